What follows belongs to an exercise in optimizing a design on an open flow for small area; a production flow would make more cautious choices. At most, simulation tests tie the RTL to the original design; equivalence was not proved. The runs stand in the order in which they began. Some may have run side by side, so a run need not build on the results above it, and the first need not be the original design. Not every run is shown, and edits may drop behaviour that the tests do not exercise. Function not checked in runs 1, 4 to 7, 15, 22, 23 and 28: the RTL went through the layout flow alone. In runs 6 to 31 the design's own scripts or RTL, not TritonCTS, make the clock network. The clock input has no modelled driver; a real chip could not lean on it and would need a root buffer or a full tree.

`flow/run.sh`:
```
#!/bin/bash
# synth_recipe.tcl (not shown) runs the flow's synth.tcl, then flattens the netlist and writes it again
# the make line also repeats each setting of config.mk as NAME=value (left out here)
make -C /OpenROAD-flow-scripts/flow DESIGN_CONFIG=/design/flow/config.mk WORK_HOME=/design/flow/orfs CLKGATE_MAP_FILE= SYNTH_SCRIPT=/design/flow/synth_recipe.tcl finish
```
`flow/config.mk`:
```
export PLATFORM = sky130hd
export DESIGN_NAME = uart_rx
export DESIGN_NICKNAME = uart_rx
export VERILOG_FILES = /design/flow/design.v
export SDC_FILE = /design/flow/constraint.sdc
export NUM_CORES = 4
export LEC_CHECK = 0
export CAP_MARGIN = 20
export CORE_MARGIN = 2
export CORE_UTILIZATION = 40
export SLEW_MARGIN = 20
```
`flow/constraint.sdc`:
```
create_clock -name core_clock -period 100.0 [get_ports {i_Clock}]
set_input_delay 20.0000 -clock core_clock [delete_from_list [all_inputs] [get_ports {i_Clock}]]
set_output_delay 20.0000 -clock core_clock [all_outputs]
set_load 0.01 [all_outputs]
```
`flow/design.v`:
```
module uart_rx
  #(parameter CLKS_PER_BIT = 104)
  (
   input        i_Clock,
   input        i_Rst,
   input        i_Rx_Serial,
   output reg [15:0] o_Rx_Byte,
  output reg square_wave,
  output reg pin1,
  output  reg pin2
  );
  parameter s_IDLE         = 3'b000;
  parameter s_RX_START_BIT = 3'b001;
  parameter s_RX_DATA_BITS = 3'b010;
  parameter s_RX_STOP_BIT  = 3'b011;
  parameter s_CLEANUP      = 3'b100;
  reg  [7:0] data_check;
  reg [7:0] first_8bit;
  reg [7:0] second_8bit;
  reg           r_Rx_Data_R;
  reg           r_Rx_Data;
  reg [15:0]     r_Clock_Count;
  reg [4:0]     r_Bit_Index;  
  reg [15:0]     r_Rx_Byte;
  reg [2:0]     r_SM_Main;
wire [60:0] distZ = 61'hFFFFFFFFFFFFFF;
reg [23:0] counter;
reg toggle;
reg toggle_n;
wire [23:0] store;
wire [15:0] distA;
reg [15:0] distB;
reg stop;
reg [15:0] rpm;
assign distA =40*distZ;
assign store = (rpm == 16'd0) ? 24'hFFFFFF : (18 * 100000)/ rpm;
  always @(posedge i_Clock)
    begin
    if (i_Rst)
    begin
      r_Rx_Data_R <= 1'b1;
      r_Rx_Data   <= 1'b1;
      o_Rx_Byte   <= 16'd0;
      rpm         <= 16'd0;
      counter     <= 24'd0;
      toggle      <= 1'b1;
      distB       <= 16'd0;
      stop        <= 1'b0;
      square_wave <= 1'b1;
      pin1        <= 1'b0;
      pin2        <= 1'b0;
    end
    else
    begin
      r_Rx_Data_R <= i_Rx_Serial;
      r_Rx_Data   <= i_Rx_Serial;
     o_Rx_Byte[15:8] <= second_8bit;
     o_Rx_Byte[7:0] <= first_8bit;
     rpm <= {second_8bit, first_8bit};
toggle_n = toggle;
if (stop==0)
begin
counter <= counter + 1;
if (counter >= store )
begin
toggle_n = ~toggle;
toggle <= toggle_n;
counter<=0;
if (second_8bit[7] == 0)
begin
pin1 <= 0;
pin2 <= 1;
end
else
begin
pin1 <= 1;
pin2 <= 0;
end
if (toggle_n==0)
begin
distB <= distB +1;
end
end
if (distB ==distA)
begin
stop <= 1;
end
else
begin
square_wave <= toggle_n;
end
end
end
end
always @(posedge i_Clock)
begin
    if (i_Rst)
    begin
      r_SM_Main     <= s_IDLE;
      r_Clock_Count <= 16'd0;
      r_Bit_Index   <= 5'd0;
      r_Rx_Byte     <= 16'd0;
      data_check    <= 8'h00;
      first_8bit    <= 8'h00;
      second_8bit   <= 8'h00;
    end
    else
      case (r_SM_Main)
        s_IDLE :
          begin
            r_Clock_Count <= 0;
            r_Bit_Index   <= 0;
            if (r_Rx_Data == 1'b0)           
              r_SM_Main <= s_RX_START_BIT;
            else
              r_SM_Main <= s_IDLE;
          end
        s_RX_START_BIT :
          begin
            if (r_Clock_Count == (CLKS_PER_BIT-1)/2)
              begin
                if (r_Rx_Data == 1'b0)
                  begin
                    r_Clock_Count <= 0;   
                    r_SM_Main     <= s_RX_DATA_BITS;
                  end
                else
                  r_SM_Main <= s_IDLE;
              end
            else
              begin
                r_Clock_Count <= r_Clock_Count + 1;
                r_SM_Main     <= s_RX_START_BIT;
              end
          end  
        s_RX_DATA_BITS :
          begin
            if (r_Clock_Count < CLKS_PER_BIT-1)
              begin
                r_Clock_Count <= r_Clock_Count + 1;
                r_SM_Main     <= s_RX_DATA_BITS;
              end
            else
              begin
                r_Clock_Count          <= 0;
                r_Rx_Byte[r_Bit_Index] <= r_Rx_Data;
                if (r_Bit_Index < 8)
                  begin
                    r_Bit_Index <= r_Bit_Index + 1;
                    r_SM_Main   <= s_RX_DATA_BITS;
                  end
                else
                  begin
						 if (data_check == 8'h01)
						 begin
                   first_8bit <= r_Rx_Byte[7:0];
						 data_check <= 8'h00;
						 end
						 if (data_check == 8'h00)
						 begin
					second_8bit <= r_Rx_Byte[7:0];
						 data_check <= 8'h01;
						 end
                    r_Bit_Index <= 0;
                    r_SM_Main   <= s_RX_STOP_BIT;
                  end
              end
          end  
        s_RX_STOP_BIT :
          begin
            if (r_Clock_Count < CLKS_PER_BIT-1)
              begin
                r_Clock_Count <= r_Clock_Count + 1;
                r_SM_Main     <= s_RX_STOP_BIT;
              end
            else
              begin
                r_Clock_Count <= 0;
                r_SM_Main     <= s_CLEANUP;
              end
          end  
        s_CLEANUP :
          begin
            r_SM_Main <= s_IDLE;
          end
        default :
          r_SM_Main <= s_IDLE;
      endcase
    end
endmodule  
```
==> impl.org, run 1 <==
** Run status
- The run finished with no timing, DRC or antenna violations.

** Cells and area
- Compared with the post-synthesis result, the final layout area differs by 6.59%.
- Nets :: 4701
- In the final layout, the share of cells above drive strength 1 is 7.10%.
- Fin area :: between 0.03 and 0.04 sq mm
- # diodes :: 0

** Global routing
- Wire length of the first global-routing pass :: around 150000 microns
- Global routing used 32.9% of the available met1 tracks.
- Most congested layer reported by global routing :: met2
- In the global route stage, overall resource usage came out at around 23%.
- Global-route track usage on met2 :: between 30% and 40%
- Entering global routing, the biggest net connects slightly below 80 pins.
- The initial antenna violation count is 0.
- For this run the aggregate overflow at the end of global routing stands at 0.
- Number of global-route vias before repair :: about 29k
- Global routing used 1.68% of the available met3 tracks.

** Clock tree
- TritonCTS clock tree :: built
- After clock tree synthesis, the clock-pin slew on the worst setup and hold paths is approximately 90 ps.
- Clock latency on the worst-skew pair, taken at its later pin, is between 300 and 400 ps.
- Worst-case clock buffer depth :: 2
- TritonCTS sink count :: between 100 and 150
- The number of hold buffers added after CTS was 0.
- CTS buffer count :: 9
- CTS H-Tree Depth :: 3
- The cell sitting at the root of the clock tree is a clkbuf_16.

** Synth
- Counting distinct cell types in the post-synthesis netlist gives 118.
- Mux share of post-synthesis cell area :: ~4.6%
- For this run, the number of Yosys warnings is 1.
- The synthesized design contains 0 enable-type register cells.
- Post-synthesis xor/xnor area fraction :: around 8.5%
- Instance count of the mapped netlist :: between 4k and 5k
- Primary flip-flop cell chosen by synthesis mapping :: dfxtp_1
- Of the total synthesized cell area, the portion taken by AND, OR, NAND and NOR gates is 28.0%.
- Sequential-to-total area share from yosys stat :: under 10%
- FFs w/ async S/R, synth :: 0%
- Yosys reg bits :: roughly 110
- Synth Area in Adders :: roughly 16%
- In this run the mean area of a mapped cell was between 6 and 7 sq um.
- Synthesized net count :: approximately 4.7k
- The synthesized netlist devotes a little under a third of its cell area to compound gates.
- Summing every instance area after synthesis gives between 0.03 and 0.04 sq mm.
- Dominant combinational cell family by area after synthesis :: compound AO/OA/AOI/OAI gates

** Detailed routing
- Avg Vias per Cell :: around 6
- The final route contains between 30k and 40k vias.
- Drt total wl :: around 95000 microns
- Once detail routing completed, the nets flagged for antenna violations numbered 0.
- First-pass iteration count of the detailed router :: 8
- DR iter-0 viols :: ~2.6k
- DRC viols :: 0
- Post-DR wirelength/cell :: between 15 and 20 microns

** Floorplan
- Number of cell rows :: 100
- Die Outline Area :: about 0.078 sq mm
- 22 I/O pins were placed.
- The die is 278 microns tall.
- Measured along the x axis, the die boundary spans ~280 microns.
- In this run the standard cell core region covers 0.0746 sq mm.
- Once the floorplan was initialized, standard cells occupied between 40% and 50% of the core.

** Critical path
- The largest individual stage delay along the critical path comes from the cell nor2_1.
- Delay of the slowest cell on the worst path :: 630 ps
- Capture point of the worst reg-to-reg path :: distB[9]$_SDFFE_PP0P_
- The number of cells on the worst reg-to-reg path is 452.
- Required time of the worst setup path :: 100230 ps
- The setup check on the worst reg-to-reg path leaves a slack of between 8000 and 9000 ps.
- Of all nets on the critical path, the largest fanout is 37.
- CP dominant cell by count :: a21oi_1
- Launch point of the worst reg-to-reg path :: o_Rx_Byte[7]$_SDFF_PP0_
- CP startpoint kind :: register
- Element type at the critical path end :: register
- Critical path data arrival time :: around 92000 ps
- Critical path type :: register to register
- The most critical setup path has its startpoint at o_Rx_Byte[7]$_SDFF_PP0_.

** STA
- Setup-failing EPs final :: 0
- The worst path uses between 90% and 100% of the clock period.
- Worst slew slack as a fraction of its limit :: a little under two fifths
- Least-Margin Pin Slew :: around 900 ps
- Hold violation total from the final report :: 0
- Timing would allow up to ~0.011 GHz.
- Slew Limit Fails :: 0
- Minimum period implied by the final worst setup slack :: around 92000 ps
- Largest clock skew in the final design :: between 15 and 20 ps

** Placement
- Detailed placement finished with a half-perimeter wire length of between 70000 and 80000 microns.
- Routability cong. :: approximately 0.95
- During placement, the flow inserted port buffers numbering 21.
- Placed instance area :: 0.0314 sq mm

** Hold path
- Type of the worst min-delay path :: register to register
- Number of instances on the worst hold path :: 1
- Hold Crit Endpoint :: o_Rx_Byte[3]$_SDFF_PP0_
- The startpoint identified for the worst hold timing path is first_8bit[3]$_SDFFE_PP0P_.

** Run
- The tool flagged a number of max-cap violations equal to 0.
-- state kept, by name, summed over array words and instances, names as in the netlist --
signal	count
toggle	1
r_Clock_Count	16
r_Rx_Byte	8
data_check	1
first_8bit	8
r_Bit_Index	5
square_wave	1
distB	16
stop	1
r_SM_Main	3
second_8bit	8
r_Rx_Data	1
o_Rx_Byte	16
pin2	1
counter	24
pin1	1
-- logic make-up after synthesis --
| kind of cell | after synthesis |
|---|---|
| AO/OA/AOI/OAI | 1420 |
| adder cells (fa/ha/maj) | 392 |
| flip-flops | 111 |
| buffers and inverters | 288 |
| multiplexers | 128 |
| XOR/XNOR | 293 |
| AND/OR/NAND/NOR | 1701 |
-- per-stage QoR --
stage                     setup WS, ps  hold slack (ps)  std cells  utilization (%)  TNS [ps]
final                             8320              454       5280             43.1         0
after global routing              -234              473       5280             43.1     -1250
after CTS                         2410              454       5256             42.5         0
after detailed placement          2920              451       5240             42.1         0
after global placement            5050              446       5240             42.1         0
after floorplan                  11000              437       4333                -         0
-- critical path, delay by kind of cell, from the launching register on --
kind            cells  cell delay, ps
xor+xnor            1             150
fa+ha+maj          31            9830
compound gates    259           50350
mux                 5            1650
simple gates      138           25450
flops               1             410
buf+inv            18            3450
-- layer usage --
metal	up-vias	routed length (microns)
li1	16066	-
met1	14643	45900
met2	854	41700
met3	153	4370
met4	0	2510
met5	-	0
-- cell usage after synthesis, types with 84 or more instances --
cell type / n / area, sq um
a21o_1: 149 / 1120
a21oi_1: 375 / 1880
clkbuf_1: 84 / 315
dfxtp_1: 111 / 2220
ha_1: 392 / 4900
inv_1: 166 / 623
nand2_1: 364 / 1370
nand2b_1: 99 / 619
nand3_1: 122 / 611
nor2_1: 533 / 2000
nor3_1: 127 / 636
o21a_1: 115 / 863
o21ai_0: 269 / 1350
xnor2_1: 166 / 1450
xor2_1: 127 / 1110
-- layout by cell type (no fill, tap or decap), types with 16 or more instances in the layout --
cell,Yosys,final
a21oi_1,375,372
nor2_1,533,527
nand3_1,122,120
mux2_2,74,74
buf_4,2,58
mux2i_1,51,51
or2_2,31,31
nand2b_1,99,99
nand4_1,56,56
a31oi_1,38,37
o31ai_1,43,43
inv_1,166,166
and2_1,45,45
a211oi_1,41,40
a21o_1,149,148
a21boi_0,27,27
o21ai_1,30,30
and3_1,34,34
nor3_1,127,123
o21bai_1,28,28
clkdlybuf4s50_1,0,20
dfxtp_1,111,110
ha_1,392,392
o21a_1,115,114
nand2_1,364,361
o21ai_0,269,267
xnor2_1,166,166
nor2b_1,66,66
or3_1,73,72
xor2_1,127,127
nor4_1,36,34
o211ai_1,50,50
nand3b_1,16,16
or4_1,17,17
-- what timing repair did --
| action | in CTS | in global routing |
|---|---|---|
| hold endpoints to repair | 0 | 0 |
| buffers inserted | 0 | 22 |
| resized for setup | 0 | 53 |
| endpoints found under the setup margin | 0 | 44 |
-- how the worst max path moves through the flow --
stage,end,slack (ps),cells past startpoint
2_1_floorplan,distB[11]$_SDFFE_PP0P_,11000,481
3_3_place_gp,distB[9]$_SDFFE_PP0P_,5050,448
3_5_place_dp,distB[9]$_SDFFE_PP0P_,2920,446
4_1_cts,distB[9]$_SDFFE_PP0P_,2410,446
5_1_grt,distB[9]$_SDFFE_PP0P_,-230,455
6_report,distB[9]$_SDFFE_PP0P_,8320,452
-- layout make-up --
type	count	area, sq um
flip-flops and latches	111	2220
fillers	7759	42500
clock buffers	9	225
inverters	167	627
repair buffers	81	672
multi-input cells	3936	27100
well taps	969	1210
clock inverters	7	96.3
Power of run 1 is left out: the tool's default activity adds up to more than one toggle a clock period on the data nets, which glitch-free logic cannot reach.
==> inputs of run 2 (changes only) <==
==> flow/design.v (replaced) <==
module uart_rx
  #(parameter CLKS_PER_BIT = 104)
  (
   input             i_Clock,
   input             i_Rst,
   input             i_Rx_Serial,
   output reg [15:0] o_Rx_Byte,
   output reg        square_wave,
   output reg        pin1,
   output reg        pin2
   );
  reg       r_Rx_Data;
  reg [3:0] r_Phase;
  reg [6:0] r_Count;
  reg [7:0] r_Byte;
  reg       r_Hi_Done;       
  reg [23:0] counter;
  reg [15:0] distB;
  reg [20:0] store;
  reg [20:0] quot;
  reg [15:0] rem;
  wire idle    = (r_Phase == 4'd0);
  wire start   = (r_Phase == 4'd1);
  wire data    = (r_Phase >= 4'd2) && (r_Phase <= 4'd9);
  wire slot8   = (r_Phase == 4'd10);
  wire stopb   = (r_Phase == 4'd11);
  wire cleanup = (r_Phase == 4'd12);
  wire c_end  = r_Count[6] & r_Count[5] & r_Count[2] & r_Count[1] & r_Count[0];
  wire c_half = r_Count[5] & r_Count[4] & r_Count[1] & r_Count[0];
  wire adv_start = start & c_half;
  wire adv_bit   = (data | slot8 | stopb) & c_end;
  wire upd       = stopb & (r_Count == 7'd0);   
  always @(posedge i_Clock) begin
    if (i_Rst) begin
      r_Rx_Data <= 1'b1;
      r_Phase   <= 4'd0;
      r_Count   <= 7'd0;
      r_Hi_Done <= 1'b0;
    end else begin
      r_Rx_Data <= i_Rx_Serial;
      r_Count   <= (idle | adv_start | adv_bit) ? 7'd0 : r_Count + 7'd1;
      if (idle) begin
        if (!r_Rx_Data) r_Phase <= 4'd1;
      end else if (adv_start) begin
        r_Phase <= r_Rx_Data ? 4'd0 : 4'd2;
      end else if (adv_bit | cleanup) begin
        r_Phase <= cleanup ? 4'd0 : r_Phase + 4'd1;
      end
      if (slot8 & c_end) r_Hi_Done <= ~r_Hi_Done;
    end
  end
  always @(posedge i_Clock)
    if (data & c_end) r_Byte <= {r_Rx_Data, r_Byte[7:1]};
  always @(posedge i_Clock) begin
    if (i_Rst)
      o_Rx_Byte <= 16'd0;
    else if (upd) begin
      if (r_Hi_Done) o_Rx_Byte[15:8] <= r_Byte;
      else           o_Rx_Byte[7:0]  <= r_Byte;
    end
  end
  localparam [20:0] DIVIDEND = 21'd1800000;
  wire [15:0] divisor = r_Hi_Done ? {o_Rx_Byte[15:8], r_Byte} : {r_Byte, o_Rx_Byte[7:0]};
  wire [6:0]  bit_no  = 7'd103 - r_Count;
  wire        nbit    = (bit_no <= 7'd20) ? DIVIDEND[bit_no[4:0]] : 1'b0;
  wire [16:0] trial   = {rem, nbit};
  wire [17:0] diff    = {1'b0, trial} - {2'b00, divisor};
  wire        qbit    = ~diff[17];
  always @(posedge i_Clock) begin
    rem   <= slot8 ? (qbit ? diff[15:0] : trial[15:0]) : 16'd0;
    quot  <= {quot[19:0], qbit};
    if (upd) store <= quot;
  end
  wire rpm_zero = (o_Rx_Byte == 16'd0);
  wire ge = rpm_zero ? (&counter)
                     : ((|counter[23:21]) | (counter[20:0] >= store));
  wire stop = (distB == 16'd65496);
  wire ev   = ge & ~stop;
  wire hi7  = (upd & r_Hi_Done) ? r_Byte[7] : o_Rx_Byte[15];
  always @(posedge i_Clock) begin
    if (i_Rst) begin
      counter     <= 24'd0;
      distB       <= 16'd0;
      square_wave <= 1'b1;
      pin1        <= 1'b0;
      pin2        <= 1'b0;
    end else if (!stop) begin
      counter <= ev ? 24'd0 : counter + 24'd1;
      if (ev) begin
        square_wave <= ~square_wave;
        pin1        <= hi7;
        pin2        <= ~hi7;
        if (square_wave) distB <= distB + 16'd1;
      end
    end
  end
endmodule
==> impl.org, run 2 <==
** Floorplan
- The core footprint is 0.0171 sq mm (-77%).
- DIE WIDTH :: 136 microns (-51%)
- Die height :: 136 microns (-51%)
- IO Pins :: 22 (unchanged)
- The number of placement rows came to 48 (-52%).
- The floorplan die area is 0.0184 sq mm (-76%).
- The effective utilization at floorplan came to 40.4% (about the same).

** Clock tree
- Worst-case clock buffer depth :: 2 (unchanged)
- The hold buffer count at CTS is 0 (unchanged).
- Register clock-pin slew on the reported worst setup and hold paths :: 60 ps (-30 ps)
- Clock tree synthesis selected as its root buffer the cell clkbuf_16.
- Post-CTS setup buffer count :: 0 (unchanged)
- TritonCTS sink count :: 138 (+24%)
- The TritonCTS buffer count is 17 (+8).
- CTS H-Tree Depth :: 4 (+1)
- Later-pin clock latency in the skew report :: 430 ps (+60 ps)
- The post-CTS resize count is 0 (unchanged).
- TritonCTS clock tree :: built

** Hold path
- The worst hold path cell count was 0 (-1).
- In this run the most critical hold path is launched from quot[5]$_DFF_P_.
- Type of the worst min-delay path :: register to register
- The path with the worst hold slack has its endpoint at quot[6]$_DFF_P_.

** Critical path
- Grouping stages by cell kind, the critical path spends the most delay in buffers and inverters.
- The worst setup path is of the register to primary output kind.
- Critical path data arrival time :: 1460 ps (-90450 ps)
- Ordered cell list for the critical path :: clkdlybuf4s50_1
- Launch point of the worst reg-to-reg path :: r_Count[3]$_SDFF_PP0_
- Number of buffers and inverters on the critical path :: 1 (-17)
- Required time of the worst setup path :: 80000 ps (-20230 ps)
- Library cell contributing the largest single delay on the critical path :: clkdlybuf4s50_1
- Maximum fanout encountered on the critical timing path :: 7 (-81%)
- STA classifies the critical path startpoint as a register.
- The worst setup path is captured at a primary output.
- Internal reg-to-reg setup slack :: 95800 ps (+87480 ps)
- Delay of the slowest cell on the worst path :: 590 ps (-40 ps)
- The endpoint identified for the worst register-to-register timing path is rem[13]$_SDFF_PN0_.
- The number of cell instances on the worst register-to-register path was 16 (-96%).

** STA
- Least-Margin Pin Slew :: 976 ps (+72.5 ps)
- The final max-slew violation count was 0 (unchanged).
- Maximum clock frequency :: 0.0466 GHz (+330%)
- Setup repair after global routing missed its margin :: no
- Minimum setup slack in the final design :: 78540 ps (+70220 ps)
- Worst slew slack as a fraction of its limit :: 34.8% (-3.2 points)
- Minimum period implied by the final worst setup slack :: 21460 ps (-70220 ps)
- The setup-violating endpoint count in the final report came to 0 (unchanged).
- The period utilization was 21.5% (-70 points).
- The setup skew after layout is 5.57 ps (-12.3 ps).
- The accumulated negative setup slack is 0 ps (unchanged).
- The number of hold violations in the final report is 0 (unchanged).

** Global routing
- The initial antenna violation count came to 0 (unchanged).
- The via count of the first global-routing pass was 4813 (-83%).
- The pin count of the biggest net entering global routing was 52 (-33%).
- GRT Resource Usage Total :: 16.2% (-7.0 points)
- The total grt overflow came to 0 (unchanged).
- Wire length of the first global-routing pass :: 23400 microns (-85%)

** Synth
- Synthesized net count :: 750 (-84%)
- Biggest area contributors in the synthesized netlist :: dfxtp_1, edfxtp_1, ha_1, mux2i_1, nor2_1
- Sequential-to-total area share from yosys stat :: 44.1% (+37 points)
- Yosys reg bits :: 138 (+24%)
- Average instance area after synthesis :: 9.98 sq um (+43%)
- dfxtp_1 is the most common cell in the netlist.
- The number of different library cells in the post-synthesis netlist came to 68 (-42%).
- The synthesized instance count was 694 (-84%).
- The compound-gate portion of the synthesized area came to 9.56% (-22 points).
- Of all cell types, the one taking the most synthesized area is dfxtp_1.
- The cell area after synthesis came to 0.00692 sq mm (-77%).
- The number of enable flip-flop cells after synthesis came to 29 (+29).
- FFs w/ async S/R, synth :: 0% (unchanged)
- Number of warning messages in the yosys log :: 1 (unchanged)
- Top-area cell type share of the netlist area :: 31.5% (+15 points)
- Primary flip-flop cell chosen by synthesis mapping :: dfxtp_1
- Leading cell types by count after synthesis :: dfxtp_1, nor2_1, ha_1
- The post-synthesis share of cell area spent on xor and xnor gates was 5.06% (-3.5 points).
- After synthesis, the largest family of logic cells by area is simple AND/OR/NAND/NOR gates.
- The adder-cell share of the synthesized area is 9.69% (-6.6 points).
- Post-synthesis share of cell area spent on and, or, nand and nor gates :: 20.4% (-7.6 points)
- Mux share of post-synthesis cell area :: 6.99% (+2.4 points)

** Detailed routing
- The detailed-routing iteration count for the pre-antenna-repair pass was 5 (-3).
- Number of nets still failing antenna checks after routing :: 0 (unchanged)
- Via Count :: 4944 (-84%)
- Avg Vias per Cell :: 5.20 (-13%)
- The initial detailed-routing violation count came to 297 (-88%).
- Post-DR wirelength/cell :: 14.8 microns (-17%)
- DRC viols :: 0 (unchanged)
- The routed wire length was 14100 microns (-85%).

** Cells and area
- Most flop-heavy register :: counter
- Nets :: 769 (-84%)
- Synthesis-to-finish area growth :: 13.3%
- The fill cell total of the finished layout was 1585 (-80%).
- Max FFs per register :: 24 (unchanged)
- The share of post-route cells with drive strength above 1 was 11.2% (+4.1 points).
- # diodes :: 0 (unchanged)
- Most common cell after layout, fill and taps aside :: dfxtp_1
- The largest registers in the layout are counter x24, quot x21, store x21.
- Highest-count cells in the layout ignoring fill and taps :: dfxtp_1, nor2_1, ha_1

** Placement
- Count of input and output buffers :: 21 (unchanged)
- The pre-CTS worst setup slack came to 78130 ps (+75210 ps).
- The final weighted congestion in routability-driven placement is 0.809 (-15%).
- Half-perimeter wire length after detailed placement :: 10100 microns (-86%)

** Run status
- The flow ran to the end and the layout has no timing, DRC or antenna violations.

** Run
- The max-capacitance violation count was 0 (unchanged).
[run 2: cell types whose count changed in the layout (fill, tap and decap cells not counted), moves of 113 or more]
cell     previous run  this run
xnor2_1           166        22
nand2_1           361        39
inv_1             166        37
a21oi_1           372        34
ha_1              392        52
nor2_1            527        71
a21o_1            148         9
o21ai_0           267        16
nor3_1            123        10
[run 2: metrics by stage]
step	area, sq um	utilization [%]	cells	hold slack (ps)
floorplan	6920	-	694	327
global placement	7280	42.5	919	329
detailed placement	7280	42.5	919	333
CTS	7850	45.8	951	346
global route	7850	45.8	951	353
finish	7850	45.8	951	343
[run 2: cells by family (layout without fill, tap and decap cells)]
family / after synthesis / count (layout)
xor gates and xnor gates: 40 / 40
muxes: 47 / 47
and+or+nand+nor: 253 / 253
buffers and inverters: 60 / 92
DFF: 138 / 138
AOI/OAI and AO/OA: 103 / 103
adders and majority gates: 53 / 53
[run 2: worst max path at each step]
stage	from	end	slack [ps]	depth (start not counted)
final	square_wave$_SDFFE_PP1P_	square_wave	78540	1
after global routing	i_Rst	counter[1]$_SDFFE_PP0N_	78390	3
after CTS	square_wave$_SDFFE_PP1P_	square_wave	78530	1
after detailed placement	i_Rst	counter[0]$_SDFFE_PP0N_	78130	3
after global placement	i_Rst	counter[3]$_SDFFE_PP0N_	78170	3
after floorplan	i_Rst	o_Rx_Byte[15]$_SDFFE_PP0P_	79280	3
[run 2: layout make-up]
type | count | area [sq um] | area share [%]
Clock buffer | 17 | 425 | 5.42
Clock inverter | 15 | 139 | 1.77
Inverter | 37 | 139 | 1.77
Multi-Input combinational cell | 496 | 3590 | 45.7
Sequential cell | 138 | 3050 | 38.9
Tap cell | 225 | 282 | 3.59
Timing Repair Buffer | 23 | 220 | 2.81
[run 2: metal layers]
metal | GRT usage, % | wire length [microns]
met1 | 19.8 | 6430
met4 | 5.84 | 229
met5 | 0 | 0
met3 | 4.23 | 449
met2 | 27.6 | 6960
Power of run 2 is not shown: the default activity estimate is doubtful for this run.
==> inputs of run 3 (changes only) <==
--- a/flow/config.mk
+++ b/flow/config.mk
@@ -5,7 +5,9 @@
 export SDC_FILE = /design/flow/constraint.sdc
 export NUM_CORES = 4
 export LEC_CHECK = 0
+export ABC_AREA = 1
 export CAP_MARGIN = 20
 export CORE_MARGIN = 2
-export CORE_UTILIZATION = 40
+export CORE_UTILIZATION = 60
+export CTS_BUF_LIST = sky130_fd_sc_hd__clkbuf_2 sky130_fd_sc_hd__clkbuf_4 sky130_fd_sc_hd__clkbuf_8
 export SLEW_MARGIN = 20
==> impl.org, run 3 <==
** Synth
- Biggest area contributors in the synthesized netlist :: dfxtp_1, edfxtp_1, nand2_1, ha_1, inv_1
- Summed over all instances, the cell type with the most area after synthesis is dfxtp_1.
- The fraction of synthesized cell area taken by the top area cell type was 29.9% (-1.6 points).
- The register area share after synthesis came to 41.8% (-2.3 points).
- The most common cell in the synthesized netlist is nand2_1.
- The count of state elements after synthesis came to 138 (unchanged).
- The average size of a mapped cell came to 7.73 sq um (-22%).
- The most used flip-flop cell after synthesis is dfxtp_1.
- The number of different library cells in the post-synthesis netlist came to 43 (-37%).
- Netlist area before placement :: 0.00730 sq mm (+5.5%)
- Leading cell types by count after synthesis :: nand2_1, inv_1, dfxtp_1
- The proportion of register bits with asynchronous set or reset after synthesis was 0% (unchanged).
- Synthesized net count :: 1000 (+33%)
- The number of enable flip-flop cells after synthesis was 29 (unchanged).
- Number of warning messages in the yosys log :: 1 (unchanged)
- The synthesized instance count came to 944 (+36%).

** Clock tree
- Worst-case clock buffer depth :: 2 (unchanged)
- Post-CTS setup buffer count :: 0 (unchanged)
- TritonCTS clock tree :: built
- CTS placed an instance of clkbuf_8 at the clock tree root.
- The H-tree depth reported by CTS came to 4 (unchanged).
- The insertion delay of the later-clocked pin in the worst-skew pair is 450 ps (+20 ps).
- The TritonCTS sink count is 138 (unchanged).
- Hold_buf cts :: 0 (unchanged)
- The clock edge transition at the registers on the reported setup and hold paths was 90 ps (+30 ps).
- CTS buffer count :: 17 (unchanged)
- PostCTS Resize Cnt :: 0 (unchanged)

** Cells and area
- Filler Cell Count :: 1027 (-35%)
- Total area of multi-input combinational cells :: 0.00358 sq mm (-0.31%)
- In the final layout, the registers with the most flip-flops are counter x24, quot x21, store x21.
- The library cell used most frequently in the layout, excluding fill and tap cells, is nand2_1.
- Nets :: 1021 (+33%)
- The area growth from synthesis to layout is 9.37%.
- The share of post-route cells with drive strength above 1 came to 6.75% (-4.4 points).
- Area used by sequential logic in the layout :: 0.00305 sq mm (unchanged)
- # diodes :: 0 (unchanged)
- Highest-count cells in the layout ignoring fill and taps :: nand2_1, inv_1, dfxtp_1
- The flip-flop count of the largest register, all copies and words added came to 24 (unchanged).
- Most flop-heavy register :: counter

** Detailed routing
- First-pass iteration count of the detailed router :: 6 (+1)
- The number of routed nets with antenna violations came to 0 (unchanged).
- After detailed routing, no signal wire sits above met4.
- Via Count :: 6062 (+23%)
- The routed wire length came to 15600 microns (+11%).
- Met2 wirelength from detailed routing :: 7460 microns (+7.2%)
- Sum of met3 wire segment lengths after detailed routing :: 712 microns (+59%)
- The average wire per standard cell came to 13.9 microns (-6.2%).
- The routed metal-1 wirelength came to 7130 microns (+11%).
- The via count normalized by instance count is 5.39 (+3.6%).
- The post-route DRC violation count came to 0 (unchanged).
- DR iter-0 viols :: 405 (+36%)

** Critical path
- Reg2Reg Depth :: 19 (+3)
- Internal reg-to-reg setup slack :: 96510 ps (+710 ps)
- Number of buffers and inverters on the critical path :: 1 (unchanged)
- By startpoint and endpoint, the worst setup path is classified as register to primary output.
- In this run the critical register-to-register path is launched from r_Count[3]$_SDFF_PP0_.
- The data required time at the worst endpoint is 80000 ps (about the same).
- On the critical path the largest part of the delay comes from buffers and inverters.
- Maximum fanout encountered on the critical timing path :: 8 (+1)
- Capture point of the worst reg-to-reg path :: rem[12]$_SDFF_PN0_
- Among all stages on the critical path, the largest delay is contributed by clkdlybuf4s50_1.
- The maximum cell stage delay along the critical path was 600 ps (about the same).
- STA classifies the critical path startpoint as a register.
- Critical path data arrival time :: 1540 ps (+80 ps)
- Ordered cell list for the critical path :: clkdlybuf4s50_1
- Element type at the critical path end :: primary output

** STA
- Setup repair after global routing missed its margin :: no
- The minimum clock period is 21540 ps (+79.1 ps).
- Hold violation total from the final report :: 0 (unchanged)
- The slew of the pin with the lowest slew margin came to 943 ps (-32.8 ps).
- The setup-violating endpoint count in the final report is 0 (unchanged).
- Final clock period utilization by the worst path :: 21.5% (+0.079 points)
- The final max-slew violation count was 0 (unchanged).
- The relative slew slack is 37.1% (+2.3 points).
- The setup skew after layout was 12.7 ps (+7.17 ps).
- The accumulated negative setup slack came to 0 ps (unchanged).
- Maximum clock frequency :: 0.0464 GHz (-0.37%)

** Global routing
- The via count of the first global-routing pass came to 5791 (+20%).
- The total grt overflow came to 0 (unchanged).
- GRT Resource Usage Total :: 25.4% (+9.2 points)
- Initial antenna violation count :: 0 (unchanged)
- Largest net degree at the start of global routing :: 34 (-35%)
- Wire length of the first global-routing pass :: 26400 microns (+12%)

** Floorplan
- Initial cell density of the core :: 61.0% (+21 points)
- DIE WIDTH :: 114 microns (-16%)
- The die height came to 114 microns (-16%).
- Die Outline Area :: 0.0131 sq mm (-29%)
- The core footprint is 0.0120 sq mm (-30%).
- The number of placement rows came to 40 (-17%).
- IO Pins :: 22 (unchanged)

** Hold path
- Launch point of the worst hold path :: quot[17]$_DFF_P_
- Hold Crit Endpoint :: quot[18]$_DFF_P_
- Type of the worst min-delay path :: register to register
- The worst hold path cell count came to 0 (unchanged).

** Placement
- The detailed placement HPWL was 11400 microns (+13%).
- Count of input and output buffers :: 21 (unchanged)
- The final weighted congestion in routability-driven placement is 0.864 (+6.8%).

** Run
- Max Cap Viol :: 0 (unchanged)

** Run status
- The flow ran to the end and the layout has no timing, DRC or antenna violations.
==> run 3: worst max-delay path by stage <==
stage / start / end / slack [ps] / depth (start not counted)
finish: square_wave$_SDFFE_PP1P_ / square_wave / 78460 / 1
global route: i_Rst / distB[7]$_SDFFE_PP0P_ / 78370 / 7
CTS: square_wave$_SDFFE_PP1P_ / square_wave / 78440 / 1
detailed placement: i_Rst / distB[7]$_SDFFE_PP0P_ / 78030 / 7
global placement: i_Rst / distB[7]$_SDFFE_PP0P_ / 78100 / 7
floorplan: i_Rst / r_Phase[0]$_SDFFE_PP0P_ / 79060 / 5
==> run 3: logic make-up (layout without fill, tap and decap cells) <==
| logic type | count (synthesis) | after routing | share of synthesized area [%] |
|---|---|---|---|
| AO/OA/AOI/OAI | 142 | 142 | 10.3 |
| XOR/XNOR | 25 | 25 | 3.00 |
| adder cells (fa/ha/maj) | 53 | 53 | 9.19 |
| buffers and inverters | 164 | 198 | 9.19 |
| flip-flops | 138 | 138 | 41.8 |
| AND/OR/NAND/NOR | 422 | 422 | 26.5 |
==> run 3: cell type report <==
type / count / area share [%]
multi-input cells: 642 / 44.8
repair buffers: 23 / 2.82
flip-flops and latches: 138 / 38.2
well taps: 147 / 2.30
clock buffers: 18 / 3.10
inverters: 143 / 6.72
clock inverters: 14 / 2.02
==> run 3: layer usage <==
metal / vias up / global-route usage [%]
li1: 3138 / -
met5: - / 0
met1: 2760 / 32.4
met4: 0 / 10.0
met3: 23 / 5.61
met2: 141 / 42.1
==> run 3: metrics by stage <==
step / setup WS [ps] / util [%] / std cells / hold WS, ps / cell area, sq um
3_3_place_gp: 78100 / 63.3 / 1093 / 330 / 7580
6_report: 78460 / 66.8 / 1125 / 346 / 7990
5_1_grt: 78370 / 66.8 / 1125 / 361 / 7990
4_1_cts: 78440 / 66.8 / 1125 / 352 / 7990
3_5_place_dp: 78030 / 63.3 / 1093 / 336 / 7580
2_1_floorplan: 79060 / - / 944 / 327 / 7300
Power of run 3 is not shown: the default activity estimate is doubtful for this run.
==> inputs of run 4 (changes only) <==
==> flow/design.v (replaced) <==
module uart_rx
  #(parameter CLKS_PER_BIT = 104)
  (
   input             i_Clock,
   input             i_Rst,
   input             i_Rx_Serial,
   output reg [15:0] o_Rx_Byte,
   output reg        square_wave,
   output reg        pin1,
   output reg        pin2
   );
  reg       r_Rx_Data;
  reg [3:0] r_Phase;
  reg [6:0] r_Count;         
  reg [7:0] r_Byte;
  reg       r_Hi_Done;       
  reg [23:0] counter;
  reg [15:0] steps;          
  reg [20:0] store;
  reg [20:0] quot;
  reg [15:0] rem;
  wire idle    = (r_Phase == 4'd0);
  wire start   = (r_Phase == 4'd1);
  wire data    = (r_Phase >= 4'd2) && (r_Phase <= 4'd9);
  wire slot8   = (r_Phase == 4'd10);
  wire stopb   = (r_Phase == 4'd11);
  wire cleanup = (r_Phase == 4'd12);
  wire c_zero = (r_Count == 7'd0);
  wire c_top  = r_Count[6] & r_Count[5] & r_Count[2] & r_Count[1] & r_Count[0];
  wire adv_start = start & c_zero;
  wire adv_bit   = (data | slot8 | stopb) & c_zero;
  wire upd       = stopb & c_top;        
  always @(posedge i_Clock) begin
    if (i_Rst) begin
      r_Rx_Data <= 1'b1;
      r_Phase   <= 4'd0;
      r_Hi_Done <= 1'b0;
    end else begin
      r_Rx_Data <= i_Rx_Serial;
      if (idle) begin
        if (!r_Rx_Data) r_Phase <= 4'd1;
      end else if (adv_start) begin
        r_Phase <= r_Rx_Data ? 4'd0 : 4'd2;
      end else if (adv_bit | cleanup) begin
        r_Phase <= cleanup ? 4'd0 : r_Phase + 4'd1;
      end
      if (slot8 & c_zero) r_Hi_Done <= ~r_Hi_Done;
    end
  end
  always @(posedge i_Clock)
    r_Count <= idle ? 7'd51 : c_zero ? 7'd103 : r_Count - 7'd1;
  always @(posedge i_Clock)
    if (data & c_zero) r_Byte <= {r_Rx_Data, r_Byte[7:1]};
  always @(posedge i_Clock) begin
    if (i_Rst)
      o_Rx_Byte <= 16'd0;
    else if (upd) begin
      if (r_Hi_Done) o_Rx_Byte[15:8] <= r_Byte;
      else           o_Rx_Byte[7:0]  <= r_Byte;
    end
  end
  localparam [31:0] DIVIDEND = 32'd1800000;
  wire [15:0] divisor = r_Hi_Done ? {o_Rx_Byte[15:8], r_Byte} : {r_Byte, o_Rx_Byte[7:0]};
  wire        nbit    = ~r_Count[6] & ~r_Count[5] & DIVIDEND[r_Count[4:0]];
  wire [16:0] trial   = {rem, nbit};
  wire [17:0] diff    = {1'b0, trial} - {2'b00, divisor};
  wire        qbit    = ~diff[17];
  always @(posedge i_Clock) begin
    rem  <= slot8 ? (qbit ? diff[15:0] : trial[15:0]) : 16'd0;
    quot <= {quot[19:0], qbit};
    if (upd) store <= quot;
  end
  localparam [15:0] STEPS_SEED = 16'hFFFF;
  localparam [15:0] STEPS_STOP = 16'h9097;   
  wire rpm_zero = (o_Rx_Byte == 16'd0);
  wire ge = rpm_zero ? (&counter)
                     : ((|counter[23:21]) | (counter[20:0] >= store));
  wire stop = (steps == STEPS_STOP);
  wire ev   = ge & ~stop;
  wire hi7  = (upd & r_Hi_Done) ? r_Byte[7] : o_Rx_Byte[15];
  always @(posedge i_Clock) begin
    if (i_Rst) begin
      counter     <= 24'd0;
      steps       <= STEPS_SEED;
      square_wave <= 1'b1;
      pin1        <= 1'b0;
      pin2        <= 1'b0;
    end else begin
      counter <= ev ? 24'd0 : counter + 24'd1;
      if (ev) begin
        square_wave <= ~square_wave;
        pin1        <= hi7;
        pin2        <= ~hi7;
        if (square_wave)
          steps <= {steps[14:0], steps[15] ^ steps[14] ^ steps[12] ^ steps[3]};
      end
    end
  end
endmodule
==> flow/flow/run.sh (new file) <==
#!/bin/bash
# Standard ORFS layout with a lighter clock tree (no dummy loads, small
# buffers), minimum-size port buffers and power recovery (downsizing).
set -euo pipefail
export CTS_ARGS="-sink_clustering_enable -repair_clock_nets -dont_use_dummy_load -buf_list sky130_fd_sc_hd__clkbuf_8 -sink_clustering_size 30 -sink_clustering_max_diameter 60"
export BUFFER_PORTS_ARGS="-buffer_cell sky130_fd_sc_hd__buf_1"
export RECOVER_POWER=100
bash standard.sh > flow_make.log 2>&1
==> flow/standard.sh (new file) <==
#!/bin/bash
# synth_recipe.tcl (not shown) runs the flow's synth.tcl, then flattens the netlist and writes it again
# the make line also repeats each setting of config.mk as NAME=value (left out here)
make -C /OpenROAD-flow-scripts/flow DESIGN_CONFIG=/design/flow/config.mk WORK_HOME=/design/flow/orfs CLKGATE_MAP_FILE= SYNTH_SCRIPT=/design/flow/synth_recipe.tcl "${@:-finish}"
==> flow/config.mk (replaced) <==
export PLATFORM = sky130hd
export DESIGN_NAME = uart_rx
export DESIGN_NICKNAME = uart_rx
export VERILOG_FILES = /design/flow/design.v
export SDC_FILE = /design/flow/constraint.sdc
export NUM_CORES = 4
export LEC_CHECK = 0
export CAP_MARGIN = 20
export CORE_MARGIN = 2
export CORE_UTILIZATION = 40
export SLEW_MARGIN = 20
removed: flow/run.sh
==> impl.org, run 4 <==
** Run status
- Status :: complete, but fails checks
- A clean result was blocked by max-capacitance violations, max-slew violations.

** Floorplan
- The horizontal die dimension is 132 microns (+15%).
- Initial cell density of the core :: 41.0% (-20 points)
- IO Pins :: 22 (unchanged)
- The floorplan die area came to 0.0173 sq mm (+33%).
- Placeable Area :: 0.0159 sq mm (+33%)
- Die height :: 132 microns (+15%)
- The number of placement rows was 46 (+15%).

** STA
- The slew of the pin with the lowest slew margin was 1800 ps (+852 ps).
- The final max-slew violation count is 44 (+44).
- Worst-case hold slack :: 338 ps (-7.74 ps)
- The period utilization came to 22.3% (+0.72 points).
- The accumulated negative setup slack is 0 ps (unchanged).
- The setup skew after layout came to 19.3 ps (+6.59 ps).
- The relative slew slack was -19.7% (-57 points).
- Setup repair after global routing left no endpoint under its margin.
- Minimum period implied by the final worst setup slack :: 22260 ps (+717 ps)
- Maximum clock frequency :: 0.0449 GHz (-3.2%)
- The number of hold violations in the final report was 0 (unchanged).
- The setup-violating endpoint count in the final report came to 0 (unchanged).

** Clock tree
- Register clock-pin slew on the reported worst setup and hold paths :: 70 ps (-20 ps)
- Clock root buffer master :: clkbuf_8
- The post-CTS setup buffer count was 0 (unchanged).
- The TritonCTS buffer count is 17 (unchanged).
- Worst-case clock buffer depth :: 2 (unchanged)
- Later-pin clock latency in the skew report :: 440 ps (about the same)
- The H-tree depth reported by CTS was 4 (unchanged).
- TritonCTS sink count :: 138 (unchanged)
- The post-CTS resize count is 0 (unchanged).
- TritonCTS built the clock tree.
- Hold_buf cts :: 0 (unchanged)

** Global routing
- The total grt overflow is 0 (unchanged).
- The initial antenna violation count came to 0 (unchanged).
- The fraction of met3 tracks used by global routing came to 3.36% (-2.3 points).
- The via count of the first global-routing pass is 4457 (-23%).
- The overall track demand over capacity in global routing is 15.6% (-9.8 points).
- Largest net degree at the start of global routing :: 44 (+29%)
- The layer flagged by global routing as most heavily used is met2.
- The global-route met2 utilization was 25.2% (-17 points).
- Wire length of the first global-routing pass :: 21600 microns (-18%)
- Met1 track demand over resource in global routing :: 20.0% (-12 points)

** Cells and area
- The library cell used most frequently in the layout, excluding fill and tap cells, is dfxtp_1.
- Max FFs per register :: 24 (unchanged)
- The largest registers in the layout are counter x24, quot x21, store x21.
- The area growth from synthesis to layout is 7.17%.
- In the layout the commonest cells are dfxtp_1, nor2_1, mux2i_1.
- Filler Cell Count :: 1568 (+53%)
- The number of inserted diodes came to 0 (unchanged).
- The share of post-route cells with drive strength above 1 is 3.89% (-2.9 points).
- The number of nets in the finished design is 721 (-29%).
- Most flop-heavy register :: counter

** Detailed routing
- Number of nets still failing antenna checks after routing :: 0 (unchanged)
- The initial detailed-routing violation count was 295 (-27%).
- The routed wire length is 12600 microns (-19%).
- The via count normalized by instance count is 5.10 (-5.3%).
- The average wire per standard cell was 14.2 microns (+2.4%).
- Via Count :: 4515 (-26%)
- First-pass iteration count of the detailed router :: 5 (-1)
- DRC viols :: 0 (unchanged)

** Critical path
- Cell family with most CP delay :: buffers and inverters
- Number of buffers and inverters on the critical path :: 1 (unchanged)
- Library cell contributing the largest single delay on the critical path :: clkbuf_1
- Maximum fanout encountered on the critical timing path :: 43 (+35)
- STA classifies the critical path endpoint as a register.
- Ordered cell list for the critical path :: clkbuf_1 > or2_0 > nor2_1
- The data required time at the worst endpoint is 100270 ps (+20270 ps).
- CP startpoint kind :: input pin
- The maximum cell stage delay along the critical path is 1260 ps (+660 ps).
- The data arrival at the endpoint of the critical path came to 22530 ps (+20990 ps).
- Critical path type :: input pin to register

** Synth
- The synthesized netlist net count was 695 (-31%).
- The cell area after synthesis came to 0.00651 sq mm (-11%).
- Sequential-to-total area share from yosys stat :: 46.9% (+5.1 points)
- Biggest area contributors in the synthesized netlist :: dfxtp_1, edfxtp_1, mux2i_1, ha_1, nor2_1
- Instance count of the mapped netlist :: 645 (-32%)
- Number of flops mapped to enable cells by yosys :: 29 (unchanged)
- The number of different library cells in the post-synthesis netlist was 61 (+42%).
- Primary flip-flop cell chosen by synthesis mapping :: dfxtp_1
- Cell taking the most area after synthesis :: dfxtp_1
- Average instance area after synthesis :: 10.1 sq um (+31%)
- After synthesis, the most frequently instantiated cells are dfxtp_1, nor2_1, mux2i_1.
- The warning count from the yosys run came to 1 (unchanged).
- The count of state elements after synthesis came to 138 (unchanged).
- Most frequently used cell type in the post-synthesis netlist :: dfxtp_1
- Top-area cell type share of the netlist area :: 33.5% (+3.6 points)
- The proportion of register bits with asynchronous set or reset after synthesis came to 0% (unchanged).

** Hold path
- Type of the worst min-delay path :: register to register

** Placement
- The quantity of I/O buffers inserted on ports was 21 (unchanged).
- Routability cong. :: 0.888 (+2.8%)
- The detailed placement HPWL was 9220 microns (-19%).

** Run
- The max-capacitance violation count is 1 (+1).
## run 4: cell families (layout without fill, tap and decap cells)
| family | Yosys count | count (layout) | share of synthesized area [%] |
|---|---|---|---|
| adders and majority gates | 47 | 47 | 9.15 |
| and+or+nand+nor | 223 | 223 | 17.2 |
| AOI/OAI and AO/OA | 85 | 85 | 8.72 |
| xor gates and xnor gates | 37 | 37 | 4.98 |
| buffers and inverters | 55 | 79 | 3.84 |
| DFF | 138 | 138 | 46.9 |
| muxes | 60 | 60 | 9.24 |
## run 4: final timing paths
path	from	to	slack, ps	cells past startpoint
hold / removal	quot[4]$_DFF_P_	quot[5]$_DFF_P_	340	0
hold reg to reg	quot[4]$_DFF_P_	quot[5]$_DFF_P_	340	0
setup / recovery	i_Rst	counter[3]$_SDFF_PP0_	77740	3
setup reg to reg	r_Hi_Done$_SDFFE_PP0P_	rem[1]$_SDFF_PP0_	95420	10
## run 4: worst register-to-register path: stages, from the launching register on
cell and delay, ps:
dfxtp_1 1040, mux2i_1 380, ha_1 280, nand2b_1 110, a2111oi_0 200, o31ai_1 420, a31oi_1 180, nor3_1 730
inv_1 590, and2_0 320, a211oi_1 210
## run 4: metal layers
metal  wire length, microns  vias up
met4                    246        0
met1                   6090     2114
li1                       -     2316
met3                    404       16
met2                   5830       69
met5                      0        -
## run 4: metrics by stage
step	cells	setup WS, ps	util, %	area, sq um
6_report	885	77740	43.9	6980
5_1_grt	885	77440	43.9	6980
4_1_cts	885	78780	44.1	7010
3_5_place_dp	868	78310	42.6	6770
3_3_place_gp	868	78380	42.6	6770
2_1_floorplan	645	79050	-	6510
## run 4: layout make-up
cell class                      instances  area, sq um  share of cell area, %
Inverter                               40          150                   2.15
Timing Repair Buffer                   22         82.6                   1.18
Tap cell                              216          270                   3.87
Multi-Input combinational cell        452         3190                   45.7
Sequential cell                       138         3050                   43.8
Clock buffer                           17          234                   3.35
Power of run 4 is not shown: the default activity estimate is doubtful for this run.
==> inputs of run 5 (changes only) <==
==> flow/run.sh (new file) <==
#!/bin/bash
# synth_recipe.tcl (not shown) runs the flow's synth.tcl, then flattens the netlist and writes it again
# the make line also repeats each setting of config.mk as NAME=value (left out here)
make -C /OpenROAD-flow-scripts/flow DESIGN_CONFIG=/design/flow/config.mk WORK_HOME=/design/flow/orfs CLKGATE_MAP_FILE= SYNTH_SCRIPT=/design/flow/synth_recipe.tcl finish
removed: flow/flow/run.sh
removed: flow/standard.sh
==> impl.org, run 5 <==
** Synth
- Number of warning messages in the yosys log :: 1 (unchanged)
- Number of flops mapped to enable cells by yosys :: 29 (unchanged)
- The synthesized instance count was 645 (unchanged).
- The number of different library cells in the post-synthesis netlist was 61 (unchanged).
- Cell taking the most area after synthesis :: dfxtp_1
- Most frequently used cell type in the post-synthesis netlist :: dfxtp_1
- The register area share after synthesis is 46.9% (unchanged).
- Synthesized net count :: 695 (unchanged)
- The cell area after synthesis was 0.00651 sq mm (unchanged).
- The most used flip-flop cell after synthesis is dfxtp_1.
- FFs w/ async S/R, synth :: 0% (unchanged)
- Top-area cell type share of the netlist area :: 33.5% (unchanged)
- Counting instances in the post-synthesis netlist gives the leading cell types as dfxtp_1, nor2_1, mux2i_1.
- The count of state elements after synthesis is 138 (unchanged).
- Biggest area contributors in the synthesized netlist :: dfxtp_1, edfxtp_1, mux2i_1, ha_1, nor2_1
- The average size of a mapped cell was 10.1 sq um (unchanged).

** Critical path
- On the critical path the largest part of the delay comes from buffers and inverters.
- Element type at the critical path end :: primary output
- The worst setup path is launched from a register.
- The maximum fanout along the worst path is 4 (-91%).
- Delay of the slowest cell on the worst path :: 590 ps (-670 ps)
- Ordered cell list for the critical path :: clkdlybuf4s50_1
- For this design, the slowest cell found on the critical path is clkdlybuf4s50_1.
- The critical path is of the register to primary output type.
- The data arrival at the endpoint of the critical path came to 1450 ps (-21080 ps).
- Required time of the worst setup path :: 80000 ps (-20270 ps)
- The count of buffering cells on the critical path with inverters included is 1 (unchanged).

** Detailed routing
- The met3 wire length came to 318 microns (-21%).
- DR iter-0 viols :: 214 (-27%)
- The via count normalized by instance count is 5.16 (+1.1%).
- The detailed-routing iteration count for the pre-antenna-repair pass was 6 (+1).
- The routed metal-1 wirelength came to 6030 microns (-0.95%).
- The number of routed nets with antenna violations is 0 (unchanged).
- The post-route DRC violation count came to 0 (unchanged).
- The average wire per standard cell was 14.3 microns (+0.59%).
- Via Count :: 4654 (+3.1%)
- The wire length on met2 came to 6410 microns (+9.8%).
- The routed wire length came to 12900 microns (+2.5%).
- Uppermost layer routed :: met4

** Clock tree
- Clock root buffer master :: clkbuf_16
- The buffer levels on the longest clock path came to 2 (unchanged).
- The TritonCTS buffer count was 17 (unchanged).
- PostCTS Resize Cnt :: 0 (unchanged)
- TritonCTS sink count :: 138 (unchanged)
- The insertion delay of the later-clocked pin in the worst-skew pair was 420 ps (-20 ps).
- Register clock-pin slew on the reported worst setup and hold paths :: 60 ps (about the same)
- Hold_buf cts :: 0 (unchanged)
- The H-tree depth reported by CTS came to 4 (unchanged).
- TritonCTS built the clock tree.
- The post-CTS setup buffer count came to 0 (unchanged).

** Global routing
- GRT Resource Usage Total :: 16.0% (+0.36 points)
- The pin count of the biggest net entering global routing was 44 (unchanged).
- The via count of the first global-routing pass is 4711 (+5.7%).
- Total global routing overflow :: 0 (unchanged)
- The initial antenna violation count was 0 (unchanged).
- Wire length of the first global-routing pass :: 22400 microns (+3.7%)

** STA
- The timing-limited maximum frequency was 0.0466 GHz (+3.8%).
- Setup repair after global routing left no endpoint under its margin.
- The relative slew slack came to 45.6% (+65 points).
- The number of hold violations in the final report came to 0 (unchanged).
- The setup skew after layout came to 11.4 ps (-7.98 ps).
- The accumulated negative setup slack came to 0 ps (unchanged).
- Slew Limit Fails :: 0 (-100%)
- The period utilization is 21.4% (-0.81 points).
- Least-Margin Pin Slew :: 815 ps (-980 ps)
- The minimum clock period is 21450 ps (-810 ps).
- The setup-violating endpoint count in the final report is 0 (unchanged).

** Placement
- Number of cells in the design after placement :: 870 (+0.23%)
- Routability cong. :: 0.846 (-4.7%)
- The quantity of I/O buffers inserted on ports was 21 (unchanged).
- Half-perimeter wire length after detailed placement :: 9440 microns (+2.4%)

** Cells and area
- Highest-count cells in the layout ignoring fill and taps :: dfxtp_1, nor2_1, mux2i_1
- The sequential standard cell area came to 0.00305 sq mm (unchanged).
- Leaving out fill and tap cells, the most frequent cell in the layout is dfxtp_1.
- The number of nets in the finished design is 723 (+0.28%).
- # diodes :: 0 (unchanged)
- The fill cell total of the finished layout is 1519 (-3.1%).
- The share of post-route cells with drive strength above 1 came to 6.71% (+2.8 points).
- Synthesis-to-finish area growth :: 14.5%
- The largest registers in the layout are counter x24, quot x21, store x21.
- The combined area of the multi-input logic cells came to 0.00321 sq mm (+0.78%).
- Most flop-heavy register :: counter
- The number of non-filler instances in the completed layout is 902 (+1.9%).
- The final standard cell utilization of the core was 46.9% (+3.0 points).
- The flip-flop count of the largest register, all copies and words added came to 24 (unchanged).

** Floorplan
- The core footprint was 0.0159 sq mm (unchanged).
- The I/O pin count is 22 (unchanged).
- Number of cell rows :: 46 (unchanged)
- Die height :: 132 microns (unchanged)
- Initial cell density of the core :: 41.0% (unchanged)
- The floorplan die area is 0.0173 sq mm (unchanged).
- The horizontal die dimension was 132 microns (unchanged).

** Hold path
- The worst hold path belongs to the class register to register.

** Run status
- The flow ran to the end and the layout has no timing, DRC or antenna violations.

** Run
- Max Cap Viol :: 0 (-1)
==> run 5: cell counts after synthesis <==
Identical to the previous run, type by type.
==> run 5: per-layer routing <==
layer,GRT usage [%],up-vias
li1,-,2342
met1,19.7,2243
met2,26.9,59
met3,3.94,10
met4,6.16,0
met5,0,-
==> run 5: final cells by class <==
class / count / area share [%]
clock buffer: 19 / 5.81
clock inverter: 13 / 1.41
inverter: 40 / 2.01
multi-input combinational: 452 / 43.1
sequential: 138 / 40.9
tap: 216 / 3.62
timing repair buffer: 24 / 3.12
==> run 5: worst paths after layout <==
check                                   from           endpoint  slack (ps)  cells past startpoint
setup / recovery  o_Rx_Byte[10]$_SDFFE_PP0P_      o_Rx_Byte[10]       78550                      1
hold reg to reg              quot[6]$_DFF_P_    quot[7]$_DFF_P_         350                      0
setup reg to reg      r_Hi_Done$_SDFFE_PP0P_  rem[1]$_SDFF_PP0_       96100                     11
hold / removal               quot[6]$_DFF_P_    quot[7]$_DFF_P_         350                      0
==> run 5: metrics by stage <==
stage	instance area, sq um	setup slack (ps)	hold slack [ps]
CTS	7460	78550	346
global placement	6920	78200	329
finish	7460	78550	346
global route	7460	78430	352
floorplan	6510	79050	327
detailed placement	6920	78140	333
==> run 5: cell families after synthesis <==
group	Yosys count	synth area share, %
AND/OR/NAND/NOR	223	17.2
multiplexers	60	9.24
flip-flops	138	46.9
adder cells (fa/ha/maj)	47	9.15
AO/OA/AOI/OAI	85	8.72
XOR/XNOR	37	4.98
buffers and inverters	55	3.84
Power of run 5 is not shown: the default activity estimate is doubtful for this run.
==> inputs of run 6 (changes only) <==
==> flow/flow/run.sh (new file) <==
#!/bin/bash
# ORFS layout (standard.sh) with two changes: the clock tree is built
# by hand (one root buffer and a few leaf buffers, see cts_hook.tcl) and the
# port buffers are the smallest buffer cell.
set -euo pipefail
here=$(pwd)
export PRE_CTS_TCL=$here/flow/cts_hook.tcl
export MCTS_NBUF=8
export MCTS_BCELL=sky130_fd_sc_hd__clkbuf_8
export MCTS_RCELL=sky130_fd_sc_hd__clkbuf_16
export BUFFER_PORTS_ARGS="-buffer_cell sky130_fd_sc_hd__buf_1"
bash standard.sh > $here/flow_make.log 2>&1
==> flow/flow/cts_hook.tcl (new file) <==
# Manual clock buffering: the clock port drives one root buffer, which drives
# nbuf leaf buffers (or the registers directly when nbuf is 0); registers are
# split among the leaves by position.
proc manual_cts {nbuf bcell {rcell sky130_fd_sc_hd__clkbuf_16}} {
  set block [ord::get_db_block]
  set port_net [$block findNet i_Clock]
  set sinks {}
  foreach it [$port_net getITerms] {
    if {[$it isInputSignal]} { lappend sinks $it }
  }
  set master [[ord::get_db] findMaster $rcell]
  set root [odb::dbInst_create $block $master clkroot]
  set rnet [odb::dbNet_create $block clknet_root]
  $rnet setSigType CLOCK
  [$root findITerm A] connect $port_net
  [$root findITerm X] connect $rnet
  # centroid of sinks
  set n [llength $sinks]
  set sx 0; set sy 0
  foreach it $sinks {
    set b [[$it getInst] getBBox]
    set sx [expr {$sx + ([$b xMin] + [$b xMax]) / 2}]
    set sy [expr {$sy + ([$b yMin] + [$b yMax]) / 2}]
  }
  set cx [expr {$sx / $n}]; set cy [expr {$sy / $n}]
  $root setLocation $cx $cy
  $root setPlacementStatus PLACED
  if {$nbuf == 0} {
    foreach it $sinks { $it disconnect; $it connect $rnet }
    return
  }
  # split sinks into nbuf groups by angle around the centroid
  set lst {}
  foreach it $sinks {
    set b [[$it getInst] getBBox]
    set x [expr {([$b xMin] + [$b xMax]) / 2 - $cx}]
    set y [expr {([$b yMin] + [$b yMax]) / 2 - $cy}]
    lappend lst [list [expr {atan2($y, $x)}] $it $x $y]
  }
  set lst [lsort -real -index 0 $lst]
  set bm [[ord::get_db] findMaster $bcell]
  for {set k 0} {$k < $nbuf} {incr k} {
    set lo [expr {$k * $n / $nbuf}]; set hi [expr {($k + 1) * $n / $nbuf}]
    set buf [odb::dbInst_create $block $bm clkleaf_$k]
    set net [odb::dbNet_create $block clknet_leaf_$k]
    $net setSigType CLOCK
    [$buf findITerm A] connect $rnet
    [$buf findITerm X] connect $net
    set gx 0; set gy 0
    for {set i $lo} {$i < $hi} {incr i} {
      set e [lindex $lst $i]
      set it [lindex $e 1]
      $it disconnect; $it connect $net
      set gx [expr {$gx + [lindex $e 2]}]; set gy [expr {$gy + [lindex $e 3]}]
    }
    set m [expr {$hi - $lo}]
    $buf setLocation [expr {int($cx + $gx / $m)}] [expr {int($cy + $gy / $m)}]
    $buf setPlacementStatus PLACED
  }
}

# ORFS's cts.tcl calls clock_tree_synthesis after this hook; build the tree
# by hand instead (one root buffer, a few leaf buffers).
rename clock_tree_synthesis tritoncts_unused
proc clock_tree_synthesis {args} {
  manual_cts $::env(MCTS_NBUF) $::env(MCTS_BCELL) $::env(MCTS_RCELL)
}
==> flow/standard.sh (new file) <==
#!/bin/bash
# synth_recipe.tcl (not shown) runs the flow's synth.tcl, then flattens the netlist and writes it again
# the make line also repeats each setting of config.mk as NAME=value (left out here)
make -C /OpenROAD-flow-scripts/flow DESIGN_CONFIG=/design/flow/config.mk WORK_HOME=/design/flow/orfs CLKGATE_MAP_FILE= SYNTH_SCRIPT=/design/flow/synth_recipe.tcl "${@:-finish}"
removed: flow/run.sh
==> impl.org, run 6 <==
** STA
- Worst-case hold slack :: 345 ps (-0.516 ps)
- The final max-slew violation count came to 0 (unchanged).
- The setup skew after layout is 15.5 ps (+4.17 ps).
- Least-Margin Pin Slew :: 1130 ps (+316 ps)
- Setup-failing EPs final :: 0 (unchanged)
- The timing-limited maximum frequency came to 0.0469 GHz (+0.65%).
- Final clock period utilization by the worst path :: 21.3% (-0.14 points)
- The minimum clock period was 21310 ps (-139 ps).
- The number of hold violations in the final report was 0 (unchanged).
- Setup repair after global routing missed its margin :: no
- Worst slew slack as a fraction of its limit :: 24.4% (-21 points)
- Sum of negative setup slack :: 0 ps (unchanged)

** Floorplan
- The floorplan die area is 0.0173 sq mm (unchanged).
- Placeable Area :: 0.0159 sq mm (unchanged)
- Number of cell rows :: 46 (unchanged)
- Initial cell density of the core :: 41.0% (unchanged)
- IO Pins :: 22 (unchanged)
- The die height was 132 microns (unchanged).
- DIE WIDTH :: 132 microns (unchanged)

** Clock tree
- The clock edge transition at the registers on the reported setup and hold paths is 110 ps (+50 ps).
- Later-pin clock latency in the skew report :: 360 ps (-60 ps)
- The post-CTS setup buffer count came to 0 (unchanged).
- Hold_buf cts :: 0 (unchanged)
- PostCTS Resize Cnt :: 0 (unchanged)

** Global routing
- The wire length of the first global-routing pass came to 21300 microns (-4.8%).
- GRT Resource Usage Total :: 14.4% (-1.6 points)
- Number of global-route vias before repair :: 4381 (-7.0%)
- Initial antenna violation count :: 0 (unchanged)
- The pin count of the biggest net entering global routing was 44 (unchanged).
- The total grt overflow is 0 (unchanged).

** Synth
- The synthesized netlist net count is 695 (unchanged).
- After synthesis, the most frequently instantiated cells are dfxtp_1, nor2_1, mux2i_1.
- Primary flip-flop cell chosen by synthesis mapping :: dfxtp_1
- Cell taking the most area after synthesis :: dfxtp_1
- The synthesized instance count was 645 (unchanged).
- Most frequently used cell type in the post-synthesis netlist :: dfxtp_1
- The warning count from the yosys run was 1 (unchanged).
- Netlist area before placement :: 0.00651 sq mm (unchanged)
- Biggest area contributors in the synthesized netlist :: dfxtp_1, edfxtp_1, mux2i_1, ha_1, nor2_1
- The count of state elements after synthesis was 138 (unchanged).
- Number of flops mapped to enable cells by yosys :: 29 (unchanged)
- The number of different library cells in the post-synthesis netlist is 61 (unchanged).
- The fraction of synthesized cell area taken by the top area cell type was 33.5% (unchanged).
- FFs w/ async S/R, synth :: 0% (unchanged)
- Sequential-to-total area share from yosys stat :: 46.9% (unchanged)
- The average size of a mapped cell is 10.1 sq um (unchanged).

** Cells and area
- The number of inserted diodes is 0 (unchanged).
- Fin area :: 0.00691 sq mm (-7.3%)
- The share of post-route cells with drive strength above 1 is 4.08% (-2.6 points).
- Most flop-heavy register :: counter
- In the final layout, the registers with the most flip-flops are counter x24, quot x21, store x21.
- Post-layout utilization of the core :: 43.5% (-3.4 points)
- Synthesis-to-finish area growth :: 6.11%
- Leaving out fill and tap cells, the most frequent cell in the layout is dfxtp_1.
- Max FFs per register :: 24 (unchanged)
- Highest-count cells in the layout ignoring fill and taps :: dfxtp_1, nor2_1, mux2i_1
- The number of nets in the finished design is 713 (-1.4%).

** Run status
- The flow ran to the end and the layout has no timing, DRC or antenna violations.

** Detailed routing
- Via Count :: 4502 (-3.3%)
- The routed wire length came to 12600 microns (-2.4%).
- Number of nets still failing antenna checks after routing :: 0 (unchanged)
- The detailed-routing iteration count for the pre-antenna-repair pass was 4 (-2).
- The average wire per standard cell came to 14.4 microns (+0.43%).
- The via count normalized by instance count is 5.13 (-0.51%).
- The initial detailed-routing violation count was 269 (+26%).
- DRC viols :: 0 (unchanged)

** Critical path
- The worst setup path is launched from an input pin.
- The worst setup path is of the input pin to register kind.
- Required time of the worst setup path :: 100220 ps (+20220 ps)
- The data arrival at the endpoint of the critical path is 21530 ps (+20080 ps).
- STA classifies the critical path endpoint as a register.
- Maximum fanout encountered on the critical timing path :: 43 (+39)

** Hold path
- The worst hold path belongs to the class register to register.

** Placement
- The placed instance area came to 0.00677 sq mm (-2.1%).
- The final weighted congestion in routability-driven placement was 0.888 (+5.0%).
- The detailed placement HPWL came to 9220 microns (-2.3%).
- The quantity of I/O buffers inserted on ports was 21 (unchanged).

** Run
- The max-capacitance violation count came to 0 (unchanged).
run 6: path summary, 6_finish.rpt:
kind	to	slack, ps	startpoint	cells after the start
worst max-delay path	counter[17]$_SDFF_PP0_	78690	i_Rst	3
worst min-delay path	quot[15]$_DFF_P_	350	quot[14]$_DFF_P_	0
worst max register to register	rem[1]$_SDFF_PP0_	96040	r_Hi_Done$_SDFFE_PP0P_	10
worst min register to register	quot[15]$_DFF_P_	350	quot[14]$_DFF_P_	0
run 6: cells by family (layout without fill, tap and decap cells):
| group | after synthesis | in the layout | share of synthesized area (%) |
|---|---|---|---|
| buffers and inverters | 55 | 71 | 3.84 |
| muxes | 60 | 60 | 9.24 |
| AOI/OAI and AO/OA | 85 | 85 | 8.72 |
| xor gates and xnor gates | 37 | 37 | 4.98 |
| adders and majority gates | 47 | 47 | 9.15 |
| DFF | 138 | 138 | 46.9 |
| and+or+nand+nor | 223 | 223 | 17.2 |
run 6: critical path: stages:
cell and delay [ps]:
clkbuf_2 620, or2_1 760, nor2_1 120
run 6: per-layer routing:
| metal | track usage, % | wire length [microns] | vias to the layer above |
|---|---|---|---|
| met1 | 19.9 | 6130 | 2117 |
| met3 | 1.12 | 351 | 16 |
| li1 | - | - | 2304 |
| met2 | 25.1 | 5890 | 65 |
| met5 | 0 | 0 | - |
| met4 | 1.99 | 219 | 0 |
run 6: layout make-up:
class	count	area (sq um)
fillers	1555	8980
flip-flops and latches	138	3050
repair buffers	22	87.6
well taps	216	270
plain buffers	9	135
multi-input cells	452	3210
inverters	40	150
run 6: metrics by stage:
step,cells,worst slack (ps)
after floorplan,645,79050
after global routing,877,78530
final,877,78690
after CTS,877,78310
after detailed placement,868,78310
after global placement,868,78380
Power of run 6 is not shown: the default activity estimate is doubtful for this run.
==> inputs of run 7 (changes only) <==
--- a/flow/config.mk
+++ b/flow/config.mk
@@ -7,5 +7,5 @@
 export LEC_CHECK = 0
 export CAP_MARGIN = 20
 export CORE_MARGIN = 2
-export CORE_UTILIZATION = 40
+export CORE_UTILIZATION = 65
 export SLEW_MARGIN = 20
==> impl.org, run 7 <==
** Synth
- FFs w/ async S/R, synth :: 0% (unchanged)
- The register area share after synthesis came to 46.9% (unchanged).
- Number of flops mapped to enable cells by yosys :: 29 (unchanged)
- Number of warning messages in the yosys log :: 1 (unchanged)
- Cell taking the most area after synthesis :: dfxtp_1
- The count of state elements after synthesis came to 138 (unchanged).
- In the synthesized netlist the dominant register cell turns out to be dfxtp_1.
- The synthesized instance count is 645 (unchanged).
- The average size of a mapped cell was 10.1 sq um (unchanged).
- Synthesized net count :: 695 (unchanged)
- Netlist area before placement :: 0.00651 sq mm (unchanged)
- After synthesis, the cell types taking the most area are dfxtp_1, edfxtp_1, mux2i_1, ha_1, nor2_1.
- Number of distinct library cell variants in the gate-level netlist after synthesis :: 61 (unchanged)
- The commonest cells after synthesis are dfxtp_1, nor2_1, mux2i_1.
- Top-area cell type share of the netlist area :: 33.5% (unchanged)
- Most frequently used cell type in the post-synthesis netlist :: dfxtp_1

** Floorplan
- The floorplan die area is 0.0108 sq mm (-37%).
- Die height :: 104 microns (-21%)
- The horizontal die dimension is 104 microns (-21%).
- IO Pins :: 22 (unchanged)
- The core footprint was 0.00973 sq mm (-39%).
- The number of placement rows came to 36 (-22%).
- The effective utilization at floorplan is 66.9% (+26 points).

** Cells and area
- The fill cell total of the finished layout is 786 (-49%).
- Most flop-heavy register :: counter
- Ratio of cells with drive above 1 in the final layout :: 4.23% (+0.14 points)
- Highest-count cells in the layout ignoring fill and taps :: dfxtp_1, nor2_1, mux2i_1
- Fin area :: 0.00681 sq mm (-1.4%)
- Most common cell after layout, fill and taps aside :: dfxtp_1
- The number of nets in the finished design was 714 (+0.14%).
- The largest registers in the layout are counter x24, quot x21, store x21.
- # diodes :: 0 (unchanged)
- Relative to the synthesized area, the layout overhead comes to 4.63%.
- The flip-flop count of the largest register, all copies and words added was 24 (unchanged).

** Placement
- The quantity of I/O buffers inserted on ports was 21 (unchanged).
- Half-perimeter wire length after detailed placement :: 9050 microns (-1.8%)
- Placed instance area :: 0.00668 sq mm (-1.4%)
- The pre-CTS worst setup slack is 78350 ps (+47.2 ps).
- The final weighted congestion in routability-driven placement came to 0.879 (-1.0%).

** STA
- The minimum setup slack in the final design is 78700 ps (+13.8 ps).
- The accumulated negative setup slack is 0 ps (unchanged).
- The setup skew after layout was 11.2 ps (-4.29 ps).
- Setup repair after global routing left no endpoint under its margin.
- The setup-violating endpoint count in the final report was 0 (unchanged).
- The relative slew slack is 45.1% (+21 points).
- Final clock period utilization by the worst path :: 21.3% (about the same)
- Maximum clock frequency :: 0.0470 GHz (about the same)
- Least-Margin Pin Slew :: 824 ps (-308 ps)
- The final max-slew violation count is 0 (unchanged).
- The number of hold violations in the final report came to 0 (unchanged).
- The minimum clock period was 21300 ps (-13.8 ps).

** Global routing
- The total grt overflow was 0 (unchanged).
- Number of global-route vias before repair :: 4467 (+2.0%)
- The pin count of the biggest net entering global routing is 44 (unchanged).
- Wire length of the first global-routing pass :: 21000 microns (-1.3%)
- GRT Resource Usage Total :: 22.9% (+8.6 points)
- Initial antenna violation count :: 0 (unchanged)

** Critical path
- The maximum cell stage delay along the critical path was 730 ps (-30 ps).
- The critical path starts at i_Rst.
- CP startpoint kind :: input pin
- Launch point of the worst reg-to-reg path :: r_Hi_Done$_SDFFE_PP0P_
- Ordered cell list for the critical path :: clkbuf_2 > or2_1 > nor2_1
- Maximum fanout encountered on the critical timing path :: 43 (unchanged)
- The data arrival at the endpoint of the critical path came to 21500 ps (-30 ps).
- The worst setup path is captured at a register.
- The critical path ends at counter[7]$_SDFF_PP0_.
- The reg-to-reg setup timing slack is 96250 ps (+210 ps).
- Reg2Reg Depth :: 11 (+1)
- The slowest stage of the critical path is the or2_1 cell.
- Cell family with most CP delay :: simple AND/OR/NAND/NOR gates
- Capture point of the worst reg-to-reg path :: rem[1]$_SDFF_PP0_
- The data required time at the worst endpoint is 100200 ps (-20 ps).
- Critical path type :: input pin to register
- The number of stages on the worst setup path was 3 (unchanged).
- Number of buffers and inverters on the critical path :: 1 (unchanged)

** Detailed routing
- The number of routed nets with antenna violations is 0 (unchanged).
- Avg Vias per Cell :: 5.69 (+11%)
- The routed wire length is 12300 microns (-2.6%).
- DRC viols :: 0 (unchanged)
- The average wire per standard cell was 15.4 microns (+7.5%).
- The initial detailed-routing violation count was 214 (-20%).
- First-pass iteration count of the detailed router :: 4 (unchanged)
- Via Count :: 4526 (+0.53%)

** Clock tree
- The insertion delay of the later-clocked pin in the worst-skew pair came to 350 ps (about the same).
- Post-CTS setup buffer count :: 0 (unchanged)
- The hold buffer count at CTS came to 0 (unchanged).
- The post-CTS resize count came to 0 (unchanged).
- Register clock-pin slew on the reported worst setup and hold paths :: 100 ps (about the same)

** Hold path
- Type of the worst min-delay path :: register to register

** Run status
- The flow ran to the end and the layout has no timing, DRC or antenna violations.

** Run
- Max Cap Viol :: 0 (unchanged)
[run 7: cell counts after synthesis]
Identical to the previous run, type by type.
[run 7: area by class of cell]
type	count	area, sq um	area share (%)
well taps	133	166	2.44
multi-input cells	452	3210	47.2
plain buffers	9	135	1.98
repair buffers	23	95.1	1.40
inverters	40	150	2.20
flip-flops and latches	138	3050	44.8
[run 7: routing by layer]
| metal | vias up | GRT usage (%) | share of wire [%] |
|---|---|---|---|
| met3 | 22 | 1.82 | 3.2 |
| met5 | - | 0 | 0 |
| met2 | 61 | 42.6 | 51 |
| li1 | 2290 | - | - |
| met1 | 2153 | 29.0 | 44 |
| met4 | 0 | 5.21 | 2.4 |
[run 7: worst min-delay path by stage]
stage	start	slack, ps	cells after the start	to
after floorplan	quot[9]$_DFF_P_	330	0	quot[10]$_DFF_P_
final	quot[19]$_DFF_P_	350	0	quot[20]$_DFF_P_
after global placement	quot[3]$_DFF_P_	330	0	quot[4]$_DFF_P_
after global routing	quot[14]$_DFF_P_	360	0	quot[15]$_DFF_P_
after CTS	quot[19]$_DFF_P_	340	0	quot[20]$_DFF_P_
after detailed placement	quot[19]$_DFF_P_	340	0	quot[20]$_DFF_P_
[run 7: logic make-up (layout without fill, tap and decap cells)]
family	Yosys count	count (layout)	synth area share, %
simple gates	223	223	17.2
flops	138	138	46.9
compound gates	85	85	8.72
mux	60	60	9.24
buf+inv	55	72	3.84
fa+ha+maj	47	47	9.15
xor+xnor	37	37	4.98
[run 7: stage by stage]
step	hold WS [ps]	util [%]	std cells
floorplan	327	-	645
global placement	329	68.6	786
detailed placement	335	68.6	786
CTS	335	70.0	795
global route	361	70.0	795
finish	348	70.0	795
Power of run 7 is not shown: the default activity estimate is doubtful for this run.
==> inputs of run 8 (changes only) <==
--- a/flow/design.v
+++ b/flow/design.v
@@ -63,8 +63,18 @@
   wire [15:0] divisor = r_Hi_Done ? {o_Rx_Byte[15:8], r_Byte} : {r_Byte, o_Rx_Byte[7:0]};
   wire        nbit    = ~r_Count[6] & ~r_Count[5] & DIVIDEND[r_Count[4:0]];
   wire [16:0] trial   = {rem, nbit};
-  wire [17:0] diff    = {1'b0, trial} - {2'b00, divisor};
-  wire        qbit    = ~diff[17];
+  wire [17:0] borrow;
+  wire [16:0] diff;
+  assign borrow[0] = 1'b0;
+  genvar gi;
+  generate
+    for (gi = 0; gi < 17; gi = gi + 1) begin : g_sub
+      wire dv = (gi < 16) ? divisor[gi] : 1'b0;
+      assign diff[gi]     = trial[gi] ^ dv ^ borrow[gi];
+      assign borrow[gi+1] = (~trial[gi] & dv) | (~trial[gi] & borrow[gi]) | (dv & borrow[gi]);
+    end
+  endgenerate
+  wire        qbit    = ~borrow[17];
   always @(posedge i_Clock) begin
     rem  <= slot8 ? (qbit ? diff[15:0] : trial[15:0]) : 16'd0;
     quot <= {quot[19:0], qbit};
@@ -73,8 +83,15 @@
   localparam [15:0] STEPS_SEED = 16'hFFFF;
   localparam [15:0] STEPS_STOP = 16'h9097;   
   wire rpm_zero = (o_Rx_Byte == 16'd0);
+  wire [21:0] cb;
+  assign cb[0] = 1'b0;
+  generate
+    for (gi = 0; gi < 21; gi = gi + 1) begin : g_cmp
+      assign cb[gi+1] = (~counter[gi] & store[gi]) | (~(counter[gi] ^ store[gi]) & cb[gi]);
+    end
+  endgenerate
   wire ge = rpm_zero ? (&counter)
-                     : ((|counter[23:21]) | (counter[20:0] >= store));
+                     : ((|counter[23:21]) | ~cb[21]);
   wire stop = (steps == STEPS_STOP);
   wire ev   = ge & ~stop;
   wire hi7  = (upd & r_Hi_Done) ? r_Byte[7] : o_Rx_Byte[15];
--- a/flow/config.mk
+++ b/flow/config.mk
@@ -7,5 +7,5 @@
 export LEC_CHECK = 0
 export CAP_MARGIN = 20
 export CORE_MARGIN = 2
-export CORE_UTILIZATION = 65
+export CORE_UTILIZATION = 40
 export SLEW_MARGIN = 20
==> impl.org, run 8 <==
** Critical path
- Element type at the critical path end :: register
- The slowest stage of the critical path belongs to the cell or3_1.
- Maximum fanout encountered on the critical timing path :: 44 (+2.3%)
- The worst setup path is of the input pin to register kind.
- Number of buffers and inverters on the critical path :: 1 (unchanged)
- The data required time at the worst endpoint came to 100210 ps (about the same).
- Delay of the slowest cell on the worst path :: 760 ps (+30 ps)
- The data arrival at the endpoint of the critical path came to 21550 ps (+50 ps).
- Cell family with most CP delay :: simple AND/OR/NAND/NOR gates
- CP startpoint kind :: input pin
- The critical path goes through clkbuf_2 > or3_1 > nor2_1.

** Cells and area
- Highest-count cells in the layout ignoring fill and taps :: dfxtp_1, nor2_1, inv_1
- Most common cell after layout, fill and taps aside :: dfxtp_1
- Compared with the post-synthesis result, the final layout area differs by 5.89%.
- The combined area of the multi-input logic cells was 0.00278 sq mm (-13%).
- Final instance count without filler cells :: 765 (-3.8%)
- Registers with the most flip-flops :: counter x24, quot x21, store x21
- The cell area after layout is 0.00646 sq mm (-5.2%).
- The number of nets in the finished design was 627 (-12%).
- Filler Cell Count :: 1383 (+76%)
- Post-layout utilization of the core :: 42.9% (-27 points)
- The sequential standard cell area was 0.00305 sq mm (unchanged).
- Most flop-heavy register :: counter
- # diodes :: 0 (unchanged)
- The flip-flop count of the largest register, all copies and words added came to 24 (unchanged).
- The share of post-route cells with drive strength above 1 is 7.97% (+3.7 points).

** Detailed routing
- First-pass iteration count of the detailed router :: 4 (unchanged)
- Avg Vias per Cell :: 5.01 (-12%)
- The average wire per standard cell was 14.2 microns (-8.0%).
- The initial detailed-routing violation count is 192 (-10%).
- The routed wire length came to 10900 microns (-12%).
- The number of routed nets with antenna violations came to 0 (unchanged).
- Via Count :: 3833 (-15%)
- The post-route DRC violation count was 0 (unchanged).

** STA
- Setup repair after global routing left no endpoint under its margin.
- The relative slew slack was 29.9% (-15 points).
- The minimum clock period was 21350 ps (+50.1 ps).
- Sum of negative setup slack :: 0 ps (unchanged)
- The final max-slew violation count is 0 (unchanged).
- The number of hold violations in the final report came to 0 (unchanged).
- The setup-violating endpoint count in the final report came to 0 (unchanged).
- Largest clock skew in the final design :: 16.4 ps (+5.13 ps)
- Least-Margin Pin Slew :: 1050 ps (+227 ps)
- Maximum clock frequency :: 0.0468 GHz (-0.23%)
- The period utilization was 21.3% (+0.050 points).

** Run status
- The run finished with no timing, DRC or antenna violations.

** Synth
- The number of enable flip-flop cells after synthesis is 29 (unchanged).
- FFs w/ async S/R, synth :: 0% (unchanged)
- The register area share after synthesis is 50.1% (+3.2 points).
- Netlist area before placement :: 0.00610 sq mm (-6.4%)
- Leading cell types by count after synthesis :: dfxtp_1, nor2_1, inv_1
- Average instance area after synthesis :: 10.8 sq um (+6.5%)
- Biggest area contributors in the synthesized netlist :: dfxtp_1, edfxtp_1, ha_1, nor2_1, mux2i_1
- Synthesized net count :: 615 (-12%)
- Among all cell types in the netlist, the one instantiated most often is dfxtp_1.
- The count of state elements after synthesis came to 138 (unchanged).
- Instance count of the mapped netlist :: 567 (-12%)
- The fraction of synthesized cell area taken by the top area cell type is 35.8% (+2.3 points).
- The most used flip-flop cell after synthesis is dfxtp_1.
- dfxtp_1 takes more of the synthesized area than any other cell.
- Number of distinct library cell variants in the gate-level netlist after synthesis :: 57 (-6.6%)
- Number of warning messages in the yosys log :: 1 (unchanged)

** Floorplan
- DIE WIDTH :: 127 microns (+22%)
- The floorplan die area came to 0.0162 sq mm (+50%).
- The die height came to 127 microns (+22%).
- Placeable Area :: 0.0150 sq mm (+55%)
- Number of cell rows :: 45 (+25%)
- IO Pins :: 22 (unchanged)
- Initial cell density of the core :: 40.6% (-26 points)

** Placement
- The final weighted congestion in routability-driven placement was 0.756 (-14%).
- The quantity of I/O buffers inserted on ports was 21 (unchanged).
- The placed instance area is 0.00631 sq mm (-5.5%).
- Number of cells in the design after placement :: 755 (-3.9%)
- Half-perimeter wire length after detailed placement :: 7780 microns (-14%)

** Run
- Max Cap Viol :: 0 (unchanged)

** Global routing
- Initial antenna violation count :: 0 (unchanged)
- The overall track demand over capacity in global routing is 13.7% (-9.3 points).
- The total grt overflow was 0 (unchanged).
- Largest net degree at the start of global routing :: 45 (+2.3%)
- The via count of the first global-routing pass was 3927 (-12%).
- Wire length of the first global-routing pass :: 18900 microns (-9.9%)

** Clock tree
- Register clock-pin slew on the reported worst setup and hold paths :: 100 ps (about the same)
- PostCTS Resize Cnt :: 0 (unchanged)
- Post-CTS setup buffer count :: 0 (unchanged)
- The insertion delay of the later-clocked pin in the worst-skew pair is 350 ps (about the same).
- Hold_buf cts :: 0 (unchanged)

** Hold path
- Type of the worst min-delay path :: register to register
## run 8: path summary, 6_finish.rpt
path | slack [ps] | from | depth (start not counted) | end
setup / recovery | 78650 | i_Rst | 3 | counter[9]$_SDFF_PP0_
hold / removal | 350 | quot[12]$_DFF_P_ | 0 | quot[13]$_DFF_P_
setup reg to reg | 91640 | r_Hi_Done$_SDFFE_PP0P_ | 20 | rem[2]$_SDFF_PP0_
hold reg to reg | 350 | quot[12]$_DFF_P_ | 0 | quot[13]$_DFF_P_
## run 8: cells by family (layout without fill, tap and decap cells)
family | after synthesis | count (layout) | share of synthesized area [%]
flip-flops | 138 | 138 | 50.1
AO/OA/AOI/OAI | 57 | 57 | 6.92
XOR/XNOR | 28 | 28 | 4.02
adder cells (fa/ha/maj) | 45 | 45 | 11.1
buffers and inverters | 64 | 74 | 4.41
multiplexers | 49 | 49 | 8.39
AND/OR/NAND/NOR | 186 | 186 | 15.1
## run 8: layout make-up
class / count / share of cell area, %
repair buffers: 22 / 1.41
multi-input cells: 365 / 43.1
inverters: 43 / 2.50
plain buffers: 9 / 2.09
flip-flops and latches: 138 / 47.3
well taps: 188 / 3.64
## run 8: per-layer routing
| layer | routed length [microns] | GRT usage, % |
|---|---|---|
| met3 | 372 | 1.38 |
| met2 | 5000 | 23.4 |
| met4 | 222 | 2.33 |
| met1 | 5260 | 19.1 |
| met5 | 0 | 0 |
## run 8: per-stage QoR
stage	hold WS (ps)	setup WS, ps
detailed placement	335	78310
global route	363	78530
CTS	338	78300
global placement	332	78340
floorplan	327	79050
finish	347	78650
Power of run 8 is not shown: the default activity estimate is doubtful for this run.
==> inputs of run 9 (changes only) <==
==> flow/flow/run.sh (replaced) <==
#!/bin/bash
# The standard layout (standard.sh) with three changes:
#  - synthesis maps the logic with an area-oriented ABC script
#    (flow/abc_area.script) and without ORFS's adder cell extraction; the
#    rest of synthesis (register mapping, flattening, renaming) is the standard flow's
#    standard synthesis, unchanged;
#  - the clock tree is built by hand: one root buffer and a few leaf buffers
#    (flow/cts_hook.tcl);
#  - the port buffers are the smallest buffer cell.
# Each tool's output stays in ORFS's logs under orfs/logs; make's output is in
# flow_make.log.
set -euo pipefail
here=$(pwd)

# synthesis: ORFS's synth.tcl with the abc call pointed at our script
sed -e 's#^  log_cmd abc {\*}\$abc_args$#  set abc_args [lreplace $abc_args 1 1 '"$here"'/flow/abc_area.script]\n  log_cmd abc {*}$abc_args#' \
  "$FLOW_HOME/scripts/synth.tcl" > "$here/synth_custom.tcl"
grep -q "abc_area.script" "$here/synth_custom.tcl"
sed -e 's#^source \$::env(SCRIPTS_DIR)/synth.tcl$#source '"$here"'/synth_custom.tcl#' \
  "$here/synth_recipe.tcl" > "$here/synth_recipe_custom.tcl"
grep -q "synth_custom.tcl" "$here/synth_recipe_custom.tcl"
sed -e 's#SYNTH_SCRIPT=[^ ]*#SYNTH_SCRIPT='"$here"'/synth_recipe_custom.tcl ADDER_MAP_FILE=#' \
  "$here/standard.sh" > "$here/standard_custom.sh"
grep -q "synth_recipe_custom.tcl ADDER_MAP_FILE=" "$here/standard_custom.sh"

export PRE_CTS_TCL=$here/flow/cts_hook.tcl
export MCTS_NBUF=8
export MCTS_BCELL=sky130_fd_sc_hd__clkbuf_8
export MCTS_RCELL=sky130_fd_sc_hd__clkbuf_16
export BUFFER_PORTS_ARGS="-buffer_cell sky130_fd_sc_hd__buf_1"
bash "$here/standard_custom.sh" > "$here/flow_make.log" 2>&1
==> flow/flow/abc_area.script (new file) <==
strash
&get -n
&fraig -x
&put
scorr
dc2
strash
&get -n
&dch -f
&nf -R 1000
&put
==> impl.org, run 9 <==
** Global routing
- Number of global-route vias before repair :: 3745 (-4.6%)
- The total grt overflow was 0 (unchanged).
- The initial antenna violation count came to 0 (unchanged).
- GRT Resource Usage Total :: 14.3% (+0.62 points)
- The wire length of the first global-routing pass is 17500 microns (-7.8%).
- Largest net degree at the start of global routing :: 43 (-4.4%)

** STA
- Hold violation total from the final report :: 0 (unchanged)
- Largest clock skew in the final design :: 15.2 ps (-1.19 ps)
- Worst slew slack as a fraction of its limit :: 45.7% (+16 points)
- The smallest hold slack was 351 ps (+3.67 ps).
- The accumulated negative setup slack was 0 ps (unchanged).
- The minimum setup slack in the final design is 78740 ps (+88.4 ps).
- Minimum period implied by the final worst setup slack :: 21260 ps (-88.4 ps)
- The period utilization is 21.3% (-0.088 points).
- Least-Margin Pin Slew :: 814 ps (-237 ps)
- Setup repair after global routing missed its margin :: no
- The final max-slew violation count is 0 (unchanged).
- The timing-limited maximum frequency is 0.0470 GHz (+0.42%).
- Setup-failing EPs final :: 0 (unchanged)

** Synth
- Top-area cell type share of the netlist area :: 41.0% (+5.2 points)
- Post-synthesis xor/xnor area fraction :: 2.80% (-1.2 points)
- The number of enable flip-flop cells after synthesis was 29 (unchanged).
- After synthesis, the largest family of logic cells by area is simple AND/OR/NAND/NOR gates.
- Number of distinct library cell variants in the gate-level netlist after synthesis :: 45 (-21%)
- Mux share of post-synthesis cell area :: 1.15% (-7.2 points)
- Leading cell types by count after synthesis :: dfxtp_1, nand2_1, nor2_1
- Instance count of the mapped netlist :: 554 (-2.3%)
- The register area share after synthesis came to 57.4% (+7.3 points).
- Summed over all instances, the cell type with the most area after synthesis is dfxtp_1.
- Yosys reg bits :: 138 (unchanged)
- Biggest area contributors in the synthesized netlist :: dfxtp_1, edfxtp_1, a21oi_1, nand2_1, nor2_1
- Netlist area before placement :: 0.00532 sq mm (-13%)
- The compound-gate portion of the synthesized area is 13.5% (+6.5 points).
- Average instance area after synthesis :: 9.60 sq um (-11%)
- The warning count from the yosys run came to 1 (unchanged).
- dfxtp_1 is the most common cell in the netlist.
- Post-synthesis share of cell area spent on and, or, nand and nor gates :: 23.0% (+7.9 points)
- The adder-cell share of the synthesized area was 0.753% (-10 points).
- FFs w/ async S/R, synth :: 0% (unchanged)
- The synthesized netlist net count is 557 (-9.4%).
- Primary flip-flop cell chosen by synthesis mapping :: dfxtp_1

** Run status
- Status :: timing/DRC/antenna clean

** Floorplan
- The core footprint was 0.0131 sq mm (-13%).
- Die Outline Area :: 0.0142 sq mm (-12%)
- The number of placement rows was 42 (-6.7%).
- The I/O pin count came to 22 (unchanged).
- The effective utilization at floorplan is 40.5% (-0.072 points).
- The die height was 119 microns (-6.4%).
- The horizontal die dimension is 119 microns (-6.4%).

** Run
- The max-capacitance violation count was 0 (unchanged).

** Placement
- The pre-CTS worst setup slack is 78340 ps (+37.0 ps).
- The detailed placement HPWL came to 7020 microns (-9.8%).
- Routability cong. :: 0.764 (+1.1%)
- The quantity of I/O buffers inserted on ports came to 21 (unchanged).

** Clock tree
- The post-CTS setup buffer count came to 0 (unchanged).
- The hold buffer count at CTS is 0 (unchanged).
- Later-pin clock latency in the skew report :: 350 ps (about the same)
- Register clock-pin slew on the reported worst setup and hold paths :: 100 ps (about the same)
- PostCTS Resize Cnt :: 0 (unchanged)

** Critical path
- Critical path type :: input pin to register
- The worst setup path is launched from an input pin.
- STA classifies the critical path endpoint as a register.
- The slowest stage of the critical path belongs to the cell or2_1.
- The data required time at the worst endpoint is 100200 ps (about the same).
- Reg2Reg Depth :: 42 (+110%)
- Internal reg-to-reg setup slack :: 93600 ps (+1960 ps)
- The maximum fanout along the worst path was 42 (-4.5%).
- Critical path data arrival time :: 21460 ps (-90 ps)
- Ordered cell list for the critical path :: clkbuf_2 > or2_1 > nor2_1
- Delay of the slowest cell on the worst path :: 710 ps (-50 ps)

** Hold path
- Type of the worst min-delay path :: register to register
- Number of instances on the worst hold path :: 0 (unchanged)

** Cells and area
- Max FFs per register :: 24 (unchanged)
- Leaving out fill and tap cells, the most frequent cells in the layout are dfxtp_1, nand2_1, nor2_1.
- Most flop-heavy register :: counter
- The share of post-route cells with drive strength above 1 was 2.56% (-5.4 points).
- The largest registers in the layout are counter x24, quot x21, store x21.
- Nets :: 591 (-5.7%)
- # diodes :: 0 (unchanged)
- Synthesis-to-finish area growth :: 8.73%
- Most common cell after layout, fill and taps aside :: dfxtp_1

** Detailed routing
- DR iter-0 viols :: 249 (+30%)
- Avg Vias per Cell :: 5.20 (+3.9%)
- DRC viols :: 0 (unchanged)
- The average wire per standard cell was 13.4 microns (-5.9%).
- The detailed-routing iteration count for the pre-antenna-repair pass is 4 (unchanged).
- Number of nets still failing antenna checks after routing :: 0 (unchanged)
- The routed wire length came to 10200 microns (-6.2%).
- Via Count :: 3966 (+3.5%)
[run 9: cell types whose count changed after synthesis, sizes merged, moves of 28 or more]
cell and change:
nor3 +28, ha -30, inv -43, nor2 -35
nand2 +39, a21oi +42
[run 9: worst max-delay path: cells and delay by family]
| kind | cells | cell delay (ps) |
|---|---|---|
| AND/OR/NAND/NOR | 2 | 830 |
| buffers and inverters | 1 | 610 |
[run 9: metal layers]
layer  track usage [%]  up-vias  routed length [microns]  part of all wire [%]
met1              20.1     1847                     4970                    49
met3              2.11       13                      390                   3.8
met2              23.8       45                     4670                    46
met4              2.28        0                      148                   1.5
met5                 0        -                        0                     0
li1                  -     2061                        -                     -
[run 9: path summary, 6_finish.rpt]
| check | startpoint | endpoint |
|---|---|---|
| hold / removal | quot[4]$_DFF_P_ | quot[5]$_DFF_P_ |
| hold reg to reg | quot[4]$_DFF_P_ | quot[5]$_DFF_P_ |
| setup reg to reg | r_Count[0]$_SDFF_PP1_ | rem[3]$_SDFF_PP0_ |
| setup / recovery | i_Rst | counter[23]$_SDFF_PP0_ |
[run 9: cell type report]
type | instances | area [sq um]
Buffer | 9 | 135
Timing Repair Buffer | 23 | 95.1
Inverter | 21 | 78.8
Sequential cell | 138 | 3050
Fill cell | 1278 | 7350
Multi-Input combinational cell | 395 | 2200
Tap cell | 176 | 220
[run 9: cells by family after synthesis]
kind of cell / count (synthesis)
AND/OR/NAND/NOR: 249
flip-flops: 138
AO/OA/AOI/OAI: 119
buffers and inverters: 21
XOR/XNOR: 17
multiplexers: 6
adder cells (fa/ha/maj): 4
[run 9: metrics by stage]
step	instance area, sq um	std cells	util, %
floorplan	5320	554	-
global placement	5640	753	42.9
detailed placement	5640	753	42.9
CTS	5780	762	44.0
global route	5780	762	44.0
finish	5780	762	44.0
Power of run 9 is not shown: the default activity estimate is doubtful for this run.
==> inputs of run 10 (changes only) <==
--- a/flow/flow/run.sh
+++ b/flow/flow/run.sh
@@ -24,8 +24,8 @@
 grep -q "synth_recipe_custom.tcl ADDER_MAP_FILE=" "$here/standard_custom.sh"
 
 export PRE_CTS_TCL=$here/flow/cts_hook.tcl
-export MCTS_NBUF=8
-export MCTS_BCELL=sky130_fd_sc_hd__clkbuf_8
-export MCTS_RCELL=sky130_fd_sc_hd__clkbuf_16
+export MCTS_NBUF=12
+export MCTS_BCELL=sky130_fd_sc_hd__clkbuf_4
+export MCTS_RCELL=sky130_fd_sc_hd__clkbuf_8
 export BUFFER_PORTS_ARGS="-buffer_cell sky130_fd_sc_hd__buf_1"
 bash "$here/standard_custom.sh" > "$here/flow_make.log" 2>&1
--- a/flow/config.mk
+++ b/flow/config.mk
@@ -7,5 +7,5 @@
 export LEC_CHECK = 0
 export CAP_MARGIN = 20
 export CORE_MARGIN = 2
-export CORE_UTILIZATION = 40
+export CORE_UTILIZATION = 70
 export SLEW_MARGIN = 20
==> impl.org, run 10 <==
** Run status
- The flow ran to the end and the layout has no timing, DRC or antenna violations.

** Cells and area
- Synthesis-to-finish area growth :: 6.61%
- The fill cell total of the finished layout was 530 (-59%).
- The combined area of the multi-input logic cells came to 0.00219 sq mm (-0.28%).
- The flip-flop count of the largest register, all copies and words added came to 24 (unchanged).
- The number of nets in the finished design is 598 (+1.2%).
- Leaving out fill and tap cells, the most frequent cell in the layout is dfxtp_1.
- The sequential standard cell area is 0.00305 sq mm (unchanged).
- Most flop-heavy register :: counter
- # diodes :: 0 (unchanged)
- In the layout the commonest cells are dfxtp_1, nand2_1, nor2_1.
- The share of post-route cells with drive strength above 1 is 3.37% (+0.81 points).
- Registers with the most flip-flops :: counter x24, quot x21, store x21

** Critical path
- The number of cell instances on the worst register-to-register path came to 42 (unchanged).
- The number of stages on the worst setup path was 1 (-2).
- Number of buffers and inverters on the critical path :: 1 (unchanged)
- The data required time at the worst endpoint came to 80000 ps (-20200 ps).
- CP startpoint kind :: register
- The maximum fanout along the worst path is 4 (-90%).
- The critical path is of the register to primary output type.
- Cell family with most CP delay :: flip-flops
- The most critical setup path has its startpoint at o_Rx_Byte[15]$_SDFFE_PP0P_.
- The startpoint identified for the worst register-to-register timing path is r_Count[0]$_SDFF_PP1_.
- The maximum cell stage delay along the critical path was 440 ps (-270 ps).
- STA classifies the critical path endpoint as a primary output.
- Critical path data arrival time :: 1020 ps (-20440 ps)
- Ordered cell list for the critical path :: buf_1
- The largest individual stage delay along the critical path comes from the cell dfxtp_1.

** STA
- Worst slew slack as a fraction of its limit :: 48.8% (+3.1 points)
- The minimum setup slack in the final design was 78980 ps (+242 ps).
- Minimum period implied by the final worst setup slack :: 21020 ps (-242 ps)
- The period utilization was 21.0% (-0.24 points).
- The accumulated negative setup slack is 0 ps (unchanged).
- Maximum clock frequency :: 0.0476 GHz (+1.2%)
- Largest clock skew in the final design :: 18.8 ps (+3.66 ps)
- Setup-failing EPs final :: 0 (unchanged)
- Hold violation total from the final report :: 0 (unchanged)
- The slew of the pin with the lowest slew margin is 767 ps (-47.4 ps).
- Setup repair after global routing missed its margin :: no
- Slew Limit Fails :: 0 (unchanged)

** Detailed routing
- The post-route DRC violation count is 0 (unchanged).
- The initial detailed-routing violation count came to 210 (-16%).
- Via Count :: 4082 (+2.9%)
- First-pass iteration count of the detailed router :: 4 (unchanged)
- The via count normalized by instance count is 5.90 (+13%).
- Number of nets still failing antenna checks after routing :: 0 (unchanged)
- The routed wire length is 10300 microns (+1.7%).
- Post-DR wirelength/cell :: 15.0 microns (+12%)

** Global routing
- Number of global-route vias before repair :: 3985 (+6.4%)
- Total global routing overflow :: 0 (unchanged)
- Initial antenna violation count :: 0 (unchanged)
- Wire length of the first global-routing pass :: 17700 microns (+1.6%)
- The pin count of the biggest net entering global routing came to 43 (unchanged).
- GRT Resource Usage Total :: 24.9% (+11 points)

** Floorplan
- The horizontal die dimension is 91.2 microns (-24%).
- The I/O pin count came to 22 (unchanged).
- The core footprint is 0.00729 sq mm (-44%).
- The effective utilization at floorplan came to 72.9% (+32 points).
- Die Outline Area :: 0.00831 sq mm (-42%)
- Die height :: 91.2 microns (-24%)
- Number of cell rows :: 31 (-26%)

** Hold path
- Launch point of the worst hold path :: quot[18]$_DFF_P_
- The worst hold path cell count is 0 (unchanged).
- In this run the worst hold path is classified as register to register.

** Placement
- Half-perimeter wire length after detailed placement :: 7170 microns (+2.1%)
- The pre-CTS worst setup slack came to 78870 ps (+532 ps).
- Count of input and output buffers :: 21 (unchanged)
- The final weighted congestion in routability-driven placement came to 0.858 (+12%).

** Clock tree
- Register clock-pin slew on the reported worst setup and hold paths :: 120 ps (+20 ps)
- PostCTS Resize Cnt :: 0 (unchanged)
- The hold buffer count at CTS came to 0 (unchanged).
- Later-pin clock latency in the skew report :: 400 ps (+50 ps)
- Post-CTS setup buffer count :: 0 (unchanged)

** Synth
- In the synthesized netlist, the cells that appear most often are dfxtp_1, nand2_1, nor2_1.
- Instance count of the mapped netlist :: 554 (unchanged)
- Netlist area before placement :: 0.00532 sq mm (unchanged)
- Number of distinct library cell variants in the gate-level netlist after synthesis :: 45 (unchanged)
- The count of state elements after synthesis came to 138 (unchanged).
- Top-area cell type share of the netlist area :: 41.0% (unchanged)
- Cell taking the most area after synthesis :: dfxtp_1
- The proportion of register bits with asynchronous set or reset after synthesis came to 0% (unchanged).
- Biggest area contributors in the synthesized netlist :: dfxtp_1, edfxtp_1, a21oi_1, nand2_1, nor2_1
- Sequential-to-total area share from yosys stat :: 57.4% (unchanged)
- Most frequently used cell type in the post-synthesis netlist :: dfxtp_1
- The warning count from the yosys run was 1 (unchanged).
- The number of enable flip-flop cells after synthesis is 29 (unchanged).
- The synthesized netlist net count is 557 (unchanged).
- Average instance area after synthesis :: 9.60 sq um (unchanged)
- In the synthesized netlist the dominant register cell turns out to be dfxtp_1.

** Run
- The max-capacitance violation count came to 0 (unchanged).
## run 10: cell count changes in the layout (fill, tap and decap cells not counted)
cell	change
clkbuf_2	-1
buf_4	+3
clkbuf_4	+12
buf_1	+1
nor4_1	+1
or2_0	+1
or2_1	-1
clkbuf_16	-1
nor4_2	-1
clkbuf_8	-7
## run 10: worst paths after layout
check                       to  slack (ps)
min reg2reg   quot[19]$_DFF_P_         350
min           quot[19]$_DFF_P_         350
max              o_Rx_Byte[15]       78980
max reg2reg  rem[4]$_SDFF_PP0_       93240
## run 10: routing by layer
layer  GRT usage [%]  wire length (microns)  vias up
met5               0                      0        -
met3            1.99                    398        8
met1            34.0                   4720     1919
met4            5.68                     96        0
met2            43.5                   5140       83
li1                -                      -     2072
## run 10: stage by stage
| stage | instance area, sq um | hold slack (ps) | utilization [%] | std cells |
|---|---|---|---|---|
| 2_1_floorplan | 5320 | 327 | - | 554 |
| 3_3_place_gp | 5560 | 330 | 76.3 | 679 |
| 3_5_place_dp | 5560 | 334 | 76.3 | 679 |
| 4_1_cts | 5670 | 337 | 77.7 | 692 |
| 5_1_grt | 5670 | 362 | 77.8 | 692 |
| 6_report | 5670 | 345 | 77.8 | 692 |
## run 10: cell type report
type	instances	share of cell area, %
flip-flops and latches	138	53.8
multi-input cells	395	38.7
well taps	99	2.18
repair buffers	26	2.05
plain buffers	13	1.83
inverters	21	1.39
## run 10: kinds of logic after synthesis
family          count (synthesis)  share of synthesized area [%]
fa+ha+maj                       4                          0.753
xor+xnor                       17                           2.80
simple gates                  249                           23.0
flops                         138                           57.4
buf+inv                        21                           1.48
mux                             6                           1.15
compound gates                119                           13.5
Power of run 10 is not shown: the default activity estimate is doubtful for this run.
==> inputs of run 11 (changes only) <==
--- a/flow/design.v
+++ b/flow/design.v
@@ -16,8 +16,8 @@
   reg       r_Hi_Done;       
   reg [23:0] counter;
   reg [15:0] steps;          
-  reg [20:0] store;
-  reg [20:0] quot;
+  reg [15:0] store;          
+  reg [15:0] quot;
   reg [15:0] rem;
   wire idle    = (r_Phase == 4'd0);
   wire start   = (r_Phase == 4'd1);
@@ -77,17 +77,30 @@
   wire        qbit    = ~borrow[17];
   always @(posedge i_Clock) begin
     rem  <= slot8 ? (qbit ? diff[15:0] : trial[15:0]) : 16'd0;
-    quot <= {quot[19:0], qbit};
+    quot <= {quot[14:0], qbit};
     if (upd) store <= quot;
   end
   localparam [15:0] STEPS_SEED = 16'hFFFF;
   localparam [15:0] STEPS_STOP = 16'h9097;   
   wire rpm_zero = (o_Rx_Byte == 16'd0);
+  wire [4:0] rl = o_Rx_Byte[4:0];
+  wire rpm_small = (o_Rx_Byte[15:5] == 11'd0) && (rl != 5'd0) && (rl < 5'd28);
+  wire [4:0] half_top =
+      !rpm_small   ? 5'd0  :
+      (rl == 5'd1) ? 5'd27 :
+      (rl == 5'd2) ? 5'd13 :
+      (rl == 5'd3) ? 5'd9  :
+      (rl == 5'd4) ? 5'd6  :
+      (rl == 5'd5) ? 5'd5  :
+      (rl == 5'd6) ? 5'd4  :
+      (rl <= 5'd9) ? 5'd3  :
+      (rl <= 5'd13) ? 5'd2 : 5'd1;
+  wire [20:0] half = {half_top, store};
   wire [21:0] cb;
   assign cb[0] = 1'b0;
   generate
     for (gi = 0; gi < 21; gi = gi + 1) begin : g_cmp
-      assign cb[gi+1] = (~counter[gi] & store[gi]) | (~(counter[gi] ^ store[gi]) & cb[gi]);
+      assign cb[gi+1] = (~counter[gi] & half[gi]) | (~(counter[gi] ^ half[gi]) & cb[gi]);
     end
   endgenerate
   wire ge = rpm_zero ? (&counter)
--- a/flow/flow/run.sh
+++ b/flow/flow/run.sh
@@ -24,8 +24,8 @@
 grep -q "synth_recipe_custom.tcl ADDER_MAP_FILE=" "$here/standard_custom.sh"
 
 export PRE_CTS_TCL=$here/flow/cts_hook.tcl
-export MCTS_NBUF=12
-export MCTS_BCELL=sky130_fd_sc_hd__clkbuf_4
-export MCTS_RCELL=sky130_fd_sc_hd__clkbuf_8
+export MCTS_NBUF=8
+export MCTS_BCELL=sky130_fd_sc_hd__clkbuf_8
+export MCTS_RCELL=sky130_fd_sc_hd__clkbuf_16
 export BUFFER_PORTS_ARGS="-buffer_cell sky130_fd_sc_hd__buf_1"
 bash "$here/standard_custom.sh" > "$here/flow_make.log" 2>&1
--- a/flow/config.mk
+++ b/flow/config.mk
@@ -7,5 +7,5 @@
 export LEC_CHECK = 0
 export CAP_MARGIN = 20
 export CORE_MARGIN = 2
-export CORE_UTILIZATION = 70
+export CORE_UTILIZATION = 40
 export SLEW_MARGIN = 20
==> impl.org, run 11 <==
** Placement
- The detailed placement HPWL was 7350 microns (+2.5%).
- Routability cong. :: 0.796 (-7.2%)
- Count of input and output buffers :: 21 (unchanged)

** Hold path
- Hold Crit Endpoint :: quot[15]$_DFF_P_
- The startpoint identified for the worst hold timing path is quot[14]$_DFF_P_.
- The worst hold path cell count came to 0 (unchanged).
- Type of the worst min-delay path :: register to register

** Detailed routing
- The number of routed nets with antenna violations came to 0 (unchanged).
- The routed wire length came to 10400 microns (+0.23%).
- DRC viols :: 0 (unchanged)
- Post-DR wirelength/cell :: 13.5 microns (-9.5%)
- The via total after detailed routing is 3981 (-2.5%).
- Avg Vias per Cell :: 5.20 (-12%)
- The initial detailed-routing violation count came to 316 (+50%).
- First-pass iteration count of the detailed router :: 4 (unchanged)

** Cells and area
- From synthesis to final layout, the design area changed by 9.22%.
- The flip-flop count of the largest register, all copies and words added was 24 (unchanged).
- Leaving out fill and tap cells, the most frequent cells in the layout are dfxtp_1, nor2_1, a21oi_1.
- The share of post-route cells with drive strength above 1 was 2.69% (-0.68 points).
- Most flop-heavy register :: counter
- Most common cell after layout, fill and taps aside :: dfxtp_1
- Nets :: 599 (+0.17%)
- # diodes :: 0 (unchanged)

** Critical path
- For this design, the slowest cell found on the critical path is or2_1.
- STA classifies the critical path startpoint as an input pin.
- The data required time at the worst endpoint was 100200 ps (+20200 ps).
- Critical path type :: input pin to register
- Maximum fanout encountered on the critical timing path :: 40 (+36)
- Delay of the slowest cell on the worst path :: 710 ps (+270 ps)
- Critical path data arrival time :: 21440 ps (+20420 ps)
- Number of buffers and inverters on the critical path :: 1 (unchanged)
- The reg-to-reg setup timing slack was 93320 ps (+80 ps).
- Capture point of the worst reg-to-reg path :: steps[0]$_SDFFE_PP1P_
- Cell family with most CP delay :: simple AND/OR/NAND/NOR gates
- The number of cell instances on the worst register-to-register path is 24 (-43%).
- Element type at the critical path end :: register
- Launch point of the worst reg-to-reg path :: counter[0]$_SDFF_PP0_
- Ordered cell list for the critical path :: clkbuf_2 > or2_1 > nor3b_1

** STA
- Hold violation total from the final report :: 0 (unchanged)
- Least-Margin Pin Slew :: 869 ps (+103 ps)
- Maximum clock frequency :: 0.0471 GHz (-1.1%)
- The relative slew slack is 41.9% (-6.9 points).
- The minimum clock period came to 21240 ps (+229 ps).
- The setup skew after layout was 17.6 ps (-1.24 ps).
- Final clock period utilization by the worst path :: 21.2% (+0.23 points)
- Setup repair after global routing left no endpoint under its margin.
- Sum of negative setup slack :: 0 ps (unchanged)
- The final max-slew violation count is 0 (unchanged).
- The setup-violating endpoint count in the final report was 0 (unchanged).

** Global routing
- Largest net degree at the start of global routing :: 41 (-4.7%)
- The wire length of the first global-routing pass is 17500 microns (-1.6%).
- Total global routing overflow :: 0 (unchanged)
- The overall track demand over capacity in global routing is 14.6% (-10 points).
- Initial antenna violation count :: 0 (unchanged)
- The via count of the first global-routing pass is 3667 (-8.0%).

** Run status
- The run finished with no timing, DRC or antenna violations.

** Floorplan
- The number of placement rows came to 41 (+32%).
- The I/O pin count is 22 (unchanged).
- Placeable Area :: 0.0126 sq mm (+73%)
- Initial cell density of the core :: 41.0% (-32 points)
- Die Outline Area :: 0.0138 sq mm (+67%)
- The horizontal die dimension is 118 microns (+29%).
- Die height :: 118 microns (+29%)

** Synth
- Biggest area contributors in the synthesized netlist :: dfxtp_1, edfxtp_1, nor2_1, a21oi_1, o21ai_0
- The count of state elements after synthesis came to 128 (-7.2%).
- The number of enable flip-flop cells after synthesis came to 24 (-17%).
- The cell area after synthesis is 0.00517 sq mm (-2.8%).
- Number of warning messages in the yosys log :: 1 (unchanged)
- The fraction of synthesized cell area taken by the top area cell type came to 40.3% (-0.75 points).
- The synthesized netlist net count was 562 (+0.90%).
- The proportion of register bits with asynchronous set or reset after synthesis is 0% (unchanged).
- The average size of a mapped cell is 9.25 sq um (-3.7%).
- In the synthesized netlist the dominant register cell turns out to be dfxtp_1.
- The most common cell in the synthesized netlist is dfxtp_1.
- Leading cell types by count after synthesis :: dfxtp_1, nor2_1, a21oi_1
- The synthesized instance count was 559 (+0.90%).
- Number of distinct library cell variants in the gate-level netlist after synthesis :: 41 (-8.9%)
- The register area share after synthesis is 54.2% (-3.2 points).
- dfxtp_1 takes more of the synthesized area than any other cell.

** Run
- The max-capacitance violation count is 0 (unchanged).

** Clock tree
- The insertion delay of the later-clocked pin in the worst-skew pair is 350 ps (-50 ps).
- The post-CTS setup buffer count came to 0 (unchanged).
- Register clock-pin slew on the reported worst setup and hold paths :: 110 ps (about the same)
- Hold_buf cts :: 0 (unchanged)
- PostCTS Resize Cnt :: 0 (unchanged)
[run 11: cell types whose count changed after synthesis, sizes merged, moves of 6 or more]
cell    previous run  this run
clkinv            21        31
maj3               4        10
nand2             62        38
nand3              2         9
o21ai             26        41
[run 11: cell type report]
| type | count | area [sq um] |
|---|---|---|
| Sequential cell | 128 | 2800 |
| Inverter | 31 | 116 |
| Multi-Input combinational cell | 400 | 2260 |
| Timing Repair Buffer | 26 | 121 |
| Tap cell | 172 | 215 |
| Buffer | 9 | 135 |
| Fill cell | 1281 | 6970 |
[run 11: kinds of logic after synthesis]
kind of cell / share of synthesized area [%]
compound gates: 14.3
xor+xnor: 2.71
fa+ha+maj: 1.94
buf+inv: 2.25
flops: 54.2
mux: 1.19
simple gates: 23.4
[run 11: worst max-delay path by stage]
stage / start / end / slack, ps / cells past startpoint
3_3_place_gp: i_Rst / counter[8]$_SDFF_PP0_ / 78070 / 3
5_1_grt: i_Rst / counter[8]$_SDFF_PP0_ / 78620 / 3
3_5_place_dp: i_Rst / counter[9]$_SDFF_PP0_ / 78350 / 3
2_1_floorplan: i_Rst / counter[12]$_SDFF_PP0_ / 79070 / 2
4_1_cts: i_Rst / counter[9]$_SDFF_PP0_ / 78360 / 3
6_report: i_Rst / counter[8]$_SDFF_PP0_ / 78760 / 3
[run 11: metrics by stage]
| stage | hold WS, ps | worst slack [ps] | cells | instance area, sq um | util [%] |
|---|---|---|---|---|---|
| after floorplan | 327 | 79070 | 559 | 5170 | - |
| after global placement | 331 | 78070 | 756 | 5500 | 43.6 |
| after detailed placement | 333 | 78350 | 757 | 5510 | 43.7 |
| after CTS | 333 | 78360 | 766 | 5650 | 44.7 |
| after global routing | 359 | 78620 | 766 | 5650 | 44.7 |
| final | 346 | 78760 | 766 | 5650 | 44.7 |
[run 11: routing by layer]
metal	part of all wire (%)	track usage, %
met1	48	20.6
met2	46	24.2
met3	3.6	1.41
met4	2.4	3.39
met5	0	0
Power of run 11 is not shown: the default activity estimate is doubtful for this run.
==> inputs of run 12 (changes only) <==
==> flow/flow/abc_area.script (replaced) <==
strash
&get -n
&fraig -x
&put
scorr
dc2
strash
&get -n
&dch -f
&nf -R 1000
&put
mfs2 -W 4 -M 5000
strash
&get -n
&dch -f
&nf -R 1000
&put
==> impl.org, run 12 <==
** Synth
- Mux share of post-synthesis cell area :: 2.35% (+1.2 points)
- Leading cell types by count after synthesis :: dfxtp_1, a21oi_1, nand2_1
- The synthesized instance count came to 539 (-3.6%).
- Synthesized net count :: 542 (-3.6%)
- Dominant combinational cell family by area after synthesis :: compound AO/OA/AOI/OAI gates
- Biggest area contributors in the synthesized netlist :: dfxtp_1, edfxtp_1, a21oi_1, nand2_1, o21ai_0
- The cell area after synthesis came to 0.00511 sq mm (-1.2%).
- Synth Area in Adders :: 3.33% (+1.4 points)
- By instance count, the leading cell after synthesis is dfxtp_1.
- The register area share after synthesis was 54.9% (+0.66 points).
- Cell taking the most area after synthesis :: dfxtp_1
- Post-synthesis share of cell area spent on and, or, nand and nor gates :: 16.3% (-7.0 points)
- The fraction of synthesized cell area taken by the top area cell type is 40.8% (+0.49 points).
- The number of different library cells in the post-synthesis netlist is 41 (unchanged).
- The proportion of register bits with asynchronous set or reset after synthesis is 0% (unchanged).
- The post-synthesis share of cell area spent on xor and xnor gates was 4.12% (+1.4 points).
- The count of state elements after synthesis was 128 (unchanged).
- Among all flip-flop cells after synthesis, the most frequent one is dfxtp_1.
- Average instance area after synthesis :: 9.48 sq um (+2.5%)
- Number of warning messages in the yosys log :: 1 (unchanged)
- Number of flops mapped to enable cells by yosys :: 24 (unchanged)
- Complex-gate fraction of the synthesized area :: 16.9% (+2.5 points)

** Cells and area
- The flip-flop count of the largest register, all copies and words added came to 24 (unchanged).
- Most flop-heavy register :: counter
- The area growth from synthesis to layout is 9.70%.
- Highest-count cells in the layout ignoring fill and taps :: dfxtp_1, a21oi_1, nand2_1
- Most common cell after layout, fill and taps aside :: dfxtp_1
- The share of post-route cells with drive strength above 1 was 3.29% (+0.60 points).
- The number of nets in the finished design came to 582 (-2.8%).
- Filler Cell Count :: 1251 (-2.3%)
- The number of inserted diodes came to 0 (unchanged).

** Detailed routing
- DR iter-0 viols :: 228 (-28%)
- Drt total wl :: 10100 microns (-3.1%)
- Avg Vias per Cell :: 5.19 (-0.20%)
- Post-DR wirelength/cell :: 13.4 microns (-0.89%)
- The detailed-routing iteration count for the pre-antenna-repair pass was 4 (unchanged).
- The routed metal-1 wirelength came to 4850 microns (-2.6%).
- The via total after detailed routing came to 3885 (-2.4%).
- The post-route DRC violation count was 0 (unchanged).
- The wire length on met2 is 4520 microns (-5.2%).
- The met3 wire length came to 490 microns (+32%).
- The number of routed nets with antenna violations was 0 (unchanged).
- Uppermost layer routed :: met4

** STA
- Slew Limit Fails :: 0 (unchanged)
- Sum of negative setup slack :: 0 ps (unchanged)
- The number of hold violations in the final report came to 0 (unchanged).
- Final clock period utilization by the worst path :: 21.1% (-0.11 points)
- Worst slew slack as a fraction of its limit :: 31.1% (-11 points)
- Setup-failing EPs final :: 0 (unchanged)
- Setup repair after global routing missed its margin :: no
- The smallest hold slack is 353 ps (+7.25 ps).
- Least-Margin Pin Slew :: 1030 ps (+160 ps)
- The minimum setup slack in the final design is 78860 ps (+109 ps).
- Maximum clock frequency :: 0.0473 GHz (+0.52%)
- Minimum period implied by the final worst setup slack :: 21140 ps (-109 ps)
- The setup skew after layout is 9.35 ps (-8.24 ps).

** Critical path
- The worst register-to-register path ends at rem[2]$_SDFF_PP0_.
- Delay of the slowest cell on the worst path :: 550 ps (-160 ps)
- CP startpoint kind :: register
- Reg2Reg Depth :: 31 (+29%)
- Ordered cell list for the critical path :: buf_1
- In this run the critical register-to-register path is launched from r_Count[0]$_SDFF_PP1_.
- Critical path type :: register to primary output
- Required time of the worst setup path :: 80000 ps (-20200 ps)
- The reg-to-reg setup timing slack is 91900 ps (-1420 ps).
- Number of buffers and inverters on the critical path :: 1 (unchanged)
- Among all stages on the critical path, the largest delay is contributed by dfxtp_1.
- Cell family with most CP delay :: flip-flops
- The maximum fanout along the worst path was 12 (-70%).
- Element type at the critical path end :: primary output
- Critical path data arrival time :: 1140 ps (-20300 ps)

** Run status
- The run finished with no timing, DRC or antenna violations.

** Floorplan
- The die height was 117 microns (-0.59%).
- The effective utilization at floorplan is 40.8% (-0.16 points).
- DIE WIDTH :: 117 microns (-0.59%)
- The core footprint came to 0.0125 sq mm (-0.81%).
- The floorplan die area came to 0.0137 sq mm (-1.2%).
- Number of cell rows :: 41 (unchanged)
- IO Pins :: 22 (unchanged)

** Placement
- Routability cong. :: 0.785 (-1.4%)
- The detailed placement HPWL is 6980 microns (-5.0%).
- The pre-CTS worst setup slack was 78610 ps (+261 ps).
- The quantity of I/O buffers inserted on ports is 21 (unchanged).

** Global routing
- Total global routing overflow :: 0 (unchanged)
- GRT Resource Usage Total :: 14.6% (+0.026 points)
- Largest net degree at the start of global routing :: 41 (unchanged)
- The via count of the first global-routing pass was 3579 (-2.4%).
- The initial antenna violation count is 0 (unchanged).
- Wire length of the first global-routing pass :: 16700 microns (-4.1%)

** Hold path
- The worst hold path cell count is 0 (unchanged).
- Type of the worst min-delay path :: register to register
- For hold timing, the worst endpoint is quot[5]$_DFF_P_.
- The worst hold path begins at quot[4]$_DFF_P_.

** Clock tree
- The post-CTS setup buffer count was 0 (unchanged).
- Later-pin clock latency in the skew report :: 340 ps (about the same)
- PostCTS Resize Cnt :: 0 (unchanged)
- Hold_buf cts :: 0 (unchanged)
- Register clock-pin slew on the reported worst setup and hold paths :: 100 ps (about the same)

** Run
- The max-capacitance violation count was 0 (unchanged).
## run 12: kinds of logic after synthesis
kind of cell	after synthesis
AND/OR/NAND/NOR	175
AO/OA/AOI/OAI	154
flip-flops	128
buffers and inverters	29
XOR/XNOR	24
adder cells (fa/ha/maj)	17
multiplexers	12
## run 12: layout make-up
cell class	count	area [sq um]	share of cell area, %
multi-input combinational	382	2200	39.3
tap	172	215	3.84
buffer	9	135	2.41
timing repair buffer	29	140	2.50
sequential	128	2800	50.0
inverter	29	109	1.94
## run 12: layer usage
layer	vias up	GRT usage, %
li1	2007	-
met1	1807	20.4
met2	56	24.6
met3	15	2.06
met4	0	2.59
met5	-	0
## run 12: worst max path at each step
| stage | start | endpoint | depth (start not counted) |
|---|---|---|---|
| 2_1_floorplan | i_Rst | counter[12]$_SDFF_PP0_ | 2 |
| 3_3_place_gp | i_Rst | counter[15]$_SDFF_PP0_ | 4 |
| 3_5_place_dp | i_Rst | counter[20]$_SDFF_PP0_ | 4 |
| 4_1_cts | i_Rst | counter[20]$_SDFF_PP0_ | 4 |
| 5_1_grt | o_Rx_Byte[1]$_SDFFE_PP0P_ | o_Rx_Byte[1] | 1 |
| 6_report | o_Rx_Byte[1]$_SDFFE_PP0P_ | o_Rx_Byte[1] | 1 |
## run 12: per-stage QoR
stage	instance area [sq um]	util, %	instances
floorplan	5110	-	539
global placement	5470	43.7	740
detailed placement	5470	43.7	740
CTS	5600	44.8	749
global route	5600	44.8	749
finish	5600	44.8	749
Power of run 12 is not shown: the default activity estimate is doubtful for this run.
==> inputs of run 13 (changes only) <==
--- a/flow/config.mk
+++ b/flow/config.mk
@@ -8,4 +8,5 @@
 export CAP_MARGIN = 20
 export CORE_MARGIN = 2
 export CORE_UTILIZATION = 40
+export GPL_TIMING_DRIVEN = 0
 export SLEW_MARGIN = 20
==> impl.org, run 13 <==
** Clock tree
- Register clock-pin slew on the reported worst setup and hold paths :: 100 ps (about the same)
- The post-CTS setup buffer count came to 0 (unchanged).
- The post-CTS resize count is 0 (unchanged).
- The hold buffer count at CTS was 0 (unchanged).
- The insertion delay of the later-clocked pin in the worst-skew pair was 350 ps (about the same).

** Synth
- Average instance area after synthesis :: 9.48 sq um (unchanged)
- Number of warning messages in the yosys log :: 1 (unchanged)
- Number of flops mapped to enable cells by yosys :: 24 (unchanged)
- In the synthesized netlist the dominant register cell turns out to be dfxtp_1.
- The proportion of register bits with asynchronous set or reset after synthesis is 0% (unchanged).
- Of all cell types, the one taking the most synthesized area is dfxtp_1.
- The count of state elements after synthesis came to 128 (unchanged).
- Biggest area contributors in the synthesized netlist :: dfxtp_1, edfxtp_1, a21oi_1, nand2_1, o21ai_0
- The fraction of synthesized cell area taken by the top area cell type came to 40.8% (unchanged).
- The synthesized instance count was 539 (unchanged).
- The register area share after synthesis came to 54.9% (unchanged).
- Most frequently used cell type in the post-synthesis netlist :: dfxtp_1
- The number of different library cells in the post-synthesis netlist is 41 (unchanged).
- Leading cell types by count after synthesis :: dfxtp_1, a21oi_1, nand2_1
- Synthesized net count :: 542 (unchanged)
- The cell area after synthesis is 0.00511 sq mm (unchanged).

** Cells and area
- Filler Cell Count :: 1208 (-3.4%)
- Nets :: 578 (-0.69%)
- Highest-count cells in the layout ignoring fill and taps :: dfxtp_1, a21oi_1, nand2_1
- # diodes :: 0 (unchanged)
- The library cell used most frequently in the layout, excluding fill and tap cells, is dfxtp_1.
- Most flop-heavy register :: counter
- The flip-flop count of the largest register, all copies and words added is 24 (unchanged).
- The share of post-route cells with drive strength above 1 is 3.49% (+0.20 points).
- Synthesis-to-finish area growth :: 9.43%

** Floorplan
- The horizontal die dimension was 117 microns (unchanged).
- Initial cell density of the core :: 40.8% (unchanged)
- Die Outline Area :: 0.0137 sq mm (unchanged)
- The core footprint was 0.0125 sq mm (unchanged).
- Number of cell rows :: 41 (unchanged)
- Die height :: 117 microns (unchanged)
- IO Pins :: 22 (unchanged)

** Detailed routing
- Number of nets still failing antenna checks after routing :: 0 (unchanged)
- Post-DR wirelength/cell :: 13.8 microns (+3.2%)
- Drt total wl :: 10300 microns (+2.6%)
- The via count normalized by instance count was 5.20 (+0.30%).
- DR iter-0 viols :: 225 (-1.3%)
- DRC viols :: 0 (unchanged)
- The via total after detailed routing was 3876 (-0.23%).
- The detailed-routing iteration count for the pre-antenna-repair pass is 6 (+2).
- After detailed routing, no signal wire sits above met4.
- Detailed-route wire length on metal 1 :: 5030 microns (+3.5%)
- Sum of met3 wire segment lengths after detailed routing :: 452 microns (-7.8%)
- Met2 wirelength from detailed routing :: 4670 microns (+3.4%)

** Critical path
- The critical path is of the input pin to register type.
- The worst register-to-register path ends at rem[5]$_SDFF_PP0_.
- STA classifies the critical path endpoint as a register.
- The data required time at the worst endpoint is 100190 ps (+20190 ps).
- Maximum fanout encountered on the critical timing path :: 40 (+28)
- CP startpoint kind :: input pin
- The number of cell instances on the worst register-to-register path is 30 (-3.2%).
- The reg-to-reg setup timing slack is 91320 ps (-580 ps).
- Launch point of the worst reg-to-reg path :: r_Count[0]$_SDFF_PP1_
- The data arrival at the endpoint of the critical path is 21490 ps (+20350 ps).

** STA
- The period utilization came to 21.3% (+0.16 points).
- The number of hold violations in the final report was 0 (unchanged).
- The relative slew slack was 37.8% (+6.7 points).
- Least-Margin Pin Slew :: 927 ps (-103 ps)
- The minimum clock period is 21300 ps (+160 ps).
- Setup-failing EPs final :: 0 (unchanged)
- The final max-slew violation count is 0 (unchanged).
- The timing-limited maximum frequency came to 0.0470 GHz (-0.75%).
- Largest clock skew in the final design :: 11.8 ps (+2.47 ps)
- The accumulated negative setup slack was 0 ps (unchanged).
- Setup repair after global routing left no endpoint under its margin.

** Global routing
- Wire length of the first global-routing pass :: 17700 microns (+5.6%)
- The total grt overflow was 0 (unchanged).
- The pin count of the biggest net entering global routing is 41 (unchanged).
- Initial antenna violation count :: 0 (unchanged)
- The via count of the first global-routing pass was 3728 (+4.2%).
- GRT Resource Usage Total :: 15.6% (+0.96 points)

** Hold path
- Type of the worst min-delay path :: register to register
- In this run the most critical hold path is launched from quot[9]$_DFF_P_.
- Hold Crit Endpoint :: quot[10]$_DFF_P_
- The worst hold path cell count is 0 (unchanged).

** Placement
- Half-perimeter wire length after detailed placement :: 7110 microns (+1.8%)
- Routability cong. :: 0.830 (+5.7%)
- Count of input and output buffers :: 21 (unchanged)

** Run status
- Status :: timing/DRC/antenna clean

** Run
- Max Cap Viol :: 0 (unchanged)
run 13: layout make-up:
cell class | count | area (sq um) | area share, %
well taps | 172 | 215 | 3.85
inverters | 29 | 109 | 1.95
multi-input cells | 382 | 2220 | 39.7
repair buffers | 25 | 108 | 1.93
plain buffers | 9 | 135 | 2.42
flip-flops and latches | 128 | 2800 | 50.2
run 13: worst max path at each step:
stage / from / slack, ps / cells after the start / to
5_1_grt: i_Rst / 78550 / 3 / counter[14]$_SDFF_PP0_
4_1_cts: i_Rst / 78330 / 3 / counter[5]$_SDFF_PP0_
2_1_floorplan: i_Rst / 79070 / 2 / counter[12]$_SDFF_PP0_
3_3_place_gp: i_Rst / 77310 / 3 / counter[5]$_SDFF_PP0_
6_report: i_Rst / 78700 / 3 / counter[5]$_SDFF_PP0_
3_5_place_dp: i_Rst / 78320 / 3 / counter[5]$_SDFF_PP0_
run 13: cells by family (layout without fill, tap and decap cells):
logic type                 Yosys count  after routing  share of synthesized area [%]
and+or+nand+nor                    175            175                           16.3
xor gates and xnor gates            24             24                           4.12
AOI/OAI and AO/OA                  154            154                           16.9
buffers and inverters               29             63                           2.13
muxes                               12             12                           2.35
adders and majority gates           17             17                           3.33
DFF                                128            128                           54.9
run 13: critical path, stage by stage:
cell and delay [ps]:
buf_2 580, or2_1 750, nor3b_1 130
run 13: layer usage:
metal	vias to the layer above	track usage, %
met5	-	0
met4	0	2.51
met3	15	1.96
met2	59	25.9
met1	1795	22.3
li1	2007	-
run 13: through the flow:
step	cells	hold WS (ps)	setup slack, ps	cell area (sq um)	utilization [%]
global placement	732	329	77310	5400	43.2
finish	745	351	78700	5590	44.7
floorplan	539	327	79070	5110	-
global route	745	357	78550	5590	44.7
detailed placement	736	334	78320	5450	43.5
CTS	745	334	78330	5580	44.6
Power of run 13 is not shown: the default activity estimate is doubtful for this run.
==> inputs of run 14 (changes only) <==
--- a/flow/flow/run.sh
+++ b/flow/flow/run.sh
@@ -24,8 +24,8 @@
 grep -q "synth_recipe_custom.tcl ADDER_MAP_FILE=" "$here/standard_custom.sh"
 
 export PRE_CTS_TCL=$here/flow/cts_hook.tcl
-export MCTS_NBUF=8
-export MCTS_BCELL=sky130_fd_sc_hd__clkbuf_8
-export MCTS_RCELL=sky130_fd_sc_hd__clkbuf_16
+export MCTS_NBUF=4
+export MCTS_BCELL=sky130_fd_sc_hd__clkbuf_16
+export MCTS_RCELL=sky130_fd_sc_hd__clkbuf_8
 export BUFFER_PORTS_ARGS="-buffer_cell sky130_fd_sc_hd__buf_1"
 bash "$here/standard_custom.sh" > "$here/flow_make.log" 2>&1
==> flow/flow/cts_hook.tcl (replaced) <==
# Hand-built clock tree: the clock port drives one root buffer, the root
# drives nbuf leaf buffers, and each leaf drives a cluster of registers.
# Clusters come from a few rounds of capacity-limited k-means on the
# registers' placed positions; each buffer sits at its loads' centroid.
proc mcts_center {pts} {
  set sx 0.0; set sy 0.0
  foreach p $pts { set sx [expr {$sx + [lindex $p 0]}]; set sy [expr {$sy + [lindex $p 1]}] }
  set n [llength $pts]
  return [list [expr {$sx / $n}] [expr {$sy / $n}]]
}

proc manual_cts {nbuf bcell rcell} {
  set block [ord::get_db_block]
  set port_net [$block findNet i_Clock]
  set sinks {}
  set pts {}
  foreach it [$port_net getITerms] {
    if {[$it isInputSignal]} {
      lappend sinks $it
      set b [[$it getInst] getBBox]
      lappend pts [list [expr {([$b xMin] + [$b xMax]) / 2.0}] [expr {([$b yMin] + [$b yMax]) / 2.0}]]
    }
  }
  set n [llength $sinks]
  set c0 [mcts_center $pts]
  # initial centers: angular sectors around the centroid
  set order {}
  for {set i 0} {$i < $n} {incr i} {
    set p [lindex $pts $i]
    lappend order [list [expr {atan2([lindex $p 1] - [lindex $c0 1], [lindex $p 0] - [lindex $c0 0])}] $i]
  }
  set order [lsort -real -index 0 $order]
  set assign [lrepeat $n 0]
  for {set k 0} {$k < $nbuf} {incr k} {
    for {set j [expr {$k * $n / $nbuf}]} {$j < ($k + 1) * $n / $nbuf} {incr j} {
      lset assign [lindex $order $j 1] $k
    }
  }
  set cap [expr {int(ceil(1.15 * $n / $nbuf))}]
  for {set round 0} {$round < 20} {incr round} {
    set centers {}
    for {set k 0} {$k < $nbuf} {incr k} {
      set g {}
      for {set i 0} {$i < $n} {incr i} { if {[lindex $assign $i] == $k} { lappend g [lindex $pts $i] } }
      if {[llength $g] == 0} { lappend centers $c0 } else { lappend centers [mcts_center $g] }
    }
    set pairs {}
    for {set i 0} {$i < $n} {incr i} {
      set p [lindex $pts $i]
      for {set k 0} {$k < $nbuf} {incr k} {
        set c [lindex $centers $k]
        lappend pairs [list [expr {abs([lindex $p 0] - [lindex $c 0]) + abs([lindex $p 1] - [lindex $c 1])}] $i $k]
      }
    }
    set pairs [lsort -real -index 0 $pairs]
    set done [lrepeat $n 0]
    set size [lrepeat $nbuf 0]
    foreach pr $pairs {
      set i [lindex $pr 1]; set k [lindex $pr 2]
      if {[lindex $done $i] || [lindex $size $k] >= $cap} { continue }
      lset done $i 1
      lset assign $i $k
      lset size $k [expr {[lindex $size $k] + 1}]
    }
  }
  set rnet [odb::dbNet_create $block clknet_root]
  $rnet setSigType CLOCK
  set root [odb::dbInst_create $block [[ord::get_db] findMaster $rcell] clkroot]
  [$root findITerm A] connect $port_net
  [$root findITerm X] connect $rnet
  set bm [[ord::get_db] findMaster $bcell]
  set bpts {}
  for {set k 0} {$k < $nbuf} {incr k} {
    set g {}
    set net [odb::dbNet_create $block clknet_leaf_$k]
    $net setSigType CLOCK
    for {set i 0} {$i < $n} {incr i} {
      if {[lindex $assign $i] == $k} {
        set it [lindex $sinks $i]
        $it disconnect
        $it connect $net
        lappend g [lindex $pts $i]
      }
    }
    if {[llength $g] == 0} { odb::dbNet_destroy $net; continue }
    set c [mcts_center $g]
    set buf [odb::dbInst_create $block $bm clkleaf_$k]
    [$buf findITerm A] connect $rnet
    [$buf findITerm X] connect $net
    $buf setLocation [expr {int([lindex $c 0])}] [expr {int([lindex $c 1])}]
    $buf setPlacementStatus PLACED
    lappend bpts $c
  }
  set c [mcts_center $bpts]
  $root setLocation [expr {int([lindex $c 0])}] [expr {int([lindex $c 1])}]
  $root setPlacementStatus PLACED
}

# ORFS's cts.tcl calls clock_tree_synthesis after this hook; build the tree
# by hand instead.
rename clock_tree_synthesis tritoncts_unused
proc clock_tree_synthesis {args} {
  manual_cts $::env(MCTS_NBUF) $::env(MCTS_BCELL) $::env(MCTS_RCELL)
}
==> impl.org, run 14 <==
** Cells and area
- Highest-count cells in the layout ignoring fill and taps :: dfxtp_1, a21oi_1, nand2_1
- # diodes :: 0 (unchanged)
- Most flop-heavy register :: counter
- From synthesis to final layout, the design area changed by 9.02%.
- The flip-flop count of the largest register, all copies and words added was 24 (unchanged).
- Ratio of cells with drive above 1 in the final layout :: 2.81% (-0.68 points)
- The library cell used most frequently in the layout, excluding fill and tap cells, is dfxtp_1.
- The number of nets in the finished design is 574 (-0.69%).

** Synth
- The fraction of synthesized cell area taken by the top area cell type is 40.8% (unchanged).
- After synthesis, the cell types taking the most area are dfxtp_1, edfxtp_1, a21oi_1, nand2_1, o21ai_0.
- Most frequently used cell type in the post-synthesis netlist :: dfxtp_1
- Number of flops mapped to enable cells by yosys :: 24 (unchanged)
- Cell taking the most area after synthesis :: dfxtp_1
- Yosys reg bits :: 128 (unchanged)
- Primary flip-flop cell chosen by synthesis mapping :: dfxtp_1
- The average size of a mapped cell is 9.48 sq um (unchanged).
- The synthesized instance count is 539 (unchanged).
- The commonest cells after synthesis are dfxtp_1, a21oi_1, nand2_1.
- Netlist area before placement :: 0.00511 sq mm (unchanged)
- The warning count from the yosys run was 1 (unchanged).
- The register area share after synthesis is 54.9% (unchanged).
- Synthesized net count :: 542 (unchanged)
- Number of distinct library cell variants in the gate-level netlist after synthesis :: 41 (unchanged)
- The proportion of register bits with asynchronous set or reset after synthesis came to 0% (unchanged).

** Floorplan
- The horizontal die dimension was 117 microns (unchanged).
- The die height is 117 microns (unchanged).
- Initial cell density of the core :: 40.8% (unchanged)
- The I/O pin count came to 22 (unchanged).
- The number of placement rows is 41 (unchanged).
- The core footprint was 0.0125 sq mm (unchanged).
- The floorplan die area was 0.0137 sq mm (unchanged).

** Critical path
- The critical path is of the input pin to register type.
- CP startpoint kind :: input pin
- The data required time at the worst endpoint is 100230 ps (+40 ps).
- Critical path data arrival time :: 21480 ps (about the same)
- The worst register-to-register path begins at r_Count[0]$_SDFF_PP1_.
- Maximum fanout encountered on the critical timing path :: 40 (unchanged)
- Tracing the worst setup path back leads to its startpoint at i_Rst.
- STA classifies the critical path endpoint as a register.

** STA
- Least-Margin Pin Slew :: 909 ps (-18.0 ps)
- Hold violation total from the final report :: 0 (unchanged)
- Setup repair after global routing missed its margin :: no
- The relative slew slack came to 38.8% (+1.0 points).
- The period utilization was 21.3% (-0.042 points).
- The setup-violating endpoint count in the final report is 0 (unchanged).
- Sum of negative setup slack :: 0 ps (unchanged)
- Minimum period implied by the final worst setup slack :: 21250 ps (-42.0 ps)
- Maximum clock frequency :: 0.0471 GHz (+0.20%)
- The final max-slew violation count came to 0 (unchanged).
- The minimum setup slack in the final design was 78750 ps (+42.0 ps).
- Largest clock skew in the final design :: 20.7 ps (+8.91 ps)

** Detailed routing
- Drt total wl :: 10100 microns (-2.5%)
- The wire length on met2 was 4640 microns (-0.60%).
- Via Count :: 3885 (+0.23%)
- The routed metal-1 wirelength is 4930 microns (-1.9%).
- The initial detailed-routing violation count is 181 (-20%).
- The average wire per standard cell is 13.6 microns (-2.0%).
- The number of routed nets with antenna violations came to 0 (unchanged).
- DRC viols :: 0 (unchanged)
- The detailed-routing iteration count for the pre-antenna-repair pass is 5 (-1).
- Avg Vias per Cell :: 5.24 (+0.77%)
- The met3 wire length is 359 microns (-21%).
- Uppermost layer routed :: met4

** Placement
- Worst slack after detailed placement :: 78320 ps (unchanged)
- Half-perimeter wire length after detailed placement :: 7110 microns (unchanged)
- The final weighted congestion in routability-driven placement is 0.830 (unchanged).
- The quantity of I/O buffers inserted on ports came to 21 (unchanged).

** Global routing
- The wire length of the first global-routing pass came to 17500 microns (-1.2%).
- The via count of the first global-routing pass came to 3676 (-1.4%).
- GRT Resource Usage Total :: 15.3% (-0.28 points)
- Initial antenna violation count :: 0 (unchanged)
- The total grt overflow was 0 (unchanged).
- Largest net degree at the start of global routing :: 41 (unchanged)

** Hold path
- Launch point of the worst hold path :: quot[5]$_DFF_P_
- The path class of the tightest hold or removal check is register to register.

** Clock tree
- The clock edge transition at the registers on the reported setup and hold paths was 120 ps (+20 ps).
- PostCTS Resize Cnt :: 0 (unchanged)
- The hold buffer count at CTS came to 0 (unchanged).
- Later-pin clock latency in the skew report :: 380 ps (+30 ps)
- The post-CTS setup buffer count was 0 (unchanged).

** Run status
- Status :: timing/DRC/antenna clean

** Run
- Max Cap Viol :: 0 (unchanged)
==> run 14: worst paths after layout <==
check	endpoint	slack, ps	cells past startpoint
worst min register to register	quot[6]$_DFF_P_	340	0
worst max-delay path	counter[23]$_SDFF_PP0_	78750	3
worst max register to register	rem[5]$_SDFF_PP0_	91390	30
worst min-delay path	quot[6]$_DFF_P_	340	0
==> run 14: area by class of cell <==
cell class	instances	area (sq um)
fill	1203	6950
sequential	128	2800
multi-input combinational	382	2220
tap	172	215
buffer	5	114
inverter	29	109
timing repair buffer	25	108
==> run 14: logic make-up after synthesis <==
logic type,after synthesis,synth area share [%]
buffers and inverters,29,2.13
adder cells (fa/ha/maj),17,3.33
flip-flops,128,54.9
XOR/XNOR,24,4.12
AND/OR/NAND/NOR,175,16.3
multiplexers,12,2.35
AO/OA/AOI/OAI,154,16.9
==> run 14: metal layers <==
metal / GRT usage [%] / vias up
met5: 0 / -
met4: 1.80 / 0
met3: 1.08 / 11
met2: 25.9 / 55
met1: 22.3 / 1823
li1: - / 1996
==> run 14: per-stage QoR <==
step                      hold slack (ps)  utilization, %  std cells  area, sq um
after floorplan                       327               -        539         5110
after global placement                329            43.2        732         5400
after detailed placement              334            43.5        736         5450
after CTS                             334            44.4        741         5560
after global routing                  345            44.5        741         5570
final                                 335            44.5        741         5570
==> run 14: critical path, stage by stage <==
cell     delay (ps)
buf_2           590
or2_1           750
nor3b_1         120
Power of run 14 is not shown: the default activity estimate is doubtful for this run.
==> inputs of run 15 (changes only) <==
--- a/flow/design.v
+++ b/flow/design.v
@@ -9,7 +9,8 @@
    output reg        pin1,
    output reg        pin2
    );
-  reg       r_Rx_Data;
+  localparam [3:0] PH_SLOT8 = 4'd8, PH_STOP = 4'd9, PH_IDLE = 4'd10,
+                   PH_START = 4'd11;
   reg [3:0] r_Phase;
   reg [6:0] r_Count;         
   reg [7:0] r_Byte;
@@ -17,51 +18,51 @@
   reg [23:0] counter;
   reg [15:0] steps;          
   reg [15:0] store;          
-  reg [15:0] quot;
+  reg [14:0] quot;
   reg [15:0] rem;
-  wire idle    = (r_Phase == 4'd0);
-  wire start   = (r_Phase == 4'd1);
-  wire data    = (r_Phase >= 4'd2) && (r_Phase <= 4'd9);
-  wire slot8   = (r_Phase == 4'd10);
-  wire stopb   = (r_Phase == 4'd11);
-  wire cleanup = (r_Phase == 4'd12);
+  wire rx      = i_Rx_Serial;
+  wire idle    = (r_Phase == PH_IDLE);
+  wire start   = (r_Phase == PH_START);
+  wire data    = ~r_Phase[3];
+  wire slot8   = (r_Phase == PH_SLOT8);
+  wire stopb   = (r_Phase == PH_STOP);
   wire c_zero = (r_Count == 7'd0);
-  wire c_top  = r_Count[6] & r_Count[5] & r_Count[2] & r_Count[1] & r_Count[0];
+  wire c_104  = r_Count[6] & r_Count[5] & r_Count[3];
+  wire c_103  = r_Count[6] & r_Count[5] & r_Count[2] & r_Count[1] & r_Count[0];
   wire adv_start = start & c_zero;
   wire adv_bit   = (data | slot8 | stopb) & c_zero;
-  wire upd       = stopb & c_top;        
+  wire upd       = stopb & c_103;
   always @(posedge i_Clock) begin
     if (i_Rst) begin
-      r_Rx_Data <= 1'b1;
-      r_Phase   <= 4'd0;
+      r_Phase   <= PH_IDLE;
       r_Hi_Done <= 1'b0;
     end else begin
-      r_Rx_Data <= i_Rx_Serial;
       if (idle) begin
-        if (!r_Rx_Data) r_Phase <= 4'd1;
+        if (!rx) r_Phase <= PH_START;
       end else if (adv_start) begin
-        r_Phase <= r_Rx_Data ? 4'd0 : 4'd2;
-      end else if (adv_bit | cleanup) begin
-        r_Phase <= cleanup ? 4'd0 : r_Phase + 4'd1;
+        r_Phase <= rx ? PH_IDLE : 4'd0;
+      end else if (adv_bit) begin
+        r_Phase <= r_Phase + 4'd1;
       end
-      if (slot8 & c_zero) r_Hi_Done <= ~r_Hi_Done;
+      if (upd) r_Hi_Done <= ~r_Hi_Done;
     end
   end
   always @(posedge i_Clock)
-    r_Count <= idle ? 7'd51 : c_zero ? 7'd103 : r_Count - 7'd1;
+    r_Count <= idle ? 7'd51 : c_zero ? (slot8 ? 7'd104 : 7'd103) : r_Count - 7'd1;
   always @(posedge i_Clock)
-    if (data & c_zero) r_Byte <= {r_Rx_Data, r_Byte[7:1]};
+    if (data & c_zero) r_Byte <= {rx, r_Byte[7:1]};
   always @(posedge i_Clock) begin
     if (i_Rst)
       o_Rx_Byte <= 16'd0;
     else if (upd) begin
-      if (r_Hi_Done) o_Rx_Byte[15:8] <= r_Byte;
-      else           o_Rx_Byte[7:0]  <= r_Byte;
+      if (!r_Hi_Done) o_Rx_Byte[15:8] <= r_Byte;
+      else            o_Rx_Byte[7:0]  <= r_Byte;
     end
   end
   localparam [31:0] DIVIDEND = 32'd1800000;
+  localparam [31:0] DIV_BY_4 = DIVIDEND >> 2;    
   wire [15:0] divisor = r_Hi_Done ? {o_Rx_Byte[15:8], r_Byte} : {r_Byte, o_Rx_Byte[7:0]};
-  wire        nbit    = ~r_Count[6] & ~r_Count[5] & DIVIDEND[r_Count[4:0]];
+  wire        nbit    = ~r_Count[6] & ~r_Count[5] & DIV_BY_4[r_Count[4:0]];
   wire [16:0] trial   = {rem, nbit};
   wire [17:0] borrow;
   wire [16:0] diff;
@@ -76,9 +77,9 @@
   endgenerate
   wire        qbit    = ~borrow[17];
   always @(posedge i_Clock) begin
-    rem  <= slot8 ? (qbit ? diff[15:0] : trial[15:0]) : 16'd0;
-    quot <= {quot[14:0], qbit};
-    if (upd) store <= quot;
+    rem  <= (slot8 | (stopb & c_104)) ? (qbit ? diff[15:0] : trial[15:0]) : 16'd0;
+    quot <= {quot[13:0], qbit};
+    if (upd) store <= {quot, qbit};
   end
   localparam [15:0] STEPS_SEED = 16'hFFFF;
   localparam [15:0] STEPS_STOP = 16'h9097;   
@@ -107,7 +108,7 @@
                      : ((|counter[23:21]) | ~cb[21]);
   wire stop = (steps == STEPS_STOP);
   wire ev   = ge & ~stop;
-  wire hi7  = (upd & r_Hi_Done) ? r_Byte[7] : o_Rx_Byte[15];
+  wire hi7  = (upd & ~r_Hi_Done) ? r_Byte[7] : o_Rx_Byte[15];
   always @(posedge i_Clock) begin
     if (i_Rst) begin
       counter     <= 24'd0;
==> flow/flow/run.sh (replaced) <==
#!/bin/bash
set -euo pipefail
here=$(pwd)

python3 "$here/flow/make_synth.py" "$here" "$FLOW_HOME"
sed -e 's#SYNTH_SCRIPT=[^ ]*#SYNTH_SCRIPT='"$here"'/synth_recipe_multi.tcl ADDER_MAP_FILE=#' \
  "$here/standard.sh" > "$here/standard_custom.sh"
grep -q "synth_recipe_multi.tcl ADDER_MAP_FILE=" "$here/standard_custom.sh"

export PRE_CTS_TCL=$here/flow/cts_hook.tcl
export MCTS_NBUF=8
export MCTS_BCELL=sky130_fd_sc_hd__clkbuf_8
export MCTS_RCELL=sky130_fd_sc_hd__clkbuf_16
export BUFFER_PORTS_ARGS="-buffer_cell sky130_fd_sc_hd__buf_1"
bash "$here/standard_custom.sh" > "$here/flow_make.log" 2>&1
==> flow/flow/abc_a.script (new file) <==
strash
&get -n
&fraig -x
&put
scorr
dc2
strash
&get -n
&dch -f
&nf -R 1000
&put
mfs2 -W 4 -M 5000
strash
&get -n
&dch -f
&nf -R 1000
&put
==> flow/flow/abc_b.script (new file) <==
strash
&get -n
&fraig -x
&put
scorr
dc2
strash
&get -n
&dch -f
&nf -R 1000
&put
==> flow/flow/abc_c.script (new file) <==
strash
dch
map -a
topo
dnsize
==> flow/flow/abc_d.script (new file) <==
strash
&get -n
&fraig -x
&put
scorr
dc2
strash
&get -n
&dch -f
&nf -R 1000
&put
mfs2 -W 4 -M 5000
strash
&get -n
&dch -f
&nf -R 1000
&put
mfs2 -W 4 -M 5000
strash
&get -n
&dch -f
&nf -R 1000
&put
==> flow/flow/abc_e.script (new file) <==
strash
dc2
strash
dch -f
map -a
mfs2 -W 4 -M 5000
strash
dch -f
map -a
==> flow/flow/abc_f.script (new file) <==
strash
&get -n
&fraig -x
&put
scorr
dc2
strash
&get -n
&dch -f
&if -K 4 -a
&mfs
&st
&dch -f
&nf -R 1000
&put
==> flow/flow/abc_g.script (new file) <==
strash
&get -n
&fraig -x
&put
scorr
dc2
strash
&get -n
&dch -f
&nf -R 1000 -a
&put
mfs2 -W 4 -M 5000
strash
&get -n
&dch -f
&nf -R 1000 -a
&put
==> flow/flow/abc_h.script (new file) <==
strash
&get -n
&fraig -x
&put
scorr
dc2
strash
&get -n
&synch2
&dch -f
&nf -R 1000
&put
mfs2 -W 4 -M 5000
strash
&get -n
&dch -f
&nf -R 1000
&put
==> flow/flow/abc_i.script (new file) <==
strash
dc2
strash
balance
rewrite
refactor
balance
rewrite
rewrite -z
balance
refactor -z
rewrite -z
balance
strash
&get -n
&dch -f
&nf -R 1000
&put
mfs2 -W 4 -M 5000
strash
&get -n
&dch -f
&nf -R 1000
&put
==> flow/flow/abc_j.script (new file) <==
strash
&get -n
&fraig -x
&put
scorr
dc2
strash
&get -n
&dch -f
&if -K 6 -a
&mfs
&st
&dch -f
&nf -R 1000
&put
mfs2 -W 4 -M 5000
strash
&get -n
&dch -f
&nf -R 1000
&put
==> flow/flow/cts_hook.tcl: back to that of run 6 <==
==> flow/flow/make_synth.py (new file) <==
"""Write synth_multi.tcl and synth_recipe_multi.tcl into the work folder.

synth_multi.tcl is ORFS's synth.tcl with its single ABC call replaced by a
loop: ABC runs once per flow/abc_*.script on the same design and the
smallest result (by liberty cell area) is kept. Everything else, register
mapping included, is ORFS's synthesis as bench's standard synthesis runs it.
synth_recipe_multi.tcl is bench's synth_recipe.tcl sourcing synth_multi.tcl.
"""
import os
import sys

work, flow_home = sys.argv[1], sys.argv[2]
src = open(os.path.join(flow_home, "scripts", "synth.tcl")).read()
old = "  log_cmd abc {*}$abc_args\n"
if src.count(old) != 1:
    sys.exit("synth.tcl: abc call not found")
new = """  set abc_rest [lrange $abc_args 2 end]
  design -save my_pre_abc
  set best_area -1
  foreach scr [lsort [glob %s/flow/abc_*.script]] {
    design -load my_pre_abc
    log_cmd abc -script $scr {*}$abc_rest
    opt_clean -purge
    set st [tee -q -s result.string stat {*}$lib_args]
    if { ![regexp {Chip area for module '[^']*': ([0-9.]+)} $st -> area] } {
      error "no area from stat after $scr"
    }
    puts "ABC script $scr: area $area"
    if { $best_area < 0 || $area < $best_area } {
      set best_area $area
      set best_scr $scr
      design -save my_best_abc
    }
  }
  design -load my_best_abc
  puts "ABC best script $best_scr: area $best_area"
""" % work
open(os.path.join(work, "synth_multi.tcl"), "w").write(src.replace(old, new))

b = open(os.path.join(work, "synth_recipe.tcl")).read()
line = "source $::env(SCRIPTS_DIR)/synth.tcl"
if b.count(line) != 1:
    sys.exit("synth_recipe.tcl: source line not found")
b = b.replace(line, "source %s/synth_multi.tcl" % work)
open(os.path.join(work, "synth_recipe_multi.tcl"), "w").write(b)
removed: flow/flow/abc_area.script
==> impl.org, run 15 <==
** STA
- The minimum clock period is 21140 ps (-113 ps).
- Hold violation total from the final report :: 0 (unchanged)
- Setup repair after global routing missed its margin :: no
- The final max-slew violation count came to 0 (unchanged).
- The period utilization came to 21.1% (-0.11 points).
- Largest clock skew in the final design :: 7.05 ps (-13.7 ps)
- The accumulated negative setup slack was 0 ps (unchanged).
- Setup-failing EPs final :: 0 (unchanged)
- The timing-limited maximum frequency came to 0.0473 GHz (+0.54%).
- The slew of the pin with the lowest slew margin is 1040 ps (+127 ps).
- Minimum setup slack in the final design :: 78860 ps (+113 ps)
- The relative slew slack is 30.8% (-8.0 points).

** Synth
- The synthesized instance count came to 550 (+2.0%).
- Most frequently used cell type in the post-synthesis netlist :: dfxtp_1
- Number of distinct library cell variants in the gate-level netlist after synthesis :: 42 (+2.4%)
- The average size of a mapped cell came to 9.31 sq um (-1.7%).
- Leading cell types by count after synthesis :: dfxtp_1, nor2_1, a21oi_1
- Number of flops mapped to enable cells by yosys :: 24 (unchanged)
- Top-area cell type share of the netlist area :: 39.9% (-0.90 points)
- Synthesized net count :: 553 (+2.0%)
- By area the synthesized netlist is led by dfxtp_1, edfxtp_1, nor2_1, a21oi_1, o21ai_0.
- The warning count from the yosys run is 1 (unchanged).
- Summed over all instances, the cell type with the most area after synthesis is dfxtp_1.
- For this run, the leading register cell type out of synthesis is dfxtp_1.
- The register area share after synthesis is 53.9% (-0.94 points).
- Yosys reg bits :: 126 (-1.6%)
- Netlist area before placement :: 0.00512 sq mm (+0.29%)
- FFs w/ async S/R, synth :: 0% (unchanged)

** Detailed routing
- First-pass iteration count of the detailed router :: 4 (-1)
- The number of routed nets with antenna violations is 0 (unchanged).
- DR iter-0 viols :: 174 (-3.9%)
- Post-DR wirelength/cell :: 12.9 microns (-4.9%)
- The post-route DRC violation count is 0 (unchanged).
- The via total after detailed routing is 3846 (-1.0%).
- The via count normalized by instance count was 5.09 (-2.8%).
- The routed wire length came to 9750 microns (-3.1%).

** Global routing
- The via count of the first global-routing pass was 3470 (-5.6%).
- The pin count of the biggest net entering global routing came to 41 (unchanged).
- The initial antenna violation count is 0 (unchanged).
- The wire length of the first global-routing pass came to 16300 microns (-6.5%).
- Total global routing overflow :: 0 (unchanged)
- The overall track demand over capacity in global routing came to 14.2% (-1.1 points).

** Critical path
- The slowest stage of the critical path belongs to the cell buf_2.
- Critical path type :: input pin to register
- Element type at the critical path end :: register
- Launch point of the worst reg-to-reg path :: r_Hi_Done$_SDFFE_PP0P_
- Reg2Reg Depth :: 34 (+13%)
- The maximum fanout along the worst path came to 40 (unchanged).
- The maximum cell stage delay along the critical path was 560 ps (-190 ps).
- Cell family with most CP delay :: buffers and inverters
- The worst register-to-register path ends at rem[11]$_SDFF_PN0_.
- STA classifies the critical path startpoint as an input pin.
- The reg-to-reg setup timing slack came to 91400 ps (about the same).
- The data required time at the worst endpoint is 100220 ps (about the same).
- The signal on the critical path passes through buf_2 > or2_1 > buf_8 > nor3_1.
- Number of buffers and inverters on the critical path :: 2 (+1)
- Critical path data arrival time :: 21360 ps (-120 ps)

** Clock tree
- Hold_buf cts :: 0 (unchanged)
- Post-CTS setup buffer count :: 0 (unchanged)
- Later-pin clock latency in the skew report :: 350 ps (-30 ps)
- Register clock-pin slew on the reported worst setup and hold paths :: 90 ps (-30 ps)
- The post-CTS resize count came to 0 (unchanged).

** Floorplan
- The number of placement rows came to 41 (unchanged).
- IO Pins :: 22 (unchanged)
- Placeable Area :: 0.0126 sq mm (+0.41%)
- The effective utilization at floorplan is 40.8% (-0.047 points).
- The die height was 117 microns (+0.15%).
- Die Outline Area :: 0.0137 sq mm (+0.29%)
- The horizontal die dimension came to 117 microns (+0.15%).

** Cells and area
- The number of nets in the finished design was 588 (+2.4%).
- The share of post-route cells with drive strength above 1 came to 2.40% (-0.41 points).
- The number of inserted diodes was 0 (unchanged).
- The register with the most flip-flops in the final layout is counter.
- Synthesis-to-finish area growth :: 9.09% (about the same)
- Most common cell after layout, fill and taps aside :: dfxtp_1
- Highest-count cells in the layout ignoring fill and taps :: dfxtp_1, nor2_1, a21oi_1
- Total area of multi-input combinational cells :: 0.00219 sq mm (-1.2%)
- The flip-flop count of the largest register, all copies and words added came to 24 (unchanged).
- Area used by sequential logic in the layout :: 0.00276 sq mm (-1.5%)
- Filler Cell Count :: 1203 (unchanged)

** Hold path
- For hold timing, the worst endpoint is quot[13]$_DFF_P_.
- The startpoint identified for the worst hold timing path is quot[12]$_DFF_P_.
- The worst hold path belongs to the class register to register.
- The worst hold path cell count was 0 (unchanged).

** Run
- Max Cap Viol :: 0 (unchanged)

** Placement
- Routability cong. :: 0.795 (-4.3%)
- Count of input and output buffers :: 21 (unchanged)
- The detailed placement HPWL came to 6870 microns (-3.3%).
- Worst slack after detailed placement :: 78470 ps (+150 ps)

** Run status
- Status :: timing/DRC/antenna clean
-- run 15: cell types whose count changed in the layout (fill, tap and decap cells not counted), sizes merged, moves of 9 or more --
cell    previous run  this run
nor3              21        30
clkinv            29        46
a21oi             75        49
nor2              43        68
nor2b              6        15
nand3              4        14
maj3              17         6
nand2             56        28
-- run 15: metrics by stage --
stage,utilization (%),cells,area [sq um],hold slack [ps]
finish,44.5,755,5590,352
global route,44.5,755,5590,359
CTS,44.5,755,5590,333
detailed placement,43.4,746,5450,333
global placement,43.1,743,5420,330
floorplan,-,550,5120,327
-- run 15: kinds of logic (layout without fill, tap and decap cells) --
group | Yosys count | in the layout | synth area share (%)
AO/OA/AOI/OAI | 127 | 127 | 13.9
XOR/XNOR | 34 | 34 | 5.81
AND/OR/NAND/NOR | 192 | 192 | 18.1
multiplexers | 19 | 19 | 3.71
adder cells (fa/ha/maj) | 6 | 6 | 1.17
buffers and inverters | 46 | 79 | 3.37
flip-flops | 126 | 126 | 53.9
-- run 15: routing by layer --
layer | GRT usage (%) | vias to the layer above | part of all wire, %
li1 | - | 1993 | -
met1 | 20.4 | 1797 | 50
met2 | 23.5 | 45 | 44
met3 | 1.70 | 11 | 3.9
met4 | 1.88 | 0 | 1.5
met5 | 0 | - | 0
-- run 15: layout make-up --
cell class,instances,area share [%]
multi-input cells,378,39.2
flip-flops and latches,126,49.4
well taps,172,3.85
plain buffers,9,2.42
repair buffers,24,1.97
inverters,46,3.09
-- run 15: worst max-delay path by stage --
stage	start	end	slack (ps)	cells after the start
floorplan	i_Rst	pin1$_SDFFE_PP0P_	78970	2
global placement	i_Rst	pin1$_SDFFE_PP0P_	77110	3
detailed placement	i_Rst	counter[15]$_SDFF_PP0_	78470	4
CTS	i_Rst	counter[15]$_SDFF_PP0_	78470	4
global route	i_Rst	counter[15]$_SDFF_PP0_	78760	4
finish	i_Rst	counter[15]$_SDFF_PP0_	78860	4
-- run 15: worst register-to-register path, delay by kind of cell (launching register included) --
kind	cells	cell delay (ps)
xor+xnor	1	150
flops	1	1020
fa+ha+maj	4	1500
simple gates	21	4720
compound gates	8	1100
Power of run 15 is not shown: the default activity estimate is doubtful for this run.
==> inputs of run 16 (changes only) <==
==> flow/design.v: back to that of run 11 <==
==> impl.org, run 16 <==
** Global routing
- The overall track demand over capacity in global routing was 15.6% (+1.4 points).
- Most congested layer reported by global routing :: met2
- Total global routing overflow :: 0 (unchanged)
- The fraction of met3 tracks used by global routing is 1.96% (+0.26 points).
- The wire length of the first global-routing pass is 17700 microns (+8.2%).
- Global-route track usage on met2 :: 25.9% (+2.4 points)
- The pin count of the biggest net entering global routing is 41 (unchanged).
- Number of global-route vias before repair :: 3728 (+7.4%)
- Met1 track demand over resource in global routing :: 22.3% (+1.9 points)
- Initial antenna violation count :: 0 (unchanged)

** Synth
- Top-area cell type share of the netlist area :: 40.8% (+0.90 points)
- Synthesized net count :: 542 (-2.0%)
- The number of different library cells in the post-synthesis netlist was 41 (-2.4%).
- Number of warning messages in the yosys log :: 1 (unchanged)
- Biggest area contributors in the synthesized netlist :: dfxtp_1, edfxtp_1, a21oi_1, nand2_1, o21ai_0
- Instance count of the mapped netlist :: 539 (-2.0%)
- Sequential-to-total area share from yosys stat :: 54.9% (+0.94 points)
- After synthesis, the most frequently instantiated cells are dfxtp_1, a21oi_1, nand2_1.
- Number of flops mapped to enable cells by yosys :: 24 (unchanged)
- Yosys reg bits :: 128 (+1.6%)
- FFs w/ async S/R, synth :: 0% (unchanged)
- The average size of a mapped cell is 9.48 sq um (+1.7%).
- Cell taking the most area after synthesis :: dfxtp_1
- Netlist area before placement :: 0.00511 sq mm (-0.29%)
- Primary flip-flop cell chosen by synthesis mapping :: dfxtp_1
- Most frequently used cell type in the post-synthesis netlist :: dfxtp_1

** STA
- The final max-slew violation count is 0 (unchanged).
- Maximum clock frequency :: 0.0470 GHz (-0.73%)
- The setup skew after layout came to 11.8 ps (+4.78 ps).
- Setup repair after global routing missed its margin :: no
- Worst slew slack as a fraction of its limit :: 37.8% (+7.0 points)
- The number of hold violations in the final report is 0 (unchanged).
- Final clock period utilization by the worst path :: 21.3% (+0.16 points)
- Setup-failing EPs final :: 0 (unchanged)
- Sum of negative setup slack :: 0 ps (unchanged)
- The slew of the pin with the lowest slew margin is 927 ps (-109 ps).
- The minimum clock period came to 21300 ps (+155 ps).

** Hold path
- The min-delay analysis places its worst path in the category register to register.

** Detailed routing
- The post-route DRC violation count came to 0 (unchanged).
- The routed wire length is 10300 microns (+5.9%).
- The detailed-routing iteration count for the pre-antenna-repair pass came to 6 (+2).
- The average wire per standard cell came to 13.8 microns (+7.3%).
- The via count normalized by instance count was 5.20 (+2.1%).
- Number of nets still failing antenna checks after routing :: 0 (unchanged)
- DR iter-0 viols :: 225 (+29%)
- Via Count :: 3876 (+0.78%)

** Cells and area
- Fin area :: 0.00559 sq mm (about the same)
- Most common cell after layout, fill and taps aside :: dfxtp_1
- # diodes :: 0 (unchanged)
- Nets :: 578 (-1.7%)
- Most flop-heavy register :: counter
- Max FFs per register :: 24 (unchanged)
- Ratio of cells with drive above 1 in the final layout :: 3.49% (+1.1 points)
- Highest-count cells in the layout ignoring fill and taps :: dfxtp_1, a21oi_1, nand2_1
- Synthesis-to-finish area growth :: 9.43%
- Filler Cell Count :: 1208 (+0.42%)

** Floorplan
- IO Pins :: 22 (unchanged)
- Die height :: 117 microns (-0.15%)
- The horizontal die dimension was 117 microns (-0.15%).
- Initial cell density of the core :: 40.8% (+0.047 points)
- Placeable Area :: 0.0125 sq mm (-0.41%)
- Number of cell rows :: 41 (unchanged)
- The floorplan die area was 0.0137 sq mm (-0.29%).

** Critical path
- Walking the worst path, the cells encountered are buf_2 > or2_1 > nor3b_1.
- The data arrival at the endpoint of the critical path is 21490 ps (+130 ps).
- Required time of the worst setup path :: 100190 ps (-30 ps)
- Element type at the critical path end :: register
- Critical path type :: input pin to register
- CP startpoint kind :: input pin
- Delay of the slowest cell on the worst path :: 750 ps (+190 ps)
- Library cell contributing the largest single delay on the critical path :: or2_1
- The maximum fanout along the worst path came to 40 (unchanged).

** Placement
- The final weighted congestion in routability-driven placement came to 0.830 (+4.5%).
- Count of input and output buffers :: 21 (unchanged)
- The placed instance area is 0.00545 sq mm (-0.11%).
- Half-perimeter wire length after detailed placement :: 7110 microns (+3.4%)

** Clock tree
- The hold buffer count at CTS is 0 (unchanged).
- The clock edge transition at the registers on the reported setup and hold paths came to 100 ps (about the same).
- Later-pin clock latency in the skew report :: 350 ps (about the same)
- The post-CTS setup buffer count came to 0 (unchanged).
- The post-CTS resize count was 0 (unchanged).

** Run status
- Status :: timing/DRC/antenna clean

** Run
- Max Cap Viol :: 0 (unchanged)
run 16: logic make-up after synthesis:
kind of cell	count (synthesis)	synth area share [%]
muxes	12	2.35
buffers and inverters	29	2.13
xor gates and xnor gates	24	4.12
adders and majority gates	17	3.33
and+or+nand+nor	175	16.3
DFF	128	54.9
AOI/OAI and AO/OA	154	16.9
run 16: per-stage QoR:
stage / setup slack (ps) / util [%] / instances / hold WS (ps)
floorplan: 79070 / - / 539 / 327
global placement: 77310 / 43.2 / 732 / 329
detailed placement: 78320 / 43.5 / 736 / 334
CTS: 78330 / 44.6 / 745 / 334
global route: 78550 / 44.7 / 745 / 357
finish: 78700 / 44.7 / 745 / 351
run 16: path summary, 6_finish.rpt:
check / startpoint / endpoint / slack (ps) / cells past startpoint
min: quot[9]$_DFF_P_ / quot[10]$_DFF_P_ / 350 / 0
max reg2reg: r_Count[0]$_SDFF_PP1_ / rem[5]$_SDFF_PP0_ / 91320 / 30
max: i_Rst / counter[5]$_SDFF_PP0_ / 78700 / 3
min reg2reg: quot[9]$_DFF_P_ / quot[10]$_DFF_P_ / 350 / 0
run 16: per-layer routing:
| layer | share of wire [%] | wire [microns] |
|---|---|---|
| met1 | 49 | 5030 |
| met2 | 45 | 4670 |
| met3 | 4.4 | 452 |
| met4 | 1.6 | 170 |
| met5 | 0 | 0 |
run 16: cell type report:
class	count	area [sq um]	share of cell area (%)
timing repair buffer	25	108	1.93
inverter	29	109	1.95
multi-input combinational	382	2220	39.7
buffer	9	135	2.42
tap	172	215	3.85
sequential	128	2800	50.2
run 16: critical path, delay by kind of cell:
kind | cells | cell delay, ps
buffers and inverters | 1 | 580
AND/OR/NAND/NOR | 2 | 880
Power of run 16 is not shown: the default activity estimate is doubtful for this run.
==> inputs of run 17 (changes only) <==
--- a/flow/flow/run.sh
+++ b/flow/flow/run.sh
@@ -9,7 +9,7 @@
 
 export PRE_CTS_TCL=$here/flow/cts_hook.tcl
 export MCTS_NBUF=8
-export MCTS_BCELL=sky130_fd_sc_hd__clkbuf_8
-export MCTS_RCELL=sky130_fd_sc_hd__clkbuf_16
+export MCTS_BCELL=sky130_fd_sc_hd__inv_8
+export MCTS_RCELL=sky130_fd_sc_hd__inv_16
 export BUFFER_PORTS_ARGS="-buffer_cell sky130_fd_sc_hd__buf_1"
 bash "$here/standard_custom.sh" > "$here/flow_make.log" 2>&1
--- a/flow/flow/cts_hook.tcl
+++ b/flow/flow/cts_hook.tcl
@@ -1,6 +1,13 @@
 # Manual clock buffering: the clock port drives one root buffer, which drives
 # nbuf leaf buffers (or the registers directly when nbuf is 0); registers are
 # split among the leaves by position.
+# output pin of a buffer (X) or inverter (Y)
+proc mcts_out {inst} {
+  set it [$inst findITerm X]
+  if {$it eq "NULL" || $it eq ""} { set it [$inst findITerm Y] }
+  return $it
+}
+
 proc manual_cts {nbuf bcell {rcell sky130_fd_sc_hd__clkbuf_16}} {
   set block [ord::get_db_block]
   set port_net [$block findNet i_Clock]
@@ -13,7 +20,7 @@
   set rnet [odb::dbNet_create $block clknet_root]
   $rnet setSigType CLOCK
   [$root findITerm A] connect $port_net
-  [$root findITerm X] connect $rnet
+  [mcts_out $root] connect $rnet
   # centroid of sinks
   set n [llength $sinks]
   set sx 0; set sy 0
@@ -45,7 +52,7 @@
     set net [odb::dbNet_create $block clknet_leaf_$k]
     $net setSigType CLOCK
     [$buf findITerm A] connect $rnet
-    [$buf findITerm X] connect $net
+    [mcts_out $buf] connect $net
     set gx 0; set gy 0
     for {set i $lo} {$i < $hi} {incr i} {
       set e [lindex $lst $i]
==> impl.org, run 17 <==
** Run status
- The flow ran to the end and the layout has no timing, DRC or antenna violations.

** Critical path
- Required time of the worst setup path :: 100010 ps (-180 ps)
- The number of cell instances on the worst register-to-register path is 30 (unchanged).
- The data arrival at the endpoint of the critical path was 21490 ps (about the same).
- Critical path type :: input pin to register
- The maximum fanout along the worst path is 40 (unchanged).
- The worst setup path is captured at a register.
- STA classifies the critical path startpoint as an input pin.

** Floorplan
- The number of placement rows is 41 (unchanged).
- Die height :: 117 microns (unchanged)
- Die Outline Area :: 0.0137 sq mm (unchanged)
- The effective utilization at floorplan was 40.8% (unchanged).
- The I/O pin count is 22 (unchanged).
- The core footprint was 0.0125 sq mm (unchanged).
- DIE WIDTH :: 117 microns (unchanged)

** Detailed routing
- The via count normalized by instance count was 5.22 (+0.31%).
- The number of routed nets with antenna violations came to 0 (unchanged).
- The detailed-routing iteration count for the pre-antenna-repair pass was 4 (-2).
- DRC viols :: 0 (unchanged)
- Drt total wl :: 10200 microns (-0.90%)
- Post-DR wirelength/cell :: 13.7 microns (-0.90%)
- DR iter-0 viols :: 205 (-8.9%)
- Via Count :: 3888 (+0.31%)

** Cells and area
- Nets :: 578 (unchanged)
- The number of inserted diodes is 0 (unchanged).
- Ratio of cells with drive above 1 in the final layout :: 3.49% (unchanged)
- Compared with the post-synthesis result, the final layout area differs by 8.94%.
- Most common cell after layout, fill and taps aside :: dfxtp_1
- The fill cell total of the finished layout is 1213 (+0.41%).
- The register with the most flip-flops in the final layout is counter.
- The flip-flop count of the largest register, all copies and words added is 24 (unchanged).
- Highest-count cells in the layout ignoring fill and taps :: dfxtp_1, a21oi_1, nand2_1

** Synth
- Most frequently used cell type in the post-synthesis netlist :: dfxtp_1
- Leading cell types by count after synthesis :: dfxtp_1, a21oi_1, nand2_1
- Cell taking the most area after synthesis :: dfxtp_1
- Number of flops mapped to enable cells by yosys :: 24 (unchanged)
- Average instance area after synthesis :: 9.48 sq um (unchanged)
- The count of state elements after synthesis is 128 (unchanged).
- For this run, the leading register cell type out of synthesis is dfxtp_1.
- The fraction of synthesized cell area taken by the top area cell type came to 40.8% (unchanged).
- Sequential-to-total area share from yosys stat :: 54.9% (unchanged)
- The proportion of register bits with asynchronous set or reset after synthesis is 0% (unchanged).
- Synthesized net count :: 542 (unchanged)
- Biggest area contributors in the synthesized netlist :: dfxtp_1, edfxtp_1, a21oi_1, nand2_1, o21ai_0
- The synthesized instance count was 539 (unchanged).
- The cell area after synthesis came to 0.00511 sq mm (unchanged).
- Number of distinct library cell variants in the gate-level netlist after synthesis :: 41 (unchanged)
- Number of warning messages in the yosys log :: 1 (unchanged)

** Global routing
- The total grt overflow came to 0 (unchanged).
- Wire length of the first global-routing pass :: 17700 microns (unchanged)
- Number of global-route vias before repair :: 3736 (+0.21%)
- GRT Resource Usage Total :: 15.5% (-0.044 points)
- The pin count of the biggest net entering global routing was 41 (unchanged).
- Initial antenna violation count :: 0 (unchanged)

** STA
- Largest clock skew in the final design :: 9.41 ps (-2.41 ps)
- The number of hold violations in the final report came to 0 (unchanged).
- The accumulated negative setup slack came to 0 ps (unchanged).
- The minimum setup slack in the final design was 78520 ps (-185 ps).
- The timing-limited maximum frequency is 0.0466 GHz (-0.86%).
- Setup repair after global routing left no endpoint under its margin.
- Least-Margin Pin Slew :: 921 ps (-5.47 ps)
- The relative slew slack is 38.0% (+0.17 points).
- The period utilization came to 21.5% (+0.18 points).
- Slew Limit Fails :: 0 (unchanged)
- Minimum period implied by the final worst setup slack :: 21480 ps (+185 ps)
- Setup-failing EPs final :: 0 (unchanged)

** Placement
- The detailed placement HPWL came to 7110 microns (unchanged).
- Worst slack after detailed placement :: 78320 ps (unchanged)
- Count of input and output buffers :: 21 (unchanged)
- The final weighted congestion in routability-driven placement is 0.830 (unchanged).

** Hold path
- The worst hold path cell count came to 0 (unchanged).
- Type of the worst min-delay path :: register to register

** Clock tree
- Later-pin clock latency in the skew report :: 160 ps (-190 ps)
- PostCTS Resize Cnt :: 0 (unchanged)
- The hold buffer count at CTS was 0 (unchanged).
- The post-CTS setup buffer count came to 0 (unchanged).
- Register clock-pin slew on the reported worst setup and hold paths :: 80 ps (-20 ps)

** Run
- The max-capacitance violation count was 0 (unchanged).
## run 17: changes by cell type in the layout (fill, tap and decap cells not counted), sizes merged
cell    delta
inv        +9
clkbuf     -9
## run 17: area by class of cell
class,count,area (sq um),area share (%)
Tap cell,172,215,3.87
Sequential cell,128,2800,50.4
Multi-Input combinational cell,382,2220,39.9
Timing Repair Buffer,25,108,1.93
Inverter,38,219,3.94
## run 17: cells by family (layout without fill, tap and decap cells)
family | Yosys count | in the layout | synth area share [%]
AND/OR/NAND/NOR | 175 | 175 | 16.3
multiplexers | 12 | 12 | 2.35
XOR/XNOR | 24 | 24 | 4.12
flip-flops | 128 | 128 | 54.9
buffers and inverters | 29 | 63 | 2.13
adder cells (fa/ha/maj) | 17 | 17 | 3.33
AO/OA/AOI/OAI | 154 | 154 | 16.9
## run 17: per-stage QoR
| step | hold slack (ps) | cell area (sq um) | util (%) | cells |
|---|---|---|---|---|
| after floorplan | 327 | 5110 | - | 539 |
| after global placement | 329 | 5400 | 43.2 | 732 |
| after detailed placement | 334 | 5450 | 43.5 | 736 |
| after CTS | 334 | 5560 | 44.4 | 745 |
| after global routing | 355 | 5560 | 44.5 | 745 |
| final | 346 | 5560 | 44.5 | 745 |
## run 17: path summary, 6_finish.rpt
kind | end | slack, ps | startpoint
worst max-delay path | counter[5]$_SDFF_PP0_ | 78520 | i_Rst
worst min-delay path | quot[10]$_DFF_P_ | 350 | quot[9]$_DFF_P_
worst max register to register | rem[5]$_SDFF_PP0_ | 91310 | r_Count[0]$_SDFF_PP1_
worst min register to register | quot[10]$_DFF_P_ | 350 | quot[9]$_DFF_P_
## run 17: worst max-delay path: stages
cell and delay (ps):
buf_2 580, or2_1 750, nor3b_1 130
## run 17: per-layer routing
layer,wire (microns),vias to the layer above,track usage [%]
met5,0,-,0
met4,176,0,2.43
met2,4640,75,26.0
met1,4890,1787,22.3
met3,523,15,1.70
li1,-,2011,-
Power of run 17 is not shown: the default activity estimate is doubtful for this run.
==> inputs of run 18 (changes only) <==
--- a/flow/flow/run.sh
+++ b/flow/flow/run.sh
@@ -9,7 +9,7 @@
 
 export PRE_CTS_TCL=$here/flow/cts_hook.tcl
 export MCTS_NBUF=8
-export MCTS_BCELL=sky130_fd_sc_hd__inv_8
-export MCTS_RCELL=sky130_fd_sc_hd__inv_16
+export MCTS_BCELL=sky130_fd_sc_hd__inv_6
+export MCTS_RCELL=sky130_fd_sc_hd__inv_12
 export BUFFER_PORTS_ARGS="-buffer_cell sky130_fd_sc_hd__buf_1"
 bash "$here/standard_custom.sh" > "$here/flow_make.log" 2>&1
==> impl.org, run 18 <==
** STA
- Setup repair after global routing left no endpoint under its margin.
- Setup-failing EPs final :: 0 (unchanged)
- Hold violation total from the final report :: 0 (unchanged)
- Final clock period utilization by the worst path :: 21.5% (about the same)
- The accumulated negative setup slack came to 0 ps (unchanged).
- Worst slew slack as a fraction of its limit :: 37.4% (-0.57 points)
- The slew of the pin with the lowest slew margin is 933 ps (+11.3 ps).
- Slew Limit Fails :: 0 (unchanged)
- The setup skew after layout was 11.2 ps (+1.79 ps).
- Minimum period implied by the final worst setup slack :: 21470 ps (-6.00 ps)
- The timing-limited maximum frequency is 0.0466 GHz (about the same).

** Synth
- Among all flip-flop cells after synthesis, the most frequent one is dfxtp_1.
- Synthesized net count :: 542 (unchanged)
- Biggest area contributors in the synthesized netlist :: dfxtp_1, edfxtp_1, a21oi_1, nand2_1, o21ai_0
- Number of warning messages in the yosys log :: 1 (unchanged)
- The average size of a mapped cell is 9.48 sq um (unchanged).
- Netlist area before placement :: 0.00511 sq mm (unchanged)
- Top-area cell type share of the netlist area :: 40.8% (unchanged)
- FFs w/ async S/R, synth :: 0% (unchanged)
- The synthesized instance count is 539 (unchanged).
- The count of state elements after synthesis is 128 (unchanged).
- Cell taking the most area after synthesis :: dfxtp_1
- Most frequently used cell type in the post-synthesis netlist :: dfxtp_1
- Leading cell types by count after synthesis :: dfxtp_1, a21oi_1, nand2_1
- Number of flops mapped to enable cells by yosys :: 24 (unchanged)
- Number of distinct library cell variants in the gate-level netlist after synthesis :: 41 (unchanged)
- The register area share after synthesis came to 54.9% (unchanged).

** Detailed routing
- DRC viols :: 0 (unchanged)
- Post-DR wirelength/cell :: 13.8 microns (+0.61%)
- The detailed-routing iteration count for the pre-antenna-repair pass is 4 (unchanged).
- Avg Vias per Cell :: 5.20 (-0.33%)
- Number of nets still failing antenna checks after routing :: 0 (unchanged)
- The via total after detailed routing is 3875 (-0.33%).
- The routed wire length is 10300 microns (+0.61%).
- The initial detailed-routing violation count was 201 (-2.0%).

** Placement
- The quantity of I/O buffers inserted on ports was 21 (unchanged).
- The detailed placement HPWL was 7110 microns (unchanged).
- Routability cong. :: 0.830 (unchanged)

** Run
- Max Cap Viol :: 0 (unchanged)

** Global routing
- The wire length of the first global-routing pass is 17700 microns (about the same).
- Number of global-route vias before repair :: 3732 (-0.11%)
- The initial antenna violation count is 0 (unchanged).
- GRT Resource Usage Total :: 15.6% (about the same)
- Largest net degree at the start of global routing :: 41 (unchanged)
- Total global routing overflow :: 0 (unchanged)

** Hold path
- Number of instances on the worst hold path :: 0 (unchanged)
- The min-delay analysis places its worst path in the category register to register.

** Floorplan
- Placeable Area :: 0.0125 sq mm (unchanged)
- The floorplan die area is 0.0137 sq mm (unchanged).
- Number of cell rows :: 41 (unchanged)
- Die height :: 117 microns (unchanged)
- DIE WIDTH :: 117 microns (unchanged)
- The I/O pin count came to 22 (unchanged).
- Initial cell density of the core :: 40.8% (unchanged)

** Clock tree
- Register clock-pin slew on the reported worst setup and hold paths :: 100 ps (+20 ps)
- Hold_buf cts :: 0 (unchanged)
- Post-CTS setup buffer count :: 0 (unchanged)
- Later-pin clock latency in the skew report :: 170 ps (about the same)
- PostCTS Resize Cnt :: 0 (unchanged)

** Critical path
- In this run the worst setup path begins at i_Rst.
- In this run the worst setup path terminates at counter[5]$_SDFF_PP0_.
- Maximum fanout encountered on the critical timing path :: 40 (unchanged)
- Required time of the worst setup path :: 100020 ps (about the same)
- Reg2Reg Depth :: 30 (unchanged)
- STA classifies the critical path endpoint as a register.
- CP startpoint kind :: input pin
- By startpoint and endpoint, the worst setup path is classified as input pin to register.
- Internal reg-to-reg setup slack :: 91330 ps (+20 ps)
- Critical path data arrival time :: 21500 ps (about the same)
- The endpoint identified for the worst register-to-register timing path is rem[1]$_SDFF_PP0_.
- Launch point of the worst reg-to-reg path :: r_Count[0]$_SDFF_PP1_

** Cells and area
- The number of nets in the finished design was 578 (unchanged).
- The share of post-route cells with drive strength above 1 was 3.49% (unchanged).
- Post-layout utilization of the core :: 44.3% (-0.19 points)
- Most flop-heavy register :: counter
- The library cell used most frequently in the layout, excluding fill and tap cells, is dfxtp_1.
- # diodes :: 0 (unchanged)
- Compared with the post-synthesis result, the final layout area differs by 8.48%.
- Highest-count cells in the layout ignoring fill and taps :: dfxtp_1, a21oi_1, nand2_1
- The flip-flop count of the largest register, all copies and words added was 24 (unchanged).

** Run status
- Status :: timing/DRC/antenna clean
## run 18: changes by cell type in the layout (fill, tap and decap cells not counted)
cell    previous run  this run
inv_12             0         1
inv_8              8         0
inv_16             1         0
inv_6              0         8
## run 18: worst min-delay path by stage
| stage | startpoint | endpoint |
|---|---|---|
| 3_3_place_gp | quot[5]$_DFF_P_ | quot[6]$_DFF_P_ |
| 6_report | quot[9]$_DFF_P_ | quot[10]$_DFF_P_ |
| 2_1_floorplan | quot[9]$_DFF_P_ | quot[10]$_DFF_P_ |
| 3_5_place_dp | quot[6]$_DFF_P_ | quot[7]$_DFF_P_ |
| 5_1_grt | quot[9]$_DFF_P_ | quot[10]$_DFF_P_ |
| 4_1_cts | quot[6]$_DFF_P_ | quot[7]$_DFF_P_ |
## run 18: per-stage QoR
step | hold slack, ps | cells | setup WS (ps) | area (sq um)
after floorplan | 327 | 539 | 79070 | 5110
after global placement | 329 | 732 | 77310 | 5400
after detailed placement | 334 | 736 | 78320 | 5450
after CTS | 334 | 745 | 78330 | 5530
after global routing | 355 | 745 | 78370 | 5540
final | 349 | 745 | 78530 | 5540
## run 18: layout make-up
type / count / area [sq um]
fillers: 1217 / 6980
multi-input cells: 382 / 2220
well taps: 172 / 215
flip-flops and latches: 128 / 2800
repair buffers: 25 / 108
inverters: 38 / 195
## run 18: per-layer routing
layer	vias to the layer above	track usage, %	share of wire [%]
li1	2009	-	-
met1	1792	22.4	49
met2	57	25.9	45
met3	17	1.75	4.2
met4	0	2.43	1.7
met5	-	0	0
## run 18: cells by family (layout without fill, tap and decap cells)
| logic type | after synthesis | in the layout | synth area share, % |
|---|---|---|---|
| simple gates | 175 | 175 | 16.3 |
| compound gates | 154 | 154 | 16.9 |
| flops | 128 | 128 | 54.9 |
| buf+inv | 29 | 63 | 2.13 |
| xor+xnor | 24 | 24 | 4.12 |
| fa+ha+maj | 17 | 17 | 3.33 |
| mux | 12 | 12 | 2.35 |
## run 18: critical path: stages
cell     delay (ps)
buf_2           580
or2_1           750
nor3b_1         130
Power of run 18 is not shown: the default activity estimate is doubtful for this run.
==> inputs of run 19 (changes only) <==
--- a/flow/flow/run.sh
+++ b/flow/flow/run.sh
@@ -8,8 +8,8 @@
 grep -q "synth_recipe_multi.tcl ADDER_MAP_FILE=" "$here/standard_custom.sh"
 
 export PRE_CTS_TCL=$here/flow/cts_hook.tcl
-export MCTS_NBUF=8
-export MCTS_BCELL=sky130_fd_sc_hd__inv_6
+export MCTS_NBUF=6
+export MCTS_BCELL=sky130_fd_sc_hd__inv_8
 export MCTS_RCELL=sky130_fd_sc_hd__inv_12
 export BUFFER_PORTS_ARGS="-buffer_cell sky130_fd_sc_hd__buf_1"
 bash "$here/standard_custom.sh" > "$here/flow_make.log" 2>&1
==> impl.org, run 19 <==
** Floorplan
- Die height :: 117 microns (unchanged)
- Initial cell density of the core :: 40.8% (unchanged)
- Number of cell rows :: 41 (unchanged)
- Die Outline Area :: 0.0137 sq mm (unchanged)
- DIE WIDTH :: 117 microns (unchanged)
- Placeable Area :: 0.0125 sq mm (unchanged)
- IO Pins :: 22 (unchanged)

** Clock tree
- The insertion delay of the later-clocked pin in the worst-skew pair came to 170 ps (about the same).
- Hold_buf cts :: 0 (unchanged)
- Register clock-pin slew on the reported worst setup and hold paths :: 100 ps (about the same)
- The post-CTS setup buffer count came to 0 (unchanged).
- PostCTS Resize Cnt :: 0 (unchanged)

** Synth
- In the synthesized netlist, the cells that appear most often are dfxtp_1, a21oi_1, nand2_1.
- Biggest area contributors in the synthesized netlist :: dfxtp_1, edfxtp_1, a21oi_1, nand2_1, o21ai_0
- Top-area cell type share of the netlist area :: 40.8% (unchanged)
- The biggest area contributor in the post-synthesis netlist is dfxtp_1.
- Yosys reg bits :: 128 (unchanged)
- FFs w/ async S/R, synth :: 0% (unchanged)
- Complex-gate fraction of the synthesized area :: 16.9% (unchanged)
- Number of distinct library cell variants in the gate-level netlist after synthesis :: 41 (unchanged)
- Number of warning messages in the yosys log :: 1 (unchanged)
- The average size of a mapped cell was 9.48 sq um (unchanged).
- Synth Area in Adders :: 3.33% (unchanged)
- Primary flip-flop cell chosen by synthesis mapping :: dfxtp_1
- The register area share after synthesis is 54.9% (unchanged).
- After synthesis, the largest family of logic cells by area is compound AO/OA/AOI/OAI gates.
- Netlist area before placement :: 0.00511 sq mm (unchanged)
- The simple-gate portion of the synthesized area came to 16.3% (unchanged).
- Mux share of post-synthesis cell area :: 2.35% (unchanged)
- Most frequently used cell type in the post-synthesis netlist :: dfxtp_1
- The synthesized netlist net count came to 542 (unchanged).
- Number of flops mapped to enable cells by yosys :: 24 (unchanged)
- The post-synthesis share of cell area spent on xor and xnor gates is 4.12% (unchanged).
- The synthesized instance count was 539 (unchanged).

** Detailed routing
- DRC viols :: 0 (unchanged)
- Drt total wl :: 10200 microns (-1.1%)
- The initial detailed-routing violation count came to 206 (+2.5%).
- The average wire per standard cell came to 13.7 microns (-0.79%).
- The via count normalized by instance count was 5.21 (+0.11%).
- The detailed-routing iteration count for the pre-antenna-repair pass is 5 (+1).
- The number of routed nets with antenna violations is 0 (unchanged).
- Via Count :: 3869 (-0.15%)

** Critical path
- The number of cell instances on the worst register-to-register path came to 30 (unchanged).
- The worst setup path is launched from an input pin.
- The data arrival at the endpoint of the critical path came to 21490 ps (about the same).
- The maximum fanout along the worst path is 40 (unchanged).
- Required time of the worst setup path :: 100020 ps (about the same)
- The worst setup path is captured at a register.
- Critical path type :: input pin to register

** Global routing
- The via count of the first global-routing pass was 3709 (-0.62%).
- Wire length of the first global-routing pass :: 17600 microns (-0.54%)
- Total global routing overflow :: 0 (unchanged)
- Largest net degree at the start of global routing :: 41 (unchanged)
- Initial antenna violation count :: 0 (unchanged)
- GRT Resource Usage Total :: 15.4% (-0.13 points)

** STA
- The relative slew slack came to 38.5% (+1.1 points).
- The timing-limited maximum frequency is 0.0466 GHz (about the same).
- The final max-slew violation count came to 0 (unchanged).
- Setup repair after global routing left no endpoint under its margin.
- The setup skew after layout came to 9.66 ps (-1.55 ps).
- Minimum period implied by the final worst setup slack :: 21470 ps (-1.80 ps)
- The period utilization is 21.5% (about the same).
- Hold violation total from the final report :: 0 (unchanged)
- Least-Margin Pin Slew :: 914 ps (-18.8 ps)
- The accumulated negative setup slack was 0 ps (unchanged).
- Setup-failing EPs final :: 0 (unchanged)

** Placement
- The detailed placement HPWL was 7110 microns (unchanged).
- Count of input and output buffers :: 21 (unchanged)
- Placed instance area :: 0.00545 sq mm (unchanged)
- The final weighted congestion in routability-driven placement was 0.830 (unchanged).

** Cells and area
- Synthesis-to-finish area growth :: 8.43% (about the same)
- The library cell used most frequently in the layout, excluding fill and tap cells, is dfxtp_1.
- Ratio of cells with drive above 1 in the final layout :: 3.15% (-0.34 points)
- Fin area :: 0.00554 sq mm (about the same)
- The number of inserted diodes is 0 (unchanged).
- Max FFs per register :: 24 (unchanged)
- The number of nets in the finished design came to 576 (-0.35%).
- Most flop-heavy register :: counter
- The library cells used most frequently in the layout, excluding fill and tap cells, are dfxtp_1, a21oi_1, nand2_1.

** Run status
- Status :: timing/DRC/antenna clean

** Hold path
- The path class of the tightest hold or removal check is register to register.
- Number of instances on the worst hold path :: 0 (unchanged)

** Run
- Max Cap Viol :: 0 (unchanged)
[run 19: cell counts after synthesis]
Identical to the previous run, type by type.
[run 19: final cells by class]
class / count / area, sq um
fillers: 1214 / 6980
inverters: 36 / 193
multi-input cells: 382 / 2220
flip-flops and latches: 128 / 2800
well taps: 172 / 215
repair buffers: 25 / 108
[run 19: path summary, 6_finish.rpt]
| check | end | slack [ps] | from |
|---|---|---|---|
| setup reg to reg | rem[1]$_SDFF_PP0_ | 91300 | r_Count[0]$_SDFF_PP1_ |
| hold / removal | quot[7]$_DFF_P_ | 350 | quot[6]$_DFF_P_ |
| setup / recovery | counter[5]$_SDFF_PP0_ | 78530 | i_Rst |
| hold reg to reg | quot[7]$_DFF_P_ | 350 | quot[6]$_DFF_P_ |
[run 19: logic make-up (layout without fill, tap and decap cells)]
kind of cell / count (synthesis) / count (layout)
adders and majority gates: 17 / 17
muxes: 12 / 12
and+or+nand+nor: 175 / 175
buffers and inverters: 29 / 61
xor gates and xnor gates: 24 / 24
DFF: 128 / 128
AOI/OAI and AO/OA: 154 / 154
[run 19: worst max-delay path: stages]
cell and delay [ps]:
buf_2 580, or2_1 750, nor3b_1 130
[run 19: layer usage]
metal	GRT usage (%)	part of all wire, %	up-vias
li1	-	-	2007
met1	22.3	49	1804
met2	25.9	46	52
met3	1.54	4.0	6
met4	2.04	0.97	0
met5	0	0	-
[run 19: stage by stage]
stage               hold slack [ps]  util [%]  setup WS [ps]  instances
global placement                329      43.2          77310        732
floorplan                       327         -          79070        539
detailed placement              334      43.5          78320        736
global route                    356      44.2          78370        743
finish                          353      44.2          78530        743
CTS                             334      44.2          78330        743
Power of run 19 is not shown: the default activity estimate is doubtful for this run.
==> inputs of run 20 (changes only) <==
--- a/flow/config.mk
+++ b/flow/config.mk
@@ -5,8 +5,8 @@
 export SDC_FILE = /design/flow/constraint.sdc
 export NUM_CORES = 4
 export LEC_CHECK = 0
-export CAP_MARGIN = 20
+export CAP_MARGIN = 0
 export CORE_MARGIN = 2
 export CORE_UTILIZATION = 40
 export GPL_TIMING_DRIVEN = 0
-export SLEW_MARGIN = 20
+export SLEW_MARGIN = 0
==> impl.org, run 20 <==
** STA
- Least-Margin Pin Slew :: 1160 ps (+244 ps)
- Maximum clock frequency :: 0.0466 GHz (about the same)
- Worst slew slack as a fraction of its limit :: 22.7% (-16 points)
- Largest clock skew in the final design :: 11.8 ps (+2.12 ps)
- The final max-slew violation count is 0 (unchanged).
- Hold violation total from the final report :: 0 (unchanged)
- Sum of negative setup slack :: 0 ps (unchanged)
- The period utilization is 21.5% (about the same).
- The setup-violating endpoint count in the final report was 0 (unchanged).
- The minimum clock period is 21460 ps (-10.9 ps).
- Setup repair after global routing left no endpoint under its margin.

** Detailed routing
- DRC viols :: 0 (unchanged)
- Drt total wl :: 10200 microns (+0.65%)
- First-pass iteration count of the detailed router :: 4 (-1)
- The average wire per standard cell came to 13.8 microns (+0.92%).
- DR iter-0 viols :: 185 (-10%)
- The via total after detailed routing is 3866 (-0.078%).
- Avg Vias per Cell :: 5.22 (+0.19%)
- The number of routed nets with antenna violations came to 0 (unchanged).

** Floorplan
- The number of placement rows was 41 (unchanged).
- Die height :: 117 microns (unchanged)
- Placeable Area :: 0.0125 sq mm (unchanged)
- IO Pins :: 22 (unchanged)
- Die Outline Area :: 0.0137 sq mm (unchanged)
- The horizontal die dimension is 117 microns (unchanged).
- Initial cell density of the core :: 40.8% (unchanged)

** Synth
- The number of different library cells in the post-synthesis netlist was 41 (unchanged).
- The cell area after synthesis came to 0.00511 sq mm (unchanged).
- Synthesized net count :: 542 (unchanged)
- The fraction of synthesized cell area taken by the top area cell type came to 40.8% (unchanged).
- Primary flip-flop cell chosen by synthesis mapping :: dfxtp_1
- Sequential-to-total area share from yosys stat :: 54.9% (unchanged)
- Most frequently used cell type in the post-synthesis netlist :: dfxtp_1
- The warning count from the yosys run came to 1 (unchanged).
- Yosys reg bits :: 128 (unchanged)
- The synthesized instance count is 539 (unchanged).
- Average instance area after synthesis :: 9.48 sq um (unchanged)
- Cell taking the most area after synthesis :: dfxtp_1
- The proportion of register bits with asynchronous set or reset after synthesis was 0% (unchanged).
- Number of flops mapped to enable cells by yosys :: 24 (unchanged)
- Biggest area contributors in the synthesized netlist :: dfxtp_1, edfxtp_1, a21oi_1, nand2_1, o21ai_0
- Counting instances in the post-synthesis netlist gives the leading cell types as dfxtp_1, a21oi_1, nand2_1.

** Global routing
- The wire length of the first global-routing pass is 17200 microns (-2.0%).
- The initial antenna violation count came to 0 (unchanged).
- GRT Resource Usage Total :: 15.2% (-0.23 points)
- The pin count of the biggest net entering global routing came to 41 (unchanged).
- Number of global-route vias before repair :: 3622 (-2.3%)
- The total grt overflow is 0 (unchanged).

** Hold path
- The min-delay analysis places its worst path in the category register to register.
- The worst hold path cell count came to 0 (unchanged).

** Cells and area
- Synthesis-to-finish area growth :: 8.11%
- Nets :: 574 (-0.35%)
- Ratio of cells with drive above 1 in the final layout :: 2.28% (-0.87 points)
- Highest-count cells in the layout ignoring fill and taps :: dfxtp_1, a21oi_1, nand2_1
- Max FFs per register :: 24 (unchanged)
- Most common cell after layout, fill and taps aside :: dfxtp_1
- Most flop-heavy register :: counter
- The number of inserted diodes is 0 (unchanged).
- The cell area after layout is 0.00552 sq mm (-0.29%).

** Clock tree
- The insertion delay of the later-clocked pin in the worst-skew pair is 170 ps (about the same).
- Hold_buf cts :: 0 (unchanged)
- The post-CTS setup buffer count came to 0 (unchanged).
- The post-CTS resize count came to 0 (unchanged).
- Register clock-pin slew on the reported worst setup and hold paths :: 110 ps (about the same)

** Critical path
- Delay of the slowest cell on the worst path :: 750 ps (about the same)
- CP startpoint kind :: input pin
- STA classifies the critical path endpoint as a register.
- The critical path is of the input pin to register type.
- The maximum fanout along the worst path was 40 (unchanged).
- Critical path data arrival time :: 21490 ps (about the same)
- The data required time at the worst endpoint is 100030 ps (about the same).
- Ordered cell list for the critical path :: buf_2 > or2_1 > nor3b_1
- The number of cell instances on the worst register-to-register path was 26 (-13%).
- Library cell contributing the largest single delay on the critical path :: or2_1

** Placement
- The placed instance area came to 0.00543 sq mm (-0.25%).
- The quantity of I/O buffers inserted on ports was 21 (unchanged).
- The final weighted congestion in routability-driven placement was 0.830 (unchanged).
- Half-perimeter wire length after detailed placement :: 7110 microns (about the same)

** Run status
- The run finished with no timing, DRC or antenna violations.

** Run
- Max Cap Viol :: 0 (unchanged)
run 20: cell counts after synthesis:
Identical to the previous run, type by type.
run 20: cells by family (layout without fill, tap and decap cells):
| logic type | Yosys count | after routing | share of synthesized area [%] |
|---|---|---|---|
| XOR/XNOR | 24 | 24 | 4.12 |
| adder cells (fa/ha/maj) | 17 | 17 | 3.33 |
| AO/OA/AOI/OAI | 154 | 154 | 16.9 |
| flip-flops | 128 | 128 | 54.9 |
| AND/OR/NAND/NOR | 175 | 175 | 16.3 |
| buffers and inverters | 29 | 59 | 2.13 |
| multiplexers | 12 | 12 | 2.35 |
run 20: worst paths after layout:
path	startpoint	end	slack, ps
max	i_Rst	counter[5]$_SDFF_PP0_	78540
min	quot[8]$_DFF_P_	quot[9]$_DFF_P_	350
max reg2reg	r_Hi_Done$_SDFFE_PP0P_	rem[1]$_SDFF_PP0_	90590
min reg2reg	quot[8]$_DFF_P_	quot[9]$_DFF_P_	350
run 20: layer usage:
metal / routed length, microns / GRT usage, %
met1: 5130 / 21.7
met2: 4660 / 25.7
met4: 157 / 2.59
met3: 296 / 1.18
met5: 0 / 0
run 20: critical path: cells and delay by family:
kind | cells | cell delay [ps]
and+or+nand+nor | 2 | 870
buffers and inverters | 1 | 580
run 20: final cells by class:
cell class,count,area (sq um)
tap,172,215
multi-input combinational,382,2210
inverter,36,193
timing repair buffer,23,98.8
sequential,128,2800
fill,1215,7000
run 20: through the flow:
step / worst slack (ps) / util [%] / hold slack [ps] / std cells
after floorplan: 79070 / - / 327 / 539
after global routing: 78360 / 44.1 / 361 / 741
after global placement: 77310 / 43.2 / 329 / 732
after CTS: 77940 / 44.1 / 334 / 741
final: 78540 / 44.1 / 350 / 741
after detailed placement: 77930 / 43.4 / 334 / 734
Power of run 20 is not shown: the default activity estimate is doubtful for this run.
==> inputs of run 21 (changes only) <==
--- a/flow/flow/cts_hook.tcl
+++ b/flow/flow/cts_hook.tcl
@@ -1,6 +1,8 @@
-# Manual clock buffering: the clock port drives one root buffer, which drives
-# nbuf leaf buffers (or the registers directly when nbuf is 0); registers are
-# split among the leaves by position.
+# Manual clock tree: the clock port drives one root cell (a buffer or an
+# inverter), which drives nbuf leaf cells of the same kind (or the registers
+# directly when nbuf is 0); the registers are split among the leaves by their
+# angle around the registers' centroid, and each leaf sits at the centroid of
+# its registers.
 # output pin of a buffer (X) or inverter (Y)
 proc mcts_out {inst} {
   set it [$inst findITerm X]
==> impl.org, run 21 <==
** Run status
- Status :: timing/DRC/antenna clean

** Clock tree
- The post-CTS setup buffer count was 0 (unchanged).
- PostCTS Resize Cnt :: 0 (unchanged)
- The hold buffer count at CTS came to 0 (unchanged).
- The insertion delay of the later-clocked pin in the worst-skew pair is 170 ps (about the same).
- Register clock-pin slew on the reported worst setup and hold paths :: 110 ps (about the same)

** Cells and area
- Most common cell after layout, fill and taps aside :: dfxtp_1
- # diodes :: 0 (unchanged)
- Most flop-heavy register :: counter
- The share of post-route cells with drive strength above 1 came to 2.28% (unchanged).
- The flip-flop count of the largest register, all copies and words added came to 24 (unchanged).
- Highest-count cells in the layout ignoring fill and taps :: dfxtp_1, a21oi_1, nand2_1
- The number of nets in the finished design came to 574 (unchanged).
- Synthesis-to-finish area growth :: 8.11% (unchanged)

** STA
- Worst slew slack as a fraction of its limit :: 22.7% (unchanged)
- The period utilization was 21.5% (unchanged).
- The number of hold violations in the final report was 0 (unchanged).
- The setup-violating endpoint count in the final report came to 0 (unchanged).
- Maximum clock frequency :: 0.0466 GHz (unchanged)
- The final max-slew violation count was 0 (unchanged).
- Largest clock skew in the final design :: 11.8 ps (unchanged)
- Minimum period implied by the final worst setup slack :: 21460 ps (unchanged)
- The accumulated negative setup slack was 0 ps (unchanged).
- The slew of the pin with the lowest slew margin is 1160 ps (unchanged).
- Setup repair after global routing missed its margin :: no

** Synth
- Top-area cell type share of the netlist area :: 40.8% (unchanged)
- The number of enable flip-flop cells after synthesis came to 24 (unchanged).
- Sorting the synthesized cells by how often they occur yields dfxtp_1, a21oi_1, nand2_1.
- Mux share of post-synthesis cell area :: 2.35% (unchanged)
- The simple-gate portion of the synthesized area was 16.3% (unchanged).
- The post-synthesis share of cell area spent on xor and xnor gates was 4.12% (unchanged).
- Sequential-to-total area share from yosys stat :: 54.9% (unchanged)
- Biggest area contributors in the synthesized netlist :: dfxtp_1, edfxtp_1, a21oi_1, nand2_1, o21ai_0
- Yosys reg bits :: 128 (unchanged)
- FFs w/ async S/R, synth :: 0% (unchanged)
- dfxtp_1 is the most common cell in the netlist.
- The average size of a mapped cell is 9.48 sq um (unchanged).
- Complex-gate fraction of the synthesized area :: 16.9% (unchanged)
- Dominant combinational cell family by area after synthesis :: compound AO/OA/AOI/OAI gates
- The warning count from the yosys run came to 1 (unchanged).
- The number of different library cells in the post-synthesis netlist was 41 (unchanged).
- Primary flip-flop cell chosen by synthesis mapping :: dfxtp_1
- The adder-cell share of the synthesized area was 3.33% (unchanged).
- Netlist area before placement :: 0.00511 sq mm (unchanged)
- Instance count of the mapped netlist :: 539 (unchanged)
- Synthesized net count :: 542 (unchanged)
- The synthesized design spends more area on one cell type than any other, namely dfxtp_1.

** Global routing
- Largest net degree at the start of global routing :: 41 (unchanged)
- Initial antenna violation count :: 0 (unchanged)
- The wire length of the first global-routing pass is 17200 microns (unchanged).
- Total global routing overflow :: 0 (unchanged)
- GRT Resource Usage Total :: 15.2% (unchanged)
- Number of global-route vias before repair :: 3622 (unchanged)

** Critical path
- Element type at the critical path end :: register
- Ordered cell list for the critical path :: buf_2 > or2_1 > nor3b_1
- The data arrival at the endpoint of the critical path is 21490 ps (about the same).
- Internal reg-to-reg setup slack :: 90590 ps (about the same)
- The endpoint identified for the worst register-to-register timing path is rem[1]$_SDFF_PP0_.
- The data required time at the worst endpoint was 100030 ps (about the same).
- The slowest stage of the critical path belongs to the cell or2_1.
- Reg2Reg Depth :: 26 (unchanged)
- Maximum fanout encountered on the critical timing path :: 40 (unchanged)
- Launch point of the worst reg-to-reg path :: r_Hi_Done$_SDFFE_PP0P_
- Delay of the slowest cell on the worst path :: 750 ps (about the same)
- CP startpoint kind :: input pin
- The setup path with the least slack is of type input pin to register.

** Placement
- The final weighted congestion in routability-driven placement was 0.830 (unchanged).
- Count of input and output buffers :: 21 (unchanged)
- Half-perimeter wire length after detailed placement :: 7110 microns (unchanged)

** Detailed routing
- DRC viols :: 0 (unchanged)
- Number of nets still failing antenna checks after routing :: 0 (unchanged)
- DR iter-0 viols :: 185 (unchanged)
- Avg Vias per Cell :: 5.22 (unchanged)
- The via total after detailed routing was 3866 (unchanged).
- Post-DR wirelength/cell :: 13.8 microns (unchanged)
- The detailed-routing iteration count for the pre-antenna-repair pass is 4 (unchanged).
- The routed wire length is 10200 microns (unchanged).

** Floorplan
- IO Pins :: 22 (unchanged)
- DIE WIDTH :: 117 microns (unchanged)
- The floorplan die area was 0.0137 sq mm (unchanged).
- Initial cell density of the core :: 40.8% (unchanged)
- The number of placement rows was 41 (unchanged).
- Placeable Area :: 0.0125 sq mm (unchanged)
- The die height was 117 microns (unchanged).

** Hold path
- The path with the worst hold slack has its endpoint at quot[9]$_DFF_P_.
- Number of instances on the worst hold path :: 0 (unchanged)
- The path class of the tightest hold or removal check is register to register.
- In this run the most critical hold path is launched from quot[8]$_DFF_P_.

** Run
- Max Cap Viol :: 0 (unchanged)
-- run 21: cell counts in the layout (fill, tap and decap cells not counted) --
Identical to the previous run, type by type.
-- run 21: how the worst max path moves through the flow --
stage	startpoint	endpoint	cells past startpoint
global route	i_Rst	counter[14]$_SDFF_PP0_	3
CTS	i_Rst	counter[12]$_SDFF_PP0_	3
floorplan	i_Rst	counter[12]$_SDFF_PP0_	2
finish	i_Rst	counter[5]$_SDFF_PP0_	3
global placement	i_Rst	counter[5]$_SDFF_PP0_	3
detailed placement	i_Rst	counter[5]$_SDFF_PP0_	3
-- run 21: layer usage --
metal	track usage (%)	part of all wire (%)
met1	21.7	50
met2	25.7	45
met3	1.18	2.9
met4	2.59	1.5
met5	0	0
-- run 21: kinds of logic after synthesis --
family / after synthesis
flops: 128
mux: 12
compound gates: 154
fa+ha+maj: 17
simple gates: 175
xor+xnor: 24
buf+inv: 29
-- run 21: layout make-up --
class	instances	area, sq um
fillers	1215	7000
multi-input cells	382	2210
inverters	36	193
well taps	172	215
flip-flops and latches	128	2800
repair buffers	23	98.8
-- run 21: per-stage QoR --
stage | hold slack, ps | worst slack, ps | instances | area [sq um] | utilization (%)
2_1_floorplan | 327 | 79070 | 539 | 5110 | -
3_3_place_gp | 329 | 77310 | 732 | 5400 | 43.2
3_5_place_dp | 334 | 77930 | 734 | 5430 | 43.4
4_1_cts | 334 | 77940 | 741 | 5520 | 44.1
5_1_grt | 361 | 78360 | 741 | 5520 | 44.1
6_report | 350 | 78540 | 741 | 5520 | 44.1
-- run 21: critical path, delay by kind of cell --
kind                   cells  cell delay [ps]
and+or+nand+nor            2              870
buffers and inverters      1              580
Power of run 21 is not shown: the default activity estimate is doubtful for this run.
==> inputs of run 22 (changes only) <==
==> flow/design.v: back to that of run 15 <==
==> impl.org, run 22 <==
** Global routing
- The wire length of the first global-routing pass came to 16100 microns (-6.7%).
- The total grt overflow came to 0 (unchanged).
- GRT Resource Usage Total :: 13.9% (-1.3 points)
- Largest net degree at the start of global routing :: 41 (unchanged)
- Number of global-route vias before repair :: 3383 (-6.6%)
- Initial antenna violation count :: 0 (unchanged)

** Placement
- Half-perimeter wire length after detailed placement :: 6710 microns (-5.7%)
- Routability cong. :: 0.795 (-4.3%)
- The quantity of I/O buffers inserted on ports was 21 (unchanged).

** Cells and area
- The number of nets in the finished design came to 584 (+1.7%).
- Ratio of cells with drive above 1 in the final layout :: 1.73% (-0.56 points)
- In the layout the commonest cells are dfxtp_1, nor2_1, a21oi_1.
- Post-layout utilization of the core :: 43.9% (-0.21 points)
- Most common cell after layout, fill and taps aside :: dfxtp_1
- The number of inserted diodes came to 0 (unchanged).
- Relative to the synthesized area, the layout overhead comes to 7.72%.
- Max FFs per register :: 24 (unchanged)
- More flip-flops sit in one register than any other, and that register is counter.

** Detailed routing
- First-pass iteration count of the detailed router :: 4 (unchanged)
- DRC viols :: 0 (unchanged)
- Post-DR wirelength/cell :: 12.6 microns (-8.8%)
- Number of nets still failing antenna checks after routing :: 0 (unchanged)
- The via count normalized by instance count came to 5.09 (-2.4%).
- The routed wire length is 9470 microns (-7.6%).
- Via Count :: 3824 (-1.1%)
- The initial detailed-routing violation count was 266 (+44%).

** Run
- The max-capacitance violation count came to 0 (unchanged).

** Synth
- The most used flip-flop cell after synthesis is dfxtp_1.
- The synthesized instance count came to 550 (+2.0%).
- The average size of a mapped cell is 9.31 sq um (-1.7%).
- Number of warning messages in the yosys log :: 1 (unchanged)
- Synthesized net count :: 553 (+2.0%)
- Biggest area contributors in the synthesized netlist :: dfxtp_1, edfxtp_1, nor2_1, a21oi_1, o21ai_0
- Netlist area before placement :: 0.00512 sq mm (+0.29%)
- Leading cell types by count after synthesis :: dfxtp_1, nor2_1, a21oi_1
- Sequential-to-total area share from yosys stat :: 53.9% (-0.94 points)
- The number of enable flip-flop cells after synthesis is 24 (unchanged).
- The fraction of synthesized cell area taken by the top area cell type is 39.9% (-0.90 points).
- FFs w/ async S/R, synth :: 0% (unchanged)
- The count of state elements after synthesis is 126 (-1.6%).
- Most frequently used cell type in the post-synthesis netlist :: dfxtp_1
- Cell taking the most area after synthesis :: dfxtp_1
- The number of different library cells in the post-synthesis netlist came to 42 (+2.4%).

** Floorplan
- IO Pins :: 22 (unchanged)
- Placeable Area :: 0.0126 sq mm (+0.41%)
- DIE WIDTH :: 117 microns (+0.15%)
- The die height was 117 microns (+0.15%).
- Die Outline Area :: 0.0137 sq mm (+0.29%)
- The effective utilization at floorplan came to 40.8% (-0.047 points).
- The number of placement rows is 41 (unchanged).

** Hold path
- Number of instances on the worst hold path :: 0 (unchanged)
- The path with the worst hold slack has its endpoint at quot[4]$_DFF_P_.
- Type of the worst min-delay path :: register to register
- Launch point of the worst hold path :: quot[3]$_DFF_P_

** Critical path
- The worst register-to-register path begins at r_Hi_Done$_SDFFE_PP0P_.
- The data arrival at the endpoint of the critical path was 21550 ps (+60 ps).
- The worst setup path is captured at a register.
- Maximum fanout encountered on the critical timing path :: 40 (unchanged)
- The worst setup path is of the input pin to register kind.
- Required time of the worst setup path :: 100020 ps (about the same)
- Capture point of the worst reg-to-reg path :: rem[2]$_SDFF_PN0_
- Internal reg-to-reg setup slack :: 91490 ps (+900 ps)
- STA classifies the critical path startpoint as an input pin.
- Reg2Reg Depth :: 34 (+31%)

** STA
- Sum of negative setup slack :: 0 ps (unchanged)
- Hold violation total from the final report :: 0 (unchanged)
- Setup repair after global routing missed its margin :: no
- Setup-failing EPs final :: 0 (unchanged)
- The timing-limited maximum frequency was 0.0464 GHz (-0.32%).
- The smallest hold slack came to 352 ps (+1.61 ps).
- Least-Margin Pin Slew :: 1030 ps (-130 ps)
- Minimum period implied by the final worst setup slack :: 21530 ps (+68.1 ps)
- Largest clock skew in the final design :: 9.93 ps (-1.84 ps)
- The relative slew slack is 31.4% (+8.7 points).
- Final clock period utilization by the worst path :: 21.5% (+0.068 points)
- The final max-slew violation count came to 0 (unchanged).

** Clock tree
- Later-pin clock latency in the skew report :: 170 ps (about the same)
- The clock edge transition at the registers on the reported setup and hold paths is 100 ps (about the same).
- PostCTS Resize Cnt :: 0 (unchanged)
- The post-CTS setup buffer count was 0 (unchanged).
- The hold buffer count at CTS was 0 (unchanged).

** Run status
- Status :: timing/DRC/antenna clean
## run 22: final cells by class
cell class | count | area (sq um)
Fill cell | 1237 | 7050
Sequential cell | 126 | 2760
Multi-Input combinational cell | 378 | 2190
Inverter | 53 | 256
Tap cell | 172 | 215
Timing Repair Buffer | 22 | 91.3
## run 22: metal layers
layer	up-vias	GRT usage, %	wire length, microns
li1	1982	-	-
met1	1784	21.3	4910
met2	50	22.1	4120
met3	8	1.49	333
met4	0	1.18	102
met5	-	0	0
## run 22: worst max-delay path by stage
stage / start / endpoint / depth (start not counted)
floorplan: i_Rst / pin1$_SDFFE_PP0P_ / 2
global placement: i_Rst / pin1$_SDFFE_PP0P_ / 3
detailed placement: i_Rst / pin1$_SDFFE_PP0P_ / 3
CTS: i_Rst / pin1$_SDFFE_PP0P_ / 3
global route: i_Rst / counter[23]$_SDFF_PP0_ / 3
finish: i_Rst / pin1$_SDFFE_PP0P_ / 3
## run 22: logic make-up after synthesis
logic type / after synthesis / synth area share [%]
compound gates: 127 / 13.9
buf+inv: 46 / 3.37
fa+ha+maj: 6 / 1.17
simple gates: 192 / 18.1
xor+xnor: 34 / 5.81
mux: 19 / 3.71
flops: 126 / 53.9
## run 22: through the flow
stage          std cells  setup slack [ps]  cell area (sq um)
2_1_floorplan        550             78970               5120
3_3_place_gp         743             77110               5420
6_report             751             78470               5520
3_5_place_dp         744             78240               5430
4_1_cts              751             78230               5520
5_1_grt              751             78340               5520
## run 22: worst max-delay path, cell delays in order
cell,delay [ps]
buf_2,570
or2_1,790
o22ai_1,180
Power of run 22 is not shown: the default activity estimate is doubtful for this run.
==> inputs of run 23 (changes only) <==
--- a/flow/design.v
+++ b/flow/design.v
@@ -11,6 +11,7 @@
    );
   localparam [3:0] PH_SLOT8 = 4'd8, PH_STOP = 4'd9, PH_IDLE = 4'd10,
                    PH_START = 4'd11;
+  reg       r_Rx_Data;
   reg [3:0] r_Phase;
   reg [6:0] r_Count;         
   reg [7:0] r_Byte;
@@ -18,51 +19,50 @@
   reg [23:0] counter;
   reg [15:0] steps;          
   reg [15:0] store;          
-  reg [14:0] quot;
+  reg [15:0] quot;
   reg [15:0] rem;
-  wire rx      = i_Rx_Serial;
   wire idle    = (r_Phase == PH_IDLE);
   wire start   = (r_Phase == PH_START);
   wire data    = ~r_Phase[3];
   wire slot8   = (r_Phase == PH_SLOT8);
   wire stopb   = (r_Phase == PH_STOP);
   wire c_zero = (r_Count == 7'd0);
-  wire c_104  = r_Count[6] & r_Count[5] & r_Count[3];
-  wire c_103  = r_Count[6] & r_Count[5] & r_Count[2] & r_Count[1] & r_Count[0];
+  wire c_top  = r_Count[6] & r_Count[5] & r_Count[3];    
   wire adv_start = start & c_zero;
   wire adv_bit   = (data | slot8 | stopb) & c_zero;
-  wire upd       = stopb & c_103;
+  wire upd       = stopb & c_top;        
   always @(posedge i_Clock) begin
     if (i_Rst) begin
+      r_Rx_Data <= 1'b1;
       r_Phase   <= PH_IDLE;
       r_Hi_Done <= 1'b0;
     end else begin
+      r_Rx_Data <= i_Rx_Serial;
       if (idle) begin
-        if (!rx) r_Phase <= PH_START;
+        if (!r_Rx_Data) r_Phase <= PH_START;
       end else if (adv_start) begin
-        r_Phase <= rx ? PH_IDLE : 4'd0;
+        r_Phase <= r_Rx_Data ? PH_IDLE : 4'd0;
       end else if (adv_bit) begin
         r_Phase <= r_Phase + 4'd1;
       end
-      if (upd) r_Hi_Done <= ~r_Hi_Done;
+      if (slot8 & c_zero) r_Hi_Done <= ~r_Hi_Done;
     end
   end
   always @(posedge i_Clock)
     r_Count <= idle ? 7'd51 : c_zero ? (slot8 ? 7'd104 : 7'd103) : r_Count - 7'd1;
   always @(posedge i_Clock)
-    if (data & c_zero) r_Byte <= {rx, r_Byte[7:1]};
+    if (data & c_zero) r_Byte <= {r_Rx_Data, r_Byte[7:1]};
   always @(posedge i_Clock) begin
     if (i_Rst)
       o_Rx_Byte <= 16'd0;
     else if (upd) begin
-      if (!r_Hi_Done) o_Rx_Byte[15:8] <= r_Byte;
-      else            o_Rx_Byte[7:0]  <= r_Byte;
+      if (r_Hi_Done) o_Rx_Byte[15:8] <= r_Byte;
+      else           o_Rx_Byte[7:0]  <= r_Byte;
     end
   end
   localparam [31:0] DIVIDEND = 32'd1800000;
-  localparam [31:0] DIV_BY_4 = DIVIDEND >> 2;    
   wire [15:0] divisor = r_Hi_Done ? {o_Rx_Byte[15:8], r_Byte} : {r_Byte, o_Rx_Byte[7:0]};
-  wire        nbit    = ~r_Count[6] & ~r_Count[5] & DIV_BY_4[r_Count[4:0]];
+  wire        nbit    = ~r_Count[6] & ~r_Count[5] & DIVIDEND[r_Count[4:0]];
   wire [16:0] trial   = {rem, nbit};
   wire [17:0] borrow;
   wire [16:0] diff;
@@ -77,9 +77,9 @@
   endgenerate
   wire        qbit    = ~borrow[17];
   always @(posedge i_Clock) begin
-    rem  <= (slot8 | (stopb & c_104)) ? (qbit ? diff[15:0] : trial[15:0]) : 16'd0;
-    quot <= {quot[13:0], qbit};
-    if (upd) store <= {quot, qbit};
+    rem  <= slot8 ? (qbit ? diff[15:0] : trial[15:0]) : 16'd0;
+    quot <= {quot[14:0], qbit};
+    if (upd) store <= quot;
   end
   localparam [15:0] STEPS_SEED = 16'hFFFF;
   localparam [15:0] STEPS_STOP = 16'h9097;   
@@ -108,7 +108,7 @@
                      : ((|counter[23:21]) | ~cb[21]);
   wire stop = (steps == STEPS_STOP);
   wire ev   = ge & ~stop;
-  wire hi7  = (upd & ~r_Hi_Done) ? r_Byte[7] : o_Rx_Byte[15];
+  wire hi7  = (upd & r_Hi_Done) ? r_Byte[7] : o_Rx_Byte[15];
   always @(posedge i_Clock) begin
     if (i_Rst) begin
       counter     <= 24'd0;
==> impl.org, run 23 <==
** Cells and area
- Highest-count cells in the layout ignoring fill and taps :: dfxtp_1, nor2_1, a21oi_1
- Synthesis-to-finish area growth :: 8.26%
- # diodes :: 0 (unchanged)
- The flip-flop count of the largest register, all copies and words added came to 24 (unchanged).
- The share of post-route cells with drive strength above 1 was 2.11% (+0.38 points).
- The number of nets in the finished design was 575 (-1.5%).
- The library cell used most frequently in the layout, excluding fill and tap cells, is dfxtp_1.
- Most flop-heavy register :: counter
- Filler Cell Count :: 1242 (+0.40%)

** Clock tree
- The hold buffer count at CTS came to 0 (unchanged).
- Post-CTS setup buffer count :: 0 (unchanged)
- PostCTS Resize Cnt :: 0 (unchanged)
- The insertion delay of the later-clocked pin in the worst-skew pair came to 170 ps (about the same).
- Register clock-pin slew on the reported worst setup and hold paths :: 100 ps (about the same)

** Synth
- Biggest area contributors in the synthesized netlist :: dfxtp_1, edfxtp_1, nor2_1, a21oi_1, o21ai_0
- The register area share after synthesis was 54.7% (+0.79 points).
- Instance count of the mapped netlist :: 540 (-1.8%)
- The count of state elements after synthesis came to 128 (+1.6%).
- By count the netlist is led by dfxtp_1, nor2_1, a21oi_1.
- Number of warning messages in the yosys log :: 1 (unchanged)
- Most frequently used cell type in the post-synthesis netlist :: dfxtp_1
- Top-area cell type share of the netlist area :: 40.7% (+0.79 points)
- The largest total area in the synthesized netlist belongs to dfxtp_1.
- The number of different library cells in the post-synthesis netlist came to 41 (-2.4%).
- FFs w/ async S/R, synth :: 0% (unchanged)
- The average size of a mapped cell was 9.48 sq um (+1.8%).
- Number of flops mapped to enable cells by yosys :: 24 (unchanged)
- Synthesized net count :: 543 (-1.8%)
- Netlist area before placement :: 0.00512 sq mm (about the same)
- The most used flip-flop cell after synthesis is dfxtp_1.

** STA
- The setup skew after layout came to 10.0 ps (+0.117 ps).
- Slew Limit Fails :: 0 (unchanged)
- Setup repair after global routing missed its margin :: no
- Final clock period utilization by the worst path :: 21.5% (about the same)
- The accumulated negative setup slack was 0 ps (unchanged).
- The number of hold violations in the final report came to 0 (unchanged).
- Least-Margin Pin Slew :: 1250 ps (+219 ps)
- Maximum clock frequency :: 0.0465 GHz (about the same)
- The setup-violating endpoint count in the final report was 0 (unchanged).
- The relative slew slack is 16.4% (-15 points).
- Minimum period implied by the final worst setup slack :: 21510 ps (-19.2 ps)

** Run
- The max-capacitance violation count came to 0 (unchanged).

** Floorplan
- The number of placement rows was 41 (unchanged).
- Placeable Area :: 0.0126 sq mm (unchanged)
- The I/O pin count was 22 (unchanged).
- Die height :: 117 microns (about the same)
- The effective utilization at floorplan came to 40.7% (about the same).
- DIE WIDTH :: 117 microns (about the same)
- The floorplan die area was 0.0137 sq mm (about the same).

** Detailed routing
- Number of nets still failing antenna checks after routing :: 0 (unchanged)
- The routed wire length is 9870 microns (+4.2%).
- The initial detailed-routing violation count came to 212 (-20%).
- The detailed-routing iteration count for the pre-antenna-repair pass came to 4 (unchanged).
- The average wire per standard cell came to 13.3 microns (+5.5%).
- Via Count :: 3803 (-0.55%)
- The via count normalized by instance count came to 5.13 (+0.66%).
- The post-route DRC violation count came to 0 (unchanged).

** Global routing
- The total grt overflow came to 0 (unchanged).
- The pin count of the biggest net entering global routing was 43 (+4.9%).
- The initial antenna violation count is 0 (unchanged).
- The overall track demand over capacity in global routing was 14.5% (+0.61 points).
- Wire length of the first global-routing pass :: 16400 microns (+2.4%)
- The via count of the first global-routing pass was 3432 (+1.4%).

** Hold path
- Type of the worst min-delay path :: register to register

** Critical path
- The worst setup path is launched from an input pin.
- Critical path type :: input pin to register
- STA classifies the critical path endpoint as a register.
- The maximum fanout along the worst path is 42 (+5.0%).
- Critical path data arrival time :: 21530 ps (-20 ps)
- Required time of the worst setup path :: 100020 ps (about the same)

** Placement
- The detailed placement HPWL was 7060 microns (+5.2%).
- Count of input and output buffers :: 21 (unchanged)
- Routability cong. :: 0.747 (-5.9%)

** Run status
- The flow ran to the end and the layout has no timing, DRC or antenna violations.
-- run 23: cell count changes after synthesis, sizes merged, moves of 4 or more --
cell and delta:
clkinv -13, maj3 +11, nor2b -10, nor2 +9, nand3 -8, a211oi +6
mux2i -6, xnor2 -4
-- run 23: path summary, 6_finish.rpt --
check,slack (ps),from,cells past startpoint,end
min reg2reg,350,quot[12]$_DFF_P_,0,quot[13]$_DFF_P_
max reg2reg,89940,r_Hi_Done$_SDFFE_PP0P_,28,rem[2]$_SDFF_PN0_
max,78490,i_Rst,3,pin1$_SDFFE_PP0P_
min,350,quot[12]$_DFF_P_,0,quot[13]$_DFF_P_
-- run 23: kinds of logic after synthesis --
kind of cell	count (synthesis)	synth area share, %
and+or+nand+nor	193	17.8
DFF	128	54.7
AOI/OAI and AO/OA	127	14.2
buffers and inverters	33	2.42
xor gates and xnor gates	28	4.79
adders and majority gates	17	3.32
muxes	14	2.76
-- run 23: metrics by stage --
step                      cells  setup WS [ps]  hold WS, ps  instance area, sq um  util, %
after floorplan             540          78970          327                  5120        -
after global placement      733          77110          331                  5420     43.1
after detailed placement    735          77860          334                  5460     43.4
after CTS                   742          77860          334                  5540     44.1
after global routing        742          78320          358                  5540     44.1
final                       742          78490          354                  5540     44.1
-- run 23: critical path: stages --
cell     delay (ps)
buf_2           580
or2_1           770
o22ai_1         180
-- run 23: final cells by class --
type / count / area [sq um] / area share, %
well taps: 172 / 215 / 3.88
multi-input cells: 379 / 2220 / 40.0
repair buffers: 23 / 103 / 1.85
inverters: 40 / 208 / 3.75
flip-flops and latches: 128 / 2800 / 50.6
-- run 23: metal layers --
metal | share of wire [%] | track usage [%]
met1 | 50 | 20.4
met2 | 45 | 24.6
met3 | 3.6 | 1.80
met4 | 1.5 | 2.20
met5 | 0 | 0
Power of run 23 is not shown: the default activity estimate is doubtful for this run.
==> inputs of run 24 (changes only) <==
--- a/flow/design.v
+++ b/flow/design.v
@@ -9,8 +9,6 @@
    output reg        pin1,
    output reg        pin2
    );
-  localparam [3:0] PH_SLOT8 = 4'd8, PH_STOP = 4'd9, PH_IDLE = 4'd10,
-                   PH_START = 4'd11;
   reg       r_Rx_Data;
   reg [3:0] r_Phase;
   reg [6:0] r_Count;         
@@ -21,35 +19,36 @@
   reg [15:0] store;          
   reg [15:0] quot;
   reg [15:0] rem;
-  wire idle    = (r_Phase == PH_IDLE);
-  wire start   = (r_Phase == PH_START);
-  wire data    = ~r_Phase[3];
-  wire slot8   = (r_Phase == PH_SLOT8);
-  wire stopb   = (r_Phase == PH_STOP);
+  wire idle    = (r_Phase == 4'd0);
+  wire start   = (r_Phase == 4'd1);
+  wire data    = (r_Phase >= 4'd2) && (r_Phase <= 4'd9);
+  wire slot8   = (r_Phase == 4'd10);
+  wire stopb   = (r_Phase == 4'd11);
+  wire cleanup = (r_Phase == 4'd12);
   wire c_zero = (r_Count == 7'd0);
-  wire c_top  = r_Count[6] & r_Count[5] & r_Count[3];    
+  wire c_top  = r_Count[6] & r_Count[5] & r_Count[2] & r_Count[1] & r_Count[0];
   wire adv_start = start & c_zero;
   wire adv_bit   = (data | slot8 | stopb) & c_zero;
   wire upd       = stopb & c_top;        
   always @(posedge i_Clock) begin
     if (i_Rst) begin
       r_Rx_Data <= 1'b1;
-      r_Phase   <= PH_IDLE;
+      r_Phase   <= 4'd0;
       r_Hi_Done <= 1'b0;
     end else begin
       r_Rx_Data <= i_Rx_Serial;
       if (idle) begin
-        if (!r_Rx_Data) r_Phase <= PH_START;
+        if (!r_Rx_Data) r_Phase <= 4'd1;
       end else if (adv_start) begin
-        r_Phase <= r_Rx_Data ? PH_IDLE : 4'd0;
-      end else if (adv_bit) begin
-        r_Phase <= r_Phase + 4'd1;
+        r_Phase <= r_Rx_Data ? 4'd0 : 4'd2;
+      end else if (adv_bit | cleanup) begin
+        r_Phase <= cleanup ? 4'd0 : r_Phase + 4'd1;
       end
       if (slot8 & c_zero) r_Hi_Done <= ~r_Hi_Done;
     end
   end
   always @(posedge i_Clock)
-    r_Count <= idle ? 7'd51 : c_zero ? (slot8 ? 7'd104 : 7'd103) : r_Count - 7'd1;
+    r_Count <= idle ? 7'd51 : c_zero ? 7'd103 : r_Count - 7'd1;
   always @(posedge i_Clock)
     if (data & c_zero) r_Byte <= {r_Rx_Data, r_Byte[7:1]};
   always @(posedge i_Clock) begin
--- a/flow/flow/run.sh
+++ b/flow/flow/run.sh
@@ -8,7 +8,7 @@
 grep -q "synth_recipe_multi.tcl ADDER_MAP_FILE=" "$here/standard_custom.sh"
 
 export PRE_CTS_TCL=$here/flow/cts_hook.tcl
-export MCTS_NBUF=6
+export MCTS_NBUF=5
 export MCTS_BCELL=sky130_fd_sc_hd__inv_8
 export MCTS_RCELL=sky130_fd_sc_hd__inv_12
 export BUFFER_PORTS_ARGS="-buffer_cell sky130_fd_sc_hd__buf_1"
--- a/flow/config.mk
+++ b/flow/config.mk
@@ -7,6 +7,6 @@
 export LEC_CHECK = 0
 export CAP_MARGIN = 0
 export CORE_MARGIN = 2
-export CORE_UTILIZATION = 40
+export CORE_UTILIZATION = 65
 export GPL_TIMING_DRIVEN = 0
 export SLEW_MARGIN = 0
==> impl.org, run 24 <==
** Synth
- The most used flip-flop cell after synthesis is dfxtp_1.
- The number of different library cells in the post-synthesis netlist came to 41 (unchanged).
- The number of enable flip-flop cells after synthesis came to 24 (unchanged).
- Biggest area contributors in the synthesized netlist :: dfxtp_1, edfxtp_1, a21oi_1, nand2_1, o21ai_0
- Yosys reg bits :: 128 (unchanged)
- The average size of a mapped cell is 9.48 sq um (about the same).
- The register area share after synthesis came to 54.9% (+0.15 points).
- Netlist area before placement :: 0.00511 sq mm (-0.27%)
- Summed over all instances, the cell type with the most area after synthesis is dfxtp_1.
- The fraction of synthesized cell area taken by the top area cell type is 40.8% (+0.11 points).
- Most frequently used cell type in the post-synthesis netlist :: dfxtp_1
- Leading cell types by count after synthesis :: dfxtp_1, a21oi_1, nand2_1
- The synthesized netlist net count came to 542 (-0.18%).
- Number of warning messages in the yosys log :: 1 (unchanged)
- FFs w/ async S/R, synth :: 0% (unchanged)
- The synthesized instance count came to 539 (-0.19%).

** Critical path
- The maximum cell stage delay along the critical path was 1070 ps (+300 ps).
- CP startpoint kind :: input pin
- The data arrival at the endpoint of the critical path came to 21780 ps (+250 ps).
- Critical path type :: input pin to register
- Walking the worst path, the cells encountered are buf_2 > or2_0 > nor3b_1.
- Library cell contributing the largest single delay on the critical path :: or2_0
- Number of buffers and inverters on the critical path :: 1 (unchanged)
- Worst setup path start :: i_Rst
- The data required time at the worst endpoint is 100000 ps (-20 ps).
- Element type at the critical path end :: register
- Maximum fanout encountered on the critical timing path :: 40 (-4.8%)
- In this design, the largest share of critical-path delay is due to simple AND/OR/NAND/NOR gates.
- The worst register-to-register path begins at r_Hi_Done$_SDFFE_PP0P_.

** Placement
- Half-perimeter wire length after detailed placement :: 6720 microns (-4.8%)
- The placed instance area came to 0.00533 sq mm (-2.4%).
- The quantity of I/O buffers inserted on ports is 21 (unchanged).
- The final weighted congestion in routability-driven placement came to 0.843 (+13%).

** Floorplan
- Die Outline Area :: 0.00858 sq mm (-37%)
- The die height is 92.6 microns (-21%).
- Number of cell rows :: 32 (-22%)
- The effective utilization at floorplan is 66.4% (+26 points).
- Placeable Area :: 0.00769 sq mm (-39%)
- DIE WIDTH :: 92.6 microns (-21%)
- The I/O pin count came to 22 (unchanged).

** Detailed routing
- Avg Vias per Cell :: 5.81 (+13%)
- The post-route DRC violation count was 0 (unchanged).
- The average wire per standard cell was 14.2 microns (+6.7%).
- Via Count :: 3892 (+2.3%)
- The met3 wire length was 397 microns (+13%).
- After detailed routing, no signal wire sits above met4.
- The initial detailed-routing violation count came to 234 (+10%).
- Detailed-route wire length on metal 1 :: 4580 microns (-6.9%)
- The routed wire length is 9510 microns (-3.7%).
- Met2 wirelength from detailed routing :: 4430 microns (-0.47%)
- The number of routed nets with antenna violations is 0 (unchanged).
- The detailed-routing iteration count for the pre-antenna-repair pass was 6 (+2).

** Cells and area
- Post-layout utilization of the core :: 70.4% (+26 points)
- Fin area :: 0.00541 sq mm (-2.4%)
- # diodes :: 0 (unchanged)
- Ranked by flip-flop count, first place goes to counter.
- The fill cell total of the finished layout is 628 (-49%).
- The share of post-route cells with drive strength above 1 came to 1.76% (-0.34 points).
- The number of nets in the finished design came to 573 (-0.35%).
- Highest-count cells in the layout ignoring fill and taps :: dfxtp_1, a21oi_1, nand2_1
- Synthesis-to-finish area growth :: 5.90%
- Leaving out fill and tap cells, the most frequent cell in the layout is dfxtp_1.
- Max FFs per register :: 24 (unchanged)

** STA
- The number of hold violations in the final report was 0 (unchanged).
- Setup repair after global routing missed its margin :: no
- Maximum clock frequency :: 0.0459 GHz (-1.2%)
- Worst-case hold slack :: 358 ps (+3.39 ps)
- The final max-slew violation count is 0 (unchanged).
- Setup-failing EPs final :: 0 (unchanged)
- Worst slew slack as a fraction of its limit :: 12.5% (-3.8 points)
- The accumulated negative setup slack came to 0 ps (unchanged).
- Minimum period implied by the final worst setup slack :: 21780 ps (+270 ps)
- Largest clock skew in the final design :: 16.0 ps (+5.95 ps)
- The slew of the pin with the lowest slew margin is 1310 ps (+64.9 ps).
- Final clock period utilization by the worst path :: 21.8% (+0.27 points)

** Clock tree
- Hold_buf cts :: 0 (unchanged)
- Post-CTS setup buffer count :: 0 (unchanged)
- Later-pin clock latency in the skew report :: 170 ps (about the same)
- PostCTS Resize Cnt :: 0 (unchanged)
- The clock edge transition at the registers on the reported setup and hold paths was 110 ps (about the same).

** Global routing
- Wire length of the first global-routing pass :: 16000 microns (-2.9%)
- Largest net degree at the start of global routing :: 41 (-4.7%)
- Number of global-route vias before repair :: 3542 (+3.2%)
- Total global routing overflow :: 0 (unchanged)
- GRT Resource Usage Total :: 22.1% (+7.6 points)
- The initial antenna violation count is 0 (unchanged).

** Run status
- The run finished with no timing, DRC or antenna violations.

** Run
- Max Cap Viol :: 0 (unchanged)

** Hold path
- Type of the worst min-delay path :: register to register
- In this run the most critical hold path is launched from quot[4]$_DFF_P_.
run 24: cell types whose count changed after synthesis, moves of 3 or more:
cell	before	now
nor2_1	77	43
a21oi_1	50	75
nand2_1	31	56
nor3_1	30	21
clkinv_1	33	29
a31oi_1	5	8
nand4_1	3	6
run 24: per-stage QoR:
step / worst slack (ps) / std cells
final: 78220 / 670
after global routing: 78030 / 670
after CTS: 78030 / 669
after detailed placement: 78030 / 663
after global placement: 77380 / 662
after floorplan: 79070 / 539
run 24: layout make-up:
cell class | instances | area (sq um) | share of cell area [%]
Sequential cell | 128 | 2800 | 51.8
Multi-Input combinational cell | 382 | 2200 | 40.7
Inverter | 35 | 181 | 3.35
Tap cell | 102 | 128 | 2.36
Timing Repair Buffer | 23 | 96.3 | 1.78
run 24: logic make-up after synthesis:
kind of cell / count (synthesis) / share of synthesized area (%)
flops: 128 / 54.9
simple gates: 175 / 16.3
mux: 12 / 2.35
xor+xnor: 24 / 4.12
compound gates: 154 / 16.9
fa+ha+maj: 17 / 3.33
buf+inv: 29 / 2.13
run 24: final timing paths:
check,endpoint,cells past startpoint,slack [ps]
setup / recovery,counter[5]$_SDFF_PP0_,3,78220
hold / removal,quot[5]$_DFF_P_,0,360
setup reg to reg,rem[1]$_SDFF_PP0_,26,90880
hold reg to reg,quot[5]$_DFF_P_,0,360
run 24: layer usage:
metal | track usage, % | vias up
li1 | - | 1998
met1 | 31.7 | 1812
met2 | 38.4 | 74
met3 | 1.87 | 8
met4 | 2.33 | 0
met5 | 0 | -
Power of run 24 is not shown: the default activity estimate is doubtful for this run.
==> inputs of run 25 (changes only) <==
--- a/flow/flow/run.sh
+++ b/flow/flow/run.sh
@@ -8,7 +8,7 @@
 grep -q "synth_recipe_multi.tcl ADDER_MAP_FILE=" "$here/standard_custom.sh"
 
 export PRE_CTS_TCL=$here/flow/cts_hook.tcl
-export MCTS_NBUF=5
+export MCTS_NBUF=6
 export MCTS_BCELL=sky130_fd_sc_hd__inv_8
 export MCTS_RCELL=sky130_fd_sc_hd__inv_12
 export BUFFER_PORTS_ARGS="-buffer_cell sky130_fd_sc_hd__buf_1"
==> impl.org, run 25 <==
** Critical path
- The reg-to-reg setup timing slack was 90880 ps (about the same).
- Library cell contributing the largest single delay on the critical path :: or2_0
- Capture point of the worst reg-to-reg path :: rem[1]$_SDFF_PP0_
- The data required time at the worst endpoint is 100000 ps (about the same).
- In this run the critical register-to-register path is launched from r_Hi_Done$_SDFFE_PP0P_.
- The number of cell instances on the worst register-to-register path came to 26 (unchanged).
- Delay of the slowest cell on the worst path :: 1060 ps (about the same)
- Number of cells on the critical path :: 3 (unchanged)
- Maximum fanout encountered on the critical timing path :: 40 (unchanged)
- Critical path type :: input pin to register
- The count of buffering cells on the critical path with inverters included came to 1 (unchanged).
- Critical path data arrival time :: 21770 ps (about the same)
- Worst setup path start :: i_Rst
- Element type at the critical path end :: register
- Traced cell by cell, the critical path runs through buf_2 > or2_0 > nor3b_1.
- STA classifies the critical path startpoint as an input pin.
- Critical path destination :: counter[5]$_SDFF_PP0_
- Broken down by cell family, the worst path's largest delay share belongs to simple AND/OR/NAND/NOR gates.

** Synth
- Sequential-to-total area share from yosys stat :: 54.9% (unchanged)
- The count of state elements after synthesis came to 128 (unchanged).
- The simple-gate portion of the synthesized area is 16.3% (unchanged).
- Leading cell types by count after synthesis :: dfxtp_1, a21oi_1, nand2_1
- The number of enable flip-flop cells after synthesis was 24 (unchanged).
- Among all flip-flop cells after synthesis, the most frequent one is dfxtp_1.
- Mux share of post-synthesis cell area :: 2.35% (unchanged)
- The synthesized netlist net count is 542 (unchanged).
- Dominant combinational cell family by area after synthesis :: compound AO/OA/AOI/OAI gates
- Synth Area in Adders :: 3.33% (unchanged)
- The largest total area in the synthesized netlist belongs to dfxtp_1.
- Instance count of the mapped netlist :: 539 (unchanged)
- The warning count from the yosys run is 1 (unchanged).
- The cell area after synthesis came to 0.00511 sq mm (unchanged).
- In the post-synthesis netlist, the biggest area contributors are dfxtp_1, edfxtp_1, a21oi_1, nand2_1, o21ai_0.
- Average instance area after synthesis :: 9.48 sq um (unchanged)
- The fraction of synthesized cell area taken by the top area cell type came to 40.8% (unchanged).
- The compound-gate portion of the synthesized area is 16.9% (unchanged).
- Post-synthesis xor/xnor area fraction :: 4.12% (unchanged)
- Number of distinct library cell variants in the gate-level netlist after synthesis :: 41 (unchanged)
- dfxtp_1 is the most common cell in the netlist.
- The proportion of register bits with asynchronous set or reset after synthesis was 0% (unchanged).

** Run status
- The flow ran to the end and the layout has no timing, DRC or antenna violations.

** STA
- The smallest hold slack is 346 ps (-12.1 ps).
- Setup-failing EPs final :: 0 (unchanged)
- Slew Limit Fails :: 0 (unchanged)
- The accumulated negative setup slack came to 0 ps (unchanged).
- Maximum clock frequency :: 0.0459 GHz (about the same)
- Worst slew slack as a fraction of its limit :: 13.1% (+0.52 points)
- The number of hold violations in the final report was 0 (unchanged).
- Final clock period utilization by the worst path :: 21.8% (about the same)
- Setup repair after global routing missed its margin :: no
- Minimum period implied by the final worst setup slack :: 21770 ps (-11.6 ps)
- Least-Margin Pin Slew :: 1300 ps (-7.85 ps)
- Largest clock skew in the final design :: 17.4 ps (+1.40 ps)

** Run
- The max-capacitance violation count was 0 (unchanged).

** Floorplan
- DIE WIDTH :: 92.6 microns (unchanged)
- Die Outline Area :: 0.00858 sq mm (unchanged)
- The number of placement rows was 32 (unchanged).
- Placeable Area :: 0.00769 sq mm (unchanged)
- The effective utilization at floorplan came to 66.4% (unchanged).
- The I/O pin count came to 22 (unchanged).
- Die height :: 92.6 microns (unchanged)

** Clock tree
- Register clock-pin slew on the reported worst setup and hold paths :: 100 ps (about the same)
- The insertion delay of the later-clocked pin in the worst-skew pair is 170 ps (about the same).
- PostCTS Resize Cnt :: 0 (unchanged)
- Post-CTS setup buffer count :: 0 (unchanged)
- Hold_buf cts :: 0 (unchanged)

** Cells and area
- Highest-count cells in the layout ignoring fill and taps :: dfxtp_1, a21oi_1, nand2_1
- Ranked by flip-flop count, first place goes to counter.
- The number of nets in the finished design was 574 (+0.17%).
- Leaving out fill and tap cells, the most frequent cell in the layout is dfxtp_1.
- Synthesis-to-finish area growth :: 6.12%
- The number of inserted diodes was 0 (unchanged).
- The cell area after layout was 0.00542 sq mm (+0.21%).
- The flip-flop count of the largest register, all copies and words added is 24 (unchanged).
- Ratio of cells with drive above 1 in the final layout :: 1.93% (+0.17 points)

** Global routing
- GRT Resource Usage Total :: 22.2% (+0.053 points)
- Total global routing overflow :: 0 (unchanged)
- Largest net degree at the start of global routing :: 41 (unchanged)
- The initial antenna violation count is 0 (unchanged).
- Number of global-route vias before repair :: 3555 (+0.37%)
- The wire length of the first global-routing pass is 16000 microns (+0.13%).

** Detailed routing
- The average wire per standard cell was 14.2 microns (+0.38%).
- The detailed-routing iteration count for the pre-antenna-repair pass was 5 (-1).
- Number of nets still failing antenna checks after routing :: 0 (unchanged)
- Via Count :: 3897 (+0.13%)
- Drt total wl :: 9560 microns (+0.53%)
- The via count normalized by instance count came to 5.81 (about the same).
- The initial detailed-routing violation count is 186 (-21%).
- The post-route DRC violation count is 0 (unchanged).

** Placement
- The quantity of I/O buffers inserted on ports was 21 (unchanged).
- Half-perimeter wire length after detailed placement :: 6720 microns (unchanged)
- Placed instance area :: 0.00533 sq mm (unchanged)
- Routability cong. :: 0.843 (unchanged)

** Hold path
- Type of the worst min-delay path :: register to register
[run 25: cell count changes in the layout (fill, tap and decap cells not counted), sizes merged]
cell,change
inv,+1
[run 25: worst min path at each step]
stage	from	endpoint	slack, ps	cells past startpoint
after global routing	quot[0]$_DFF_P_	quot[1]$_DFF_P_	370	0
after CTS	quot[4]$_DFF_P_	quot[5]$_DFF_P_	340	0
after detailed placement	quot[0]$_DFF_P_	quot[1]$_DFF_P_	340	0
after floorplan	quot[9]$_DFF_P_	quot[10]$_DFF_P_	330	0
final	quot[4]$_DFF_P_	quot[5]$_DFF_P_	350	0
after global placement	quot[8]$_DFF_P_	quot[9]$_DFF_P_	330	0
[run 25: cells by family after synthesis]
kind of cell             Yosys count
AND/OR/NAND/NOR                  175
AO/OA/AOI/OAI                    154
flip-flops                       128
buffers and inverters             29
XOR/XNOR                          24
adder cells (fa/ha/maj)           17
multiplexers                      12
[run 25: worst register-to-register path, delay by kind of cell (launching register included)]
family,cells,cell delay [ps]
adder cells (fa/ha/maj),11,4220
AND/OR/NAND/NOR,11,2450
flip-flops,1,1050
AO/OA/AOI/OAI,3,1040
multiplexers,1,250
[run 25: layer usage]
layer / vias up / part of all wire, % / global-route usage [%]
met5: - / 0 / 0
met4: 0 / 1.0 / 2.45
met3: 10 / 4.6 / 2.20
met2: 78 / 45 / 38.0
met1: 1802 / 49 / 32.0
li1: 2007 / - / -
[run 25: area by class of cell]
| class | count | area (sq um) |
|---|---|---|
| repair buffers | 23 | 96.3 |
| fillers | 625 | 2270 |
| flip-flops and latches | 128 | 2800 |
| multi-input cells | 382 | 2200 |
| well taps | 102 | 128 |
| inverters | 36 | 193 |
[run 25: through the flow]
stage | worst slack (ps) | cells | util (%)
finish | 78230 | 671 | 70.5
global route | 78020 | 671 | 70.5
CTS | 78030 | 670 | 70.4
detailed placement | 78030 | 663 | 69.4
global placement | 77380 | 662 | 69.1
floorplan | 79070 | 539 | -
Power of run 25 is not shown: the default activity estimate is doubtful for this run.
==> inputs of run 26 (changes only) <==
==> flow/design.v (replaced) <==
module uart_rx
  #(parameter CLKS_PER_BIT = 104)
  (
   input             i_Clock,
   input             i_Rst,
   input             i_Rx_Serial,
   output reg [15:0] o_Rx_Byte,
   output reg        square_wave,
   output reg        pin1,
   output            pin2
   );
  localparam [3:0] PH_SLOT8 = 4'd8, PH_STOP = 4'd9, PH_IDLE = 4'd10,
                   PH_START = 4'd11;
  reg [3:0] r_Phase;
  reg [6:0] r_Count;         
  reg [7:0] r_Byte;
  reg       r_Hi_Done;       
  reg [23:0] counter;
  reg [15:0] steps;          
  reg [15:0] store;          
  reg [14:0] quot;
  reg [15:0] rem;
  wire rx      = i_Rx_Serial;
  wire idle    = (r_Phase == PH_IDLE);
  wire start   = (r_Phase == PH_START);
  wire data    = ~r_Phase[3];
  wire slot8   = (r_Phase == PH_SLOT8);
  wire stopb   = (r_Phase == PH_STOP);
  wire c_zero = (r_Count == 7'd0);
  wire c_104  = r_Count[6] & r_Count[5] & r_Count[3];
  wire c_103  = r_Count[6] & r_Count[5] & r_Count[2] & r_Count[1] & r_Count[0];
  wire adv_start = start & c_zero;
  wire adv_bit   = (data | slot8 | stopb) & c_zero;
  wire upd       = stopb & c_103;
  always @(posedge i_Clock) begin
    if (i_Rst) begin
      r_Phase   <= PH_IDLE;
      r_Hi_Done <= 1'b0;
    end else begin
      if (idle) begin
        if (!rx) r_Phase <= PH_START;
      end else if (adv_start) begin
        r_Phase <= rx ? PH_IDLE : 4'd0;
      end else if (adv_bit) begin
        r_Phase <= r_Phase + 4'd1;
      end
      if (upd) r_Hi_Done <= ~r_Hi_Done;
    end
  end
  always @(posedge i_Clock)
    r_Count <= idle ? 7'd51 : c_zero ? (slot8 ? 7'd104 : 7'd103) : r_Count - 7'd1;
  always @(posedge i_Clock)
    if (data & c_zero) r_Byte <= {rx, r_Byte[7:1]};
  always @(posedge i_Clock) begin
    if (i_Rst)
      o_Rx_Byte <= 16'd0;
    else if (upd) begin
      if (!r_Hi_Done) o_Rx_Byte[15:8] <= r_Byte;
      else            o_Rx_Byte[7:0]  <= r_Byte;
    end
  end
  localparam [31:0] DIVIDEND = 32'd1800000;
  localparam [31:0] DIV_BY_4 = DIVIDEND >> 2;    
  wire [15:0] divisor = r_Hi_Done ? {o_Rx_Byte[15:8], r_Byte} : {r_Byte, o_Rx_Byte[7:0]};
  wire        nbit    = ~r_Count[6] & ~r_Count[5] & DIV_BY_4[r_Count[4:0]];
  wire [16:0] trial   = {rem, nbit};
  wire [17:0] borrow;
  wire [16:0] diff;
  assign borrow[0] = 1'b0;
  genvar gi;
  generate
    for (gi = 0; gi < 17; gi = gi + 1) begin : g_sub
      wire dv = (gi < 16) ? divisor[gi] : 1'b0;
      assign diff[gi]     = trial[gi] ^ dv ^ borrow[gi];
      assign borrow[gi+1] = (~trial[gi] & dv) | (~trial[gi] & borrow[gi]) | (dv & borrow[gi]);
    end
  endgenerate
  wire        qbit    = ~borrow[17];
  always @(posedge i_Clock) begin
    rem  <= (slot8 | (stopb & c_104)) ? (qbit ? diff[15:0] : trial[15:0]) : 16'd0;
    quot <= {quot[13:0], qbit};
    if (upd) store <= {quot, qbit};
  end
  localparam [15:0] STEPS_SEED = 16'hFFFF;
  localparam [15:0] STEPS_STOP = 16'h9097;   
  wire rpm_zero = (o_Rx_Byte == 16'd0);
  wire [4:0] rl = o_Rx_Byte[4:0];
  wire rpm_small = (o_Rx_Byte[15:5] == 11'd0) && (rl != 5'd0) && (rl < 5'd28);
  wire [4:0] half_top =
      !rpm_small   ? 5'd0  :
      (rl == 5'd1) ? 5'd27 :
      (rl == 5'd2) ? 5'd13 :
      (rl == 5'd3) ? 5'd9  :
      (rl == 5'd4) ? 5'd6  :
      (rl == 5'd5) ? 5'd5  :
      (rl == 5'd6) ? 5'd4  :
      (rl <= 5'd9) ? 5'd3  :
      (rl <= 5'd13) ? 5'd2 : 5'd1;
  wire [20:0] half = {half_top, store};
  wire [21:0] cb;
  assign cb[0] = 1'b0;
  generate
    for (gi = 0; gi < 21; gi = gi + 1) begin : g_cmp
      assign cb[gi+1] = (~counter[gi] & half[gi]) | (~(counter[gi] ^ half[gi]) & cb[gi]);
    end
  endgenerate
  wire ge = rpm_zero ? (&counter)
                     : ((|counter[23:21]) | ~cb[21]);
  wire stop = (steps == STEPS_STOP);
  wire ev   = ge & ~stop;
  wire hi7  = (upd & ~r_Hi_Done) ? r_Byte[7] : o_Rx_Byte[15];
  assign pin2 = ~pin1 & (steps != STEPS_SEED);
  always @(posedge i_Clock) begin
    if (i_Rst) begin
      counter     <= 24'd0;
      steps       <= STEPS_SEED;
      square_wave <= 1'b1;
      pin1        <= 1'b0;
    end else begin
      counter <= ev ? 24'd0 : counter + 24'd1;
      if (ev) begin
        square_wave <= ~square_wave;
        pin1        <= hi7;
        if (square_wave)
          steps <= {steps[14:0], steps[15] ^ steps[14] ^ steps[12] ^ steps[3]};
      end
    end
  end
endmodule
==> impl.org, run 26 <==
** Critical path
- Library cell contributing the largest single delay on the critical path :: dfxtp_1
- Reg2Reg Depth :: 24 (-7.7%)
- The maximum cell stage delay along the critical path was 350 ps (-710 ps).
- Required time of the worst setup path :: 80000 ps (-20000 ps)
- Internal reg-to-reg setup slack :: 92330 ps (+1450 ps)
- By startpoint and endpoint, the worst setup path is classified as register to primary output.
- Maximum fanout encountered on the critical timing path :: 2 (-95%)
- CP startpoint kind :: register
- The critical path goes through clkinv_1 > nor3_1 > nand4_1 > nor4_1 > nor2_1 > buf_1.
- STA classifies the critical path endpoint as a primary output.
- Critical path data arrival time :: 1430 ps (-20340 ps)

** Cells and area
- Nets :: 568 (-1.0%)
- Highest-count cells in the layout ignoring fill and taps :: dfxtp_1, a21oi_1, nand2_1
- The sequential standard cell area was 0.00274 sq mm (-2.1%).
- The number of inserted diodes came to 0 (unchanged).
- Most flop-heavy register :: counter
- Compared with the post-synthesis result, the final layout area differs by 5.91%.
- Max FFs per register :: 24 (unchanged)
- The library cell used most frequently in the layout, excluding fill and tap cells, is dfxtp_1.
- Ratio of cells with drive above 1 in the final layout :: 1.78% (-0.16 points)
- The fill cell total of the finished layout is 598 (-4.3%).
- Total area of multi-input combinational cells :: 0.00225 sq mm (+2.1%)

** Synth
- Complex-gate fraction of the synthesized area :: 12.9% (-3.9 points)
- Instance count of the mapped netlist :: 535 (-0.74%)
- The register area share after synthesis was 53.8% (-1.1 points).
- Mux share of post-synthesis cell area :: 3.16% (+0.81 points)
- The fraction of synthesized cell area taken by the top area cell type is 39.6% (-1.1 points).
- Dominant combinational cell family by area after synthesis :: simple AND/OR/NAND/NOR gates
- Biggest area contributors in the synthesized netlist :: dfxtp_1, edfxtp_1, a21oi_1, nand2_1, maj3_1
- Leading cell types by count after synthesis :: dfxtp_1, a21oi_1, nand2_1
- The warning count from the yosys run is 1 (unchanged).
- dfxtp_1 takes more of the synthesized area than any other cell.
- The simple-gate portion of the synthesized area was 18.2% (+1.8 points).
- Synth Area in Adders :: 3.93% (+0.59 points)
- The cell area after synthesis came to 0.00510 sq mm (-0.15%).
- The post-synthesis share of cell area spent on xor and xnor gates was 5.67% (+1.6 points).
- The number of different library cells in the post-synthesis netlist was 40 (-2.4%).
- By instance count, the leading cell after synthesis is dfxtp_1.
- FFs w/ async S/R, synth :: 0% (unchanged)
- The average size of a mapped cell came to 9.53 sq um (+0.60%).
- Number of flops mapped to enable cells by yosys :: 24 (unchanged)
- Among all flip-flop cells after synthesis, the most frequent one is dfxtp_1.
- Synthesized net count :: 538 (-0.74%)
- Yosys reg bits :: 125 (-2.3%)

** STA
- Worst-case hold slack :: 354 ps (+8.63 ps)
- Worst slew slack as a fraction of its limit :: 30.8% (+18 points)
- The final max-slew violation count came to 0 (unchanged).
- Maximum clock frequency :: 0.0467 GHz (+1.6%)
- The number of hold violations in the final report came to 0 (unchanged).
- Least-Margin Pin Slew :: 1040 ps (-268 ps)
- The setup-violating endpoint count in the final report was 0 (unchanged).
- Largest clock skew in the final design :: 7.03 ps (-10.4 ps)
- The period utilization came to 21.4% (-0.34 points).
- The accumulated negative setup slack was 0 ps (unchanged).
- Setup repair after global routing missed its margin :: no
- The minimum clock period came to 21430 ps (-343 ps).

** Hold path
- In this run the worst hold path is classified as register to register.
- The worst hold path cell count was 0 (unchanged).

** Placement
- The quantity of I/O buffers inserted on ports is 21 (unchanged).
- The detailed placement HPWL was 6710 microns (about the same).
- Routability cong. :: 0.792 (-6.0%)

** Detailed routing
- The number of routed nets with antenna violations was 0 (unchanged).
- The via count normalized by instance count is 5.75 (-0.94%).
- First-pass iteration count of the detailed router :: 4 (-1)
- Drt total wl :: 9410 microns (-1.5%)
- The post-route DRC violation count is 0 (unchanged).
- The average wire per standard cell is 14.2 microns (-0.61%).
- DR iter-0 viols :: 142 (-24%)
- Via Count :: 3826 (-1.8%)

** Clock tree
- Post-CTS setup buffer count :: 0 (unchanged)
- PostCTS Resize Cnt :: 0 (unchanged)
- The clock edge transition at the registers on the reported setup and hold paths came to 100 ps (about the same).
- Hold_buf cts :: 0 (unchanged)
- Later-pin clock latency in the skew report :: 160 ps (about the same)

** Floorplan
- The I/O pin count was 22 (unchanged).
- Die height :: 92.6 microns (about the same)
- The floorplan die area came to 0.00857 sq mm (-0.14%).
- DIE WIDTH :: 92.6 microns (about the same)
- The core footprint came to 0.00765 sq mm (-0.52%).
- The effective utilization at floorplan came to 66.7% (+0.25 points).
- The number of placement rows is 32 (unchanged).

** Global routing
- The global-route met2 utilization came to 41.4% (+3.5 points).
- Most congested layer reported by global routing :: met2
- Largest net degree at the start of global routing :: 40 (-2.4%)
- Met3 demand-to-capacity share in global routing :: 1.95% (-0.24 points)
- The overall track demand over capacity in global routing was 22.2% (+0.045 points).
- Initial antenna violation count :: 0 (unchanged)
- The global-route track usage on met1 was 28.4% (-3.6 points).
- The total grt overflow was 0 (unchanged).
- Number of global-route vias before repair :: 3609 (+1.5%)
- The wire length of the first global-routing pass came to 16200 microns (+1.4%).

** Run
- The max-capacitance violation count is 0 (unchanged).

** Run status
- The flow ran to the end and the layout has no timing, DRC or antenna violations.
run 26: stage by stage:
step | worst slack [ps] | area, sq um | utilization, % | std cells
final | 78570 | 5400 | 70.6 | 665
after global routing | 78350 | 5400 | 70.6 | 665
after CTS | 78020 | 5390 | 70.5 | 665
after detailed placement | 78010 | 5310 | 69.4 | 658
after global placement | 77440 | 5310 | 69.4 | 658
after floorplan | 79000 | 5100 | - | 535
run 26: logic make-up after synthesis:
kind of cell               Yosys count
adders and majority gates           20
and+or+nand+nor                    191
muxes                               16
xor gates and xnor gates            33
AOI/OAI and AO/OA                  118
buffers and inverters               32
DFF                                125
run 26: final cells by class:
| type | count | share of cell area (%) |
|---|---|---|
| Sequential cell | 125 | 50.8 |
| Tap cell | 102 | 2.36 |
| Multi-Input combinational cell | 378 | 41.6 |
| Inverter | 39 | 3.78 |
| Timing Repair Buffer | 21 | 1.48 |
run 26: worst paths after layout:
path	end	startpoint
max	pin2	steps[0]$_SDFFE_PP1P_
min	quot[4]$_DFF_P_	quot[3]$_DFF_P_
max reg2reg	rem[1]$_SDFF_PN0_	r_Hi_Done$_SDFFE_PP0P_
min reg2reg	quot[4]$_DFF_P_	quot[3]$_DFF_P_
run 26: per-layer routing:
layer	wire length, microns	up-vias
met2	4710	38
met3	242	12
li1	-	1954
met1	4310	1822
met4	146	0
met5	0	-
run 26: worst max-delay path, delay by kind of cell, from the launching register on:
family | cells | cell delay (ps)
buffers and inverters | 2 | 210
and+or+nand+nor | 4 | 710
DFF | 1 | 350
Power of run 26 is not shown: the default activity estimate is doubtful for this run.
==> inputs of run 27 (changes only) <==
--- a/flow/config.mk
+++ b/flow/config.mk
@@ -7,6 +7,6 @@
 export LEC_CHECK = 0
 export CAP_MARGIN = 0
 export CORE_MARGIN = 2
-export CORE_UTILIZATION = 65
+export CORE_UTILIZATION = 80
 export GPL_TIMING_DRIVEN = 0
 export SLEW_MARGIN = 0
==> impl.org, run 27 <==
** Critical path
- The maximum fanout along the worst path came to 2 (unchanged).
- By startpoint and endpoint, the worst setup path is classified as register to primary output.
- The reg-to-reg setup timing slack came to 92110 ps (-220 ps).
- Critical path data arrival time :: 1480 ps (+50 ps)
- Element type at the critical path end :: primary output
- The worst setup path is launched from a register.
- Delay of the slowest cell on the worst path :: 360 ps (about the same)
- The data required time at the worst endpoint is 80000 ps (about the same).
- Ordered cell list for the critical path :: clkinv_1 > nor3_1 > nand4_1 > nor4_1 > nor2_1 > buf_1
- Library cell contributing the largest single delay on the critical path :: dfxtp_1

** Synth
- The average size of a mapped cell was 9.53 sq um (unchanged).
- The register area share after synthesis came to 53.8% (unchanged).
- The synthesized netlist net count came to 538 (unchanged).
- Instance count of the mapped netlist :: 535 (unchanged)
- The count of state elements after synthesis was 125 (unchanged).
- Leading cell types by count after synthesis :: dfxtp_1, a21oi_1, nand2_1
- FFs w/ async S/R, synth :: 0% (unchanged)
- Top-area cell type share of the netlist area :: 39.6% (unchanged)
- dfxtp_1 takes more of the synthesized area than any other cell.
- The number of enable flip-flop cells after synthesis was 24 (unchanged).
- The warning count from the yosys run came to 1 (unchanged).
- Most frequently used cell type in the post-synthesis netlist :: dfxtp_1
- Netlist area before placement :: 0.00510 sq mm (unchanged)
- The number of different library cells in the post-synthesis netlist was 40 (unchanged).
- Primary flip-flop cell chosen by synthesis mapping :: dfxtp_1
- Biggest area contributors in the synthesized netlist :: dfxtp_1, edfxtp_1, a21oi_1, nand2_1, maj3_1

** Detailed routing
- Drt total wl :: 10200 microns (+8.2%)
- The via total after detailed routing was 4033 (+5.4%).
- DR iter-0 viols :: 209 (+47%)
- Post-DR wirelength/cell :: 15.9 microns (+12%)
- First-pass iteration count of the detailed router :: 5 (+1)
- The number of routed nets with antenna violations is 0 (unchanged).
- Avg Vias per Cell :: 6.29 (+9.4%)
- The post-route DRC violation count came to 0 (unchanged).

** Global routing
- Initial antenna violation count :: 0 (unchanged)
- The overall track demand over capacity in global routing was 29.2% (+6.9 points).
- The pin count of the biggest net entering global routing came to 40 (unchanged).
- Wire length of the first global-routing pass :: 17300 microns (+6.8%)
- The total grt overflow was 0 (unchanged).
- The via count of the first global-routing pass is 3869 (+7.2%).

** Cells and area
- Leaving out fill and tap cells, the most frequent cell in the layout is dfxtp_1.
- Most flop-heavy register :: counter
- The area growth from synthesis to layout is 5.47%.
- The flip-flop count of the largest register, all copies and words added is 24 (unchanged).
- The final standard cell utilization of the core came to 86.2% (+16 points).
- The share of post-route cells with drive strength above 1 was 1.77% (-0.0031 points).
- Highest-count cells in the layout ignoring fill and taps :: dfxtp_1, a21oi_1, nand2_1
- Nets :: 569 (+0.18%)
- # diodes :: 0 (unchanged)

** Placement
- The pre-CTS worst setup slack was 78020 ps (+6.60 ps).
- Count of input and output buffers :: 21 (unchanged)
- Routability cong. :: 0.811 (+2.3%)
- Half-perimeter wire length after detailed placement :: 7280 microns (+8.5%)

** STA
- Maximum clock frequency :: 0.0466 GHz (-0.25%)
- The setup skew after layout is 10.5 ps (+3.47 ps).
- The period utilization is 21.5% (+0.053 points).
- Minimum period implied by the final worst setup slack :: 21480 ps (+53.5 ps)
- Setup repair after global routing left no endpoint under its margin.
- Worst slew slack as a fraction of its limit :: 27.8% (-3.0 points)
- Hold violation total from the final report :: 0 (unchanged)
- The minimum setup slack in the final design was 78520 ps (-53.5 ps).
- The smallest hold slack is 357 ps (+2.43 ps).
- Slew Limit Fails :: 0 (unchanged)
- Least-Margin Pin Slew :: 1080 ps (+45.6 ps)
- The accumulated negative setup slack is 0 ps (unchanged).
- The setup-violating endpoint count in the final report is 0 (unchanged).

** Floorplan
- Placeable Area :: 0.00624 sq mm (-18%)
- The number of placement rows came to 29 (-9.4%).
- The I/O pin count was 22 (unchanged).
- The floorplan die area was 0.00703 sq mm (-18%).
- The die height is 83.8 microns (-9.4%).
- The effective utilization at floorplan was 81.7% (+15 points).
- The horizontal die dimension was 83.8 microns (-9.4%).

** Run status
- The run finished with no timing, DRC or antenna violations.

** Run
- The max-capacitance violation count came to 0 (unchanged).

** Clock tree
- Hold_buf cts :: 0 (unchanged)
- Register clock-pin slew on the reported worst setup and hold paths :: 100 ps (about the same)
- Post-CTS setup buffer count :: 0 (unchanged)
- The post-CTS resize count came to 0 (unchanged).
- Later-pin clock latency in the skew report :: 170 ps (about the same)

** Hold path
- The min-delay analysis places its worst path in the category register to register.
==> run 27: final cells by class <==
class / instances / area [sq um]
repair buffers: 22 / 91.3
fillers: 339 / 862
flip-flops and latches: 125 / 2740
multi-input cells: 378 / 2240
inverters: 39 / 204
well taps: 77 / 96.3
==> run 27: final timing paths <==
kind,from,endpoint,depth (start not counted)
setup reg to reg,r_Hi_Done$_SDFFE_PP0P_,rem[1]$_SDFF_PN0_,24
setup / recovery,steps[0]$_SDFFE_PP1P_,pin2,6
hold / removal,quot[0]$_DFF_P_,quot[1]$_DFF_P_,0
hold reg to reg,quot[0]$_DFF_P_,quot[1]$_DFF_P_,0
==> run 27: cell families after synthesis <==
logic type | share of synthesized area, %
flip-flops | 53.8
AND/OR/NAND/NOR | 18.2
XOR/XNOR | 5.67
multiplexers | 3.16
adder cells (fa/ha/maj) | 3.93
buffers and inverters | 2.36
AO/OA/AOI/OAI | 12.9
==> run 27: metrics by stage <==
stage,instances,area (sq um)
floorplan,535,5100
global placement,633,5280
detailed placement,634,5290
CTS,641,5370
global route,641,5380
finish,641,5380
==> run 27: routing by layer <==
metal	vias up	global-route usage (%)	routed length [microns]
met5	-	0	0
met4	0	9.68	325
met3	36	2.57	458
met2	117	51.3	5110
met1	1918	38.2	4290
li1	1962	-	-
==> run 27: worst max-delay path: cells and delay by family (launching register included) <==
kind / cells / cell delay (ps)
DFF: 1 / 360
and+or+nand+nor: 4 / 730
buffers and inverters: 2 / 230
Power of run 27 is not shown: the default activity estimate is doubtful for this run.
==> inputs of run 28 (changes only) <==
--- a/flow/design.v
+++ b/flow/design.v
@@ -15,7 +15,7 @@
   reg [6:0] r_Count;         
   reg [7:0] r_Byte;
   reg       r_Hi_Done;       
-  reg [23:0] counter;
+  reg [23:0] cnt_n;          
   reg [15:0] steps;          
   reg [15:0] store;          
   reg [14:0] quot;
@@ -81,8 +81,8 @@
     quot <= {quot[13:0], qbit};
     if (upd) store <= {quot, qbit};
   end
-  localparam [15:0] STEPS_SEED = 16'hFFFF;
-  localparam [15:0] STEPS_STOP = 16'h9097;   
+  localparam [15:0] STEPS_SEED = 16'h0000;
+  localparam [15:0] STEPS_STOP = 16'h6F68;   
   wire rpm_zero = (o_Rx_Byte == 16'd0);
   wire [4:0] rl = o_Rx_Byte[4:0];
   wire rpm_small = (o_Rx_Byte[15:5] == 11'd0) && (rl != 5'd0) && (rl < 5'd28);
@@ -101,28 +101,28 @@
   assign cb[0] = 1'b0;
   generate
     for (gi = 0; gi < 21; gi = gi + 1) begin : g_cmp
-      assign cb[gi+1] = (~counter[gi] & half[gi]) | (~(counter[gi] ^ half[gi]) & cb[gi]);
+      assign cb[gi+1] = (cnt_n[gi] & half[gi]) | ((cnt_n[gi] ^ half[gi]) & cb[gi]);
     end
   endgenerate
-  wire ge = rpm_zero ? (&counter)
-                     : ((|counter[23:21]) | ~cb[21]);
+  wire ge = rpm_zero ? ~(|cnt_n)
+                     : (~(&cnt_n[23:21]) | ~cb[21]);
   wire stop = (steps == STEPS_STOP);
   wire ev   = ge & ~stop;
   wire hi7  = (upd & ~r_Hi_Done) ? r_Byte[7] : o_Rx_Byte[15];
   assign pin2 = ~pin1 & (steps != STEPS_SEED);
   always @(posedge i_Clock) begin
     if (i_Rst) begin
-      counter     <= 24'd0;
+      cnt_n       <= 24'hFFFFFF;
       steps       <= STEPS_SEED;
       square_wave <= 1'b1;
       pin1        <= 1'b0;
     end else begin
-      counter <= ev ? 24'd0 : counter + 24'd1;
+      cnt_n <= ev ? 24'hFFFFFF : cnt_n - 24'd1;
       if (ev) begin
         square_wave <= ~square_wave;
         pin1        <= hi7;
         if (square_wave)
-          steps <= {steps[14:0], steps[15] ^ steps[14] ^ steps[12] ^ steps[3]};
+          steps <= {steps[14:0], ~(steps[15] ^ steps[14] ^ steps[12] ^ steps[3])};
       end
     end
   end
--- a/flow/config.mk
+++ b/flow/config.mk
@@ -7,6 +7,6 @@
 export LEC_CHECK = 0
 export CAP_MARGIN = 0
 export CORE_MARGIN = 2
-export CORE_UTILIZATION = 80
+export CORE_UTILIZATION = 65
 export GPL_TIMING_DRIVEN = 0
 export SLEW_MARGIN = 0
==> impl.org, run 28 <==
** Run status
- Status :: timing/DRC/antenna clean

** Synth
- Top-area cell type share of the netlist area :: 40.4% (+0.73 points)
- Number of warning messages in the yosys log :: 1 (unchanged)
- Primary flip-flop cell chosen by synthesis mapping :: dfxtp_1
- The synthesized instance count was 505 (-5.6%).
- The average size of a mapped cell is 9.92 sq um (+4.0%).
- The synthesized netlist net count came to 508 (-5.6%).
- The count of state elements after synthesis is 125 (unchanged).
- Sequential-to-total area share from yosys stat :: 54.8% (+0.99 points)
- Biggest area contributors in the synthesized netlist :: dfxtp_1, edfxtp_1, mux2i_1, nor2_1, nand2_1
- By instance count, the leading cell after synthesis is dfxtp_1.
- Leading cell types by count after synthesis :: dfxtp_1, nor2_1, nand2_1
- The cell area after synthesis came to 0.00501 sq mm (-1.8%).
- The number of enable flip-flop cells after synthesis came to 24 (unchanged).
- Cell taking the most area after synthesis :: dfxtp_1
- Number of distinct library cell variants in the gate-level netlist after synthesis :: 41 (+2.5%)
- FFs w/ async S/R, synth :: 0% (unchanged)

** Global routing
- Total global routing overflow :: 0 (unchanged)
- The overall track demand over capacity in global routing came to 22.2% (-6.9 points).
- Initial antenna violation count :: 0 (unchanged)
- Number of global-route vias before repair :: 3479 (-10%)
- The pin count of the biggest net entering global routing is 39 (-2.5%).
- The wire length of the first global-routing pass was 16000 microns (-7.6%).

** STA
- Largest clock skew in the final design :: 8.93 ps (-1.57 ps)
- Sum of negative setup slack :: 0 ps (unchanged)
- Slew Limit Fails :: 0 (unchanged)
- The timing-limited maximum frequency was 0.0467 GHz (+0.36%).
- Final clock period utilization by the worst path :: 21.4% (-0.078 points)
- Least-Margin Pin Slew :: 1250 ps (+168 ps)
- The setup-violating endpoint count in the final report came to 0 (unchanged).
- The relative slew slack is 15.8% (-12 points).
- The smallest hold slack is 354 ps (-2.35 ps).
- Minimum period implied by the final worst setup slack :: 21400 ps (-77.8 ps)
- Setup repair after global routing left no endpoint under its margin.
- The number of hold violations in the final report came to 0 (unchanged).

** Cells and area
- The fill cell total of the finished layout is 625 (+84%).
- The combined area of the multi-input logic cells came to 0.00227 sq mm (+1.2%).
- Highest-count cells in the layout ignoring fill and taps :: dfxtp_1, nand2_1, nor2_1
- # diodes :: 0 (unchanged)
- Leaving out fill and tap cells, the most frequent cell in the layout is dfxtp_1.
- The final standard cell utilization of the core came to 70.0% (-16 points).
- From synthesis to final layout, the design area changed by 6.32%.
- Most flop-heavy register :: cnt_n
- The sequential standard cell area was 0.00274 sq mm (unchanged).
- The share of post-route cells with drive strength above 1 came to 2.25% (+0.47 points).
- Nets :: 539 (-5.3%)
- Max FFs per register :: 24 (unchanged)

** Placement
- Count of input and output buffers :: 21 (unchanged)
- Routability cong. :: 0.837 (+3.3%)
- Half-perimeter wire length after detailed placement :: 6580 microns (-9.6%)

** Critical path
- CP startpoint kind :: input pin
- By startpoint and endpoint, the worst setup path is classified as input pin to register.
- Maximum fanout encountered on the critical timing path :: 38 (+36)
- Required time of the worst setup path :: 99990 ps (+19990 ps)
- The worst setup path is captured at a register.
- Critical path data arrival time :: 21400 ps (+19920 ps)

** Detailed routing
- The average wire per standard cell was 14.7 microns (-7.3%).
- Via Count :: 3714 (-7.9%)
- The initial detailed-routing violation count came to 110 (-47%).
- The routed wire length came to 9370 microns (-8.0%).
- The detailed-routing iteration count for the pre-antenna-repair pass was 4 (-1).
- The number of routed nets with antenna violations was 0 (unchanged).
- Avg Vias per Cell :: 5.84 (-7.2%)
- The post-route DRC violation count is 0 (unchanged).

** Hold path
- The worst hold path belongs to the class register to register.

** Floorplan
- The core footprint is 0.00761 sq mm (+22%).
- Die height :: 91.8 microns (+9.5%)
- Initial cell density of the core :: 65.8% (-16 points)
- The I/O pin count is 22 (unchanged).
- Number of cell rows :: 32 (+10%)
- The floorplan die area was 0.00842 sq mm (+20%).
- DIE WIDTH :: 91.8 microns (+9.5%)

** Clock tree
- PostCTS Resize Cnt :: 0 (unchanged)
- Hold_buf cts :: 0 (unchanged)
- The insertion delay of the later-clocked pin in the worst-skew pair is 160 ps (about the same).
- The clock edge transition at the registers on the reported setup and hold paths was 90 ps (about the same).
- The post-CTS setup buffer count is 0 (unchanged).

** Run
- The max-capacitance violation count is 0 (unchanged).
==> run 28: cell count changes after synthesis, moves of 12 or more <==
cell	delta
mux2i_1	+13
nand3_1	+12
nor2_1	+23
or3_1	+12
a21oi_1	-21
clkinv_1	-30
nor3_1	-23
and3_1	-16
==> run 28: layout make-up <==
type	instances	share of cell area, %
multi-input combinational	378	42.7
inverter	9	1.72
sequential	125	51.5
timing repair buffer	22	1.72
tap	102	2.40
==> run 28: per-stage QoR <==
| step | instances | setup slack [ps] | area, sq um |
|---|---|---|---|
| 3_3_place_gp | 628 | 77450 | 5210 |
| 5_1_grt | 636 | 78490 | 5320 |
| 6_report | 636 | 78600 | 5320 |
| 4_1_cts | 636 | 78430 | 5320 |
| 2_1_floorplan | 505 | 78930 | 5010 |
| 3_5_place_dp | 629 | 78420 | 5230 |
==> run 28: worst paths after layout <==
path | from | to | cells after the start | slack (ps)
setup / recovery | i_Rst | cnt_n[10]$_SDFF_PP1_ | 3 | 78600
hold / removal | quot[3]$_DFF_P_ | quot[4]$_DFF_P_ | 0 | 350
setup reg to reg | r_Hi_Done$_SDFFE_PP0P_ | rem[5]$_SDFF_PN0_ | 27 | 90610
hold reg to reg | quot[3]$_DFF_P_ | quot[4]$_DFF_P_ | 0 | 350
==> run 28: worst max-delay path, stage by stage <==
cell,delay (ps)
buf_2,320
nor2_2,880
nand2_1,160
==> run 28: kinds of logic (layout without fill, tap and decap cells) <==
| group | count (synthesis) | count (layout) | synth area share (%) |
|---|---|---|---|
| compound gates | 99 | 99 | 11.9 |
| simple gates | 199 | 199 | 18.2 |
| buf+inv | 2 | 31 | 0.150 |
| mux | 28 | 28 | 5.60 |
| fa+ha+maj | 11 | 11 | 2.20 |
| xor+xnor | 41 | 41 | 7.17 |
| flops | 125 | 125 | 54.8 |
==> run 28: per-layer routing <==
metal / up-vias / GRT usage, % / part of all wire (%)
met4: 0 / 3.86 / 1.3
met3: 10 / 2.30 / 3.6
met5: - / 0 / 0
li1: 1887 / - / -
met1: 1774 / 31.1 / 47
met2: 43 / 38.1 / 48
Power of run 28 is not shown: the default activity estimate is doubtful for this run.
==> inputs of run 29 (changes only) <==
--- a/flow/design.v
+++ b/flow/design.v
@@ -12,8 +12,10 @@
   localparam [3:0] PH_SLOT8 = 4'd8, PH_STOP = 4'd9, PH_IDLE = 4'd10,
                    PH_START = 4'd11;
   reg [3:0] r_Phase;
-  reg [6:0] r_Count;         
-  reg [7:0] r_Byte;
+  reg [6:0] r_Count_n;       
+  wire [6:0] r_Count = ~r_Count_n;
+  reg [7:0] r_Byte_n;        
+  wire [7:0] r_Byte = ~r_Byte_n;
   reg       r_Hi_Done;       
   reg [23:0] cnt_n;          
   reg [15:0] steps;          
@@ -48,9 +50,9 @@
     end
   end
   always @(posedge i_Clock)
-    r_Count <= idle ? 7'd51 : c_zero ? (slot8 ? 7'd104 : 7'd103) : r_Count - 7'd1;
+    r_Count_n <= ~(idle ? 7'd51 : c_zero ? (slot8 ? 7'd104 : 7'd103) : r_Count - 7'd1);
   always @(posedge i_Clock)
-    if (data & c_zero) r_Byte <= {rx, r_Byte[7:1]};
+    if (data & c_zero) r_Byte_n <= {~rx, r_Byte_n[7:1]};
   always @(posedge i_Clock) begin
     if (i_Rst)
       o_Rx_Byte <= 16'd0;
==> impl.org, run 29 <==
** Run status
- The run finished with no timing, DRC or antenna violations.

** Global routing
- The via count of the first global-routing pass was 3373 (-3.0%).
- The overall track demand over capacity in global routing is 22.1% (-0.14 points).
- Wire length of the first global-routing pass :: 15500 microns (-3.1%)
- The initial antenna violation count is 0 (unchanged).
- Largest net degree at the start of global routing :: 39 (unchanged)
- The total grt overflow is 0 (unchanged).

** STA
- Final clock period utilization by the worst path :: 21.4% (about the same)
- Setup-failing EPs final :: 0 (unchanged)
- The number of hold violations in the final report was 0 (unchanged).
- Maximum clock frequency :: 0.0467 GHz (about the same)
- Setup repair after global routing missed its margin :: no
- Sum of negative setup slack :: 0 ps (unchanged)
- Worst-case hold slack :: 353 ps (-1.77 ps)
- Least-Margin Pin Slew :: 1370 ps (+115 ps)
- The minimum clock period came to 21400 ps (-1.60 ps).
- The final max-slew violation count came to 0 (unchanged).
- Largest clock skew in the final design :: 9.78 ps (+0.852 ps)
- Worst slew slack as a fraction of its limit :: 8.92% (-6.9 points)

** Cells and area
- Synthesis-to-finish area growth :: 6.86%
- The final standard cell utilization of the core was 72.4% (+2.4 points).
- The number of nets in the finished design is 536 (-0.56%).
- # diodes :: 0 (unchanged)
- Most common cell after layout, fill and taps aside :: dfxtp_1
- Highest-count cells in the layout ignoring fill and taps :: dfxtp_1, nor2_1, nand2_1
- Most flop-heavy register :: cnt_n
- Fin area :: 0.00528 sq mm (-0.85%)
- Ratio of cells with drive above 1 in the final layout :: 2.82% (+0.58 points)
- The fill cell total of the finished layout came to 596 (-4.6%).
- Max FFs per register :: 24 (unchanged)

** Placement
- The placed instance area came to 0.00519 sq mm (-0.81%).
- Half-perimeter wire length after detailed placement :: 6470 microns (-1.7%)
- The final weighted congestion in routability-driven placement was 0.863 (+3.1%).
- The quantity of I/O buffers inserted on ports was 21 (unchanged).

** Detailed routing
- The number of routed nets with antenna violations was 0 (unchanged).
- Via Count :: 3665 (-1.3%)
- DRC viols :: 0 (unchanged)
- Drt total wl :: 9220 microns (-1.6%)
- The average wire per standard cell came to 14.6 microns (-0.71%).
- The initial detailed-routing violation count was 199 (+81%).
- First-pass iteration count of the detailed router :: 5 (+1)
- The via count normalized by instance count was 5.82 (-0.38%).

** Synth
- The average size of a mapped cell was 9.88 sq um (-0.36%).
- By instance count, the leading cell after synthesis is dfxtp_1.
- The most used flip-flop cell after synthesis is dfxtp_1.
- The register area share after synthesis came to 55.5% (+0.75 points).
- The proportion of register bits with asynchronous set or reset after synthesis was 0% (unchanged).
- Instance count of the mapped netlist :: 500 (-0.99%)
- Yosys reg bits :: 125 (unchanged)
- The number of enable flip-flop cells after synthesis is 24 (unchanged).
- Number of warning messages in the yosys log :: 1 (unchanged)
- Sorting the synthesized cells by area gives the leading types as dfxtp_1, edfxtp_1, nor2_1, xnor2_1, a21oi_1.
- Leading cell types by count after synthesis :: dfxtp_1, nor2_1, nand2_1
- The synthesized netlist net count was 503 (-0.98%).
- Cell taking the most area after synthesis :: dfxtp_1
- The cell area after synthesis is 0.00494 sq mm (-1.3%).
- The number of different library cells in the post-synthesis netlist is 36 (-12%).
- Top-area cell type share of the netlist area :: 40.9% (+0.55 points)

** Clock tree
- The post-CTS setup buffer count is 0 (unchanged).
- The hold buffer count at CTS is 0 (unchanged).
- PostCTS Resize Cnt :: 0 (unchanged)
- Register clock-pin slew on the reported worst setup and hold paths :: 100 ps (about the same)
- Later-pin clock latency in the skew report :: 170 ps (about the same)

** Floorplan
- The die height is 91.2 microns (-0.65%).
- Initial cell density of the core :: 67.7% (+1.9 points)
- Die Outline Area :: 0.00831 sq mm (-1.3%)
- The core footprint was 0.00729 sq mm (-4.1%).
- IO Pins :: 22 (unchanged)
- Number of cell rows :: 31 (-3.1%)
- DIE WIDTH :: 91.2 microns (-0.65%)

** Run
- Max Cap Viol :: 0 (unchanged)

** Critical path
- Critical path data arrival time :: 1400 ps (-20000 ps)
- Element type at the critical path end :: primary output
- Critical path type :: register to primary output
- CP startpoint kind :: register
- Maximum fanout encountered on the critical timing path :: 3 (-92%)
- Required time of the worst setup path :: 80000 ps (-19990 ps)

** Hold path
- In this run the worst hold path is classified as register to register.
run 29: worst paths after layout:
kind	from	to	slack (ps)	depth (start not counted)
setup / recovery	steps[0]$_SDFFE_PP0P_	pin2	78600	4
hold / removal	quot[3]$_DFF_P_	quot[4]$_DFF_P_	350	0
setup reg to reg	r_Hi_Done$_SDFFE_PP0P_	rem[3]$_SDFF_PN0_	91770	25
hold reg to reg	quot[3]$_DFF_P_	quot[4]$_DFF_P_	350	0
run 29: worst max-delay path: stages (launching register included):
cell and delay (ps):
dfxtp_1 330, or4_1 560, nor2_1 130, a31oi_1 80
buf_1 140
run 29: cell families after synthesis:
group,share of synthesized area [%]
AOI/OAI and AO/OA,14.2
xor gates and xnor gates,7.62
adders and majority gates,2.43
buffers and inverters,0.304
DFF,55.5
muxes,3.04
and+or+nand+nor,16.8
run 29: routing by layer:
layer	global-route usage [%]	vias up	share of wire [%]
met5	0	-	0
met4	5.18	0	2.4
li1	-	1868	-
met2	38.4	60	48
met1	30.3	1721	47
met3	1.58	16	2.9
run 29: cell type report:
class / instances / area [sq um] / area share [%]
Inverter: 11 / 98.8 / 1.87
Timing Repair Buffer: 24 / 114 / 2.16
Tap cell: 99 / 124 / 2.35
Sequential cell: 125 / 2740 / 52.0
Multi-Input combinational cell: 371 / 2200 / 41.7
run 29: through the flow:
| stage | cells | worst slack, ps |
|---|---|---|
| final | 630 | 78600 |
| after global routing | 630 | 78500 |
| after CTS | 630 | 78760 |
| after detailed placement | 623 | 78770 |
| after global placement | 620 | 77390 |
| after floorplan | 500 | 78900 |
Power of run 29 is not shown: the default activity estimate is doubtful for this run.
==> inputs of run 30 (changes only) <==
--- a/flow/config.mk
+++ b/flow/config.mk
@@ -9,4 +9,5 @@
 export CORE_MARGIN = 2
 export CORE_UTILIZATION = 65
 export GPL_TIMING_DRIVEN = 0
+export PLACE_DENSITY = 0.85
 export SLEW_MARGIN = 0
==> impl.org, run 30 <==
** Critical path
- STA classifies the critical path endpoint as a primary output.
- Critical path data arrival time :: 1390 ps (about the same)
- The critical path starts at steps[0]$_SDFFE_PP0P_.
- The reg-to-reg setup timing slack came to 91560 ps (-210 ps).
- The maximum cell stage delay along the critical path came to 560 ps (about the same).
- Number of buffers and inverters on the critical path :: 1 (unchanged)
- The setup path with the least slack is of type register to primary output.
- The startpoint identified for the worst register-to-register timing path is r_Hi_Done$_SDFFE_PP0P_.
- Reg2Reg Depth :: 25 (unchanged)
- On the critical path, the stage with the largest delay is an instance of or4_1.
- Number of cells on the critical path :: 4 (unchanged)
- The worst register-to-register path ends at rem[3]$_SDFF_PN0_.
- The kind of cell with the highest combined delay along the critical path is simple AND/OR/NAND/NOR gates.
- Required time of the worst setup path :: 80000 ps (about the same)
- In this run the worst setup path terminates at pin2.
- Ordered cell list for the critical path :: or4_1 > nor2_1 > a31oi_1 > buf_1
- The worst setup path is launched from a register.
- The maximum fanout along the worst path is 3 (unchanged).

** Detailed routing
- Via Count :: 3735 (+1.9%)
- The initial detailed-routing violation count was 245 (+23%).
- First-pass iteration count of the detailed router :: 4 (-1)
- The post-route DRC violation count came to 0 (unchanged).
- Number of nets still failing antenna checks after routing :: 0 (unchanged)
- The via count normalized by instance count was 5.93 (+1.9%).
- Post-DR wirelength/cell :: 14.9 microns (+1.6%)
- The routed wire length is 9370 microns (+1.6%).

** Cells and area
- Post-layout utilization of the core :: 72.3% (about the same)
- Nets :: 536 (unchanged)
- The top cell types in the final layout, fill and taps aside, are dfxtp_1, nor2_1, nand2_1.
- Leaving out fill and tap cells, the most frequent cell in the layout is dfxtp_1.
- # diodes :: 0 (unchanged)
- Ratio of cells with drive above 1 in the final layout :: 2.64% (-0.19 points)
- Counting flops per register, the top entry is cnt_n.
- Max FFs per register :: 24 (unchanged)
- Synthesis-to-finish area growth :: 6.79% (about the same)

** STA
- The slew of the pin with the lowest slew margin is 1340 ps (-21.4 ps).
- Sum of negative setup slack :: 0 ps (unchanged)
- Hold violation total from the final report :: 0 (unchanged)
- Maximum clock frequency :: 0.0468 GHz (about the same)
- The setup-violating endpoint count in the final report came to 0 (unchanged).
- Minimum period implied by the final worst setup slack :: 21390 ps (-10.4 ps)
- Worst slew slack as a fraction of its limit :: 10.3% (+1.4 points)
- The final max-slew violation count was 0 (unchanged).
- The setup skew after layout is 6.90 ps (-2.88 ps).
- Setup repair after global routing left no endpoint under its margin.
- Final clock period utilization by the worst path :: 21.4% (about the same)

** Synth
- The register area share after synthesis was 55.5% (unchanged).
- The synthesized instance count came to 500 (unchanged).
- Number of warning messages in the yosys log :: 1 (unchanged)
- The average size of a mapped cell was 9.88 sq um (unchanged).
- Biggest area contributors in the synthesized netlist :: dfxtp_1, edfxtp_1, nor2_1, xnor2_1, a21oi_1
- The cell area after synthesis is 0.00494 sq mm (unchanged).
- The commonest cells after synthesis are dfxtp_1, nor2_1, nand2_1.
- Synthesized net count :: 503 (unchanged)
- Top-area cell type share of the netlist area :: 40.9% (unchanged)
- FFs w/ async S/R, synth :: 0% (unchanged)
- The number of enable flip-flop cells after synthesis was 24 (unchanged).
- Yosys instantiated no cell more often than dfxtp_1.
- The number of different library cells in the post-synthesis netlist came to 36 (unchanged).
- Cell taking the most area after synthesis :: dfxtp_1
- The count of state elements after synthesis is 125 (unchanged).
- For this run, the leading register cell type out of synthesis is dfxtp_1.

** Clock tree
- Register clock-pin slew on the reported worst setup and hold paths :: 100 ps (about the same)
- Hold_buf cts :: 0 (unchanged)
- Later-pin clock latency in the skew report :: 160 ps (about the same)
- Post-CTS setup buffer count :: 0 (unchanged)
- PostCTS Resize Cnt :: 0 (unchanged)

** Run status
- The run finished with no timing, DRC or antenna violations.

** Hold path
- In this run the most critical hold path is launched from quot[6]$_DFF_P_.
- The min-delay analysis places its worst path in the category register to register.

** Run
- The max-capacitance violation count was 0 (unchanged).

** Global routing
- The wire length of the first global-routing pass came to 15900 microns (+2.2%).
- Largest net degree at the start of global routing :: 39 (unchanged)
- The overall track demand over capacity in global routing is 22.3% (+0.26 points).
- Initial antenna violation count :: 0 (unchanged)
- Number of global-route vias before repair :: 3459 (+2.5%)
- Total global routing overflow :: 0 (unchanged)

** Floorplan
- Placeable Area :: 0.00729 sq mm (unchanged)
- Die height :: 91.2 microns (unchanged)
- The number of placement rows came to 31 (unchanged).
- The effective utilization at floorplan came to 67.7% (unchanged).
- IO Pins :: 22 (unchanged)
- Die Outline Area :: 0.00831 sq mm (unchanged)
- The horizontal die dimension came to 91.2 microns (unchanged).

** Placement
- The final weighted congestion in routability-driven placement is 0.826 (-4.2%).
- The detailed placement HPWL came to 6560 microns (+1.4%).
- Count of input and output buffers :: 21 (unchanged)
[run 30: cell count changes in the layout (fill, tap and decap cells not counted)]
cell	change
a21oi_1	+1
a21oi_2	-1
[run 30: cell type report]
cell class                 count  area (sq um)
multi-input combinational    371          2200
inverter                      11          98.8
sequential                   125          2740
tap                           99           124
timing repair buffer          24           114
fill                         551          2020
[run 30: routing by layer]
layer,routed length (microns),vias up,track usage (%),part of all wire [%]
met5,0,-,0,0
met4,190,0,3.54,2.0
met3,435,20,1.58,4.6
met2,4370,90,38.9,47
met1,4370,1756,31.4,47
li1,-,1869,-,-
[run 30: how the worst min path moves through the flow]
stage	to	slack (ps)	depth (start not counted)
detailed placement	quot[14]$_DFF_P_	340	0
global placement	quot[4]$_DFF_P_	330	0
floorplan	quot[10]$_DFF_P_	330	0
global route	quot[2]$_DFF_P_	360	0
CTS	quot[7]$_DFF_P_	340	0
finish	quot[7]$_DFF_P_	350	0
[run 30: metrics by stage]
stage,setup WS (ps),hold WS (ps),instance area [sq um],cells
final,78610,354,5280,630
after global routing,78480,364,5280,630
after CTS,78790,338,5280,630
after detailed placement,78780,337,5190,623
after global placement,77410,328,5140,620
after floorplan,78900,327,4940,500
[run 30: cell families after synthesis]
| group | share of synthesized area (%) |
|---|---|
| compound gates | 14.2 |
| xor+xnor | 7.62 |
| fa+ha+maj | 2.43 |
| buf+inv | 0.304 |
| flops | 55.5 |
| mux | 3.04 |
| simple gates | 16.8 |
Power of run 30 is not shown: the default activity estimate is doubtful for this run.
==> inputs of run 31 (changes only) <==
--- a/flow/config.mk
+++ b/flow/config.mk
@@ -7,7 +7,7 @@
 export LEC_CHECK = 0
 export CAP_MARGIN = 0
 export CORE_MARGIN = 2
-export CORE_UTILIZATION = 65
+export CORE_UTILIZATION = 50
 export GPL_TIMING_DRIVEN = 0
-export PLACE_DENSITY = 0.85
+export PLACE_DENSITY = 0.9
 export SLEW_MARGIN = 0
==> impl.org, run 31 <==
** STA
- The setup-violating endpoint count in the final report was 0 (unchanged).
- Worst slew slack as a fraction of its limit :: 8.65% (-1.7 points)
- The period utilization came to 21.4% (+0.052 points).
- Minimum period implied by the final worst setup slack :: 21440 ps (+51.5 ps)
- The number of hold violations in the final report is 0 (unchanged).
- Sum of negative setup slack :: 0 ps (unchanged)
- The slew of the pin with the lowest slew margin is 1370 ps (+26.2 ps).
- Setup repair after global routing left no endpoint under its margin.
- The setup skew after layout was 11.6 ps (+4.74 ps).
- Maximum clock frequency :: 0.0466 GHz (-0.24%)
- Slew Limit Fails :: 0 (unchanged)

** Global routing
- The pin count of the biggest net entering global routing was 39 (unchanged).
- The initial antenna violation count was 0 (unchanged).
- Number of global-route vias before repair :: 3651 (+5.6%)
- Wire length of the first global-routing pass :: 16500 microns (+3.9%)
- GRT Resource Usage Total :: 18.8% (-3.6 points)
- The total grt overflow came to 0 (unchanged).

** Cells and area
- The share of post-route cells with drive strength above 1 is 2.45% (-0.18 points).
- # diodes :: 0 (unchanged)
- Most common cell after layout, fill and taps aside :: dfxtp_1
- Nets :: 535 (-0.19%)
- Synthesis-to-finish area growth :: 7.35%
- Max FFs per register :: 24 (unchanged)
- The top cell types in the final layout, fill and taps aside, are dfxtp_1, nor2_1, nand2_1.
- Most flop-heavy register :: cnt_n

** Detailed routing
- DR iter-0 viols :: 243 (-0.82%)
- The number of routed nets with antenna violations came to 0 (unchanged).
- The routed wire length was 9780 microns (+4.4%).
- Via Count :: 3779 (+1.2%)
- First-pass iteration count of the detailed router :: 4 (unchanged)
- The average wire per standard cell is 14.7 microns (-0.84%).
- Avg Vias per Cell :: 5.70 (-3.9%)
- DRC viols :: 0 (unchanged)

** Hold path
- Type of the worst min-delay path :: register to register
- Number of instances on the worst hold path :: 0 (unchanged)

** Critical path
- The data arrival at the endpoint of the critical path is 1440 ps (+50 ps).
- The worst register-to-register path begins at r_Hi_Done$_SDFFE_PP0P_.
- The data required time at the worst endpoint was 80000 ps (about the same).
- Delay of the slowest cell on the worst path :: 580 ps (+20 ps)
- The worst setup path is launched from a register.
- The most critical setup path has its endpoint at pin2.
- On the critical path, the stage with the largest delay is an instance of or4_1.
- Internal reg-to-reg setup slack :: 91520 ps (-40 ps)
- Reg2Reg Depth :: 25 (unchanged)
- Ordered cell list for the critical path :: or4_1 > nor2_1 > a31oi_1 > buf_1
- Tracing the worst setup path back leads to its startpoint at steps[0]$_SDFFE_PP0P_.
- Element type at the critical path end :: primary output
- The endpoint identified for the worst register-to-register timing path is rem[3]$_SDFF_PN0_.
- The worst setup path is of the register to primary output kind.
- Maximum fanout encountered on the critical timing path :: 3 (unchanged)

** Synth
- Cell taking the most area after synthesis :: dfxtp_1
- Number of distinct library cell variants in the gate-level netlist after synthesis :: 36 (unchanged)
- The count of state elements after synthesis came to 125 (unchanged).
- The proportion of register bits with asynchronous set or reset after synthesis is 0% (unchanged).
- Netlist area before placement :: 0.00494 sq mm (unchanged)
- The synthesized instance count came to 500 (unchanged).
- Yosys instantiated no cell more often than dfxtp_1.
- For this run, the leading register cell type out of synthesis is dfxtp_1.
- Sequential-to-total area share from yosys stat :: 55.5% (unchanged)
- The fraction of synthesized cell area taken by the top area cell type is 40.9% (unchanged).
- The synthesized netlist net count was 503 (unchanged).
- Biggest area contributors in the synthesized netlist :: dfxtp_1, edfxtp_1, nor2_1, xnor2_1, a21oi_1
- The average size of a mapped cell is 9.88 sq um (unchanged).
- Leading cell types by count after synthesis :: dfxtp_1, nor2_1, nand2_1
- The warning count from the yosys run came to 1 (unchanged).
- Number of flops mapped to enable cells by yosys :: 24 (unchanged)

** Run
- Max Cap Viol :: 0 (unchanged)

** Floorplan
- Number of cell rows :: 36 (+16%)
- The die height was 103 microns (+13%).
- Die Outline Area :: 0.0107 sq mm (+29%)
- The I/O pin count came to 22 (unchanged).
- The effective utilization at floorplan was 51.0% (-17 points).
- The horizontal die dimension was 103 microns (+13%).
- The core footprint is 0.00968 sq mm (+33%).

** Clock tree
- Post-CTS setup buffer count :: 0 (unchanged)
- Later-pin clock latency in the skew report :: 170 ps (about the same)
- The clock edge transition at the registers on the reported setup and hold paths was 100 ps (about the same).
- PostCTS Resize Cnt :: 0 (unchanged)
- Hold_buf cts :: 0 (unchanged)

** Placement
- Routability cong. :: 0.805 (-2.6%)
- Half-perimeter wire length after detailed placement :: 7020 microns (+7.0%)
- The quantity of I/O buffers inserted on ports is 21 (unchanged).

** Run status
- The run finished with no timing, DRC or antenna violations.
run 31: critical path: cells and delay by family, from the launching register on:
kind / cells / cell delay [ps]
flip-flops: 1 / 340
AO/OA/AOI/OAI: 1 / 80
AND/OR/NAND/NOR: 2 / 720
buffers and inverters: 1 / 140
run 31: layer usage:
layer,up-vias,global-route usage [%],routed length [microns]
met1,1785,23.0,4090
li1,1881,-,-
met5,-,0,0
met4,0,5.06,254
met2,91,34.7,4930
met3,22,2.22,499
run 31: area by class of cell:
cell class	instances	area, sq um
Sequential cell	125	2740
Fill cell	833	4380
Multi-Input combinational cell	371	2200
Inverter	11	98.8
Timing Repair Buffer	23	98.8
Tap cell	133	166
run 31: worst min-delay path by stage:
stage | slack, ps | to | start
after floorplan | 330 | quot[10]$_DFF_P_ | quot[9]$_DFF_P_
after global placement | 330 | quot[1]$_DFF_P_ | quot[0]$_DFF_P_
after detailed placement | 340 | quot[11]$_DFF_P_ | quot[10]$_DFF_P_
after CTS | 340 | quot[11]$_DFF_P_ | quot[10]$_DFF_P_
after global routing | 360 | quot[11]$_DFF_P_ | quot[10]$_DFF_P_
final | 360 | quot[7]$_DFF_P_ | quot[6]$_DFF_P_
run 31: cells by family (layout without fill, tap and decap cells):
group	after synthesis	after routing	share of synthesized area, %
AO/OA/AOI/OAI	115	115	14.2
XOR/XNOR	43	43	7.62
adder cells (fa/ha/maj)	12	12	2.43
buffers and inverters	4	34	0.304
flip-flops	125	125	55.5
multiplexers	15	15	3.04
AND/OR/NAND/NOR	186	186	16.8
run 31: through the flow:
step                cell area (sq um)  hold slack, ps  cells  setup WS (ps)  util [%]
floorplan                        4940             327    500          78900         -
global placement                 5180             332    654          77550      53.5
detailed placement               5220             336    656          78020      53.9
CTS                              5300             336    663          78020      54.7
global route                     5300             359    663          78490      54.8
finish                           5300             356    663          78560      54.8
Power of run 31 is not shown: the default activity estimate is doubtful for this run.

what the ideal ports hide:
The results above use ideal ports. As a check the final layouts listed here were re-extracted and re-timed, cells and wires unchanged.
Step 1 assumes that a clkbuf_16 drives the clock port and a buf_2 every other input.
Step 2 times the ports against the registers' clock, not the clock port: input delays grow and output delays shrink by t, the midpoint of the rising clock arrivals with the driver on.
Slacks: ideal ports / drivers / drivers and shift; pairs: ideal ports / drivers.
run	shift t [ns]	setup slack, ns	worst setup path after step 2	pins driven straight from the clock port
run 1	0.409	8.319 / 8.319 / 8.319	register to register	1
run 2	0.464	78.537 / 78.496 / 78.127	input to register	1
run 3	0.483	78.458 / 78.422 / 78.016	input to register	1
run 4	0.473	77.741 / 77.745 / 77.272	input to register	1
run 5	0.450	78.550 / 78.510 / 78.167	input to register	1
run 6	0.393	78.690 / 78.711 / 78.318	input to register	1
run 7	0.380	78.704 / 78.722 / 78.342	input to register	1
run 8	0.382	78.653 / 78.675 / 78.293	input to register	1
run 9	0.379	78.742 / 78.759 / 78.381	input to register	1
run 10	0.425	78.984 / 78.951 / 78.865	input to register	1
run 11	0.383	78.755 / 78.771 / 78.389	input to register	1
run 12	0.377	78.865 / 78.824 / 78.628	input to register	1
run 13	0.380	78.705 / 78.724 / 78.344	input to register	1
run 14	0.401	78.747 / 78.759 / 78.358	input to register	1
run 15	0.382	78.860 / 78.846 / 78.497	input to register	1
run 16	0.380	78.705 / 78.724 / 78.344	input to register	1
run 17	0.228	78.520 / 78.567 / 78.339	input to register	1
run 18	0.229	78.526 / 78.566 / 78.337	input to register	1
run 19	0.226	78.528 / 78.567 / 78.342	input to register	1
run 20	0.228	78.539 / 78.577 / 78.348	input to register	1
run 21	0.228	78.539 / 78.577 / 78.348	input to register	1
run 22	0.226	78.471 / 78.510 / 78.284	input to register	1
run 23	0.228	78.490 / 78.522 / 78.295	input to register	1
run 24	0.224	78.220 / 78.257 / 78.033	input to register	1
run 25	0.222	78.231 / 78.268 / 78.046	input to register	1
run 26	0.218	78.574 / 78.516 / 78.406	input to register	1
run 27	0.219	78.520 / 78.461 / 78.375	input to register	1
run 28	0.218	78.598 / 78.638 / 78.420	input to register	1
run 29	0.221	78.600 / 78.543 / 78.764	register to output	1
run 30	0.218	78.610 / 78.550 / 78.769	register to output	1
run 31	0.221	78.559 / 78.499 / 78.447	input to register	1
For run 4, which loses most, drivers alone change the setup slack by +0.004 ns; drivers and shift together by -0.469 ns.
